Source: an optimization exercise on an open RTL-to-GDS flow (aim: small area, a short achievable clock period and few clock cycles). Production flows keep margins and buffers that such runs may drop.
At most, simulation tests tie the RTL to the original design; equivalence was not proved.
The runs stand in the order in which they began. Some may have run side by side, so a run need not build on the results above it, and the first need not be the original design.
The series may have gaps, and a smaller design here may also do less where the tests do not look.
The RTL of runs 2 to 8, 12 to 15, 19, 20 and 28 to 30 was laid out without a check of its function.

File: flow/design.v
module mult_accelerator (
	input clk,
	output reg read_n,
	output reg write_n,
	output chipselect,
	input waitrequest,
	output reg [31:0] address,
	output [1:0] byteenable,
	input readdatavalid,
	input [15:0] readdata,
	output reg [15:0] writedata,
	input reset_n
);
assign byteenable = 2'b11;
assign chipselect = 1'b1;
parameter SDRAM_BASE = 32'hC0000000,
	PIXELS_BASE = SDRAM_BASE + 2,
	WEIGHTS_BASE = PIXELS_BASE + 98,
	RESULTS_BASE = WEIGHTS_BASE + 78400,
	LAYER1_BASE = RESULTS_BASE + 400,
	WEIGHTS2_BASE = LAYER1_BASE + 26,
	RESULTS2_BASE = WEIGHTS2_BASE + 20000;
parameter [4:0] 
	IDLE  = 0,
	LOAD_ADDR = 8,
	READ_PIXELS = 1,
	READ_PIXELS_ACK = 6,
	READ_WEIGHTS = 2,
	READ_WEIGHTS_ACK = 7,
	COMP = 3,
	WRITE  = 4,
	WRITE_DONE = 5;
reg [15:0] weights_in;  
reg [15:0] pixels_in;  
reg [31:0] read_address_w, read_address_p, write_address;
reg signed [15:0] sum0;  
reg signed [15:0] sum1;
reg signed [15:0] sum2;
reg signed [15:0] sum3;
reg [4:0] state, next_state;
reg weights_load, pixels_load;
reg weights_wait, pixels_wait;
reg shift_en;
reg write_en;
reg idle;
reg addr_load;
reg start, done;
reg result_valid;
reg is_layer2;
reg [1:0] shift_count;  
reg [10:0] pixel_count;
reg [9:0] row_count;  
always @ (posedge clk)  
	state <= (!reset_n) ? IDLE: next_state;
always @ (*) begin 
	idle = 0;
	addr_load = 0;
	weights_load = 0;
	pixels_load = 0;
	weights_wait = 0;
	pixels_wait = 0;
	shift_en = 0;
	write_en = 0;
	done = 0;
	address = SDRAM_BASE;
	read_n = 1;
	write_n = 1;
	writedata = 16'b1;
	next_state = IDLE;
	case (state)
		IDLE: begin
			idle = 1;
			address = SDRAM_BASE; 
			read_n = 0;
			next_state = (start) ? LOAD_ADDR: IDLE;
		end
		LOAD_ADDR: begin
			addr_load = 1;
			next_state = READ_PIXELS;
		end
		READ_PIXELS: begin
			pixels_load = 1;
			address = read_address_p;
			read_n = 0;
			next_state = (!waitrequest) ? READ_PIXELS_ACK: READ_PIXELS;
		end
		READ_PIXELS_ACK: begin
			pixels_wait = 1;
			next_state = (readdatavalid) ? READ_WEIGHTS: READ_PIXELS_ACK;
		end
		READ_WEIGHTS: begin
			weights_load = 1;
			address = read_address_w;
			read_n = 0;
			next_state = (!waitrequest) ? READ_WEIGHTS_ACK: READ_WEIGHTS;
		end
		READ_WEIGHTS_ACK: begin
			weights_wait = 1;
			next_state = (readdatavalid) ? COMP: READ_WEIGHTS_ACK;
		end
		COMP: begin
			shift_en = 1;
			if (is_layer2) 
				next_state = (pixel_count >= 196) ? WRITE: ((shift_count >= 3) ? READ_PIXELS: READ_WEIGHTS);
			else
				next_state = (pixel_count >= 780) ? WRITE: ((shift_count >= 3) ? READ_PIXELS: READ_WEIGHTS);
		end
		WRITE: begin
			write_en = 1;
			writedata = $signed(sum0 + sum1 + sum2 + sum3);
			address = write_address;
			write_n = 0;
			next_state = (waitrequest) ? WRITE: ((row_count >= 199) ? WRITE_DONE: READ_PIXELS);
		end
		WRITE_DONE: begin
			done = 1;
			writedata = 16'hFFFF;
			address = SDRAM_BASE;
			write_n = 0;
			next_state = (waitrequest) ? WRITE_DONE: IDLE;
		end
	endcase
end
always @(posedge clk) begin 
	sum0 <= sum0;
	sum1 <= sum1;
	sum2 <= sum2;
	sum3 <= sum3;
	weights_in <= weights_in;
	pixels_in <= pixels_in;
	if (idle) begin
		sum0 <= 0;
		sum1 <= 0;
		sum2 <= 0;
		sum3 <= 0;
		weights_in <= 0;
		pixels_in <= 0;
	end
	if (weights_wait) begin
		weights_in <= (readdatavalid) ? readdata: weights_in;
	end
	if (pixels_wait) begin
		pixels_in <= (readdatavalid) ? readdata: pixels_in;
	end
	if (shift_en) begin 
		sum0 <= (pixels_in[12] == 1) ? (sum0 + $signed(weights_in[3:0])): sum0;
		sum1 <= (pixels_in[13] == 1) ? (sum1 + $signed(weights_in[7:4])): sum1;
		sum2 <= (pixels_in[14] == 1) ? (sum2 + $signed(weights_in[11:8])): sum2;
		sum3 <= (pixels_in[15] == 1) ? (sum3 + $signed(weights_in[15:12])): sum3;
		pixels_in <= pixels_in << 4;
	end
	if (write_en) begin
		sum0 <= (!waitrequest) ? 0: sum0;
		sum1 <= (!waitrequest) ? 0: sum1;
		sum2 <= (!waitrequest) ? 0: sum2;
		sum3 <= (!waitrequest) ? 0: sum3;
	end
end
always @ (posedge clk) begin  
	read_address_p <= read_address_p;
	read_address_w <= read_address_w;
	write_address <= write_address;
	if (idle) begin
		read_address_p <= PIXELS_BASE; 
		read_address_w <= WEIGHTS_BASE; 
		write_address <= RESULTS_BASE; 
	end
	else if (addr_load && is_layer2) begin
		read_address_p <= LAYER1_BASE; 
		read_address_w <= WEIGHTS2_BASE; 
		write_address <= RESULTS2_BASE; 
	end
	else if (pixels_load) begin
		read_address_p <= (!waitrequest) ? read_address_p + 2: read_address_p;
	end
	else if (weights_load) begin
		read_address_w <= (!waitrequest) ? read_address_w + 2: read_address_w;
	end
	else if (write_en) begin
		read_address_p <= (is_layer2) ? LAYER1_BASE: PIXELS_BASE;
		write_address <= (waitrequest) ? write_address: write_address + 2;
	end
end
always @ (posedge clk) begin  
	shift_count <= (idle || write_en) ? 0: ((shift_en) ? shift_count + 1: shift_count);
end
always @ (posedge clk) begin  
	pixel_count <= (idle || write_en) ? 0: ((shift_en) ? pixel_count + 4: pixel_count);
end
always @ (posedge clk) begin  
	row_count <= (idle) ? 0: ((write_en && !waitrequest) ? row_count + 1: row_count);
end
always @ (posedge clk) begin 
	start <= (idle && readdatavalid && (readdata == 16'hFFFE || readdata == 16'hFFFD)) ? 1: 0;
end
always @ (posedge clk) begin
	is_layer2 <= is_layer2;
	if (idle && readdatavalid && readdata == 16'hFFFE)
		is_layer2 <= 0;
	if (idle && readdatavalid && readdata == 16'hFFFD)
		is_layer2 <= 1;
end
endmodule
File: flow/run.sh
#!/bin/bash
# synth_recipe.tcl (not shown) runs the flow's synth.tcl, then flattens the netlist and writes it again
# the make line also repeats each setting of config.mk as NAME=value (left out here)
make -C /OpenROAD-flow-scripts/flow DESIGN_CONFIG=/design/flow/config.mk WORK_HOME=/design/flow/orfs CLKGATE_MAP_FILE= SYNTH_SCRIPT=/design/flow/synth_recipe.tcl finish
File: flow/config.mk
export PLATFORM = sky130hd
export DESIGN_NAME = mult_accelerator
export DESIGN_NICKNAME = mult_accelerator
export VERILOG_FILES = /design/flow/design.v
export SDC_FILE = /design/flow/constraint.sdc
export NUM_CORES = 4
export LEC_CHECK = 0
export CAP_MARGIN = 20
export CORE_MARGIN = 2
export CORE_UTILIZATION = 40
export PLACE_DENSITY = 0.6
export SLEW_MARGIN = 20
File: flow/constraint.sdc
create_clock -name core_clock -period 6.0 [get_ports {clk}]
set_input_delay 1.2000 -clock core_clock [delete_from_list [all_inputs] [get_ports {clk}]]
set_output_delay 1.2000 -clock core_clock [all_outputs]
set_load 0.01 [all_outputs]
==> impl_metrics.py, run 1 <==
metrics = {
    "floorplanning": {
        "fp.dieH_um": 191,
        "die_area_sq_mm": 0.0366,
        "die_x_um": 191,
        "initial_utilization_pct": 40.6,
        "core_area_sq_mm": 0.0345,
        "io-pin-count": 73,
        "rows": 68,
    },
    "final_layout": {
        "drive_gt1_share_pct": 5.11,
        "area_delta_synth_final_pct": 14.1,
        "fillers": 3356,
        "regArea_sq_mm": 0.00527,
        "multi_input_area_sq_mm": 0.00805,
        "nets": 1742,
        "postLayoutCoreUtil_pct": 46.4,
        "num_antenna_cells": 0,
    },
    "job": {
        "cap_violations": 0,
    },
    "synth": {
        "synth_area_sq_mm": 0.0140,
        "syn_area_per_cell_sq_um": 9.01,
        "async_flop_share_pct": 0,
        "ys_seq_area_share_pct": 37.5,
        "ys.warnings.count": 1,
        "synth-seq-cells": 217,
        "synth_ff_type": "dfxtp_1",
        "postSynthCellCount": 1557,
        "yosysUniqueCellTypes": 76,
        "synth_edf_count": 92,
    },
    "clock_network": {
        "root_buffer": "clkbuf_16",
        "holdBufCountCts": 0,
        "post_cts_buffers": 0,
        "cts_tree": "done",
        "clk_pin_slew_ns": 0.06,
        "numCtsBuffers": 26,
        "htreeDepth": 1,
        "clkLatencyLatePin_ns": 0.55,
        "numClockSinks": 217,
        "cts_resized": 0,
        "cts_buffer_depth": 3,
    },
    "setup_path": {
        "arrival_ns": 4.62,
        "cpMostUsedCell": "fa_1",
        "crit_chain": "inv_1 > fa_1 > fa_1 > inv_1 > ha_1 > fa_1 > a211oi_2 > o21ai_0 > a41o_1 > a31oi_1 > xnor2_1 > o21ai_0 > clkdlybuf4s50_1",
        "path_max_fanout": 3,
        "cp-start-kind": "flop",
        "path_buf_inv": 3,
        "cp_slowest_stage_delay_ns": 0.56,
        "critPathSlowestCell": "clkdlybuf4s50_1",
        "critPathTopFamily": "adder cells",
        "reg2reg_slack_ns": 2.68,
        "path_class": "reg2out",
        "cp.required_ns": 4.80,
        "endpoint_kind": "output port",
    },
    "route": {
        "vias": 11400,
        "drc": 0,
        "routed_wl_um": 34900,
        "dr.first_iter.drc_count": 815,
        "drtPass1Iterations": 6,
        "antenna_left": 0,
        "wl_per_cell_um": 16.8,
        "via_per_inst": 5.47,
    },
    "global_routing": {
        "met2_usage_pct": 32.6,
        "grt_overflow": 0,
        "grt_pass1_vias": 11100,
        "grt_busiest_layer": "met2",
        "grt_max_degree": 48,
        "antenna_found_initial": 0,
        "grt_use_met3_pct": 2.26,
        "met1_usage_pct": 25.7,
        "track_usage_pct": 19.2,
        "grt_pass1_wl_um": 57200,
    },
    "timing": {
        "relSlewSlack_pct": 32.1,
        "hold_viol": 0,
        "maxSlewViolCount": 0,
        "tightest_slew_ns": 1.01,
        "fin_skew_ns": 0.0314,
        "fin_crit_ns": 5.82,
        "holdWs_ns": 0.467,
        "setup_viol": 0,
        "final.setup.worst_slack_ns": 0.184,
        "clock.fmax_mhz": 172,
        "fin_crit_sh_pct": 96.9,
    },
    "placed_design": {
        "hpwl_um": 25200,
        "io_buffers": 69,
        "dpl_worst_slack_ns": 0.643,
        "gp_congestion": 0.845,
    },
    "min_path": {
        "hold_class": "reg2reg",
    },
    "run_status": {
        "outcome": "timing/DRC/antenna clean",
    },
}
[worst reg2reg max path, cell delays in order, from the launching register on]
cell,delay [ns]
dfxtp_1,0.56
or4b_1,0.88
buf_4,0.30
nor4_4,0.65
nand2_1,0.30
nor4_1,0.29
xnor2_1,0.16
nand2_1,0.07
[through the flow]
step / std cells / area, sq um / setup TNS (ns)
global placement: 2033 / 15200 / 0
CTS: 2079 / 16000 / 0
global route: 2079 / 16000 / -0.0118
detailed placement: 2033 / 15200 / 0
finish: 2079 / 16000 / 0
floorplan: 1559 / 14000 / 0
[cells in the final DEF, fill, tap and decap left out, types with 8 or more instances in the layout]
cell type / synthesis / routed
nand3_1: 45 / 44
a22o_1: 17 / 17
a21oi_1: 88 / 88
and4_1: 13 / 13
and3_1: 23 / 23
buf_4: 3 / 13
nor2_1: 151 / 151
nor4_1: 11 / 10
a222oi_1: 29 / 29
mux2i_1: 8 / 8
nor2b_1: 11 / 11
or3_1: 20 / 20
fa_1: 34 / 34
xor2_1: 71 / 71
xnor2_1: 68 / 68
a21o_1: 20 / 20
a211oi_1: 17 / 16
clkbuf_16: 0 / 26
ha_1: 82 / 82
nand2b_1: 23 / 23
o21a_1: 12 / 12
nor3_1: 35 / 32
nand4_1: 30 / 30
and2_1: 27 / 27
edfxtp_1: 92 / 92
clkdlybuf4s50_1: 0 / 69
inv_1: 143 / 143
nand2_1: 106 / 106
dfxtp_1: 125 / 125
o21ai_0: 81 / 81
[sequential cells by signal, summed over array words and instances (netlist names)]
name	count
sum2	16
sum3	16
read_address_w	31
state	4
read_address_p	32
write_address	31
is_layer2	1
row_count	10
pixels_in	16
weights_in	16
sum1	16
pixel_count	9
start	1
shift_count	2
sum0	16
[cell families (layout without fill, tap and decap cells)]
logic type,after synthesis,in the layout,share of synthesized area (%)
xor gates and xnor gates,139,139,8.67
adders and majority gates,116,116,12.2
buffers and inverters,206,271,5.63
and+or+nand+nor,537,537,19.6
AOI/OAI and AO/OA,332,332,15.7
muxes,9,9,0.651
other,1,3,0.0267
DFF,217,217,37.5
[cells in the mapped netlist, types with 4 or more instances]
cell / count / area, sq um
nor2_1: 151 / 567
inv_1: 143 / 537
dfxtp_1: 125 / 2500
nand2_1: 106 / 398
edfxtp_1: 92 / 2760
a21oi_1: 88 / 440
ha_1: 82 / 1030
o21ai_0: 81 / 405
xor2_1: 71 / 622
xnor2_1: 68 / 596
clkbuf_1: 51 / 191
nand3_1: 45 / 225
nor3_1: 35 / 175
fa_1: 34 / 681
nand4_1: 30 / 188
a222oi_1: 29 / 290
and2_1: 27 / 169
and3_1: 23 / 144
nand2b_1: 23 / 144
a21o_1: 20 / 150
or3_1: 20 / 125
a211oi_1: 17 / 128
a22o_1: 17 / 149
and4_1: 13 / 114
o21a_1: 12 / 90.1
nor2b_1: 11 / 68.8
nor4_1: 11 / 68.8
mux2i_1: 8 / 80.1
a31oi_1: 7 / 43.8
nand3b_1: 7 / 52.6
o21bai_1: 7 / 52.6
a21boi_0: 6 / 45.0
o31ai_1: 6 / 45.0
or2_2: 6 / 37.5
buf_1: 5 / 18.8
nor3b_1: 5 / 37.5
o211a_1: 5 / 50.1
o211ai_1: 5 / 37.5
a2111oi_0: 4 / 35.0
a41oi_1: 4 / 35.0
or3b_2: 4 / 35.0
or4_1: 4 / 30.0
[final timing paths]
path / from / endpoint / depth (start not counted)
worst max-delay path: sum1[1] / writedata[15] / 13
worst min-delay path: shift_count[1] / shift_count[1] / 2
worst max register to register: state[1] / write_address[30] / 7
worst min register to register: shift_count[1] / shift_count[1] / 2
[cell type report]
class / instances / area share (%)
Multi-Input combinational cell: 1136 / 50.2
Timing Repair Buffer: 82 / 4.92
Inverter: 143 / 3.35
Tap cell: 455 / 3.55
Clock buffer: 37 / 4.57
Sequential cell: 217 / 32.9
Clock inverter: 9 / 0.500
[routing by layer]
metal  up-vias  part of all wire [%]  wire length (um)
met3        57                   4.1              1440
li1       5630                     -                 -
met5         -                     0                 0
met1      5422                    46             16100
met2       264                    47             16300
met4         0                   2.9              1010
Testbench counts, summed over its fixed seeds: cycles 1,943,510.
Power of run 1 is not shown: the default activity estimate is doubtful for this run.
==> run 2: changes to the inputs <==
==> flow/design.v (replaced) <==
module mult_accelerator (
	input clk,
	output reg read_n,
	output reg write_n,
	output chipselect,
	input waitrequest,
	output [31:0] address,
	output [1:0] byteenable,
	input readdatavalid,
	input [15:0] readdata,
	output [15:0] writedata,
	input reset_n
);
assign byteenable = 2'b11;
assign chipselect = 1'b1;
localparam [15:0] PIX1 = 16'd1,     W1 = 16'd50,    R1 = 16'd39250,
                  PIX2 = 16'd39450, W2 = 16'd39463, R2 = 16'd49463;
localparam [2:0] S_POLL = 3'd0, S_RUN = 3'd1, S_END = 3'd2, S_WR = 3'd3, S_FLAG = 3'd4;
reg [2:0]  state;
reg        layer2;       
reg        ph;           
reg [7:0]  c;            
reg [7:0]  r;            
reg [15:0] wptr;         
reg [1:0]  t1, t2;       
reg [15:0] pix;          
reg signed [6:0]  sum_q;  
reg signed [13:0] acc;
reg [15:0] waddr;
wire req = !read_n || !write_n;
wire taken = req && !waitrequest;
always @(*) begin
	read_n = 1'b1;
	write_n = 1'b1;
	waddr = 16'd0;
	case (state)
		S_POLL: read_n = 1'b0;
		S_RUN: begin
			read_n = 1'b0;
			waddr = ph ? ((layer2 ? PIX2 : PIX1) + c[7:2]) : wptr;
		end
		S_END: begin
			read_n = !ph;
			waddr = (layer2 ? PIX2 : PIX1) + c[7:2];
		end
		S_WR: begin
			write_n = 1'b0;
			waddr = (layer2 ? R2 : R1) + r;
		end
		S_FLAG: write_n = 1'b0;
		default: ;
	endcase
end
assign address = {2'b11, 13'd0, waddr, 1'b0};
assign writedata = {{2{acc[13]}}, acc};
wire arr_pix = t2[0];
wire arr_wt  = t2[1];
wire is_cmd  = (&readdata[15:2]) && (readdata[1] ^ readdata[0]);
wire start   = (state == S_POLL) && readdatavalid && is_cmd;
wire last_c  = layer2 ? (c == 8'd49) : (c == 8'd195);
wire last_r  = (r == 8'd199);
wire signed [6:0] gsum =
	(pix[12] ? {{3{readdata[3]}},  readdata[3:0]}   : 7'sd0) +
	(pix[13] ? {{3{readdata[7]}},  readdata[7:4]}   : 7'sd0) +
	(pix[14] ? {{3{readdata[11]}}, readdata[11:8]}  : 7'sd0) +
	(pix[15] ? {{3{readdata[15]}}, readdata[15:12]} : 7'sd0);
always @(posedge clk) begin
	if (!reset_n) begin
		state <= S_POLL;
		t1 <= 2'b00;
		t2 <= 2'b00;
	end else begin
		t2 <= t1;
		t1 <= 2'b00;
		case (state)
			S_POLL: if (start) state <= S_RUN;
			S_RUN: if (taken) begin
				t1 <= ph ? 2'b01 : 2'b10;
				if (!ph && last_c) state <= S_END;
			end
			S_END: begin
				if (ph && taken) t1 <= 2'b01;
				if (t1 != 2'b10 && t2 != 2'b10 && (!ph || taken)) state <= S_WR;
			end
			S_WR: if (taken) state <= last_r ? S_FLAG : S_RUN;
			S_FLAG: if (taken) state <= S_POLL;
			default: state <= S_POLL;
		endcase
	end
end
always @(posedge clk) begin
	if (start) begin
		layer2 <= readdata[0];
		ph <= 1'b1;
		c <= 8'd0;
		r <= 8'd0;
		wptr <= readdata[0] ? W2 : W1;
	end
	if ((state == S_RUN || state == S_END) && taken) begin
		if (ph)
			ph <= 1'b0;
		else begin
			wptr <= wptr + 16'd1;
			c <= last_c ? 8'd0 : c + 8'd1;
			ph <= last_c || (c[1:0] == 2'b11);
		end
	end
	if (state == S_WR && taken)
		r <= r + 8'd1;
end
always @(posedge clk) begin
	if (arr_pix)
		pix <= readdata;
	else if (arr_wt)
		pix <= {pix[11:0], 4'b0};
	sum_q <= arr_wt ? gsum : 7'sd0;
	if (start || (state == S_WR && taken))
		acc <= {14{state == S_WR && last_r}};
	else
		acc <= acc + sum_q;
end
endmodule
==> impl_metrics.py, run 2 <==
metrics = {
    "job": {
        "cap_violations": 0,
    },
    "synth": {
        "ys.warnings.count": 1,
        "synth_ff_type": "dfxtp_1",
        "synth_common_cells": "dfxtp_1, nand2_1, nor2_1",
        "syn_area_per_cell_sq_um": 9.28,
        "yosysMostFrequentCell": "dfxtp_1",
        "synth-seq-cells": 78,
        "synth_edf_count": 26,
        "yosysTopAreaCellShare_pct": 20.3,
        "synth_area_sq_mm": 0.00512,
        "ys_seq_area_share_pct": 35.6,
        "yosys.area.top_type": "dfxtp_1",
        "synth_area_leaders": "dfxtp_1, edfxtp_1, ha_1",
        "async_flop_share_pct": 0,
        "postSynthCellCount": 552,
        "yosysUniqueCellTypes": 67,
    },
    "placed_design": {
        "dpl_worst_slack_ns": 1.75,
        "hpwl_um": 8500,
        "dpl_cell_area_sq_mm": 0.00569,
        "io_buffers": 53,
        "gp_congestion": 0.883,
        "dp.cells": 754,
    },
    "final_layout": {
        "regArea_sq_mm": 0.00182,
        "num_antenna_cells": 0,
        "fillers": 1234,
        "nets": 655,
        "mostFrequentLayoutCells": "clkdlybuf4s50_1, dfxtp_1, nand2_1",
        "reg.largest.list": "pix: 16 flops, wptr: 16 flops, acc: 14 flops",
        "area_delta_synth_final_pct": 16.7,
        "drive_gt1_share_pct": 6.86,
        "final_cells": 770,
        "multi_input_area_sq_mm": 0.00299,
        "final_common_cell": "clkdlybuf4s50_1",
        "postLayoutCellArea_sq_mm": 0.00598,
    },
    "timing": {
        "tightest_slew_ns": 0.904,
        "hold_viol": 0,
        "fin_crit_sh_pct": 71.9,
        "fin_skew_ns": 0.00707,
        "rsz0062_at_grt": "false",
        "final.setup.worst_slack_ns": 1.68,
        "maxSlewViolCount": 0,
        "fin_tns_setup_ns": 0,
        "clock.fmax_mhz": 232,
        "fin_crit_ns": 4.32,
        "relSlewSlack_pct": 39.5,
        "setup_viol": 0,
    },
    "clock_network": {
        "cts_tree": "done",
        "numCtsBuffers": 9,
        "numClockSinks": 78,
        "clk_pin_slew_ns": 0.06,
        "cts_resized": 0,
        "cts_buffer_depth": 2,
        "post_cts_buffers": 0,
        "holdBufCountCts": 0,
        "htreeDepth": 3,
        "clkLatencyLatePin_ns": 0.35,
        "root_buffer": "clkbuf_16",
    },
    "global_routing": {
        "grt_pass1_vias": 3859,
        "grt_max_degree": 24,
        "track_usage_pct": 17.9,
        "antenna_found_initial": 0,
        "grt_overflow": 0,
        "grt_pass1_wl_um": 19000,
    },
    "setup_path": {
        "critPathSlowestCell": "edfxtp_1",
        "cp.required_ns": 4.80,
        "cp.depth": 10,
        "path_buf_inv": 4,
        "crit_chain": "inv_1 > ha_1 > inv_1 > fa_1 > inv_1 > a31oi_1 > xnor2_1 > a22oi_1 > nand2_1 > clkdlybuf4s50_1",
        "cpMostUsedCell": "inv_1",
        "reg2reg_to": "sum_q[5]",
        "r2r-start": "pix[12]",
        "cp_slowest_stage_delay_ns": 0.72,
        "arrival_ns": 3.12,
        "critPathTopFamily": "buffers and inverters",
        "crit_end": "address[5]",
        "r2r_cells": 9,
        "cp-start-kind": "flop",
        "path_max_fanout": 14,
        "reg2reg_slack_ns": 3.03,
        "critPathLaunch": "layer2",
        "endpoint_kind": "output port",
        "path_class": "reg2out",
    },
    "run_status": {
        "outcome": "timing/DRC/antenna clean",
    },
    "floorplanning": {
        "die_x_um": 117,
        "io-pin-count": 73,
        "die_area_sq_mm": 0.0137,
        "fp.dieH_um": 117,
        "initial_utilization_pct": 40.8,
        "rows": 41,
        "core_area_sq_mm": 0.0126,
    },
    "route": {
        "wl_per_cell_um": 14.8,
        "vias": 4089,
        "routed_wl_um": 11400,
        "antenna_left": 0,
        "via_per_inst": 5.31,
        "dr.first_iter.drc_count": 229,
        "drtPass1Iterations": 5,
        "drc": 0,
    },
    "min_path": {
        "holdPathStages": 1,
        "hold_class": "reg2reg",
    },
}
==> run 2: changes by cell type after synthesis, sizes merged, moves of 51 or more <==
cell | previous run | this run
dfxtp | 125 | 52
nand2 | 106 | 38
inv | 143 | 33
ha | 82 | 31
xor2 | 71 | 8
nor2 | 152 | 36
edfxtp | 92 | 26
a21oi | 88 | 19
==> run 2: cells by family after synthesis <==
logic type	count (synthesis)	synth area share, %
flip-flops	78	35.6
adder cells (fa/ha/maj)	42	11.9
AND/OR/NAND/NOR	181	19.2
XOR/XNOR	30	5.13
buffers and inverters	74	7.33
AO/OA/AOI/OAI	128	17.1
other	2	0.147
multiplexers	17	3.66
==> run 2: how the worst min path moves through the flow <==
stage,slack (ns),to,from
after global placement,0.43,t2[0],t1[0]
after floorplan,0.42,t2[0],t1[0]
after CTS,0.46,t2[1],t1[1]
final,0.46,t2[1],t1[1]
after detailed placement,0.44,t2[0],t1[0]
after global routing,0.47,t2[1],t1[1]
==> run 2: cell type report <==
| cell class | instances | area share [%] |
|---|---|---|
| tap | 172 | 3.60 |
| clock buffer | 10 | 3.83 |
| timing repair buffer | 54 | 9.00 |
| multi-input combinational | 417 | 50.0 |
| clock inverter | 6 | 1.03 |
| sequential | 78 | 30.5 |
| inverter | 33 | 2.07 |
==> run 2: per-layer routing <==
metal	global-route usage [%]	part of all wire [%]	vias to the layer above
li1	-	-	2021
met1	23.9	49	1951
met2	27.6	45	98
met3	3.14	4.5	19
met4	9.49	2.3	0
met5	0	0	-
==> run 2: metrics by stage <==
stage / hold WS [ns] / util [%]
final: 0.455 / 47.6
after detailed placement: 0.443 / 45.3
after CTS: 0.459 / 47.6
after global placement: 0.431 / 45.3
after global routing: 0.468 / 47.6
after floorplan: 0.420 / -
Power of run 2 is not shown: the default activity estimate is doubtful for this run.
==> run 3: changes to the inputs <==
--- a/flow/config.mk
+++ b/flow/config.mk
@@ -7,2 +7,3 @@
 export LEC_CHECK = 0
+export ABC_CLOCK_PERIOD_IN_PS = 2400
 export CAP_MARGIN = 20
@@ -11,2 +12,3 @@
 export PLACE_DENSITY = 0.6
+export SETUP_SLACK_MARGIN = 3.6
 export SLEW_MARGIN = 20
==> impl_metrics.py, run 3 <==
metrics = {
    "run_status": {
        "outcome": "timing/DRC/antenna clean",
    },
    "synth": {
        "synth_area_leaders": "dfxtp_1, edfxtp_1, ha_1",
        "synth_area_sq_mm": 0.00512,
        "yosys.area_share.simple_pct": 19.2,
        "synth_xor_area_share_pct": 5.13,
        "synth_compound_area_share_pct": 17.1,
        "ys_seq_area_share_pct": 35.6,
        "synth_common_cells": "dfxtp_1, nand2_1, nor2_1",
        "synth-seq-cells": 78,
        "yosys.area.top_type": "dfxtp_1",
        "async_flop_share_pct": 0,
        "synth_ff_type": "dfxtp_1",
        "synthMuxAreaShare_pct": 3.66,
        "ys.warnings.count": 1,
        "yosysUniqueCellTypes": 67,
        "synth_edf_count": 26,
        "syn_area_per_cell_sq_um": 9.28,
        "synth_adder_area_share_pct": 11.9,
        "synth_top_family_by_area": "simple AND/OR/NAND/NOR gates",
        "yosysTopAreaCellShare_pct": 20.3,
        "yosysMostFrequentCell": "dfxtp_1",
        "postSynthCellCount": 552,
    },
    "timing": {
        "rsz0062_at_grt": "true",
        "clock.fmax_mhz": 272,
        "fin_crit_ns": 3.68,
        "tightest_slew_ns": 0.803,
        "hold_viol": 0,
        "fin_skew_ns": 0.00952,
        "holdWs_ns": 0.451,
        "maxSlewViolCount": 0,
        "setup_viol": 0,
        "relSlewSlack_pct": 46.1,
        "fin_crit_sh_pct": 61.3,
        "fin_tns_setup_ns": 0,
    },
    "clock_network": {
        "cts_buffer_depth": 2,
        "numCtsBuffers": 9,
        "root_buffer": "clkbuf_16",
        "numClockSinks": 78,
        "clkLatencyLatePin_ns": 0.35,
        "cts_tree": "done",
        "clk_pin_slew_ns": 0.06,
        "holdBufCountCts": 0,
        "htreeDepth": 3,
    },
    "floorplanning": {
        "initial_utilization_pct": 40.8,
        "core_area_sq_mm": 0.0126,
        "io-pin-count": 73,
        "fp.dieH_um": 117,
        "die_area_sq_mm": 0.0137,
        "rows": 41,
        "die_x_um": 117,
    },
    "global_routing": {
        "grt_use_met3_pct": 2.99,
        "met2_usage_pct": 32.3,
        "grt_pass1_vias": 4144,
        "grt_max_degree": 19,
        "grt_overflow": 0,
        "grt_busiest_layer": "met2",
        "antenna_found_initial": 0,
        "met1_usage_pct": 26.7,
        "grt_pass1_wl_um": 21000,
        "track_usage_pct": 19.9,
    },
    "route": {
        "vias": 4377,
        "wl_per_cell_um": 16.1,
        "drc": 0,
        "routed_wl_um": 13200,
        "dr.first_iter.drc_count": 251,
        "via_per_inst": 5.34,
        "antenna_left": 0,
        "drtPass1Iterations": 6,
    },
    "placed_design": {
        "io_buffers": 53,
        "gp_congestion": 0.836,
        "hpwl_um": 8680,
        "dpl_cell_area_sq_mm": 0.00581,
    },
    "final_layout": {
        "mostFrequentLayoutCells": "dfxtp_1, nor2_1, nand2_1",
        "postLayoutCoreUtil_pct": 54.0,
        "drive_gt1_share_pct": 30.1,
        "fillers": 1114,
        "final_common_cell": "dfxtp_1",
        "num_antenna_cells": 0,
        "nets": 704,
        "area_delta_synth_final_pct": 32.5,
        "reg.largest.list": "pix: 16 flops, wptr: 16 flops, acc: 14 flops",
        "postLayoutCellArea_sq_mm": 0.00679,
        "multi_input_area_sq_mm": 0.00349,
        "regArea_sq_mm": 0.00183,
    },
    "setup_path": {
        "arrival_ns": 2.48,
        "endpoint_kind": "output port",
        "r2r-start": "pix[12]",
        "reg2reg_slack_ns": 3.13,
        "r2r_cells": 9,
        "path_class": "reg2out",
        "reg2reg_to": "sum_q[5]",
        "path_max_fanout": 6,
        "cp-start-kind": "flop",
        "cp.required_ns": 4.80,
    },
    "min_path": {
        "hold_path_end": "t2[0]",
        "holdPathStages": 1,
        "hold_start": "t1[0]",
        "hold_class": "reg2reg",
    },
    "job": {
        "cap_violations": 0,
    },
}
## run 3: worst max-delay path by stage
stage / start / endpoint / slack, ns
final: layer2 / address[8] / 2.32
after global routing: layer2 / address[8] / 2.25
after CTS: layer2 / address[8] / 2.36
after detailed placement: readdata[0] / sum_q[5] / 1.88
after global placement: readdata[0] / sum_q[5] / 1.95
after floorplan: readdata[9] / sum_q[5] / 2.57
## run 3: layout make-up
class,count,share of cell area [%]
tap,172,3.17
timing repair buffer,100,12.4
inverter,33,1.94
clock buffer,11,3.58
sequential,78,27.0
multi-input combinational,420,51.4
clock inverter,5,0.535
## run 3: cell families after synthesis
logic type	after synthesis
AO/OA/AOI/OAI	128
XOR/XNOR	30
adder cells (fa/ha/maj)	42
buffers and inverters	74
flip-flops	78
multiplexers	17
other	2
AND/OR/NAND/NOR	181
## run 3: through the flow
step	std cells	setup WS, ns
2_1_floorplan	569	2.57
3_3_place_gp	754	1.95
3_5_place_dp	754	1.88
4_1_cts	812	2.36
5_1_grt	819	2.25
6_report	819	2.32
## run 3: critical path, cell delays in order, from the launching register on
cell,delay [ns]
edfxtp_1,0.44
buf_12,0.17
ha_4,0.23
o21a_1,0.13
o21a_1,0.20
o21ai_2,0.16
a21boi_2,0.09
or3_1,0.32
a32o_1,0.25
buf_2,0.13
## run 3: what timing repair did
item	4_1_cts	5_1_grt
hold endpoints to repair	0	0
pin swaps	57	30
setup buffers	40	6
endpoints found under the setup margin	93	62
gates resized for setup	215	28
cloned	2	1
## run 3: layer usage
layer  vias up  share of wire (%)  routed length, um
li1       2127                  -                  -
met5         -                  0                  0
met3        28                4.0                524
met4         0                2.3                308
met2       104                 48               6280
met1      2118                 46               6070
Power of run 3 is not shown: the default activity estimate is doubtful for this run.
==> run 4: changes to the inputs <==
==> flow/design.v (replaced) <==
module mult_accelerator (
	input clk,
	output read_n,
	output write_n,
	output chipselect,
	input waitrequest,
	output [31:0] address,
	output [1:0] byteenable,
	input readdatavalid,
	input [15:0] readdata,
	output [15:0] writedata,
	input reset_n
);
assign byteenable = 2'b11;
assign chipselect = 1'b1;
localparam [15:0] PIX1 = 16'd1,     W1 = 16'd50,    R1 = 16'd39250,
                  PIX2 = 16'd39450, W2 = 16'd39463, R2 = 16'd49463;
localparam [5:0] PLAST1 = PIX1[5:0] + 6'd48, PLAST2 = PIX2[5:0] + 6'd12;
localparam [9:0] RLAST1 = R1[9:0] + 10'd199, RLAST2 = R2[9:0] + 10'd199;
localparam [2:0] S_POLL = 3'd0, S_RUN = 3'd1, S_END = 3'd2, S_WR = 3'd3, S_FLAG = 3'd4;
reg [2:0]  state;
reg        layer2;       
reg        cmd;          
reg        ph;           
reg [1:0]  s;            
reg [5:0]  pa;           
reg [9:0]  ra;           
reg [15:0] wptr;         
reg [15:0] aq;           
reg        rd, wr;       
reg [1:0]  t1, t2;       
reg [15:0] pix;          
reg signed [4:0]  s01, s23;  
reg signed [13:0] acc;
assign read_n = !rd;
assign write_n = !wr;
assign address = {2'b11, 13'd0, aq, 1'b0};
assign writedata = {{2{acc[13]}}, acc};
wire taken = (rd || wr) && !waitrequest;
wire [15:0] pix_addr = {layer2 ? PIX2[15:6] : PIX1[15:6], pa};
wire [15:0] pix_first = layer2 ? PIX2 : PIX1;
wire [15:0] res_addr = {layer2 ? R2[15:10] : R1[15:10], ra};
wire row_end = (pa == (layer2 ? PLAST2 : PLAST1)) && (s == (layer2 ? 2'd1 : 2'd3));
wire last_r  = (ra == (layer2 ? RLAST2 : RLAST1));
wire acc_done = (t1 != 2'b10) && (t2 != 2'b10);
wire [15:0] wnext = wptr + 16'd1;
wire [5:0]  pnext = pa + 6'd1;
always @(posedge clk) begin
	if (!reset_n) begin
		state <= S_POLL;
		rd <= 1'b1;
		wr <= 1'b0;
		aq <= 16'd0;
		cmd <= 1'b0;
	end else begin
		cmd <= 1'b0;
		case (state)
			S_POLL: begin
				cmd <= readdatavalid && (&readdata[15:2]) && (readdata[1] ^ readdata[0]);
				if (cmd) begin
					state <= S_RUN;
					aq <= pix_first;
				end
			end
			S_RUN: if (taken) begin
				if (ph)
					aq <= wptr;
				else if (row_end) begin
					state <= S_END;
					aq <= pix_first;
				end else if (s == 2'd3)
					aq <= {pix_addr[15:6], pnext};
				else
					aq <= wnext;
			end
			S_END: begin
				if (taken) rd <= 1'b0;
				if (acc_done && (!ph || taken)) begin
					state <= S_WR;
					aq <= res_addr;
					rd <= 1'b0;
					wr <= 1'b1;
				end
			end
			S_WR: if (taken) begin
				if (last_r) begin
					state <= S_FLAG;
					aq <= 16'd0;
				end else begin
					state <= S_RUN;
					aq <= wptr;
					rd <= 1'b1;
					wr <= 1'b0;
				end
			end
			S_FLAG: if (taken) begin
				state <= S_POLL;
				rd <= 1'b1;
				wr <= 1'b0;
			end
			default: state <= S_POLL;
		endcase
	end
end
always @(posedge clk) begin
	if (!reset_n) begin
		t1 <= 2'b00;
		t2 <= 2'b00;
	end else begin
		t2 <= t1;
		t1 <= (taken && rd && (state == S_RUN || state == S_END)) ? (ph ? 2'b01 : 2'b10) : 2'b00;
	end
end
always @(posedge clk) begin
	if (state == S_POLL) begin
		if (readdatavalid && !cmd)
			layer2 <= readdata[0];
		ph <= 1'b1;
		s <= 2'd0;
		pa <= layer2 ? PIX2[5:0] : PIX1[5:0];
		ra <= layer2 ? R2[9:0] : R1[9:0];
		wptr <= layer2 ? W2 : W1;
	end
	if ((state == S_RUN || state == S_END) && taken) begin
		if (ph)
			ph <= 1'b0;
		else begin
			wptr <= wnext;
			s <= row_end ? 2'd0 : s + 2'd1;
			if (row_end) begin
				ph <= 1'b1;
				pa <= layer2 ? PIX2[5:0] : PIX1[5:0];
			end else if (s == 2'd3) begin
				ph <= 1'b1;
				pa <= pnext;
			end
		end
	end
	if (state == S_WR && taken)
		ra <= ra + 10'd1;
end
wire arr_pix = t2[0];
wire arr_wt  = t2[1];
wire [3:0] g = pix[15:12] & {4{arr_wt}};
always @(posedge clk) begin
	if (arr_pix)
		pix <= readdata;
	else if (arr_wt)
		pix <= {pix[11:0], 4'b0};
	s01 <= (g[0] ? {readdata[3],  readdata[3:0]}   : 5'sd0) +
	       (g[1] ? {readdata[7],  readdata[7:4]}   : 5'sd0);
	s23 <= (g[2] ? {readdata[11], readdata[11:8]}  : 5'sd0) +
	       (g[3] ? {readdata[15], readdata[15:12]} : 5'sd0);
	if (state == S_POLL || (state == S_WR && taken))
		acc <= {14{state == S_WR && last_r}};
	else
		acc <= acc + s01 + s23;
end
endmodule
==> impl_metrics.py, run 4 <==
metrics = {
    "setup_path": {
        "reg2reg_slack_ns": 3.59,
        "r2r-start": "s23[4]",
        "cp_slowest_stage_delay_ns": 0.53,
        "path_buf_inv": 0,
        "crit_chain": "fa_1 > ha_4 > nand3_2 > o2111ai_2 > a31o_4 > a311oi_2 > or3_1 > a31oi_1",
        "r2r_cells": 8,
        "crit_end": "acc[12]",
        "cp.required_ns": 6.29,
        "reg2reg_to": "acc[12]",
        "critPathSlowestCell": "fa_1",
        "path_class": "reg2reg",
        "critPathLaunch": "s23[4]",
        "arrival_ns": 2.70,
        "endpoint_kind": "flop",
        "critPathTopFamily": "adder cells",
        "cp.depth": 8,
        "cp-start-kind": "flop",
        "path_max_fanout": 4,
    },
    "route": {
        "antenna_left": 0,
        "dr.first_iter.drc_count": 376,
        "routed_wl_um": 16600,
        "vias": 5252,
        "drc": 0,
        "route.met2.wl_um": 7530,
        "highest_layer": "met4",
        "m1WireLength_um": 7670,
        "route.met3.wl_um": 882,
        "wl_per_cell_um": 17.2,
        "drtPass1Iterations": 5,
        "via_per_inst": 5.46,
    },
    "final_layout": {
        "mostFrequentLayoutCells": "dfxtp_1, nand2_1, o21ai_0",
        "area_delta_synth_final_pct": 22.3,
        "drive_gt1_share_pct": 21.3,
        "final_common_cell": "dfxtp_1",
        "postLayoutCoreUtil_pct": 50.2,
        "reg.largest.list": "aq: 16 flops, pix: 16 flops, wptr: 16 flops",
        "num_antenna_cells": 0,
        "final_cells": 962,
        "nets": 807,
        "fillers": 1429,
    },
    "synth": {
        "yosys.area.top_type": "dfxtp_1",
        "synth_area_sq_mm": 0.00627,
        "synth_common_cells": "dfxtp_1, nand2_1, o21ai_0",
        "ys.warnings.count": 1,
        "postSynthCellCount": 681,
        "synth_area_leaders": "dfxtp_1, edfxtp_1, fa_1",
        "yosysMostFrequentCell": "dfxtp_1",
        "synth_ff_type": "dfxtp_1",
        "async_flop_share_pct": 0,
        "synth-seq-cells": 102,
        "ys_seq_area_share_pct": 36.9,
        "synth_edf_count": 27,
        "yosysTopAreaCellShare_pct": 23.9,
        "syn_area_per_cell_sq_um": 9.21,
        "yosysUniqueCellTypes": 77,
    },
    "timing": {
        "final.setup.worst_slack_ns": 3.59,
        "tightest_slew_ns": 1.04,
        "clock.fmax_mhz": 415,
        "fin_crit_ns": 2.41,
        "setup_viol": 0,
        "rsz0062_at_grt": "true",
        "fin_skew_ns": 0.00921,
        "maxSlewViolCount": 0,
        "fin_tns_setup_ns": 0,
        "relSlewSlack_pct": 30.4,
        "hold_viol": 0,
        "fin_crit_sh_pct": 40.2,
    },
    "clock_network": {
        "cts_buffer_depth": 2,
        "clk_pin_slew_ns": 0.07,
        "htreeDepth": 3,
        "numClockSinks": 102,
        "root_buffer": "clkbuf_16",
        "holdBufCountCts": 0,
        "clkLatencyLatePin_ns": 0.37,
        "numCtsBuffers": 9,
        "cts_tree": "done",
    },
    "global_routing": {
        "grt_pass1_vias": 4967,
        "grt_overflow": 0,
        "grt_pass1_wl_um": 26100,
        "antenna_found_initial": 0,
        "grt_max_degree": 20,
        "track_usage_pct": 20.0,
    },
    "placed_design": {
        "io_buffers": 53,
        "dp.cells": 910,
        "dpl_worst_slack_ns": 2.36,
        "hpwl_um": 11300,
        "gp_congestion": 0.898,
    },
    "floorplanning": {
        "fp.dieH_um": 129,
        "die_area_sq_mm": 0.0167,
        "die_x_um": 129,
        "core_area_sq_mm": 0.0153,
        "initial_utilization_pct": 41.1,
        "io-pin-count": 73,
        "rows": 45,
    },
    "run_status": {
        "outcome": "timing/DRC/antenna clean",
    },
    "job": {
        "cap_violations": 0,
    },
    "min_path": {
        "hold_class": "reg2reg",
    },
}
run 4: cell count changes in the layout (fill, tap and decap cells not counted), moves of 15 or more:
cell / before / now
buf_2: 19 / 1
o21ai_1: 26 / 11
a21oi_1: 10 / 37
dfxtp_1: 49 / 65
dlygate4sd2_1: 20 / 37
nand2_1: 32 / 58
o21ai_0: 8 / 47
run 4: worst reg2reg max path, delay by kind of cell (launching register included):
kind / cells / cell delay, ns
flip-flops: 1 / 0.38
adder cells (fa/ha/maj): 2 / 0.84
AND/OR/NAND/NOR: 2 / 0.41
AO/OA/AOI/OAI: 4 / 0.70
run 4: worst min-delay path by stage:
stage               startpoint    end  slack, ns  cells after the start
global route             t1[0]  t2[0]       0.47                      1
CTS                      t1[0]  t2[0]       0.46                      1
global placement         t1[0]  t2[0]       0.44                      1
detailed placement       t1[0]  t2[0]       0.44                      1
floorplan                t1[0]  t2[0]       0.42                      1
finish                   aq[2]  aq[2]       0.45                      2
run 4: logic make-up (layout without fill, tap and decap cells):
kind of cell	after synthesis	after routing	synth area share, %
flops	102	102	36.9
xor+xnor	38	38	5.31
other cells	2	19	0.120
simple gates	226	227	19.4
fa+ha+maj	41	41	10.1
buf+inv	83	135	7.18
compound gates	171	171	17.8
mux	18	18	3.17
run 4: area by class of cell:
type / count / area (sq um) / area share (%)
Sequential cell: 102 / 2330 / 30.4
Timing Repair Buffer: 89 / 767 / 10.0
Clock buffer: 12 / 258 / 3.36
Multi-Input combinational cell: 514 / 3900 / 50.8
Timing Repair inverter: 1 / 7.51 / 0.0979
Inverter: 29 / 113 / 1.47
Tap cell: 211 / 264 / 3.44
Clock inverter: 4 / 30.0 / 0.392
run 4: layer usage:
layer | vias to the layer above | global-route usage [%]
met5 | - | 0
met4 | 0 | 9.72
met3 | 32 | 3.39
met2 | 154 | 30.3
met1 | 2525 | 27.7
li1 | 2541 | -
run 4: stage by stage:
step / hold WS, ns / cell area (sq um)
finish: 0.453 / 7660
global route: 0.469 / 7660
detailed placement: 0.439 / 6830
global placement: 0.436 / 6830
floorplan: 0.420 / 6360
CTS: 0.458 / 7450
run 4: repair_timing:
item,in CTS,in global routing
gates resized for setup,94,36
setup endpoints to repair,103,46
pin swaps,24,17
setup buffers,22,12
gates cloned,2,0
Power of run 4 is not shown: the default activity estimate is doubtful for this run.
==> run 5: changes to the inputs <==
==> flow/design.v (replaced) <==
module mult_accelerator (
	input clk,
	output read_n,
	output write_n,
	output chipselect,
	input waitrequest,
	output [31:0] address,
	output [1:0] byteenable,
	input readdatavalid,
	input [15:0] readdata,
	output [15:0] writedata,
	input reset_n
);
assign byteenable = 2'b11;
assign chipselect = 1'b1;
localparam [15:0] PIX1 = 16'd1,     W1 = 16'd50,    R1 = 16'd39250,
                  PIX2 = 16'd39450, W2 = 16'd39463, R2 = 16'd49463;
localparam [5:0] PEND1 = PIX1[5:0] + 6'd49, PEND2 = PIX2[5:0] + 6'd13;
localparam [9:0] REND1 = R1[9:0] + 10'd200, REND2 = R2[9:0] + 10'd200;
localparam [13:0] OFS1 = -14'sd6272, OFS2 = -14'sd1600;
localparam [2:0] S_POLL = 3'd0, S_RUN = 3'd1, S_END = 3'd2, S_WR = 3'd3, S_FLAG = 3'd4;
reg [2:0]  state;
reg        layer2;       
reg        cmd;          
reg        ph;           
reg [1:0]  s;            
reg [5:0]  pa;           
reg [9:0]  ra;           
reg [15:0] wptr;         
reg [15:0] aq;           
reg        rd, wr;       
reg [1:0]  t1, t2;       
reg [15:0] pix;          
reg [1:0]  q;            
reg [4:0]  y01, y23;     
reg        yv;           
reg        cy;           
reg [5:0]  acc_lo;
reg [7:0]  acc_hi;
assign read_n = !rd;
assign write_n = !wr;
assign address = {2'b11, 13'd0, aq, 1'b0};
assign writedata = {{2{acc_hi[7]}}, acc_hi, acc_lo};
wire taken = (rd || wr) && !waitrequest;
wire [9:0] phi = layer2 ? PIX2[15:6] : PIX1[15:6];
wire [5:0] plo = layer2 ? PIX2[5:0] : PIX1[5:0];
wire row_end = (pa == (layer2 ? PEND2 : PEND1)) && (s == (layer2 ? 2'd1 : 2'd3));
wire last_r  = (ra == (layer2 ? REND2 : REND1));
wire acc_done = (t1 != 2'b10) && (t2 != 2'b10) && !yv;
always @(posedge clk) begin
	if (!reset_n) begin
		state <= S_POLL;
		rd <= 1'b1;
		wr <= 1'b0;
		aq <= 16'd0;
		cmd <= 1'b0;
	end else begin
		cmd <= 1'b0;
		case (state)
			S_POLL: begin
				cmd <= readdatavalid && (&readdata[15:2]) && (readdata[1] ^ readdata[0]);
				if (cmd) begin
					state <= S_RUN;
					aq <= {phi, plo};
				end
			end
			S_RUN: if (taken) begin
				if (ph || s != 2'd3)
					aq <= wptr;
				if (!ph && row_end) begin
					state <= S_END;
					aq <= {phi, plo};
				end else if (!ph && s == 2'd3)
					aq <= {phi, pa};
			end
			S_END: begin
				if (taken) rd <= 1'b0;
				if (acc_done && (!ph || taken)) begin
					state <= S_WR;
					aq <= {layer2 ? R2[15:10] : R1[15:10], ra};
					rd <= 1'b0;
					wr <= 1'b1;
				end
			end
			S_WR: if (taken) begin
				if (last_r) begin
					state <= S_FLAG;
					aq <= 16'd0;
				end else begin
					state <= S_RUN;
					aq <= wptr;
					rd <= 1'b1;
					wr <= 1'b0;
				end
			end
			S_FLAG: if (taken) begin
				state <= S_POLL;
				rd <= 1'b1;
				wr <= 1'b0;
			end
			default: state <= S_POLL;
		endcase
	end
end
always @(posedge clk) begin
	if (!reset_n) begin
		t1 <= 2'b00;
		t2 <= 2'b00;
	end else begin
		t2 <= t1;
		t1 <= (taken && rd && (state == S_RUN || state == S_END)) ? (ph ? 2'b01 : 2'b10) : 2'b00;
	end
end
wire wnext_load = ((state == S_RUN) && taken && (ph || (s != 2'd3 && !row_end))) ||
                  ((state == S_WR) && taken && !last_r);
always @(posedge clk) begin
	if (state == S_POLL) begin
		if (readdatavalid && !cmd)
			layer2 <= readdata[0];
		ph <= 1'b1;
		s <= 2'd0;
		pa <= plo + 6'd1;
		ra <= layer2 ? R2[9:0] : R1[9:0];
		wptr <= layer2 ? W2 : W1;
	end
	if (wnext_load)
		wptr <= wptr + 16'd1;
	if (state == S_RUN && taken) begin
		if (ph)
			ph <= 1'b0;
		else begin
			s <= row_end ? 2'd0 : s + 2'd1;
			if (row_end) begin
				ph <= 1'b1;
				pa <= plo + 6'd1;
			end else if (s == 2'd3) begin
				ph <= 1'b1;
				pa <= pa + 6'd1;
			end
		end
	end
	if (state == S_END && taken)
		ph <= 1'b0;
	if (state == S_END && acc_done && (!ph || taken))
		ra <= ra + 10'd1;
end
wire arr_pix = t2[0];
wire arr_wt  = t2[1];
reg [3:0] g;
always @(*)
	case (q)
		2'd0: g = pix[15:12];
		2'd1: g = pix[11:8];
		2'd2: g = pix[7:4];
		default: g = pix[3:0];
	endcase
wire [3:0] o0 = g[0] ? {~readdata[3],  readdata[2:0]}   : 4'd8;
wire [3:0] o1 = g[1] ? {~readdata[7],  readdata[6:4]}   : 4'd8;
wire [3:0] o2 = g[2] ? {~readdata[11], readdata[10:8]}  : 4'd8;
wire [3:0] o3 = g[3] ? {~readdata[15], readdata[14:12]} : 4'd8;
wire [6:0] lo_sum = acc_lo + y01 + y23;
always @(posedge clk) begin
	if (arr_pix)
		pix <= readdata;
	if (arr_pix)
		q <= 2'd0;
	else if (arr_wt)
		q <= q + 2'd1;
	y01 <= arr_wt ? o0 + o1 : 5'd0;
	y23 <= arr_wt ? o2 + o3 : 5'd0;
	yv <= arr_wt;
	if (state == S_POLL || (state == S_WR && taken)) begin
		acc_lo <= {6{state == S_WR && last_r}};
		acc_hi <= (state == S_WR && last_r) ? 8'hFF : (layer2 ? OFS2[13:6] : OFS1[13:6]);
		cy <= 1'b0;
	end else begin
		acc_lo <= lo_sum[5:0];
		acc_hi <= acc_hi + cy;
		cy <= lo_sum[6];
	end
end
endmodule
==> flow/flow/run.sh (new file) <==
#!/bin/bash
# Standard layout, with plain buffers on the ports.
set -e
echo 'export BUFFER_PORTS_ARGS = -buffer_cell sky130_fd_sc_hd__buf_1' >> config.mk
bash standard.sh > standard.log 2>&1
==> flow/standard.sh (new file) <==
#!/bin/bash
# synth_recipe.tcl (not shown) runs the flow's synth.tcl, then flattens the netlist and writes it again
# the make line also repeats each setting of config.mk as NAME=value (left out here)
make -C /OpenROAD-flow-scripts/flow DESIGN_CONFIG=/design/flow/config.mk WORK_HOME=/design/flow/orfs CLKGATE_MAP_FILE= SYNTH_SCRIPT=/design/flow/synth_recipe.tcl "${@:-finish}"
--- a/flow/config.mk
+++ b/flow/config.mk
@@ -7,3 +7,2 @@
 export LEC_CHECK = 0
-export ABC_CLOCK_PERIOD_IN_PS = 2400
 export CAP_MARGIN = 20
@@ -11,2 +10,3 @@
 export CORE_UTILIZATION = 40
+export CTS_BUF_LIST = sky130_fd_sc_hd__clkbuf_8
 export PLACE_DENSITY = 0.6
@@ -14 +14,2 @@
 export SLEW_MARGIN = 20
+export BUFFER_PORTS_ARGS = -buffer_cell sky130_fd_sc_hd__buf_1
removed: flow/run.sh
==> impl_metrics.py, run 5 <==
metrics = {
    "setup_path": {
        "crit_chain": "buf_8 > o21bai_4 > a2111oi_4 > buf_4 > o211a_4 > buf_4 > nor2_1 > o32ai_1",
        "cp.required_ns": 6.28,
        "path_class": "in2reg",
        "critPathSlowestCell": "a2111oi_4",
        "cpMostUsedCell": "buf_4",
        "endpoint_kind": "flop",
        "arrival_ns": 2.73,
        "cp_slowest_stage_delay_ns": 0.44,
        "cp-start-kind": "input pin",
        "path_max_fanout": 5,
    },
    "placed_design": {
        "hpwl_um": 9550,
        "io_buffers": 53,
        "gp_congestion": 0.841,
    },
    "clock_network": {
        "htreeDepth": 3,
        "root_buffer": "clkbuf_8",
        "clkLatencyLatePin_ns": 0.39,
        "numCtsBuffers": 9,
        "holdBufCountCts": 0,
        "cts_tree": "done",
        "cts_buffer_depth": 2,
        "numClockSinks": 106,
        "clk_pin_slew_ns": 0.10,
    },
    "global_routing": {
        "track_usage_pct": 18.5,
        "grt_pass1_vias": 4345,
        "antenna_found_initial": 0,
        "grt_max_degree": 24,
        "grt_overflow": 0,
        "grt_pass1_wl_um": 21900,
    },
    "final_layout": {
        "nets": 712,
        "drive_gt1_share_pct": 16.5,
        "postLayoutCoreUtil_pct": 48.3,
        "fillers": 1297,
        "num_antenna_cells": 0,
        "final_common_cell": "nand2_1",
        "reg.largest.list": "aq: 16 flops, pix: 16 flops, wptr: 16 flops",
        "area_delta_synth_final_pct": 18.3,
        "mostFrequentLayoutCells": "nand2_1, dfxtp_1, buf_1",
    },
    "synth": {
        "postSynthCellCount": 592,
        "yosysMostFrequentCell": "nand2_1",
        "synth_ff_type": "dfxtp_1",
        "ys_seq_area_share_pct": 45.2,
        "synth-seq-cells": 106,
        "yosysTopAreaCellShare_pct": 22.9,
        "ys.warnings.count": 1,
        "yosys.area.top_type": "edfxtp_1",
        "synth_area_leaders": "edfxtp_1, dfxtp_1, ha_1",
        "yosysUniqueCellTypes": 64,
        "synth_edf_count": 43,
        "synth_common_cells": "nand2_1, dfxtp_1, nor2_1",
        "synth_area_sq_mm": 0.00565,
        "syn_area_per_cell_sq_um": 9.54,
        "async_flop_share_pct": 0,
    },
    "timing": {
        "relSlewSlack_pct": 43.8,
        "rsz0062_at_grt": "true",
        "fin_crit_sh_pct": 40.8,
        "fin_tns_setup_ns": 0,
        "tightest_slew_ns": 0.836,
        "fin_crit_ns": 2.45,
        "clock.fmax_mhz": 408,
        "setup_viol": 0,
        "maxSlewViolCount": 0,
        "hold_viol": 0,
        "fin_skew_ns": 0.0152,
    },
    "route": {
        "via_per_inst": 5.32,
        "drc": 0,
        "vias": 4499,
        "wl_per_cell_um": 16.0,
        "dr.first_iter.drc_count": 319,
        "routed_wl_um": 13500,
        "drtPass1Iterations": 4,
        "antenna_left": 0,
    },
    "floorplanning": {
        "initial_utilization_pct": 40.9,
        "fp.dieH_um": 123,
        "rows": 43,
        "die_area_sq_mm": 0.0151,
        "core_area_sq_mm": 0.0138,
        "die_x_um": 123,
        "io-pin-count": 73,
    },
    "min_path": {
        "hold_class": "reg2reg",
    },
    "run_status": {
        "outcome": "timing/DRC/antenna clean",
    },
    "job": {
        "cap_violations": 0,
    },
}
run 5: changes by cell type after synthesis, moves of 8 or more:
cell      before  now
o21ai_0       55   32
nand2_1       61   72
mux2_2        15    0
fa_1          16    8
edfxtp_1      27   43
and3_1        19    7
dfxtp_1       75   63
xnor2_1       23   15
and2_1        11   20
run 5: layout make-up:
cell class                      count  area, sq um  area share [%]
Multi-Input combinational cell    436         3120            46.7
Sequential cell                   106         2560            38.3
Timing Repair Buffer               82          473            7.07
Tap cell                          180          225            3.37
Clock buffer                       10          138            2.06
Inverter                           26          103            1.53
Clock inverter                      6         65.1           0.973
run 5: final timing paths:
check	start	endpoint	slack (ns)	cells after the start
worst min-delay path	t1[1]	t2[1]	0.46	1
worst min register to register	t1[1]	t2[1]	0.46	1
worst max register to register	q[1]	y01[3]	3.61	11
worst max-delay path	waitrequest	aq[8]	3.55	8
run 5: metrics by stage:
| step | setup slack [ns] | hold slack [ns] | cells | cell area (sq um) |
|---|---|---|---|---|
| global placement | 2.89 | 0.438 | 799 | 5920 |
| CTS | 3.58 | 0.458 | 835 | 6430 |
| floorplan | 3.49 | 0.393 | 609 | 5760 |
| detailed placement | 2.83 | 0.444 | 799 | 5920 |
| finish | 3.55 | 0.457 | 846 | 6690 |
| global route | 3.49 | 0.462 | 846 | 6690 |
run 5: kinds of logic (layout without fill, tap and decap cells):
| logic type | after synthesis | count (layout) | synth area share, % |
|---|---|---|---|
| other | 2 | 19 | 0.133 |
| and+or+nand+nor | 217 | 218 | 18.7 |
| muxes | 6 | 6 | 1.28 |
| AOI/OAI and AO/OA | 125 | 126 | 14.9 |
| xor gates and xnor gates | 36 | 36 | 5.58 |
| adders and majority gates | 31 | 31 | 7.93 |
| buffers and inverters | 69 | 124 | 6.25 |
| DFF | 106 | 106 | 45.2 |
run 5: routing by layer:
metal	routed length (um)	global-route usage, %
met1	6320	25.7
met2	6350	29.1
met3	695	3.44
met4	179	5.96
met5	0	0
run 5: what timing repair did:
action / 4_1_cts / 5_1_grt
gates resized for setup: 34 / 37
buffers inserted: 18 / 10
endpoints found under the hold margin: 0 / 0
cloned: 2 / 1
endpoints found under the setup margin: 84 / 80
pin swaps: 15 / 15
run 5: critical path: cells and delay by family:
| family | cells | cell delay [ns] |
|---|---|---|
| and+or+nand+nor | 1 | 0.04 |
| AOI/OAI and AO/OA | 4 | 1.06 |
| buffers and inverters | 3 | 0.43 |
Power of run 5 is not shown: the default activity estimate is doubtful for this run.
==> run 6: changes to the inputs <==
--- a/flow/design.v
+++ b/flow/design.v
@@ -20,3 +20,4 @@
 localparam [13:0] OFS1 = -14'sd6272, OFS2 = -14'sd1600;
-localparam [2:0] S_POLL = 3'd0, S_RUN = 3'd1, S_END = 3'd2, S_WR = 3'd3, S_FLAG = 3'd4;
+localparam [2:0] S_POLL = 3'd0, S_RUN = 3'd1, S_END = 3'd2, S_WR = 3'd3,
+                 S_FL0 = 3'd4, S_FLAG = 3'd5;
 reg [2:0]  state;
@@ -43,3 +44,3 @@
 assign writedata = {{2{acc_hi[7]}}, acc_hi, acc_lo};
-wire taken = (rd || wr) && !waitrequest;
+wire adv = !(rd || wr) || !waitrequest;
 wire [9:0] phi = layer2 ? PIX2[15:6] : PIX1[15:6];
@@ -49,2 +50,3 @@
 wire acc_done = (t1 != 2'b10) && (t2 != 2'b10) && !yv;
+wire row_first = (state == S_RUN) && !ph && (s == 2'd0) && (pa == plo + 6'd1);
 always @(posedge clk) begin
@@ -52,17 +54,15 @@
 		state <= S_POLL;
+		rd <= 1'b0;
+		wr <= 1'b0;
+	end else if (state == S_POLL && cmd) begin
+		state <= S_RUN;
 		rd <= 1'b1;
-		wr <= 1'b0;
-		aq <= 16'd0;
-		cmd <= 1'b0;
-	end else begin
-		cmd <= 1'b0;
+		aq <= {phi, plo};
+	end else if (adv) begin
 		case (state)
 			S_POLL: begin
-				cmd <= readdatavalid && (&readdata[15:2]) && (readdata[1] ^ readdata[0]);
-				if (cmd) begin
-					state <= S_RUN;
-					aq <= {phi, plo};
-				end
+				rd <= 1'b1;
+				aq <= 16'd0;
 			end
-			S_RUN: if (taken) begin
+			S_RUN: begin
 				if (ph || s != 2'd3)
@@ -76,7 +76,6 @@
 			S_END: begin
-				if (taken) rd <= 1'b0;
-				if (acc_done && (!ph || taken)) begin
+				rd <= 1'b0;
+				if (acc_done) begin
 					state <= S_WR;
 					aq <= {layer2 ? R2[15:10] : R1[15:10], ra};
-					rd <= 1'b0;
 					wr <= 1'b1;
@@ -84,7 +83,7 @@
 			end
-			S_WR: if (taken) begin
-				if (last_r) begin
-					state <= S_FLAG;
-					aq <= 16'd0;
-				end else begin
+			S_WR: begin
+				wr <= 1'b0;
+				if (last_r)
+					state <= S_FL0;
+				else begin
 					state <= S_RUN;
@@ -92,13 +91,22 @@
 					rd <= 1'b1;
-					wr <= 1'b0;
 				end
 			end
-			S_FLAG: if (taken) begin
+			S_FL0: begin
+				state <= S_FLAG;
+				aq <= 16'd0;
+				wr <= 1'b1;
+			end
+			default: begin
 				state <= S_POLL;
-				rd <= 1'b1;
 				wr <= 1'b0;
 			end
-			default: state <= S_POLL;
 		endcase
 	end
+end
+always @(posedge clk) begin
+	if (!reset_n)
+		cmd <= 1'b0;
+	else
+		cmd <= (state == S_POLL) && !cmd && readdatavalid &&
+		       (&readdata[15:2]) && (readdata[1] ^ readdata[0]);
 end
@@ -110,7 +118,5 @@
 		t2 <= t1;
-		t1 <= (taken && rd && (state == S_RUN || state == S_END)) ? (ph ? 2'b01 : 2'b10) : 2'b00;
+		t1 <= (!waitrequest && rd && (state == S_RUN || state == S_END)) ? {!ph, ph} : 2'b00;
 	end
 end
-wire wnext_load = ((state == S_RUN) && taken && (ph || (s != 2'd3 && !row_end))) ||
-                  ((state == S_WR) && taken && !last_r);
 always @(posedge clk) begin
@@ -124,23 +130,26 @@
 		wptr <= layer2 ? W2 : W1;
-	end
-	if (wnext_load)
-		wptr <= wptr + 16'd1;
-	if (state == S_RUN && taken) begin
-		if (ph)
-			ph <= 1'b0;
-		else begin
-			s <= row_end ? 2'd0 : s + 2'd1;
-			if (row_end) begin
-				ph <= 1'b1;
-				pa <= plo + 6'd1;
-			end else if (s == 2'd3) begin
-				ph <= 1'b1;
-				pa <= pa + 6'd1;
+	end else if (adv) begin
+		if ((state == S_RUN && (ph || (s != 2'd3 && !row_end))) ||
+		    (state == S_WR && !last_r))
+			wptr <= wptr + 16'd1;
+		if (state == S_RUN) begin
+			if (ph)
+				ph <= 1'b0;
+			else begin
+				s <= row_end ? 2'd0 : s + 2'd1;
+				if (row_end) begin
+					ph <= 1'b1;
+					pa <= plo + 6'd1;
+				end else if (s == 2'd3) begin
+					ph <= 1'b1;
+					pa <= pa + 6'd1;
+				end
 			end
 		end
+		if (state == S_END) begin
+			ph <= 1'b0;
+			if (acc_done)
+				ra <= ra + 10'd1;
+		end
 	end
-	if (state == S_END && taken)
-		ph <= 1'b0;
-	if (state == S_END && acc_done && (!ph || taken))
-		ra <= ra + 10'd1;
 end
@@ -171,5 +180,5 @@
 	yv <= arr_wt;
-	if (state == S_POLL || (state == S_WR && taken)) begin
-		acc_lo <= {6{state == S_WR && last_r}};
-		acc_hi <= (state == S_WR && last_r) ? 8'hFF : (layer2 ? OFS2[13:6] : OFS1[13:6]);
+	if (row_first || state == S_FL0) begin
+		acc_lo <= {6{state == S_FL0}};
+		acc_hi <= (state == S_FL0) ? 8'hFF : (layer2 ? OFS2[13:6] : OFS1[13:6]);
 		cy <= 1'b0;
==> flow/flow/run.sh (replaced) <==
#!/bin/bash
# Standard layout, with plain buffers on the ports.
set -e
echo 'export BUFFER_PORTS_ARGS = -buffer_cell sky130_fd_sc_hd__buf_2' >> config.mk
bash standard.sh > standard.log 2>&1
--- a/flow/config.mk
+++ b/flow/config.mk
@@ -9,7 +9,7 @@
 export CORE_MARGIN = 2
-export CORE_UTILIZATION = 40
+export CORE_UTILIZATION = 65
 export CTS_BUF_LIST = sky130_fd_sc_hd__clkbuf_8
-export PLACE_DENSITY = 0.6
+export PLACE_DENSITY = 0.75
 export SETUP_SLACK_MARGIN = 3.6
 export SLEW_MARGIN = 20
-export BUFFER_PORTS_ARGS = -buffer_cell sky130_fd_sc_hd__buf_1
+export BUFFER_PORTS_ARGS = -buffer_cell sky130_fd_sc_hd__buf_2
==> impl_metrics.py, run 6 <==
metrics = {
    "timing": {
        "holdWs_ns": 0.473,
        "clock.fmax_mhz": 431,
        "fin_tns_setup_ns": 0,
        "tightest_slew_ns": 0.717,
        "fin_crit_sh_pct": 38.7,
        "relSlewSlack_pct": 51.9,
        "hold_viol": 0,
        "setup_viol": 0,
        "fin_skew_ns": 0.0152,
        "rsz0062_at_grt": "true",
        "fin_crit_ns": 2.32,
        "maxSlewViolCount": 0,
    },
    "setup_path": {
        "reg2reg_slack_ns": 3.68,
        "path_max_fanout": 9,
        "cp_slowest_stage_delay_ns": 0.56,
        "cp.required_ns": 6.13,
        "arrival_ns": 2.45,
        "critPathSlowestCell": "nand4b_1",
        "crit_chain": "nand4b_1 > nor4_4 > o22ai_4 > a221o_1",
        "endpoint_kind": "flop",
        "r2r_cells": 4,
        "reg2reg_to": "aq[5]",
        "r2r-start": "pa[3]",
        "cp-start-kind": "flop",
        "path_class": "reg2reg",
    },
    "clock_network": {
        "numClockSinks": 106,
        "clk_pin_slew_ns": 0.11,
        "htreeDepth": 3,
        "cts_buffer_depth": 2,
        "numCtsBuffers": 9,
        "clkLatencyLatePin_ns": 0.38,
        "holdBufCountCts": 0,
        "cts_tree": "done",
        "root_buffer": "clkbuf_8",
    },
    "synth": {
        "synth_compound_area_share_pct": 12.0,
        "yosysTopAreaCellShare_pct": 33.4,
        "synth_area_leaders": "edfxtp_1, dfxtp_1, ha_1",
        "synth_edf_count": 65,
        "synthMuxAreaShare_pct": 2.31,
        "yosysMostFrequentCell": "edfxtp_1",
        "yosysUniqueCellTypes": 60,
        "synth_common_cells": "edfxtp_1, nand2_1, dfxtp_1",
        "synth-seq-cells": 106,
        "synth_ff_type": "edfxtp_1",
        "synth_top_family_by_area": "simple AND/OR/NAND/NOR gates",
        "yosys.area_share.simple_pct": 18.0,
        "ys.warnings.count": 1,
        "yosys.area.top_type": "edfxtp_1",
        "async_flop_share_pct": 0,
        "synth_xor_area_share_pct": 6.14,
        "synth_area_sq_mm": 0.00585,
        "postSynthCellCount": 579,
        "synth_adder_area_share_pct": 7.87,
        "syn_area_per_cell_sq_um": 10.1,
        "ys_seq_area_share_pct": 47.4,
    },
    "global_routing": {
        "grt_max_degree": 30,
        "grt_pass1_vias": 3976,
        "grt_pass1_wl_um": 19800,
        "antenna_found_initial": 0,
        "track_usage_pct": 25.4,
        "grt_overflow": 0,
    },
    "floorplanning": {
        "die_x_um": 98.9,
        "fp.dieH_um": 98.9,
        "initial_utilization_pct": 67.1,
        "io-pin-count": 73,
        "die_area_sq_mm": 0.00978,
        "rows": 34,
        "core_area_sq_mm": 0.00872,
    },
    "min_path": {
        "hold_start": "t1[0]",
        "holdPathStages": 1,
        "hold_path_end": "t2[0]",
        "hold_class": "reg2reg",
    },
    "route": {
        "wl_per_cell_um": 16.5,
        "antenna_left": 0,
        "via_per_inst": 5.86,
        "vias": 4336,
        "drtPass1Iterations": 5,
        "routed_wl_um": 12200,
        "drc": 0,
        "dr.first_iter.drc_count": 262,
    },
    "placed_design": {
        "gp_congestion": 0.927,
        "hpwl_um": 8630,
        "dpl_cell_area_sq_mm": 0.00613,
        "io_buffers": 53,
        "dp.cells": 721,
    },
    "run_status": {
        "outcome": "timing/DRC/antenna clean",
    },
    "final_layout": {
        "mostFrequentLayoutCells": "edfxtp_1, buf_2, nand2_1",
        "num_antenna_cells": 0,
        "drive_gt1_share_pct": 18.0,
        "reg.largest.list": "aq: 16 flops, pix: 16 flops, wptr: 16 flops",
        "final_cells": 740,
        "final_common_cell": "edfxtp_1",
        "area_delta_synth_final_pct": 11.2,
        "postLayoutCellArea_sq_mm": 0.00650,
        "fillers": 628,
        "nets": 679,
    },
    "job": {
        "cap_violations": 0,
    },
}
==> run 6: cell types whose count changed after synthesis, sizes merged, moves of 5 or more <==
cell / before / now
mux2i: 6 / 12
inv: 25 / 30
nor2: 45 / 37
a21oi: 38 / 28
nand2: 72 / 50
a31oi: 9 / 2
buf: 30 / 25
dfxtp: 63 / 41
o21a: 4 / 10
and3: 7 / 14
edfxtp: 43 / 65
==> run 6: routing by layer <==
metal	routed length [um]	track usage (%)	part of all wire [%]
met4	113	7.17	0.93
met1	5840	38.9	48
met2	5450	36.9	45
met3	811	4.96	6.6
met5	0	0	0
==> run 6: cell families (layout without fill, tap and decap cells) <==
kind of cell | count (synthesis) | in the layout
flops | 106 | 106
fa+ha+maj | 32 | 32
simple gates | 203 | 203
xor+xnor | 41 | 41
other cells | 2 | 19
mux | 13 | 13
compound gates | 109 | 109
buf+inv | 73 | 109
==> run 6: worst max-delay path by stage <==
stage | from | endpoint | slack [ns] | depth (start not counted)
after global routing | q[1] | y01[3] | 3.51 | 11
after CTS | q[1] | y01[3] | 3.60 | 11
final | pa[3] | aq[5] | 3.68 | 4
after global placement | waitrequest | aq[10] | 3.41 | 4
after floorplan | waitrequest | ra[0] | 3.65 | 4
after detailed placement | waitrequest | aq[10] | 3.35 | 4
==> run 6: worst max-delay path: cells and delay by family (launching register included) <==
family          cells  cell delay, ns
compound gates      2            0.58
simple gates        2            0.99
flops               1            0.52
==> run 6: stage by stage <==
| step | worst slack, ns | util [%] |
|---|---|---|
| finish | 3.68 | 74.6 |
| global route | 3.51 | 74.6 |
| CTS | 3.60 | 73.0 |
| detailed placement | 3.35 | 70.3 |
| global placement | 3.41 | 70.3 |
| floorplan | 3.65 | - |
==> run 6: area by class of cell <==
type | instances | area (sq um) | area share (%)
clock buffer | 9 | 124 | 1.90
clock inverter | 7 | 81.3 | 1.25
sequential | 106 | 2780 | 42.8
timing repair buffer | 61 | 325 | 5.00
tap | 108 | 135 | 2.08
multi-input combinational | 417 | 2930 | 45.1
inverter | 32 | 123 | 1.89
==> run 6: timing repair <==
action / in CTS / in global routing
gates resized for setup: 6 / 29
gates cloned: 0 / 0
pin swaps: 3 / 11
setup buffers: 1 / 2
setup endpoints to repair: 45 / 71
Power of run 6 is not shown: the default activity estimate is doubtful for this run.
==> run 7: changes to the inputs <==
==> flow/design.v: back to that of run 5 <==
==> impl_metrics.py, run 7 <==
metrics = {
    "run_status": {
        "outcome": "timing/DRC/antenna clean",
    },
    "timing": {
        "rsz0062_at_grt": "true",
        "fin_tns_setup_ns": 0,
        "hold_viol": 0,
        "maxSlewViolCount": 0,
        "fin_crit_ns": 2.40,
        "fin_crit_sh_pct": 39.9,
        "tightest_slew_ns": 1.01,
        "setup_viol": 0,
        "relSlewSlack_pct": 32.4,
        "fin_skew_ns": 0.0123,
        "clock.fmax_mhz": 417,
    },
    "synth": {
        "synth_ff_type": "dfxtp_1",
        "synth_common_cells": "nand2_1, dfxtp_1, nor2_1",
        "yosys.area.top_type": "edfxtp_1",
        "yosysTopAreaCellShare_pct": 22.9,
        "ys_seq_area_share_pct": 45.2,
        "async_flop_share_pct": 0,
        "ys.warnings.count": 1,
        "syn_area_per_cell_sq_um": 9.54,
        "synth_edf_count": 43,
        "synth-seq-cells": 106,
        "postSynthCellCount": 592,
        "synth_area_leaders": "edfxtp_1, dfxtp_1, ha_1",
        "synth_area_sq_mm": 0.00565,
        "yosysUniqueCellTypes": 64,
        "yosysMostFrequentCell": "nand2_1",
    },
    "clock_network": {
        "root_buffer": "clkbuf_8",
        "htreeDepth": 3,
        "numCtsBuffers": 9,
        "clk_pin_slew_ns": 0.11,
        "numClockSinks": 106,
        "clkLatencyLatePin_ns": 0.38,
        "holdBufCountCts": 0,
        "cts_buffer_depth": 2,
        "cts_tree": "done",
    },
    "setup_path": {
        "reg2reg_slack_ns": 3.63,
        "path_buf_inv": 2,
        "arrival_ns": 1.20,
        "critPathTopFamily": "flip-flops",
        "cp.required_ns": 4.80,
        "endpoint_kind": "output port",
        "cp_slowest_stage_delay_ns": 0.49,
        "path_max_fanout": 4,
        "crit_chain": "inv_1 > buf_2",
        "path_class": "reg2out",
        "critPathSlowestCell": "dfxtp_1",
        "cp-start-kind": "flop",
    },
    "route": {
        "wl_per_cell_um": 17.1,
        "dr.first_iter.drc_count": 344,
        "antenna_left": 0,
        "drtPass1Iterations": 5,
        "via_per_inst": 5.92,
        "vias": 4521,
        "routed_wl_um": 13100,
        "drc": 0,
    },
    "floorplanning": {
        "die_x_um": 97.2,
        "fp.dieH_um": 97.2,
        "initial_utilization_pct": 65.7,
        "io-pin-count": 73,
        "die_area_sq_mm": 0.00945,
        "rows": 34,
        "core_area_sq_mm": 0.00859,
    },
    "placed_design": {
        "io_buffers": 53,
        "dp.cells": 728,
        "hpwl_um": 9180,
        "gp_congestion": 0.883,
    },
    "final_layout": {
        "area_delta_synth_final_pct": 14.5,
        "final_cells": 764,
        "final_common_cell": "nand2_1",
        "num_antenna_cells": 0,
        "nets": 702,
        "reg.largest.list": "aq: 16 flops, pix: 16 flops, wptr: 16 flops",
        "drive_gt1_share_pct": 20.4,
        "mostFrequentLayoutCells": "nand2_1, dfxtp_1, buf_2",
    },
    "global_routing": {
        "track_usage_pct": 27.0,
        "grt_max_degree": 24,
        "antenna_found_initial": 0,
        "grt_pass1_vias": 4248,
        "grt_overflow": 0,
        "grt_pass1_wl_um": 20800,
    },
    "job": {
        "cap_violations": 0,
    },
    "min_path": {
        "hold_class": "reg2reg",
    },
}
run 7: changes by cell type after synthesis, sizes merged, moves of 5 or more:
cell    delta
nor2       +8
a31oi      +7
dfxtp     +22
a21oi     +10
and3       -7
inv        -5
buf        +5
edfxtp    -22
mux2i      -6
nand2     +22
o21a       -6
run 7: what timing repair did:
item	in CTS	in global routing
pin swaps	6	10
buffers inserted	11	7
endpoints found under the setup margin	70	65
cloned	2	0
endpoints found under the hold margin	0	0
resized for setup	21	26
run 7: cell type report:
cell class                      count  area [sq um]
Tap cell                          108           135
Timing Repair Buffer               72           438
Multi-Input combinational cell    436          3030
Inverter                           26           103
Sequential cell                   106          2560
Fill cell                         634          2130
Clock buffer                       10           138
Clock inverter                      6          61.3
run 7: metrics by stage:
stage,hold WS [ns],worst slack [ns],area (sq um),util [%]
final,0.476,3.60,6470,75.3
after global routing,0.503,3.53,6470,75.3
after CTS,0.473,3.55,6290,73.2
after detailed placement,0.447,2.90,5910,68.8
after global placement,0.434,2.96,5910,68.8
after floorplan,0.393,3.49,5760,-
run 7: path summary, 6_finish.rpt:
kind	startpoint	endpoint	cells past startpoint
max	rd	read_n	2
max reg2reg	layer2	wptr[0]	6
min reg2reg	t1[0]	t2[0]	1
min	t1[0]	t2[0]	1
run 7: cell families after synthesis:
kind of cell | after synthesis | synth area share, %
fa+ha+maj | 31 | 7.93
other cells | 2 | 0.133
buf+inv | 69 | 6.25
simple gates | 217 | 18.7
flops | 106 | 45.2
xor+xnor | 36 | 5.58
mux | 6 | 1.28
compound gates | 125 | 14.9
run 7: routing by layer:
metal,GRT usage (%),vias up,wire length [um]
li1,-,2173,-
met1,38.4,2127,5650
met2,43.1,196,6300
met3,5.18,25,971
met4,7.05,0,162
met5,0,-,0
Power of run 7 is not shown: the default activity estimate is doubtful for this run.
==> run 8: changes to the inputs <==
==> flow/design.v (replaced) <==
module mult_accelerator (
	input clk,
	output read_n,
	output write_n,
	output chipselect,
	input waitrequest,
	output [31:0] address,
	output [1:0] byteenable,
	input readdatavalid,
	input [15:0] readdata,
	output [15:0] writedata,
	input reset_n
);
assign byteenable = 2'b11;
assign chipselect = 1'b1;
localparam [15:0] PIX1 = 16'd1,     W1 = 16'd50,    R1 = 16'd39250,
                  PIX2 = 16'd39450, W2 = 16'd39463, R2 = 16'd49463;
localparam [5:0] PLAST1 = PIX1[5:0] + 6'd48, PLAST2 = PIX2[5:0] + 6'd12;
localparam [9:0] RLAST1 = R1[9:0] + 10'd199, RLAST2 = R2[9:0] + 10'd199;
localparam [13:0] OFS1 = -14'sd6272, OFS2 = -14'sd1600;
localparam [2:0] S_POLL = 3'd0, S_RUN = 3'd1, S_END = 3'd2, S_WR = 3'd3,
                 S_FL0 = 3'd4, S_FLAG = 3'd5;
reg [2:0]  state;
reg        layer2;       
reg        cmd;          
reg        ph;           
reg [1:0]  sd;           
reg        gl;           
reg        rl;           
reg [5:0]  pa;           
reg [9:0]  ra;           
reg [15:0] wptr;         
reg [15:0] aq;           
reg        rd, wr;       
reg [1:0]  t1, t2;       
reg        clr;          
reg [15:0] pix;          
reg [1:0]  q;            
reg [4:0]  y01, y23;     
reg        yv;           
reg        cy;           
reg [5:0]  acc_lo;
reg [7:0]  acc_hi;
assign read_n = !rd;
assign write_n = !wr;
assign address = {2'b11, 13'd0, aq, 1'b0};
assign writedata = {{2{acc_hi[7]}}, acc_hi, acc_lo};
wire adv = !(rd || wr) || !waitrequest;
wire [9:0] phi = layer2 ? PIX2[15:6] : PIX1[15:6];
wire [5:0] plo = layer2 ? PIX2[5:0] : PIX1[5:0];
wire wl = (sd == 2'd0);                
wire acc_done = !t1[1] && !t2[1] && !yv;
always @(posedge clk) begin
	if (!reset_n) begin
		state <= S_POLL;
		rd <= 1'b0;
		wr <= 1'b0;
	end else if (state == S_POLL && cmd) begin
		state <= S_RUN;
		rd <= 1'b1;
		aq <= {phi, plo};
	end else if (adv) begin
		case (state)
			S_POLL: begin
				rd <= 1'b1;
				aq <= 16'd0;
			end
			S_RUN: begin
				if (ph || !wl)
					aq <= wptr;
				else if (gl) begin
					state <= S_END;
					aq <= {phi, plo};
				end else
					aq <= {phi, pa};
			end
			S_END: begin
				rd <= 1'b0;
				if (acc_done) begin
					state <= S_WR;
					aq <= {layer2 ? R2[15:10] : R1[15:10], ra};
					wr <= 1'b1;
				end
			end
			S_WR: begin
				wr <= 1'b0;
				if (rl)
					state <= S_FL0;
				else begin
					state <= S_RUN;
					aq <= wptr;
					rd <= 1'b1;
				end
			end
			S_FL0: begin
				state <= S_FLAG;
				aq <= 16'd0;
				wr <= 1'b1;
			end
			default: begin
				state <= S_POLL;
				wr <= 1'b0;
			end
		endcase
	end
end
always @(posedge clk) begin
	if (!reset_n) begin
		cmd <= 1'b0;
		t1 <= 2'b00;
		t2 <= 2'b00;
	end else begin
		cmd <= (state == S_POLL) && !cmd && readdatavalid &&
		       (&readdata[15:2]) && (readdata[1] ^ readdata[0]);
		t2 <= t1;
		t1 <= (!waitrequest && rd && (state == S_RUN || state == S_END)) ? {!ph, ph} : 2'b00;
	end
end
always @(posedge clk) begin
	if (state == S_POLL) begin
		if (readdatavalid && !cmd)
			layer2 <= readdata[0];
		ph <= 1'b1;
		gl <= 1'b0;
		pa <= plo + 6'd1;
		ra <= layer2 ? R2[9:0] : R1[9:0];
		wptr <= layer2 ? W2 : W1;
	end else if (adv) begin
		if ((state == S_RUN && (ph || !wl)) || (state == S_WR && !rl))
			wptr <= wptr + 16'd1;
		if ((state == S_RUN || state == S_END) && ph) begin
			ph <= 1'b0;
			sd <= (layer2 && gl) ? 2'd1 : 2'd3;
		end
		if (state == S_RUN && !ph) begin
			sd <= sd - 2'd1;
			if (wl) begin
				ph <= 1'b1;
				if (gl) begin
					pa <= plo + 6'd1;
					gl <= 1'b0;
				end else begin
					pa <= pa + 6'd1;
					gl <= (pa == (layer2 ? PLAST2 : PLAST1));
				end
			end
		end
		if (state == S_END && acc_done) begin
			ra <= ra + 10'd1;
			rl <= (ra == (layer2 ? RLAST2 : RLAST1));
		end
	end
end
wire arr_pix = t2[0];
wire arr_wt  = t2[1];
reg [3:0] g;
always @(*)
	case (q)
		2'd0: g = pix[15:12];
		2'd1: g = pix[11:8];
		2'd2: g = pix[7:4];
		default: g = pix[3:0];
	endcase
wire [3:0] o0 = g[0] ? {~readdata[3],  readdata[2:0]}   : 4'd8;
wire [3:0] o1 = g[1] ? {~readdata[7],  readdata[6:4]}   : 4'd8;
wire [3:0] o2 = g[2] ? {~readdata[11], readdata[10:8]}  : 4'd8;
wire [3:0] o3 = g[3] ? {~readdata[15], readdata[14:12]} : 4'd8;
wire [6:0] lo_sum = acc_lo + y01 + y23;
always @(posedge clk) begin
	clr <= (state == S_POLL && cmd) || (state == S_WR && adv);
	if (arr_pix)
		pix <= readdata;
	if (arr_pix)
		q <= 2'd0;
	else if (arr_wt)
		q <= q + 2'd1;
	y01 <= arr_wt ? o0 + o1 : 5'd0;
	y23 <= arr_wt ? o2 + o3 : 5'd0;
	yv <= arr_wt;
	if (clr || state == S_FL0) begin
		acc_lo <= {6{state == S_FL0}};
		acc_hi <= (state == S_FL0) ? 8'hFF : (layer2 ? OFS2[13:6] : OFS1[13:6]);
		cy <= 1'b0;
	end else begin
		acc_lo <= lo_sum[5:0];
		acc_hi <= acc_hi + cy;
		cy <= lo_sum[6];
	end
end
endmodule
==> impl_metrics.py, run 8 <==
metrics = {
    "setup_path": {
        "r2r-start": "q[1]",
        "path_class": "reg2reg",
        "reg2reg_slack_ns": 3.61,
        "cp.required_ns": 6.29,
        "r2r_cells": 11,
        "path_max_fanout": 4,
        "arrival_ns": 2.68,
        "reg2reg_to": "y01[4]",
        "cp-start-kind": "flop",
        "endpoint_kind": "flop",
    },
    "timing": {
        "hold_viol": 0,
        "fin_skew_ns": 0.0167,
        "tightest_slew_ns": 0.813,
        "setup_viol": 0,
        "fin_crit_ns": 2.39,
        "fin_crit_sh_pct": 39.8,
        "fin_tns_setup_ns": 0,
        "maxSlewViolCount": 0,
        "clock.fmax_mhz": 418,
        "relSlewSlack_pct": 45.6,
        "rsz0062_at_grt": "true",
        "holdWs_ns": 0.450,
    },
    "min_path": {
        "holdPathStages": 1,
        "hold_path_end": "t2[0]",
        "hold_start": "t1[0]",
        "hold_class": "reg2reg",
    },
    "synth": {
        "yosys.area_share.simple_pct": 17.2,
        "synth-seq-cells": 109,
        "synth_top_family_by_area": "simple AND/OR/NAND/NOR gates",
        "synthMuxAreaShare_pct": 1.99,
        "yosysMostFrequentCell": "edfxtp_1",
        "ys_seq_area_share_pct": 46.9,
        "synth_ff_type": "edfxtp_1",
        "syn_area_per_cell_sq_um": 10.6,
        "async_flop_share_pct": 0,
        "synth_common_cells": "edfxtp_1, dfxtp_1, nor2_1",
        "synth_area_sq_mm": 0.00611,
        "yosys.area.top_type": "edfxtp_1",
        "synth_area_leaders": "edfxtp_1, dfxtp_1, ha_1",
        "ys.warnings.count": 1,
        "postSynthCellCount": 578,
        "synth_xor_area_share_pct": 4.73,
        "synth_edf_count": 68,
        "synth_compound_area_share_pct": 13.6,
        "yosysUniqueCellTypes": 76,
        "synth_adder_area_share_pct": 7.34,
        "yosysTopAreaCellShare_pct": 33.4,
    },
    "route": {
        "antenna_left": 0,
        "via_per_inst": 6.01,
        "dr.first_iter.drc_count": 284,
        "drtPass1Iterations": 6,
        "vias": 4408,
        "wl_per_cell_um": 17.6,
        "drc": 0,
        "routed_wl_um": 12900,
    },
    "clock_network": {
        "clkLatencyLatePin_ns": 0.38,
        "numClockSinks": 109,
        "clk_pin_slew_ns": 0.11,
        "root_buffer": "clkbuf_8",
        "cts_buffer_depth": 2,
        "holdBufCountCts": 0,
        "cts_tree": "done",
        "numCtsBuffers": 9,
        "htreeDepth": 3,
    },
    "global_routing": {
        "grt_overflow": 0,
        "grt_pass1_wl_um": 20000,
        "grt_pass1_vias": 4145,
        "antenna_found_initial": 0,
        "grt_max_degree": 26,
        "track_usage_pct": 25.4,
    },
    "floorplanning": {
        "fp.dieH_um": 101,
        "io-pin-count": 73,
        "rows": 35,
        "die_area_sq_mm": 0.0102,
        "core_area_sq_mm": 0.00920,
        "initial_utilization_pct": 66.4,
        "die_x_um": 101,
    },
    "placed_design": {
        "gp_congestion": 0.886,
        "hpwl_um": 9280,
        "dp.cells": 713,
        "io_buffers": 53,
    },
    "final_layout": {
        "num_antenna_cells": 0,
        "reg.largest.list": "aq: 16 flops, pix: 16 flops, wptr: 16 flops",
        "final_common_cell": "edfxtp_1",
        "final_cells": 734,
        "mostFrequentLayoutCells": "edfxtp_1, buf_2, nor2_1",
        "nets": 669,
        "drive_gt1_share_pct": 17.5,
        "area_delta_synth_final_pct": 7.01,
    },
    "run_status": {
        "outcome": "timing/DRC/antenna clean",
    },
    "job": {
        "cap_violations": 0,
    },
}
[run 8: how the worst max path moves through the flow]
stage,from,endpoint,slack [ns],depth (start not counted)
4_1_cts,q[0],y23[3],3.60,11
5_1_grt,q[1],y01[4],3.51,11
3_5_place_dp,waitrequest,wptr[7],3.40,5
2_1_floorplan,waitrequest,wptr[0],3.69,5
6_report,q[1],y01[4],3.61,11
3_3_place_gp,waitrequest,wptr[7],3.42,5
[run 8: kinds of logic (layout without fill, tap and decap cells)]
logic type      after synthesis  in the layout
xor+xnor                     33             33
other cells                   2             19
buf+inv                      84            112
fa+ha+maj                    31             31
compound gates              121            121
flops                       109            109
simple gates                187            187
mux                          11             11
[run 8: metrics by stage]
stage          worst slack [ns]  util [%]  area (sq um)
3_3_place_gp               3.42      67.8          6230
5_1_grt                    3.51      71.0          6530
3_5_place_dp               3.40      67.8          6230
4_1_cts                    3.60      70.2          6460
6_report                   3.61      71.0          6530
2_1_floorplan              3.69         -          6180
[run 8: what timing repair did]
| item | 4_1_cts | 5_1_grt |
|---|---|---|
| pin swaps | 0 | 8 |
| setup buffers | 1 | 4 |
| resized for setup | 3 | 14 |
| setup endpoints to repair | 13 | 23 |
[run 8: worst max-delay path: stages (launching register included)]
cell and delay (ns):
dfxtp_4 0.40, inv_2 0.06, ha_2 0.19, a222oi_1 0.41
mux2i_1 0.20, and2_1 0.20, ha_1 0.19, inv_1 0.07
fa_1 0.18, nor2b_1 0.06, o21a_1 0.17, o21a_1 0.17
[run 8: final cells by class]
class                   instances  area [sq um]
fillers                       703          2660
inverters                      36           135
well taps                     111           139
clock buffers                   9           124
flip-flops and latches        109          2870
multi-input cells             402          2860
clock inverters                 7          88.8
repair buffers                 60           318
[run 8: per-layer routing]
metal	vias to the layer above	GRT usage (%)	wire length (um)
li1	2115	-	-
met1	2111	31.3	5400
met2	150	43.9	6430
met3	32	5.76	731
met4	0	8.63	333
met5	-	0	0
Power of run 8 is not shown: the default activity estimate is doubtful for this run.
==> run 9: changes to the inputs <==
--- a/flow/design.v
+++ b/flow/design.v
@@ -37,3 +37,2 @@
 reg [15:0] pix;          
-reg [1:0]  q;            
 reg [4:0]  y01, y23;     
@@ -155,10 +154,3 @@
 wire arr_wt  = t2[1];
-reg [3:0] g;
-always @(*)
-	case (q)
-		2'd0: g = pix[15:12];
-		2'd1: g = pix[11:8];
-		2'd2: g = pix[7:4];
-		default: g = pix[3:0];
-	endcase
+wire [3:0] g = pix[15:12];
 wire [3:0] o0 = g[0] ? {~readdata[3],  readdata[2:0]}   : 4'd8;
@@ -172,6 +164,4 @@
 		pix <= readdata;
-	if (arr_pix)
-		q <= 2'd0;
 	else if (arr_wt)
-		q <= q + 2'd1;
+		pix <= {pix[11:0], 4'd0};
 	y01 <= arr_wt ? o0 + o1 : 5'd0;
==> impl_metrics.py, run 9 <==
metrics = {
    "synth": {
        "ys.warnings.count": 1,
        "syn_area_per_cell_sq_um": 10.2,
        "synth_edf_count": 68,
        "yosysMostFrequentCell": "edfxtp_1",
        "synth_ff_type": "edfxtp_1",
        "synth_area_sq_mm": 0.00586,
        "synth-seq-cells": 107,
        "postSynthCellCount": 574,
        "yosysTopAreaCellShare_pct": 34.9,
        "async_flop_share_pct": 0,
        "ys_seq_area_share_pct": 48.2,
        "synth_area_leaders": "edfxtp_1, dfxtp_1, ha_1",
        "synth_common_cells": "edfxtp_1, nand2_1, a21oi_1",
        "yosysUniqueCellTypes": 62,
        "yosys.area.top_type": "edfxtp_1",
    },
    "clock_network": {
        "cts_buffer_depth": 2,
        "htreeDepth": 3,
        "cts_resized": 3,
        "clk_pin_slew_ns": 0.10,
        "clkLatencyLatePin_ns": 0.38,
        "post_cts_buffers": 0,
        "cts_tree": "done",
        "numCtsBuffers": 9,
        "root_buffer": "clkbuf_8",
        "numClockSinks": 107,
        "holdBufCountCts": 0,
    },
    "final_layout": {
        "area_delta_synth_final_pct": 7.56,
        "postLayoutCellArea_sq_mm": 0.00630,
        "num_antenna_cells": 0,
        "final_common_cell": "edfxtp_1",
        "nets": 656,
        "drive_gt1_share_pct": 16.4,
        "mostFrequentLayoutCells": "edfxtp_1, buf_2, nand2_1",
        "postLayoutCoreUtil_pct": 72.2,
        "reg.largest.list": "aq: 16 flops, pix: 16 flops, wptr: 16 flops",
    },
    "global_routing": {
        "antenna_found_initial": 0,
        "grt_pass1_wl_um": 19800,
        "track_usage_pct": 25.2,
        "grt_pass1_vias": 4026,
        "grt_max_degree": 24,
        "grt_overflow": 0,
    },
    "placed_design": {
        "io_buffers": 53,
        "dpl_cell_area_sq_mm": 0.00606,
        "gp_congestion": 0.908,
        "hpwl_um": 8590,
    },
    "setup_path": {
        "path_class": "in2reg",
        "arrival_ns": 2.25,
        "cp.required_ns": 6.02,
        "endpoint_kind": "flop",
        "cp_slowest_stage_delay_ns": 0.42,
        "cp-start-kind": "input pin",
        "path_max_fanout": 16,
        "crit_chain": "buf_2 > o21ai_1 > a21oi_1 > nor2_4",
        "critPathSlowestCell": "nor2_4",
    },
    "job": {
        "cap_violations": 0,
    },
    "floorplanning": {
        "die_x_um": 98.9,
        "core_area_sq_mm": 0.00872,
        "rows": 34,
        "initial_utilization_pct": 67.2,
        "io-pin-count": 73,
        "fp.dieH_um": 98.9,
        "die_area_sq_mm": 0.00979,
    },
    "timing": {
        "maxSlewViolCount": 0,
        "fin_skew_ns": 0.0176,
        "setup_viol": 0,
        "fin_crit_sh_pct": 37.2,
        "clock.fmax_mhz": 448,
        "fin_tns_setup_ns": 0,
        "hold_viol": 0,
        "relSlewSlack_pct": 50.3,
        "rsz0062_at_grt": "false",
        "fin_crit_ns": 2.23,
        "tightest_slew_ns": 0.744,
    },
    "route": {
        "routed_wl_um": 12000,
        "vias": 4305,
        "drtPass1Iterations": 5,
        "via_per_inst": 5.96,
        "dr.first_iter.drc_count": 268,
        "wl_per_cell_um": 16.6,
        "drc": 0,
        "antenna_left": 0,
    },
    "run_status": {
        "outcome": "timing/DRC/antenna clean",
    },
    "min_path": {
        "hold_class": "reg2reg",
    },
}
-- run 9: layout make-up --
class                   count  area [sq um]
well taps                 108           135
clock inverters             7          91.3
fillers                   655          2420
repair buffers             55           280
inverters                  22          82.6
multi-input cells         414          2760
clock buffers               9           124
flip-flops and latches    107          2820
-- run 9: stage by stage --
stage	worst slack (ns)	std cells	hold WS (ns)
2_1_floorplan	3.66	591	0.358
3_3_place_gp	3.21	706	0.423
3_5_place_dp	3.17	706	0.424
4_1_cts	3.66	722	0.459
5_1_grt	3.63	722	0.478
6_report	3.77	722	0.465
-- run 9: logic make-up after synthesis --
family / share of synthesized area [%]
XOR/XNOR: 4.79
adder cells (fa/ha/maj): 6.79
AO/OA/AOI/OAI: 13.0
AND/OR/NAND/NOR: 18.0
multiplexers: 2.86
flip-flops: 48.2
buffers and inverters: 6.22
other: 0.128
-- run 9: path summary, 6_finish.rpt --
| kind | cells after the start | from | end | slack (ns) |
|---|---|---|---|---|
| worst max-delay path | 4 | waitrequest | wptr[8] | 3.77 |
| worst min-delay path | 1 | t1[0] | t2[0] | 0.47 |
| worst max register to register | 5 | sd[0] | aq[9] | 3.78 |
| worst min register to register | 1 | t1[0] | t2[0] | 0.47 |
-- run 9: critical path: cells and delay by family --
family	cells	cell delay, ns
and+or+nand+nor	1	0.42
buffers and inverters	1	0.13
AOI/OAI and AO/OA	2	0.50
-- run 9: metal layers --
layer	wire length (um)	track usage [%]	up-vias
met5	0	0	-
met4	217	7.90	0
met3	690	3.48	23
met2	5420	37.3	157
met1	5670	38.8	2043
li1	-	-	2082
Testbench counts for the RTL of run 9, summed over its fixed seeds: cycles 573,099.
Power of run 9 is not shown: the default activity estimate is doubtful for this run.
==> run 10: changes to the inputs <==
--- a/flow/config.mk
+++ b/flow/config.mk
@@ -12,3 +12,3 @@
 export PLACE_DENSITY = 0.75
-export SETUP_SLACK_MARGIN = 3.6
+export SETUP_SLACK_MARGIN = 4.0
 export SLEW_MARGIN = 20
==> impl_metrics.py, run 10 <==
metrics = {
    "synth": {
        "synth_ff_type": "edfxtp_1",
        "synth_area_leaders": "edfxtp_1, dfxtp_1, ha_1",
        "yosysMostFrequentCell": "edfxtp_1",
        "yosysTopAreaCellShare_pct": 34.9,
        "async_flop_share_pct": 0,
        "synth_area_sq_mm": 0.00586,
        "syn_area_per_cell_sq_um": 10.2,
        "yosys.area.top_type": "edfxtp_1",
        "synth_common_cells": "edfxtp_1, nand2_1, a21oi_1",
        "ys.warnings.count": 1,
        "synth_edf_count": 68,
        "synth-seq-cells": 107,
        "ys_seq_area_share_pct": 48.2,
        "yosysUniqueCellTypes": 62,
        "postSynthCellCount": 574,
    },
    "global_routing": {
        "grt_max_degree": 24,
        "grt_pass1_wl_um": 21000,
        "track_usage_pct": 26.7,
        "grt_pass1_vias": 4284,
        "antenna_found_initial": 0,
        "grt_overflow": 0,
    },
    "final_layout": {
        "area_delta_synth_final_pct": 17.0,
        "drive_gt1_share_pct": 28.9,
        "postLayoutCoreUtil_pct": 78.6,
        "fillers": 540,
        "mostFrequentLayoutCells": "edfxtp_1, nand2_1, a21oi_1",
        "nets": 678,
        "num_antenna_cells": 0,
        "final_common_cell": "edfxtp_1",
        "reg.largest.list": "aq: 16 flops, pix: 16 flops, wptr: 16 flops",
    },
    "clock_network": {
        "htreeDepth": 3,
        "root_buffer": "clkbuf_8",
        "cts_buffer_depth": 2,
        "holdBufCountCts": 0,
        "cts_tree": "done",
        "numCtsBuffers": 9,
        "clk_pin_slew_ns": 0.10,
        "clkLatencyLatePin_ns": 0.38,
        "numClockSinks": 107,
    },
    "route": {
        "vias": 4500,
        "dr.first_iter.drc_count": 325,
        "routed_wl_um": 13100,
        "wl_per_cell_um": 17.7,
        "via_per_inst": 6.05,
        "drtPass1Iterations": 4,
        "drc": 0,
        "antenna_left": 0,
    },
    "floorplanning": {
        "die_x_um": 98.9,
        "rows": 34,
        "fp.dieH_um": 98.9,
        "initial_utilization_pct": 67.2,
        "io-pin-count": 73,
        "core_area_sq_mm": 0.00872,
        "die_area_sq_mm": 0.00979,
    },
    "setup_path": {
        "reg2reg_slack_ns": 3.91,
        "path_buf_inv": 1,
        "r2r_cells": 8,
        "path_class": "reg2out",
        "path_max_fanout": 1,
        "reg2reg_to": "acc_lo[5]",
        "critPathSlowestCell": "edfxtp_1",
        "cp_slowest_stage_delay_ns": 0.40,
        "crit_chain": "buf_2",
        "cp-start-kind": "flop",
        "critPathTopFamily": "flip-flops",
        "cp.required_ns": 4.80,
        "arrival_ns": 0.92,
        "endpoint_kind": "output port",
        "r2r-start": "y23[1]",
    },
    "placed_design": {
        "hpwl_um": 8690,
        "io_buffers": 53,
        "gp_congestion": 0.913,
    },
    "min_path": {
        "hold_start": "t1[0]",
        "hold_path_end": "t2[0]",
        "holdPathStages": 1,
        "hold_class": "reg2reg",
    },
    "timing": {
        "fin_crit_sh_pct": 35.4,
        "fin_crit_ns": 2.12,
        "clock.fmax_mhz": 471,
        "rsz0062_at_grt": "true",
        "fin_tns_setup_ns": 0,
        "hold_viol": 0,
        "setup_viol": 0,
        "fin_skew_ns": 0.0130,
        "relSlewSlack_pct": 37.4,
        "holdWs_ns": 0.466,
        "maxSlewViolCount": 0,
        "tightest_slew_ns": 0.934,
    },
    "job": {
        "cap_violations": 0,
    },
    "run_status": {
        "outcome": "timing/DRC/antenna clean",
    },
}
## run 10: final cells by class
cell class              instances  area (sq um)  share of cell area, %
well taps                     108           135                   1.97
repair buffers                 76           619                   9.04
flip-flops and latches        107          2860                   41.7
clock inverters                 7          57.6                  0.840
multi-input cells             415          2970                   43.4
inverters                      22          83.8                   1.22
clock buffers                   9           124                   1.81
## run 10: what timing repair did
action / 4_1_cts / 5_1_grt
setup buffers: 15 / 6
pin swaps: 14 / 13
resized for setup: 61 / 22
endpoints found under the setup margin: 119 / 85
cloned: 0 / 2
## run 10: worst max-delay path by stage
stage / start / endpoint / depth (start not counted)
floorplan: readdata[4] / y01[4] / 7
global placement: state[2] / ra[6] / 5
detailed placement: state[2] / ra[6] / 5
CTS: aq[15] / address[16] / 1
global route: y23[1] / acc_lo[5] / 8
finish: aq[15] / address[16] / 1
## run 10: layer usage
metal  GRT usage (%)  up-vias  part of all wire, %
met5               0        -                    0
met1            39.5     2142                   45
met2            40.4      201                   46
met4            8.01        0                  1.9
met3            4.89       24                  6.9
li1                -     2133                    -
## run 10: kinds of logic after synthesis
| family | synth area share, % |
|---|---|
| AOI/OAI and AO/OA | 13.0 |
| xor gates and xnor gates | 4.79 |
| adders and majority gates | 6.79 |
| buffers and inverters | 6.22 |
| DFF | 48.2 |
| muxes | 2.86 |
| other | 0.128 |
| and+or+nand+nor | 18.0 |
## run 10: metrics by stage
step / instance area (sq um) / instances / setup slack (ns)
global placement: 6160 / 705 / 3.54
CTS: 6680 / 736 / 3.87
finish: 6850 / 744 / 3.88
detailed placement: 6160 / 705 / 3.53
global route: 6850 / 744 / 3.79
floorplan: 6030 / 591 / 3.76
Power of run 10 is not shown: the default activity estimate is doubtful for this run.
==> run 11: changes to the inputs <==
--- a/flow/config.mk
+++ b/flow/config.mk
@@ -12,3 +12,3 @@
 export PLACE_DENSITY = 0.75
-export SETUP_SLACK_MARGIN = 4.0
+export SETUP_SLACK_MARGIN = 3.8
 export SLEW_MARGIN = 20
==> impl_metrics.py, run 11 <==
metrics = {
    "floorplanning": {
        "die_x_um": 98.9,
        "io-pin-count": 73,
        "fp.dieH_um": 98.9,
        "die_area_sq_mm": 0.00979,
        "rows": 34,
        "core_area_sq_mm": 0.00872,
        "initial_utilization_pct": 67.2,
    },
    "placed_design": {
        "io_buffers": 53,
        "dpl_worst_slack_ns": 3.39,
        "gp_congestion": 0.902,
        "hpwl_um": 8850,
        "dp.cells": 706,
    },
    "final_layout": {
        "num_antenna_cells": 0,
        "mostFrequentLayoutCells": "edfxtp_1, buf_2, nand2_1",
        "area_delta_synth_final_pct": 8.95,
        "reg.largest.list": "aq: 16 flops, pix: 16 flops, wptr: 16 flops",
        "final_cells": 723,
        "drive_gt1_share_pct": 19.7,
        "final_common_cell": "edfxtp_1",
        "nets": 657,
        "fillers": 633,
    },
    "timing": {
        "maxSlewViolCount": 0,
        "holdWs_ns": 0.462,
        "fin_tns_setup_ns": 0,
        "fin_skew_ns": 0.00923,
        "final.setup.worst_slack_ns": 3.84,
        "rsz0062_at_grt": "false",
        "fin_crit_sh_pct": 36.0,
        "tightest_slew_ns": 0.690,
        "clock.fmax_mhz": 464,
        "setup_viol": 0,
        "hold_viol": 0,
        "fin_crit_ns": 2.16,
        "relSlewSlack_pct": 54.0,
    },
    "global_routing": {
        "grt_busiest_layer": "met2",
        "track_usage_pct": 26.0,
        "met2_usage_pct": 40.5,
        "antenna_found_initial": 0,
        "grt_pass1_vias": 4247,
        "met1_usage_pct": 37.8,
        "grt_max_degree": 30,
        "grt_pass1_wl_um": 20500,
        "grt_use_met3_pct": 3.76,
        "grt_overflow": 0,
    },
    "setup_path": {
        "critPathLaunch": "aq[6]",
        "path_buf_inv": 1,
        "cp_slowest_stage_delay_ns": 0.43,
        "critPathSlowestCell": "edfxtp_1",
        "r2r_cells": 8,
        "critPathTopFamily": "flip-flops",
        "cp.depth": 1,
        "reg2reg_to": "acc_lo[5]",
        "path_class": "reg2out",
        "reg2reg_slack_ns": 3.92,
        "endpoint_kind": "output port",
        "path_max_fanout": 1,
        "crit_chain": "buf_2",
        "r2r-start": "acc_lo[1]",
        "cp.required_ns": 4.80,
        "crit_end": "address[7]",
        "cp-start-kind": "flop",
        "arrival_ns": 0.96,
    },
    "synth": {
        "ys.warnings.count": 1,
        "async_flop_share_pct": 0,
        "synth_ff_type": "edfxtp_1",
        "synth_area_leaders": "edfxtp_1, dfxtp_1, ha_1",
        "synth_edf_count": 68,
        "yosysMostFrequentCell": "edfxtp_1",
        "postSynthCellCount": 574,
        "synth_area_sq_mm": 0.00586,
        "yosysUniqueCellTypes": 62,
        "syn_area_per_cell_sq_um": 10.2,
        "synth-seq-cells": 107,
        "synth_common_cells": "edfxtp_1, nand2_1, a21oi_1",
        "ys_seq_area_share_pct": 48.2,
        "yosys.area.top_type": "edfxtp_1",
        "yosysTopAreaCellShare_pct": 34.9,
    },
    "min_path": {
        "hold_class": "reg2reg",
    },
    "clock_network": {
        "numCtsBuffers": 9,
        "root_buffer": "clkbuf_8",
        "htreeDepth": 3,
        "holdBufCountCts": 0,
        "cts_tree": "done",
        "clkLatencyLatePin_ns": 0.37,
        "clk_pin_slew_ns": 0.10,
        "numClockSinks": 107,
        "cts_buffer_depth": 2,
    },
    "route": {
        "via_per_inst": 6.05,
        "vias": 4375,
        "wl_per_cell_um": 16.9,
        "drtPass1Iterations": 6,
        "dr.first_iter.drc_count": 223,
        "drc": 0,
        "routed_wl_um": 12200,
        "antenna_left": 0,
    },
    "job": {
        "cap_violations": 0,
    },
    "run_status": {
        "outcome": "timing/DRC/antenna clean",
    },
}
## run 11: cell counts after synthesis
No cell type changed its count.
## run 11: worst min-delay path by stage
stage	from	end	cells after the start
4_1_cts	t1[0]	t2[0]	1
6_report	t1[0]	t2[0]	1
5_1_grt	t1[0]	t2[0]	1
3_3_place_gp	t1[0]	t2[0]	1
2_1_floorplan	t2[1]	yv	0
3_5_place_dp	t1[0]	t2[0]	1
## run 11: cell type report
| cell class | instances | area, sq um | area share [%] |
|---|---|---|---|
| tap | 108 | 135 | 2.12 |
| sequential | 107 | 2830 | 44.3 |
| clock buffer | 9 | 124 | 1.94 |
| inverter | 22 | 86.3 | 1.35 |
| clock inverter | 7 | 88.8 | 1.39 |
| multi-input combinational | 414 | 2820 | 44.2 |
| timing repair buffer | 56 | 300 | 4.71 |
## run 11: timing repair
action,in CTS,in global routing
pin swaps,1,0
setup buffers,1,0
gates resized for setup,6,7
endpoints found under the setup margin,45,47
## run 11: stage by stage
step | util [%] | cell area [sq um]
CTS | 72.9 | 6360
detailed placement | 70.1 | 6120
global route | 73.2 | 6380
floorplan | - | 5980
finish | 73.2 | 6380
global placement | 70.1 | 6120
## run 11: metal layers
layer / part of all wire, % / vias up
li1: - / 2090
met3: 8.3 / 17
met5: 0 / -
met2: 46 / 207
met4: 1.3 / 0
met1: 44 / 2061
## run 11: logic make-up after synthesis
logic type | after synthesis | share of synthesized area, %
AO/OA/AOI/OAI | 122 | 13.0
AND/OR/NAND/NOR | 199 | 18.0
other | 2 | 0.128
adder cells (fa/ha/maj) | 27 | 6.79
multiplexers | 15 | 2.86
XOR/XNOR | 32 | 4.79
flip-flops | 107 | 48.2
buffers and inverters | 70 | 6.22
Power of run 11 is not shown: the default activity estimate is doubtful for this run.
==> run 12: changes to the inputs <==
==> flow/design.v (replaced) <==
module mult_accelerator (
	input clk,
	output read_n,
	output write_n,
	output chipselect,
	input waitrequest,
	output [31:0] address,
	output [1:0] byteenable,
	input readdatavalid,
	input [15:0] readdata,
	output [15:0] writedata,
	input reset_n
);
assign byteenable = 2'b11;
assign chipselect = 1'b1;
localparam [15:0] PIX1 = 16'd1,     W1 = 16'd50,    R1 = 16'd39250,
                  PIX2 = 16'd39450, W2 = 16'd39463, R2 = 16'd49463;
localparam [5:0] PLAST1 = PIX1[5:0] + 6'd48, PLAST2 = PIX2[5:0] + 6'd12;
localparam [9:0] RLAST1 = R1[9:0] + 10'd199, RLAST2 = R2[9:0] + 10'd199;
localparam [2:0] S_POLL = 3'd0, S_RUN = 3'd1, S_END = 3'd2, S_WR = 3'd3,
                 S_FL0 = 3'd4, S_FLAG = 3'd5;
reg [2:0]  state;
reg        layer2;       
reg        cmd;          
reg        rd, wr;       
reg [15:0] aq;           
reg        cp;           
reg [3:0]  cg;           
reg [5:0]  pa;           
reg        pdone;        
reg        vcur, vnxt;   
reg [15:0] pcur, pnxt;
reg        lcur, lnxt;   
reg [3:0]  rm;           
reg [15:0] gptr;         
reg [9:0]  ra;           
reg        rl;           
reg        t1p, t2p, t1w, t2w;  
reg [3:0]  t1g, t2g;     
reg        clr;          
reg [4:0]  y01, y23;     
reg        yv;           
reg [1:0]  cy;           
reg [5:0]  acc_lo;
reg [7:0]  acc_hi;
assign read_n = !rd;
assign write_n = !wr;
assign address = {2'b11, 13'd0, aq, 1'b0};
assign writedata = {{2{acc_hi[7]}}, acc_hi, acc_lo};
wire adv = !(rd || wr) || !waitrequest;
wire [9:0] phi = layer2 ? PIX2[15:6] : PIX1[15:6];
wire [5:0] plo = layer2 ? PIX2[5:0] : PIX1[5:0];
wire acc_done = !t1w && !t2w && !yv;
function [3:0] need;
	input [15:0] w;
	need = {|w[3:0], |w[7:4], |w[11:8], |w[15:12]};
endfunction
wire cur_free = vcur && (rm == 4'd0);            
wire [2:0] occ = vcur + vnxt + t1p + t2p + (rd && cp) - cur_free;
wire can_p = !pdone && (occ < 3'd2);
wire can_w = vcur && (rm != 4'd0);
wire [1:0] k = rm[0] ? 2'd0 : rm[1] ? 2'd1 : rm[2] ? 2'd2 : 2'd3;
wire rm_one = (rm & (rm - 4'd1)) == 4'd0;
wire [3:0] kbit = 4'd1 << k;
wire [3:0] knib = pcur[15 - 4*k -: 4];
wire [2:0] klo = {1'b0, gptr[1:0]} + {1'b0, k};
wire [13:0] ghi1 = gptr[15:2] + 14'd1;
wire [15:0] waddr = {klo[2] ? ghi1 : gptr[15:2], klo[1:0]};
wire l2last = layer2 && lcur;
wire [2:0] glo = {1'b0, gptr[1:0]} + (l2last ? 3'd2 : 3'd4);
wire [15:0] gnext = {glo[2] ? ghi1 : gptr[15:2], glo[1:0]};
wire row_left = !pdone || t1p || t2p || (rd && cp) || vnxt || can_w;
wire run_choose = adv && (state == S_RUN || state == S_WR && !rl);
wire choose_p = run_choose && can_p || adv && state == S_END && !acc_done && can_p;
wire choose_w = run_choose && !can_p && can_w;
wire rel = cur_free || choose_w && rm_one;
always @(posedge clk) begin
	if (!reset_n) begin
		state <= S_POLL;
		rd <= 1'b0;
		wr <= 1'b0;
	end else if (state == S_POLL && cmd) begin
		state <= S_RUN;
		rd <= 1'b0;
	end else if (adv) begin
		case (state)
			S_POLL: begin
				rd <= 1'b1;
				aq <= 16'd0;
			end
			S_RUN: if (!row_left) begin
				state <= S_END;
				rd <= 1'b0;
			end
			S_END: if (acc_done) begin
				state <= S_WR;
				rd <= 1'b0;
				wr <= 1'b1;
				aq <= {layer2 ? R2[15:10] : R1[15:10], ra};
			end
			S_WR: begin
				wr <= 1'b0;
				state <= rl ? S_FL0 : S_RUN;
			end
			S_FL0: begin
				state <= S_FLAG;
				aq <= 16'd0;
				wr <= 1'b1;
			end
			default: begin
				state <= S_POLL;
				wr <= 1'b0;
			end
		endcase
		if (choose_p || choose_w || state == S_RUN || state == S_END && !acc_done)
			rd <= choose_p || choose_w;
		if (choose_p) begin
			aq <= {phi, pa};
			cp <= 1'b1;
			cg <= {3'd0, pa == (layer2 ? PLAST2 : PLAST1)};
		end
		if (choose_w) begin
			aq <= waddr;
			cp <= 1'b0;
			cg <= knib;
		end
	end
end
always @(posedge clk) begin
	if (!reset_n) begin
		cmd <= 1'b0;
		t1p <= 1'b0;
		t2p <= 1'b0;
		t1w <= 1'b0;
		t2w <= 1'b0;
	end else begin
		cmd <= (state == S_POLL) && !cmd && readdatavalid &&
		       (&readdata[15:2]) && (readdata[1] ^ readdata[0]);
		t2p <= t1p;
		t2w <= t1w;
		t1p <= !waitrequest && rd && cp && state != S_POLL;
		t1w <= !waitrequest && rd && !cp && state != S_POLL;
	end
	t2g <= t1g;
	t1g <= cg;
end
wire [15:0] pin = {readdata[15:8], (layer2 && t2g[0]) ? 8'd0 : readdata[7:0]};
always @(posedge clk) begin
	if (state == S_POLL) begin
		if (readdatavalid && !cmd)
			layer2 <= readdata[0];
		vcur <= 1'b0;
		vnxt <= 1'b0;
		pa <= plo;
		pdone <= 1'b0;
		ra <= layer2 ? R2[9:0] : R1[9:0];
		gptr <= layer2 ? W2 : W1;
	end else begin
		if (choose_p) begin
			pa <= pa + 6'd1;
			pdone <= (pa == (layer2 ? PLAST2 : PLAST1));
		end
		if (state == S_RUN && adv && !row_left) begin
			pa <= plo;
			pdone <= 1'b0;
		end
		if (choose_w)
			rm <= rm & ~kbit;
		if (rel)
			gptr <= gnext;
		if (rel || !vcur) begin
			if (vnxt) begin
				pcur <= pnxt;
				lcur <= lnxt;
				rm <= need(pnxt);
				vcur <= 1'b1;
				vnxt <= t2p;
				pnxt <= pin;
				lnxt <= t2g[0];
			end else begin
				pcur <= pin;
				lcur <= t2g[0];
				rm <= need(pin);
				vcur <= t2p;
			end
		end else if (t2p) begin
			pnxt <= pin;
			lnxt <= t2g[0];
			vnxt <= 1'b1;
		end
		if (state == S_END && adv && acc_done) begin
			ra <= ra + 10'd1;
			rl <= (ra == (layer2 ? RLAST2 : RLAST1));
		end
	end
end
wire arr_wt = t2w;
wire [3:0] g = t2g;
wire [3:0] o0 = g[0] ? {~readdata[3],  readdata[2:0]}   : 4'd8;
wire [3:0] o1 = g[1] ? {~readdata[7],  readdata[6:4]}   : 4'd8;
wire [3:0] o2 = g[2] ? {~readdata[11], readdata[10:8]}  : 4'd8;
wire [3:0] o3 = g[3] ? {~readdata[15], readdata[14:12]} : 4'd8;
wire [7:0] lo_sum = acc_lo + {yv, y01} + y23;
wire [1:0] hd = lo_sum[7:6] - yv;    
always @(posedge clk) begin
	clr <= (state == S_POLL && cmd) || (state == S_WR && adv);
	y01 <= arr_wt ? o0 + o1 : 5'd0;
	y23 <= arr_wt ? o2 + o3 : 5'd0;
	yv <= arr_wt;
	if (clr || state == S_FL0) begin
		acc_lo <= {6{state == S_FL0}};
		acc_hi <= {8{state == S_FL0}};
		cy <= 2'd0;
	end else begin
		acc_lo <= lo_sum[5:0];
		acc_hi <= acc_hi + {{6{cy[1]}}, cy};
		cy <= hd;
	end
end
endmodule
==> impl_metrics.py, run 12 <==
metrics = {
    "final_layout": {
        "final_common_cell": "edfxtp_1",
        "nets": 878,
        "mostFrequentLayoutCells": "edfxtp_1, buf_2, nor2_1",
        "num_antenna_cells": 0,
        "area_delta_synth_final_pct": 21.3,
        "postLayoutCoreUtil_pct": 81.4,
        "drive_gt1_share_pct": 31.0,
    },
    "min_path": {
        "hold_path_end": "t2g[3]",
        "hold_start": "t1g[3]",
        "hold_class": "reg2reg",
        "holdPathStages": 0,
    },
    "clock_network": {
        "clkLatencyLatePin_ns": 0.45,
        "cts_buffer_depth": 2,
        "numCtsBuffers": 17,
        "holdBufCountCts": 0,
        "root_buffer": "clkbuf_8",
        "cts_tree": "done",
        "numClockSinks": 142,
        "htreeDepth": 4,
        "clk_pin_slew_ns": 0.08,
    },
    "timing": {
        "tightest_slew_ns": 0.744,
        "hold_viol": 0,
        "fin_skew_ns": 0.00952,
        "relSlewSlack_pct": 50.4,
        "clock.fmax_mhz": 256,
        "final.setup.worst_slack_ns": 2.09,
        "setup_viol": 0,
        "maxSlewViolCount": 0,
        "rsz0062_at_grt": "true",
        "fin_crit_ns": 3.91,
        "fin_tns_setup_ns": 0,
        "fin_crit_sh_pct": 65.2,
    },
    "setup_path": {
        "path_class": "reg2reg",
        "endpoint_kind": "flop",
        "cp_slowest_stage_delay_ns": 0.46,
        "crit_chain": "o41ai_4 > fa_1 > inv_1 > ha_1 > a31o_2 > fa_2 > buf_4 > buf_6 > nor4_4 > nand3_1 > a22o_4 > a221oi_2 > a21oi_2",
        "r2r_cells": 13,
        "reg2reg_to": "aq[3]",
        "reg2reg_slack_ns": 2.09,
        "path_max_fanout": 5,
        "r2r-start": "rm[0]",
        "critPathSlowestCell": "fa_1",
        "cp.required_ns": 6.19,
        "cp-start-kind": "flop",
        "arrival_ns": 4.10,
    },
    "synth": {
        "synth_adder_area_share_pct": 8.30,
        "yosys.area_share.simple_pct": 15.1,
        "yosysTopAreaCellShare_pct": 36.3,
        "synth-seq-cells": 142,
        "synth_area_sq_mm": 0.00769,
        "synth_compound_area_share_pct": 12.4,
        "yosys.area.top_type": "edfxtp_1",
        "synth_ff_type": "edfxtp_1",
        "synth_xor_area_share_pct": 5.35,
        "syn_area_per_cell_sq_um": 10.7,
        "synth_top_family_by_area": "simple AND/OR/NAND/NOR gates",
        "ys_seq_area_share_pct": 49.1,
        "yosysMostFrequentCell": "edfxtp_1",
        "yosysUniqueCellTypes": 70,
        "synth_edf_count": 93,
        "ys.warnings.count": 1,
        "synthMuxAreaShare_pct": 4.18,
        "synth_common_cells": "edfxtp_1, nor2_1, a21oi_1, dfxtp_1, nand2_1",
        "async_flop_share_pct": 0,
        "synth_area_leaders": "edfxtp_1, dfxtp_1, ha_1",
        "postSynthCellCount": 717,
    },
    "global_routing": {
        "track_usage_pct": 30.4,
        "grt_max_degree": 30,
        "grt_overflow": 0,
        "antenna_found_initial": 0,
        "grt_pass1_vias": 5653,
        "grt_pass1_wl_um": 29900,
    },
    "floorplanning": {
        "die_x_um": 113,
        "rows": 39,
        "die_area_sq_mm": 0.0127,
        "core_area_sq_mm": 0.0115,
        "initial_utilization_pct": 67.1,
        "fp.dieH_um": 113,
        "io-pin-count": 73,
    },
    "route": {
        "vias": 6006,
        "drtPass1Iterations": 5,
        "drc": 0,
        "dr.first_iter.drc_count": 675,
        "via_per_inst": 6.19,
        "antenna_left": 0,
        "routed_wl_um": 19000,
        "wl_per_cell_um": 19.6,
    },
    "placed_design": {
        "gp_congestion": 0.863,
        "io_buffers": 53,
        "hpwl_um": 12300,
        "dpl_worst_slack_ns": 1.17,
    },
    "run_status": {
        "outcome": "timing/DRC/antenna clean",
    },
    "job": {
        "cap_violations": 0,
    },
}
-- run 12: cell count changes in the layout (fill, tap and decap cells not counted), moves of 9 or more --
cell	change
ha_1	+10
inv_1	+9
buf_4	+33
buf_6	+16
edfxtp_1	+25
xnor2_1	+12
nor2_1	+10
clkbuf_8	+9
a21oi_2	+9
-- run 12: per-layer routing --
metal | routed length, um | vias up | GRT usage, %
met3 | 1400 | 63 | 5.20
met4 | 623 | 0 | 9.35
li1 | - | 2739 | -
met2 | 9050 | 293 | 49.2
met1 | 7970 | 2911 | 42.5
met5 | 0 | - | 0
-- run 12: critical path, delay by kind of cell, from the launching register on --
family	cells	cell delay (ns)
fa+ha+maj	3	1.10
simple gates	2	0.32
flops	1	0.43
compound gates	5	1.47
buf+inv	3	0.32
-- run 12: how the worst max path moves through the flow --
stage | startpoint | to | cells after the start
6_report | rm[0] | aq[3] | 13
5_1_grt | rm[0] | aq[3] | 13
4_1_cts | rm[2] | pnxt[4] | 13
3_5_place_dp | rm[3] | aq[8] | 12
3_3_place_gp | rm[3] | aq[8] | 12
2_1_floorplan | rm[3] | lnxt | 10
-- run 12: area by class of cell --
cell class                 instances  area, sq um
multi-input combinational        508         3920
sequential                       142         3800
fill                             667         2140
timing repair buffer             110          873
clock buffer                      18          248
tap                              143          179
clock inverter                    14          166
inverter                          36          145
-- run 12: through the flow --
step | area [sq um] | hold slack (ns) | std cells
after floorplan | 7900 | 0.310 | 735
after global placement | 8080 | 0.316 | 883
after detailed placement | 8080 | 0.317 | 883
after CTS | 9040 | 0.344 | 954
after global routing | 9330 | 0.354 | 971
final | 9330 | 0.344 | 971
-- run 12: what timing repair did --
action	CTS	global route
setup endpoints to repair	132	145
hold endpoints to repair	0	0
cloned	3	2
pin swaps	23	20
buffers inserted	36	15
resized for setup	54	41
-- run 12: kinds of logic (layout without fill, tap and decap cells) --
| group | count (synthesis) | after routing |
|---|---|---|
| AND/OR/NAND/NOR | 220 | 222 |
| flip-flops | 142 | 142 |
| other | 2 | 20 |
| multiplexers | 29 | 29 |
| XOR/XNOR | 47 | 47 |
| AO/OA/AOI/OAI | 146 | 146 |
| buffers and inverters | 87 | 178 |
| adder cells (fa/ha/maj) | 44 | 44 |
Power of run 12 is not shown: the default activity estimate is doubtful for this run.
==> run 13: changes to the inputs <==
--- a/flow/design.v
+++ b/flow/design.v
@@ -57,16 +57,20 @@
 endfunction
+wire can_w = vcur && (rm != 4'd0);
 wire cur_free = vcur && (rm == 4'd0);            
-wire [2:0] occ = vcur + vnxt + t1p + t2p + (rd && cp) - cur_free;
-wire can_p = !pdone && (occ < 3'd2);
-wire can_w = vcur && (rm != 4'd0);
-wire [1:0] k = rm[0] ? 2'd0 : rm[1] ? 2'd1 : rm[2] ? 2'd2 : 2'd3;
-wire rm_one = (rm & (rm - 4'd1)) == 4'd0;
-wire [3:0] kbit = 4'd1 << k;
-wire [3:0] knib = pcur[15 - 4*k -: 4];
-wire [2:0] klo = {1'b0, gptr[1:0]} + {1'b0, k};
+wire cur_p = rd && cp;
+wire can_p = !pdone && !(can_w && (vnxt || t1p || t2p || cur_p) ||
+                         vnxt && (t1p || t2p || cur_p) ||
+                         t1p && (t2p || cur_p) ||
+                         t2p && cur_p);
+wire [3:0] kbit = {rm[3] && rm[2:0] == 3'd0, rm[2] && rm[1:0] == 2'd0, rm[1] && !rm[0], rm[0]};
+wire rm_one = !(rm[0] && (rm[1] || rm[2] || rm[3]) || rm[1] && (rm[2] || rm[3]) || rm[2] && rm[3]);
+wire [3:0] knib = ({4{kbit[0]}} & pcur[15:12]) | ({4{kbit[1]}} & pcur[11:8]) |
+                  ({4{kbit[2]}} & pcur[7:4])   | ({4{kbit[3]}} & pcur[3:0]);
+wire [1:0] gl = gptr[1:0];
+wire [1:0] klo = {gl[1] ^ kbit[2] ^ kbit[3] ^ (gl[0] && (kbit[1] || kbit[3])), gl[0] ^ kbit[1] ^ kbit[3]};
+wire kcy = gl == 2'd1 ? kbit[3] : gl == 2'd2 ? (kbit[2] || kbit[3]) : gl == 2'd3 ? !kbit[0] : 1'b0;
 wire [13:0] ghi1 = gptr[15:2] + 14'd1;
-wire [15:0] waddr = {klo[2] ? ghi1 : gptr[15:2], klo[1:0]};
+wire [15:0] waddr = {kcy ? ghi1 : gptr[15:2], klo};
 wire l2last = layer2 && lcur;
-wire [2:0] glo = {1'b0, gptr[1:0]} + (l2last ? 3'd2 : 3'd4);
-wire [15:0] gnext = {glo[2] ? ghi1 : gptr[15:2], glo[1:0]};
+wire [15:0] gnext = l2last ? {gl[1] ? ghi1 : gptr[15:2], !gl[1], gl[0]} : {ghi1, gl};
 wire row_left = !pdone || t1p || t2p || (rd && cp) || vnxt || can_w;
==> impl_metrics.py, run 13 <==
metrics = {
    "synth": {
        "ys.warnings.count": 1,
        "postSynthCellCount": 705,
        "yosysTopAreaCellShare_pct": 36.7,
        "yosysMostFrequentCell": "edfxtp_1",
        "ys_seq_area_share_pct": 49.7,
        "yosysUniqueCellTypes": 72,
        "synth_ff_type": "edfxtp_1",
        "synth_area_leaders": "edfxtp_1, dfxtp_1, ha_1",
        "syn_area_per_cell_sq_um": 10.8,
        "synth_edf_count": 93,
        "synth_area_sq_mm": 0.00760,
        "synth-seq-cells": 142,
        "synth_common_cells": "edfxtp_1, nor2_1, dfxtp_1",
        "yosys.area.top_type": "edfxtp_1",
        "async_flop_share_pct": 0,
    },
    "placed_design": {
        "hpwl_um": 11800,
        "gp_congestion": 0.879,
        "io_buffers": 53,
    },
    "clock_network": {
        "cts_tree": "done",
        "clkLatencyLatePin_ns": 0.47,
        "numClockSinks": 142,
        "numCtsBuffers": 17,
        "cts_buffer_depth": 2,
        "root_buffer": "clkbuf_8",
        "clk_pin_slew_ns": 0.08,
        "htreeDepth": 4,
    },
    "floorplanning": {
        "fp.dieH_um": 112,
        "initial_utilization_pct": 66.6,
        "die_area_sq_mm": 0.0126,
        "core_area_sq_mm": 0.0114,
        "die_x_um": 112,
        "io-pin-count": 73,
        "rows": 39,
    },
    "final_layout": {
        "num_antenna_cells": 0,
        "drive_gt1_share_pct": 35.1,
        "mostFrequentLayoutCells": "edfxtp_1, buf_4, buf_2",
        "nets": 886,
        "area_delta_synth_final_pct": 27.8,
        "multi_input_area_sq_mm": 0.00392,
        "fillers": 592,
        "final_common_cell": "edfxtp_1",
        "regArea_sq_mm": 0.00381,
        "postLayoutCoreUtil_pct": 85.1,
    },
    "global_routing": {
        "antenna_found_initial": 0,
        "grt_pass1_vias": 5680,
        "grt_overflow": 0,
        "grt_pass1_wl_um": 29600,
        "grt_max_degree": 33,
        "track_usage_pct": 30.0,
    },
    "setup_path": {
        "critPathSlowestCell": "edfxtp_1",
        "critPathLaunch": "rm[3]",
        "endpoint_kind": "flop",
        "critPathTopFamily": "compound AO/OA/AOI/OAI gates",
        "path_max_fanout": 8,
        "cp_slowest_stage_delay_ns": 0.49,
        "r2r-start": "rm[3]",
        "path_class": "reg2reg",
        "cp-start-kind": "flop",
        "arrival_ns": 2.67,
        "path_buf_inv": 4,
        "cp.required_ns": 6.19,
        "cpMostUsedCell": "buf_4",
        "crit_chain": "buf_6 > o41ai_4 > buf_4 > o211ai_4 > nor3_4 > nor2_4 > a211oi_4 > buf_4 > buf_12",
    },
    "timing": {
        "fin_crit_sh_pct": 41.4,
        "relSlewSlack_pct": 19.7,
        "hold_viol": 0,
        "fin_tns_setup_ns": 0,
        "tightest_slew_ns": 1.19,
        "maxSlewViolCount": 0,
        "clock.fmax_mhz": 403,
        "setup_viol": 0,
        "fin_skew_ns": 0.0137,
        "rsz0062_at_grt": "true",
        "fin_crit_ns": 2.48,
    },
    "route": {
        "vias": 6238,
        "wl_per_cell_um": 21.2,
        "routed_wl_um": 20900,
        "via_per_inst": 6.31,
        "antenna_left": 0,
        "drtPass1Iterations": 5,
        "dr.first_iter.drc_count": 808,
        "drc": 0,
    },
    "job": {
        "cap_violations": 0,
    },
    "run_status": {
        "outcome": "timing/DRC/antenna clean",
    },
    "min_path": {
        "hold_start": "t1g[1]",
        "hold_class": "reg2reg",
    },
}
run 13: repair_timing:
action	in CTS	in global routing
buffers inserted	46	34
endpoints found under the setup margin	152	137
cloned	4	3
gates resized for setup	40	69
pin swaps	13	36
hold buffers	0	0
run 13: worst paths after layout:
kind	endpoint	slack, ns	depth (start not counted)
max	aq[13]	3.52	9
min	t2g[1]	0.34	0
max reg2reg	aq[13]	3.52	9
min reg2reg	t2g[1]	0.34	0
run 13: logic make-up after synthesis:
family	count (synthesis)	synth area share, %
other cells	2	0.0988
fa+ha+maj	35	6.62
mux	22	3.18
simple gates	238	16.6
compound gates	134	12.4
buf+inv	84	5.94
xor+xnor	48	5.53
flops	142	49.7
run 13: through the flow:
| stage | cells | area, sq um | hold WS (ns) | worst slack (ns) |
|---|---|---|---|---|
| finish | 988 | 9710 | 0.339 | 3.52 |
| global route | 988 | 9710 | 0.352 | 3.46 |
| CTS | 951 | 9110 | 0.336 | 3.56 |
| detailed placement | 869 | 7990 | 0.313 | 2.56 |
| global placement | 869 | 7990 | 0.316 | 2.67 |
| floorplan | 722 | 7860 | 0.310 | 3.19 |
run 13: final cells by class:
type / count / area share, %
repair buffers: 142 / 12.3
repair inverters: 1 / 0.0515
clock inverters: 14 / 2.45
clock buffers: 18 / 2.55
flip-flops and latches: 142 / 39.2
well taps: 143 / 1.84
multi-input cells: 497 / 40.3
inverters: 31 / 1.26
run 13: routing by layer:
metal	global-route usage [%]	vias up	wire, um
li1	-	2795	-
met1	41.8	3049	8540
met2	48.2	338	10300
met3	5.78	56	1560
met4	9.67	0	514
met5	0	-	0
Power of run 13 is not shown: the default activity estimate is doubtful for this run.
==> run 14: changes to the inputs <==
--- a/flow/design.v
+++ b/flow/design.v
@@ -76,6 +76,9 @@
 wire row_left = !pdone || t1p || t2p || (rd && cp) || vnxt || can_w;
-wire run_choose = adv && (state == S_RUN || state == S_WR && !rl);
-wire choose_p = run_choose && can_p || adv && state == S_END && !acc_done && can_p;
-wire choose_w = run_choose && !can_p && can_w;
-wire rel = cur_free || choose_w && rm_one;
+wire run_sel = (state == S_RUN) || (state == S_WR && !rl);
+wire cp_sel = (run_sel || state == S_END && !acc_done) && can_p;
+wire cw_sel = run_sel && !can_p && can_w;
+wire wr_sel = (state == S_END && acc_done) || state == S_FL0;
+wire choose_p = adv && cp_sel;
+wire choose_w = adv && cw_sel;
+wire rel = cur_free;
 always @(posedge clk) begin
@@ -89,45 +92,22 @@
 	end else if (adv) begin
+		rd <= cp_sel || cw_sel || state == S_POLL;
+		wr <= wr_sel;
 		case (state)
-			S_POLL: begin
-				rd <= 1'b1;
-				aq <= 16'd0;
-			end
-			S_RUN: if (!row_left) begin
-				state <= S_END;
-				rd <= 1'b0;
-			end
-			S_END: if (acc_done) begin
-				state <= S_WR;
-				rd <= 1'b0;
-				wr <= 1'b1;
-				aq <= {layer2 ? R2[15:10] : R1[15:10], ra};
-			end
-			S_WR: begin
-				wr <= 1'b0;
-				state <= rl ? S_FL0 : S_RUN;
-			end
-			S_FL0: begin
-				state <= S_FLAG;
-				aq <= 16'd0;
-				wr <= 1'b1;
-			end
-			default: begin
-				state <= S_POLL;
-				wr <= 1'b0;
-			end
+			S_RUN: if (!row_left) state <= S_END;
+			S_END: if (acc_done) state <= S_WR;
+			S_WR: state <= rl ? S_FL0 : S_RUN;
+			S_FL0: state <= S_FLAG;
+			S_FLAG: state <= S_POLL;
+			default: state <= S_POLL;
 		endcase
-		if (choose_p || choose_w || state == S_RUN || state == S_END && !acc_done)
-			rd <= choose_p || choose_w;
-		if (choose_p) begin
-			aq <= {phi, pa};
-			cp <= 1'b1;
-			cg <= {3'd0, pa == (layer2 ? PLAST2 : PLAST1)};
-		end
-		if (choose_w) begin
-			aq <= waddr;
-			cp <= 1'b0;
-			cg <= knib;
-		end
-	end
-end
+	end
+end
+always @(posedge clk)
+	if (adv) begin
+		aq <= cp_sel ? {phi, pa} :
+		      cw_sel ? waddr :
+		      (state == S_END) ? {layer2 ? R2[15:10] : R1[15:10], ra} : 16'd0;
+		cp <= cp_sel;
+		cg <= cp_sel ? {3'd0, pa == (layer2 ? PLAST2 : PLAST1)} : knib;
+	end
 always @(posedge clk) begin
--- a/flow/config.mk
+++ b/flow/config.mk
@@ -12,3 +12,3 @@
 export PLACE_DENSITY = 0.75
-export SETUP_SLACK_MARGIN = 3.8
+export SETUP_SLACK_MARGIN = 3.6
 export SLEW_MARGIN = 20
==> impl_metrics.py, run 14 <==
metrics = {
    "run_status": {
        "outcome": "timing/DRC/antenna clean",
    },
    "route": {
        "routed_wl_um": 16400,
        "via_per_inst": 6.09,
        "drtPass1Iterations": 5,
        "drc": 0,
        "vias": 5539,
        "wl_per_cell_um": 18.0,
        "antenna_left": 0,
        "dr.first_iter.drc_count": 459,
    },
    "timing": {
        "maxSlewViolCount": 0,
        "tightest_slew_ns": 0.883,
        "fin_crit_ns": 2.58,
        "setup_viol": 0,
        "clock.fmax_mhz": 388,
        "fin_crit_sh_pct": 43.0,
        "rsz0062_at_grt": "true",
        "hold_viol": 0,
        "fin_tns_setup_ns": 0,
        "fin_skew_ns": 0.0125,
        "relSlewSlack_pct": 40.7,
        "holdWs_ns": 0.342,
    },
    "clock_network": {
        "numCtsBuffers": 17,
        "cts_buffer_depth": 2,
        "root_buffer": "clkbuf_8",
        "cts_tree": "done",
        "numClockSinks": 142,
        "htreeDepth": 4,
        "clk_pin_slew_ns": 0.07,
        "holdBufCountCts": 0,
        "clkLatencyLatePin_ns": 0.45,
    },
    "synth": {
        "yosysTopAreaCellShare_pct": 37.4,
        "synth_xor_area_share_pct": 4.46,
        "synth_adder_area_share_pct": 6.60,
        "synth_common_cells": "edfxtp_1, dfxtp_1, nand2_1",
        "yosysMostFrequentCell": "edfxtp_1",
        "synth_top_family_by_area": "simple AND/OR/NAND/NOR gates",
        "synth_edf_count": 93,
        "ys_seq_area_share_pct": 50.5,
        "yosysUniqueCellTypes": 66,
        "yosys.area_share.simple_pct": 16.8,
        "synth_compound_area_share_pct": 12.6,
        "synth_area_leaders": "edfxtp_1, dfxtp_1, ha_1",
        "async_flop_share_pct": 0,
        "synth_area_sq_mm": 0.00747,
        "ys.warnings.count": 1,
        "synth_ff_type": "edfxtp_1",
        "yosys.area.top_type": "edfxtp_1",
        "synthMuxAreaShare_pct": 3.59,
        "syn_area_per_cell_sq_um": 10.7,
        "postSynthCellCount": 697,
        "synth-seq-cells": 142,
    },
    "global_routing": {
        "grt_pass1_wl_um": 26500,
        "track_usage_pct": 27.2,
        "grt_max_degree": 33,
        "antenna_found_initial": 0,
        "grt_pass1_vias": 5405,
        "grt_overflow": 0,
    },
    "final_layout": {
        "num_antenna_cells": 0,
        "drive_gt1_share_pct": 19.5,
        "mostFrequentLayoutCells": "edfxtp_1, buf_2, nand2_1",
        "nets": 807,
        "final_common_cell": "edfxtp_1",
        "fillers": 822,
        "area_delta_synth_final_pct": 11.2,
    },
    "floorplanning": {
        "die_x_um": 111,
        "die_area_sq_mm": 0.0124,
        "core_area_sq_mm": 0.0113,
        "fp.dieH_um": 111,
        "initial_utilization_pct": 66.0,
        "io-pin-count": 73,
        "rows": 39,
    },
    "setup_path": {
        "reg2reg_to": "cy[1]",
        "arrival_ns": 2.92,
        "cp.required_ns": 6.34,
        "path_max_fanout": 2,
        "cp-start-kind": "flop",
        "endpoint_kind": "flop",
        "path_class": "reg2reg",
        "reg2reg_slack_ns": 3.42,
        "r2r-start": "acc_lo[1]",
        "r2r_cells": 9,
    },
    "job": {
        "cap_violations": 0,
    },
    "placed_design": {
        "gp_congestion": 0.881,
        "hpwl_um": 11200,
        "io_buffers": 53,
    },
    "min_path": {
        "hold_class": "reg2reg",
        "hold_start": "t1g[0]",
        "hold_path_end": "t2g[0]",
        "holdPathStages": 0,
    },
}
[run 14: changes by cell type after synthesis, moves of 4 or more]
cell,delta
o21ai_0,+11
nor2_1,-10
nand2_1,+8
xnor2_1,-8
and3_1,-6
clkbuf_1,+6
nand3_1,-5
a21oi_1,+4
a221o_1,-4
and2_1,+4
o21ai_1,+4
o31a_1,+4
o31ai_1,-4
[run 14: stage by stage]
stage                     area [sq um]  worst slack (ns)  utilization, %  instances
after floorplan                   7560              3.61               -        714
after global placement            7710              2.80            68.1        858
after detailed placement          7710              2.85            68.1        858
after CTS                         8240              3.48            72.8        905
after global routing              8300              3.36            73.4        909
final                             8300              3.42            73.4        909
[run 14: metal layers]
metal | up-vias | GRT usage [%] | part of all wire, %
li1 | 2619 | - | -
met1 | 2685 | 36.6 | 43
met2 | 197 | 42.8 | 48
met3 | 38 | 5.90 | 6.7
met4 | 0 | 11.9 | 2.5
met5 | - | 0 | 0
[run 14: logic make-up after synthesis]
kind of cell,after synthesis
flip-flops,142
other,2
adder cells (fa/ha/maj),34
multiplexers,24
XOR/XNOR,38
buffers and inverters,81
AO/OA/AOI/OAI,142
AND/OR/NAND/NOR,234
[run 14: area by class of cell]
class / count / area, sq um / area share (%)
timing repair inverter: 2 / 12.5 / 0.151
tap: 143 / 179 / 2.15
multi-input combinational: 491 / 3420 / 41.2
inverter: 28 / 115 / 1.39
clock buffer: 21 / 289 / 3.48
timing repair buffer: 71 / 429 / 5.17
clock inverter: 11 / 75.1 / 0.904
sequential: 142 / 3780 / 45.5
[run 14: worst max-delay path by stage]
stage                            from       end  depth (start not counted)
after floorplan           waitrequest     rm[0]                          5
after global placement       state[1]  pcur[10]                          3
after detailed placement     state[1]  pnxt[10]                          3
after CTS                   acc_lo[2]     cy[1]                         10
after global routing        acc_lo[1]     cy[1]                          9
final                       acc_lo[1]     cy[1]                          9
[run 14: repair_timing]
action                                  CTS  global route
resized for setup                        11            12
setup buffers                            14             3
gates cloned                              1             1
pin swaps                                 8             9
endpoints found under the setup margin   95            90
[run 14: worst max-delay path, cell delays in order (launching register included)]
cell and delay [ns]:
dfxtp_1 0.33, fa_1 0.58, ha_2 0.20, inv_1 0.06
fa_2 0.35, nor2b_1 0.14, o21ai_0 0.13, a21oi_1 0.25
o21ai_1 0.14, mux2_4 0.30
Power of run 14 is not shown: the default activity estimate is doubtful for this run.
==> run 15: changes to the inputs <==
--- a/flow/config.mk
+++ b/flow/config.mk
@@ -12,3 +12,3 @@
 export PLACE_DENSITY = 0.75
-export SETUP_SLACK_MARGIN = 3.6
+export SETUP_SLACK_MARGIN = 3.8
 export SLEW_MARGIN = 20
==> impl_metrics.py, run 15 <==
metrics = {
    "timing": {
        "hold_viol": 0,
        "maxSlewViolCount": 0,
        "fin_crit_ns": 2.51,
        "fin_tns_setup_ns": 0,
        "rsz0062_at_grt": "true",
        "clock.fmax_mhz": 399,
        "tightest_slew_ns": 0.729,
        "setup_viol": 0,
        "fin_crit_sh_pct": 41.8,
        "relSlewSlack_pct": 51.4,
        "fin_skew_ns": 0.0102,
    },
    "synth": {
        "synth_ff_type": "edfxtp_1",
        "synth_area_leaders": "edfxtp_1, dfxtp_1, ha_1",
        "ys_seq_area_share_pct": 50.5,
        "ys.warnings.count": 1,
        "synth_area_sq_mm": 0.00747,
        "async_flop_share_pct": 0,
        "syn_area_per_cell_sq_um": 10.7,
        "postSynthCellCount": 697,
        "yosys.area.top_type": "edfxtp_1",
        "yosysTopAreaCellShare_pct": 37.4,
        "synth_edf_count": 93,
        "synth_common_cells": "edfxtp_1, dfxtp_1, nand2_1",
        "synth-seq-cells": 142,
        "yosysUniqueCellTypes": 66,
        "yosysMostFrequentCell": "edfxtp_1",
    },
    "route": {
        "via_per_inst": 6.10,
        "antenna_left": 0,
        "vias": 5652,
        "dr.first_iter.drc_count": 537,
        "routed_wl_um": 17200,
        "drtPass1Iterations": 5,
        "drc": 0,
        "wl_per_cell_um": 18.6,
    },
    "clock_network": {
        "htreeDepth": 4,
        "root_buffer": "clkbuf_8",
        "cts_buffer_depth": 2,
        "clk_pin_slew_ns": 0.08,
        "numClockSinks": 142,
        "numCtsBuffers": 17,
        "cts_tree": "done",
        "clkLatencyLatePin_ns": 0.46,
        "holdBufCountCts": 0,
    },
    "placed_design": {
        "gp_congestion": 0.940,
        "hpwl_um": 11300,
        "io_buffers": 53,
    },
    "setup_path": {
        "cp-start-kind": "flop",
        "endpoint_kind": "flop",
        "crit_end": "cy[1]",
        "path_class": "reg2reg",
        "path_buf_inv": 0,
        "reg2reg_to": "cy[1]",
        "r2r_cells": 10,
        "critPathSlowestCell": "fa_1",
        "critPathTopFamily": "adder cells",
        "cp.depth": 10,
        "critPathLaunch": "y23[2]",
        "arrival_ns": 2.86,
        "cp_slowest_stage_delay_ns": 0.56,
        "reg2reg_slack_ns": 3.49,
        "path_max_fanout": 2,
        "r2r-start": "y23[2]",
        "crit_chain": "fa_1 > ha_1 > a21o_1 > a21oi_2 > o21ai_1 > a21oi_1 > xor2_1 > ha_2 > nor3_1 > mux2_2",
        "cp.required_ns": 6.35,
    },
    "floorplanning": {
        "fp.dieH_um": 111,
        "io-pin-count": 73,
        "die_area_sq_mm": 0.0124,
        "die_x_um": 111,
        "rows": 39,
        "initial_utilization_pct": 66.0,
        "core_area_sq_mm": 0.0113,
    },
    "final_layout": {
        "area_delta_synth_final_pct": 15.4,
        "drive_gt1_share_pct": 26.4,
        "mostFrequentLayoutCells": "edfxtp_1, buf_2, nand2_1",
        "nets": 825,
        "final_common_cell": "edfxtp_1",
        "num_antenna_cells": 0,
    },
    "min_path": {
        "hold_class": "reg2reg",
        "holdPathStages": 0,
    },
    "global_routing": {
        "grt_max_degree": 33,
        "grt_overflow": 0,
        "track_usage_pct": 28.4,
        "antenna_found_initial": 0,
        "grt_pass1_wl_um": 27700,
        "grt_pass1_vias": 5481,
    },
    "job": {
        "cap_violations": 0,
    },
    "run_status": {
        "outcome": "timing/DRC/antenna clean",
    },
}
-- run 15: cell count changes in the layout (fill, tap and decap cells not counted), moves of 4 or more --
cell / previous run / this run
clkbuf_8: 21 / 17
dfxtp_4: 0 / 4
ha_1: 24 / 20
inv_1: 30 / 23
dfxtp_2: 5 / 9
inv_2: 0 / 4
dfxtp_1: 44 / 36
and2_4: 0 / 6
buf_4: 15 / 31
and2_1: 30 / 24
-- run 15: worst register-to-register path: stages, from the launching register on --
cell and delay, ns:
dfxtp_2 0.32, fa_1 0.56, ha_1 0.23, a21o_1 0.17
a21oi_2 0.16, o21ai_1 0.09, a21oi_1 0.18, xor2_1 0.18
ha_2 0.19, nor3_1 0.05, mux2_2 0.28
-- run 15: kinds of logic after synthesis --
kind of cell               share of synthesized area, %
adders and majority gates                          6.60
AOI/OAI and AO/OA                                  12.6
and+or+nand+nor                                    16.8
xor gates and xnor gates                           4.46
buffers and inverters                              5.36
other                                             0.101
DFF                                                50.5
muxes                                              3.59
-- run 15: how the worst min path moves through the flow --
stage,startpoint,endpoint,slack [ns]
2_1_floorplan,t1g[0],t2g[0],0.31
3_3_place_gp,t1g[0],t2g[0],0.32
3_5_place_dp,t1g[1],t2g[1],0.31
4_1_cts,t1g[1],t2g[1],0.34
5_1_grt,t1g[1],t2g[1],0.35
6_report,t1g[0],t2g[0],0.34
-- run 15: metal layers --
| layer | up-vias | wire, um | GRT usage (%) |
|---|---|---|---|
| met4 | 0 | 311 | 9.79 |
| met5 | - | 0 | 0 |
| li1 | 2662 | - | - |
| met1 | 2752 | 7360 | 38.7 |
| met3 | 26 | 1090 | 5.08 |
| met2 | 212 | 8490 | 46.3 |
-- run 15: area by class of cell --
cell class | count | area, sq um
Timing Repair Buffer | 89 | 563
Clock inverter | 15 | 131
Multi-Input combinational cell | 491 | 3580
Inverter | 28 | 120
Fill cell | 738 | 2700
Clock buffer | 17 | 234
Sequential cell | 142 | 3800
Tap cell | 143 | 179
Timing Repair inverter | 2 | 12.5
-- run 15: what timing repair did --
action | in CTS | in global routing
gates resized for setup | 29 | 32
endpoints found under the setup margin | 117 | 106
gates cloned | 2 | 0
endpoints found under the hold margin | 0 | 0
setup buffers | 23 | 10
pin swaps | 6 | 10
-- run 15: per-stage QoR --
step           instance area [sq um]  instances  worst slack (ns)  hold slack (ns)  util, %
2_1_floorplan                   7650        714              3.59            0.310        -
3_3_place_gp                    7800        860              2.96            0.316     68.9
3_5_place_dp                    7800        860              2.90            0.313     68.9
4_1_cts                         8440        917              3.53            0.335     74.5
5_1_grt                         8620        927              3.40            0.347     76.1
6_report                        8620        927              3.49            0.336     76.1
Power of run 15 is not shown: the default activity estimate is doubtful for this run.
==> run 16: changes to the inputs <==
--- a/flow/design.v
+++ b/flow/design.v
@@ -32,3 +32,2 @@
 reg [15:0] pcur, pnxt;
-reg        lcur, lnxt;   
 reg [3:0]  rm;           
@@ -42,3 +41,2 @@
 reg        yv;           
-reg [1:0]  cy;           
 reg [5:0]  acc_lo;
@@ -73,3 +71,3 @@
 wire [15:0] waddr = {kcy ? ghi1 : gptr[15:2], klo};
-wire l2last = layer2 && lcur;
+wire l2last = layer2 && pdone && !t1p && !t2p && !cur_p && !vnxt;
 wire [15:0] gnext = l2last ? {gl[1] ? ghi1 : gptr[15:2], !gl[1], gl[0]} : {ghi1, gl};
@@ -110,3 +108,3 @@
 		cp <= cp_sel;
-		cg <= cp_sel ? {3'd0, pa == (layer2 ? PLAST2 : PLAST1)} : knib;
+		cg <= knib;
 	end
@@ -130,3 +128,4 @@
 end
-wire [15:0] pin = {readdata[15:8], (layer2 && t2g[0]) ? 8'd0 : readdata[7:0]};
+wire pin_last = layer2 && pdone && !t1p && !cur_p;
+wire [15:0] pin = {readdata[15:8], pin_last ? 8'd0 : readdata[7:0]};
 always @(posedge clk) begin
@@ -157,3 +156,2 @@
 				pcur <= pnxt;
-				lcur <= lnxt;
 				rm <= need(pnxt);
@@ -162,6 +160,4 @@
 				pnxt <= pin;
-				lnxt <= t2g[0];
 			end else begin
 				pcur <= pin;
-				lcur <= t2g[0];
 				rm <= need(pin);
@@ -171,3 +167,2 @@
 			pnxt <= pin;
-			lnxt <= t2g[0];
 			vnxt <= 1'b1;
@@ -187,3 +182,4 @@
 wire [7:0] lo_sum = acc_lo + {yv, y01} + y23;
-wire [1:0] hd = lo_sum[7:6] - yv;    
+reg [1:0] cr;     
+reg       yd;     
 always @(posedge clk) begin
@@ -196,7 +192,9 @@
 		acc_hi <= {8{state == S_FL0}};
-		cy <= 2'd0;
+		cr <= 2'd0;
+		yd <= 1'b0;
 	end else begin
 		acc_lo <= lo_sum[5:0];
-		acc_hi <= acc_hi + {{6{cy[1]}}, cy};
-		cy <= hd;
+		acc_hi <= acc_hi + cr - yd;
+		cr <= lo_sum[7:6];
+		yd <= yv;
 	end
==> impl_metrics.py, run 16 <==
metrics = {
    "run_status": {
        "outcome": "timing/DRC/antenna clean",
    },
    "global_routing": {
        "antenna_found_initial": 0,
        "grt_max_degree": 34,
        "grt_overflow": 0,
        "grt_pass1_wl_um": 27800,
        "track_usage_pct": 28.7,
        "grt_pass1_vias": 5602,
    },
    "floorplanning": {
        "fp.dieH_um": 111,
        "io-pin-count": 73,
        "initial_utilization_pct": 66.1,
        "rows": 39,
        "die_area_sq_mm": 0.0124,
        "die_x_um": 111,
        "core_area_sq_mm": 0.0113,
    },
    "final_layout": {
        "postLayoutCellArea_sq_mm": 0.00863,
        "drive_gt1_share_pct": 25.6,
        "nets": 828,
        "final_common_cell": "edfxtp_1",
        "num_antenna_cells": 0,
        "area_delta_synth_final_pct": 15.3,
        "mostFrequentLayoutCells": "edfxtp_1, buf_2, nand2_1",
        "fillers": 768,
    },
    "setup_path": {
        "endpoint_kind": "flop",
        "cp.required_ns": 6.21,
        "cp_slowest_stage_delay_ns": 0.54,
        "r2r_cells": 6,
        "r2r-start": "gptr[3]",
        "crit_chain": "ha_1 > nand3_1 > or4_1 > o31a_1 > o21ai_1 > a21oi_1",
        "arrival_ns": 2.42,
        "critPathLaunch": "gptr[3]",
        "path_max_fanout": 5,
        "path_class": "reg2reg",
        "critPathTopFamily": "simple AND/OR/NAND/NOR gates",
        "path_buf_inv": 0,
        "critPathSlowestCell": "or4_1",
        "cp-start-kind": "flop",
        "cp.depth": 6,
    },
    "synth": {
        "synth_area_sq_mm": 0.00748,
        "synth_adder_area_share_pct": 6.75,
        "yosys.area_share.simple_pct": 16.8,
        "ys_seq_area_share_pct": 49.9,
        "synthMuxAreaShare_pct": 3.53,
        "synth_ff_type": "edfxtp_1",
        "synth-seq-cells": 141,
        "yosysMostFrequentCell": "edfxtp_1",
        "synth_xor_area_share_pct": 4.68,
        "yosysUniqueCellTypes": 64,
        "syn_area_per_cell_sq_um": 10.7,
        "synth_common_cells": "edfxtp_1, dfxtp_1, nand2_1",
        "postSynthCellCount": 699,
        "yosys.area.top_type": "edfxtp_1",
        "ys.warnings.count": 1,
        "synth_area_leaders": "edfxtp_1, dfxtp_1, ha_1",
        "synth_top_family_by_area": "simple AND/OR/NAND/NOR gates",
        "async_flop_share_pct": 0,
        "synth_edf_count": 91,
        "synth_compound_area_share_pct": 12.5,
        "yosysTopAreaCellShare_pct": 36.5,
    },
    "route": {
        "drc": 0,
        "antenna_left": 0,
        "routed_wl_um": 17300,
        "wl_per_cell_um": 18.6,
        "dr.first_iter.drc_count": 455,
        "drtPass1Iterations": 5,
        "via_per_inst": 6.17,
        "vias": 5733,
    },
    "min_path": {
        "hold_class": "reg2reg",
        "holdPathStages": 0,
        "hold_start": "t1g[1]",
    },
    "timing": {
        "fin_crit_sh_pct": 36.8,
        "relSlewSlack_pct": 56.7,
        "tightest_slew_ns": 0.649,
        "fin_skew_ns": 0.00936,
        "clock.fmax_mhz": 453,
        "setup_viol": 0,
        "rsz0062_at_grt": "true",
        "maxSlewViolCount": 0,
        "fin_tns_setup_ns": 0,
        "fin_crit_ns": 2.21,
        "hold_viol": 0,
    },
    "clock_network": {
        "htreeDepth": 4,
        "clkLatencyLatePin_ns": 0.45,
        "numClockSinks": 141,
        "cts_buffer_depth": 2,
        "root_buffer": "clkbuf_8",
        "numCtsBuffers": 17,
        "holdBufCountCts": 0,
        "clk_pin_slew_ns": 0.08,
        "cts_tree": "done",
    },
    "placed_design": {
        "hpwl_um": 11400,
        "dpl_cell_area_sq_mm": 0.00778,
        "io_buffers": 53,
        "gp_congestion": 0.880,
    },
    "job": {
        "cap_violations": 0,
    },
}
## run 16: changes by cell type after synthesis, moves of 3 or more
| cell | change |
|---|---|
| a22oi_1 | +3 |
| o31a_1 | +3 |
| a221o_1 | +4 |
| a21o_1 | +4 |
| xnor2_1 | +3 |
| o41a_1 | -4 |
| nor3_1 | -3 |
| a221oi_1 | -8 |
| inv_1 | +7 |
| clkbuf_1 | -5 |
## run 16: through the flow
step,setup slack (ns),cells,utilization (%),hold WS [ns]
finish,3.79,929,76.2,0.331
global route,3.71,929,76.2,0.342
CTS,3.79,922,74.9,0.332
detailed placement,2.78,862,68.7,0.315
global placement,2.90,862,68.7,0.314
floorplan,3.40,716,-,0.310
## run 16: layer usage
layer	up-vias	track usage (%)	wire (um)
li1	2653	-	-
met1	2780	37.0	6990
met2	268	47.8	8490
met3	32	8.15	1520
met4	0	8.48	278
met5	-	0	0
## run 16: what timing repair did
action / 4_1_cts / 5_1_grt
buffers inserted: 25 / 7
pin swaps: 5 / 3
setup endpoints to repair: 132 / 73
cloned: 3 / 0
gates resized for setup: 24 / 30
## run 16: final timing paths
| path | end | slack (ns) |
|---|---|---|
| worst min register to register | t2g[1] | 0.33 |
| worst max-delay path | aq[14] | 3.79 |
| worst max register to register | aq[14] | 3.79 |
| worst min-delay path | t2g[1] | 0.33 |
## run 16: layout make-up
cell class | instances | area [sq um] | area share, %
Clock buffer | 19 | 262 | 3.03
Timing Repair inverter | 2 | 12.5 | 0.145
Clock inverter | 13 | 148 | 1.71
Tap cell | 143 | 179 | 2.07
Timing Repair Buffer | 87 | 556 | 6.44
Multi-Input combinational cell | 490 | 3580 | 41.5
Sequential cell | 141 | 3750 | 43.5
Inverter | 34 | 138 | 1.59
## run 16: logic make-up (layout without fill, tap and decap cells)
family                   after synthesis  count (layout)
other                                  2              19
AND/OR/NAND/NOR                      231             232
XOR/XNOR                              40              40
buffers and inverters                 86             155
adder cells (fa/ha/maj)               35              35
flip-flops                           141             141
AO/OA/AOI/OAI                        140             140
multiplexers                          24              24
## run 16: worst reg2reg max path, cell delays in order (launching register included)
cell and delay [ns]:
edfxtp_1 0.42, ha_1 0.27, nand3_1 0.20, or4_1 0.54
o31a_1 0.24, o21ai_1 0.20, a21oi_1 0.10
Testbench counts for the RTL of run 16, summed over its fixed seeds: cycles 420,833.
Power of run 16 is not shown: the default activity estimate is doubtful for this run.
==> run 17: changes to the inputs <==
--- a/flow/config.mk
+++ b/flow/config.mk
@@ -11,2 +11,4 @@
 export CTS_BUF_LIST = sky130_fd_sc_hd__clkbuf_8
+export CTS_CLUSTER_DIAMETER = 60
+export CTS_CLUSTER_SIZE = 24
 export PLACE_DENSITY = 0.75
==> impl_metrics.py, run 17 <==
metrics = {
    "setup_path": {
        "r2r_cells": 6,
        "critPathSlowestCell": "or4_1",
        "path_class": "reg2reg",
        "arrival_ns": 2.42,
        "critPathLaunch": "gptr[3]",
        "cp-start-kind": "flop",
        "r2r-start": "gptr[3]",
        "cp_slowest_stage_delay_ns": 0.54,
        "crit_end": "aq[14]",
        "endpoint_kind": "flop",
        "reg2reg_slack_ns": 3.79,
        "reg2reg_to": "aq[14]",
        "crit_chain": "ha_1 > nand3_1 > or4_1 > o31a_1 > o21ai_1 > a21oi_1",
        "cp.required_ns": 6.21,
        "path_max_fanout": 5,
    },
    "synth": {
        "ys.warnings.count": 1,
        "synth_area_sq_mm": 0.00748,
        "synth-seq-cells": 141,
        "yosysMostFrequentCell": "edfxtp_1",
        "syn_area_per_cell_sq_um": 10.7,
        "synth_common_cells": "edfxtp_1, dfxtp_1, nand2_1",
        "yosysUniqueCellTypes": 64,
        "synth_edf_count": 91,
        "ys_seq_area_share_pct": 49.9,
        "postSynthCellCount": 699,
        "synth_ff_type": "edfxtp_1",
        "synth_area_leaders": "edfxtp_1, dfxtp_1, ha_1",
        "yosysTopAreaCellShare_pct": 36.5,
        "async_flop_share_pct": 0,
        "yosys.area.top_type": "edfxtp_1",
    },
    "final_layout": {
        "drive_gt1_share_pct": 25.6,
        "postLayoutCoreUtil_pct": 76.2,
        "num_antenna_cells": 0,
        "final_common_cell": "edfxtp_1",
        "fillers": 768,
        "area_delta_synth_final_pct": 15.3,
        "final_cells": 929,
        "nets": 828,
        "mostFrequentLayoutCells": "edfxtp_1, buf_2, nand2_1",
    },
    "min_path": {
        "hold_class": "reg2reg",
    },
    "global_routing": {
        "antenna_found_initial": 0,
        "track_usage_pct": 28.7,
        "grt_overflow": 0,
        "grt_max_degree": 34,
        "grt_pass1_vias": 5602,
        "grt_pass1_wl_um": 27800,
    },
    "route": {
        "via_per_inst": 6.17,
        "vias": 5733,
        "dr.first_iter.drc_count": 455,
        "antenna_left": 0,
        "drc": 0,
        "drtPass1Iterations": 5,
        "wl_per_cell_um": 18.6,
        "routed_wl_um": 17300,
    },
    "job": {
        "cap_violations": 0,
    },
    "floorplanning": {
        "die_x_um": 111,
        "rows": 39,
        "initial_utilization_pct": 66.1,
        "die_area_sq_mm": 0.0124,
        "io-pin-count": 73,
        "core_area_sq_mm": 0.0113,
        "fp.dieH_um": 111,
    },
    "timing": {
        "fin_crit_ns": 2.21,
        "fin_crit_sh_pct": 36.8,
        "fin_tns_setup_ns": 0,
        "holdWs_ns": 0.331,
        "maxSlewViolCount": 0,
        "setup_viol": 0,
        "hold_viol": 0,
        "fin_skew_ns": 0.00936,
        "clock.fmax_mhz": 453,
        "tightest_slew_ns": 0.649,
        "rsz0062_at_grt": "true",
        "relSlewSlack_pct": 56.7,
    },
    "clock_network": {
        "htreeDepth": 4,
        "cts_tree": "done",
        "cts_buffer_depth": 2,
        "root_buffer": "clkbuf_8",
        "clkLatencyLatePin_ns": 0.45,
        "numCtsBuffers": 17,
        "numClockSinks": 141,
        "clk_pin_slew_ns": 0.08,
    },
    "placed_design": {
        "gp_congestion": 0.880,
        "dp.cells": 862,
        "hpwl_um": 11400,
        "io_buffers": 53,
    },
    "run_status": {
        "outcome": "timing/DRC/antenna clean",
    },
}
run 17: cell counts in the layout (fill, tap and decap cells not counted):
No cell type changed its count.
run 17: critical path, delay by kind of cell (launching register included):
family | cells | cell delay [ns]
adders and majority gates | 1 | 0.26
DFF | 1 | 0.42
and+or+nand+nor | 2 | 0.74
AOI/OAI and AO/OA | 3 | 0.54
run 17: worst min path at each step:
| stage | start | end | slack, ns | cells after the start |
|---|---|---|---|---|
| after floorplan | t1g[0] | t2g[0] | 0.31 | 0 |
| after global placement | t1g[0] | t2g[0] | 0.31 | 0 |
| after detailed placement | t1g[1] | t2g[1] | 0.31 | 0 |
| after CTS | t1g[1] | t2g[1] | 0.33 | 0 |
| after global routing | t1g[1] | t2g[1] | 0.34 | 0 |
| final | t1g[1] | t2g[1] | 0.33 | 0 |
run 17: area by class of cell:
type | count | area (sq um) | share of cell area (%)
flip-flops and latches | 141 | 3750 | 43.5
multi-input cells | 490 | 3580 | 41.5
repair buffers | 87 | 556 | 6.44
clock buffers | 19 | 262 | 3.03
well taps | 143 | 179 | 2.07
clock inverters | 13 | 148 | 1.71
inverters | 34 | 138 | 1.59
repair inverters | 2 | 12.5 | 0.145
run 17: metal layers:
| metal | up-vias | share of wire (%) | GRT usage (%) |
|---|---|---|---|
| met4 | 0 | 1.6 | 8.48 |
| met3 | 32 | 8.8 | 8.15 |
| met5 | - | 0 | 0 |
| met2 | 268 | 49 | 47.8 |
| li1 | 2653 | - | - |
| met1 | 2780 | 40 | 37.0 |
run 17: stage by stage:
| stage | worst slack [ns] | area (sq um) |
|---|---|---|
| after floorplan | 3.40 | 7630 |
| after global placement | 2.90 | 7780 |
| after detailed placement | 2.78 | 7780 |
| after CTS | 3.79 | 8480 |
| after global routing | 3.71 | 8630 |
| final | 3.79 | 8630 |
run 17: repair_timing:
| item | in CTS | in global routing |
|---|---|---|
| resized for setup | 24 | 30 |
| cloned | 3 | 0 |
| pin swaps | 5 | 3 |
| hold buffers | 0 | 0 |
| setup buffers | 25 | 7 |
| setup endpoints to repair | 132 | 73 |
run 17: cell families after synthesis:
group	share of synthesized area, %
simple gates	16.8
flops	49.9
other cells	0.100
buf+inv	5.73
fa+ha+maj	6.75
mux	3.53
compound gates	12.5
xor+xnor	4.68
Power of run 17 is not shown: the default activity estimate is doubtful for this run.
==> run 18: changes to the inputs <==
--- a/flow/config.mk
+++ b/flow/config.mk
@@ -11,6 +11,4 @@
 export CTS_BUF_LIST = sky130_fd_sc_hd__clkbuf_8
-export CTS_CLUSTER_DIAMETER = 60
-export CTS_CLUSTER_SIZE = 24
 export PLACE_DENSITY = 0.75
-export SETUP_SLACK_MARGIN = 3.8
+export SETUP_SLACK_MARGIN = 3.6
 export SLEW_MARGIN = 20
==> impl_metrics.py, run 18 <==
metrics = {
    "synth": {
        "synth_compound_area_share_pct": 12.5,
        "synth_adder_area_share_pct": 6.75,
        "async_flop_share_pct": 0,
        "ys_seq_area_share_pct": 49.9,
        "synth_xor_area_share_pct": 4.68,
        "yosysTopAreaCellShare_pct": 36.5,
        "yosysUniqueCellTypes": 64,
        "syn_area_per_cell_sq_um": 10.7,
        "synth_edf_count": 91,
        "synth_top_family_by_area": "simple AND/OR/NAND/NOR gates",
        "yosysMostFrequentCell": "edfxtp_1",
        "ys.warnings.count": 1,
        "synthMuxAreaShare_pct": 3.53,
        "synth_common_cells": "edfxtp_1, dfxtp_1, nand2_1",
        "synth_area_sq_mm": 0.00748,
        "yosys.area_share.simple_pct": 16.8,
        "synth_area_leaders": "edfxtp_1, dfxtp_1, ha_1",
        "postSynthCellCount": 699,
        "synth-seq-cells": 141,
        "yosys.area.top_type": "edfxtp_1",
        "synth_ff_type": "edfxtp_1",
    },
    "route": {
        "drtPass1Iterations": 5,
        "m1WireLength_um": 7260,
        "dr.first_iter.drc_count": 490,
        "highest_layer": "met4",
        "wl_per_cell_um": 18.2,
        "routed_wl_um": 16600,
        "vias": 5503,
        "drc": 0,
        "via_per_inst": 6.02,
        "route.met3.wl_um": 988,
        "antenna_left": 0,
        "route.met2.wl_um": 8020,
    },
    "setup_path": {
        "crit_chain": "o41ai_4 > a21oi_2 > nor4_4 > buf_4 > a21o_1",
        "cp_slowest_stage_delay_ns": 0.52,
        "path_max_fanout": 8,
        "arrival_ns": 2.47,
        "endpoint_kind": "flop",
        "critPathSlowestCell": "edfxtp_1",
        "path_class": "reg2reg",
        "cp.required_ns": 6.14,
        "cp-start-kind": "flop",
    },
    "min_path": {
        "hold_class": "reg2reg",
    },
    "timing": {
        "clock.fmax_mhz": 428,
        "rsz0062_at_grt": "true",
        "fin_skew_ns": 0.0125,
        "hold_viol": 0,
        "setup_viol": 0,
        "fin_crit_ns": 2.34,
        "tightest_slew_ns": 0.910,
        "maxSlewViolCount": 0,
        "fin_tns_setup_ns": 0,
        "relSlewSlack_pct": 38.9,
        "fin_crit_sh_pct": 38.9,
    },
    "clock_network": {
        "clk_pin_slew_ns": 0.08,
        "cts_tree": "done",
        "htreeDepth": 4,
        "numClockSinks": 141,
        "cts_buffer_depth": 2,
        "clkLatencyLatePin_ns": 0.45,
        "root_buffer": "clkbuf_8",
        "numCtsBuffers": 17,
    },
    "global_routing": {
        "grt_overflow": 0,
        "antenna_found_initial": 0,
        "grt_max_degree": 34,
        "grt_pass1_vias": 5325,
        "grt_pass1_wl_um": 27100,
        "track_usage_pct": 27.9,
    },
    "final_layout": {
        "drive_gt1_share_pct": 18.7,
        "final_common_cell": "edfxtp_1",
        "postLayoutCoreUtil_pct": 73.4,
        "area_delta_synth_final_pct": 11.1,
        "mostFrequentLayoutCells": "edfxtp_1, buf_2, dfxtp_1",
        "num_antenna_cells": 0,
        "nets": 813,
    },
    "floorplanning": {
        "die_x_um": 111,
        "io-pin-count": 73,
        "core_area_sq_mm": 0.0113,
        "fp.dieH_um": 111,
        "initial_utilization_pct": 66.1,
        "die_area_sq_mm": 0.0124,
        "rows": 39,
    },
    "placed_design": {
        "gp_congestion": 0.906,
        "hpwl_um": 11300,
        "io_buffers": 53,
    },
    "run_status": {
        "outcome": "timing/DRC/antenna clean",
    },
    "job": {
        "cap_violations": 0,
    },
}
-- run 18: repair_timing --
item	4_1_cts	5_1_grt
setup endpoints to repair	81	93
setup buffers	14	3
hold buffers	0	0
pin swaps	2	3
gates resized for setup	8	6
cloned	3	0
-- run 18: path summary, 6_finish.rpt --
check | startpoint | to | slack, ns | cells after the start
setup / recovery | rm[2] | pa[2] | 3.66 | 5
hold / removal | cg[1] | t1g[1] | 0.34 | 0
setup reg to reg | rm[2] | pa[2] | 3.66 | 5
hold reg to reg | cg[1] | t1g[1] | 0.34 | 0
-- run 18: per-stage QoR --
stage,std cells,hold slack (ns),worst slack [ns],area [sq um]
final,914,0.341,3.66,8310
after global routing,914,0.347,3.53,8310
after CTS,911,0.342,3.60,8280
after detailed placement,862,0.324,2.71,7720
after global placement,862,0.316,2.88,7720
after floorplan,716,0.310,3.40,7570
-- run 18: layout make-up --
cell class | instances | area [sq um]
clock buffers | 21 | 289
clock inverters | 11 | 111
fillers | 794 | 3010
inverters | 34 | 135
multi-input cells | 490 | 3440
flip-flops and latches | 141 | 3740
well taps | 143 | 179
repair buffers | 72 | 408
repair inverters | 2 | 12.5
-- run 18: logic make-up after synthesis --
logic type / count (synthesis)
buffers and inverters: 86
XOR/XNOR: 40
AO/OA/AOI/OAI: 140
adder cells (fa/ha/maj): 35
other: 2
flip-flops: 141
AND/OR/NAND/NOR: 231
multiplexers: 24
-- run 18: worst max-delay path, delay by kind of cell, from the launching register on --
| kind | cells | cell delay (ns) |
|---|---|---|
| AOI/OAI and AO/OA | 3 | 0.98 |
| DFF | 1 | 0.52 |
| and+or+nand+nor | 1 | 0.31 |
| buffers and inverters | 1 | 0.20 |
-- run 18: metal layers --
metal	vias to the layer above	track usage, %
met1	2660	38.0
met2	203	44.9
met3	33	4.98
met4	0	10.8
met5	-	0
li1	2607	-
Power of run 18 is not shown: the default activity estimate is doubtful for this run.
==> run 19: changes to the inputs <==
--- a/flow/design.v
+++ b/flow/design.v
@@ -39,6 +39,6 @@
 reg        clr;          
-reg [4:0]  y01, y23;     
+reg [5:0]  y;            
 reg        yv;           
-reg [5:0]  acc_lo;
-reg [7:0]  acc_hi;
+reg [4:0]  acc_lo;
+reg [8:0]  acc_hi;
 assign read_n = !rd;
@@ -46,3 +46,3 @@
 assign address = {2'b11, 13'd0, aq, 1'b0};
-assign writedata = {{2{acc_hi[7]}}, acc_hi, acc_lo};
+assign writedata = {{2{acc_hi[8]}}, acc_hi, acc_lo};
 wire adv = !(rd || wr) || !waitrequest;
@@ -181,3 +181,3 @@
 wire [3:0] o3 = g[3] ? {~readdata[15], readdata[14:12]} : 4'd8;
-wire [7:0] lo_sum = acc_lo + {yv, y01} + y23;
+wire [6:0] lo_sum = acc_lo + y;
 reg [1:0] cr;     
@@ -186,8 +186,7 @@
 	clr <= (state == S_POLL && cmd) || (state == S_WR && adv);
-	y01 <= arr_wt ? o0 + o1 : 5'd0;
-	y23 <= arr_wt ? o2 + o3 : 5'd0;
+	y <= arr_wt ? o0 + o1 + o2 + o3 : 6'd0;
 	yv <= arr_wt;
 	if (clr || state == S_FL0) begin
-		acc_lo <= {6{state == S_FL0}};
-		acc_hi <= {8{state == S_FL0}};
+		acc_lo <= {5{state == S_FL0}};
+		acc_hi <= {9{state == S_FL0}};
 		cr <= 2'd0;
@@ -195,5 +194,5 @@
 	end else begin
-		acc_lo <= lo_sum[5:0];
+		acc_lo <= lo_sum[4:0];
 		acc_hi <= acc_hi + cr - yd;
-		cr <= lo_sum[7:6];
+		cr <= lo_sum[6:5];
 		yd <= yv;
--- a/flow/config.mk
+++ b/flow/config.mk
@@ -12,3 +12,3 @@
 export PLACE_DENSITY = 0.75
-export SETUP_SLACK_MARGIN = 3.6
+export SETUP_SLACK_MARGIN = 3.7
 export SLEW_MARGIN = 20
==> impl_metrics.py, run 19 <==
metrics = {
    "global_routing": {
        "track_usage_pct": 28.5,
        "grt_pass1_vias": 5141,
        "grt_pass1_wl_um": 26000,
        "grt_overflow": 0,
        "antenna_found_initial": 0,
        "grt_max_degree": 33,
    },
    "final_layout": {
        "num_antenna_cells": 0,
        "final_common_cell": "edfxtp_1",
        "drive_gt1_share_pct": 24.1,
        "area_delta_synth_final_pct": 14.0,
        "fillers": 754,
        "mostFrequentLayoutCells": "edfxtp_1, buf_2, nand2_1",
        "nets": 813,
    },
    "route": {
        "dr.first_iter.drc_count": 486,
        "antenna_left": 0,
        "via_per_inst": 6.04,
        "vias": 5512,
        "drtPass1Iterations": 6,
        "drc": 0,
        "wl_per_cell_um": 17.9,
        "routed_wl_um": 16300,
    },
    "timing": {
        "hold_viol": 0,
        "fin_crit_sh_pct": 50.8,
        "fin_tns_setup_ns": 0,
        "relSlewSlack_pct": 55.3,
        "fin_skew_ns": 0.0123,
        "maxSlewViolCount": 0,
        "setup_viol": 0,
        "tightest_slew_ns": 0.670,
        "rsz0062_at_grt": "true",
        "fin_crit_ns": 3.05,
        "clock.fmax_mhz": 328,
    },
    "clock_network": {
        "htreeDepth": 4,
        "numClockSinks": 137,
        "root_buffer": "clkbuf_8",
        "cts_tree": "done",
        "numCtsBuffers": 17,
        "cts_buffer_depth": 2,
        "clk_pin_slew_ns": 0.08,
        "clkLatencyLatePin_ns": 0.46,
    },
    "synth": {
        "synth_ff_type": "edfxtp_1",
        "syn_area_per_cell_sq_um": 10.7,
        "synth_area_leaders": "edfxtp_1, dfxtp_1, ha_1",
        "async_flop_share_pct": 0,
        "postSynthCellCount": 686,
        "synth_common_cells": "edfxtp_1, nand2_1, dfxtp_1",
        "synth-seq-cells": 137,
        "yosys.area.top_type": "edfxtp_1",
        "yosysUniqueCellTypes": 66,
        "yosysTopAreaCellShare_pct": 37.4,
        "yosysMostFrequentCell": "edfxtp_1",
        "ys.warnings.count": 1,
        "ys_seq_area_share_pct": 49.9,
        "synth_area_sq_mm": 0.00732,
        "synth_edf_count": 91,
    },
    "min_path": {
        "hold_class": "reg2reg",
        "holdPathStages": 0,
    },
    "floorplanning": {
        "initial_utilization_pct": 67.2,
        "die_x_um": 110,
        "die_area_sq_mm": 0.0121,
        "rows": 38,
        "core_area_sq_mm": 0.0109,
        "io-pin-count": 73,
        "fp.dieH_um": 110,
    },
    "setup_path": {
        "path_max_fanout": 2,
        "cp.required_ns": 6.41,
        "cp-start-kind": "input pin",
        "endpoint_kind": "flop",
        "arrival_ns": 3.46,
        "r2r_cells": 9,
        "path_class": "in2reg",
    },
    "placed_design": {
        "gp_congestion": 0.906,
        "io_buffers": 53,
        "hpwl_um": 10600,
    },
    "job": {
        "cap_violations": 0,
    },
    "run_status": {
        "outcome": "timing/DRC/antenna clean",
    },
}
run 19: what timing repair did:
item | CTS | global route
endpoints found under the setup margin | 96 | 47
gates cloned | 3 | 0
setup buffers | 22 | 8
hold buffers | 0 | 0
gates resized for setup | 23 | 19
pin swaps | 11 | 7
run 19: worst paths after layout:
check	slack, ns	end	from
min	0.33	t2g[1]	t1g[1]
max	2.95	y[5]	readdata[9]
min reg2reg	0.33	t2g[1]	t1g[1]
max reg2reg	3.39	y[5]	t2g[0]
run 19: area by class of cell:
class / count / area (sq um) / share of cell area [%]
flip-flops and latches: 137 / 3660 / 43.9
multi-input cells: 476 / 3430 / 41.1
repair buffers: 86 / 551 / 6.60
clock buffers: 19 / 262 / 3.13
well taps: 140 / 175 / 2.10
inverters: 40 / 158 / 1.89
clock inverters: 13 / 95.1 / 1.14
repair inverters: 2 / 12.5 / 0.150
run 19: routing by layer:
layer  vias to the layer above  GRT usage (%)  wire [um]
li1                       2592              -          -
met1                      2681           38.1       7070
met2                       218           47.0       7990
met3                        21           6.76       1050
met4                         0           7.86        187
met5                         -              0          0
run 19: cells by family (layout without fill, tap and decap cells):
kind of cell | Yosys count | after routing | share of synthesized area (%)
AO/OA/AOI/OAI | 132 | 132 | 12.0
XOR/XNOR | 43 | 43 | 5.15
adder cells (fa/ha/maj) | 33 | 33 | 6.67
buffers and inverters | 91 | 160 | 6.17
flip-flops | 137 | 137 | 49.9
multiplexers | 21 | 21 | 3.20
other | 2 | 19 | 0.103
AND/OR/NAND/NOR | 227 | 228 | 16.7
run 19: through the flow:
| stage | util (%) | setup slack, ns | cells | hold slack, ns | instance area, sq um |
|---|---|---|---|---|---|
| 6_report | 76.6 | 2.95 | 913 | 0.331 | 8340 |
| 5_1_grt | 76.6 | 2.88 | 913 | 0.336 | 8340 |
| 4_1_cts | 75.5 | 2.96 | 905 | 0.330 | 8220 |
| 3_5_place_dp | 69.7 | 2.38 | 848 | 0.312 | 7590 |
| 3_3_place_gp | 69.7 | 2.48 | 848 | 0.311 | 7590 |
| 2_1_floorplan | - | 2.66 | 703 | 0.310 | 7430 |
run 19: worst max-delay path: stages:
cell,delay (ns)
buf_8,0.10
and2_4,0.15
fa_1,0.55
inv_2,0.04
fa_1,0.45
inv_2,0.08
ha_4,0.12
inv_2,0.03
fa_2,0.35
nor2b_2,0.15
o21a_1,0.14
o21a_1,0.10
Power of run 19 is not shown: the default activity estimate is doubtful for this run.
==> run 20: changes to the inputs <==
--- a/flow/config.mk
+++ b/flow/config.mk
@@ -12,3 +12,3 @@
 export PLACE_DENSITY = 0.75
-export SETUP_SLACK_MARGIN = 3.7
+export SETUP_SLACK_MARGIN = 3.8
 export SLEW_MARGIN = 20
==> impl_metrics.py, run 20 <==
metrics = {
    "run_status": {
        "outcome": "timing/DRC/antenna clean",
    },
    "timing": {
        "maxSlewViolCount": 0,
        "fin_tns_setup_ns": 0,
        "tightest_slew_ns": 0.662,
        "hold_viol": 0,
        "fin_crit_ns": 3.06,
        "clock.fmax_mhz": 327,
        "fin_skew_ns": 0.00982,
        "rsz0062_at_grt": "true",
        "relSlewSlack_pct": 55.9,
        "fin_crit_sh_pct": 51.0,
        "setup_viol": 0,
    },
    "synth": {
        "postSynthCellCount": 686,
        "syn_area_per_cell_sq_um": 10.7,
        "ys.warnings.count": 1,
        "synth_area_leaders": "edfxtp_1, dfxtp_1, ha_1",
        "ys_seq_area_share_pct": 49.9,
        "synth-seq-cells": 137,
        "yosysTopAreaCellShare_pct": 37.4,
        "async_flop_share_pct": 0,
        "synth_ff_type": "edfxtp_1",
        "synthMuxAreaShare_pct": 3.20,
        "yosysMostFrequentCell": "edfxtp_1",
        "synth_common_cells": "edfxtp_1, nand2_1, dfxtp_1",
        "synth_adder_area_share_pct": 6.67,
        "synth_xor_area_share_pct": 5.15,
        "yosys.area.top_type": "edfxtp_1",
        "synth_top_family_by_area": "simple AND/OR/NAND/NOR gates",
        "synth_area_sq_mm": 0.00732,
        "yosys.area_share.simple_pct": 16.7,
        "yosysUniqueCellTypes": 66,
        "synth_edf_count": 91,
        "synth_compound_area_share_pct": 12.0,
    },
    "final_layout": {
        "nets": 824,
        "regArea_sq_mm": 0.00367,
        "area_delta_synth_final_pct": 16.9,
        "drive_gt1_share_pct": 27.4,
        "final_common_cell": "edfxtp_1",
        "multi_input_area_sq_mm": 0.00345,
        "num_antenna_cells": 0,
        "fillers": 697,
        "mostFrequentLayoutCells": "edfxtp_1, nand2_1, buf_2",
    },
    "global_routing": {
        "antenna_found_initial": 0,
        "track_usage_pct": 28.9,
        "grt_max_degree": 33,
        "grt_pass1_vias": 5389,
        "grt_overflow": 0,
        "grt_pass1_wl_um": 26200,
    },
    "setup_path": {
        "r2r_cells": 9,
        "path_class": "in2reg",
        "cp.required_ns": 6.39,
        "crit_chain": "buf_8 > and2_4 > fa_1 > inv_1 > fa_1 > inv_2 > ha_4 > inv_2 > fa_2 > nor2b_2 > o21a_1 > o21a_1",
        "path_max_fanout": 2,
        "r2r-start": "t2g[0]",
        "crit_end": "y[5]",
        "path_buf_inv": 4,
        "reg2reg_slack_ns": 3.41,
        "arrival_ns": 3.45,
        "critPathSlowestCell": "fa_1",
        "cp_slowest_stage_delay_ns": 0.54,
        "critPathTopFamily": "adder cells",
        "critPathLaunch": "readdata[9]",
        "cp-start-kind": "input pin",
        "endpoint_kind": "flop",
        "reg2reg_to": "y[5]",
        "cp.depth": 12,
    },
    "floorplanning": {
        "die_x_um": 110,
        "io-pin-count": 73,
        "fp.dieH_um": 110,
        "die_area_sq_mm": 0.0121,
        "initial_utilization_pct": 67.2,
        "rows": 38,
        "core_area_sq_mm": 0.0109,
    },
    "clock_network": {
        "numClockSinks": 137,
        "clkLatencyLatePin_ns": 0.44,
        "root_buffer": "clkbuf_8",
        "clk_pin_slew_ns": 0.08,
        "holdBufCountCts": 0,
        "htreeDepth": 4,
        "cts_tree": "done",
        "cts_buffer_depth": 2,
        "numCtsBuffers": 17,
    },
    "min_path": {
        "hold_class": "reg2reg",
    },
    "placed_design": {
        "hpwl_um": 11000,
        "gp_congestion": 0.870,
        "io_buffers": 53,
    },
    "route": {
        "drtPass1Iterations": 8,
        "vias": 5595,
        "drc": 0,
        "via_per_inst": 6.06,
        "antenna_left": 0,
        "wl_per_cell_um": 18.6,
        "dr.first_iter.drc_count": 511,
        "routed_wl_um": 17200,
    },
    "job": {
        "cap_violations": 0,
    },
}
-- run 20: cell counts after synthesis --
Identical to the previous run, type by type.
-- run 20: through the flow --
step,setup WS (ns),instances,utilization [%],area [sq um],hold WS [ns]
after floorplan,2.66,703,-,7450,0.310
after global placement,2.47,849,69.9,7610,0.313
after detailed placement,2.41,849,69.9,7610,0.319
after CTS,2.91,907,76.6,8340,0.333
after global routing,2.87,924,78.6,8550,0.344
final,2.94,924,78.6,8550,0.334
-- run 20: final cells by class --
class	count	share of cell area [%]
clock buffers	20	3.22
repair inverters	2	0.146
multi-input cells	475	40.4
flip-flops and latches	137	42.9
clock inverters	12	1.40
well taps	140	2.05
inverters	40	1.84
repair buffers	98	8.07
-- run 20: cells by family (layout without fill, tap and decap cells) --
family                     count (synthesis)  after routing
and+or+nand+nor                          227            227
DFF                                      137            137
AOI/OAI and AO/OA                        132            132
buffers and inverters                     91            172
xor gates and xnor gates                  43             43
adders and majority gates                 33             33
muxes                                     21             21
other                                      2             19
-- run 20: worst min-delay path by stage --
stage | start | to | slack, ns | depth (start not counted)
finish | t1g[2] | t2g[2] | 0.33 | 0
global route | t1g[3] | t2g[3] | 0.34 | 0
CTS | t1g[3] | t2g[3] | 0.33 | 0
detailed placement | t1g[0] | t2g[0] | 0.32 | 0
global placement | t1g[0] | t2g[0] | 0.31 | 0
floorplan | t1g[0] | t2g[0] | 0.31 | 0
-- run 20: layer usage --
metal  vias up  GRT usage (%)  part of all wire, %
li1       2614              -                    -
met4         0           10.4                  2.2
met5         -              0                    0
met3        32           5.53                  7.4
met2       241           48.8                   49
met1      2708           37.3                   41
-- run 20: worst register-to-register path, cell delays in order (launching register included) --
cell and delay [ns]:
dfxtp_1 0.39, nand2_1 0.10, fa_1 0.53, inv_1 0.05, fa_1 0.53, inv_1 0.04, ha_1 0.33, nor2b_2 0.18
o21a_1 0.17, o21a_1 0.16
-- run 20: timing repair --
item                                    CTS  global route
endpoints found under the setup margin  119            75
setup buffers                            24            15
pin swaps                                17            13
gates resized for setup                  38            31
cloned                                    2             2
Power of run 20 is not shown: the default activity estimate is doubtful for this run.
==> run 21: changes to the inputs <==
==> flow/design.v: back to that of run 9 <==
--- a/flow/config.mk
+++ b/flow/config.mk
@@ -10,3 +10,3 @@
 export CORE_UTILIZATION = 65
-export CTS_BUF_LIST = sky130_fd_sc_hd__clkbuf_8
+export CTS_BUF_LIST = sky130_fd_sc_hd__clkbuf_4 sky130_fd_sc_hd__clkbuf_8
 export PLACE_DENSITY = 0.75
==> impl_metrics.py, run 21 <==
metrics = {
    "placed_design": {
        "dpl_worst_slack_ns": 3.39,
        "hpwl_um": 8850,
        "gp_congestion": 0.902,
        "io_buffers": 53,
    },
    "synth": {
        "async_flop_share_pct": 0,
        "synth_xor_area_share_pct": 4.79,
        "synth_common_cells": "edfxtp_1, nand2_1, a21oi_1",
        "synth_edf_count": 68,
        "synth_top_family_by_area": "simple AND/OR/NAND/NOR gates",
        "synth-seq-cells": 107,
        "yosysMostFrequentCell": "edfxtp_1",
        "synthMuxAreaShare_pct": 2.86,
        "synth_compound_area_share_pct": 13.0,
        "postSynthCellCount": 574,
        "ys_seq_area_share_pct": 48.2,
        "yosys.area.top_type": "edfxtp_1",
        "syn_area_per_cell_sq_um": 10.2,
        "yosysUniqueCellTypes": 62,
        "synth_adder_area_share_pct": 6.79,
        "yosysTopAreaCellShare_pct": 34.9,
        "synth_ff_type": "edfxtp_1",
        "synth_area_leaders": "edfxtp_1, dfxtp_1, ha_1",
        "synth_area_sq_mm": 0.00586,
        "ys.warnings.count": 1,
        "yosys.area_share.simple_pct": 18.0,
    },
    "global_routing": {
        "grt_pass1_vias": 4248,
        "antenna_found_initial": 0,
        "grt_pass1_wl_um": 20500,
        "grt_max_degree": 30,
        "grt_overflow": 0,
        "track_usage_pct": 26.0,
    },
    "final_layout": {
        "drive_gt1_share_pct": 19.8,
        "multi_input_area_sq_mm": 0.00282,
        "fillers": 634,
        "regArea_sq_mm": 0.00283,
        "mostFrequentLayoutCells": "edfxtp_1, buf_2, nand2_1",
        "final_common_cell": "edfxtp_1",
        "num_antenna_cells": 0,
        "area_delta_synth_final_pct": 9.02,
        "nets": 657,
        "reg.largest.list": "aq: 16 flops, pix: 16 flops, wptr: 16 flops",
    },
    "timing": {
        "final.setup.worst_slack_ns": 3.83,
        "rsz0062_at_grt": "false",
        "fin_crit_ns": 2.17,
        "fin_tns_setup_ns": 0,
        "fin_skew_ns": 0.0102,
        "fin_crit_sh_pct": 36.1,
        "tightest_slew_ns": 0.689,
        "setup_viol": 0,
        "relSlewSlack_pct": 54.1,
        "hold_viol": 0,
        "maxSlewViolCount": 0,
        "clock.fmax_mhz": 462,
    },
    "route": {
        "wl_per_cell_um": 17.0,
        "dr.first_iter.drc_count": 258,
        "via_per_inst": 6.11,
        "drc": 0,
        "antenna_left": 0,
        "drtPass1Iterations": 5,
        "routed_wl_um": 12300,
        "vias": 4415,
    },
    "setup_path": {
        "reg2reg_slack_ns": 3.91,
        "cp-start-kind": "flop",
        "crit_chain": "buf_2",
        "cp.required_ns": 4.80,
        "path_class": "reg2out",
        "arrival_ns": 0.97,
        "critPathSlowestCell": "edfxtp_1",
        "path_buf_inv": 1,
        "cp_slowest_stage_delay_ns": 0.44,
        "endpoint_kind": "output port",
        "critPathTopFamily": "flip-flops",
        "path_max_fanout": 1,
    },
    "clock_network": {
        "cts_buffer_depth": 2,
        "numCtsBuffers": 9,
        "clk_pin_slew_ns": 0.10,
        "cts_tree": "done",
        "clkLatencyLatePin_ns": 0.37,
        "root_buffer": "clkbuf_8",
        "numClockSinks": 107,
        "holdBufCountCts": 0,
        "htreeDepth": 3,
    },
    "floorplanning": {
        "io-pin-count": 73,
        "rows": 34,
        "core_area_sq_mm": 0.00872,
        "die_x_um": 98.9,
        "fp.dieH_um": 98.9,
        "initial_utilization_pct": 67.2,
        "die_area_sq_mm": 0.00979,
    },
    "min_path": {
        "hold_class": "reg2reg",
    },
    "run_status": {
        "outcome": "timing/DRC/antenna clean",
    },
    "job": {
        "cap_violations": 0,
    },
}
[run 21: changes by cell type after synthesis, sizes merged, moves of 7 or more]
cell / delta
nand2: -7
dfxtp: -7
xnor2: -13
nor4: -15
inv: -19
edfxtp: -23
[run 21: layout make-up]
cell class	count	share of cell area [%]
clock inverter	6	1.33
timing repair buffer	56	4.70
tap	108	2.12
clock buffer	10	2.06
inverter	22	1.35
multi-input combinational	414	44.2
sequential	107	44.3
[run 21: timing repair]
| item | 4_1_cts | 5_1_grt |
|---|---|---|
| setup endpoints to repair | 45 | 47 |
| pin swaps | 1 | 0 |
| gates resized for setup | 6 | 7 |
| buffers inserted | 1 | 0 |
[run 21: final timing paths]
kind	from	endpoint	cells past startpoint
max reg2reg	acc_lo[1]	acc_lo[5]	8
min reg2reg	t1[0]	t2[0]	1
max	aq[6]	address[7]	1
min	t1[0]	t2[0]	1
[run 21: through the flow]
step                cell area, sq um  hold WS (ns)  util, %  cells
finish                          6380         0.463     73.2    723
global route                    6380         0.490     73.2    723
CTS                             6360         0.461     73.0    723
detailed placement              6120         0.423     70.1    706
global placement                6120         0.425     70.1    706
floorplan                       5980         0.358        -    591
[run 21: routing by layer]
layer	track usage (%)	routed length [um]	vias up
met4	8.43	172	0
li1	-	-	2093
met1	37.8	5550	2098
met3	3.76	928	17
met2	40.5	5680	207
met5	0	0	-
[run 21: kinds of logic after synthesis]
logic type / after synthesis
buffers and inverters: 70
XOR/XNOR: 32
AND/OR/NAND/NOR: 199
AO/OA/AOI/OAI: 122
adder cells (fa/ha/maj): 27
flip-flops: 107
other: 2
multiplexers: 15
Testbench counts for the RTL of run 21, summed over its fixed seeds: cycles 573,099.
Power of run 21 is not shown: the default activity estimate is doubtful for this run.
==> run 22: changes to the inputs <==
--- a/flow/config.mk
+++ b/flow/config.mk
@@ -9,5 +9,5 @@
 export CORE_MARGIN = 2
-export CORE_UTILIZATION = 65
-export CTS_BUF_LIST = sky130_fd_sc_hd__clkbuf_4 sky130_fd_sc_hd__clkbuf_8
-export PLACE_DENSITY = 0.75
+export CORE_UTILIZATION = 75
+export CTS_BUF_LIST = sky130_fd_sc_hd__clkbuf_8
+export PLACE_DENSITY = 0.85
 export SETUP_SLACK_MARGIN = 3.8
==> impl_metrics.py, run 22 <==
metrics = {
    "setup_path": {
        "reg2reg_to": "acc_lo[5]",
        "critPathSlowestCell": "edfxtp_1",
        "r2r-start": "acc_lo[1]",
        "path_max_fanout": 1,
        "cp.depth": 1,
        "reg2reg_slack_ns": 3.89,
        "r2r_cells": 8,
        "cp.required_ns": 4.80,
        "critPathTopFamily": "flip-flops",
        "path_buf_inv": 1,
        "endpoint_kind": "output port",
        "cp_slowest_stage_delay_ns": 0.43,
        "critPathLaunch": "aq[6]",
        "crit_end": "address[7]",
        "path_class": "reg2out",
        "crit_chain": "buf_2",
        "arrival_ns": 0.97,
        "cp-start-kind": "flop",
    },
    "synth": {
        "postSynthCellCount": 574,
        "synth-seq-cells": 107,
        "yosysUniqueCellTypes": 62,
        "yosysTopAreaCellShare_pct": 34.9,
        "ys_seq_area_share_pct": 48.2,
        "synth_edf_count": 68,
        "synth_area_sq_mm": 0.00586,
        "ys.warnings.count": 1,
        "synth_ff_type": "edfxtp_1",
        "yosysMostFrequentCell": "edfxtp_1",
        "synth_area_leaders": "edfxtp_1, dfxtp_1, ha_1",
        "async_flop_share_pct": 0,
        "synth_common_cells": "edfxtp_1, nand2_1, a21oi_1",
        "yosys.area.top_type": "edfxtp_1",
        "syn_area_per_cell_sq_um": 10.2,
    },
    "route": {
        "route.met2.wl_um": 6110,
        "route.met3.wl_um": 1290,
        "drc": 0,
        "drtPass1Iterations": 5,
        "routed_wl_um": 13000,
        "via_per_inst": 6.32,
        "m1WireLength_um": 5270,
        "antenna_left": 0,
        "highest_layer": "met4",
        "dr.first_iter.drc_count": 534,
        "vias": 4533,
        "wl_per_cell_um": 18.1,
    },
    "clock_network": {
        "htreeDepth": 3,
        "clkLatencyLatePin_ns": 0.37,
        "numClockSinks": 107,
        "root_buffer": "clkbuf_8",
        "cts_tree": "done",
        "cts_buffer_depth": 2,
        "numCtsBuffers": 9,
        "clk_pin_slew_ns": 0.11,
    },
    "floorplanning": {
        "core_area_sq_mm": 0.00765,
        "io-pin-count": 73,
        "fp.dieH_um": 92.4,
        "rows": 32,
        "die_area_sq_mm": 0.00853,
        "die_x_um": 92.4,
        "initial_utilization_pct": 76.6,
    },
    "final_layout": {
        "nets": 657,
        "mostFrequentLayoutCells": "edfxtp_1, buf_2, nand2_1",
        "regArea_sq_mm": 0.00283,
        "final_common_cell": "edfxtp_1",
        "area_delta_synth_final_pct": 8.46,
        "multi_input_area_sq_mm": 0.00282,
        "drive_gt1_share_pct": 19.8,
        "fillers": 459,
        "reg.largest.list": "aq: 16 flops, pix: 16 flops, wptr: 16 flops",
        "num_antenna_cells": 0,
    },
    "timing": {
        "fin_crit_ns": 2.17,
        "fin_tns_setup_ns": 0,
        "tightest_slew_ns": 0.702,
        "rsz0062_at_grt": "true",
        "clock.fmax_mhz": 461,
        "maxSlewViolCount": 0,
        "fin_crit_sh_pct": 36.2,
        "relSlewSlack_pct": 53.2,
        "hold_viol": 0,
        "setup_viol": 0,
        "fin_skew_ns": 0.00865,
    },
    "global_routing": {
        "grt_max_degree": 30,
        "antenna_found_initial": 0,
        "grt_overflow": 0,
        "track_usage_pct": 31.5,
        "grt_pass1_vias": 4328,
        "grt_pass1_wl_um": 21000,
    },
    "min_path": {
        "hold_class": "reg2reg",
    },
    "placed_design": {
        "io_buffers": 53,
        "hpwl_um": 9160,
        "gp_congestion": 0.956,
    },
    "job": {
        "cap_violations": 0,
    },
    "run_status": {
        "outcome": "timing/DRC/antenna clean",
    },
}
run 22: cell count changes in the layout (fill, tap and decap cells not counted), sizes merged:
cell	delta
inv	+2
clkbuf	+1
bufinv	-2
clkinv	-1
run 22: area by class of cell:
cell class                 count  share of cell area [%]
sequential                   107                    44.5
multi-input combinational    414                    44.3
timing repair buffer          56                    4.73
clock buffer                  11                    2.38
tap                          102                    2.01
inverter                      22                    1.36
clock inverter                 5                   0.650
run 22: kinds of logic after synthesis:
group | count (synthesis) | share of synthesized area [%]
AOI/OAI and AO/OA | 122 | 13.0
xor gates and xnor gates | 32 | 4.79
adders and majority gates | 27 | 6.79
buffers and inverters | 70 | 6.22
DFF | 107 | 48.2
muxes | 15 | 2.86
other | 2 | 0.128
and+or+nand+nor | 199 | 18.0
run 22: worst min-delay path by stage:
stage,from,end,cells after the start
floorplan,t2[1],yv,0
global placement,t1[0],t2[0],1
detailed placement,t1[0],t2[0],1
CTS,t1[0],t2[0],1
global route,t1[0],t2[0],1
finish,t1[0],t2[0],1
run 22: layer usage:
metal / track usage [%] / vias up
met4: 13.4 / 0
met2: 50.2 / 295
met1: 43.6 / 2119
li1: - / 2081
met5: 0 / -
met3: 4.64 / 38
run 22: repair_timing:
item / in CTS / in global routing
setup buffers: 0 / 1
endpoints found under the setup margin: 30 / 60
hold buffers: 0 / 0
pin swaps: 0 / 1
resized for setup: 6 / 7
run 22: through the flow:
stage	cell area, sq um	std cells	utilization (%)	worst slack, ns	hold slack (ns)
final	6350	717	83.1	3.83	0.480
after global routing	6350	717	83.1	3.79	0.488
after floorplan	5980	591	-	3.76	0.358
after CTS	6310	716	82.5	3.80	0.476
after detailed placement	6110	700	79.9	3.40	0.435
after global placement	6110	700	79.9	3.45	0.428
Power of run 22 is not shown: the default activity estimate is doubtful for this run.
==> run 23: changes to the inputs <==
==> flow/design.v: back to that of run 16 <==
--- a/flow/config.mk
+++ b/flow/config.mk
@@ -9,6 +9,6 @@
 export CORE_MARGIN = 2
-export CORE_UTILIZATION = 75
-export CTS_BUF_LIST = sky130_fd_sc_hd__clkbuf_8
-export PLACE_DENSITY = 0.85
-export SETUP_SLACK_MARGIN = 3.8
+export CORE_UTILIZATION = 65
+export CTS_BUF_LIST = sky130_fd_sc_hd__clkbuf_8 sky130_fd_sc_hd__clkbuf_16
+export PLACE_DENSITY = 0.75
+export SETUP_SLACK_MARGIN = 3.7
 export SLEW_MARGIN = 20
==> impl_metrics.py, run 23 <==
metrics = {
    "run_status": {
        "outcome": "timing/DRC/antenna clean",
    },
    "synth": {
        "synth_edf_count": 91,
        "synth_area_sq_mm": 0.00748,
        "synth_adder_area_share_pct": 6.75,
        "async_flop_share_pct": 0,
        "yosysUniqueCellTypes": 64,
        "yosys.area.top_type": "edfxtp_1",
        "postSynthCellCount": 699,
        "ys_seq_area_share_pct": 49.9,
        "synth_compound_area_share_pct": 12.5,
        "synthMuxAreaShare_pct": 3.53,
        "ys.warnings.count": 1,
        "yosysMostFrequentCell": "edfxtp_1",
        "yosys.area_share.simple_pct": 16.8,
        "synth_common_cells": "edfxtp_1, dfxtp_1, nand2_1",
        "synth_xor_area_share_pct": 4.68,
        "yosysTopAreaCellShare_pct": 36.5,
        "synth_ff_type": "edfxtp_1",
        "synth-seq-cells": 141,
        "synth_area_leaders": "edfxtp_1, dfxtp_1, ha_1",
        "syn_area_per_cell_sq_um": 10.7,
        "synth_top_family_by_area": "simple AND/OR/NAND/NOR gates",
    },
    "timing": {
        "fin_skew_ns": 0.00645,
        "rsz0062_at_grt": "false",
        "clock.fmax_mhz": 446,
        "hold_viol": 0,
        "maxSlewViolCount": 0,
        "tightest_slew_ns": 0.872,
        "relSlewSlack_pct": 41.5,
        "fin_tns_setup_ns": 0,
        "fin_crit_sh_pct": 37.4,
        "setup_viol": 0,
        "fin_crit_ns": 2.24,
        "final.setup.worst_slack_ns": 3.76,
    },
    "job": {
        "cap_violations": 0,
    },
    "global_routing": {
        "grt_pass1_vias": 5266,
        "track_usage_pct": 27.0,
        "grt_overflow": 0,
        "grt_pass1_wl_um": 26200,
        "antenna_found_initial": 0,
        "grt_max_degree": 34,
    },
    "route": {
        "dr.first_iter.drc_count": 536,
        "m1WireLength_um": 7200,
        "route.met2.wl_um": 7990,
        "drtPass1Iterations": 5,
        "vias": 5590,
        "routed_wl_um": 16500,
        "drc": 0,
        "wl_per_cell_um": 17.8,
        "highest_layer": "met4",
        "route.met3.wl_um": 1070,
        "antenna_left": 0,
        "via_per_inst": 6.05,
    },
    "clock_network": {
        "clk_pin_slew_ns": 0.05,
        "holdBufCountCts": 0,
        "clkLatencyLatePin_ns": 0.42,
        "numCtsBuffers": 17,
        "htreeDepth": 4,
        "numClockSinks": 141,
        "cts_buffer_depth": 2,
        "root_buffer": "clkbuf_16",
        "cts_tree": "done",
    },
    "floorplanning": {
        "fp.dieH_um": 111,
        "initial_utilization_pct": 66.1,
        "rows": 39,
        "core_area_sq_mm": 0.0113,
        "io-pin-count": 73,
        "die_area_sq_mm": 0.0124,
        "die_x_um": 111,
    },
    "final_layout": {
        "area_delta_synth_final_pct": 14.7,
        "num_antenna_cells": 0,
        "fillers": 757,
        "postLayoutCoreUtil_pct": 75.8,
        "mostFrequentLayoutCells": "edfxtp_1, buf_2, dfxtp_1",
        "drive_gt1_share_pct": 20.1,
        "final_common_cell": "edfxtp_1",
        "postLayoutCellArea_sq_mm": 0.00859,
        "nets": 823,
    },
    "placed_design": {
        "gp_congestion": 0.898,
        "io_buffers": 53,
        "hpwl_um": 11000,
        "dpl_worst_slack_ns": 2.69,
        "dpl_cell_area_sq_mm": 0.00772,
    },
    "setup_path": {
        "crit_chain": "inv_1 > buf_2",
        "crit_end": "read_n",
        "critPathTopFamily": "flip-flops",
        "endpoint_kind": "output port",
        "path_buf_inv": 2,
        "critPathSlowestCell": "dfxtp_2",
        "arrival_ns": 1.04,
        "cp-start-kind": "flop",
        "path_class": "reg2out",
        "r2r_cells": 7,
        "cp.required_ns": 4.80,
        "reg2reg_to": "cr[1]",
        "r2r-start": "acc_lo[1]",
        "critPathLaunch": "rd",
        "path_max_fanout": 5,
        "cp.depth": 2,
        "cp_slowest_stage_delay_ns": 0.39,
        "reg2reg_slack_ns": 3.80,
    },
    "min_path": {
        "hold_class": "reg2reg",
    },
}
## run 23: logic make-up after synthesis
family,count (synthesis)
AND/OR/NAND/NOR,231
flip-flops,141
adder cells (fa/ha/maj),35
AO/OA/AOI/OAI,140
XOR/XNOR,40
buffers and inverters,86
multiplexers,24
other,2
## run 23: metrics by stage
step                instances  hold WS, ns
global route              924        0.344
finish                    924        0.325
CTS                       915        0.327
detailed placement        862        0.312
floorplan                 716        0.310
global placement          862        0.315
## run 23: metal layers
metal / up-vias / GRT usage [%]
met1: 2721 / 36.1
met2: 215 / 44.0
met4: 0 / 9.96
met5: - / 0
li1: 2637 / -
met3: 17 / 5.58
## run 23: repair_timing
action | 4_1_cts | 5_1_grt
resized for setup | 8 | 13
setup endpoints to repair | 83 | 110
pin swaps | 3 | 4
hold endpoints to repair | 0 | 0
gates cloned | 3 | 0
setup buffers | 18 | 9
## run 23: how the worst min path moves through the flow
stage | to | start | cells after the start | slack [ns]
2_1_floorplan | t2g[0] | t1g[0] | 0 | 0.31
3_3_place_gp | t2g[0] | t1g[0] | 0 | 0.32
3_5_place_dp | t2g[1] | t1g[1] | 0 | 0.31
4_1_cts | t2g[1] | t1g[1] | 0 | 0.33
5_1_grt | t2g[0] | t1g[0] | 0 | 0.34
6_report | t2g[0] | t1g[0] | 0 | 0.33
## run 23: final cells by class
class / instances / area (sq um) / area share (%)
Clock buffer: 23 / 531 / 6.18
Sequential cell: 141 / 3740 / 43.5
Tap cell: 143 / 179 / 2.08
Timing Repair Buffer: 82 / 483 / 5.63
Multi-Input combinational cell: 490 / 3470 / 40.4
Inverter: 34 / 135 / 1.57
Timing Repair inverter: 2 / 12.5 / 0.146
Clock inverter: 9 / 41.3 / 0.481
Testbench counts for the RTL of run 23, summed over its fixed seeds: cycles 420,833.
Power of run 23 is not shown: the default activity estimate is doubtful for this run.
==> run 24: changes to the inputs <==
--- a/flow/config.mk
+++ b/flow/config.mk
@@ -10,3 +10,3 @@
 export CORE_UTILIZATION = 65
-export CTS_BUF_LIST = sky130_fd_sc_hd__clkbuf_8 sky130_fd_sc_hd__clkbuf_16
+export CTS_BUF_LIST = sky130_fd_sc_hd__clkbuf_16
 export PLACE_DENSITY = 0.75
==> impl_metrics.py, run 24 <==
metrics = {
    "run_status": {
        "outcome": "timing/DRC/antenna clean",
    },
    "synth": {
        "yosysMostFrequentCell": "edfxtp_1",
        "ys_seq_area_share_pct": 49.9,
        "synth_common_cells": "edfxtp_1, dfxtp_1, nand2_1",
        "async_flop_share_pct": 0,
        "ys.warnings.count": 1,
        "synth_xor_area_share_pct": 4.68,
        "synth_adder_area_share_pct": 6.75,
        "yosys.area_share.simple_pct": 16.8,
        "yosys.area.top_type": "edfxtp_1",
        "synth_top_family_by_area": "simple AND/OR/NAND/NOR gates",
        "yosysUniqueCellTypes": 64,
        "yosysTopAreaCellShare_pct": 36.5,
        "synth-seq-cells": 141,
        "synth_edf_count": 91,
        "synth_area_leaders": "edfxtp_1, dfxtp_1, ha_1",
        "synth_area_sq_mm": 0.00748,
        "syn_area_per_cell_sq_um": 10.7,
        "postSynthCellCount": 699,
        "synthMuxAreaShare_pct": 3.53,
        "synth_compound_area_share_pct": 12.5,
        "synth_ff_type": "edfxtp_1",
    },
    "global_routing": {
        "grt_pass1_wl_um": 26200,
        "met2_usage_pct": 44.0,
        "met1_usage_pct": 36.5,
        "grt_use_met3_pct": 5.19,
        "track_usage_pct": 27.0,
        "grt_overflow": 0,
        "grt_busiest_layer": "met2",
        "antenna_found_initial": 0,
        "grt_pass1_vias": 5261,
        "grt_max_degree": 34,
    },
    "clock_network": {
        "cts_tree": "done",
        "numClockSinks": 141,
        "numCtsBuffers": 17,
        "htreeDepth": 4,
        "clk_pin_slew_ns": 0.05,
        "root_buffer": "clkbuf_16",
        "cts_buffer_depth": 2,
        "clkLatencyLatePin_ns": 0.43,
    },
    "floorplanning": {
        "core_area_sq_mm": 0.0113,
        "rows": 39,
        "fp.dieH_um": 111,
        "die_area_sq_mm": 0.0124,
        "die_x_um": 111,
        "io-pin-count": 73,
        "initial_utilization_pct": 66.1,
    },
    "placed_design": {
        "dpl_cell_area_sq_mm": 0.00772,
        "hpwl_um": 11000,
        "io_buffers": 53,
        "gp_congestion": 0.898,
    },
    "timing": {
        "hold_viol": 0,
        "maxSlewViolCount": 0,
        "setup_viol": 0,
        "fin_skew_ns": 0.00697,
        "relSlewSlack_pct": 40.7,
        "holdWs_ns": 0.326,
        "clock.fmax_mhz": 445,
        "fin_crit_sh_pct": 37.4,
        "tightest_slew_ns": 0.883,
        "rsz0062_at_grt": "true",
        "fin_crit_ns": 2.25,
        "fin_tns_setup_ns": 0,
    },
    "setup_path": {
        "path_max_fanout": 5,
        "cp_slowest_stage_delay_ns": 0.40,
        "crit_chain": "inv_1 > buf_2",
        "critPathSlowestCell": "dfxtp_2",
        "cp.required_ns": 4.80,
        "arrival_ns": 1.05,
        "cp-start-kind": "flop",
        "path_class": "reg2out",
        "critPathLaunch": "rd",
        "r2r-start": "rm[3]",
        "endpoint_kind": "output port",
    },
    "route": {
        "dr.first_iter.drc_count": 526,
        "vias": 5562,
        "via_per_inst": 6.03,
        "routed_wl_um": 16600,
        "drtPass1Iterations": 5,
        "wl_per_cell_um": 18.0,
        "drc": 0,
        "antenna_left": 0,
    },
    "min_path": {
        "hold_class": "reg2reg",
        "hold_start": "t1g[0]",
    },
    "final_layout": {
        "final_common_cell": "edfxtp_1",
        "postLayoutCellArea_sq_mm": 0.00853,
        "num_antenna_cells": 0,
        "nets": 821,
        "drive_gt1_share_pct": 19.6,
        "mostFrequentLayoutCells": "edfxtp_1, buf_2, dfxtp_1",
        "area_delta_synth_final_pct": 14.0,
    },
    "job": {
        "cap_violations": 0,
    },
}
-- run 24: changes by cell type in the layout (fill, tap and decap cells not counted), sizes merged --
cell / before / now
buf: 82 / 80
clkbuf: 23 / 19
clkinv: 4 / 6
inv: 37 / 39
-- run 24: worst max-delay path: cells and delay by family (launching register included) --
kind	cells	cell delay (ns)
flops	1	0.40
buf+inv	2	0.22
-- run 24: metrics by stage --
step / instances / setup slack (ns) / util [%]
finish: 922 / 3.75 / 75.4
global route: 922 / 3.64 / 75.4
CTS: 915 / 3.62 / 74.6
detailed placement: 862 / 2.69 / 68.2
global placement: 862 / 2.85 / 68.2
floorplan: 716 / 3.40 / -
-- run 24: final timing paths --
kind,to,slack [ns],depth (start not counted)
worst max-delay path,read_n,3.75,2
worst max register to register,aq[0],3.76,5
worst min-delay path,t2g[0],0.33,0
worst min register to register,t2g[0],0.33,0
-- run 24: repair_timing --
action,CTS,global route
resized for setup,9,12
buffers inserted,18,7
hold buffers,0,0
setup endpoints to repair,83,111
cloned,3,0
pin swaps,3,3
-- run 24: layout make-up --
type,count,area (sq um)
Sequential cell,141,3740
Multi-Input combinational cell,490,3470
Fill cell,773,2790
Clock buffer,19,475
Timing Repair Buffer,80,468
Tap cell,143,179
Inverter,34,135
Clock inverter,13,56.3
Timing Repair inverter,2,12.5
-- run 24: cell families (layout without fill, tap and decap cells) --
group,count (synthesis),after routing
xor+xnor,40,40
fa+ha+maj,35,35
mux,24,24
simple gates,231,232
compound gates,140,140
other cells,2,19
buf+inv,86,148
flops,141,141
-- run 24: per-layer routing --
layer | wire length, um | share of wire (%)
met1 | 7200 | 43
met2 | 8020 | 48
met3 | 1110 | 6.7
met4 | 237 | 1.4
met5 | 0 | 0
Power of run 24 is not shown: the default activity estimate is doubtful for this run.
==> run 25: changes to the inputs <==
--- a/flow/config.mk
+++ b/flow/config.mk
@@ -9,5 +9,5 @@
 export CORE_MARGIN = 2
-export CORE_UTILIZATION = 65
-export CTS_BUF_LIST = sky130_fd_sc_hd__clkbuf_16
-export PLACE_DENSITY = 0.75
+export CORE_UTILIZATION = 75
+export CTS_BUF_LIST = sky130_fd_sc_hd__clkbuf_8
+export PLACE_DENSITY = 0.85
 export SETUP_SLACK_MARGIN = 3.7
==> impl_metrics.py, run 25 <==
metrics = {
    "setup_path": {
        "critPathTopFamily": "flip-flops",
        "path_max_fanout": 5,
        "path_buf_inv": 2,
        "critPathSlowestCell": "dfxtp_2",
        "crit_chain": "inv_1 > buf_2",
        "cp-start-kind": "flop",
        "path_class": "reg2out",
        "cp_slowest_stage_delay_ns": 0.42,
        "cp.required_ns": 4.80,
        "reg2reg_slack_ns": 3.70,
        "arrival_ns": 1.11,
        "endpoint_kind": "output port",
    },
    "timing": {
        "fin_crit_sh_pct": 38.5,
        "tightest_slew_ns": 0.663,
        "final.setup.worst_slack_ns": 3.69,
        "holdWs_ns": 0.337,
        "fin_tns_setup_ns": 0,
        "clock.fmax_mhz": 433,
        "relSlewSlack_pct": 55.8,
        "setup_viol": 0,
        "rsz0062_at_grt": "true",
        "fin_crit_ns": 2.31,
        "hold_viol": 0,
        "maxSlewViolCount": 0,
        "fin_skew_ns": 0.0112,
    },
    "synth": {
        "synth_edf_count": 91,
        "yosysUniqueCellTypes": 64,
        "yosys.area_share.simple_pct": 16.8,
        "synth_ff_type": "edfxtp_1",
        "ys_seq_area_share_pct": 49.9,
        "ys.warnings.count": 1,
        "synthMuxAreaShare_pct": 3.53,
        "synth_top_family_by_area": "simple AND/OR/NAND/NOR gates",
        "synth_xor_area_share_pct": 4.68,
        "async_flop_share_pct": 0,
        "postSynthCellCount": 699,
        "yosys.area.top_type": "edfxtp_1",
        "syn_area_per_cell_sq_um": 10.7,
        "synth_common_cells": "edfxtp_1, dfxtp_1, nand2_1",
        "synth_adder_area_share_pct": 6.75,
        "synth-seq-cells": 141,
        "synth_area_leaders": "edfxtp_1, dfxtp_1, ha_1",
        "synth_compound_area_share_pct": 12.5,
        "yosysMostFrequentCell": "edfxtp_1",
        "synth_area_sq_mm": 0.00748,
        "yosysTopAreaCellShare_pct": 36.5,
    },
    "final_layout": {
        "fillers": 499,
        "final_common_cell": "edfxtp_1",
        "num_antenna_cells": 0,
        "nets": 822,
        "mostFrequentLayoutCells": "edfxtp_1, buf_2, dfxtp_1",
        "area_delta_synth_final_pct": 12.8,
        "drive_gt1_share_pct": 20.8,
        "regArea_sq_mm": 0.00373,
        "final_cells": 913,
        "multi_input_area_sq_mm": 0.00350,
    },
    "route": {
        "antenna_left": 0,
        "routed_wl_um": 18000,
        "wl_per_cell_um": 19.8,
        "drtPass1Iterations": 5,
        "drc": 0,
        "via_per_inst": 6.50,
        "dr.first_iter.drc_count": 661,
        "vias": 5931,
    },
    "floorplanning": {
        "initial_utilization_pct": 76.9,
        "core_area_sq_mm": 0.00973,
        "die_area_sq_mm": 0.0108,
        "fp.dieH_um": 104,
        "rows": 36,
        "die_x_um": 104,
        "io-pin-count": 73,
    },
    "placed_design": {
        "gp_congestion": 0.946,
        "dp.cells": 852,
        "hpwl_um": 11100,
        "io_buffers": 53,
        "dpl_worst_slack_ns": 2.73,
    },
    "global_routing": {
        "antenna_found_initial": 0,
        "track_usage_pct": 32.7,
        "grt_pass1_vias": 5606,
        "grt_overflow": 0,
        "grt_max_degree": 34,
        "grt_pass1_wl_um": 27700,
    },
    "job": {
        "cap_violations": 0,
    },
    "run_status": {
        "outcome": "timing/DRC/antenna clean",
    },
    "clock_network": {
        "numCtsBuffers": 17,
        "cts_buffer_depth": 2,
        "clkLatencyLatePin_ns": 0.44,
        "cts_tree": "done",
        "root_buffer": "clkbuf_8",
        "numClockSinks": 141,
        "htreeDepth": 4,
        "clk_pin_slew_ns": 0.08,
    },
    "min_path": {
        "hold_class": "reg2reg",
    },
}
-- run 25: cell families after synthesis --
family	Yosys count
xor gates and xnor gates	40
muxes	24
DFF	141
other	2
and+or+nand+nor	231
AOI/OAI and AO/OA	140
adders and majority gates	35
buffers and inverters	86
-- run 25: layer usage --
metal  vias to the layer above  track usage [%]  routed length, um
li1                       2637                -                  -
met1                      2793             42.1               6800
met2                       424             53.5               8760
met3                        77             8.77               1920
met4                         0             12.5                556
met5                         -                0                  0
-- run 25: repair_timing --
item / CTS / global route
pin swaps: 2 / 3
gates cloned: 3 / 0
buffers inserted: 17 / 9
hold endpoints to repair: 0 / 0
setup endpoints to repair: 98 / 98
gates resized for setup: 8 / 18
hold buffers: 0 / 0
-- run 25: per-stage QoR --
| step | util [%] | cell area [sq um] |
|---|---|---|
| floorplan | - | 7570 |
| global placement | 79.2 | 7710 |
| detailed placement | 79.2 | 7710 |
| CTS | 85.3 | 8300 |
| global route | 86.7 | 8440 |
| finish | 86.7 | 8440 |
-- run 25: area by class of cell --
class                           count  share of cell area, %
Inverter                           34                   1.60
Timing Repair Buffer               81                   5.63
Clock inverter                     15                   2.14
Timing Repair inverter              2                  0.119
Multi-Input combinational cell    490                   41.5
Tap cell                          133                   1.97
Clock buffer                       17                   2.77
Sequential cell                   141                   44.3
-- run 25: worst paths after layout --
| check | endpoint | start | cells after the start |
|---|---|---|---|
| setup / recovery | read_n | rd | 2 |
| setup reg to reg | aq[5] | rm[2] | 7 |
| hold / removal | t2g[0] | t1g[0] | 0 |
| hold reg to reg | t2g[0] | t1g[0] | 0 |
Power of run 25 is not shown: the default activity estimate is doubtful for this run.
==> run 26: changes to the inputs <==
--- a/flow/config.mk
+++ b/flow/config.mk
@@ -9,6 +9,6 @@
 export CORE_MARGIN = 2
-export CORE_UTILIZATION = 75
+export CORE_UTILIZATION = 65
 export CTS_BUF_LIST = sky130_fd_sc_hd__clkbuf_8
-export PLACE_DENSITY = 0.85
-export SETUP_SLACK_MARGIN = 3.7
+export PLACE_DENSITY = 0.75
+export SETUP_SLACK_MARGIN = 3.75
 export SLEW_MARGIN = 20
==> impl_metrics.py, run 26 <==
metrics = {
    "synth": {
        "yosysTopAreaCellShare_pct": 36.5,
        "async_flop_share_pct": 0,
        "yosys.area.top_type": "edfxtp_1",
        "synth-seq-cells": 141,
        "synth_common_cells": "edfxtp_1, dfxtp_1, nand2_1",
        "syn_area_per_cell_sq_um": 10.7,
        "synth_area_sq_mm": 0.00748,
        "synth_ff_type": "edfxtp_1",
        "synth_edf_count": 91,
        "postSynthCellCount": 699,
        "yosysUniqueCellTypes": 64,
        "yosysMostFrequentCell": "edfxtp_1",
        "ys_seq_area_share_pct": 49.9,
        "ys.warnings.count": 1,
        "synth_area_leaders": "edfxtp_1, dfxtp_1, ha_1",
    },
    "route": {
        "vias": 5650,
        "via_per_inst": 6.09,
        "dr.first_iter.drc_count": 548,
        "routed_wl_um": 16600,
        "antenna_left": 0,
        "drtPass1Iterations": 5,
        "wl_per_cell_um": 17.9,
        "drc": 0,
    },
    "final_layout": {
        "final_common_cell": "edfxtp_1",
        "area_delta_synth_final_pct": 13.6,
        "mostFrequentLayoutCells": "edfxtp_1, buf_2, dfxtp_1",
        "postLayoutCoreUtil_pct": 75.1,
        "fillers": 776,
        "final_cells": 928,
        "nets": 827,
        "num_antenna_cells": 0,
        "drive_gt1_share_pct": 22.3,
    },
    "floorplanning": {
        "io-pin-count": 73,
        "rows": 39,
        "initial_utilization_pct": 66.1,
        "die_area_sq_mm": 0.0124,
        "die_x_um": 111,
        "core_area_sq_mm": 0.0113,
        "fp.dieH_um": 111,
    },
    "clock_network": {
        "cts_tree": "done",
        "numCtsBuffers": 17,
        "clk_pin_slew_ns": 0.08,
        "clkLatencyLatePin_ns": 0.45,
        "root_buffer": "clkbuf_8",
        "cts_buffer_depth": 2,
        "htreeDepth": 4,
        "numClockSinks": 141,
    },
    "run_status": {
        "outcome": "timing/DRC/antenna clean",
    },
    "placed_design": {
        "io_buffers": 53,
        "dp.cells": 862,
        "gp_congestion": 0.888,
        "dpl_worst_slack_ns": 2.71,
        "hpwl_um": 11100,
    },
    "setup_path": {
        "endpoint_kind": "output port",
        "path_class": "reg2out",
        "cp.required_ns": 4.80,
        "path_max_fanout": 5,
        "arrival_ns": 1.01,
        "reg2reg_slack_ns": 3.82,
        "cp-start-kind": "flop",
    },
    "timing": {
        "fin_crit_ns": 2.21,
        "fin_crit_sh_pct": 36.9,
        "maxSlewViolCount": 0,
        "tightest_slew_ns": 0.919,
        "rsz0062_at_grt": "true",
        "fin_skew_ns": 0.0113,
        "setup_viol": 0,
        "relSlewSlack_pct": 38.3,
        "fin_tns_setup_ns": 0,
        "hold_viol": 0,
        "clock.fmax_mhz": 452,
        "final.setup.worst_slack_ns": 3.79,
    },
    "global_routing": {
        "track_usage_pct": 27.3,
        "grt_busiest_layer": "met2",
        "grt_pass1_vias": 5326,
        "grt_pass1_wl_um": 26900,
        "met2_usage_pct": 44.2,
        "grt_use_met3_pct": 5.19,
        "antenna_found_initial": 0,
        "grt_overflow": 0,
        "met1_usage_pct": 37.4,
        "grt_max_degree": 34,
    },
    "min_path": {
        "hold_class": "reg2reg",
    },
    "job": {
        "cap_violations": 0,
    },
}
## run 26: cell counts after synthesis
Identical to the previous run, type by type.
## run 26: cells by family after synthesis
group	after synthesis	share of synthesized area (%)
flip-flops	141	49.9
AO/OA/AOI/OAI	140	12.5
XOR/XNOR	40	4.68
multiplexers	24	3.53
AND/OR/NAND/NOR	231	16.8
adder cells (fa/ha/maj)	35	6.75
other	2	0.100
buffers and inverters	86	5.73
## run 26: worst max-delay path, cell delays in order (launching register included)
cell     delay (ns)
dfxtp_4        0.39
inv_2          0.06
buf_6          0.12
## run 26: worst paths after layout
path	start	endpoint	depth (start not counted)
max	rd	read_n	2
max reg2reg	rm[3]	aq[0]	5
min reg2reg	t1g[1]	t2g[1]	0
min	t1g[1]	t2g[1]	0
## run 26: per-stage QoR
step	hold WS, ns	area, sq um
after floorplan	0.310	7610
after global placement	0.313	7760
after detailed placement	0.317	7760
after CTS	0.337	8350
after global routing	0.343	8500
final	0.339	8500
## run 26: layer usage
metal	vias to the layer above	wire, um	part of all wire [%]
li1	2647	-	-
met1	2710	7150	43
met2	262	8070	48
met3	31	1120	6.7
met4	0	314	1.9
met5	-	0	0
## run 26: cell type report
| cell class | count | area [sq um] | share of cell area [%] |
|---|---|---|---|
| flip-flops and latches | 141 | 3740 | 43.9 |
| multi-input cells | 490 | 3540 | 41.6 |
| repair buffers | 86 | 536 | 6.30 |
| clock buffers | 17 | 234 | 2.75 |
| well taps | 143 | 179 | 2.10 |
| inverters | 34 | 135 | 1.59 |
| clock inverters | 15 | 133 | 1.56 |
| repair inverters | 2 | 12.5 | 0.147 |
## run 26: what timing repair did
item	CTS	global route
setup endpoints to repair	97	95
resized for setup	17	15
cloned	3	0
pin swaps	4	5
hold buffers	0	0
setup buffers	18	13
Power of run 26 is not shown: the default activity estimate is doubtful for this run.
==> run 27: changes to the inputs <==
--- a/flow/config.mk
+++ b/flow/config.mk
@@ -12,3 +12,3 @@
 export PLACE_DENSITY = 0.75
-export SETUP_SLACK_MARGIN = 3.75
+export SETUP_SLACK_MARGIN = 3.7
 export SLEW_MARGIN = 20
==> impl_metrics.py, run 27 <==
metrics = {
    "clock_network": {
        "holdBufCountCts": 0,
        "clkLatencyLatePin_ns": 0.46,
        "htreeDepth": 4,
        "clk_pin_slew_ns": 0.07,
        "numCtsBuffers": 17,
        "cts_buffer_depth": 2,
        "root_buffer": "clkbuf_8",
        "cts_tree": "done",
        "numClockSinks": 141,
    },
    "setup_path": {
        "crit_chain": "inv_2 > buf_2",
        "cp.required_ns": 4.80,
        "path_buf_inv": 2,
        "arrival_ns": 1.02,
        "r2r-start": "rm[2]",
        "reg2reg_slack_ns": 3.79,
        "endpoint_kind": "output port",
        "critPathSlowestCell": "dfxtp_4",
        "r2r_cells": 6,
        "cp.depth": 2,
        "cp_slowest_stage_delay_ns": 0.39,
        "path_max_fanout": 5,
        "critPathTopFamily": "flip-flops",
        "cp-start-kind": "flop",
        "path_class": "reg2out",
        "reg2reg_to": "aq[5]",
    },
    "global_routing": {
        "grt_max_degree": 34,
        "antenna_found_initial": 0,
        "grt_overflow": 0,
        "grt_pass1_wl_um": 26100,
        "grt_pass1_vias": 5243,
        "track_usage_pct": 27.0,
    },
    "placed_design": {
        "hpwl_um": 11000,
        "dp.cells": 862,
        "io_buffers": 53,
        "dpl_worst_slack_ns": 2.69,
        "gp_congestion": 0.898,
    },
    "timing": {
        "hold_viol": 0,
        "fin_crit_sh_pct": 37.0,
        "fin_tns_setup_ns": 0,
        "tightest_slew_ns": 0.871,
        "clock.fmax_mhz": 450,
        "setup_viol": 0,
        "relSlewSlack_pct": 41.6,
        "maxSlewViolCount": 0,
        "rsz0062_at_grt": "false",
        "fin_skew_ns": 0.00944,
        "fin_crit_ns": 2.22,
        "final.setup.worst_slack_ns": 3.78,
        "holdWs_ns": 0.331,
    },
    "synth": {
        "postSynthCellCount": 699,
        "yosysMostFrequentCell": "edfxtp_1",
        "yosysUniqueCellTypes": 64,
        "synth_area_leaders": "edfxtp_1, dfxtp_1, ha_1",
        "synth_common_cells": "edfxtp_1, dfxtp_1, nand2_1",
        "yosysTopAreaCellShare_pct": 36.5,
        "synth-seq-cells": 141,
        "ys.warnings.count": 1,
        "synth_edf_count": 91,
        "synth_ff_type": "edfxtp_1",
        "async_flop_share_pct": 0,
        "yosys.area.top_type": "edfxtp_1",
        "synth_area_sq_mm": 0.00748,
        "syn_area_per_cell_sq_um": 10.7,
        "ys_seq_area_share_pct": 49.9,
    },
    "final_layout": {
        "area_delta_synth_final_pct": 12.0,
        "final_cells": 921,
        "drive_gt1_share_pct": 19.8,
        "final_common_cell": "edfxtp_1",
        "num_antenna_cells": 0,
        "fillers": 792,
        "nets": 820,
        "mostFrequentLayoutCells": "edfxtp_1, buf_2, dfxtp_1",
    },
    "route": {
        "routed_wl_um": 16300,
        "via_per_inst": 6.02,
        "drtPass1Iterations": 5,
        "vias": 5547,
        "drc": 0,
        "dr.first_iter.drc_count": 473,
        "antenna_left": 0,
        "wl_per_cell_um": 17.7,
    },
    "floorplanning": {
        "die_x_um": 111,
        "die_area_sq_mm": 0.0124,
        "core_area_sq_mm": 0.0113,
        "io-pin-count": 73,
        "initial_utilization_pct": 66.1,
        "rows": 39,
        "fp.dieH_um": 111,
    },
    "min_path": {
        "hold_class": "reg2reg",
        "hold_path_end": "t2g[0]",
        "hold_start": "t1g[0]",
        "holdPathStages": 0,
    },
    "run_status": {
        "outcome": "timing/DRC/antenna clean",
    },
    "job": {
        "cap_violations": 0,
    },
}
## run 27: cell counts after synthesis
No cell type changed its count.
## run 27: timing repair
item / 4_1_cts / 5_1_grt
gates cloned: 3 / 0
setup buffers: 18 / 6
endpoints found under the setup margin: 84 / 99
pin swaps: 3 / 3
resized for setup: 9 / 13
## run 27: per-stage QoR
| stage | cell area [sq um] | util, % |
|---|---|---|
| finish | 8380 | 74.0 |
| global route | 8380 | 74.0 |
| CTS | 8300 | 73.3 |
| detailed placement | 7720 | 68.2 |
| global placement | 7720 | 68.2 |
| floorplan | 7570 | - |
## run 27: routing by layer
| layer | vias up | part of all wire (%) | GRT usage (%) |
|---|---|---|---|
| li1 | 2631 | - | - |
| met1 | 2632 | 43 | 36.3 |
| met2 | 255 | 48 | 43.5 |
| met3 | 29 | 7.5 | 6.07 |
| met4 | 0 | 1.7 | 9.79 |
| met5 | - | 0 | 0 |
## run 27: cell families after synthesis
family                   after synthesis  synth area share, %
AND/OR/NAND/NOR                      231                 16.8
AO/OA/AOI/OAI                        140                 12.5
XOR/XNOR                              40                 4.68
other                                  2                0.100
adder cells (fa/ha/maj)               35                 6.75
multiplexers                          24                 3.53
flip-flops                           141                 49.9
buffers and inverters                 86                 5.73
## run 27: worst max-delay path by stage
| stage | startpoint | endpoint | slack (ns) |
|---|---|---|---|
| 5_1_grt | gptr[2] | aq[14] | 3.69 |
| 3_5_place_dp | state[2] | pcur[9] | 2.69 |
| 6_report | rd | read_n | 3.78 |
| 4_1_cts | waitrequest | aq[0] | 3.67 |
| 2_1_floorplan | waitrequest | pa[1] | 3.40 |
| 3_3_place_gp | state[2] | pcur[13] | 2.85 |
## run 27: area by class of cell
class / count / area (sq um) / share of cell area (%)
Clock buffer: 21 / 289 / 3.45
Clock inverter: 11 / 101 / 1.21
Inverter: 34 / 135 / 1.61
Multi-Input combinational cell: 490 / 3460 / 41.3
Sequential cell: 141 / 3740 / 44.6
Tap cell: 143 / 179 / 2.13
Timing Repair Buffer: 79 / 460 / 5.49
Timing Repair inverter: 2 / 12.5 / 0.149
Power of run 27 is not shown: the default activity estimate is doubtful for this run.
==> run 28: changes to the inputs <==
==> flow/design.v (replaced) <==
module mult_accelerator (
	input clk,
	output read_n,
	output write_n,
	output chipselect,
	input waitrequest,
	output [31:0] address,
	output [1:0] byteenable,
	input readdatavalid,
	input [15:0] readdata,
	output [15:0] writedata,
	input reset_n
);
assign byteenable = 2'b11;
assign chipselect = 1'b1;
localparam [15:0] PIX1 = 16'd1,     W1 = 16'd50,    R1 = 16'd39250,
                  PIX2 = 16'd39450, W2 = 16'd39463, R2 = 16'd49463;
localparam [5:0] PLAST1 = PIX1[5:0] + 6'd48, PLAST2 = PIX2[5:0] + 6'd12;
localparam [9:0] RLAST1 = R1[9:0] + 10'd199, RLAST2 = R2[9:0] + 10'd199;
localparam [2:0] S_POLL = 3'd0, S_RUN = 3'd1, S_END = 3'd2, S_WR = 3'd3,
                 S_FL0 = 3'd4, S_FLAG = 3'd5;
localparam [1:0] K_P = 2'd0,   
                 K_D = 2'd1,   
                 K_F = 2'd2;   
reg [2:0]  state;
reg        layer2;       
reg        cmd;          
reg        rd, wr;       
reg [15:0] aq;           
reg [1:0]  kd;           
reg [1:0]  ck;           
reg [5:0]  pa;           
reg        pe;           
reg        first;        
reg        dv;           
reg        dl;           
reg [15:0] gb;           
reg [2:0]  rm;           
reg [9:0]  ra;           
reg        rl;           
reg        t1p, t2p, t1w, t2w;  
reg [1:0]  t1k, t2k;     
reg [15:0] pix;          
reg [11:0] pixb;         
reg        clr;          
reg [4:0]  y01, y23;     
reg        yv;           
reg [1:0]  cr;           
reg        yd;           
reg [5:0]  acc_lo;
reg [7:0]  acc_hi;
assign read_n = !rd;
assign write_n = !wr;
assign address = {2'b11, 13'd0, aq, 1'b0};
assign writedata = {{2{acc_hi[7]}}, acc_hi, acc_lo};
wire adv = !(rd || wr) || !waitrequest;
wire [9:0] phi = layer2 ? PIX2[15:6] : PIX1[15:6];
wire [5:0] plo = layer2 ? PIX2[5:0] : PIX1[5:0];
wire acc_done = !t1w && !t2w && !yv;
wire plast = (pa == (layer2 ? PLAST2 : PLAST1));
wire [11:0] dsrc = (kd == K_P || t1p || t2p) ? pix[11:0] : pixb;
wire [2:0] need = {|dsrc[3:0] && !(layer2 && dl), |dsrc[7:4] && !(layer2 && dl), |dsrc[11:8]};
wire decide = (kd == K_F && dv) || (kd == K_P && dl);
wire [2:0] m = decide ? need : (kd == K_D) ? rm : 3'd0;
wire [2:0] mbit = {m[2] && m[1:0] == 2'd0, m[1] && !m[0], m[0]};
wire [1:0] mk = m[0] ? 2'd1 : m[1] ? 2'd2 : 2'd3;
wire n_d = (m != 3'd0);                           
wire n_f = !n_d && kd == K_P && !dl;              
wire n_end = !n_d && dl && kd != K_F;             
wire n_p = !n_d && !n_f && !n_end && !(pe && t1p);
wire [2:0] off = (state == S_WR) ? (layer2 ? 3'd2 : 3'd4) :
                 n_d ? {1'b0, mk} :
                 first ? 3'd0 : 3'd4;
wire [2:0] osum = {1'b0, gb[1:0]} + off;
wire [13:0] ghi1 = gb[15:2] + 14'd1;
wire [15:0] waddr = {osum[2] ? ghi1 : gb[15:2], osum[1:0]};
always @(posedge clk) begin
	if (!reset_n) begin
		state <= S_POLL;
		rd <= 1'b0;
		wr <= 1'b0;
	end else if (state == S_POLL && cmd) begin
		state <= S_RUN;
		rd <= 1'b1;
		aq <= {phi, plo};
		kd <= K_P;
	end else if (adv) begin
		case (state)
			S_POLL: begin
				rd <= 1'b1;
				aq <= 16'd0;
			end
			S_RUN: begin
				rd <= n_d || n_f || n_p;
				if (n_end)
					state <= S_END;
				if (n_p) begin
					aq <= {phi, pa};
					kd <= K_P;
				end else if (n_d || n_f) begin
					aq <= waddr;
					kd <= n_d ? K_D : K_F;
					ck <= n_d ? mk : 2'd0;
				end
			end
			S_END: if (acc_done) begin
				state <= S_WR;
				wr <= 1'b1;
				aq <= {layer2 ? R2[15:10] : R1[15:10], ra};
			end
			S_WR: begin
				wr <= 1'b0;
				if (rl)
					state <= S_FL0;
				else begin
					state <= S_RUN;
					rd <= 1'b1;
					aq <= waddr;
					kd <= K_F;
					ck <= 2'd0;
				end
			end
			S_FL0: begin
				state <= S_FLAG;
				aq <= 16'd0;
				wr <= 1'b1;
			end
			default: begin
				state <= S_POLL;
				wr <= 1'b0;
			end
		endcase
	end
end
always @(posedge clk) begin
	if (state == S_POLL) begin
		if (readdatavalid && !cmd)
			layer2 <= readdata[0];
		pa <= plo + 6'd1;
		pe <= 1'b0;
		first <= 1'b1;
		dv <= 1'b0;
		dl <= 1'b0;
		gb <= layer2 ? W2 : W1;
		ra <= layer2 ? R2[9:0] : R1[9:0];
	end else if (adv) begin
		if (state == S_RUN) begin
			rm <= m & ~mbit;
			if (n_p) begin
				pa <= plast ? plo : pa + 6'd1;
				pe <= plast;
				if (dv)
					gb <= {ghi1, gb[1:0]};
				dv <= 1'b1;
				if (pe)
					dl <= 1'b1;
			end
			if (n_f)
				first <= 1'b0;
		end
		if (state == S_END && acc_done) begin
			ra <= ra + 10'd1;
			rl <= (ra == (layer2 ? RLAST2 : RLAST1));
		end
		if (state == S_WR && !rl) begin
			gb <= waddr;
			dv <= 1'b0;
			dl <= 1'b0;
		end
	end
end
always @(posedge clk) begin
	if (!reset_n) begin
		cmd <= 1'b0;
		t1p <= 1'b0;
		t2p <= 1'b0;
		t1w <= 1'b0;
		t2w <= 1'b0;
	end else begin
		cmd <= (state == S_POLL) && !cmd && readdatavalid &&
		       (&readdata[15:2]) && (readdata[1] ^ readdata[0]);
		t2p <= t1p;
		t2w <= t1w;
		t1p <= !waitrequest && rd && state == S_RUN && kd == K_P;
		t1w <= !waitrequest && rd && state == S_RUN && kd != K_P;
	end
	t2k <= t1k;
	t1k <= ck;
end
always @(posedge clk)
	if (t2p) begin
		pixb <= pix[11:0];
		pix <= readdata;
	end
wire [3:0] g = (t2k == 2'd0) ? pix[15:12] :
               (t2k == 2'd1) ? pixb[11:8] :
               (t2k == 2'd2) ? pixb[7:4] : pixb[3:0];
wire arr_wt = t2w;
wire [3:0] o0 = g[0] ? {~readdata[3],  readdata[2:0]}   : 4'd8;
wire [3:0] o1 = g[1] ? {~readdata[7],  readdata[6:4]}   : 4'd8;
wire [3:0] o2 = g[2] ? {~readdata[11], readdata[10:8]}  : 4'd8;
wire [3:0] o3 = g[3] ? {~readdata[15], readdata[14:12]} : 4'd8;
wire [7:0] lo_sum = acc_lo + {yv, y01} + y23;
always @(posedge clk) begin
	clr <= (state == S_POLL && cmd) || (state == S_WR && adv);
	y01 <= arr_wt ? o0 + o1 : 5'd0;
	y23 <= arr_wt ? o2 + o3 : 5'd0;
	yv <= arr_wt;
	if (clr || state == S_FL0) begin
		acc_lo <= {6{state == S_FL0}};
		acc_hi <= {8{state == S_FL0}};
		cr <= 2'd0;
		yd <= 1'b0;
	end else begin
		acc_lo <= lo_sum[5:0];
		acc_hi <= acc_hi + cr - yd;
		cr <= lo_sum[7:6];
		yd <= yv;
	end
end
endmodule
==> impl_metrics.py, run 28 <==
metrics = {
    "timing": {
        "fin_crit_ns": 3.58,
        "clock.fmax_mhz": 279,
        "fin_crit_sh_pct": 59.7,
        "tightest_slew_ns": 0.837,
        "fin_tns_setup_ns": 0,
        "rsz0062_at_grt": "true",
        "setup_viol": 0,
        "fin_skew_ns": 0.0117,
        "final.setup.worst_slack_ns": 2.42,
        "relSlewSlack_pct": 44.1,
        "holdWs_ns": 0.331,
        "hold_viol": 0,
        "maxSlewViolCount": 0,
    },
    "clock_network": {
        "cts_buffer_depth": 2,
        "holdBufCountCts": 0,
        "clkLatencyLatePin_ns": 0.45,
        "cts_tree": "done",
        "root_buffer": "clkbuf_8",
        "clk_pin_slew_ns": 0.08,
        "numClockSinks": 131,
        "htreeDepth": 4,
        "numCtsBuffers": 17,
    },
    "route": {
        "vias": 6305,
        "drc": 0,
        "dr.first_iter.drc_count": 720,
        "drtPass1Iterations": 5,
        "wl_per_cell_um": 20.5,
        "via_per_inst": 6.42,
        "antenna_left": 0,
        "routed_wl_um": 20100,
    },
    "setup_path": {
        "critPathSlowestCell": "or4_4",
        "cp-start-kind": "flop",
        "cp.required_ns": 6.25,
        "crit_chain": "or4_4 > o221ai_4 > nand3_4 > and3_4 > a21o_1 > fa_2 > buf_12 > buf_4 > inv_6 > nor3_2 > o21ai_0 > o31a_1 > o2111ai_1 > o211ai_1",
        "path_class": "reg2reg",
        "cp_slowest_stage_delay_ns": 0.60,
        "arrival_ns": 3.83,
        "endpoint_kind": "flop",
        "path_max_fanout": 5,
    },
    "min_path": {
        "hold_class": "reg2reg",
    },
    "final_layout": {
        "mostFrequentLayoutCells": "edfxtp_1, nand2_1, buf_2",
        "num_antenna_cells": 0,
        "final_cells": 982,
        "reg.largest.list": "aq: 16 flops, gb: 16 flops, pix: 16 flops",
        "area_delta_synth_final_pct": 23.1,
        "nets": 883,
        "drive_gt1_share_pct": 29.4,
        "final_common_cell": "edfxtp_1",
    },
    "floorplanning": {
        "core_area_sq_mm": 0.0113,
        "rows": 39,
        "io-pin-count": 73,
        "fp.dieH_um": 111,
        "die_area_sq_mm": 0.0123,
        "die_x_um": 111,
        "initial_utilization_pct": 65.8,
    },
    "synth": {
        "async_flop_share_pct": 0,
        "postSynthCellCount": 734,
        "synth_common_cells": "edfxtp_1, nand2_1, dfxtp_1",
        "synth-seq-cells": 131,
        "ys.warnings.count": 1,
        "yosysUniqueCellTypes": 76,
        "ys_seq_area_share_pct": 46.7,
        "syn_area_per_cell_sq_um": 10.1,
        "synth_ff_type": "edfxtp_1",
        "yosysMostFrequentCell": "edfxtp_1",
        "synth_edf_count": 84,
        "synth_area_leaders": "edfxtp_1, dfxtp_1, ha_1",
        "yosys.area.top_type": "edfxtp_1",
        "synth_area_sq_mm": 0.00742,
        "yosysTopAreaCellShare_pct": 34.0,
    },
    "placed_design": {
        "hpwl_um": 12600,
        "io_buffers": 53,
        "gp_congestion": 0.934,
        "dp.cells": 897,
        "dpl_worst_slack_ns": 2.16,
    },
    "global_routing": {
        "antenna_found_initial": 0,
        "grt_max_degree": 32,
        "track_usage_pct": 31.3,
        "grt_overflow": 0,
        "grt_pass1_wl_um": 30300,
        "grt_pass1_vias": 6038,
    },
    "job": {
        "cap_violations": 0,
    },
    "run_status": {
        "outcome": "timing/DRC/antenna clean",
    },
}
[run 28: final timing paths]
| path | slack (ns) | end | from | cells after the start |
|---|---|---|---|---|
| worst max register to register | 2.42 | aq[15] | pixb[7] | 14 |
| worst min register to register | 0.33 | t2k[1] | t1k[1] | 0 |
| worst max-delay path | 2.42 | aq[15] | pixb[7] | 14 |
| worst min-delay path | 0.33 | t2k[1] | t1k[1] | 0 |
[run 28: cell families (layout without fill, tap and decap cells)]
kind of cell / after synthesis / count (layout) / share of synthesized area (%)
AOI/OAI and AO/OA: 166 / 166 / 15.3
xor gates and xnor gates: 34 / 34 / 4.27
adders and majority gates: 37 / 37 / 7.25
buffers and inverters: 91 / 178 / 5.87
DFF: 131 / 131 / 46.7
muxes: 17 / 17 / 3.04
other: 2 / 19 / 0.101
and+or+nand+nor: 256 / 257 / 17.5
[run 28: cell type report]
class	count	area (sq um)
clock inverters	15	189
inverters	41	163
flip-flops and latches	131	3480
clock buffers	17	234
multi-input cells	530	4040
fillers	660	2140
repair buffers	105	848
well taps	143	179
[run 28: worst max-delay path, delay by kind of cell (launching register included)]
family | cells | cell delay (ns)
buffers and inverters | 3 | 0.40
adder cells (fa/ha/maj) | 1 | 0.38
AND/OR/NAND/NOR | 4 | 0.95
flip-flops | 1 | 0.40
AO/OA/AOI/OAI | 6 | 1.24
[run 28: per-stage QoR]
| step | util, % | cell area [sq um] |
|---|---|---|
| floorplan | - | 7620 |
| finish | 81.0 | 9130 |
| detailed placement | 68.8 | 7750 |
| global route | 81.0 | 9130 |
| global placement | 68.8 | 7750 |
| CTS | 77.7 | 8760 |
[run 28: timing repair]
action,4_1_cts,5_1_grt
buffers inserted,28,20
resized for setup,61,60
endpoints found under the setup margin,107,96
pin swaps,34,30
cloned,4,1
[run 28: per-layer routing]
metal / part of all wire, % / track usage (%) / up-vias
met5: 0 / 0 / -
met4: 4.9 / 15.3 / 0
met3: 9.2 / 7.98 / 88
met2: 49 / 52.1 / 390
met1: 37 / 38.0 / 2995
li1: - / - / 2832
Power of run 28 is not shown: the default activity estimate is doubtful for this run.
==> run 29: changes to the inputs <==
--- a/flow/design.v
+++ b/flow/design.v
@@ -44,2 +44,3 @@
 reg [11:0] pixb;         
+reg [2:0]  np, nb;       
 reg        clr;          
@@ -60,4 +61,4 @@
 wire plast = (pa == (layer2 ? PLAST2 : PLAST1));
-wire [11:0] dsrc = (kd == K_P || t1p || t2p) ? pix[11:0] : pixb;
-wire [2:0] need = {|dsrc[3:0] && !(layer2 && dl), |dsrc[7:4] && !(layer2 && dl), |dsrc[11:8]};
+wire [2:0] dsrc = (kd == K_P || t1p || t2p) ? np : nb;
+wire [2:0] need = {dsrc[2:1] & {2{!(layer2 && dl)}}, dsrc[0]};
 wire decide = (kd == K_F && dv) || (kd == K_P && dl);
@@ -70,8 +71,11 @@
 wire n_p = !n_d && !n_f && !n_end && !(pe && t1p);
-wire [2:0] off = (state == S_WR) ? (layer2 ? 3'd2 : 3'd4) :
-                 n_d ? {1'b0, mk} :
-                 first ? 3'd0 : 3'd4;
-wire [2:0] osum = {1'b0, gb[1:0]} + off;
+wire [1:0] gl = gb[1:0];
+wire f4 = (state == S_WR) ? !layer2 : !n_d && !first;
+wire f2 = (state == S_WR) ? layer2 : n_d && mbit[1];
+wire f1 = (state != S_WR) && n_d && mbit[0];
+wire f3 = (state != S_WR) && n_d && mbit[2];
+wire fcy = f4 || f3 && gl != 2'd0 || f2 && gl[1] || f1 && gl == 2'd3;
+wire [1:0] flo = f1 ? gl + 2'd1 : f2 ? {!gl[1], gl[0]} : f3 ? gl - 2'd1 : gl;
 wire [13:0] ghi1 = gb[15:2] + 14'd1;
-wire [15:0] waddr = {osum[2] ? ghi1 : gb[15:2], osum[1:0]};
+wire [15:0] waddr = {fcy ? ghi1 : gb[15:2], flo};
 always @(posedge clk) begin
@@ -193,2 +197,4 @@
 		pix <= readdata;
+		nb <= np;
+		np <= {|readdata[3:0], |readdata[7:4], |readdata[11:8]};
 	end
==> impl_metrics.py, run 29 <==
metrics = {
    "run_status": {
        "outcome": "timing/DRC/antenna clean",
    },
    "route": {
        "dr.first_iter.drc_count": 794,
        "wl_per_cell_um": 19.6,
        "vias": 5986,
        "drtPass1Iterations": 6,
        "routed_wl_um": 18800,
        "via_per_inst": 6.24,
        "drc": 0,
        "antenna_left": 0,
    },
    "setup_path": {
        "critPathSlowestCell": "edfxtp_1",
        "crit_end": "aq[9]",
        "cp_slowest_stage_delay_ns": 0.45,
        "endpoint_kind": "flop",
        "reg2reg_slack_ns": 3.48,
        "cp.required_ns": 6.17,
        "path_max_fanout": 4,
        "critPathLaunch": "kd[1]",
        "cp-start-kind": "flop",
        "r2r_cells": 11,
        "crit_chain": "buf_6 > mux2i_4 > a211oi_2 > buf_4 > o21a_4 > nor4_4 > buf_4 > buf_6 > and3_4 > o21ai_4 > o211ai_1",
        "path_class": "reg2reg",
        "arrival_ns": 2.69,
        "reg2reg_to": "aq[9]",
        "r2r-start": "kd[1]",
    },
    "global_routing": {
        "grt_max_degree": 25,
        "grt_overflow": 0,
        "track_usage_pct": 30.6,
        "antenna_found_initial": 0,
        "grt_pass1_vias": 5717,
        "grt_pass1_wl_um": 29600,
    },
    "final_layout": {
        "fillers": 713,
        "final_common_cell": "edfxtp_1",
        "num_antenna_cells": 0,
        "reg.largest.list": "aq: 16 flops, gb: 16 flops, pix: 16 flops",
        "drive_gt1_share_pct": 26.8,
        "mostFrequentLayoutCells": "edfxtp_1, nand2_1, buf_2",
        "nets": 863,
        "area_delta_synth_final_pct": 20.1,
    },
    "floorplanning": {
        "initial_utilization_pct": 65.9,
        "core_area_sq_mm": 0.0113,
        "fp.dieH_um": 111,
        "io-pin-count": 73,
        "die_x_um": 111,
        "rows": 39,
        "die_area_sq_mm": 0.0123,
    },
    "clock_network": {
        "clkLatencyLatePin_ns": 0.46,
        "numClockSinks": 137,
        "htreeDepth": 4,
        "numCtsBuffers": 17,
        "holdBufCountCts": 0,
        "cts_tree": "done",
        "clk_pin_slew_ns": 0.07,
        "cts_buffer_depth": 2,
        "root_buffer": "clkbuf_8",
    },
    "timing": {
        "relSlewSlack_pct": 61.5,
        "fin_skew_ns": 0.00904,
        "holdWs_ns": 0.330,
        "setup_viol": 0,
        "fin_crit_sh_pct": 42.0,
        "maxSlewViolCount": 0,
        "rsz0062_at_grt": "true",
        "fin_crit_ns": 2.52,
        "fin_tns_setup_ns": 0,
        "hold_viol": 0,
        "tightest_slew_ns": 0.578,
        "clock.fmax_mhz": 397,
        "final.setup.worst_slack_ns": 3.48,
    },
    "placed_design": {
        "gp_congestion": 0.944,
        "dpl_worst_slack_ns": 2.82,
        "io_buffers": 53,
        "hpwl_um": 12600,
    },
    "synth": {
        "synth_common_cells": "edfxtp_1, nand2_1, o21ai_0",
        "ys_seq_area_share_pct": 48.8,
        "synth_edf_count": 90,
        "ys.warnings.count": 1,
        "yosysMostFrequentCell": "edfxtp_1",
        "yosysUniqueCellTypes": 70,
        "yosys.area.top_type": "edfxtp_1",
        "synth-seq-cells": 137,
        "synth_ff_type": "edfxtp_1",
        "async_flop_share_pct": 0,
        "yosysTopAreaCellShare_pct": 36.2,
        "synth_area_leaders": "edfxtp_1, dfxtp_1, ha_1",
        "synth_area_sq_mm": 0.00746,
        "syn_area_per_cell_sq_um": 10.4,
        "postSynthCellCount": 716,
    },
    "job": {
        "cap_violations": 0,
    },
    "min_path": {
        "hold_class": "reg2reg",
    },
}
## run 29: cell count changes after synthesis, sizes merged, moves of 4 or more
cell,delta
o2111ai,+6
and3,+10
buf,-5
a31oi,+4
nand2b,+4
nand3,-11
mux2i,-10
edfxtp,+6
xor2,+5
a22o,+5
nand2,-23
o221ai,-4
nor4,-4
## run 29: layout make-up
class	count	area [sq um]	area share [%]
sequential	137	3670	40.9
tap	143	179	2.00
clock inverter	14	111	1.24
inverter	43	161	1.80
timing repair buffer	97	691	7.71
multi-input combinational	509	3920	43.7
clock buffer	17	234	2.61
## run 29: cells by family after synthesis
group	share of synthesized area, %
other	0.101
and+or+nand+nor	16.8
buffers and inverters	5.72
AOI/OAI and AO/OA	15.2
DFF	48.8
adders and majority gates	7.28
muxes	1.48
xor gates and xnor gates	4.58
## run 29: how the worst min path moves through the flow
| stage | start | to | slack, ns | cells past startpoint |
|---|---|---|---|---|
| finish | t1k[0] | t2k[0] | 0.33 | 0 |
| global route | t1k[0] | t2k[0] | 0.33 | 0 |
| detailed placement | t1k[0] | t2k[0] | 0.32 | 0 |
| global placement | t1k[1] | t2k[1] | 0.32 | 0 |
| CTS | t1k[0] | t2k[0] | 0.34 | 0 |
| floorplan | t1k[0] | t2k[0] | 0.31 | 0 |
## run 29: critical path, delay by kind of cell (launching register included)
family | cells | cell delay (ns)
buf+inv | 4 | 0.61
mux | 1 | 0.19
compound gates | 4 | 0.74
simple gates | 2 | 0.25
flops | 1 | 0.45
## run 29: metrics by stage
stage	cell area (sq um)	util, %	std cells
6_report	8960	79.1	960
5_1_grt	8960	79.1	960
4_1_cts	8780	77.5	952
3_5_place_dp	7850	69.4	885
3_3_place_gp	7850	69.4	885
2_1_floorplan	7660	-	733
## run 29: metal layers
metal / global-route usage [%] / up-vias / routed length (um)
met5: 0 / - / 0
met3: 6.45 / 50 / 1760
li1: - / 2751 / -
met4: 10.6 / 0 / 505
met1: 44.4 / 2823 / 7980
met2: 46.2 / 362 / 8540
## run 29: what timing repair did
action	CTS	global route
cloned	1	1
endpoints found under the setup margin	97	86
resized for setup	62	36
buffers inserted	35	7
pin swaps	22	11
Power of run 29 is not shown: the default activity estimate is doubtful for this run.
==> run 30: changes to the inputs <==
==> flow/design.v: back to that of run 8 <==
--- a/flow/config.mk
+++ b/flow/config.mk
@@ -12,3 +12,3 @@
 export PLACE_DENSITY = 0.75
-export SETUP_SLACK_MARGIN = 3.7
+export SETUP_SLACK_MARGIN = 3.8
 export SLEW_MARGIN = 20
==> impl_metrics.py, run 30 <==
metrics = {
    "placed_design": {
        "hpwl_um": 9190,
        "dpl_worst_slack_ns": 3.42,
        "io_buffers": 53,
        "gp_congestion": 0.943,
        "dp.cells": 712,
    },
    "clock_network": {
        "clk_pin_slew_ns": 0.11,
        "cts_tree": "done",
        "holdBufCountCts": 0,
        "clkLatencyLatePin_ns": 0.39,
        "cts_buffer_depth": 2,
        "numClockSinks": 109,
        "root_buffer": "clkbuf_8",
        "numCtsBuffers": 9,
        "htreeDepth": 3,
    },
    "timing": {
        "setup_viol": 0,
        "fin_skew_ns": 0.0129,
        "relSlewSlack_pct": 45.7,
        "maxSlewViolCount": 0,
        "hold_viol": 0,
        "rsz0062_at_grt": "true",
        "clock.fmax_mhz": 418,
        "fin_crit_ns": 2.39,
        "tightest_slew_ns": 0.812,
        "final.setup.worst_slack_ns": 3.61,
        "fin_tns_setup_ns": 0,
        "fin_crit_sh_pct": 39.9,
    },
    "setup_path": {
        "crit_chain": "inv_4 > ha_4 > a222oi_1 > mux2i_2 > and2_4 > ha_4 > inv_2 > fa_2 > nor2b_2 > o21a_1 > o21a_1",
        "path_max_fanout": 4,
        "cp-start-kind": "flop",
        "path_buf_inv": 2,
        "path_class": "reg2reg",
        "critPathTopFamily": "compound AO/OA/AOI/OAI gates",
        "cp.required_ns": 6.30,
        "endpoint_kind": "flop",
        "cp_slowest_stage_delay_ns": 0.50,
        "arrival_ns": 2.69,
        "critPathSlowestCell": "a222oi_1",
    },
    "final_layout": {
        "reg.largest.list": "aq: 16 flops, pix: 16 flops, wptr: 16 flops",
        "fillers": 656,
        "final_cells": 746,
        "area_delta_synth_final_pct": 11.2,
        "final_common_cell": "edfxtp_1",
        "nets": 681,
        "num_antenna_cells": 0,
        "postLayoutCoreUtil_pct": 73.8,
        "drive_gt1_share_pct": 24.4,
        "mostFrequentLayoutCells": "edfxtp_1, buf_2, nor2_1",
    },
    "global_routing": {
        "grt_pass1_wl_um": 20500,
        "antenna_found_initial": 0,
        "grt_max_degree": 36,
        "grt_overflow": 0,
        "grt_pass1_vias": 4168,
        "track_usage_pct": 26.3,
    },
    "route": {
        "routed_wl_um": 13500,
        "drc": 0,
        "via_per_inst": 6.17,
        "wl_per_cell_um": 18.0,
        "dr.first_iter.drc_count": 275,
        "vias": 4604,
        "antenna_left": 0,
        "drtPass1Iterations": 5,
    },
    "synth": {
        "synth_area_leaders": "edfxtp_1, dfxtp_1, ha_1",
        "async_flop_share_pct": 0,
        "yosysTopAreaCellShare_pct": 33.4,
        "synth_ff_type": "edfxtp_1",
        "synth_edf_count": 68,
        "ys_seq_area_share_pct": 46.9,
        "ys.warnings.count": 1,
        "yosysMostFrequentCell": "edfxtp_1",
        "synth-seq-cells": 109,
        "yosys.area.top_type": "edfxtp_1",
        "syn_area_per_cell_sq_um": 10.6,
        "synth_area_sq_mm": 0.00611,
        "synth_common_cells": "edfxtp_1, dfxtp_1, nor2_1",
        "postSynthCellCount": 578,
        "yosysUniqueCellTypes": 76,
    },
    "floorplanning": {
        "io-pin-count": 73,
        "fp.dieH_um": 101,
        "rows": 35,
        "die_x_um": 101,
        "die_area_sq_mm": 0.0102,
        "core_area_sq_mm": 0.00920,
        "initial_utilization_pct": 66.4,
    },
    "run_status": {
        "outcome": "timing/DRC/antenna clean",
    },
    "job": {
        "cap_violations": 0,
    },
    "min_path": {
        "hold_class": "reg2reg",
    },
}
## run 30: layer usage
| metal | routed length, um | GRT usage [%] | vias up |
|---|---|---|---|
| li1 | - | - | 2144 |
| met1 | 5380 | 32.7 | 2223 |
| met2 | 6850 | 44.3 | 202 |
| met3 | 817 | 5.62 | 35 |
| met4 | 403 | 11.5 | 0 |
| met5 | 0 | 0 | - |
## run 30: cell families (layout without fill, tap and decap cells)
group / count (synthesis) / after routing / share of synthesized area [%]
buf+inv: 84 / 124 / 8.16
mux: 11 / 11 / 1.99
fa+ha+maj: 31 / 31 / 7.34
xor+xnor: 33 / 33 / 4.73
compound gates: 121 / 121 / 13.6
flops: 109 / 109 / 46.9
other cells: 2 / 19 / 0.123
simple gates: 187 / 187 / 17.2
## run 30: through the flow
step / hold WS (ns) / cell area [sq um]
2_1_floorplan: 0.399 / 6260
3_3_place_gp: 0.415 / 6300
3_5_place_dp: 0.427 / 6300
4_1_cts: 0.450 / 6710
5_1_grt: 0.459 / 6790
6_report: 0.443 / 6790
## run 30: final timing paths
kind / to / depth (start not counted) / slack [ns] / from
min: t2[0] / 1 / 0.44 / t1[0]
max: y01[4] / 11 / 3.61 / q[1]
min reg2reg: t2[0] / 1 / 0.44 / t1[0]
max reg2reg: y01[4] / 11 / 3.61 / q[1]
## run 30: final cells by class
type	instances	area, sq um	area share (%)
Tap cell	111	139	2.05
Clock buffer	9	124	1.82
Sequential cell	109	2880	42.4
Multi-Input combinational cell	402	3030	44.6
Timing Repair Buffer	72	424	6.25
Clock inverter	7	55.1	0.811
Inverter	36	140	2.06
## run 30: repair_timing
item | 4_1_cts | 5_1_grt
pin swaps | 23 | 6
gates cloned | 0 | 0
buffers inserted | 11 | 7
gates resized for setup | 33 | 6
setup endpoints to repair | 79 | 40
## run 30: worst register-to-register path: stages (launching register included)
cell and delay (ns):
dfxtp_4 0.39, inv_4 0.06, ha_4 0.17, a222oi_1 0.50
mux2i_2 0.19, and2_4 0.21, ha_4 0.15, inv_2 0.05
fa_2 0.21, nor2b_2 0.05, o21a_1 0.17, o21a_1 0.16
Power of run 30 is not shown: the default activity estimate is doubtful for this run.
==> run 31: changes to the inputs <==
--- a/flow/design.v
+++ b/flow/design.v
@@ -37,3 +37,2 @@
 reg [15:0] pix;          
-reg [1:0]  q;            
 reg [4:0]  y01, y23;     
@@ -155,10 +154,3 @@
 wire arr_wt  = t2[1];
-reg [3:0] g;
-always @(*)
-	case (q)
-		2'd0: g = pix[15:12];
-		2'd1: g = pix[11:8];
-		2'd2: g = pix[7:4];
-		default: g = pix[3:0];
-	endcase
+wire [3:0] g = pix[15:12];
 wire [3:0] o0 = g[0] ? {~readdata[3],  readdata[2:0]}   : 4'd8;
@@ -172,6 +164,4 @@
 		pix <= readdata;
-	if (arr_pix)
-		q <= 2'd0;
 	else if (arr_wt)
-		q <= q + 2'd1;
+		pix <= {pix[11:0], 4'd0};
 	y01 <= arr_wt ? o0 + o1 : 5'd0;
--- a/flow/config.mk
+++ b/flow/config.mk
@@ -7,2 +7,3 @@
 export LEC_CHECK = 0
+export ABC_CLOCK_PERIOD_IN_PS = 2200
 export CAP_MARGIN = 20
==> impl_metrics.py, run 31 <==
metrics = {
    "min_path": {
        "hold_start": "t1[0]",
        "hold_class": "reg2reg",
        "holdPathStages": 1,
        "hold_path_end": "t2[0]",
    },
    "clock_network": {
        "root_buffer": "clkbuf_8",
        "numCtsBuffers": 9,
        "numClockSinks": 107,
        "cts_tree": "done",
        "holdBufCountCts": 0,
        "htreeDepth": 3,
        "clk_pin_slew_ns": 0.10,
        "cts_buffer_depth": 2,
        "clkLatencyLatePin_ns": 0.37,
    },
    "timing": {
        "hold_viol": 0,
        "clock.fmax_mhz": 464,
        "fin_skew_ns": 0.00923,
        "relSlewSlack_pct": 54.0,
        "fin_tns_setup_ns": 0,
        "holdWs_ns": 0.462,
        "final.setup.worst_slack_ns": 3.84,
        "maxSlewViolCount": 0,
        "setup_viol": 0,
        "fin_crit_sh_pct": 36.0,
        "fin_crit_ns": 2.16,
        "rsz0062_at_grt": "false",
        "tightest_slew_ns": 0.690,
    },
    "synth": {
        "ys.warnings.count": 1,
        "yosysTopAreaCellShare_pct": 34.9,
        "postSynthCellCount": 574,
        "yosys.area.top_type": "edfxtp_1",
        "synth_area_leaders": "edfxtp_1, dfxtp_1, ha_1",
        "synth_area_sq_mm": 0.00586,
        "async_flop_share_pct": 0,
        "syn_area_per_cell_sq_um": 10.2,
        "synth_edf_count": 68,
        "synth_ff_type": "edfxtp_1",
        "synth-seq-cells": 107,
        "yosysMostFrequentCell": "edfxtp_1",
        "yosysUniqueCellTypes": 62,
        "ys_seq_area_share_pct": 48.2,
        "synth_common_cells": "edfxtp_1, nand2_1, a21oi_1",
    },
    "setup_path": {
        "cp.required_ns": 4.80,
        "path_class": "reg2out",
        "path_buf_inv": 1,
        "endpoint_kind": "output port",
        "reg2reg_slack_ns": 3.92,
        "crit_chain": "buf_2",
        "cp_slowest_stage_delay_ns": 0.43,
        "r2r-start": "acc_lo[1]",
        "reg2reg_to": "acc_lo[5]",
        "path_max_fanout": 1,
        "critPathSlowestCell": "edfxtp_1",
        "cp-start-kind": "flop",
        "arrival_ns": 0.96,
        "critPathTopFamily": "flip-flops",
        "r2r_cells": 8,
    },
    "route": {
        "antenna_left": 0,
        "drtPass1Iterations": 6,
        "via_per_inst": 6.05,
        "dr.first_iter.drc_count": 223,
        "wl_per_cell_um": 16.9,
        "drc": 0,
        "routed_wl_um": 12200,
        "vias": 4375,
    },
    "final_layout": {
        "drive_gt1_share_pct": 19.7,
        "final_cells": 723,
        "area_delta_synth_final_pct": 8.95,
        "nets": 657,
        "reg.largest.list": "aq: 16 flops, pix: 16 flops, wptr: 16 flops",
        "num_antenna_cells": 0,
        "mostFrequentLayoutCells": "edfxtp_1, buf_2, nand2_1",
        "final_common_cell": "edfxtp_1",
    },
    "floorplanning": {
        "die_x_um": 98.9,
        "rows": 34,
        "core_area_sq_mm": 0.00872,
        "io-pin-count": 73,
        "fp.dieH_um": 98.9,
        "die_area_sq_mm": 0.00979,
        "initial_utilization_pct": 67.2,
    },
    "job": {
        "cap_violations": 0,
    },
    "placed_design": {
        "dp.cells": 706,
        "hpwl_um": 8850,
        "dpl_worst_slack_ns": 3.39,
        "gp_congestion": 0.902,
        "io_buffers": 53,
    },
    "run_status": {
        "outcome": "timing/DRC/antenna clean",
    },
    "global_routing": {
        "track_usage_pct": 26.0,
        "antenna_found_initial": 0,
        "grt_pass1_vias": 4247,
        "grt_overflow": 0,
        "grt_pass1_wl_um": 20500,
        "grt_max_degree": 30,
    },
}
## run 31: layer usage
metal	vias up	share of wire (%)	GRT usage, %	wire, um
met5	-	0	0	0
li1	2090	-	-	-
met2	207	46	40.5	5610
met3	17	8.3	3.76	1020
met1	2061	44	37.8	5440
met4	0	1.3	8.43	161
## run 31: repair_timing
action	CTS	global route
pin swaps	1	0
resized for setup	6	7
setup buffers	1	0
setup endpoints to repair	45	47
## run 31: final cells by class
cell class / instances / area, sq um
Tap cell: 108 / 135
Timing Repair Buffer: 56 / 300
Inverter: 22 / 86.3
Multi-Input combinational cell: 414 / 2820
Sequential cell: 107 / 2830
Clock buffer: 9 / 124
Clock inverter: 7 / 88.8
Fill cell: 633 / 2340
## run 31: worst max-delay path by stage
stage / slack (ns) / cells past startpoint / end / startpoint
finish: 3.84 / 1 / address[7] / aq[6]
global route: 3.80 / 4 / ra[3] / state[1]
CTS: 3.82 / 2 / read_n / rd
detailed placement: 3.39 / 4 / wptr[1] / waitrequest
global placement: 3.41 / 4 / wptr[2] / waitrequest
floorplan: 3.76 / 7 / y01[4] / readdata[4]
## run 31: logic make-up after synthesis
family          after synthesis  share of synthesized area (%)
mux                          15                           2.86
simple gates                199                           18.0
compound gates              122                           13.0
buf+inv                      70                           6.22
other cells                   2                          0.128
flops                       107                           48.2
xor+xnor                     32                           4.79
fa+ha+maj                    27                           6.79
## run 31: per-stage QoR
| stage | area [sq um] | util, % |
|---|---|---|
| floorplan | 5980 | - |
| detailed placement | 6120 | 70.1 |
| finish | 6380 | 73.2 |
| CTS | 6360 | 72.9 |
| global route | 6380 | 73.2 |
| global placement | 6120 | 70.1 |
Testbench counts for the RTL of run 31, summed over its fixed seeds: cycles 573,099.
Power of run 31 is not shown: the default activity estimate is doubtful for this run.
==> run 32: changes to the inputs <==
==> flow/design.v: back to that of run 16 <==
--- a/flow/config.mk
+++ b/flow/config.mk
@@ -13,3 +13,3 @@
 export PLACE_DENSITY = 0.75
-export SETUP_SLACK_MARGIN = 3.8
+export SETUP_SLACK_MARGIN = 3.7
 export SLEW_MARGIN = 20
==> impl_metrics.py, run 32 <==
metrics = {
    "synth": {
        "ys_seq_area_share_pct": 49.9,
        "postSynthCellCount": 699,
        "ys.warnings.count": 1,
        "async_flop_share_pct": 0,
        "yosys.area.top_type": "edfxtp_1",
        "synth_ff_type": "edfxtp_1",
        "synth_area_sq_mm": 0.00748,
        "synth_edf_count": 91,
        "synth_area_leaders": "edfxtp_1, dfxtp_1, ha_1",
        "yosysUniqueCellTypes": 64,
        "synth_common_cells": "edfxtp_1, dfxtp_1, nand2_1",
        "syn_area_per_cell_sq_um": 10.7,
        "yosysMostFrequentCell": "edfxtp_1",
        "yosysTopAreaCellShare_pct": 36.5,
        "synth-seq-cells": 141,
    },
    "placed_design": {
        "io_buffers": 53,
        "gp_congestion": 0.898,
        "hpwl_um": 11000,
    },
    "job": {
        "cap_violations": 0,
    },
    "clock_network": {
        "root_buffer": "clkbuf_8",
        "cts_buffer_depth": 2,
        "clk_pin_slew_ns": 0.07,
        "holdBufCountCts": 0,
        "clkLatencyLatePin_ns": 0.46,
        "numClockSinks": 141,
        "cts_tree": "done",
        "numCtsBuffers": 17,
        "htreeDepth": 4,
    },
    "min_path": {
        "hold_path_end": "t2g[0]",
        "hold_start": "t1g[0]",
        "holdPathStages": 0,
        "hold_class": "reg2reg",
    },
    "timing": {
        "rsz0062_at_grt": "false",
        "clock.fmax_mhz": 450,
        "fin_crit_sh_pct": 37.0,
        "fin_crit_ns": 2.22,
        "maxSlewViolCount": 0,
        "relSlewSlack_pct": 41.6,
        "tightest_slew_ns": 0.871,
        "hold_viol": 0,
        "setup_viol": 0,
        "fin_skew_ns": 0.00944,
        "fin_tns_setup_ns": 0,
    },
    "setup_path": {
        "cp-start-kind": "flop",
        "path_class": "reg2out",
        "r2r_cells": 6,
        "critPathSlowestCell": "dfxtp_4",
        "path_max_fanout": 5,
        "critPathTopFamily": "flip-flops",
        "reg2reg_to": "aq[5]",
        "r2r-start": "rm[2]",
        "cp.required_ns": 4.80,
        "path_buf_inv": 2,
        "crit_chain": "inv_2 > buf_2",
        "endpoint_kind": "output port",
        "reg2reg_slack_ns": 3.79,
        "arrival_ns": 1.02,
        "cp_slowest_stage_delay_ns": 0.39,
    },
    "global_routing": {
        "grt_pass1_vias": 5243,
        "grt_max_degree": 34,
        "track_usage_pct": 27.0,
        "antenna_found_initial": 0,
        "grt_pass1_wl_um": 26100,
        "grt_overflow": 0,
    },
    "route": {
        "dr.first_iter.drc_count": 473,
        "via_per_inst": 6.02,
        "antenna_left": 0,
        "routed_wl_um": 16300,
        "drtPass1Iterations": 5,
        "vias": 5547,
        "drc": 0,
        "wl_per_cell_um": 17.7,
    },
    "floorplanning": {
        "initial_utilization_pct": 66.1,
        "io-pin-count": 73,
        "rows": 39,
        "fp.dieH_um": 111,
        "die_x_um": 111,
        "core_area_sq_mm": 0.0113,
        "die_area_sq_mm": 0.0124,
    },
    "final_layout": {
        "final_common_cell": "edfxtp_1",
        "drive_gt1_share_pct": 19.8,
        "num_antenna_cells": 0,
        "nets": 820,
        "mostFrequentLayoutCells": "edfxtp_1, buf_2, dfxtp_1",
        "area_delta_synth_final_pct": 12.0,
    },
    "run_status": {
        "outcome": "timing/DRC/antenna clean",
    },
}
==> run 32: changes by cell type after synthesis, moves of 7 or more <==
| cell | delta |
|---|---|
| nor4_1 | +10 |
| and2_1 | +7 |
| clkbuf_1 | +7 |
| nor2_1 | +9 |
| edfxtp_1 | +23 |
| inv_1 | +13 |
| dfxtp_1 | +11 |
| o21ai_0 | +8 |
| xnor2_1 | +12 |
| ha_1 | +7 |
==> run 32: worst max-delay path by stage <==
stage	startpoint	to	slack [ns]	depth (start not counted)
floorplan	waitrequest	pa[1]	3.40	6
global placement	state[2]	pcur[13]	2.85	3
detailed placement	state[2]	pcur[9]	2.69	3
CTS	waitrequest	aq[0]	3.67	3
global route	gptr[2]	aq[14]	3.69	6
finish	rd	read_n	3.78	2
==> run 32: kinds of logic after synthesis <==
family,count (synthesis),synth area share [%]
other,2,0.100
AO/OA/AOI/OAI,140,12.5
XOR/XNOR,40,4.68
AND/OR/NAND/NOR,231,16.8
adder cells (fa/ha/maj),35,6.75
multiplexers,24,3.53
buffers and inverters,86,5.73
flip-flops,141,49.9
==> run 32: metrics by stage <==
| step | utilization, % | hold WS (ns) | cell area, sq um | setup WS (ns) | cells |
|---|---|---|---|---|---|
| finish | 74.0 | 0.331 | 8380 | 3.78 | 921 |
| global route | 74.0 | 0.349 | 8380 | 3.69 | 921 |
| CTS | 73.3 | 0.332 | 8300 | 3.67 | 915 |
| detailed placement | 68.2 | 0.312 | 7720 | 2.69 | 862 |
| global placement | 68.2 | 0.315 | 7720 | 2.85 | 862 |
| floorplan | - | 0.310 | 7570 | 3.40 | 716 |
==> run 32: layer usage <==
layer	GRT usage [%]	vias to the layer above	routed length (um)
met1	36.3	2632	7050
met4	9.79	0	285
met5	0	-	0
li1	-	2631	-
met2	43.5	255	7790
met3	6.07	29	1220
==> run 32: final cells by class <==
type | count | area, sq um
Clock buffer | 21 | 289
Fill cell | 792 | 2940
Timing Repair Buffer | 79 | 460
Timing Repair inverter | 2 | 12.5
Clock inverter | 11 | 101
Multi-Input combinational cell | 490 | 3460
Tap cell | 143 | 179
Sequential cell | 141 | 3740
Inverter | 34 | 135
==> run 32: timing repair <==
action	CTS	global route
setup buffers	18	6
resized for setup	9	13
pin swaps	3	3
endpoints found under the setup margin	84	99
gates cloned	3	0
Testbench counts for the RTL of run 32, summed over its fixed seeds: cycles 420,833.
Power of run 32 is not shown: the default activity estimate is doubtful for this run.
==> run 33: changes to the inputs <==
==> flow/flow/run.sh (replaced) <==
#!/bin/bash
# Standard layout, with plain buffers on the ports and a clock tree without
# dummy balancing loads.
set -e
cat >> config.mk <<'CFG'
export BUFFER_PORTS_ARGS = -buffer_cell sky130_fd_sc_hd__buf_2
export CTS_ARGS = -sink_clustering_enable -repair_clock_nets -buf_list sky130_fd_sc_hd__clkbuf_8 -dont_use_dummy_load
CFG
bash standard.sh > standard.log 2>&1
--- a/flow/config.mk
+++ b/flow/config.mk
@@ -7,3 +7,2 @@
 export LEC_CHECK = 0
-export ABC_CLOCK_PERIOD_IN_PS = 2200
 export CAP_MARGIN = 20
@@ -16 +15,2 @@
 export BUFFER_PORTS_ARGS = -buffer_cell sky130_fd_sc_hd__buf_2
+export CTS_ARGS = -sink_clustering_enable -repair_clock_nets -buf_list sky130_fd_sc_hd__clkbuf_8 -dont_use_dummy_load
==> impl_metrics.py, run 33 <==
metrics = {
    "synth": {
        "synth_area_leaders": "edfxtp_1, dfxtp_1, ha_1",
        "synth_xor_area_share_pct": 4.68,
        "synth_edf_count": 91,
        "synthMuxAreaShare_pct": 3.53,
        "synth_compound_area_share_pct": 12.5,
        "synth_common_cells": "edfxtp_1, dfxtp_1, nand2_1",
        "synth_ff_type": "edfxtp_1",
        "synth_area_sq_mm": 0.00748,
        "postSynthCellCount": 699,
        "synth_adder_area_share_pct": 6.75,
        "synth_top_family_by_area": "simple AND/OR/NAND/NOR gates",
        "synth-seq-cells": 141,
        "yosys.area_share.simple_pct": 16.8,
        "yosys.area.top_type": "edfxtp_1",
        "async_flop_share_pct": 0,
        "yosysMostFrequentCell": "edfxtp_1",
        "yosysUniqueCellTypes": 64,
        "ys_seq_area_share_pct": 49.9,
        "yosysTopAreaCellShare_pct": 36.5,
        "syn_area_per_cell_sq_um": 10.7,
        "ys.warnings.count": 1,
    },
    "floorplanning": {
        "fp.dieH_um": 111,
        "die_area_sq_mm": 0.0124,
        "core_area_sq_mm": 0.0113,
        "io-pin-count": 73,
        "rows": 39,
        "die_x_um": 111,
        "initial_utilization_pct": 66.1,
    },
    "setup_path": {
        "endpoint_kind": "output port",
        "cp-start-kind": "flop",
        "cp.required_ns": 4.80,
        "path_class": "reg2out",
        "arrival_ns": 1.07,
        "reg2reg_slack_ns": 3.80,
        "path_max_fanout": 5,
    },
    "timing": {
        "rsz0062_at_grt": "true",
        "fin_tns_setup_ns": 0,
        "setup_viol": 0,
        "maxSlewViolCount": 0,
        "final.setup.worst_slack_ns": 3.73,
        "hold_viol": 0,
        "tightest_slew_ns": 0.902,
        "fin_crit_sh_pct": 37.8,
        "relSlewSlack_pct": 39.5,
        "fin_skew_ns": 0.0206,
        "fin_crit_ns": 2.27,
        "clock.fmax_mhz": 441,
    },
    "route": {
        "routed_wl_um": 16100,
        "antenna_left": 0,
        "wl_per_cell_um": 17.8,
        "vias": 5435,
        "dr.first_iter.drc_count": 556,
        "drtPass1Iterations": 5,
        "drc": 0,
        "via_per_inst": 5.99,
    },
    "placed_design": {
        "hpwl_um": 11000,
        "dpl_worst_slack_ns": 2.69,
        "dp.cells": 862,
        "gp_congestion": 0.898,
        "io_buffers": 53,
    },
    "final_layout": {
        "area_delta_synth_final_pct": 9.95,
        "fillers": 807,
        "nets": 821,
        "final_cells": 907,
        "mostFrequentLayoutCells": "edfxtp_1, buf_2, dfxtp_1",
        "num_antenna_cells": 0,
        "final_common_cell": "edfxtp_1",
        "drive_gt1_share_pct": 18.6,
        "postLayoutCoreUtil_pct": 72.7,
        "multi_input_area_sq_mm": 0.00346,
        "regArea_sq_mm": 0.00374,
    },
    "clock_network": {
        "holdBufCountCts": 0,
        "root_buffer": "clkbuf_8",
        "clkLatencyLatePin_ns": 0.45,
        "numClockSinks": 141,
        "clk_pin_slew_ns": 0.07,
        "htreeDepth": 4,
        "cts_buffer_depth": 2,
        "cts_tree": "done",
        "numCtsBuffers": 17,
    },
    "global_routing": {
        "track_usage_pct": 26.7,
        "antenna_found_initial": 0,
        "grt_pass1_wl_um": 25900,
        "grt_overflow": 0,
        "grt_pass1_vias": 5245,
        "grt_max_degree": 34,
    },
    "job": {
        "cap_violations": 0,
    },
    "run_status": {
        "outcome": "timing/DRC/antenna clean",
    },
    "min_path": {
        "hold_class": "reg2reg",
    },
}
==> run 33: path summary, 6_finish.rpt <==
kind | start | end | depth (start not counted)
min | t1g[0] | t2g[0] | 0
max | rd | read_n | 2
min reg2reg | t1g[0] | t2g[0] | 0
max reg2reg | rm[3] | aq[0] | 5
==> run 33: per-stage QoR <==
step / hold slack (ns) / area, sq um
after global routing: 0.347 / 8230
after global placement: 0.315 / 7720
final: 0.331 / 8230
after floorplan: 0.310 / 7570
after detailed placement: 0.312 / 7720
after CTS: 0.328 / 8150
==> run 33: layout make-up <==
| class | count | share of cell area, % |
|---|---|---|
| clock buffers | 17 | 2.84 |
| repair buffers | 80 | 5.69 |
| well taps | 143 | 2.17 |
| repair inverters | 2 | 0.152 |
| multi-input cells | 490 | 42.1 |
| inverters | 34 | 1.64 |
| flip-flops and latches | 141 | 45.4 |
==> run 33: kinds of logic (layout without fill, tap and decap cells) <==
| logic type | count (synthesis) | count (layout) |
|---|---|---|
| adders and majority gates | 35 | 35 |
| and+or+nand+nor | 231 | 232 |
| AOI/OAI and AO/OA | 140 | 140 |
| muxes | 24 | 24 |
| buffers and inverters | 86 | 133 |
| xor gates and xnor gates | 40 | 40 |
| DFF | 141 | 141 |
| other | 2 | 19 |
==> run 33: repair_timing <==
action / CTS / global route
endpoints found under the hold margin: 0 / 0
buffers inserted: 19 / 6
resized for setup: 10 / 9
cloned: 3 / 0
pin swaps: 3 / 3
setup endpoints to repair: 84 / 75
==> run 33: per-layer routing <==
layer | vias to the layer above | GRT usage [%] | share of wire [%]
li1 | 2616 | - | -
met1 | 2612 | 36.0 | 45
met2 | 187 | 43.0 | 48
met3 | 20 | 5.58 | 6.0
met4 | 0 | 10.5 | 1.5
met5 | - | 0 | 0
==> run 33: worst max-delay path, cell delays in order (launching register included) <==
cell	delay, ns
dfxtp_2	0.40
inv_1	0.09
buf_2	0.14
Power of run 33 is not shown: the default activity estimate is doubtful for this run.
==> run 34: changes to the inputs <==
==> flow/design.v: back to that of run 9 <==
--- a/flow/config.mk
+++ b/flow/config.mk
@@ -12,3 +12,3 @@
 export PLACE_DENSITY = 0.75
-export SETUP_SLACK_MARGIN = 3.7
+export SETUP_SLACK_MARGIN = 3.8
 export SLEW_MARGIN = 20
==> impl_metrics.py, run 34 <==
metrics = {
    "placed_design": {
        "hpwl_um": 8850,
        "io_buffers": 53,
        "gp_congestion": 0.902,
    },
    "timing": {
        "setup_viol": 0,
        "clock.fmax_mhz": 465,
        "maxSlewViolCount": 0,
        "fin_crit_sh_pct": 35.8,
        "hold_viol": 0,
        "tightest_slew_ns": 0.680,
        "fin_skew_ns": 0.0336,
        "fin_tns_setup_ns": 0,
        "relSlewSlack_pct": 54.6,
        "rsz0062_at_grt": "false",
        "fin_crit_ns": 2.15,
    },
    "global_routing": {
        "grt_pass1_vias": 4194,
        "grt_pass1_wl_um": 20300,
        "track_usage_pct": 25.8,
        "grt_overflow": 0,
        "grt_max_degree": 30,
        "antenna_found_initial": 0,
    },
    "setup_path": {
        "cp.required_ns": 4.80,
        "critPathSlowestCell": "edfxtp_1",
        "critPathTopFamily": "flip-flops",
        "arrival_ns": 0.95,
        "cp-start-kind": "flop",
        "crit_chain": "buf_2",
        "cp_slowest_stage_delay_ns": 0.43,
        "path_max_fanout": 1,
        "path_buf_inv": 1,
        "path_class": "reg2out",
        "endpoint_kind": "output port",
    },
    "clock_network": {
        "root_buffer": "clkbuf_8",
        "clk_pin_slew_ns": 0.10,
        "numCtsBuffers": 9,
        "clkLatencyLatePin_ns": 0.36,
        "htreeDepth": 3,
        "cts_buffer_depth": 2,
        "holdBufCountCts": 0,
        "cts_tree": "done",
        "numClockSinks": 107,
    },
    "final_layout": {
        "final_common_cell": "edfxtp_1",
        "reg.largest.list": "aq: 16 flops, pix: 16 flops, wptr: 16 flops",
        "area_delta_synth_final_pct": 7.46,
        "drive_gt1_share_pct": 18.8,
        "nets": 657,
        "num_antenna_cells": 0,
        "mostFrequentLayoutCells": "edfxtp_1, buf_2, nand2_1",
    },
    "route": {
        "drtPass1Iterations": 5,
        "dr.first_iter.drc_count": 229,
        "m1WireLength_um": 5540,
        "route.met2.wl_um": 5670,
        "via_per_inst": 6.10,
        "route.met3.wl_um": 914,
        "vias": 4367,
        "wl_per_cell_um": 17.1,
        "drc": 0,
        "routed_wl_um": 12200,
        "antenna_left": 0,
        "highest_layer": "met4",
    },
    "min_path": {
        "hold_class": "reg2reg",
    },
    "floorplanning": {
        "die_x_um": 98.9,
        "rows": 34,
        "io-pin-count": 73,
        "fp.dieH_um": 98.9,
        "core_area_sq_mm": 0.00872,
        "die_area_sq_mm": 0.00979,
        "initial_utilization_pct": 67.2,
    },
    "synth": {
        "yosysTopAreaCellShare_pct": 34.9,
        "ys.warnings.count": 1,
        "synth_common_cells": "edfxtp_1, nand2_1, a21oi_1",
        "async_flop_share_pct": 0,
        "yosysMostFrequentCell": "edfxtp_1",
        "synth_ff_type": "edfxtp_1",
        "yosysUniqueCellTypes": 62,
        "synth_area_sq_mm": 0.00586,
        "synth_area_leaders": "edfxtp_1, dfxtp_1, ha_1",
        "synth-seq-cells": 107,
        "synth_edf_count": 68,
        "syn_area_per_cell_sq_um": 10.2,
        "yosys.area.top_type": "edfxtp_1",
        "postSynthCellCount": 574,
        "ys_seq_area_share_pct": 48.2,
    },
    "run_status": {
        "outcome": "timing/DRC/antenna clean",
    },
    "job": {
        "cap_violations": 0,
    },
}
## run 34: path summary, 6_finish.rpt
check,from,to,slack [ns],depth (start not counted)
max,aq[6],address[7],3.85,1
min,t1[0],t2[0],0.46,1
max reg2reg,acc_lo[1],acc_lo[5],3.92,8
min reg2reg,t1[0],t2[0],0.46,1
## run 34: area by class of cell
cell class	instances	area [sq um]
flip-flops and latches	107	2830
multi-input cells	414	2820
fillers	648	2430
repair buffers	56	300
well taps	108	135
clock buffers	9	124
inverters	22	86.3
## run 34: metal layers
metal  global-route usage (%)  vias to the layer above
li1                         -                     2081
met1                     38.1                     2087
met2                     40.3                      186
met3                     3.76                       13
met4                     7.17                        0
met5                        0                        -
## run 34: metrics by stage
step                area [sq um]  worst slack [ns]  utilization (%)  std cells  hold WS, ns
finish                      6290              3.85             72.2        716        0.461
global route                6290              3.80             72.2        716        0.488
CTS                         6270              3.81             71.9        716        0.460
detailed placement          6120              3.39             70.1        706        0.423
global placement            6120              3.41             70.1        706        0.425
floorplan                   5980              3.76                -        591        0.358
## run 34: cells by family after synthesis
| group | after synthesis | synth area share, % |
|---|---|---|
| compound gates | 122 | 13.0 |
| simple gates | 199 | 18.0 |
| mux | 15 | 2.86 |
| xor+xnor | 32 | 4.79 |
| other cells | 2 | 0.128 |
| fa+ha+maj | 27 | 6.79 |
| buf+inv | 70 | 6.22 |
| flops | 107 | 48.2 |
## run 34: repair_timing
| item | in CTS | in global routing |
|---|---|---|
| buffers inserted | 1 | 0 |
| cloned | 0 | 0 |
| endpoints found under the hold margin | 0 | 0 |
| resized for setup | 4 | 9 |
| endpoints found under the setup margin | 42 | 66 |
| pin swaps | 1 | 0 |
Testbench counts for the RTL of run 34, summed over its fixed seeds: cycles 573,099.
Power of run 34 is not shown: the default activity estimate is doubtful for this run.
==> run 35: changes to the inputs <==
==> flow/flow/run.sh (replaced) <==
#!/bin/bash
# Standard layout, with plain buffers on the ports and a clock tree without
# dummy balancing loads.
set -e
cat >> config.mk <<'CFG'
export BUFFER_PORTS_ARGS = -buffer_cell sky130_fd_sc_hd__buf_2
export CTS_ARGS = -repair_clock_nets -buf_list sky130_fd_sc_hd__clkbuf_8 -dont_use_dummy_load
CFG
bash standard.sh > standard.log 2>&1
--- a/flow/config.mk
+++ b/flow/config.mk
@@ -15,2 +15,2 @@
 export BUFFER_PORTS_ARGS = -buffer_cell sky130_fd_sc_hd__buf_2
-export CTS_ARGS = -sink_clustering_enable -repair_clock_nets -buf_list sky130_fd_sc_hd__clkbuf_8 -dont_use_dummy_load
+export CTS_ARGS = -repair_clock_nets -buf_list sky130_fd_sc_hd__clkbuf_8 -dont_use_dummy_load
==> impl_metrics.py, run 35 <==
metrics = {
    "timing": {
        "fin_crit_sh_pct": 35.8,
        "maxSlewViolCount": 0,
        "hold_viol": 0,
        "rsz0062_at_grt": "false",
        "fin_crit_ns": 2.15,
        "tightest_slew_ns": 0.680,
        "relSlewSlack_pct": 54.6,
        "fin_tns_setup_ns": 0,
        "setup_viol": 0,
        "clock.fmax_mhz": 465,
        "fin_skew_ns": 0.0336,
        "holdWs_ns": 0.461,
    },
    "synth": {
        "async_flop_share_pct": 0,
        "synth_common_cells": "edfxtp_1, nand2_1, a21oi_1",
        "yosysUniqueCellTypes": 62,
        "synth_ff_type": "edfxtp_1",
        "synth_area_sq_mm": 0.00586,
        "synth_area_leaders": "edfxtp_1, dfxtp_1, ha_1",
        "syn_area_per_cell_sq_um": 10.2,
        "synth-seq-cells": 107,
        "ys_seq_area_share_pct": 48.2,
        "yosysTopAreaCellShare_pct": 34.9,
        "postSynthCellCount": 574,
        "ys.warnings.count": 1,
        "yosys.area.top_type": "edfxtp_1",
        "yosysMostFrequentCell": "edfxtp_1",
        "synth_edf_count": 68,
    },
    "final_layout": {
        "reg.largest.list": "aq: 16 flops, pix: 16 flops, wptr: 16 flops",
        "postLayoutCoreUtil_pct": 72.2,
        "drive_gt1_share_pct": 18.8,
        "mostFrequentLayoutCells": "edfxtp_1, buf_2, nand2_1",
        "nets": 657,
        "final_cells": 716,
        "final_common_cell": "edfxtp_1",
        "num_antenna_cells": 0,
        "area_delta_synth_final_pct": 7.46,
    },
    "global_routing": {
        "grt_pass1_vias": 4194,
        "grt_overflow": 0,
        "grt_pass1_wl_um": 20300,
        "antenna_found_initial": 0,
        "grt_max_degree": 30,
        "track_usage_pct": 25.8,
    },
    "setup_path": {
        "cp_slowest_stage_delay_ns": 0.43,
        "cp-start-kind": "flop",
        "cp.required_ns": 4.80,
        "path_max_fanout": 1,
        "path_class": "reg2out",
        "crit_chain": "buf_2",
        "critPathSlowestCell": "edfxtp_1",
        "arrival_ns": 0.95,
        "path_buf_inv": 1,
        "endpoint_kind": "output port",
        "critPathTopFamily": "flip-flops",
    },
    "route": {
        "route.met3.wl_um": 914,
        "via_per_inst": 6.10,
        "vias": 4367,
        "m1WireLength_um": 5540,
        "wl_per_cell_um": 17.1,
        "dr.first_iter.drc_count": 229,
        "routed_wl_um": 12200,
        "route.met2.wl_um": 5670,
        "highest_layer": "met4",
        "drc": 0,
        "drtPass1Iterations": 5,
        "antenna_left": 0,
    },
    "placed_design": {
        "gp_congestion": 0.902,
        "hpwl_um": 8850,
        "io_buffers": 53,
        "dp.cells": 706,
    },
    "floorplanning": {
        "die_x_um": 98.9,
        "rows": 34,
        "fp.dieH_um": 98.9,
        "die_area_sq_mm": 0.00979,
        "io-pin-count": 73,
        "core_area_sq_mm": 0.00872,
        "initial_utilization_pct": 67.2,
    },
    "clock_network": {
        "clkLatencyLatePin_ns": 0.36,
        "cts_buffer_depth": 2,
        "numClockSinks": 107,
        "htreeDepth": 3,
        "clk_pin_slew_ns": 0.10,
        "holdBufCountCts": 0,
        "numCtsBuffers": 9,
        "cts_tree": "done",
        "root_buffer": "clkbuf_8",
    },
    "job": {
        "cap_violations": 0,
    },
    "min_path": {
        "hold_class": "reg2reg",
    },
    "run_status": {
        "outcome": "timing/DRC/antenna clean",
    },
}
## run 35: cell counts after synthesis
Identical to the previous run, type by type.
## run 35: cells by family (layout without fill, tap and decap cells)
group | count (synthesis) | count (layout) | synth area share, %
flip-flops | 107 | 107 | 48.2
AO/OA/AOI/OAI | 122 | 122 | 13.0
XOR/XNOR | 32 | 32 | 4.79
other | 2 | 19 | 0.128
multiplexers | 15 | 15 | 2.86
buffers and inverters | 70 | 87 | 6.22
AND/OR/NAND/NOR | 199 | 199 | 18.0
adder cells (fa/ha/maj) | 27 | 27 | 6.79
## run 35: layout make-up
type	count	area [sq um]
fill	648	2430
sequential	107	2830
inverter	22	86.3
tap	108	135
multi-input combinational	414	2820
clock buffer	9	124
timing repair buffer	56	300
## run 35: what timing repair did
| item | 4_1_cts | 5_1_grt |
|---|---|---|
| pin swaps | 1 | 0 |
| setup endpoints to repair | 42 | 66 |
| resized for setup | 4 | 9 |
| buffers inserted | 1 | 0 |
## run 35: metrics by stage
step | area, sq um | setup WS (ns)
after floorplan | 5980 | 3.76
after global placement | 6120 | 3.41
after detailed placement | 6120 | 3.39
after CTS | 6270 | 3.81
after global routing | 6290 | 3.80
final | 6290 | 3.85
## run 35: final timing paths
check             startpoint          to  slack, ns  cells past startpoint
setup / recovery       aq[6]  address[7]       3.85                      1
hold / removal         t1[0]       t2[0]       0.46                      1
setup reg to reg   acc_lo[1]   acc_lo[5]       3.92                      8
hold reg to reg        t1[0]       t2[0]       0.46                      1
## run 35: metal layers
layer  GRT usage (%)  vias up
met2            40.3      186
met4            7.17        0
met5               0        -
met3            3.76       13
met1            38.1     2087
li1                -     2081
Power of run 35 is not shown: the default activity estimate is doubtful for this run.
==> run 36: changes to the inputs <==
--- a/flow/flow/run.sh
+++ b/flow/flow/run.sh
@@ -6,3 +6,3 @@
 export BUFFER_PORTS_ARGS = -buffer_cell sky130_fd_sc_hd__buf_2
-export CTS_ARGS = -repair_clock_nets -buf_list sky130_fd_sc_hd__clkbuf_8 -dont_use_dummy_load
+export CTS_ARGS = -sink_clustering_enable -repair_clock_nets -buf_list sky130_fd_sc_hd__clkbuf_8 -dont_use_dummy_load -sink_clustering_size 30 -sink_clustering_max_diameter 100
 CFG
--- a/flow/config.mk
+++ b/flow/config.mk
@@ -15,2 +15,2 @@
 export BUFFER_PORTS_ARGS = -buffer_cell sky130_fd_sc_hd__buf_2
-export CTS_ARGS = -repair_clock_nets -buf_list sky130_fd_sc_hd__clkbuf_8 -dont_use_dummy_load
+export CTS_ARGS = -sink_clustering_enable -repair_clock_nets -buf_list sky130_fd_sc_hd__clkbuf_8 -dont_use_dummy_load -sink_clustering_size 30 -sink_clustering_max_diameter 100
==> impl_metrics.py, run 36 <==
metrics = {
    "timing": {
        "rsz0062_at_grt": "false",
        "hold_viol": 0,
        "maxSlewViolCount": 0,
        "fin_tns_setup_ns": 0,
        "tightest_slew_ns": 0.680,
        "fin_crit_ns": 2.15,
        "setup_viol": 0,
        "fin_crit_sh_pct": 35.8,
        "fin_skew_ns": 0.0336,
        "clock.fmax_mhz": 465,
        "relSlewSlack_pct": 54.6,
    },
    "synth": {
        "yosysTopAreaCellShare_pct": 34.9,
        "synth_area_leaders": "edfxtp_1, dfxtp_1, ha_1",
        "yosysMostFrequentCell": "edfxtp_1",
        "synth_ff_type": "edfxtp_1",
        "postSynthCellCount": 574,
        "yosysUniqueCellTypes": 62,
        "ys_seq_area_share_pct": 48.2,
        "yosys.area.top_type": "edfxtp_1",
        "synth_area_sq_mm": 0.00586,
        "synth-seq-cells": 107,
        "syn_area_per_cell_sq_um": 10.2,
        "ys.warnings.count": 1,
        "async_flop_share_pct": 0,
        "synth_common_cells": "edfxtp_1, nand2_1, a21oi_1",
        "synth_edf_count": 68,
    },
    "setup_path": {
        "cp_slowest_stage_delay_ns": 0.43,
        "path_max_fanout": 1,
        "critPathTopFamily": "flip-flops",
        "path_class": "reg2out",
        "path_buf_inv": 1,
        "cp-start-kind": "flop",
        "arrival_ns": 0.95,
        "reg2reg_slack_ns": 3.92,
        "crit_chain": "buf_2",
        "endpoint_kind": "output port",
        "critPathSlowestCell": "edfxtp_1",
        "cp.required_ns": 4.80,
    },
    "route": {
        "wl_per_cell_um": 17.1,
        "dr.first_iter.drc_count": 229,
        "via_per_inst": 6.10,
        "drtPass1Iterations": 5,
        "routed_wl_um": 12200,
        "drc": 0,
        "vias": 4367,
        "antenna_left": 0,
    },
    "global_routing": {
        "track_usage_pct": 25.8,
        "grt_pass1_vias": 4194,
        "met2_usage_pct": 40.3,
        "grt_overflow": 0,
        "met1_usage_pct": 38.1,
        "grt_pass1_wl_um": 20300,
        "grt_busiest_layer": "met2",
        "grt_max_degree": 30,
        "antenna_found_initial": 0,
        "grt_use_met3_pct": 3.76,
    },
    "final_layout": {
        "mostFrequentLayoutCells": "edfxtp_1, buf_2, nand2_1",
        "regArea_sq_mm": 0.00283,
        "final_common_cell": "edfxtp_1",
        "num_antenna_cells": 0,
        "final_cells": 716,
        "reg.largest.list": "aq: 16 flops, pix: 16 flops, wptr: 16 flops",
        "drive_gt1_share_pct": 18.8,
        "area_delta_synth_final_pct": 7.46,
        "fillers": 648,
        "multi_input_area_sq_mm": 0.00282,
        "postLayoutCellArea_sq_mm": 0.00629,
        "nets": 657,
    },
    "placed_design": {
        "io_buffers": 53,
        "gp_congestion": 0.902,
        "dpl_cell_area_sq_mm": 0.00612,
        "hpwl_um": 8850,
        "dp.cells": 706,
    },
    "floorplanning": {
        "io-pin-count": 73,
        "initial_utilization_pct": 67.2,
        "core_area_sq_mm": 0.00872,
        "fp.dieH_um": 98.9,
        "rows": 34,
        "die_x_um": 98.9,
        "die_area_sq_mm": 0.00979,
    },
    "clock_network": {
        "cts_buffer_depth": 2,
        "root_buffer": "clkbuf_8",
        "holdBufCountCts": 0,
        "numCtsBuffers": 9,
        "numClockSinks": 107,
        "clkLatencyLatePin_ns": 0.36,
        "clk_pin_slew_ns": 0.10,
        "cts_tree": "done",
        "htreeDepth": 3,
    },
    "job": {
        "cap_violations": 0,
    },
    "run_status": {
        "outcome": "timing/DRC/antenna clean",
    },
    "min_path": {
        "hold_class": "reg2reg",
    },
}
run 36: cell counts after synthesis:
Identical to the previous run, type by type.
run 36: final cells by class:
| type | instances | share of cell area [%] |
|---|---|---|
| tap | 108 | 2.15 |
| timing repair buffer | 56 | 4.77 |
| multi-input combinational | 414 | 44.8 |
| inverter | 22 | 1.37 |
| clock buffer | 9 | 1.97 |
| sequential | 107 | 44.9 |
run 36: worst paths after layout:
kind	startpoint	end	depth (start not counted)
max	aq[6]	address[7]	1
min	t1[0]	t2[0]	1
max reg2reg	acc_lo[1]	acc_lo[5]	8
min reg2reg	t1[0]	t2[0]	1
run 36: per-layer routing:
metal / wire [um] / vias to the layer above
li1: - / 2081
met4: 102 / 0
met1: 5540 / 2087
met2: 5670 / 186
met3: 914 / 13
met5: 0 / -
run 36: repair_timing:
action | 4_1_cts | 5_1_grt
pin swaps | 1 | 0
hold endpoints to repair | 0 | 0
resized for setup | 4 | 9
endpoints found under the setup margin | 42 | 66
gates cloned | 0 | 0
setup buffers | 1 | 0
run 36: logic make-up (layout without fill, tap and decap cells):
logic type / Yosys count / in the layout / share of synthesized area [%]
other: 2 / 19 / 0.128
DFF: 107 / 107 / 48.2
xor gates and xnor gates: 32 / 32 / 4.79
buffers and inverters: 70 / 87 / 6.22
and+or+nand+nor: 199 / 199 / 18.0
muxes: 15 / 15 / 2.86
adders and majority gates: 27 / 27 / 6.79
AOI/OAI and AO/OA: 122 / 122 / 13.0
run 36: per-stage QoR:
| stage | utilization [%] | setup WS [ns] | hold WS (ns) |
|---|---|---|---|
| 6_report | 72.2 | 3.85 | 0.461 |
| 5_1_grt | 72.2 | 3.80 | 0.488 |
| 3_5_place_dp | 70.1 | 3.39 | 0.423 |
| 3_3_place_gp | 70.1 | 3.41 | 0.425 |
| 4_1_cts | 71.9 | 3.81 | 0.460 |
| 2_1_floorplan | - | 3.76 | 0.358 |
Power of run 36 is not shown: the default activity estimate is doubtful for this run.
==> run 37: changes to the inputs <==
==> flow/design.v: back to that of run 16 <==
==> flow/flow/run.sh (replaced) <==
#!/bin/bash
# Standard layout, with plain buffers on the ports and a clock tree without
# dummy balancing loads.
set -e
cat >> config.mk <<'CFG'
export BUFFER_PORTS_ARGS = -buffer_cell sky130_fd_sc_hd__buf_2
export CTS_ARGS = -sink_clustering_enable -repair_clock_nets -buf_list sky130_fd_sc_hd__clkbuf_8 -dont_use_dummy_load
CFG
bash standard.sh > standard.log 2>&1
--- a/flow/config.mk
+++ b/flow/config.mk
@@ -15,2 +15,2 @@
 export BUFFER_PORTS_ARGS = -buffer_cell sky130_fd_sc_hd__buf_2
-export CTS_ARGS = -sink_clustering_enable -repair_clock_nets -buf_list sky130_fd_sc_hd__clkbuf_8 -dont_use_dummy_load -sink_clustering_size 30 -sink_clustering_max_diameter 100
+export CTS_ARGS = -sink_clustering_enable -repair_clock_nets -buf_list sky130_fd_sc_hd__clkbuf_8 -dont_use_dummy_load
==> impl_metrics.py, run 37 <==
metrics = {
    "timing": {
        "rsz0062_at_grt": "true",
        "tightest_slew_ns": 0.659,
        "fin_crit_ns": 2.21,
        "setup_viol": 0,
        "fin_skew_ns": 0.0191,
        "relSlewSlack_pct": 56.0,
        "fin_crit_sh_pct": 36.8,
        "clock.fmax_mhz": 453,
        "hold_viol": 0,
        "maxSlewViolCount": 0,
        "fin_tns_setup_ns": 0,
    },
    "route": {
        "vias": 5624,
        "drtPass1Iterations": 7,
        "dr.first_iter.drc_count": 490,
        "drc": 0,
        "routed_wl_um": 17100,
        "via_per_inst": 6.15,
        "wl_per_cell_um": 18.7,
        "antenna_left": 0,
    },
    "floorplanning": {
        "rows": 39,
        "io-pin-count": 73,
        "die_area_sq_mm": 0.0124,
        "die_x_um": 111,
        "fp.dieH_um": 111,
        "core_area_sq_mm": 0.0113,
        "initial_utilization_pct": 66.1,
    },
    "synth": {
        "yosysMostFrequentCell": "edfxtp_1",
        "yosys.area.top_type": "edfxtp_1",
        "synth_edf_count": 91,
        "yosysUniqueCellTypes": 64,
        "synth_ff_type": "edfxtp_1",
        "syn_area_per_cell_sq_um": 10.7,
        "synth-seq-cells": 141,
        "ys.warnings.count": 1,
        "synth_area_sq_mm": 0.00748,
        "ys_seq_area_share_pct": 49.9,
        "synth_area_leaders": "edfxtp_1, dfxtp_1, ha_1",
        "synth_common_cells": "edfxtp_1, dfxtp_1, nand2_1",
        "yosysTopAreaCellShare_pct": 36.5,
        "async_flop_share_pct": 0,
        "postSynthCellCount": 699,
    },
    "setup_path": {
        "cp.depth": 6,
        "endpoint_kind": "flop",
        "path_buf_inv": 1,
        "reg2reg_slack_ns": 3.79,
        "path_class": "reg2reg",
        "cp-start-kind": "flop",
        "critPathSlowestCell": "o41ai_4",
        "cp.required_ns": 6.18,
        "crit_chain": "buf_6 > o41ai_4 > and3_4 > nand3_4 > nand2_4 > mux2_2",
        "cp_slowest_stage_delay_ns": 0.50,
        "critPathLaunch": "rm[2]",
        "reg2reg_to": "pa[3]",
        "r2r_cells": 6,
        "critPathTopFamily": "compound AO/OA/AOI/OAI gates",
        "crit_end": "pa[3]",
        "arrival_ns": 2.38,
        "path_max_fanout": 7,
        "r2r-start": "rm[2]",
    },
    "run_status": {
        "outcome": "timing/DRC/antenna clean",
    },
    "global_routing": {
        "grt_overflow": 0,
        "grt_pass1_wl_um": 27400,
        "grt_pass1_vias": 5507,
        "grt_max_degree": 34,
        "antenna_found_initial": 0,
        "track_usage_pct": 28.1,
    },
    "placed_design": {
        "gp_congestion": 0.880,
        "hpwl_um": 11400,
        "io_buffers": 53,
        "dp.cells": 862,
    },
    "clock_network": {
        "htreeDepth": 4,
        "clkLatencyLatePin_ns": 0.44,
        "numClockSinks": 141,
        "holdBufCountCts": 0,
        "cts_tree": "done",
        "clk_pin_slew_ns": 0.08,
        "numCtsBuffers": 17,
        "root_buffer": "clkbuf_8",
        "cts_buffer_depth": 2,
    },
    "final_layout": {
        "drive_gt1_share_pct": 23.2,
        "nets": 828,
        "final_common_cell": "edfxtp_1",
        "num_antenna_cells": 0,
        "area_delta_synth_final_pct": 13.1,
        "mostFrequentLayoutCells": "edfxtp_1, buf_2, dfxtp_1",
        "final_cells": 914,
    },
    "min_path": {
        "hold_class": "reg2reg",
    },
    "job": {
        "cap_violations": 0,
    },
}
## run 37: worst reg2reg max path: stages, from the launching register on
cell	delay, ns
edfxtp_1	0.45
buf_6	0.17
o41ai_4	0.50
and3_4	0.28
nand3_4	0.09
nand2_4	0.13
mux2_2	0.34
## run 37: metal layers
layer  global-route usage [%]  vias to the layer above  wire (um)
li1                         -                     2625          -
met1                     37.3                     2691       6910
met2                     46.5                      271       8330
met3                     6.72                       37       1450
met4                     8.31                        0        368
met5                        0                        -          0
## run 37: kinds of logic (layout without fill, tap and decap cells)
family / count (synthesis) / in the layout / synth area share [%]
compound gates: 140 / 140 / 12.5
flops: 141 / 141 / 49.9
other cells: 2 / 19 / 0.100
buf+inv: 86 / 140 / 5.73
xor+xnor: 40 / 40 / 4.68
fa+ha+maj: 35 / 35 / 6.75
simple gates: 231 / 232 / 16.8
mux: 24 / 24 / 3.53
## run 37: metrics by stage
stage | hold slack [ns] | area, sq um | worst slack [ns] | util [%]
after floorplan | 0.310 | 7630 | 3.40 | -
after detailed placement | 0.315 | 7780 | 2.78 | 68.7
after global routing | 0.342 | 8460 | 3.71 | 74.7
after CTS | 0.333 | 8300 | 3.80 | 73.3
after global placement | 0.314 | 7780 | 2.90 | 68.7
final | 0.332 | 8460 | 3.79 | 74.7
## run 37: cell type report
cell class / count / area, sq um
flip-flops and latches: 141 / 3740
multi-input cells: 490 / 3600
fillers: 799 / 2860
repair buffers: 87 / 557
clock buffers: 17 / 234
well taps: 143 / 179
inverters: 34 / 135
repair inverters: 2 / 12.5
## run 37: repair_timing
item                                    in CTS  in global routing
endpoints found under the setup margin     134                 54
pin swaps                                    5                  6
gates resized for setup                     20                 27
cloned                                       3                  0
buffers inserted                            25                  7
## run 37: worst min-delay path by stage
stage               slack [ns]     end  cells after the start   start
floorplan                 0.31  t2g[0]                      0  t1g[0]
global placement          0.31  t2g[0]                      0  t1g[0]
detailed placement        0.31  t2g[1]                      0  t1g[1]
CTS                       0.33  t2g[1]                      0  t1g[1]
global route              0.34  t2g[1]                      0  t1g[1]
finish                    0.33  t2g[1]                      0  t1g[1]
Testbench counts for the RTL of run 37, summed over its fixed seeds: cycles 420,833.
Power of run 37 is not shown: the default activity estimate is doubtful for this run.
==> run 38: changes to the inputs <==
==> flow/design.v: back to that of run 9 <==
--- a/flow/config.mk
+++ b/flow/config.mk
@@ -12,3 +12,3 @@
 export PLACE_DENSITY = 0.75
-export SETUP_SLACK_MARGIN = 3.8
+export SETUP_SLACK_MARGIN = 3.7
 export SLEW_MARGIN = 20
==> impl_metrics.py, run 38 <==
metrics = {
    "floorplanning": {
        "die_area_sq_mm": 0.00979,
        "io-pin-count": 73,
        "core_area_sq_mm": 0.00872,
        "die_x_um": 98.9,
        "rows": 34,
        "initial_utilization_pct": 67.2,
        "fp.dieH_um": 98.9,
    },
    "setup_path": {
        "endpoint_kind": "flop",
        "critPathTopFamily": "simple AND/OR/NAND/NOR gates",
        "path_buf_inv": 1,
        "path_class": "in2reg",
        "path_max_fanout": 10,
        "cp-start-kind": "input pin",
        "critPathSlowestCell": "o21ai_1",
        "cp_slowest_stage_delay_ns": 0.30,
        "arrival_ns": 2.23,
        "cp.required_ns": 6.02,
        "crit_chain": "buf_2 > o21ai_1 > and3_1 > or2_2",
    },
    "final_layout": {
        "postLayoutCellArea_sq_mm": 0.00624,
        "fillers": 703,
        "reg.largest.list": "aq: 16 flops, pix: 16 flops, wptr: 16 flops",
        "final_common_cell": "edfxtp_1",
        "nets": 657,
        "drive_gt1_share_pct": 16.3,
        "area_delta_synth_final_pct": 6.62,
        "num_antenna_cells": 0,
        "postLayoutCoreUtil_pct": 71.6,
        "mostFrequentLayoutCells": "edfxtp_1, buf_2, nand2_1",
    },
    "synth": {
        "synth_common_cells": "edfxtp_1, nand2_1, a21oi_1",
        "synth_edf_count": 68,
        "ys.warnings.count": 1,
        "synth_area_leaders": "edfxtp_1, dfxtp_1, ha_1",
        "ys_seq_area_share_pct": 48.2,
        "postSynthCellCount": 574,
        "async_flop_share_pct": 0,
        "yosysMostFrequentCell": "edfxtp_1",
        "yosys.area.top_type": "edfxtp_1",
        "syn_area_per_cell_sq_um": 10.2,
        "synth_ff_type": "edfxtp_1",
        "yosysTopAreaCellShare_pct": 34.9,
        "yosysUniqueCellTypes": 62,
        "synth-seq-cells": 107,
        "synth_area_sq_mm": 0.00586,
    },
    "timing": {
        "clock.fmax_mhz": 453,
        "fin_tns_setup_ns": 0,
        "final.setup.worst_slack_ns": 3.79,
        "relSlewSlack_pct": 32.8,
        "setup_viol": 0,
        "maxSlewViolCount": 0,
        "fin_crit_ns": 2.21,
        "fin_skew_ns": 0.0343,
        "rsz0062_at_grt": "false",
        "hold_viol": 0,
        "tightest_slew_ns": 1.00,
        "fin_crit_sh_pct": 36.8,
    },
    "global_routing": {
        "grt_max_degree": 30,
        "antenna_found_initial": 0,
        "grt_overflow": 0,
        "grt_pass1_wl_um": 20200,
        "track_usage_pct": 25.8,
        "grt_pass1_vias": 4101,
    },
    "clock_network": {
        "numClockSinks": 107,
        "clkLatencyLatePin_ns": 0.36,
        "cts_tree": "done",
        "clk_pin_slew_ns": 0.10,
        "numCtsBuffers": 9,
        "htreeDepth": 3,
        "cts_buffer_depth": 2,
        "holdBufCountCts": 0,
        "root_buffer": "clkbuf_8",
    },
    "placed_design": {
        "gp_congestion": 0.869,
        "hpwl_um": 8980,
        "dpl_worst_slack_ns": 3.34,
        "dpl_cell_area_sq_mm": 0.00606,
        "io_buffers": 53,
    },
    "min_path": {
        "hold_class": "reg2reg",
    },
    "run_status": {
        "outcome": "timing/DRC/antenna clean",
    },
    "route": {
        "via_per_inst": 6.11,
        "drc": 0,
        "routed_wl_um": 12500,
        "antenna_left": 0,
        "drtPass1Iterations": 5,
        "wl_per_cell_um": 17.5,
        "vias": 4372,
        "dr.first_iter.drc_count": 294,
    },
    "job": {
        "cap_violations": 0,
    },
}
-- run 38: changes by cell type after synthesis, moves of 6 or more --
cell      previous run  this run
edfxtp_1            91        68
and2_1              29        22
inv_1               34        21
o21ai_0             38        30
nor2_1              45        36
ha_1                26        19
xnor2_1             25        13
buf_2                6        12
clkbuf_1            19        12
nor4_1              11         1
dfxtp_1             50        39
-- run 38: kinds of logic (layout without fill, tap and decap cells) --
logic type,after synthesis,in the layout,synth area share (%)
AOI/OAI and AO/OA,122,122,13.0
xor gates and xnor gates,32,32,4.79
adders and majority gates,27,27,6.79
buffers and inverters,70,86,6.22
DFF,107,107,48.2
muxes,15,15,2.86
other,2,19,0.128
and+or+nand+nor,199,200,18.0
-- run 38: layer usage --
layer | up-vias | track usage, % | part of all wire (%)
met5 | - | 0 | 0
met3 | 14 | 5.04 | 6.9
met4 | 0 | 7.80 | 1.3
met2 | 185 | 38.9 | 46
li1 | 2082 | - | -
met1 | 2091 | 38.2 | 46
-- run 38: path summary, 6_finish.rpt --
path,from,endpoint,slack [ns],cells after the start
worst max register to register,state[1],ra[8],3.84,4
worst max-delay path,waitrequest,ra[8],3.79,4
worst min-delay path,t1[1],t2[1],0.49,1
worst min register to register,t1[1],t2[1],0.49,1
-- run 38: area by class of cell --
| cell class | count | area (sq um) | share of cell area (%) |
|---|---|---|---|
| Multi-Input combinational cell | 415 | 2780 | 44.5 |
| Clock buffer | 9 | 124 | 1.98 |
| Inverter | 22 | 86.3 | 1.38 |
| Sequential cell | 107 | 2830 | 45.2 |
| Tap cell | 108 | 135 | 2.16 |
| Timing Repair Buffer | 55 | 293 | 4.69 |
-- run 38: repair_timing --
action	in CTS	in global routing
setup endpoints to repair	23	50
setup buffers	0	1
gates cloned	0	1
pin swaps	0	3
gates resized for setup	3	7
-- run 38: stage by stage --
step | instances | hold WS (ns)
3_3_place_gp | 705 | 0.422
2_1_floorplan | 591 | 0.358
3_5_place_dp | 705 | 0.427
6_report | 716 | 0.485
5_1_grt | 716 | 0.510
4_1_cts | 714 | 0.483
Testbench counts for the RTL of run 38, summed over its fixed seeds: cycles 573,099.
Power of run 38 is not shown: the default activity estimate is doubtful for this run.

port drivers added, routing unchanged:
In the flow no input, the clock included, has a driving cell. The finished layouts below were timed again as built, in two steps. Step 1: set_driving_cell puts a clkbuf_16 on clk and a buf_2 on each other input, an assumption about the parent block. Step 2 adds t to the input delays and takes it off the output delays; t is the mean of the earliest and latest rising clock arrival at the registers after step 1. Input paths then give back, and output paths get back, about the clock's delay inside the block. Three values: no drivers, after step 1, after step 2; two values: the first two.
run | t, ns | setup slack, ns | worst setup path after step 2 | worst register clock-pin slew, ns
run 1 | 0.583 | 0.184 / 0.133 / 0.716 | register to output | 0.06 / 0.06
run 2 | 0.383 | 1.683 / 1.643 / 1.767 | input to register | 0.06 / 0.06
run 3 | 0.385 | 2.321 / 2.279 / 2.297 | input to register | 0.06 / 0.06
run 4 | 0.401 | 3.590 / 3.590 / 3.245 | input to register | 0.07 / 0.07
run 5 | 0.413 | 3.550 / 3.545 / 3.131 | input to register | 0.11 / 0.11
run 6 | 0.400 | 3.678 / 3.678 / 3.338 | input to register | 0.11 / 0.11
run 7 | 0.401 | 3.603 / 3.571 / 3.199 | input to register | 0.11 / 0.11
run 8 | 0.404 | 3.610 / 3.610 / 3.372 | input to register | 0.11 / 0.11
run 9 | 0.401 | 3.768 / 3.776 / 3.378 | input to register | 0.11 / 0.11
run 10 | 0.401 | 3.875 / 3.843 / 3.589 | input to register | 0.11 / 0.11
run 11 | 0.393 | 3.843 / 3.811 / 3.520 | input to register | 0.10 / 0.10
run 12 | 0.483 | 2.087 / 2.087 / 2.087 | register to register | 0.08 / 0.08
run 13 | 0.502 | 3.519 / 3.519 / 3.027 | input to register | 0.09 / 0.09
run 14 | 0.479 | 3.420 / 3.420 / 3.334 | input to register | 0.08 / 0.08
run 15 | 0.492 | 3.493 / 3.493 / 3.355 | input to register | 0.08 / 0.08
run 16 | 0.488 | 3.794 / 3.771 / 3.401 | input to register | 0.08 / 0.08
run 17 | 0.488 | 3.794 / 3.771 / 3.401 | input to register | 0.08 / 0.08
run 18 | 0.484 | 3.664 / 3.662 / 3.258 | input to register | 0.08 / 0.08
run 19 | 0.485 | 2.952 / 2.946 / 2.460 | input to register | 0.08 / 0.08
run 20 | 0.477 | 2.939 / 2.938 / 2.461 | input to register | 0.08 / 0.08
run 21 | 0.395 | 3.834 / 3.802 / 3.522 | input to register | 0.10 / 0.10
run 22 | 0.403 | 3.830 / 3.796 / 3.472 | input to register | 0.11 / 0.11
run 23 | 0.464 | 3.758 / 3.715 / 3.373 | input to register | 0.06 / 0.06
run 24 | 0.471 | 3.753 / 3.709 / 3.367 | input to register | 0.06 / 0.06
run 25 | 0.471 | 3.690 / 3.655 / 3.279 | input to register | 0.08 / 0.08
run 26 | 0.480 | 3.787 / 3.751 / 3.331 | input to register | 0.08 / 0.08
run 27 | 0.492 | 3.778 / 3.739 / 3.370 | input to register | 0.08 / 0.08
run 28 | 0.484 | 2.420 / 2.420 / 2.420 | register to register | 0.08 / 0.08
run 29 | 0.494 | 3.479 / 3.479 / 3.364 | input to register | 0.08 / 0.08
run 30 | 0.417 | 3.609 / 3.609 / 3.496 | input to register | 0.11 / 0.11
run 31 | 0.393 | 3.843 / 3.811 / 3.520 | input to register | 0.10 / 0.10
run 32 | 0.492 | 3.778 / 3.739 / 3.370 | input to register | 0.08 / 0.08
run 33 | 0.481 | 3.732 / 3.692 / 3.334 | input to register | 0.07 / 0.07
run 34 | 0.379 | 3.850 / 3.819 / 3.545 | input to register | 0.10 / 0.10
run 35 | 0.379 | 3.850 / 3.819 / 3.545 | input to register | 0.10 / 0.10
run 36 | 0.379 | 3.850 / 3.819 / 3.545 | input to register | 0.10 / 0.10
run 37 | 0.465 | 3.794 / 3.794 / 3.390 | input to register | 0.08 / 0.08
run 38 | 0.379 | 3.792 / 3.764 / 3.410 | input to register | 0.10 / 0.10
After both steps setup and hold are still met in every run listed.
